Source: an optimization exercise on an open RTL-to-GDS flow (aim: small area and a short achievable clock period). Production flows keep margins and buffers that such runs may drop.
Where RTL was checked, it was by simulation tests only, not by an equivalence proof against the original.
Runs are listed by start time; runs that overlapped did not see each other's results, and the first one shown may already differ from the original design.
Some runs may be left out. An edit can pass the tests and still lose a function that they never use.
The RTL of runs 1 to 3 was laid out without a check of its function.
Power and IR drop assume default switching activity.

### design.v
module MUX  #(parameter MUX_SIZE = 32)
(
 input   wire   [MUX_SIZE - 1 : 0]     IN_0,
 input   wire   [MUX_SIZE - 1 : 0]     IN_1,
 input   wire                          SEL,
 output  reg    [MUX_SIZE - 1 : 0]     OUT 
 );
  always @ (*)
    begin
     case(SEL)
	  1'b0 :  OUT = IN_0 ;       
	  1'b1 :  OUT = IN_1 ;     		
     endcase        	   
  end
endmodule
module Adder #(parameter ADDER_WIDTH = 32)
(
input  [ADDER_WIDTH - 1 : 0] IN_1 , IN_2 ,
output [ADDER_WIDTH - 1 : 0] OUT  
);
assign OUT = IN_1 + IN_2 ;
endmodule
module Sign_Extend #(parameter DATA_IN = 16 , DATA_OUT = 32 )
(
 input   [DATA_IN  - 1 : 0]  IN ,
 output  [DATA_OUT - 1 : 0]  OUT 
);
assign OUT = { {DATA_IN{IN[DATA_IN-1]} } , IN } ;  
endmodule
module Shift_left_twice #(parameter Shift_WIDTH = 32)
(
input   [Shift_WIDTH - 1 : 0]  Shift_IN ,
output  [Shift_WIDTH - 1 : 0]  Shift_OUT
);
assign Shift_OUT = Shift_IN << 2 ;
endmodule
module PC #(parameter PC_WIDTH = 32)
(
input                          CLK ,RST,
input      [PC_WIDTH - 1 : 0]   PC_reg ,
output reg [PC_WIDTH - 1 : 0]   PC 
);
always @( posedge CLK or negedge RST )
begin
if (!RST)
  PC <= 32'b0 ;
else 
  PC <= PC_reg ;
end
endmodule
module Register_File #(parameter RegAdd_WIDTH = 5 , RegFile_WIDTH = 32 , RegFile_DEPTH = 32)
(
 input                                  CLK ,RST ,
 input                                  WE3 ,
 input      [RegAdd_WIDTH - 1 : 0]      A1 , A2 , A3 ,
 input      [RegFile_WIDTH - 1 : 0]     WD3 ,
 output reg [RegFile_WIDTH - 1 : 0]     RD1 ,RD2
);
reg [RegFile_WIDTH - 1 : 0] RegFile [RegFile_DEPTH - 1 : 0] ;
integer I ;
always @(posedge CLK or negedge RST)
begin
if(!RST)   
    begin
      for (I = 0 ; I < RegFile_DEPTH ; I = I +1)
        begin
          RegFile[I] <= {RegFile_WIDTH{1'b0}}; 
        end
     end
else if (WE3) 
   RegFile[A3] <= WD3 ;
end 
always @*
begin
   RD1 = RegFile[A1] ;
   RD2 = RegFile[A2] ;
end
endmodule
module ALU #(parameter ALUResult_WIDTH = 32 ,
                       ALUIN_WIDTH   = 32 ,
					             ALUControl_WIDTH = 3  
	        )
(
input          [ALUIN_WIDTH - 1 : 0]         SrcA , SrcB , 
input          [ALUControl_WIDTH - 1 : 0]    ALUControl ,
output reg     [ALUResult_WIDTH - 1 : 0]     ALUResult ,
output reg                                   Zero_flag 
) ;
always @(*)
begin
 ALUResult = 32'b0 ;
 case (ALUControl)
 3'b000 : ALUResult = SrcA & SrcB ;
 3'b001 : ALUResult = SrcA | SrcB ;
 3'b010 : ALUResult = SrcA + SrcB ;
 3'b100 : ALUResult = SrcA - SrcB ;
 3'b101 : ALUResult = SrcA * SrcB ;
 3'b110 : begin 
           if(SrcA < SrcB)
             ALUResult = 32'b1 ; 
		   else
		     ALUResult = 32'b0 ; 
		  end
default : ALUResult = 32'b0 ;
 endcase
end
always @(*) begin
 Zero_flag = (ALUResult == 32'b0);
end 
endmodule
module Control_Unit #(parameter OpCode_WIDTH = 6 ,Funct_Width = 6 , ALUControl_WIDTH = 3 , ALUOp_WIDTH = 2)
(
 input       [OpCode_WIDTH - 1 : 0]         OpCode ,
 input       [Funct_Width  - 1 : 0]          Funct ,
 input                                       Zero_flag ,
 output  reg                                 MemtoReg ,
 output  reg                                 MemWrite ,
 output  reg                                 PCSrc ,
 output  reg [ALUControl_WIDTH - 1 : 0]      ALUControl ,
 output  reg                                 ALUSrc ,
 output  reg                                 RegDst ,
 output  reg                                 RegWrite  ,
 output  reg                                 Jump
); 
  reg [ALUOp_WIDTH - 1 : 0] ALUOp ;
  reg Branch ;
  always @(*)
  begin
    Jump     = 1'b0 ;
    ALUOp    = 2'b00 ;
    MemWrite = 1'b0 ;
    RegWrite = 1'b0 ;
    RegDst   = 1'b0 ;
    ALUSrc   = 1'b0 ;
    MemtoReg = 1'b0 ;
    Branch   = 1'b0 ;
    case (OpCode) 
      6'b10_0011 : begin      
        RegWrite = 1'b1 ;
        ALUSrc   = 1'b1 ;
        MemtoReg = 1'b1 ;
      end
      6'b10_1011 : begin    
        MemWrite = 1'b1 ;
        ALUSrc   = 1'b1 ;
        MemtoReg = 1'b1 ;
      end
      6'b00_0000 : begin    
        ALUOp    = 2'b10 ;
        RegWrite = 1'b1 ;
        RegDst   = 1'b1 ;
      end
      6'b00_1000 : begin    
        RegWrite = 1'b1 ;
        ALUSrc   = 1'b1 ;
      end
      6'b00_0100 : begin      
        ALUOp  = 2'b01 ;
        Branch = 1'b1 ;
      end
      6'b00_0010 : begin      
        Jump     = 1'b1 ;
      end
      default : begin    
        Jump     = 1'b0 ;
        ALUOp    = 2'b00 ;
        MemWrite = 1'b0 ;
        RegWrite = 1'b0 ;
        RegDst   = 1'b0 ;
        ALUSrc   = 1'b0 ;
        MemtoReg = 1'b0 ;
        Branch   = 1'b0 ;
      end
    endcase 
  end
  always @(*)
  begin
    case(ALUOp)
      2'b00 : ALUControl = 3'b010 ;
      2'b01 : ALUControl = 3'b100 ;
      2'b10 : begin 
        case (Funct)
          6'b10_0000 : ALUControl = 3'b010;
          6'b10_0010 : ALUControl = 3'b100;
          6'b10_0100 : ALUControl = 3'b000;
          6'b10_0101 : ALUControl = 3'b001;
          6'b10_1010 : ALUControl = 3'b110;
          6'b01_1100 : ALUControl = 3'b101; 
          default :    ALUControl = 3'b010;
        endcase 
      end
      default: ALUControl = 3'b010;
    endcase
  end
always @(*) begin
 PCSrc = Branch & Zero_flag ;
end
endmodule
module Data_Path 
   #(parameter MIPS_SIZE = 32 , 
			   ALUControl_WIDTH = 3 ,
			   RegAdd_WIDTH = 5  
    )
(
 input                                 CLK , RST ,
 input   [MIPS_SIZE - 1 : 0 ]          ReadData ,
 output  [MIPS_SIZE - 1 : 0 ]          WriteData ,
 output  [MIPS_SIZE - 1 : 0]           PC ,
 input   [MIPS_SIZE - 1 : 0]           instr ,
 output  [MIPS_SIZE - 1 : 0]           ALUResult ,
 output                                Zero_flag ,
 input                                 MemtoReg ,
 input                                 PCSrc ,
 input   [ALUControl_WIDTH - 1 : 0]    ALUControl ,
 input                                 ALUSrc ,
 input                                 RegDst ,
 input                                 RegWrite  ,
 input                                 Jump
);
wire  [RegAdd_WIDTH - 1 : 0]   A3_mux ;
wire  [MIPS_SIZE - 1 : 0]      WD3_Result ;
wire  [MIPS_SIZE - 1 : 0]      RD1_SrcA ;
wire  [MIPS_SIZE - 1 : 0]      SrcB_mux ;
wire  [MIPS_SIZE - 1 : 0]      Signlmm ; 
wire  [MIPS_SIZE - 1 : 0]      Signlmm_Shift ; 
wire  [MIPS_SIZE - 1 : 0]      PCPlus4 ;
wire  [MIPS_SIZE - 1 : 0]      PCBranch ;
wire  [MIPS_SIZE - 1 : 0]      Branch_mux ;
wire  [MIPS_SIZE - 1 : 0]      Shift_mux ;
wire  [MIPS_SIZE - 1 : 0]      PC_mux ;
Register_File RegFile (
.CLK(CLK) ,
.RST(RST) ,
.A1(instr[25:21]) ,
.A2(instr[20:16]) ,
.A3(A3_mux) ,
.WE3(RegWrite) ,
.WD3(WD3_Result) ,
.RD1(RD1_SrcA) ,
.RD2(WriteData)
);
MUX #(.MUX_SIZE(5)) MUX_A3 (
.IN_0(instr[20:16]) ,
.IN_1(instr[15:11]) ,
.SEL(RegDst) ,
.OUT(A3_mux)
);
MUX  MUX_Result (
.IN_0(ALUResult) ,
.IN_1(ReadData) ,
.SEL(MemtoReg) ,
.OUT(WD3_Result)
);
Sign_Extend Sign_Extend (
.IN(instr[15:0]) ,
.OUT(Signlmm) 
);
MUX  MUX_SrcB (
.IN_0(WriteData) ,
.IN_1(Signlmm) ,
.SEL(ALUSrc) ,
.OUT(SrcB_mux)
);
ALU ALU1 (
.SrcA(RD1_SrcA) ,
.SrcB(SrcB_mux) ,
.ALUControl(ALUControl) ,
.ALUResult(ALUResult) ,
.Zero_flag(Zero_flag)
);
Shift_left_twice SLT_Signlmm (
.Shift_IN(Signlmm) ,
.Shift_OUT(Signlmm_Shift)
);
Shift_left_twice SLT_PCJump (
.Shift_IN({6'd0 ,instr[25:0] }) ,
.Shift_OUT(Shift_mux)
);
Adder Adder_PCBranch(
.IN_1(Signlmm_Shift) ,
.IN_2(PCPlus4) ,
.OUT(PCBranch)
);
Adder Adder_PCPlus4(
.IN_1(PC) ,
.IN_2(32'd4) ,
.OUT(PCPlus4)
);
MUX MUX_Branch (
.IN_0(PCPlus4) ,
.IN_1(PCBranch) ,
.SEL(PCSrc) ,
.OUT(Branch_mux)
);
MUX MUX_PCJump (
.IN_0(Branch_mux) ,
.IN_1({PCPlus4[31:28],Shift_mux[27:0]}) ,
.SEL(Jump) ,
.OUT(PC_mux)
);
PC PC1 (
.CLK(CLK) ,
.RST(RST) ,
.PC_reg(PC_mux) ,
.PC(PC)
);
endmodule
module MIPS 
#( parameter    MIPS_SIZE = 32 , 
			    ALUControl_WIDTH = 3 	 
)            
(
input  wire                           CLK ,
input  wire                           RST ,
input  wire [MIPS_SIZE - 1 : 0]       instr ,
input  wire [MIPS_SIZE - 1 : 0]       ReadData ,
output wire [MIPS_SIZE - 1 : 0]       PC ,
output wire [MIPS_SIZE - 1 : 0]       ALUOut ,
output wire [MIPS_SIZE - 1 : 0]       WriteData ,
output wire                           MemWrite
);
 wire                                 Zero_flag ;
 wire                                 MemtoReg ;
 wire                                 PCSrc ;
 wire   [ALUControl_WIDTH - 1 : 0]    ALUControl ;
 wire                                 ALUSrc ;
 wire                                 RegDst ;
 wire                                 RegWrite  ;
 wire                                 Jump ;
Data_Path DP (
.CLK(CLK) ,
.RST(RST) ,
.ReadData(ReadData) ,
.WriteData(WriteData) ,
.PC(PC) ,
.instr(instr) ,
.ALUResult(ALUOut) ,
.Zero_flag(Zero_flag) ,
.MemtoReg(MemtoReg) ,
.PCSrc(PCSrc) ,
.ALUControl(ALUControl) ,
.ALUSrc(ALUSrc) ,
.RegDst(RegDst) ,
.RegWrite(RegWrite) ,
.Jump(Jump) 
);
Control_Unit CU (
.OpCode(instr[31:26]) ,
.Funct(instr[5:0]) ,
.Zero_flag(Zero_flag) ,
.MemtoReg(MemtoReg) ,
.MemWrite(MemWrite) ,
.PCSrc(PCSrc) ,
.ALUControl(ALUControl) ,
.ALUSrc(ALUSrc) ,
.RegDst(RegDst) ,
.RegWrite(RegWrite)  ,
.Jump(Jump)
);
endmodule
### run.sh
#!/bin/bash
# synth_recipe.tcl (not shown) runs the flow's synth.tcl, then flattens the netlist and writes it again
# the make line also repeats each setting of config.mk as NAME=value (left out here)
make -C /OpenROAD-flow-scripts/flow DESIGN_CONFIG=/design/flow/config.mk WORK_HOME=/design/flow/orfs CLKGATE_MAP_FILE= SYNTH_SCRIPT=/design/flow/synth_recipe.tcl finish
### config.mk
export PLATFORM = sky130hd
export DESIGN_NAME = MIPS
export DESIGN_NICKNAME = MIPS
export VERILOG_FILES = /design/flow/design.v
export SDC_FILE = /design/flow/constraint.sdc
export NUM_CORES = 8
export LEC_CHECK = 0
export CAP_MARGIN = 20
export CORE_MARGIN = 2
export CORE_UTILIZATION = 40
export PLACE_DENSITY = 0.6
export SETUP_SLACK_MARGIN = 0.5
export SLEW_MARGIN = 20
### constraint.sdc
create_clock -name core_clock -period 17.0 [get_ports {CLK}]
set_input_delay 3.4000 -clock core_clock [delete_from_list [all_inputs] [get_ports {CLK}]]
set_output_delay 3.4000 -clock core_clock [all_outputs]
set_load 0.01 [all_outputs]
==> run_results.csv, run 1 <==
group,metric,value,unit
finish,largest_reg_flops,1024,
job,max-cap-violations,0,
routing,ant_nets,0,
power_and_ir_drop,vdd_drop_max,0.09604,mV
synth,ys_ff_latch,1054,
floorplanning,die_w,434.3,um
placed_design,numPlacedInstances,11620,
clocking,cts-root-buf,"clkbuf_16",
clocking,cts_buffer_depth,3,
clocking,cts_hold_buf,0,
timing,rsz0062_at_grt,"yes",
timing,worstMarginPinSlew,1298,ps
synth,async_reset_ff_frac,1.000,
finish,fin_nets,10090,
grt,grt_pass1_vias,74800,
grt,grt_max_degree,167,
grt,antenna_found_initial,33,
timing,min_period,16320,ps
critical_path,crit_fanout,11,
placed_design,port_buffers,160,
min_path,worstHoldPathType,"flip-flop to flip-flop",
finish,syn_to_final_growth,22.99,%
timing,slew-limit-headroom,0.1344,
synth,yosys_warnings,7,
critical_path,path_class,"input port to output pin",
routing,vias,77350,
clocking,h-tree-depth,3,
grt,grt_pass1_wl,592500,um
critical_path,arrival,12920,ps
routing,dr.first_iter.drc_count,11760,
timing,period_share,0.9603,
power_and_ir_drop,power.leakage,41.83,nW
synth,syn_area_per_cell,8.535,sq um
timing,clock.fmax,61.26,MHz
clocking,clkSinkCount,1054,
synth,synth_cell_type_count,107,
routing,drt_wl_total,429500,um
synth,synth_edf_count,0,
routing,firstDrtPassIters,12,
finish,stdcell_count,11950,
status,outcome,"timing/DRC/antenna clean",
floorplanning,start_util,0.4037,
finish,final_area,91100,sq um
critical_path,cpMostUsedCell,"fa_1",
synth,yosys-top-cells-area,"dfrtp_1 36%, fa_1 11%, nand2_1 7.5%",
placed_design,dpl_worst_slack,-574.6,ps
placed_design,placed_area,85260,sq um
synth,synth_cells,8679,
grt,grt_usage,0.4501,
critical_path,critical_path.max_stage_delay,600,ps
critical_path,worstPathRequired,13600,ps
floorplanning,rows,157,
timing,final_hold_viol_count,0,
timing,whs,504.4,ps
critical_path,worst-r2r-setup-slack,4900,ps
placed_design,globalplace.congestion,1.063,
power_and_ir_drop,power_density,69.69,nW/um^2
timing,setup_violations,0,
synth,synth-seq-area-share,0.3561,
routing,drc_errors,0,
synth,syn_area,74070,sq um
finish,fill_cells,17770,
timing,setup_slack,675.3,ps
floorplanning,die_h,434.3,um
timing,fin_skew,89.16,ps
critical_path,path_buf_inv,18,
min_path,hold_depth,2,
clocking,clkTransAtPathRegs,60,ps
timing,tns,0,ps
synth,ys.flop_type,"dfrtp_1",
timing,slew_violations,0,
synth,synth_top_area_cell,"dfrtp_1",
placed_design,dpl.hpwl,315900,um
critical_path,cp_slowest_cell,"fa_1",
critical_path,r2r_end,"DP.PC1.PC[25]",
critical_path,cp_top_family,"adder cells",
finish,final_util,0.4965,
floorplanning,ioPinCount,163,
clocking,insertion_delay,820,ps
finish,drive_gt1_frac,0.1745,
clocking,numCtsBuffers,116,
min_path,hold_path_end,"DP.RegFile.RegFile[30][5]",
routing,vias_per_cell,6.475,
routing,wl_per_cell,35.95,um
critical_path,ff2ff_path_depth,45,
critical_path,startpoint_type,"input port",
power_and_ir_drop,power,6.349,mW
floorplanning,core_area,183500,sq um
critical_path,end_kind,"output pin",
clocking,cts_tree,"done",
critical_path,reg2reg_from,"DP.RegFile.RegFile[12][12]",
min_path,min-delay-start,"DP.RegFile.RegFile[30][5]",
critical_path,cp.depth,44,
floorplanning,dieArea,188600,sq um
grt,overflow,0,
synth,yosysTopAreaCellShare,0.3561,
## cell type report
cell class                 count  area (sq um)  area share
antenna                       20         50.05   0.0005494
clock buffer                 174          3411     0.03744
clock inverter                44         588.1    0.006455
inverter                     650          2466     0.02707
multi-input combinational   6297         44030      0.4833
sequential                  1054         26380      0.2895
tap                         2464          3083     0.03384
timing repair buffer        1242         11100      0.1218
## what timing repair did
item | CTS | global route
cloned | 0 | 1
resized for setup | 88 | 183
buffers inserted | 25 | 63
setup endpoints to repair | 15 | 17
pin swaps | 25 | 69
## Yosys cell counts (all sizes together), types with 175 or more instances
cell type     n
a21oi       182
a22oi       559
buf         203
clkbuf      476
dfrtp      1054
fa          411
ha          251
inv         637
nand2      1473
nand3       378
nand4       175
nor2        550
o21ai      1105
## cell families after synthesis
group / after synthesis / share of synthesized area
simple gates: 3041 / 0.1839
mux: 104 / 0.01492
compound gates: 2344 / 0.2011
buf+inv: 1329 / 0.07177
flops: 1054 / 0.3561
fa+ha+maj: 662 / 0.1535
other cells: 1 / 0.00005063
xor+xnor: 144 / 0.01870
## power breakdown
| part | total [mW] | internal (mW) | leakage (nW) | switching (mW) |
|---|---|---|---|---|
| logic | 1.03 | 0.374 | 25.2 | 0.654 |
| clock network | 2.69 | 1.53 | 1.96 | 1.17 |
| registers | 2.63 | 2.56 | 14.6 | 0.0666 |
## worst min-delay path, delay by kind of cell, from the launching register on
family / cells / cell delay [ps]
AND/OR/NAND/NOR: 1 / 50
AO/OA/AOI/OAI: 1 / 60
flip-flops: 1 / 360
## per-layer routing
metal,GRT usage,vias up,routed length (um)
met4,0.3064,30,38620
met3,0.1568,1871,57670
met2,0.6391,6074,172300
li1,-,31500,-
met1,0.5741,37880,160700
met5,0,-,204
## cells in the final DEF, fill, tap and decap left out, types with 175 or more instances in the layout
master	Yosys	final
a22oi_1	559	553
o21ai_0	1095	1071
nand2_1	1472	1438
nand4_1	175	175
ha_1	251	246
nor2_1	548	481
nand3_1	377	377
inv_1	633	620
fa_1	411	403
dfrtp_1	1054	1054
buf_4	8	933
## worst max path at each step
stage                         start         end  slack, ps
after floorplan           instr[18]  ALUOut[31]        750
after global placement    instr[25]  ALUOut[31]       -530
after detailed placement  instr[25]  ALUOut[27]       -570
after CTS                 instr[25]  ALUOut[27]        440
after global routing      instr[18]  ALUOut[27]        420
final                     instr[16]  ALUOut[27]        680
==> inputs of run 2 (changes only) <==
==> design.v (replaced) <==
module MUX  #(parameter MUX_SIZE = 32)
(
 input   wire   [MUX_SIZE - 1 : 0]     IN_0,
 input   wire   [MUX_SIZE - 1 : 0]     IN_1,
 input   wire                          SEL,
 output  reg    [MUX_SIZE - 1 : 0]     OUT 
 );
  always @ (*)
    begin
     case(SEL)
	  1'b0 :  OUT = IN_0 ;       
	  1'b1 :  OUT = IN_1 ;     		
     endcase        	   
  end
endmodule
module Adder #(parameter ADDER_WIDTH = 32)
(
input  [ADDER_WIDTH - 1 : 0] IN_1 , IN_2 ,
output [ADDER_WIDTH - 1 : 0] OUT  
);
assign OUT = IN_1 + IN_2 ;
endmodule
module Sign_Extend #(parameter DATA_IN = 16 , DATA_OUT = 32 )
(
 input   [DATA_IN  - 1 : 0]  IN ,
 output  [DATA_OUT - 1 : 0]  OUT 
);
assign OUT = { {DATA_IN{IN[DATA_IN-1]} } , IN } ;  
endmodule
module Shift_left_twice #(parameter Shift_WIDTH = 32)
(
input   [Shift_WIDTH - 1 : 0]  Shift_IN ,
output  [Shift_WIDTH - 1 : 0]  Shift_OUT
);
assign Shift_OUT = Shift_IN << 2 ;
endmodule
module PC (
  input             CLK, RST,
  input      [31:2] PC_next,
  output reg [31:2] PC
);
always @(posedge CLK or negedge RST)
  if (!RST) PC <= 30'b0;
  else      PC <= PC_next;
endmodule
module Register_File (
  input             CLK, RST,
  input             WE3,
  input      [4:0]  A1, A2, A3,
  input      [31:0] WD3,
  output     [31:0] RD1, RD2
);
reg [31:0] RegFile [0:31];
reg [31:0] valid;
wire [31:0] we = WE3 ? (32'b1 << A3) : 32'b0;
integer i;
always @(posedge CLK)
  for (i = 0; i < 32; i = i + 1)
    if (we[i]) RegFile[i] <= WD3;
always @(posedge CLK or negedge RST)
  if (!RST) valid <= 32'b0;
  else      valid <= valid | we;
wire [31:0] sel1 = (32'b1 << A1) & valid;
wire [31:0] sel2 = (32'b1 << A2) & valid;
reg  [31:0] r1, r2;
integer k;
always @* begin
  r1 = 32'b0; r2 = 32'b0;
  for (k = 0; k < 32; k = k + 1) begin
    r1 = r1 | ({32{sel1[k]}} & RegFile[k]);
    r2 = r2 | ({32{sel2[k]}} & RegFile[k]);
  end
end
assign RD1 = r1;
assign RD2 = r2;
endmodule
module ALU (
  input  [31:0] SrcA, RegB, Imm,
  input         ALUSrc, Sub,
  input         SelAnd, SelOr, SelSlt, SelMul,
  output [31:0] Sum,
  output [31:0] ALUResult
);
wire [31:0] b   = ALUSrc ? Imm : RegB;
wire [31:0] bx  = Sub ? ~b : b;
wire [32:0] s   = {1'b0, SrcA} + {1'b0, bx} + {32'b0, Sub};
assign Sum = s[31:0];
wire        ltu = ~s[32];
wire [31:0] prod = SrcA * RegB;
assign ALUResult = SelMul ? prod :
                   SelAnd ? (SrcA & RegB) :
                   SelOr  ? (SrcA | RegB) :
                   SelSlt ? {31'b0, ltu} : s[31:0];
endmodule
module Control_Unit (
  input      [5:0] OpCode,
  input      [5:0] Funct,
  output           MemtoReg,    
  output           MemWrite,    
  output           ALUSrc,      
  output           RegDst,      
  output           RegWrite,
  output           Branch,      
  output           Jump,        
  output           Sub,         
  output           SelAnd, SelOr, SelSlt, SelMul
);
wire rtype = OpCode == 6'b000000;
wire addi  = OpCode == 6'b001000;
wire lw    = OpCode == 6'b100011;
wire sw    = OpCode == 6'b101011;
assign Branch   = OpCode == 6'b000100;
assign Jump     = OpCode == 6'b000010;
assign MemtoReg = lw;
assign MemWrite = sw;
assign ALUSrc   = addi | lw | sw;
assign RegDst   = rtype;
assign RegWrite = rtype | addi | lw;
wire f_sub = Funct == 6'b100010;
wire f_slt = Funct == 6'b101010;
assign SelAnd = rtype & (Funct == 6'b100100);
assign SelOr  = rtype & (Funct == 6'b100101);
assign SelSlt = rtype & f_slt;
assign SelMul = rtype & (Funct == 6'b011100);
assign Sub    = (rtype & (f_sub | f_slt)) | Branch;
endmodule
module Data_Path (
  input         CLK, RST,
  input  [31:0] instr,
  input  [31:0] ReadData,
  output [31:0] PC,
  output [31:0] ALUOut,
  output [31:0] WriteData,
  input         MemtoReg, ALUSrc, RegDst, RegWrite, Branch, Jump, Sub,
  input         SelAnd, SelOr, SelSlt, SelMul
);
wire [31:0] A, B, result;
wire [31:0] imm;
Sign_Extend SE (.IN(instr[15:0]), .OUT(imm));
Register_File RF (
  .CLK(CLK), .RST(RST), .WE3(RegWrite),
  .A1(instr[25:21]), .A2(instr[20:16]),
  .A3(RegDst ? instr[15:11] : instr[20:16]),
  .WD3(MemtoReg ? ReadData : result),
  .RD1(A), .RD2(B)
);
assign WriteData = B;
ALU alu (
  .SrcA(A), .RegB(B), .Imm(imm), .ALUSrc(ALUSrc), .Sub(Sub),
  .SelAnd(SelAnd), .SelOr(SelOr), .SelSlt(SelSlt), .SelMul(SelMul),
  .Sum(ALUOut), .ALUResult(result)
);
wire [31:2] pc;
wire [31:2] pc4 = pc + 30'd1;
wire [31:2] pcb = pc4 + imm[29:0];
wire        taken = Branch & (A == B);
wire [31:2] pcn = Jump ? {pc4[31:28], instr[25:0]} : taken ? pcb : pc4;
PC pcreg (.CLK(CLK), .RST(RST), .PC_next(pcn), .PC(pc));
assign PC = {pc, 2'b00};
endmodule
module MIPS (
  input  wire        CLK,
  input  wire        RST,
  input  wire [31:0] instr,
  input  wire [31:0] ReadData,
  output wire [31:0] PC,
  output wire [31:0] ALUOut,
  output wire [31:0] WriteData,
  output wire        MemWrite
);
wire MemtoReg, ALUSrc, RegDst, RegWrite, Branch, Jump, Sub;
wire SelAnd, SelOr, SelSlt, SelMul;
Control_Unit CU (
  .OpCode(instr[31:26]), .Funct(instr[5:0]),
  .MemtoReg(MemtoReg), .MemWrite(MemWrite), .ALUSrc(ALUSrc),
  .RegDst(RegDst), .RegWrite(RegWrite), .Branch(Branch), .Jump(Jump),
  .Sub(Sub), .SelAnd(SelAnd), .SelOr(SelOr), .SelSlt(SelSlt), .SelMul(SelMul)
);
Data_Path DP (
  .CLK(CLK), .RST(RST), .instr(instr), .ReadData(ReadData),
  .PC(PC), .ALUOut(ALUOut), .WriteData(WriteData),
  .MemtoReg(MemtoReg), .ALUSrc(ALUSrc), .RegDst(RegDst), .RegWrite(RegWrite),
  .Branch(Branch), .Jump(Jump), .Sub(Sub),
  .SelAnd(SelAnd), .SelOr(SelOr), .SelSlt(SelSlt), .SelMul(SelMul)
);
endmodule
==> run_results.csv, run 2 <==
group,metric,value,unit
critical_path,cp_top_family,"simple AND/OR/NAND/NOR gates",
timing,setup_slack,927.5,ps
critical_path,arrival,12670,ps
clocking,h-tree-depth,3,
timing,worstMarginPinSlew,1364,ps
routing,dr.first_iter.drc_count,13340,
min_path,worstHoldPathType,"flip-flop to flip-flop",
synth,synth_edf_count,1024,
synth,syn_area_per_cell,10.14,sq um
synth,synthMuxAreaShare,0.002420,
finish,regMostFlops,"DP.RF.RegFile",
finish,final_util,0.4597,
timing,tns,0,ps
power_and_ir_drop,power,7.438,mW
finish,final_common_cell,"nand2_1",
timing,slew_violations,0,
floorplanning,ioPinCount,163,
synth,synth_fa_ha_area_frac,0.1585,
timing,whs,622.7,ps
synth,synth-seq-area-share,0.4527,
synth,yosys-top-cells-area,"edfxtp_1 43%, fa_1 12%, nand2_1 5.7%",
timing,fin_skew,59.59,ps
routing,firstDrtPassIters,11,
synth,ys_ff_latch,1086,
finish,stdcell_count,9711,
finish,layout_common_cells,"1079 x nand2_1, 1024 x edfxtp_1, 602 x o22ai_1",
synth,syn_area,71350,sq um
grt,grt_max_degree,63,
routing,ant_nets,0,
placed_design,globalplace.congestion,1.083,
placed_design,port_buffers,160,
timing,slew-limit-headroom,0.08835,
clocking,clkTransAtPathRegs,60,ps
routing,drt_wl_total,441700,um
routing,drc_errors,0,
grt,overflow,0,
critical_path,path_buf_inv,4,
grt,grt_pass1_vias,66780,
power_and_ir_drop,power_frac_comb,0.198,
timing,setup_violations,0,
power_and_ir_drop,power_density,90.99,nW/um^2
routing,wl_per_cell,45.49,um
critical_path,cp_slowest_cell,"clkdlybuf4s50_1",
power_and_ir_drop,p_int,5.110,mW
floorplanning,start_util,0.4012,
clocking,cts-root-buf,"clkbuf_16",
floorplanning,dieArea,181800,sq um
timing,clock.fmax,62.22,MHz
synth,synth_cells,7037,
timing,final_hold_viol_count,0,
synth,yosysTopAreaCellShare,0.4310,
clocking,numCtsBuffers,117,
clocking,cts_hold_buf,0,
floorplanning,die_h,426.3,um
min_path,min-delay-start,"DP.pcreg.PC[31]",
routing,vias_per_cell,7.297,
critical_path,crit_fanout,19,
clocking,post_cts_buffers,0,
synth,yosysMostFrequentCell,"nand2_1",
critical_path,path_class,"input port to output pin",
floorplanning,die_w,426.3,um
synth,async_reset_ff_frac,0.05709,
floorplanning,core_area,177800,sq um
finish,fin_nets,7956,
power_and_ir_drop,switching_share,0.3130,
finish,reg.largest.list,"DP.RF.RegFile: 1024 flops, DP.RF.valid: 32 flops, DP.pcreg.PC: 30 flops",
placed_design,placed_area,77510,sq um
critical_path,crit_start,"instr[25]",
power_and_ir_drop,p_clk_frac,0.380,
status,outcome,"timing/DRC/antenna clean",
power_and_ir_drop,vdd_drop_max,0.08640,mV
critical_path,startpoint_type,"input port",
timing,period_share,0.9454,
synth,yosys_warnings,3,
routing,vias,70860,
power_and_ir_drop,power.leakage,29.59,nW
clocking,insertion_delay,840,ps
clocking,clkSinkCount,1086,
synth,ys.flop_type,"edfxtp_1",
floorplanning,rows,155,
placed_design,dpl_worst_slack,922.4,ps
synth,synth_top_area_cell,"edfxtp_1",
synth,synth-compound-area-share,0.1129,
timing,rsz0062_at_grt,"no",
placed_design,numPlacedInstances,9465,
synth,synth_commonest_cells,"1081 x nand2_1, 1024 x edfxtp_1, 602 x o22ai_1",
grt,antenna_found_initial,43,
clocking,cts-resized-gates,0,
critical_path,critical_path.cell_chain,"clkdlybuf4s50_1 -> nor2b_2 -> nand2_1 -> buf_4 -> o2111ai_1 -> or4_1 -> or3_1 -> buf_4 -> ha_1 -> a21o_1 -> a21oi_1 -> o21ai_0 -> a311o_1 -> a21oi_1 -> a211oi_1 -> or3_1 -> o31a_1 -> a211oi_1 -> xnor2_2 -> clkdlybuf4s50_1",
job,max-cap-violations,0,
finish,syn_to_final_growth,14.58,%
critical_path,end_kind,"output pin",
synth,synth_simple_gate_area_frac,0.1869,
grt,grt_usage,0.4741,
finish,largest_reg_flops,1024,
grt,grt_pass1_wl,582800,um
clocking,cts_tree,"done",
critical_path,critical_path.max_stage_delay,1230,ps
finish,final_area,81750,sq um
finish,drive_gt1_frac,0.1117,
synth,synth_top_family_by_area,"simple AND/OR/NAND/NOR gates",
placed_design,dpl.hpwl,298600,um
synth,synth_xor_area_frac,0.02502,
synth,synth_cell_type_count,97,
power_and_ir_drop,p_seq_frac,0.422,
power_and_ir_drop,p_sw,2.328,mW
timing,min_period,16070,ps
critical_path,reg2reg_from,"DP.RF.valid[7]",
clocking,cts_buffer_depth,3,
critical_path,worstPathRequired,13600,ps
## run 2: cell count changes in the layout (fill, tap and decap cells not counted), sizes merged, moves of 74 or more
cell | previous run | this run
and3 | 148 | 64
dfrtp | 1054 | 62
nor2 | 550 | 476
nand3 | 378 | 292
edfxtp | 0 | 1024
o21ai | 1105 | 91
nand4 | 175 | 313
nor4 | 44 | 127
a22oi | 559 | 82
o22ai | 12 | 602
buf | 1094 | 431
nand2 | 1473 | 1098
## run 2: cell families after synthesis
kind of cell,count (synthesis)
compound gates,1227
xor+xnor,196
fa+ha+maj,658
buf+inv,1092
flops,1086
mux,17
other cells,1
simple gates,2760
## run 2: final timing paths
check / to / slack [ps] / cells past startpoint
hold reg to reg: DP.pcreg.PC[31] / 620 / 2
hold / removal: DP.pcreg.PC[31] / 620 / 2
min in group asynchronous: DP.pcreg.PC[30] / 2870 / 2
setup / recovery: ALUOut[30] / 930 / 20
max in group asynchronous: DP.RF.valid[2] / 13370 / 2
setup reg to reg: DP.RF.RegFile[14][29] / 4800 / 35
## run 2: metal layers
metal  part of all wire  vias to the layer above  routed length, um  track usage
met1               0.34                    34900             150300       0.5608
li1                   -                    25890                  -            -
met4               0.10                       40              44270       0.3537
met2               0.39                     7485             172800       0.6474
met3               0.17                     2552              73830       0.2463
met5             0.0013                        -                573      0.02063
## run 2: cell type report
class	instances	area [sq um]
Fill cell	16800	96090
Timing Repair Buffer	588	4921
Inverter	579	2175
Clock inverter	80	1032
Clock buffer	136	3062
Tap cell	2355	2947
Antenna cell	27	67.56
Sequential cell	1086	32340
Multi-Input combinational cell	4860	35210
## run 2: worst reg2reg max path, delay by kind of cell, from the launching register on
kind                     cells  cell delay (ps)
AO/OA/AOI/OAI                9             3610
XOR/XNOR                     1              190
adder cells (fa/ha/maj)      9             3540
buffers and inverters        9             1780
flip-flops                   1              990
AND/OR/NAND/NOR              7             1750
## run 2: power groups by stage
stage / sequential (mW) / clock [mW] / combinational (mW)
global placement: 3.19 / 0 / 1.37
finish: 3.14 / 2.83 / 1.47
global route: 3.14 / 2.89 / 1.50
floorplan: 3.16 / 0 / 0.696
CTS: 3.13 / 2.79 / 1.39
detailed placement: 3.19 / 0 / 1.38
==> inputs of run 3 (changes only) <==
==> design.v (replaced) <==
module MUX  #(parameter MUX_SIZE = 32)
(
 input   wire   [MUX_SIZE - 1 : 0]     IN_0,
 input   wire   [MUX_SIZE - 1 : 0]     IN_1,
 input   wire                          SEL,
 output  reg    [MUX_SIZE - 1 : 0]     OUT 
 );
  always @ (*)
    begin
     case(SEL)
	  1'b0 :  OUT = IN_0 ;       
	  1'b1 :  OUT = IN_1 ;     		
     endcase        	   
  end
endmodule
module Adder #(parameter ADDER_WIDTH = 32)
(
input  [ADDER_WIDTH - 1 : 0] IN_1 , IN_2 ,
output [ADDER_WIDTH - 1 : 0] OUT  
);
assign OUT = IN_1 + IN_2 ;
endmodule
module Sign_Extend #(parameter DATA_IN = 16 , DATA_OUT = 32 )
(
 input   [DATA_IN  - 1 : 0]  IN ,
 output  [DATA_OUT - 1 : 0]  OUT 
);
assign OUT = { {DATA_IN{IN[DATA_IN-1]} } , IN } ;  
endmodule
module Shift_left_twice #(parameter Shift_WIDTH = 32)
(
input   [Shift_WIDTH - 1 : 0]  Shift_IN ,
output  [Shift_WIDTH - 1 : 0]  Shift_OUT
);
assign Shift_OUT = Shift_IN << 2 ;
endmodule
module PC (
  input             CLK, RST,
  input      [31:2] PC_next,
  output reg [31:2] PC
);
always @(posedge CLK or negedge RST)
  if (!RST) PC <= 30'b0;
  else      PC <= PC_next;
endmodule
module Register_File (
  input         CLK, RST,
  input         WE3,
  input  [4:0]  A1, A2, A3,
  input  [31:0] WD3,
  input         Inval,         
  input  [4:0]  AI,
  input         Hit1, Hit2,
  input  [31:0] BypVal,
  output [31:0] RD1, RD2
);
reg [31:0] RegFile [0:31];
reg [31:0] valid;
wire [31:0] we  = WE3   ? (32'b1 << A3) : 32'b0;
wire [31:0] inv = Inval ? (32'b1 << AI) : 32'b0;
integer i;
always @(posedge CLK)
  for (i = 0; i < 32; i = i + 1)
    if (we[i]) RegFile[i] <= WD3;
always @(posedge CLK or negedge RST)
  if (!RST) valid <= 32'b0;
  else      valid <= (valid | we) & ~inv;
wire [31:0] sel1 = (32'b1 << A1) & valid;
wire [31:0] sel2 = (32'b1 << A2) & valid;
reg  [31:0] r1, r2;
integer k;
always @* begin
  r1 = {32{Hit1}} & BypVal;
  r2 = {32{Hit2}} & BypVal;
  for (k = 0; k < 32; k = k + 1) begin
    r1 = r1 | ({32{sel1[k]}} & RegFile[k]);
    r2 = r2 | ({32{sel2[k]}} & RegFile[k]);
  end
end
assign RD1 = r1;
assign RD2 = r2;
endmodule
module ALU (
  input  [31:0] SrcA, RegB, Imm,
  input         ALUSrc, Sub,
  input         SelAnd, SelOr, SelSlt,
  output [31:0] Sum,
  output [31:0] ALUResult
);
wire [31:0] b   = ALUSrc ? Imm : RegB;
wire [31:0] bx  = Sub ? ~b : b;
wire [32:0] s   = {1'b0, SrcA} + {1'b0, bx} + {32'b0, Sub};
wire        ltu = ~s[32];
assign Sum = s[31:0];
assign ALUResult = SelAnd ? (SrcA & RegB) :
                   SelOr  ? (SrcA | RegB) :
                   SelSlt ? {31'b0, ltu} : s[31:0];
endmodule
module Multiplier (
  input  [31:0] a, b,
  output [31:0] ra, rb
);
wire t1;
wire t2;
wire p3;
wire p4;
wire p5;
wire p6;
wire p7;
wire p8;
wire p9;
wire p10;
wire p11;
wire p12;
wire p13;
wire p14;
wire p15;
wire p16;
wire p17;
wire p18;
wire p19;
wire p20;
wire p21;
wire p22;
wire p23;
wire p24;
wire p25;
wire p26;
wire p27;
wire p28;
wire p29;
wire p30;
wire p31;
wire p32;
wire p33;
wire t34;
wire t35;
wire p36;
wire p37;
wire p38;
wire p39;
wire p40;
wire p41;
wire p42;
wire p43;
wire p44;
wire p45;
wire p46;
wire p47;
wire p48;
wire p49;
wire p50;
wire p51;
wire p52;
wire p53;
wire p54;
wire p55;
wire p56;
wire p57;
wire p58;
wire p59;
wire p60;
wire p61;
wire p62;
wire p63;
wire p64;
wire t65;
wire t66;
wire p67;
wire p68;
wire p69;
wire p70;
wire p71;
wire p72;
wire p73;
wire p74;
wire p75;
wire p76;
wire p77;
wire p78;
wire p79;
wire p80;
wire p81;
wire p82;
wire p83;
wire p84;
wire p85;
wire p86;
wire p87;
wire p88;
wire p89;
wire p90;
wire p91;
wire p92;
wire p93;
wire t94;
wire t95;
wire p96;
wire p97;
wire p98;
wire p99;
wire p100;
wire p101;
wire p102;
wire p103;
wire p104;
wire p105;
wire p106;
wire p107;
wire p108;
wire p109;
wire p110;
wire p111;
wire p112;
wire p113;
wire p114;
wire p115;
wire p116;
wire p117;
wire p118;
wire p119;
wire p120;
wire t121;
wire t122;
wire p123;
wire p124;
wire p125;
wire p126;
wire p127;
wire p128;
wire p129;
wire p130;
wire p131;
wire p132;
wire p133;
wire p134;
wire p135;
wire p136;
wire p137;
wire p138;
wire p139;
wire p140;
wire p141;
wire p142;
wire p143;
wire p144;
wire p145;
wire t146;
wire t147;
wire p148;
wire p149;
wire p150;
wire p151;
wire p152;
wire p153;
wire p154;
wire p155;
wire p156;
wire p157;
wire p158;
wire p159;
wire p160;
wire p161;
wire p162;
wire p163;
wire p164;
wire p165;
wire p166;
wire p167;
wire p168;
wire t169;
wire t170;
wire p171;
wire p172;
wire p173;
wire p174;
wire p175;
wire p176;
wire p177;
wire p178;
wire p179;
wire p180;
wire p181;
wire p182;
wire p183;
wire p184;
wire p185;
wire p186;
wire p187;
wire p188;
wire p189;
wire t190;
wire t191;
wire p192;
wire p193;
wire p194;
wire p195;
wire p196;
wire p197;
wire p198;
wire p199;
wire p200;
wire p201;
wire p202;
wire p203;
wire p204;
wire p205;
wire p206;
wire p207;
wire p208;
wire t209;
wire t210;
wire p211;
wire p212;
wire p213;
wire p214;
wire p215;
wire p216;
wire p217;
wire p218;
wire p219;
wire p220;
wire p221;
wire p222;
wire p223;
wire p224;
wire p225;
wire t226;
wire t227;
wire p228;
wire p229;
wire p230;
wire p231;
wire p232;
wire p233;
wire p234;
wire p235;
wire p236;
wire p237;
wire p238;
wire p239;
wire p240;
wire t241;
wire t242;
wire p243;
wire p244;
wire p245;
wire p246;
wire p247;
wire p248;
wire p249;
wire p250;
wire p251;
wire p252;
wire p253;
wire t254;
wire t255;
wire p256;
wire p257;
wire p258;
wire p259;
wire p260;
wire p261;
wire p262;
wire p263;
wire p264;
wire t265;
wire t266;
wire p267;
wire p268;
wire p269;
wire p270;
wire p271;
wire p272;
wire p273;
wire t274;
wire t275;
wire p276;
wire p277;
wire p278;
wire p279;
wire p280;
wire t281;
wire t282;
wire p283;
wire p284;
wire p285;
wire t286;
wire t287;
wire p288;
wire s289;
wire c290;
wire s291;
wire c292;
wire s293;
wire c294;
wire s295;
wire c296;
wire s297;
wire c298;
wire s299;
wire c300;
wire s301;
wire c302;
wire s303;
wire c304;
wire s305;
wire c306;
wire s307;
wire c308;
wire s309;
wire c310;
wire s311;
wire c312;
wire s313;
wire c314;
wire s315;
wire c316;
wire s317;
wire c318;
wire s319;
wire c320;
wire s321;
wire c322;
wire s323;
wire c324;
wire s325;
wire c326;
wire s327;
wire c328;
wire s329;
wire c330;
wire s331;
wire c332;
wire s333;
wire c334;
wire s335;
wire c336;
wire s337;
wire c338;
wire s339;
wire c340;
wire s341;
wire c342;
wire s343;
wire c344;
wire s345;
wire c346;
wire s347;
wire c348;
wire s349;
wire c350;
wire s351;
wire c352;
wire s353;
wire c354;
wire s355;
wire c356;
wire s357;
wire c358;
wire s359;
wire c360;
wire s361;
wire c362;
wire s363;
wire c364;
wire s365;
wire c366;
wire s367;
wire c368;
wire s369;
wire c370;
wire s371;
wire c372;
wire s373;
wire c374;
wire s375;
wire c376;
wire s377;
wire c378;
wire s379;
wire c380;
wire s381;
wire c382;
wire s383;
wire c384;
wire s385;
wire c386;
wire s387;
wire c388;
wire s389;
wire c390;
wire s391;
wire c392;
wire s393;
wire c394;
wire s395;
wire c396;
wire s397;
wire c398;
wire s399;
wire c400;
wire s401;
wire c402;
wire s403;
wire c404;
wire s405;
wire c406;
wire s407;
wire c408;
wire s409;
wire c410;
wire s411;
wire c412;
wire s413;
wire c414;
wire s415;
wire c416;
wire s417;
wire c418;
wire s419;
wire c420;
wire s421;
wire c422;
wire s423;
wire c424;
wire s425;
wire c426;
wire s427;
wire c428;
wire s429;
wire c430;
wire s431;
wire c432;
wire s433;
wire c434;
wire s435;
wire c436;
wire s437;
wire c438;
wire s439;
wire c440;
wire s441;
wire c442;
wire s443;
wire c444;
wire s445;
wire c446;
wire s447;
wire c448;
wire s449;
wire c450;
wire s451;
wire c452;
wire s453;
wire c454;
wire s455;
wire c456;
wire s457;
wire c458;
wire s459;
wire c460;
wire s461;
wire c462;
wire s463;
wire c464;
wire s465;
wire c466;
wire s467;
wire c468;
wire s469;
wire c470;
wire s471;
wire c472;
wire s473;
wire c474;
wire s475;
wire c476;
wire s477;
wire c478;
wire s479;
wire c480;
wire s481;
wire c482;
wire s483;
wire c484;
wire s485;
wire c486;
wire s487;
wire c488;
wire s489;
wire c490;
wire s491;
wire c492;
wire s493;
wire c494;
wire s495;
wire c496;
wire s497;
wire c498;
wire s499;
wire c500;
wire s501;
wire c502;
wire s503;
wire c504;
wire s505;
wire c506;
wire s507;
wire c508;
wire s509;
wire c510;
wire s511;
wire c512;
wire s513;
wire c514;
wire s515;
wire c516;
wire s517;
wire c518;
wire s519;
wire c520;
wire s521;
wire c522;
wire s523;
wire c524;
wire s525;
wire c526;
wire s527;
wire c528;
wire s529;
wire c530;
wire s531;
wire c532;
wire s533;
wire c534;
wire s535;
wire c536;
wire s537;
wire c538;
wire s539;
wire c540;
wire s541;
wire c542;
wire s543;
wire c544;
wire s545;
wire c546;
wire s547;
wire c548;
wire s549;
wire c550;
wire s551;
wire c552;
wire s553;
wire c554;
wire s555;
wire c556;
wire s557;
wire c558;
wire s559;
wire c560;
wire s561;
wire c562;
wire s563;
wire c564;
wire s565;
wire c566;
wire s567;
wire c568;
wire s569;
wire c570;
wire s571;
wire c572;
wire s573;
wire c574;
wire s575;
wire c576;
wire s577;
wire c578;
wire s579;
wire c580;
wire s581;
wire c582;
wire s583;
wire c584;
wire s585;
wire c586;
wire s587;
wire c588;
wire s589;
wire c590;
wire s591;
wire c592;
wire s593;
wire c594;
wire s595;
wire c596;
wire s597;
wire c598;
wire s599;
wire c600;
wire s601;
wire c602;
wire s603;
wire c604;
wire s605;
wire c606;
wire s607;
wire c608;
wire s609;
wire c610;
wire s611;
wire c612;
wire s613;
wire c614;
wire s615;
wire c616;
wire s617;
wire c618;
wire s619;
wire c620;
wire s621;
wire c622;
wire s623;
wire c624;
wire s625;
wire c626;
wire s627;
wire c628;
wire s629;
wire c630;
wire s631;
wire c632;
wire s633;
wire c634;
wire s635;
wire c636;
wire s637;
wire c638;
wire s639;
wire c640;
wire s641;
wire c642;
wire s643;
wire c644;
wire s645;
wire c646;
wire s647;
wire c648;
wire s649;
wire c650;
wire s651;
wire c652;
wire s653;
wire c654;
wire s655;
wire c656;
wire s657;
wire c658;
wire s659;
wire c660;
wire s661;
wire c662;
wire s663;
wire c664;
wire s665;
wire c666;
wire s667;
wire c668;
wire s669;
wire c670;
wire s671;
wire c672;
wire s673;
wire c674;
wire s675;
wire c676;
wire s677;
wire c678;
wire s679;
wire c680;
wire s681;
wire c682;
wire s683;
wire c684;
wire s685;
wire c686;
wire s687;
wire c688;
wire s689;
wire c690;
wire s691;
wire c692;
wire s693;
wire c694;
wire s695;
wire c696;
wire s697;
wire c698;
wire s699;
wire c700;
wire s701;
wire c702;
wire s703;
wire c704;
wire s705;
wire c706;
wire s707;
wire c708;
wire x1_0 = b[0] ^ 1'b0;
wire x2_0 = (b[1] ^ b[0]) & ~x1_0;
wire ng_0 = b[1];
assign t1 = x1_0 & a[0];
assign t2 = ng_0 & ~(x1_0 & a[0]);
assign p3 = ((x1_0 & a[1]) | (x2_0 & a[0])) ^ ng_0;
assign p4 = ((x1_0 & a[2]) | (x2_0 & a[1])) ^ ng_0;
assign p5 = ((x1_0 & a[3]) | (x2_0 & a[2])) ^ ng_0;
assign p6 = ((x1_0 & a[4]) | (x2_0 & a[3])) ^ ng_0;
assign p7 = ((x1_0 & a[5]) | (x2_0 & a[4])) ^ ng_0;
assign p8 = ((x1_0 & a[6]) | (x2_0 & a[5])) ^ ng_0;
assign p9 = ((x1_0 & a[7]) | (x2_0 & a[6])) ^ ng_0;
assign p10 = ((x1_0 & a[8]) | (x2_0 & a[7])) ^ ng_0;
assign p11 = ((x1_0 & a[9]) | (x2_0 & a[8])) ^ ng_0;
assign p12 = ((x1_0 & a[10]) | (x2_0 & a[9])) ^ ng_0;
assign p13 = ((x1_0 & a[11]) | (x2_0 & a[10])) ^ ng_0;
assign p14 = ((x1_0 & a[12]) | (x2_0 & a[11])) ^ ng_0;
assign p15 = ((x1_0 & a[13]) | (x2_0 & a[12])) ^ ng_0;
assign p16 = ((x1_0 & a[14]) | (x2_0 & a[13])) ^ ng_0;
assign p17 = ((x1_0 & a[15]) | (x2_0 & a[14])) ^ ng_0;
assign p18 = ((x1_0 & a[16]) | (x2_0 & a[15])) ^ ng_0;
assign p19 = ((x1_0 & a[17]) | (x2_0 & a[16])) ^ ng_0;
assign p20 = ((x1_0 & a[18]) | (x2_0 & a[17])) ^ ng_0;
assign p21 = ((x1_0 & a[19]) | (x2_0 & a[18])) ^ ng_0;
assign p22 = ((x1_0 & a[20]) | (x2_0 & a[19])) ^ ng_0;
assign p23 = ((x1_0 & a[21]) | (x2_0 & a[20])) ^ ng_0;
assign p24 = ((x1_0 & a[22]) | (x2_0 & a[21])) ^ ng_0;
assign p25 = ((x1_0 & a[23]) | (x2_0 & a[22])) ^ ng_0;
assign p26 = ((x1_0 & a[24]) | (x2_0 & a[23])) ^ ng_0;
assign p27 = ((x1_0 & a[25]) | (x2_0 & a[24])) ^ ng_0;
assign p28 = ((x1_0 & a[26]) | (x2_0 & a[25])) ^ ng_0;
assign p29 = ((x1_0 & a[27]) | (x2_0 & a[26])) ^ ng_0;
assign p30 = ((x1_0 & a[28]) | (x2_0 & a[27])) ^ ng_0;
assign p31 = ((x1_0 & a[29]) | (x2_0 & a[28])) ^ ng_0;
assign p32 = ((x1_0 & a[30]) | (x2_0 & a[29])) ^ ng_0;
assign p33 = ((x1_0 & a[31]) | (x2_0 & a[30])) ^ ng_0;
wire x1_1 = b[2] ^ b[1];
wire x2_1 = (b[3] ^ b[2]) & ~x1_1;
wire ng_1 = b[3];
assign t34 = x1_1 & a[0];
assign t35 = ng_1 & ~(x1_1 & a[0]);
assign p36 = ((x1_1 & a[1]) | (x2_1 & a[0])) ^ ng_1;
assign p37 = ((x1_1 & a[2]) | (x2_1 & a[1])) ^ ng_1;
assign p38 = ((x1_1 & a[3]) | (x2_1 & a[2])) ^ ng_1;
assign p39 = ((x1_1 & a[4]) | (x2_1 & a[3])) ^ ng_1;
assign p40 = ((x1_1 & a[5]) | (x2_1 & a[4])) ^ ng_1;
assign p41 = ((x1_1 & a[6]) | (x2_1 & a[5])) ^ ng_1;
assign p42 = ((x1_1 & a[7]) | (x2_1 & a[6])) ^ ng_1;
assign p43 = ((x1_1 & a[8]) | (x2_1 & a[7])) ^ ng_1;
assign p44 = ((x1_1 & a[9]) | (x2_1 & a[8])) ^ ng_1;
assign p45 = ((x1_1 & a[10]) | (x2_1 & a[9])) ^ ng_1;
assign p46 = ((x1_1 & a[11]) | (x2_1 & a[10])) ^ ng_1;
assign p47 = ((x1_1 & a[12]) | (x2_1 & a[11])) ^ ng_1;
assign p48 = ((x1_1 & a[13]) | (x2_1 & a[12])) ^ ng_1;
assign p49 = ((x1_1 & a[14]) | (x2_1 & a[13])) ^ ng_1;
assign p50 = ((x1_1 & a[15]) | (x2_1 & a[14])) ^ ng_1;
assign p51 = ((x1_1 & a[16]) | (x2_1 & a[15])) ^ ng_1;
assign p52 = ((x1_1 & a[17]) | (x2_1 & a[16])) ^ ng_1;
assign p53 = ((x1_1 & a[18]) | (x2_1 & a[17])) ^ ng_1;
assign p54 = ((x1_1 & a[19]) | (x2_1 & a[18])) ^ ng_1;
assign p55 = ((x1_1 & a[20]) | (x2_1 & a[19])) ^ ng_1;
assign p56 = ((x1_1 & a[21]) | (x2_1 & a[20])) ^ ng_1;
assign p57 = ((x1_1 & a[22]) | (x2_1 & a[21])) ^ ng_1;
assign p58 = ((x1_1 & a[23]) | (x2_1 & a[22])) ^ ng_1;
assign p59 = ((x1_1 & a[24]) | (x2_1 & a[23])) ^ ng_1;
assign p60 = ((x1_1 & a[25]) | (x2_1 & a[24])) ^ ng_1;
assign p61 = ((x1_1 & a[26]) | (x2_1 & a[25])) ^ ng_1;
assign p62 = ((x1_1 & a[27]) | (x2_1 & a[26])) ^ ng_1;
assign p63 = ((x1_1 & a[28]) | (x2_1 & a[27])) ^ ng_1;
assign p64 = ((x1_1 & a[29]) | (x2_1 & a[28])) ^ ng_1;
wire x1_2 = b[4] ^ b[3];
wire x2_2 = (b[5] ^ b[4]) & ~x1_2;
wire ng_2 = b[5];
assign t65 = x1_2 & a[0];
assign t66 = ng_2 & ~(x1_2 & a[0]);
assign p67 = ((x1_2 & a[1]) | (x2_2 & a[0])) ^ ng_2;
assign p68 = ((x1_2 & a[2]) | (x2_2 & a[1])) ^ ng_2;
assign p69 = ((x1_2 & a[3]) | (x2_2 & a[2])) ^ ng_2;
assign p70 = ((x1_2 & a[4]) | (x2_2 & a[3])) ^ ng_2;
assign p71 = ((x1_2 & a[5]) | (x2_2 & a[4])) ^ ng_2;
assign p72 = ((x1_2 & a[6]) | (x2_2 & a[5])) ^ ng_2;
assign p73 = ((x1_2 & a[7]) | (x2_2 & a[6])) ^ ng_2;
assign p74 = ((x1_2 & a[8]) | (x2_2 & a[7])) ^ ng_2;
assign p75 = ((x1_2 & a[9]) | (x2_2 & a[8])) ^ ng_2;
assign p76 = ((x1_2 & a[10]) | (x2_2 & a[9])) ^ ng_2;
assign p77 = ((x1_2 & a[11]) | (x2_2 & a[10])) ^ ng_2;
assign p78 = ((x1_2 & a[12]) | (x2_2 & a[11])) ^ ng_2;
assign p79 = ((x1_2 & a[13]) | (x2_2 & a[12])) ^ ng_2;
assign p80 = ((x1_2 & a[14]) | (x2_2 & a[13])) ^ ng_2;
assign p81 = ((x1_2 & a[15]) | (x2_2 & a[14])) ^ ng_2;
assign p82 = ((x1_2 & a[16]) | (x2_2 & a[15])) ^ ng_2;
assign p83 = ((x1_2 & a[17]) | (x2_2 & a[16])) ^ ng_2;
assign p84 = ((x1_2 & a[18]) | (x2_2 & a[17])) ^ ng_2;
assign p85 = ((x1_2 & a[19]) | (x2_2 & a[18])) ^ ng_2;
assign p86 = ((x1_2 & a[20]) | (x2_2 & a[19])) ^ ng_2;
assign p87 = ((x1_2 & a[21]) | (x2_2 & a[20])) ^ ng_2;
assign p88 = ((x1_2 & a[22]) | (x2_2 & a[21])) ^ ng_2;
assign p89 = ((x1_2 & a[23]) | (x2_2 & a[22])) ^ ng_2;
assign p90 = ((x1_2 & a[24]) | (x2_2 & a[23])) ^ ng_2;
assign p91 = ((x1_2 & a[25]) | (x2_2 & a[24])) ^ ng_2;
assign p92 = ((x1_2 & a[26]) | (x2_2 & a[25])) ^ ng_2;
assign p93 = ((x1_2 & a[27]) | (x2_2 & a[26])) ^ ng_2;
wire x1_3 = b[6] ^ b[5];
wire x2_3 = (b[7] ^ b[6]) & ~x1_3;
wire ng_3 = b[7];
assign t94 = x1_3 & a[0];
assign t95 = ng_3 & ~(x1_3 & a[0]);
assign p96 = ((x1_3 & a[1]) | (x2_3 & a[0])) ^ ng_3;
assign p97 = ((x1_3 & a[2]) | (x2_3 & a[1])) ^ ng_3;
assign p98 = ((x1_3 & a[3]) | (x2_3 & a[2])) ^ ng_3;
assign p99 = ((x1_3 & a[4]) | (x2_3 & a[3])) ^ ng_3;
assign p100 = ((x1_3 & a[5]) | (x2_3 & a[4])) ^ ng_3;
assign p101 = ((x1_3 & a[6]) | (x2_3 & a[5])) ^ ng_3;
assign p102 = ((x1_3 & a[7]) | (x2_3 & a[6])) ^ ng_3;
assign p103 = ((x1_3 & a[8]) | (x2_3 & a[7])) ^ ng_3;
assign p104 = ((x1_3 & a[9]) | (x2_3 & a[8])) ^ ng_3;
assign p105 = ((x1_3 & a[10]) | (x2_3 & a[9])) ^ ng_3;
assign p106 = ((x1_3 & a[11]) | (x2_3 & a[10])) ^ ng_3;
assign p107 = ((x1_3 & a[12]) | (x2_3 & a[11])) ^ ng_3;
assign p108 = ((x1_3 & a[13]) | (x2_3 & a[12])) ^ ng_3;
assign p109 = ((x1_3 & a[14]) | (x2_3 & a[13])) ^ ng_3;
assign p110 = ((x1_3 & a[15]) | (x2_3 & a[14])) ^ ng_3;
assign p111 = ((x1_3 & a[16]) | (x2_3 & a[15])) ^ ng_3;
assign p112 = ((x1_3 & a[17]) | (x2_3 & a[16])) ^ ng_3;
assign p113 = ((x1_3 & a[18]) | (x2_3 & a[17])) ^ ng_3;
assign p114 = ((x1_3 & a[19]) | (x2_3 & a[18])) ^ ng_3;
assign p115 = ((x1_3 & a[20]) | (x2_3 & a[19])) ^ ng_3;
assign p116 = ((x1_3 & a[21]) | (x2_3 & a[20])) ^ ng_3;
assign p117 = ((x1_3 & a[22]) | (x2_3 & a[21])) ^ ng_3;
assign p118 = ((x1_3 & a[23]) | (x2_3 & a[22])) ^ ng_3;
assign p119 = ((x1_3 & a[24]) | (x2_3 & a[23])) ^ ng_3;
assign p120 = ((x1_3 & a[25]) | (x2_3 & a[24])) ^ ng_3;
wire x1_4 = b[8] ^ b[7];
wire x2_4 = (b[9] ^ b[8]) & ~x1_4;
wire ng_4 = b[9];
assign t121 = x1_4 & a[0];
assign t122 = ng_4 & ~(x1_4 & a[0]);
assign p123 = ((x1_4 & a[1]) | (x2_4 & a[0])) ^ ng_4;
assign p124 = ((x1_4 & a[2]) | (x2_4 & a[1])) ^ ng_4;
assign p125 = ((x1_4 & a[3]) | (x2_4 & a[2])) ^ ng_4;
assign p126 = ((x1_4 & a[4]) | (x2_4 & a[3])) ^ ng_4;
assign p127 = ((x1_4 & a[5]) | (x2_4 & a[4])) ^ ng_4;
assign p128 = ((x1_4 & a[6]) | (x2_4 & a[5])) ^ ng_4;
assign p129 = ((x1_4 & a[7]) | (x2_4 & a[6])) ^ ng_4;
assign p130 = ((x1_4 & a[8]) | (x2_4 & a[7])) ^ ng_4;
assign p131 = ((x1_4 & a[9]) | (x2_4 & a[8])) ^ ng_4;
assign p132 = ((x1_4 & a[10]) | (x2_4 & a[9])) ^ ng_4;
assign p133 = ((x1_4 & a[11]) | (x2_4 & a[10])) ^ ng_4;
assign p134 = ((x1_4 & a[12]) | (x2_4 & a[11])) ^ ng_4;
assign p135 = ((x1_4 & a[13]) | (x2_4 & a[12])) ^ ng_4;
assign p136 = ((x1_4 & a[14]) | (x2_4 & a[13])) ^ ng_4;
assign p137 = ((x1_4 & a[15]) | (x2_4 & a[14])) ^ ng_4;
assign p138 = ((x1_4 & a[16]) | (x2_4 & a[15])) ^ ng_4;
assign p139 = ((x1_4 & a[17]) | (x2_4 & a[16])) ^ ng_4;
assign p140 = ((x1_4 & a[18]) | (x2_4 & a[17])) ^ ng_4;
assign p141 = ((x1_4 & a[19]) | (x2_4 & a[18])) ^ ng_4;
assign p142 = ((x1_4 & a[20]) | (x2_4 & a[19])) ^ ng_4;
assign p143 = ((x1_4 & a[21]) | (x2_4 & a[20])) ^ ng_4;
assign p144 = ((x1_4 & a[22]) | (x2_4 & a[21])) ^ ng_4;
assign p145 = ((x1_4 & a[23]) | (x2_4 & a[22])) ^ ng_4;
wire x1_5 = b[10] ^ b[9];
wire x2_5 = (b[11] ^ b[10]) & ~x1_5;
wire ng_5 = b[11];
assign t146 = x1_5 & a[0];
assign t147 = ng_5 & ~(x1_5 & a[0]);
assign p148 = ((x1_5 & a[1]) | (x2_5 & a[0])) ^ ng_5;
assign p149 = ((x1_5 & a[2]) | (x2_5 & a[1])) ^ ng_5;
assign p150 = ((x1_5 & a[3]) | (x2_5 & a[2])) ^ ng_5;
assign p151 = ((x1_5 & a[4]) | (x2_5 & a[3])) ^ ng_5;
assign p152 = ((x1_5 & a[5]) | (x2_5 & a[4])) ^ ng_5;
assign p153 = ((x1_5 & a[6]) | (x2_5 & a[5])) ^ ng_5;
assign p154 = ((x1_5 & a[7]) | (x2_5 & a[6])) ^ ng_5;
assign p155 = ((x1_5 & a[8]) | (x2_5 & a[7])) ^ ng_5;
assign p156 = ((x1_5 & a[9]) | (x2_5 & a[8])) ^ ng_5;
assign p157 = ((x1_5 & a[10]) | (x2_5 & a[9])) ^ ng_5;
assign p158 = ((x1_5 & a[11]) | (x2_5 & a[10])) ^ ng_5;
assign p159 = ((x1_5 & a[12]) | (x2_5 & a[11])) ^ ng_5;
assign p160 = ((x1_5 & a[13]) | (x2_5 & a[12])) ^ ng_5;
assign p161 = ((x1_5 & a[14]) | (x2_5 & a[13])) ^ ng_5;
assign p162 = ((x1_5 & a[15]) | (x2_5 & a[14])) ^ ng_5;
assign p163 = ((x1_5 & a[16]) | (x2_5 & a[15])) ^ ng_5;
assign p164 = ((x1_5 & a[17]) | (x2_5 & a[16])) ^ ng_5;
assign p165 = ((x1_5 & a[18]) | (x2_5 & a[17])) ^ ng_5;
assign p166 = ((x1_5 & a[19]) | (x2_5 & a[18])) ^ ng_5;
assign p167 = ((x1_5 & a[20]) | (x2_5 & a[19])) ^ ng_5;
assign p168 = ((x1_5 & a[21]) | (x2_5 & a[20])) ^ ng_5;
wire x1_6 = b[12] ^ b[11];
wire x2_6 = (b[13] ^ b[12]) & ~x1_6;
wire ng_6 = b[13];
assign t169 = x1_6 & a[0];
assign t170 = ng_6 & ~(x1_6 & a[0]);
assign p171 = ((x1_6 & a[1]) | (x2_6 & a[0])) ^ ng_6;
assign p172 = ((x1_6 & a[2]) | (x2_6 & a[1])) ^ ng_6;
assign p173 = ((x1_6 & a[3]) | (x2_6 & a[2])) ^ ng_6;
assign p174 = ((x1_6 & a[4]) | (x2_6 & a[3])) ^ ng_6;
assign p175 = ((x1_6 & a[5]) | (x2_6 & a[4])) ^ ng_6;
assign p176 = ((x1_6 & a[6]) | (x2_6 & a[5])) ^ ng_6;
assign p177 = ((x1_6 & a[7]) | (x2_6 & a[6])) ^ ng_6;
assign p178 = ((x1_6 & a[8]) | (x2_6 & a[7])) ^ ng_6;
assign p179 = ((x1_6 & a[9]) | (x2_6 & a[8])) ^ ng_6;
assign p180 = ((x1_6 & a[10]) | (x2_6 & a[9])) ^ ng_6;
assign p181 = ((x1_6 & a[11]) | (x2_6 & a[10])) ^ ng_6;
assign p182 = ((x1_6 & a[12]) | (x2_6 & a[11])) ^ ng_6;
assign p183 = ((x1_6 & a[13]) | (x2_6 & a[12])) ^ ng_6;
assign p184 = ((x1_6 & a[14]) | (x2_6 & a[13])) ^ ng_6;
assign p185 = ((x1_6 & a[15]) | (x2_6 & a[14])) ^ ng_6;
assign p186 = ((x1_6 & a[16]) | (x2_6 & a[15])) ^ ng_6;
assign p187 = ((x1_6 & a[17]) | (x2_6 & a[16])) ^ ng_6;
assign p188 = ((x1_6 & a[18]) | (x2_6 & a[17])) ^ ng_6;
assign p189 = ((x1_6 & a[19]) | (x2_6 & a[18])) ^ ng_6;
wire x1_7 = b[14] ^ b[13];
wire x2_7 = (b[15] ^ b[14]) & ~x1_7;
wire ng_7 = b[15];
assign t190 = x1_7 & a[0];
assign t191 = ng_7 & ~(x1_7 & a[0]);
assign p192 = ((x1_7 & a[1]) | (x2_7 & a[0])) ^ ng_7;
assign p193 = ((x1_7 & a[2]) | (x2_7 & a[1])) ^ ng_7;
assign p194 = ((x1_7 & a[3]) | (x2_7 & a[2])) ^ ng_7;
assign p195 = ((x1_7 & a[4]) | (x2_7 & a[3])) ^ ng_7;
assign p196 = ((x1_7 & a[5]) | (x2_7 & a[4])) ^ ng_7;
assign p197 = ((x1_7 & a[6]) | (x2_7 & a[5])) ^ ng_7;
assign p198 = ((x1_7 & a[7]) | (x2_7 & a[6])) ^ ng_7;
assign p199 = ((x1_7 & a[8]) | (x2_7 & a[7])) ^ ng_7;
assign p200 = ((x1_7 & a[9]) | (x2_7 & a[8])) ^ ng_7;
assign p201 = ((x1_7 & a[10]) | (x2_7 & a[9])) ^ ng_7;
assign p202 = ((x1_7 & a[11]) | (x2_7 & a[10])) ^ ng_7;
assign p203 = ((x1_7 & a[12]) | (x2_7 & a[11])) ^ ng_7;
assign p204 = ((x1_7 & a[13]) | (x2_7 & a[12])) ^ ng_7;
assign p205 = ((x1_7 & a[14]) | (x2_7 & a[13])) ^ ng_7;
assign p206 = ((x1_7 & a[15]) | (x2_7 & a[14])) ^ ng_7;
assign p207 = ((x1_7 & a[16]) | (x2_7 & a[15])) ^ ng_7;
assign p208 = ((x1_7 & a[17]) | (x2_7 & a[16])) ^ ng_7;
wire x1_8 = b[16] ^ b[15];
wire x2_8 = (b[17] ^ b[16]) & ~x1_8;
wire ng_8 = b[17];
assign t209 = x1_8 & a[0];
assign t210 = ng_8 & ~(x1_8 & a[0]);
assign p211 = ((x1_8 & a[1]) | (x2_8 & a[0])) ^ ng_8;
assign p212 = ((x1_8 & a[2]) | (x2_8 & a[1])) ^ ng_8;
assign p213 = ((x1_8 & a[3]) | (x2_8 & a[2])) ^ ng_8;
assign p214 = ((x1_8 & a[4]) | (x2_8 & a[3])) ^ ng_8;
assign p215 = ((x1_8 & a[5]) | (x2_8 & a[4])) ^ ng_8;
assign p216 = ((x1_8 & a[6]) | (x2_8 & a[5])) ^ ng_8;
assign p217 = ((x1_8 & a[7]) | (x2_8 & a[6])) ^ ng_8;
assign p218 = ((x1_8 & a[8]) | (x2_8 & a[7])) ^ ng_8;
assign p219 = ((x1_8 & a[9]) | (x2_8 & a[8])) ^ ng_8;
assign p220 = ((x1_8 & a[10]) | (x2_8 & a[9])) ^ ng_8;
assign p221 = ((x1_8 & a[11]) | (x2_8 & a[10])) ^ ng_8;
assign p222 = ((x1_8 & a[12]) | (x2_8 & a[11])) ^ ng_8;
assign p223 = ((x1_8 & a[13]) | (x2_8 & a[12])) ^ ng_8;
assign p224 = ((x1_8 & a[14]) | (x2_8 & a[13])) ^ ng_8;
assign p225 = ((x1_8 & a[15]) | (x2_8 & a[14])) ^ ng_8;
wire x1_9 = b[18] ^ b[17];
wire x2_9 = (b[19] ^ b[18]) & ~x1_9;
wire ng_9 = b[19];
assign t226 = x1_9 & a[0];
assign t227 = ng_9 & ~(x1_9 & a[0]);
assign p228 = ((x1_9 & a[1]) | (x2_9 & a[0])) ^ ng_9;
assign p229 = ((x1_9 & a[2]) | (x2_9 & a[1])) ^ ng_9;
assign p230 = ((x1_9 & a[3]) | (x2_9 & a[2])) ^ ng_9;
assign p231 = ((x1_9 & a[4]) | (x2_9 & a[3])) ^ ng_9;
assign p232 = ((x1_9 & a[5]) | (x2_9 & a[4])) ^ ng_9;
assign p233 = ((x1_9 & a[6]) | (x2_9 & a[5])) ^ ng_9;
assign p234 = ((x1_9 & a[7]) | (x2_9 & a[6])) ^ ng_9;
assign p235 = ((x1_9 & a[8]) | (x2_9 & a[7])) ^ ng_9;
assign p236 = ((x1_9 & a[9]) | (x2_9 & a[8])) ^ ng_9;
assign p237 = ((x1_9 & a[10]) | (x2_9 & a[9])) ^ ng_9;
assign p238 = ((x1_9 & a[11]) | (x2_9 & a[10])) ^ ng_9;
assign p239 = ((x1_9 & a[12]) | (x2_9 & a[11])) ^ ng_9;
assign p240 = ((x1_9 & a[13]) | (x2_9 & a[12])) ^ ng_9;
wire x1_10 = b[20] ^ b[19];
wire x2_10 = (b[21] ^ b[20]) & ~x1_10;
wire ng_10 = b[21];
assign t241 = x1_10 & a[0];
assign t242 = ng_10 & ~(x1_10 & a[0]);
assign p243 = ((x1_10 & a[1]) | (x2_10 & a[0])) ^ ng_10;
assign p244 = ((x1_10 & a[2]) | (x2_10 & a[1])) ^ ng_10;
assign p245 = ((x1_10 & a[3]) | (x2_10 & a[2])) ^ ng_10;
assign p246 = ((x1_10 & a[4]) | (x2_10 & a[3])) ^ ng_10;
assign p247 = ((x1_10 & a[5]) | (x2_10 & a[4])) ^ ng_10;
assign p248 = ((x1_10 & a[6]) | (x2_10 & a[5])) ^ ng_10;
assign p249 = ((x1_10 & a[7]) | (x2_10 & a[6])) ^ ng_10;
assign p250 = ((x1_10 & a[8]) | (x2_10 & a[7])) ^ ng_10;
assign p251 = ((x1_10 & a[9]) | (x2_10 & a[8])) ^ ng_10;
assign p252 = ((x1_10 & a[10]) | (x2_10 & a[9])) ^ ng_10;
assign p253 = ((x1_10 & a[11]) | (x2_10 & a[10])) ^ ng_10;
wire x1_11 = b[22] ^ b[21];
wire x2_11 = (b[23] ^ b[22]) & ~x1_11;
wire ng_11 = b[23];
assign t254 = x1_11 & a[0];
assign t255 = ng_11 & ~(x1_11 & a[0]);
assign p256 = ((x1_11 & a[1]) | (x2_11 & a[0])) ^ ng_11;
assign p257 = ((x1_11 & a[2]) | (x2_11 & a[1])) ^ ng_11;
assign p258 = ((x1_11 & a[3]) | (x2_11 & a[2])) ^ ng_11;
assign p259 = ((x1_11 & a[4]) | (x2_11 & a[3])) ^ ng_11;
assign p260 = ((x1_11 & a[5]) | (x2_11 & a[4])) ^ ng_11;
assign p261 = ((x1_11 & a[6]) | (x2_11 & a[5])) ^ ng_11;
assign p262 = ((x1_11 & a[7]) | (x2_11 & a[6])) ^ ng_11;
assign p263 = ((x1_11 & a[8]) | (x2_11 & a[7])) ^ ng_11;
assign p264 = ((x1_11 & a[9]) | (x2_11 & a[8])) ^ ng_11;
wire x1_12 = b[24] ^ b[23];
wire x2_12 = (b[25] ^ b[24]) & ~x1_12;
wire ng_12 = b[25];
assign t265 = x1_12 & a[0];
assign t266 = ng_12 & ~(x1_12 & a[0]);
assign p267 = ((x1_12 & a[1]) | (x2_12 & a[0])) ^ ng_12;
assign p268 = ((x1_12 & a[2]) | (x2_12 & a[1])) ^ ng_12;
assign p269 = ((x1_12 & a[3]) | (x2_12 & a[2])) ^ ng_12;
assign p270 = ((x1_12 & a[4]) | (x2_12 & a[3])) ^ ng_12;
assign p271 = ((x1_12 & a[5]) | (x2_12 & a[4])) ^ ng_12;
assign p272 = ((x1_12 & a[6]) | (x2_12 & a[5])) ^ ng_12;
assign p273 = ((x1_12 & a[7]) | (x2_12 & a[6])) ^ ng_12;
wire x1_13 = b[26] ^ b[25];
wire x2_13 = (b[27] ^ b[26]) & ~x1_13;
wire ng_13 = b[27];
assign t274 = x1_13 & a[0];
assign t275 = ng_13 & ~(x1_13 & a[0]);
assign p276 = ((x1_13 & a[1]) | (x2_13 & a[0])) ^ ng_13;
assign p277 = ((x1_13 & a[2]) | (x2_13 & a[1])) ^ ng_13;
assign p278 = ((x1_13 & a[3]) | (x2_13 & a[2])) ^ ng_13;
assign p279 = ((x1_13 & a[4]) | (x2_13 & a[3])) ^ ng_13;
assign p280 = ((x1_13 & a[5]) | (x2_13 & a[4])) ^ ng_13;
wire x1_14 = b[28] ^ b[27];
wire x2_14 = (b[29] ^ b[28]) & ~x1_14;
wire ng_14 = b[29];
assign t281 = x1_14 & a[0];
assign t282 = ng_14 & ~(x1_14 & a[0]);
assign p283 = ((x1_14 & a[1]) | (x2_14 & a[0])) ^ ng_14;
assign p284 = ((x1_14 & a[2]) | (x2_14 & a[1])) ^ ng_14;
assign p285 = ((x1_14 & a[3]) | (x2_14 & a[2])) ^ ng_14;
wire x1_15 = b[30] ^ b[29];
wire x2_15 = (b[31] ^ b[30]) & ~x1_15;
wire ng_15 = b[31];
assign t286 = x1_15 & a[0];
assign t287 = ng_15 & ~(x1_15 & a[0]);
assign p288 = ((x1_15 & a[1]) | (x2_15 & a[0])) ^ ng_15;
assign s289 = t35 ^ p36 ^ p5;
assign c290 = (t35 & p36) | (t35 & p5) | (p36 & p5);
assign s291 = t65 ^ p37 ^ p6;
assign c292 = (t65 & p37) | (t65 & p6) | (p37 & p6);
assign s293 = t66 ^ p38 ^ p67;
assign c294 = (t66 & p38) | (t66 & p67) | (p38 & p67);
assign s295 = p7 ^ c292 ^ s293;
assign c296 = (p7 & c292) | (p7 & s293) | (c292 & s293);
assign s297 = t94 ^ p39 ^ p68;
assign c298 = (t94 & p39) | (t94 & p68) | (p39 & p68);
assign s299 = p8 ^ c294 ^ s297;
assign c300 = (p8 & c294) | (p8 & s297) | (c294 & s297);
assign s301 = t95 ^ p40 ^ p69;
assign c302 = (t95 & p40) | (t95 & p69) | (p40 & p69);
assign s303 = p9 ^ p96 ^ c298;
assign c304 = (p9 & p96) | (p9 & c298) | (p96 & c298);
assign s305 = s301 ^ c300 ^ s303;
assign c306 = (s301 & c300) | (s301 & s303) | (c300 & s303);
assign s307 = t121 ^ p10 ^ p41;
assign c308 = (t121 & p10) | (t121 & p41) | (p10 & p41);
assign s309 = p70 ^ p97 ^ c302;
assign c310 = (p70 & p97) | (p70 & c302) | (p97 & c302);
assign s311 = s307 ^ c304 ^ s309;
assign c312 = (s307 & c304) | (s307 & s309) | (c304 & s309);
assign s313 = t122 ^ p11 ^ p123;
assign c314 = (t122 & p11) | (t122 & p123) | (p11 & p123);
assign s315 = p42 ^ p71 ^ p98;
assign c316 = (p42 & p71) | (p42 & p98) | (p71 & p98);
assign s317 = c308 ^ s313 ^ s315;
assign c318 = (c308 & s313) | (c308 & s315) | (s313 & s315);
assign s319 = c310 ^ s317 ^ c312;
assign c320 = (c310 & s317) | (c310 & c312) | (s317 & c312);
assign s321 = t146 ^ p12 ^ p124;
assign c322 = (t146 & p12) | (t146 & p124) | (p12 & p124);
assign s323 = p43 ^ p72 ^ p99;
assign c324 = (p43 & p72) | (p43 & p99) | (p72 & p99);
assign s325 = c314 ^ c316 ^ s321;
assign c326 = (c314 & c316) | (c314 & s321) | (c316 & s321);
assign s327 = s323 ^ c318 ^ s325;
assign c328 = (s323 & c318) | (s323 & s325) | (c318 & s325);
assign s329 = t147 ^ p100 ^ p125;
assign c330 = (t147 & p100) | (t147 & p125) | (p100 & p125);
assign s331 = p13 ^ p148 ^ p44;
assign c332 = (p13 & p148) | (p13 & p44) | (p148 & p44);
assign s333 = p73 ^ c322 ^ c324;
assign c334 = (p73 & c322) | (p73 & c324) | (c322 & c324);
assign s335 = s329 ^ s331 ^ c326;
assign c336 = (s329 & s331) | (s329 & c326) | (s331 & c326);
assign s337 = s333 ^ s335 ^ c328;
assign c338 = (s333 & s335) | (s333 & c328) | (s335 & c328);
assign s339 = t169 ^ p101 ^ p126;
assign c340 = (t169 & p101) | (t169 & p126) | (p101 & p126);
assign s341 = p14 ^ p149 ^ p45;
assign c342 = (p14 & p149) | (p14 & p45) | (p149 & p45);
assign s343 = p74 ^ c330 ^ c332;
assign c344 = (p74 & c330) | (p74 & c332) | (c330 & c332);
assign s345 = s339 ^ s341 ^ c334;
assign c346 = (s339 & s341) | (s339 & c334) | (s341 & c334);
assign s347 = s343 ^ s345 ^ c336;
assign c348 = (s343 & s345) | (s343 & c336) | (s345 & c336);
assign s349 = t170 ^ p102 ^ p127;
assign c350 = (t170 & p102) | (t170 & p127) | (p102 & p127);
assign s351 = p15 ^ p150 ^ p171;
assign c352 = (p15 & p150) | (p15 & p171) | (p150 & p171);
assign s353 = p46 ^ p75 ^ c340;
assign c354 = (p46 & p75) | (p46 & c340) | (p75 & c340);
assign s355 = c342 ^ s349 ^ s351;
assign c356 = (c342 & s349) | (c342 & s351) | (s349 & s351);
assign s357 = c344 ^ s353 ^ s355;
assign c358 = (c344 & s353) | (c344 & s355) | (s353 & s355);
assign s359 = c346 ^ s357 ^ c348;
assign c360 = (c346 & s357) | (c346 & c348) | (s357 & c348);
assign s361 = t190 ^ p103 ^ p128;
assign c362 = (t190 & p103) | (t190 & p128) | (p103 & p128);
assign s363 = p151 ^ p16 ^ p172;
assign c364 = (p151 & p16) | (p151 & p172) | (p16 & p172);
assign s365 = p47 ^ p76 ^ c350;
assign c366 = (p47 & p76) | (p47 & c350) | (p76 & c350);
assign s367 = c352 ^ s361 ^ s363;
assign c368 = (c352 & s361) | (c352 & s363) | (s361 & s363);
assign s369 = c354 ^ c356 ^ s365;
assign c370 = (c354 & c356) | (c354 & s365) | (c356 & s365);
assign s371 = s367 ^ s369 ^ c358;
assign c372 = (s367 & s369) | (s367 & c358) | (s369 & c358);
assign s373 = t191 ^ p104 ^ p129;
assign c374 = (t191 & p104) | (t191 & p129) | (p104 & p129);
assign s375 = p152 ^ p17 ^ p173;
assign c376 = (p152 & p17) | (p152 & p173) | (p17 & p173);
assign s377 = p192 ^ p48 ^ p77;
assign c378 = (p192 & p48) | (p192 & p77) | (p48 & p77);
assign s379 = c362 ^ c364 ^ s373;
assign c380 = (c362 & c364) | (c362 & s373) | (c364 & s373);
assign s381 = s375 ^ s377 ^ c366;
assign c382 = (s375 & s377) | (s375 & c366) | (s377 & c366);
assign s383 = c368 ^ s379 ^ s381;
assign c384 = (c368 & s379) | (c368 & s381) | (s379 & s381);
assign s385 = c370 ^ s383 ^ c372;
assign c386 = (c370 & s383) | (c370 & c372) | (s383 & c372);
assign s387 = t209 ^ p105 ^ p130;
assign c388 = (t209 & p105) | (t209 & p130) | (p105 & p130);
assign s389 = p153 ^ p174 ^ p18;
assign c390 = (p153 & p174) | (p153 & p18) | (p174 & p18);
assign s391 = p193 ^ p49 ^ p78;
assign c392 = (p193 & p49) | (p193 & p78) | (p49 & p78);
assign s393 = c374 ^ c376 ^ c378;
assign c394 = (c374 & c376) | (c374 & c378) | (c376 & c378);
assign s395 = s387 ^ s389 ^ s391;
assign c396 = (s387 & s389) | (s387 & s391) | (s389 & s391);
assign s397 = c380 ^ s393 ^ s395;
assign c398 = (c380 & s393) | (c380 & s395) | (s393 & s395);
assign s399 = c382 ^ s397 ^ c384;
assign c400 = (c382 & s397) | (c382 & c384) | (s397 & c384);
assign s401 = t210 ^ p106 ^ p131;
assign c402 = (t210 & p106) | (t210 & p131) | (p106 & p131);
assign s403 = p154 ^ p175 ^ p19;
assign c404 = (p154 & p175) | (p154 & p19) | (p175 & p19);
assign s405 = p194 ^ p211 ^ p50;
assign c406 = (p194 & p211) | (p194 & p50) | (p211 & p50);
assign s407 = p79 ^ c388 ^ c390;
assign c408 = (p79 & c388) | (p79 & c390) | (c388 & c390);
assign s409 = c392 ^ s401 ^ s403;
assign c410 = (c392 & s401) | (c392 & s403) | (s401 & s403);
assign s411 = s405 ^ c394 ^ c396;
assign c412 = (s405 & c394) | (s405 & c396) | (c394 & c396);
assign s413 = s407 ^ s409 ^ s411;
assign c414 = (s407 & s409) | (s407 & s411) | (s409 & s411);
assign s415 = c398 ^ s413 ^ c400;
assign c416 = (c398 & s413) | (c398 & c400) | (s413 & c400);
assign s417 = t226 ^ p107 ^ p132;
assign c418 = (t226 & p107) | (t226 & p132) | (p107 & p132);
assign s419 = p155 ^ p176 ^ p195;
assign c420 = (p155 & p176) | (p155 & p195) | (p176 & p195);
assign s421 = p20 ^ p212 ^ p51;
assign c422 = (p20 & p212) | (p20 & p51) | (p212 & p51);
assign s423 = p80 ^ c402 ^ c404;
assign c424 = (p80 & c402) | (p80 & c404) | (c402 & c404);
assign s425 = c406 ^ s417 ^ s419;
assign c426 = (c406 & s417) | (c406 & s419) | (s417 & s419);
assign s427 = s421 ^ c408 ^ c410;
assign c428 = (s421 & c408) | (s421 & c410) | (c408 & c410);
assign s429 = s423 ^ s425 ^ c412;
assign c430 = (s423 & s425) | (s423 & c412) | (s425 & c412);
assign s431 = s427 ^ c414 ^ s429;
assign c432 = (s427 & c414) | (s427 & s429) | (c414 & s429);
assign s433 = t227 ^ p108 ^ p133;
assign c434 = (t227 & p108) | (t227 & p133) | (p108 & p133);
assign s435 = p156 ^ p177 ^ p196;
assign c436 = (p156 & p177) | (p156 & p196) | (p177 & p196);
assign s437 = p21 ^ p213 ^ p228;
assign c438 = (p21 & p213) | (p21 & p228) | (p213 & p228);
assign s439 = p52 ^ p81 ^ c418;
assign c440 = (p52 & p81) | (p52 & c418) | (p81 & c418);
assign s441 = c420 ^ c422 ^ s433;
assign c442 = (c420 & c422) | (c420 & s433) | (c422 & s433);
assign s443 = s435 ^ s437 ^ c424;
assign c444 = (s435 & s437) | (s435 & c424) | (s437 & c424);
assign s445 = c426 ^ s439 ^ s441;
assign c446 = (c426 & s439) | (c426 & s441) | (s439 & s441);
assign s447 = s443 ^ c428 ^ s445;
assign c448 = (s443 & c428) | (s443 & s445) | (c428 & s445);
assign s449 = c430 ^ s447 ^ c432;
assign c450 = (c430 & s447) | (c430 & c432) | (s447 & c432);
assign s451 = t241 ^ p109 ^ p134;
assign c452 = (t241 & p109) | (t241 & p134) | (p109 & p134);
assign s453 = p157 ^ p178 ^ p197;
assign c454 = (p157 & p178) | (p157 & p197) | (p178 & p197);
assign s455 = p214 ^ p22 ^ p229;
assign c456 = (p214 & p22) | (p214 & p229) | (p22 & p229);
assign s457 = p53 ^ p82 ^ c434;
assign c458 = (p53 & p82) | (p53 & c434) | (p82 & c434);
assign s459 = c436 ^ c438 ^ s451;
assign c460 = (c436 & c438) | (c436 & s451) | (c438 & s451);
assign s461 = s453 ^ s455 ^ c440;
assign c462 = (s453 & s455) | (s453 & c440) | (s455 & c440);
assign s463 = c442 ^ s457 ^ s459;
assign c464 = (c442 & s457) | (c442 & s459) | (s457 & s459);
assign s465 = c444 ^ s461 ^ c446;
assign c466 = (c444 & s461) | (c444 & c446) | (s461 & c446);
assign s467 = s463 ^ c448 ^ s465;
assign c468 = (s463 & c448) | (s463 & s465) | (c448 & s465);
assign s469 = t242 ^ p110 ^ p135;
assign c470 = (t242 & p110) | (t242 & p135) | (p110 & p135);
assign s471 = p158 ^ p179 ^ p198;
assign c472 = (p158 & p179) | (p158 & p198) | (p179 & p198);
assign s473 = p215 ^ p23 ^ p230;
assign c474 = (p215 & p23) | (p215 & p230) | (p23 & p230);
assign s475 = p243 ^ p54 ^ p83;
assign c476 = (p243 & p54) | (p243 & p83) | (p54 & p83);
assign s477 = c452 ^ c454 ^ c456;
assign c478 = (c452 & c454) | (c452 & c456) | (c454 & c456);
assign s479 = s469 ^ s471 ^ s473;
assign c480 = (s469 & s471) | (s469 & s473) | (s471 & s473);
assign s481 = s475 ^ c458 ^ c460;
assign c482 = (s475 & c458) | (s475 & c460) | (c458 & c460);
assign s483 = s477 ^ s479 ^ c462;
assign c484 = (s477 & s479) | (s477 & c462) | (s479 & c462);
assign s485 = s481 ^ c464 ^ s483;
assign c486 = (s481 & c464) | (s481 & s483) | (c464 & s483);
assign s487 = c466 ^ s485 ^ c468;
assign c488 = (c466 & s485) | (c466 & c468) | (s485 & c468);
assign s489 = t254 ^ p111 ^ p136;
assign c490 = (t254 & p111) | (t254 & p136) | (p111 & p136);
assign s491 = p159 ^ p180 ^ p199;
assign c492 = (p159 & p180) | (p159 & p199) | (p180 & p199);
assign s493 = p216 ^ p231 ^ p24;
assign c494 = (p216 & p231) | (p216 & p24) | (p231 & p24);
assign s495 = p244 ^ p55 ^ p84;
assign c496 = (p244 & p55) | (p244 & p84) | (p55 & p84);
assign s497 = c470 ^ c472 ^ c474;
assign c498 = (c470 & c472) | (c470 & c474) | (c472 & c474);
assign s499 = c476 ^ s489 ^ s491;
assign c500 = (c476 & s489) | (c476 & s491) | (s489 & s491);
assign s501 = s493 ^ s495 ^ c478;
assign c502 = (s493 & s495) | (s493 & c478) | (s495 & c478);
assign s503 = c480 ^ s497 ^ s499;
assign c504 = (c480 & s497) | (c480 & s499) | (s497 & s499);
assign s505 = s501 ^ c482 ^ s503;
assign c506 = (s501 & c482) | (s501 & s503) | (c482 & s503);
assign s507 = c484 ^ s505 ^ c486;
assign c508 = (c484 & s505) | (c484 & c486) | (s505 & c486);
assign s509 = t255 ^ p112 ^ p137;
assign c510 = (t255 & p112) | (t255 & p137) | (p112 & p137);
assign s511 = p160 ^ p181 ^ p200;
assign c512 = (p160 & p181) | (p160 & p200) | (p181 & p200);
assign s513 = p217 ^ p232 ^ p245;
assign c514 = (p217 & p232) | (p217 & p245) | (p232 & p245);
assign s515 = p25 ^ p256 ^ p56;
assign c516 = (p25 & p256) | (p25 & p56) | (p256 & p56);
assign s517 = p85 ^ c490 ^ c492;
assign c518 = (p85 & c490) | (p85 & c492) | (c490 & c492);
assign s519 = c494 ^ c496 ^ s509;
assign c520 = (c494 & c496) | (c494 & s509) | (c496 & s509);
assign s521 = s511 ^ s513 ^ s515;
assign c522 = (s511 & s513) | (s511 & s515) | (s513 & s515);
assign s523 = c498 ^ c500 ^ s517;
assign c524 = (c498 & c500) | (c498 & s517) | (c500 & s517);
assign s525 = s519 ^ s521 ^ c502;
assign c526 = (s519 & s521) | (s519 & c502) | (s521 & c502);
assign s527 = s523 ^ c504 ^ s525;
assign c528 = (s523 & c504) | (s523 & s525) | (c504 & s525);
assign s529 = c506 ^ s527 ^ c508;
assign c530 = (c506 & s527) | (c506 & c508) | (s527 & c508);
assign s531 = t265 ^ p113 ^ p138;
assign c532 = (t265 & p113) | (t265 & p138) | (p113 & p138);
assign s533 = p161 ^ p182 ^ p201;
assign c534 = (p161 & p182) | (p161 & p201) | (p182 & p201);
assign s535 = p218 ^ p233 ^ p246;
assign c536 = (p218 & p233) | (p218 & p246) | (p233 & p246);
assign s537 = p257 ^ p26 ^ p57;
assign c538 = (p257 & p26) | (p257 & p57) | (p26 & p57);
assign s539 = p86 ^ c510 ^ c512;
assign c540 = (p86 & c510) | (p86 & c512) | (c510 & c512);
assign s541 = c514 ^ c516 ^ s531;
assign c542 = (c514 & c516) | (c514 & s531) | (c516 & s531);
assign s543 = s533 ^ s535 ^ s537;
assign c544 = (s533 & s535) | (s533 & s537) | (s535 & s537);
assign s545 = c518 ^ c520 ^ c522;
assign c546 = (c518 & c520) | (c518 & c522) | (c520 & c522);
assign s547 = s539 ^ s541 ^ s543;
assign c548 = (s539 & s541) | (s539 & s543) | (s541 & s543);
assign s549 = c524 ^ s545 ^ s547;
assign c550 = (c524 & s545) | (c524 & s547) | (s545 & s547);
assign s551 = c526 ^ s549 ^ c528;
assign c552 = (c526 & s549) | (c526 & c528) | (s549 & c528);
assign s553 = t266 ^ p114 ^ p139;
assign c554 = (t266 & p114) | (t266 & p139) | (p114 & p139);
assign s555 = p162 ^ p183 ^ p202;
assign c556 = (p162 & p183) | (p162 & p202) | (p183 & p202);
assign s557 = p219 ^ p234 ^ p247;
assign c558 = (p219 & p234) | (p219 & p247) | (p234 & p247);
assign s559 = p258 ^ p267 ^ p27;
assign c560 = (p258 & p267) | (p258 & p27) | (p267 & p27);
assign s561 = p58 ^ p87 ^ c532;
assign c562 = (p58 & p87) | (p58 & c532) | (p87 & c532);
assign s563 = c534 ^ c536 ^ c538;
assign c564 = (c534 & c536) | (c534 & c538) | (c536 & c538);
assign s565 = s553 ^ s555 ^ s557;
assign c566 = (s553 & s555) | (s553 & s557) | (s555 & s557);
assign s567 = s559 ^ c540 ^ c542;
assign c568 = (s559 & c540) | (s559 & c542) | (c540 & c542);
assign s569 = c544 ^ s561 ^ s563;
assign c570 = (c544 & s561) | (c544 & s563) | (s561 & s563);
assign s571 = s565 ^ c546 ^ s567;
assign c572 = (s565 & c546) | (s565 & s567) | (c546 & s567);
assign s573 = s569 ^ c548 ^ c550;
assign c574 = (s569 & c548) | (s569 & c550) | (c548 & c550);
assign s575 = s571 ^ s573 ^ c552;
assign c576 = (s571 & s573) | (s571 & c552) | (s573 & c552);
assign s577 = t274 ^ p115 ^ p140;
assign c578 = (t274 & p115) | (t274 & p140) | (p115 & p140);
assign s579 = p163 ^ p184 ^ p203;
assign c580 = (p163 & p184) | (p163 & p203) | (p184 & p203);
assign s581 = p220 ^ p235 ^ p248;
assign c582 = (p220 & p235) | (p220 & p248) | (p235 & p248);
assign s583 = p259 ^ p268 ^ p28;
assign c584 = (p259 & p268) | (p259 & p28) | (p268 & p28);
assign s585 = p59 ^ p88 ^ c554;
assign c586 = (p59 & p88) | (p59 & c554) | (p88 & c554);
assign s587 = c556 ^ c558 ^ c560;
assign c588 = (c556 & c558) | (c556 & c560) | (c558 & c560);
assign s589 = s577 ^ s579 ^ s581;
assign c590 = (s577 & s579) | (s577 & s581) | (s579 & s581);
assign s591 = s583 ^ c562 ^ c564;
assign c592 = (s583 & c562) | (s583 & c564) | (c562 & c564);
assign s593 = c566 ^ s585 ^ s587;
assign c594 = (c566 & s585) | (c566 & s587) | (s585 & s587);
assign s595 = s589 ^ s591 ^ c568;
assign c596 = (s589 & s591) | (s589 & c568) | (s591 & c568);
assign s597 = c570 ^ s593 ^ c572;
assign c598 = (c570 & s593) | (c570 & c572) | (s593 & c572);
assign s599 = s595 ^ c574 ^ s597;
assign c600 = (s595 & c574) | (s595 & s597) | (c574 & s597);
assign s601 = t275 ^ p116 ^ p141;
assign c602 = (t275 & p116) | (t275 & p141) | (p116 & p141);
assign s603 = p164 ^ p185 ^ p204;
assign c604 = (p164 & p185) | (p164 & p204) | (p185 & p204);
assign s605 = p221 ^ p236 ^ p249;
assign c606 = (p221 & p236) | (p221 & p249) | (p236 & p249);
assign s607 = p260 ^ p269 ^ p276;
assign c608 = (p260 & p269) | (p260 & p276) | (p269 & p276);
assign s609 = p29 ^ p60 ^ p89;
assign c610 = (p29 & p60) | (p29 & p89) | (p60 & p89);
assign s611 = c578 ^ c580 ^ c582;
assign c612 = (c578 & c580) | (c578 & c582) | (c580 & c582);
assign s613 = c584 ^ s601 ^ s603;
assign c614 = (c584 & s601) | (c584 & s603) | (s601 & s603);
assign s615 = s605 ^ s607 ^ s609;
assign c616 = (s605 & s607) | (s605 & s609) | (s607 & s609);
assign s617 = c586 ^ c588 ^ c590;
assign c618 = (c586 & c588) | (c586 & c590) | (c588 & c590);
assign s619 = s611 ^ s613 ^ s615;
assign c620 = (s611 & s613) | (s611 & s615) | (s613 & s615);
assign s621 = c592 ^ c594 ^ s617;
assign c622 = (c592 & c594) | (c592 & s617) | (c594 & s617);
assign s623 = s619 ^ c596 ^ s621;
assign c624 = (s619 & c596) | (s619 & s621) | (c596 & s621);
assign s625 = c598 ^ s623 ^ c600;
assign c626 = (c598 & s623) | (c598 & c600) | (s623 & c600);
assign s627 = t281 ^ p117 ^ p142;
assign c628 = (t281 & p117) | (t281 & p142) | (p117 & p142);
assign s629 = p165 ^ p186 ^ p205;
assign c630 = (p165 & p186) | (p165 & p205) | (p186 & p205);
assign s631 = p222 ^ p237 ^ p250;
assign c632 = (p222 & p237) | (p222 & p250) | (p237 & p250);
assign s633 = p261 ^ p270 ^ p277;
assign c634 = (p261 & p270) | (p261 & p277) | (p270 & p277);
assign s635 = p30 ^ p61 ^ p90;
assign c636 = (p30 & p61) | (p30 & p90) | (p61 & p90);
assign s637 = c602 ^ c604 ^ c606;
assign c638 = (c602 & c604) | (c602 & c606) | (c604 & c606);
assign s639 = c608 ^ c610 ^ s627;
assign c640 = (c608 & c610) | (c608 & s627) | (c610 & s627);
assign s641 = s629 ^ s631 ^ s633;
assign c642 = (s629 & s631) | (s629 & s633) | (s631 & s633);
assign s643 = s635 ^ c612 ^ c614;
assign c644 = (s635 & c612) | (s635 & c614) | (c612 & c614);
assign s645 = c616 ^ s637 ^ s639;
assign c646 = (c616 & s637) | (c616 & s639) | (s637 & s639);
assign s647 = s641 ^ c618 ^ s643;
assign c648 = (s641 & c618) | (s641 & s643) | (c618 & s643);
assign s649 = c620 ^ s645 ^ c622;
assign c650 = (c620 & s645) | (c620 & c622) | (s645 & c622);
assign s651 = s647 ^ c624 ^ s649;
assign c652 = (s647 & c624) | (s647 & s649) | (c624 & s649);
assign s653 = t282 ^ p118 ^ p143;
assign c654 = (t282 & p118) | (t282 & p143) | (p118 & p143);
assign s655 = p166 ^ p187 ^ p206;
assign c656 = (p166 & p187) | (p166 & p206) | (p187 & p206);
assign s657 = p223 ^ p238 ^ p251;
assign c658 = (p223 & p238) | (p223 & p251) | (p238 & p251);
assign s659 = p262 ^ p271 ^ p278;
assign c660 = (p262 & p271) | (p262 & p278) | (p271 & p278);
assign s661 = p283 ^ p31 ^ p62;
assign c662 = (p283 & p31) | (p283 & p62) | (p31 & p62);
assign s663 = p91 ^ c628 ^ c630;
assign c664 = (p91 & c628) | (p91 & c630) | (c628 & c630);
assign s665 = c632 ^ c634 ^ c636;
assign c666 = (c632 & c634) | (c632 & c636) | (c634 & c636);
assign s667 = s653 ^ s655 ^ s657;
assign c668 = (s653 & s655) | (s653 & s657) | (s655 & s657);
assign s669 = s659 ^ s661 ^ c638;
assign c670 = (s659 & s661) | (s659 & c638) | (s661 & c638);
assign s671 = c640 ^ c642 ^ s663;
assign c672 = (c640 & c642) | (c640 & s663) | (c642 & s663);
assign s673 = s665 ^ s667 ^ s669;
assign c674 = (s665 & s667) | (s665 & s669) | (s667 & s669);
assign s675 = c644 ^ s671 ^ c646;
assign c676 = (c644 & s671) | (c644 & c646) | (s671 & c646);
assign s677 = c648 ^ s673 ^ s675;
assign c678 = (c648 & s673) | (c648 & s675) | (s673 & s675);
assign s679 = c650 ^ s677 ^ c652;
assign c680 = (c650 & s677) | (c650 & c652) | (s677 & c652);
assign s681 = t286 ^ p119 ^ p144;
assign c682 = (t286 & p119) | (t286 & p144) | (p119 & p144);
assign s683 = p167 ^ p188 ^ p207;
assign c684 = (p167 & p188) | (p167 & p207) | (p188 & p207);
assign s685 = p224 ^ p239 ^ p252;
assign c686 = (p224 & p239) | (p224 & p252) | (p239 & p252);
assign s687 = p263 ^ p272 ^ p279;
assign c688 = (p263 & p272) | (p263 & p279) | (p272 & p279);
assign s689 = p284 ^ p32 ^ p63;
assign c690 = (p284 & p32) | (p284 & p63) | (p32 & p63);
assign s691 = p92 ^ c654 ^ c656;
assign c692 = (p92 & c654) | (p92 & c656) | (c654 & c656);
assign s693 = c658 ^ c660 ^ c662;
assign c694 = (c658 & c660) | (c658 & c662) | (c660 & c662);
assign s695 = s681 ^ s683 ^ s685;
assign c696 = (s681 & s683) | (s681 & s685) | (s683 & s685);
assign s697 = s687 ^ s689 ^ c664;
assign c698 = (s687 & s689) | (s687 & c664) | (s689 & c664);
assign s699 = c666 ^ c668 ^ s691;
assign c700 = (c666 & c668) | (c666 & s691) | (c668 & s691);
assign s701 = s693 ^ s695 ^ c670;
assign c702 = (s693 & s695) | (s693 & c670) | (s695 & c670);
assign s703 = s697 ^ c672 ^ s699;
assign c704 = (s697 & c672) | (s697 & s699) | (c672 & s699);
assign s705 = c674 ^ s701 ^ c676;
assign c706 = (c674 & s701) | (c674 & c676) | (s701 & c676);
assign s707 = s703 ^ c678 ^ s705;
assign c708 = (s703 & c678) | (s703 & s705) | (c678 & s705);
assign ra[0] = t1;
assign rb[0] = 1'b0;
assign ra[1] = t2;
assign rb[1] = p3;
assign ra[2] = t34;
assign rb[2] = p4;
assign ra[3] = s289;
assign rb[3] = 1'b0;
assign ra[4] = c290;
assign rb[4] = s291;
assign ra[5] = s295;
assign rb[5] = 1'b0;
assign ra[6] = c296;
assign rb[6] = s299;
assign ra[7] = s305;
assign rb[7] = 1'b0;
assign ra[8] = c306;
assign rb[8] = s311;
assign ra[9] = s319;
assign rb[9] = 1'b0;
assign ra[10] = s327;
assign rb[10] = c320;
assign ra[11] = s337;
assign rb[11] = 1'b0;
assign ra[12] = c338;
assign rb[12] = s347;
assign ra[13] = s359;
assign rb[13] = 1'b0;
assign ra[14] = s371;
assign rb[14] = c360;
assign ra[15] = s385;
assign rb[15] = 1'b0;
assign ra[16] = s399;
assign rb[16] = c386;
assign ra[17] = s415;
assign rb[17] = 1'b0;
assign ra[18] = s431;
assign rb[18] = c416;
assign ra[19] = s449;
assign rb[19] = 1'b0;
assign ra[20] = s467;
assign rb[20] = c450;
assign ra[21] = s487;
assign rb[21] = 1'b0;
assign ra[22] = s507;
assign rb[22] = c488;
assign ra[23] = s529;
assign rb[23] = 1'b0;
assign ra[24] = s551;
assign rb[24] = c530;
assign ra[25] = s575;
assign rb[25] = 1'b0;
assign ra[26] = s599;
assign rb[26] = c576;
assign ra[27] = s625;
assign rb[27] = 1'b0;
assign ra[28] = s651;
assign rb[28] = c626;
assign ra[29] = s679;
assign rb[29] = 1'b0;
assign ra[30] = s707;
assign rb[30] = c680;
assign ra[31] = p33 ^ p64 ^ p93 ^ p120 ^ p145 ^ p168 ^ p189 ^ p208 ^ p225 ^ p240 ^ p253 ^ p264 ^ p273 ^ p280 ^ p285 ^ t287 ^ p288 ^ c682 ^ c684 ^ c686 ^ c688 ^ c690 ^ c692 ^ c694 ^ c696 ^ c698 ^ c700 ^ c702 ^ c704 ^ c706 ^ c708;
assign rb[31] = 1'b0;
endmodule
module Control_Unit (
  input      [5:0] OpCode,
  input      [5:0] Funct,
  output           MemtoReg,    
  output           MemWrite,    
  output           ALUSrc,      
  output           RegDst,      
  output           RegWrite,    
  output           Branch,      
  output           Jump,        
  output           Sub,         
  output           SelAnd, SelOr, SelSlt,
  output           Mul          
);
wire rtype = OpCode == 6'b000000;
wire addi  = OpCode == 6'b001000;
wire lw    = OpCode == 6'b100011;
wire sw    = OpCode == 6'b101011;
assign Branch   = OpCode == 6'b000100;
assign Jump     = OpCode == 6'b000010;
assign MemtoReg = lw;
assign MemWrite = sw;
assign ALUSrc   = addi | lw | sw;
assign RegDst   = rtype;
wire f_sub = Funct == 6'b100010;
wire f_slt = Funct == 6'b101010;
assign Mul      = rtype & (Funct == 6'b011100);
assign RegWrite = (rtype & ~Mul) | addi | lw;
assign SelAnd   = rtype & (Funct == 6'b100100);
assign SelOr    = rtype & (Funct == 6'b100101);
assign SelSlt   = rtype & f_slt;
assign Sub      = (rtype & (f_sub | f_slt)) | Branch;
endmodule
module Data_Path (
  input         CLK, RST,
  input  [31:0] instr,
  input  [31:0] ReadData,
  output [31:0] PC,
  output [31:0] ALUOut,
  output [31:0] WriteData,
  input         MemtoReg, ALUSrc, RegDst, RegWrite, Branch, Jump, Sub,
  input         SelAnd, SelOr, SelSlt, Mul
);
wire [4:0]  rs = instr[25:21];
wire [4:0]  rt = instr[20:16];
wire [4:0]  rd = instr[15:11];
wire [31:0] A, B, result, imm;
Sign_Extend SE (.IN(instr[15:0]), .OUT(imm));
reg  [31:0] pra, prb;
reg  [4:0]  prd;
reg         pend;
wire [31:0] pfin = pra + prb;
wire [31:0] ra, rb;
Multiplier mult (.a(A), .b(B), .ra(ra), .rb(rb));
wire [4:0] a3 = RegDst ? rd : rt;
always @(posedge CLK)
  if (Mul) begin
    pra <= ra;
    prb <= rb;
    prd <= rd;
  end
always @(posedge CLK or negedge RST)
  if (!RST)                          pend <= 1'b0;
  else if (Mul)                      pend <= 1'b1;
  else if (RegWrite && a3 == prd)    pend <= 1'b0;
Register_File RF (
  .CLK(CLK), .RST(RST),
  .WE3(RegWrite | (Mul & pend)),
  .A1(rs), .A2(rt),
  .A3(Mul ? prd : a3),
  .WD3(Mul ? pfin : MemtoReg ? ReadData : result),
  .Inval(Mul), .AI(rd),
  .Hit1(pend && rs == prd), .Hit2(pend && rt == prd), .BypVal(pfin),
  .RD1(A), .RD2(B)
);
assign WriteData = B;
ALU alu (
  .SrcA(A), .RegB(B), .Imm(imm), .ALUSrc(ALUSrc), .Sub(Sub),
  .SelAnd(SelAnd), .SelOr(SelOr), .SelSlt(SelSlt),
  .Sum(ALUOut), .ALUResult(result)
);
wire [31:2] pcq;
wire [31:2] pc4 = pcq + 30'd1;
wire [31:2] pcb = pc4 + imm[29:0];
wire        taken = Branch & (A == B);
wire [31:2] pcn = Jump ? {pc4[31:28], instr[25:0]} : taken ? pcb : pc4;
PC pcreg (.CLK(CLK), .RST(RST), .PC_next(pcn), .PC(pcq));
assign PC = {pcq, 2'b00};
endmodule
module MIPS (
  input  wire        CLK,
  input  wire        RST,
  input  wire [31:0] instr,
  input  wire [31:0] ReadData,
  output wire [31:0] PC,
  output wire [31:0] ALUOut,
  output wire [31:0] WriteData,
  output wire        MemWrite
);
wire MemtoReg, ALUSrc, RegDst, RegWrite, Branch, Jump, Sub;
wire SelAnd, SelOr, SelSlt, Mul;
Control_Unit CU (
  .OpCode(instr[31:26]), .Funct(instr[5:0]),
  .MemtoReg(MemtoReg), .MemWrite(MemWrite), .ALUSrc(ALUSrc),
  .RegDst(RegDst), .RegWrite(RegWrite), .Branch(Branch), .Jump(Jump),
  .Sub(Sub), .SelAnd(SelAnd), .SelOr(SelOr), .SelSlt(SelSlt), .Mul(Mul)
);
Data_Path DP (
  .CLK(CLK), .RST(RST), .instr(instr), .ReadData(ReadData),
  .PC(PC), .ALUOut(ALUOut), .WriteData(WriteData),
  .MemtoReg(MemtoReg), .ALUSrc(ALUSrc), .RegDst(RegDst), .RegWrite(RegWrite),
  .Branch(Branch), .Jump(Jump), .Sub(Sub),
  .SelAnd(SelAnd), .SelOr(SelOr), .SelSlt(SelSlt), .Mul(Mul)
);
endmodule
--- a/config.mk
+++ b/config.mk
@@ -9,5 +9,5 @@
 export CORE_MARGIN = 2
 export CORE_UTILIZATION = 40
 export PLACE_DENSITY = 0.6
-export SETUP_SLACK_MARGIN = 0.5
+export SETUP_SLACK_MARGIN = 4.5
 export SLEW_MARGIN = 20
==> run_results.csv, run 3 <==
group,metric,value,unit
timing,setup_violations,0,
finish,fill_cells,15490,
clocking,cts_hold_buf,0,
power_and_ir_drop,vdd_drop_max,0.09420,mV
critical_path,startpoint_type,"input port",
critical_path,critical_path.cell_chain,"buf_2 -> and3b_2 -> buf_4 -> and3_4 -> buf_4 -> a22o_1 -> a221oi_1 -> nand4_1 -> nor3_1 -> nand2_1 -> a21oi_2 -> buf_4 -> clkinv_2 -> ha_1 -> and2_1 -> a41oi_4 -> buf_12 -> buf_4 -> o31ai_4 -> o311ai_2 -> a21oi_1 -> xor2_1 -> buf_2",
clocking,cts_buffer_depth,3,
critical_path,cp_slowest_cell,"ha_1",
synth,async_reset_ff_frac,0.05526,
placed_design,dpl_worst_slack,1862,ps
power_and_ir_drop,p_seq_frac,0.429,
power_and_ir_drop,p_sw,2.375,mW
synth,ys_ff_latch,1140,
grt,grt_max_degree,64,
power_and_ir_drop,p_clk_frac,0.351,
critical_path,end_kind,"output pin",
timing,min_period,12550,ps
synth,yosysMostFrequentCell,"edfxtp_1",
finish,reg.largest.list,"DP.RF.RegFile: 1024 flops, DP.RF.valid: 32 flops, DP.pra: 32 flops",
timing,slew-limit-headroom,0.1248,
synth,synth-seq-area-share,0.4918,
finish,regArea,33920,sq um
finish,regMostFlops,"DP.RF.RegFile",
synth,synth_cells,6357,
grt,grt_usage,0.4344,
floorplanning,die_h,419.2,um
timing,tns,0,ps
grt,grt_pass1_vias,63340,
floorplanning,die_w,419.2,um
floorplanning,core_area,171500,sq um
floorplanning,start_util,0.4021,
finish,layout_common_cells,"1077 x edfxtp_1, 541 x a22oi_1, 481 x a21oi_1",
synth,synth_cell_type_count,98,
power_and_ir_drop,power_density,94.08,nW/um^2
timing,slew_violations,0,
clocking,clkSinkCount,1140,
placed_design,dpl.hpwl,239600,um
critical_path,cpMostUsedCell,"buf_4",
synth,synth_commonest_cells,"1077 x edfxtp_1, 547 x a22oi_1, 511 x a21oi_1",
power_and_ir_drop,power_frac_comb,0.220,
grt,grt_pass1_wl,527600,um
synth,yosys_warnings,4,
routing,ant_nets,0,
clocking,numCtsBuffers,121,
routing,vias,68840,
clocking,insertion_delay,810,ps
timing,setup_slack,4446,ps
timing,rsz0062_at_grt,"yes",
finish,final_common_cell,"edfxtp_1",
grt,overflow,0,
critical_path,crit_fanout,21,
floorplanning,rows,152,
min_path,worstHoldPathType,"flip-flop to flip-flop",
synth,syn_area_per_cell,10.85,sq um
timing,clock.fmax,79.65,MHz
synth,yosys-top-cells-area,"edfxtp_1 47%, fa_1 6.2%, a22oi_1 6.0%",
synth,synth_edf_count,1077,
power_and_ir_drop,switching_share,0.3094,
timing,final_hold_viol_count,0,
finish,largest_reg_flops,1024,
floorplanning,dieArea,175800,sq um
status,outcome,"timing/DRC/antenna clean",
synth,syn_area,68970,sq um
finish,drive_gt1_frac,0.1591,
routing,wl_per_cell,43.64,um
critical_path,critical_path.max_stage_delay,470,ps
clocking,cts-root-buf,"clkbuf_16",
grt,antenna_found_initial,35,
timing,worstMarginPinSlew,1313,ps
synth,synth_top_area_cell,"edfxtp_1",
power_and_ir_drop,power.leakage,29.48,nW
critical_path,path_class,"input port to output pin",
routing,drc_errors,0,
clocking,clkTransAtPathRegs,60,ps
routing,drt_wl_total,394200,um
synth,ys.flop_type,"edfxtp_1",
finish,syn_to_final_growth,18.32,%
finish,final_util,0.4757,
power_and_ir_drop,p_int,5.302,mW
placed_design,port_buffers,160,
routing,firstDrtPassIters,16,
critical_path,worstPathRequired,13600,ps
finish,multi_input_area,33580,sq um
clocking,cts_tree,"done",
routing,dr.first_iter.drc_count,16410,
critical_path,arrival,9150,ps
timing,period_share,0.7385,
synth,yosysTopAreaCellShare,0.4689,
job,max-cap-violations,0,
clocking,h-tree-depth,3,
timing,fin_skew,85.50,ps
placed_design,globalplace.congestion,1.068,
routing,vias_per_cell,7.621,
floorplanning,ioPinCount,163,
finish,fin_nets,7011,
==> run 3: changes by cell type in the layout (fill, tap and decap cells not counted), sizes merged, moves of 124 or more <==
cell / before / now
nand2: 1098 / 368
o22ai: 602 / 89
a22oi: 82 / 547
a21oi: 165 / 512
inv: 568 / 274
o21ai: 91 / 320
a221oi: 6 / 203
fa: 410 / 213
nand3: 292 / 141
nor2: 476 / 352
==> run 3: per-stage QoR <==
| step | area [sq um] | cells | power [mW] | hold slack [ps] |
|---|---|---|---|---|
| after floorplan | 68970 | 6358 | 4.257 | 534.0 |
| after global placement | 74250 | 8556 | 4.883 | 581.7 |
| after detailed placement | 74260 | 8556 | 4.905 | 597.2 |
| after CTS | 80280 | 8931 | 7.567 | 621.7 |
| after global routing | 81550 | 9010 | 7.867 | 666.3 |
| final | 81600 | 9033 | 7.677 | 626.3 |
==> run 3: path summary, 6_finish.rpt <==
| kind | slack [ps] | cells past startpoint | start | to |
|---|---|---|---|---|
| min in group asynchronous | 2830 | 2 | RST | DP.RF.valid[27] |
| worst min register to register | 630 | 2 | DP.pcreg.PC[31] | DP.pcreg.PC[31] |
| worst max-delay path | 4450 | 23 | instr[21] | ALUOut[31] |
| worst max register to register | 6610 | 32 | DP.prb[1] | DP.pra[31] |
| max in group asynchronous | 13490 | 2 | RST | DP.RF.valid[31] |
| worst min-delay path | 630 | 2 | DP.pcreg.PC[31] | DP.pcreg.PC[31] |
==> run 3: power groups by stage <==
stage / clock, mW / combinational [mW] / sequential (mW)
after floorplan: 0 / 0.925 / 3.33
after global placement: 0 / 1.54 / 3.34
after detailed placement: 0 / 1.56 / 3.34
after CTS: 2.67 / 1.60 / 3.29
after global routing: 2.79 / 1.79 / 3.30
final: 2.70 / 1.69 / 3.29
==> run 3: final cells by class <==
class	instances	area share
repair buffers	679	0.07455
clock inverters	69	0.008326
diodes	29	0.0008893
well taps	2310	0.03542
multi-input cells	4366	0.4115
flip-flops and latches	1140	0.4157
clock buffers	157	0.04017
inverters	283	0.01352
==> run 3: logic make-up (layout without fill, tap and decap cells) <==
logic type,count (synthesis),count (layout),share of synthesized area
AOI/OAI and AO/OA,2226,2227,0.2259
xor gates and xnor gates,205,205,0.02757
adders and majority gates,363,363,0.08871
buffers and inverters,864,1188,0.04811
DFF,1140,1140,0.4918
muxes,46,46,0.006712
other,1,31,0.00005437
and+or+nand+nor,1512,1523,0.1112
==> run 3: repair_timing <==
item / CTS / global route
gates resized for setup: 253 / 155
pin swaps: 65 / 57
buffers inserted: 136 / 68
setup endpoints to repair: 32 / 24
gates cloned: 13 / 3
==> run 3: per-layer routing <==
metal  GRT usage  routed length [um]  up-vias
li1            -                   -    25480
met1      0.5055              127600    32690
met2      0.6034              154700     7915
met3      0.2108               66050     2717
met4      0.3462               44490       40
met5     0.02445                1322        -
==> run 3: critical path, delay by kind of cell <==
family                   cells  cell delay, ps
AND/OR/NAND/NOR              6            1600
XOR/XNOR                     1             250
AO/OA/AOI/OAI                7            1490
buffers and inverters        8            1890
adder cells (fa/ha/maj)      1             470
==> inputs of run 4 (changes only) <==
==> design.v (replaced) <==
module MUX  #(parameter MUX_SIZE = 32)
(
 input   wire   [MUX_SIZE - 1 : 0]     IN_0,
 input   wire   [MUX_SIZE - 1 : 0]     IN_1,
 input   wire                          SEL,
 output  reg    [MUX_SIZE - 1 : 0]     OUT 
 );
  always @ (*)
    begin
     case(SEL)
	  1'b0 :  OUT = IN_0 ;       
	  1'b1 :  OUT = IN_1 ;     		
     endcase        	   
  end
endmodule
module Adder #(parameter W = 32)
(
  input  [W-1:0] a, b,
  input          cin,
  output [W-1:0] s,
  output         cout
);
localparam L = (W <= 2) ? 1 : (W <= 4) ? 2 : (W <= 8) ? 3 : (W <= 16) ? 4 : (W <= 32) ? 5 : 6;
wire [W-1:0] p = a ^ b;
reg  [W-1:0] g [0:L];
reg  [W-1:0] t [0:L];
integer l, i, j;
always @* begin
  g[0] = a & b;
  t[0] = p;
  g[0][0] = g[0][0] | (p[0] & cin);
  for (l = 0; l < L; l = l + 1) begin
    g[l+1] = g[l];
    t[l+1] = t[l];
    for (i = 0; i < W; i = i + 1)
      if ((i >> l) & 1) begin
        j = ((i >> l) << l) - 1;
        g[l+1][i] = g[l][i] | (t[l][i] & g[l][j]);
        t[l+1][i] = t[l][i] & t[l][j];
      end
  end
end
wire [W:0] c = {g[L], cin};
assign s    = p ^ c[W-1:0];
assign cout = c[W];
endmodule
module Sign_Extend #(parameter DATA_IN = 16 , DATA_OUT = 32 )
(
 input   [DATA_IN  - 1 : 0]  IN ,
 output  [DATA_OUT - 1 : 0]  OUT 
);
assign OUT = { {DATA_IN{IN[DATA_IN-1]} } , IN } ;  
endmodule
module Shift_left_twice #(parameter Shift_WIDTH = 32)
(
input   [Shift_WIDTH - 1 : 0]  Shift_IN ,
output  [Shift_WIDTH - 1 : 0]  Shift_OUT
);
assign Shift_OUT = Shift_IN << 2 ;
endmodule
module PC (
  input  [31:2] PC,
  input  [25:0] Target,       
  input  [29:0] Offset,       
  input         Jump,
  input         Taken,        
  output [31:2] PC_next
);
wire [31:2] pc4 = PC + 30'd1;
wire [31:2] pcb = pc4 + Offset;
assign PC_next = Jump ? {pc4[31:28], Target} : Taken ? pcb : pc4;
endmodule
module Register_File (
  input  [1023:0] Regs,       
  input  [31:0]   Sel,        
  input           Hit,        
  input  [31:0]   Byp,
  output [31:0]   RD
);
reg [31:0] r;
integer k;
always @* begin
  r = {32{Hit}} & Byp;
  for (k = 0; k < 32; k = k + 1)
    r = r | ({32{Sel[k]}} & Regs[32*k +: 32]);
end
assign RD = r;
endmodule
module ALU (
  input  [31:0] SrcA, RegB, Imm,
  input         ALUSrc, Sub,
  input         SelAnd, SelOr, SelSlt,
  output [31:0] Sum,
  output [31:0] ALUResult
);
wire [31:0] b  = ALUSrc ? Imm : RegB;
wire [31:0] bx = Sub ? ~b : b;
wire        co;
Adder #(32) add (.a(SrcA), .b(bx), .cin(Sub), .s(Sum), .cout(co));
assign ALUResult = SelAnd ? (SrcA & RegB) :
                   SelOr  ? (SrcA | RegB) :
                   SelSlt ? {31'b0, ~co} : Sum;
endmodule
module Multiplier (
  input  [31:0] a, b,
  output [31:0] ra, rb,
  output [2:0] rx       
);
wire t1;
wire t2;
wire p3;
wire p4;
wire p5;
wire p6;
wire p7;
wire p8;
wire p9;
wire p10;
wire p11;
wire p12;
wire p13;
wire p14;
wire p15;
wire p16;
wire p17;
wire p18;
wire p19;
wire p20;
wire p21;
wire p22;
wire p23;
wire p24;
wire p25;
wire p26;
wire p27;
wire p28;
wire p29;
wire p30;
wire p31;
wire p32;
wire p33;
wire t34;
wire t35;
wire p36;
wire p37;
wire p38;
wire p39;
wire p40;
wire p41;
wire p42;
wire p43;
wire p44;
wire p45;
wire p46;
wire p47;
wire p48;
wire p49;
wire p50;
wire p51;
wire p52;
wire p53;
wire p54;
wire p55;
wire p56;
wire p57;
wire p58;
wire p59;
wire p60;
wire p61;
wire p62;
wire p63;
wire p64;
wire t65;
wire t66;
wire p67;
wire p68;
wire p69;
wire p70;
wire p71;
wire p72;
wire p73;
wire p74;
wire p75;
wire p76;
wire p77;
wire p78;
wire p79;
wire p80;
wire p81;
wire p82;
wire p83;
wire p84;
wire p85;
wire p86;
wire p87;
wire p88;
wire p89;
wire p90;
wire p91;
wire p92;
wire p93;
wire t94;
wire t95;
wire p96;
wire p97;
wire p98;
wire p99;
wire p100;
wire p101;
wire p102;
wire p103;
wire p104;
wire p105;
wire p106;
wire p107;
wire p108;
wire p109;
wire p110;
wire p111;
wire p112;
wire p113;
wire p114;
wire p115;
wire p116;
wire p117;
wire p118;
wire p119;
wire p120;
wire t121;
wire t122;
wire p123;
wire p124;
wire p125;
wire p126;
wire p127;
wire p128;
wire p129;
wire p130;
wire p131;
wire p132;
wire p133;
wire p134;
wire p135;
wire p136;
wire p137;
wire p138;
wire p139;
wire p140;
wire p141;
wire p142;
wire p143;
wire p144;
wire p145;
wire t146;
wire t147;
wire p148;
wire p149;
wire p150;
wire p151;
wire p152;
wire p153;
wire p154;
wire p155;
wire p156;
wire p157;
wire p158;
wire p159;
wire p160;
wire p161;
wire p162;
wire p163;
wire p164;
wire p165;
wire p166;
wire p167;
wire p168;
wire t169;
wire t170;
wire p171;
wire p172;
wire p173;
wire p174;
wire p175;
wire p176;
wire p177;
wire p178;
wire p179;
wire p180;
wire p181;
wire p182;
wire p183;
wire p184;
wire p185;
wire p186;
wire p187;
wire p188;
wire p189;
wire t190;
wire t191;
wire p192;
wire p193;
wire p194;
wire p195;
wire p196;
wire p197;
wire p198;
wire p199;
wire p200;
wire p201;
wire p202;
wire p203;
wire p204;
wire p205;
wire p206;
wire p207;
wire p208;
wire t209;
wire t210;
wire p211;
wire p212;
wire p213;
wire p214;
wire p215;
wire p216;
wire p217;
wire p218;
wire p219;
wire p220;
wire p221;
wire p222;
wire p223;
wire p224;
wire p225;
wire t226;
wire t227;
wire p228;
wire p229;
wire p230;
wire p231;
wire p232;
wire p233;
wire p234;
wire p235;
wire p236;
wire p237;
wire p238;
wire p239;
wire p240;
wire t241;
wire t242;
wire p243;
wire p244;
wire p245;
wire p246;
wire p247;
wire p248;
wire p249;
wire p250;
wire p251;
wire p252;
wire p253;
wire t254;
wire t255;
wire p256;
wire p257;
wire p258;
wire p259;
wire p260;
wire p261;
wire p262;
wire p263;
wire p264;
wire t265;
wire t266;
wire p267;
wire p268;
wire p269;
wire p270;
wire p271;
wire p272;
wire p273;
wire t274;
wire t275;
wire p276;
wire p277;
wire p278;
wire p279;
wire p280;
wire t281;
wire t282;
wire p283;
wire p284;
wire p285;
wire t286;
wire t287;
wire p288;
wire s289;
wire c290;
wire s291;
wire c292;
wire s293;
wire c294;
wire s295;
wire c296;
wire s297;
wire c298;
wire s299;
wire c300;
wire s301;
wire c302;
wire s303;
wire c304;
wire s305;
wire c306;
wire s307;
wire c308;
wire s309;
wire c310;
wire s311;
wire c312;
wire s313;
wire c314;
wire s315;
wire c316;
wire s317;
wire c318;
wire s319;
wire c320;
wire s321;
wire c322;
wire s323;
wire c324;
wire s325;
wire c326;
wire s327;
wire c328;
wire s329;
wire c330;
wire s331;
wire c332;
wire s333;
wire c334;
wire s335;
wire c336;
wire s337;
wire c338;
wire s339;
wire c340;
wire s341;
wire c342;
wire s343;
wire c344;
wire s345;
wire c346;
wire s347;
wire c348;
wire s349;
wire c350;
wire s351;
wire c352;
wire s353;
wire c354;
wire s355;
wire c356;
wire s357;
wire c358;
wire s359;
wire c360;
wire s361;
wire c362;
wire s363;
wire c364;
wire s365;
wire c366;
wire s367;
wire c368;
wire s369;
wire c370;
wire s371;
wire c372;
wire s373;
wire c374;
wire s375;
wire c376;
wire s377;
wire c378;
wire s379;
wire c380;
wire s381;
wire c382;
wire s383;
wire c384;
wire s385;
wire c386;
wire s387;
wire c388;
wire s389;
wire c390;
wire s391;
wire c392;
wire s393;
wire c394;
wire s395;
wire c396;
wire s397;
wire c398;
wire s399;
wire c400;
wire s401;
wire c402;
wire s403;
wire c404;
wire s405;
wire c406;
wire s407;
wire c408;
wire s409;
wire c410;
wire s411;
wire c412;
wire s413;
wire c414;
wire s415;
wire c416;
wire s417;
wire c418;
wire s419;
wire c420;
wire s421;
wire c422;
wire s423;
wire c424;
wire s425;
wire c426;
wire s427;
wire c428;
wire s429;
wire c430;
wire s431;
wire c432;
wire s433;
wire c434;
wire s435;
wire c436;
wire s437;
wire c438;
wire s439;
wire c440;
wire s441;
wire c442;
wire s443;
wire c444;
wire s445;
wire c446;
wire s447;
wire c448;
wire s449;
wire c450;
wire s451;
wire c452;
wire s453;
wire c454;
wire s455;
wire c456;
wire s457;
wire c458;
wire s459;
wire c460;
wire s461;
wire c462;
wire s463;
wire c464;
wire s465;
wire c466;
wire s467;
wire c468;
wire s469;
wire c470;
wire s471;
wire c472;
wire s473;
wire c474;
wire s475;
wire c476;
wire s477;
wire c478;
wire s479;
wire c480;
wire s481;
wire c482;
wire s483;
wire c484;
wire s485;
wire c486;
wire s487;
wire c488;
wire s489;
wire c490;
wire s491;
wire c492;
wire s493;
wire c494;
wire s495;
wire c496;
wire s497;
wire c498;
wire s499;
wire c500;
wire s501;
wire c502;
wire s503;
wire c504;
wire s505;
wire c506;
wire s507;
wire c508;
wire s509;
wire c510;
wire s511;
wire c512;
wire s513;
wire c514;
wire s515;
wire c516;
wire s517;
wire c518;
wire s519;
wire c520;
wire s521;
wire c522;
wire s523;
wire c524;
wire s525;
wire c526;
wire s527;
wire c528;
wire s529;
wire c530;
wire s531;
wire c532;
wire s533;
wire c534;
wire s535;
wire c536;
wire s537;
wire c538;
wire s539;
wire c540;
wire s541;
wire c542;
wire s543;
wire c544;
wire s545;
wire c546;
wire s547;
wire c548;
wire s549;
wire c550;
wire s551;
wire c552;
wire s553;
wire c554;
wire s555;
wire c556;
wire s557;
wire c558;
wire s559;
wire c560;
wire s561;
wire c562;
wire s563;
wire c564;
wire s565;
wire c566;
wire s567;
wire c568;
wire s569;
wire c570;
wire s571;
wire c572;
wire s573;
wire c574;
wire s575;
wire c576;
wire s577;
wire c578;
wire s579;
wire c580;
wire s581;
wire c582;
wire s583;
wire c584;
wire s585;
wire c586;
wire s587;
wire c588;
wire s589;
wire c590;
wire s591;
wire c592;
wire s593;
wire c594;
wire s595;
wire c596;
wire s597;
wire c598;
wire s599;
wire c600;
wire s601;
wire c602;
wire s603;
wire c604;
wire s605;
wire c606;
wire s607;
wire c608;
wire s609;
wire c610;
wire s611;
wire c612;
wire s613;
wire c614;
wire s615;
wire c616;
wire s617;
wire c618;
wire s619;
wire c620;
wire s621;
wire c622;
wire s623;
wire c624;
wire s625;
wire c626;
wire s627;
wire c628;
wire s629;
wire c630;
wire s631;
wire c632;
wire s633;
wire c634;
wire s635;
wire c636;
wire s637;
wire c638;
wire s639;
wire c640;
wire s641;
wire c642;
wire s643;
wire c644;
wire s645;
wire c646;
wire s647;
wire c648;
wire s649;
wire c650;
wire s651;
wire c652;
wire s653;
wire c654;
wire s655;
wire c656;
wire s657;
wire c658;
wire s659;
wire c660;
wire s661;
wire c662;
wire s663;
wire c664;
wire s665;
wire c666;
wire s667;
wire c668;
wire s669;
wire c670;
wire s671;
wire c672;
wire s673;
wire c674;
wire s675;
wire c676;
wire s677;
wire c678;
wire s679;
wire c680;
wire s681;
wire c682;
wire s683;
wire c684;
wire s685;
wire c686;
wire s687;
wire c688;
wire s689;
wire c690;
wire s691;
wire c692;
wire s693;
wire c694;
wire s695;
wire c696;
wire s697;
wire c698;
wire s699;
wire c700;
wire s701;
wire c702;
wire s703;
wire c704;
wire s705;
wire c706;
wire s707;
wire c708;
wire x709;
wire x710;
wire x711;
wire x712;
wire x713;
wire x714;
wire x715;
wire x716;
wire x717;
wire x718;
wire x719;
wire x720;
wire x721;
wire x722;
wire x723;
wire x724;
wire x725;
wire x726;
wire x727;
wire x728;
wire x729;
wire x730;
wire x731;
wire x732;
wire x733;
wire x734;
wire x735;
wire x1_0, x2_0;
wire ng_0 = b[1];
Booth_Enc e0 (.b2(b[1]), .b1(b[0]), .b0(1'b0), .x1(x1_0), .x2(x2_0));
assign t1 = x1_0 & a[0];
assign t2 = ng_0 & ~(x1_0 & a[0]);
Booth_Sel2 sp3 (.x1(x1_0), .x2(x2_0), .ng(ng_0), .a0(a[0]), .a1(a[1]), .a2(a[2]), .p0(p3), .p1(p4));
Booth_Sel2 sp5 (.x1(x1_0), .x2(x2_0), .ng(ng_0), .a0(a[2]), .a1(a[3]), .a2(a[4]), .p0(p5), .p1(p6));
Booth_Sel2 sp7 (.x1(x1_0), .x2(x2_0), .ng(ng_0), .a0(a[4]), .a1(a[5]), .a2(a[6]), .p0(p7), .p1(p8));
Booth_Sel2 sp9 (.x1(x1_0), .x2(x2_0), .ng(ng_0), .a0(a[6]), .a1(a[7]), .a2(a[8]), .p0(p9), .p1(p10));
Booth_Sel2 sp11 (.x1(x1_0), .x2(x2_0), .ng(ng_0), .a0(a[8]), .a1(a[9]), .a2(a[10]), .p0(p11), .p1(p12));
Booth_Sel2 sp13 (.x1(x1_0), .x2(x2_0), .ng(ng_0), .a0(a[10]), .a1(a[11]), .a2(a[12]), .p0(p13), .p1(p14));
Booth_Sel2 sp15 (.x1(x1_0), .x2(x2_0), .ng(ng_0), .a0(a[12]), .a1(a[13]), .a2(a[14]), .p0(p15), .p1(p16));
Booth_Sel2 sp17 (.x1(x1_0), .x2(x2_0), .ng(ng_0), .a0(a[14]), .a1(a[15]), .a2(a[16]), .p0(p17), .p1(p18));
Booth_Sel2 sp19 (.x1(x1_0), .x2(x2_0), .ng(ng_0), .a0(a[16]), .a1(a[17]), .a2(a[18]), .p0(p19), .p1(p20));
Booth_Sel2 sp21 (.x1(x1_0), .x2(x2_0), .ng(ng_0), .a0(a[18]), .a1(a[19]), .a2(a[20]), .p0(p21), .p1(p22));
Booth_Sel2 sp23 (.x1(x1_0), .x2(x2_0), .ng(ng_0), .a0(a[20]), .a1(a[21]), .a2(a[22]), .p0(p23), .p1(p24));
Booth_Sel2 sp25 (.x1(x1_0), .x2(x2_0), .ng(ng_0), .a0(a[22]), .a1(a[23]), .a2(a[24]), .p0(p25), .p1(p26));
Booth_Sel2 sp27 (.x1(x1_0), .x2(x2_0), .ng(ng_0), .a0(a[24]), .a1(a[25]), .a2(a[26]), .p0(p27), .p1(p28));
Booth_Sel2 sp29 (.x1(x1_0), .x2(x2_0), .ng(ng_0), .a0(a[26]), .a1(a[27]), .a2(a[28]), .p0(p29), .p1(p30));
Booth_Sel2 sp31 (.x1(x1_0), .x2(x2_0), .ng(ng_0), .a0(a[28]), .a1(a[29]), .a2(a[30]), .p0(p31), .p1(p32));
Booth_Sel sp33 (.x1(x1_0), .x2(x2_0), .ng(ng_0), .a1(a[31]), .a2(a[30]), .p(p33));
wire x1_1, x2_1;
wire ng_1 = b[3];
Booth_Enc e1 (.b2(b[3]), .b1(b[2]), .b0(b[1]), .x1(x1_1), .x2(x2_1));
assign t34 = x1_1 & a[0];
assign t35 = ng_1 & ~(x1_1 & a[0]);
Booth_Sel2 sp36 (.x1(x1_1), .x2(x2_1), .ng(ng_1), .a0(a[0]), .a1(a[1]), .a2(a[2]), .p0(p36), .p1(p37));
Booth_Sel2 sp38 (.x1(x1_1), .x2(x2_1), .ng(ng_1), .a0(a[2]), .a1(a[3]), .a2(a[4]), .p0(p38), .p1(p39));
Booth_Sel2 sp40 (.x1(x1_1), .x2(x2_1), .ng(ng_1), .a0(a[4]), .a1(a[5]), .a2(a[6]), .p0(p40), .p1(p41));
Booth_Sel2 sp42 (.x1(x1_1), .x2(x2_1), .ng(ng_1), .a0(a[6]), .a1(a[7]), .a2(a[8]), .p0(p42), .p1(p43));
Booth_Sel2 sp44 (.x1(x1_1), .x2(x2_1), .ng(ng_1), .a0(a[8]), .a1(a[9]), .a2(a[10]), .p0(p44), .p1(p45));
Booth_Sel2 sp46 (.x1(x1_1), .x2(x2_1), .ng(ng_1), .a0(a[10]), .a1(a[11]), .a2(a[12]), .p0(p46), .p1(p47));
Booth_Sel2 sp48 (.x1(x1_1), .x2(x2_1), .ng(ng_1), .a0(a[12]), .a1(a[13]), .a2(a[14]), .p0(p48), .p1(p49));
Booth_Sel2 sp50 (.x1(x1_1), .x2(x2_1), .ng(ng_1), .a0(a[14]), .a1(a[15]), .a2(a[16]), .p0(p50), .p1(p51));
Booth_Sel2 sp52 (.x1(x1_1), .x2(x2_1), .ng(ng_1), .a0(a[16]), .a1(a[17]), .a2(a[18]), .p0(p52), .p1(p53));
Booth_Sel2 sp54 (.x1(x1_1), .x2(x2_1), .ng(ng_1), .a0(a[18]), .a1(a[19]), .a2(a[20]), .p0(p54), .p1(p55));
Booth_Sel2 sp56 (.x1(x1_1), .x2(x2_1), .ng(ng_1), .a0(a[20]), .a1(a[21]), .a2(a[22]), .p0(p56), .p1(p57));
Booth_Sel2 sp58 (.x1(x1_1), .x2(x2_1), .ng(ng_1), .a0(a[22]), .a1(a[23]), .a2(a[24]), .p0(p58), .p1(p59));
Booth_Sel2 sp60 (.x1(x1_1), .x2(x2_1), .ng(ng_1), .a0(a[24]), .a1(a[25]), .a2(a[26]), .p0(p60), .p1(p61));
Booth_Sel2 sp62 (.x1(x1_1), .x2(x2_1), .ng(ng_1), .a0(a[26]), .a1(a[27]), .a2(a[28]), .p0(p62), .p1(p63));
Booth_Sel sp64 (.x1(x1_1), .x2(x2_1), .ng(ng_1), .a1(a[29]), .a2(a[28]), .p(p64));
wire x1_2, x2_2;
wire ng_2 = b[5];
Booth_Enc e2 (.b2(b[5]), .b1(b[4]), .b0(b[3]), .x1(x1_2), .x2(x2_2));
assign t65 = x1_2 & a[0];
assign t66 = ng_2 & ~(x1_2 & a[0]);
Booth_Sel2 sp67 (.x1(x1_2), .x2(x2_2), .ng(ng_2), .a0(a[0]), .a1(a[1]), .a2(a[2]), .p0(p67), .p1(p68));
Booth_Sel2 sp69 (.x1(x1_2), .x2(x2_2), .ng(ng_2), .a0(a[2]), .a1(a[3]), .a2(a[4]), .p0(p69), .p1(p70));
Booth_Sel2 sp71 (.x1(x1_2), .x2(x2_2), .ng(ng_2), .a0(a[4]), .a1(a[5]), .a2(a[6]), .p0(p71), .p1(p72));
Booth_Sel2 sp73 (.x1(x1_2), .x2(x2_2), .ng(ng_2), .a0(a[6]), .a1(a[7]), .a2(a[8]), .p0(p73), .p1(p74));
Booth_Sel2 sp75 (.x1(x1_2), .x2(x2_2), .ng(ng_2), .a0(a[8]), .a1(a[9]), .a2(a[10]), .p0(p75), .p1(p76));
Booth_Sel2 sp77 (.x1(x1_2), .x2(x2_2), .ng(ng_2), .a0(a[10]), .a1(a[11]), .a2(a[12]), .p0(p77), .p1(p78));
Booth_Sel2 sp79 (.x1(x1_2), .x2(x2_2), .ng(ng_2), .a0(a[12]), .a1(a[13]), .a2(a[14]), .p0(p79), .p1(p80));
Booth_Sel2 sp81 (.x1(x1_2), .x2(x2_2), .ng(ng_2), .a0(a[14]), .a1(a[15]), .a2(a[16]), .p0(p81), .p1(p82));
Booth_Sel2 sp83 (.x1(x1_2), .x2(x2_2), .ng(ng_2), .a0(a[16]), .a1(a[17]), .a2(a[18]), .p0(p83), .p1(p84));
Booth_Sel2 sp85 (.x1(x1_2), .x2(x2_2), .ng(ng_2), .a0(a[18]), .a1(a[19]), .a2(a[20]), .p0(p85), .p1(p86));
Booth_Sel2 sp87 (.x1(x1_2), .x2(x2_2), .ng(ng_2), .a0(a[20]), .a1(a[21]), .a2(a[22]), .p0(p87), .p1(p88));
Booth_Sel2 sp89 (.x1(x1_2), .x2(x2_2), .ng(ng_2), .a0(a[22]), .a1(a[23]), .a2(a[24]), .p0(p89), .p1(p90));
Booth_Sel2 sp91 (.x1(x1_2), .x2(x2_2), .ng(ng_2), .a0(a[24]), .a1(a[25]), .a2(a[26]), .p0(p91), .p1(p92));
Booth_Sel sp93 (.x1(x1_2), .x2(x2_2), .ng(ng_2), .a1(a[27]), .a2(a[26]), .p(p93));
wire x1_3, x2_3;
wire ng_3 = b[7];
Booth_Enc e3 (.b2(b[7]), .b1(b[6]), .b0(b[5]), .x1(x1_3), .x2(x2_3));
assign t94 = x1_3 & a[0];
assign t95 = ng_3 & ~(x1_3 & a[0]);
Booth_Sel2 sp96 (.x1(x1_3), .x2(x2_3), .ng(ng_3), .a0(a[0]), .a1(a[1]), .a2(a[2]), .p0(p96), .p1(p97));
Booth_Sel2 sp98 (.x1(x1_3), .x2(x2_3), .ng(ng_3), .a0(a[2]), .a1(a[3]), .a2(a[4]), .p0(p98), .p1(p99));
Booth_Sel2 sp100 (.x1(x1_3), .x2(x2_3), .ng(ng_3), .a0(a[4]), .a1(a[5]), .a2(a[6]), .p0(p100), .p1(p101));
Booth_Sel2 sp102 (.x1(x1_3), .x2(x2_3), .ng(ng_3), .a0(a[6]), .a1(a[7]), .a2(a[8]), .p0(p102), .p1(p103));
Booth_Sel2 sp104 (.x1(x1_3), .x2(x2_3), .ng(ng_3), .a0(a[8]), .a1(a[9]), .a2(a[10]), .p0(p104), .p1(p105));
Booth_Sel2 sp106 (.x1(x1_3), .x2(x2_3), .ng(ng_3), .a0(a[10]), .a1(a[11]), .a2(a[12]), .p0(p106), .p1(p107));
Booth_Sel2 sp108 (.x1(x1_3), .x2(x2_3), .ng(ng_3), .a0(a[12]), .a1(a[13]), .a2(a[14]), .p0(p108), .p1(p109));
Booth_Sel2 sp110 (.x1(x1_3), .x2(x2_3), .ng(ng_3), .a0(a[14]), .a1(a[15]), .a2(a[16]), .p0(p110), .p1(p111));
Booth_Sel2 sp112 (.x1(x1_3), .x2(x2_3), .ng(ng_3), .a0(a[16]), .a1(a[17]), .a2(a[18]), .p0(p112), .p1(p113));
Booth_Sel2 sp114 (.x1(x1_3), .x2(x2_3), .ng(ng_3), .a0(a[18]), .a1(a[19]), .a2(a[20]), .p0(p114), .p1(p115));
Booth_Sel2 sp116 (.x1(x1_3), .x2(x2_3), .ng(ng_3), .a0(a[20]), .a1(a[21]), .a2(a[22]), .p0(p116), .p1(p117));
Booth_Sel2 sp118 (.x1(x1_3), .x2(x2_3), .ng(ng_3), .a0(a[22]), .a1(a[23]), .a2(a[24]), .p0(p118), .p1(p119));
Booth_Sel sp120 (.x1(x1_3), .x2(x2_3), .ng(ng_3), .a1(a[25]), .a2(a[24]), .p(p120));
wire x1_4, x2_4;
wire ng_4 = b[9];
Booth_Enc e4 (.b2(b[9]), .b1(b[8]), .b0(b[7]), .x1(x1_4), .x2(x2_4));
assign t121 = x1_4 & a[0];
assign t122 = ng_4 & ~(x1_4 & a[0]);
Booth_Sel2 sp123 (.x1(x1_4), .x2(x2_4), .ng(ng_4), .a0(a[0]), .a1(a[1]), .a2(a[2]), .p0(p123), .p1(p124));
Booth_Sel2 sp125 (.x1(x1_4), .x2(x2_4), .ng(ng_4), .a0(a[2]), .a1(a[3]), .a2(a[4]), .p0(p125), .p1(p126));
Booth_Sel2 sp127 (.x1(x1_4), .x2(x2_4), .ng(ng_4), .a0(a[4]), .a1(a[5]), .a2(a[6]), .p0(p127), .p1(p128));
Booth_Sel2 sp129 (.x1(x1_4), .x2(x2_4), .ng(ng_4), .a0(a[6]), .a1(a[7]), .a2(a[8]), .p0(p129), .p1(p130));
Booth_Sel2 sp131 (.x1(x1_4), .x2(x2_4), .ng(ng_4), .a0(a[8]), .a1(a[9]), .a2(a[10]), .p0(p131), .p1(p132));
Booth_Sel2 sp133 (.x1(x1_4), .x2(x2_4), .ng(ng_4), .a0(a[10]), .a1(a[11]), .a2(a[12]), .p0(p133), .p1(p134));
Booth_Sel2 sp135 (.x1(x1_4), .x2(x2_4), .ng(ng_4), .a0(a[12]), .a1(a[13]), .a2(a[14]), .p0(p135), .p1(p136));
Booth_Sel2 sp137 (.x1(x1_4), .x2(x2_4), .ng(ng_4), .a0(a[14]), .a1(a[15]), .a2(a[16]), .p0(p137), .p1(p138));
Booth_Sel2 sp139 (.x1(x1_4), .x2(x2_4), .ng(ng_4), .a0(a[16]), .a1(a[17]), .a2(a[18]), .p0(p139), .p1(p140));
Booth_Sel2 sp141 (.x1(x1_4), .x2(x2_4), .ng(ng_4), .a0(a[18]), .a1(a[19]), .a2(a[20]), .p0(p141), .p1(p142));
Booth_Sel2 sp143 (.x1(x1_4), .x2(x2_4), .ng(ng_4), .a0(a[20]), .a1(a[21]), .a2(a[22]), .p0(p143), .p1(p144));
Booth_Sel sp145 (.x1(x1_4), .x2(x2_4), .ng(ng_4), .a1(a[23]), .a2(a[22]), .p(p145));
wire x1_5, x2_5;
wire ng_5 = b[11];
Booth_Enc e5 (.b2(b[11]), .b1(b[10]), .b0(b[9]), .x1(x1_5), .x2(x2_5));
assign t146 = x1_5 & a[0];
assign t147 = ng_5 & ~(x1_5 & a[0]);
Booth_Sel2 sp148 (.x1(x1_5), .x2(x2_5), .ng(ng_5), .a0(a[0]), .a1(a[1]), .a2(a[2]), .p0(p148), .p1(p149));
Booth_Sel2 sp150 (.x1(x1_5), .x2(x2_5), .ng(ng_5), .a0(a[2]), .a1(a[3]), .a2(a[4]), .p0(p150), .p1(p151));
Booth_Sel2 sp152 (.x1(x1_5), .x2(x2_5), .ng(ng_5), .a0(a[4]), .a1(a[5]), .a2(a[6]), .p0(p152), .p1(p153));
Booth_Sel2 sp154 (.x1(x1_5), .x2(x2_5), .ng(ng_5), .a0(a[6]), .a1(a[7]), .a2(a[8]), .p0(p154), .p1(p155));
Booth_Sel2 sp156 (.x1(x1_5), .x2(x2_5), .ng(ng_5), .a0(a[8]), .a1(a[9]), .a2(a[10]), .p0(p156), .p1(p157));
Booth_Sel2 sp158 (.x1(x1_5), .x2(x2_5), .ng(ng_5), .a0(a[10]), .a1(a[11]), .a2(a[12]), .p0(p158), .p1(p159));
Booth_Sel2 sp160 (.x1(x1_5), .x2(x2_5), .ng(ng_5), .a0(a[12]), .a1(a[13]), .a2(a[14]), .p0(p160), .p1(p161));
Booth_Sel2 sp162 (.x1(x1_5), .x2(x2_5), .ng(ng_5), .a0(a[14]), .a1(a[15]), .a2(a[16]), .p0(p162), .p1(p163));
Booth_Sel2 sp164 (.x1(x1_5), .x2(x2_5), .ng(ng_5), .a0(a[16]), .a1(a[17]), .a2(a[18]), .p0(p164), .p1(p165));
Booth_Sel2 sp166 (.x1(x1_5), .x2(x2_5), .ng(ng_5), .a0(a[18]), .a1(a[19]), .a2(a[20]), .p0(p166), .p1(p167));
Booth_Sel sp168 (.x1(x1_5), .x2(x2_5), .ng(ng_5), .a1(a[21]), .a2(a[20]), .p(p168));
wire x1_6, x2_6;
wire ng_6 = b[13];
Booth_Enc e6 (.b2(b[13]), .b1(b[12]), .b0(b[11]), .x1(x1_6), .x2(x2_6));
assign t169 = x1_6 & a[0];
assign t170 = ng_6 & ~(x1_6 & a[0]);
Booth_Sel2 sp171 (.x1(x1_6), .x2(x2_6), .ng(ng_6), .a0(a[0]), .a1(a[1]), .a2(a[2]), .p0(p171), .p1(p172));
Booth_Sel2 sp173 (.x1(x1_6), .x2(x2_6), .ng(ng_6), .a0(a[2]), .a1(a[3]), .a2(a[4]), .p0(p173), .p1(p174));
Booth_Sel2 sp175 (.x1(x1_6), .x2(x2_6), .ng(ng_6), .a0(a[4]), .a1(a[5]), .a2(a[6]), .p0(p175), .p1(p176));
Booth_Sel2 sp177 (.x1(x1_6), .x2(x2_6), .ng(ng_6), .a0(a[6]), .a1(a[7]), .a2(a[8]), .p0(p177), .p1(p178));
Booth_Sel2 sp179 (.x1(x1_6), .x2(x2_6), .ng(ng_6), .a0(a[8]), .a1(a[9]), .a2(a[10]), .p0(p179), .p1(p180));
Booth_Sel2 sp181 (.x1(x1_6), .x2(x2_6), .ng(ng_6), .a0(a[10]), .a1(a[11]), .a2(a[12]), .p0(p181), .p1(p182));
Booth_Sel2 sp183 (.x1(x1_6), .x2(x2_6), .ng(ng_6), .a0(a[12]), .a1(a[13]), .a2(a[14]), .p0(p183), .p1(p184));
Booth_Sel2 sp185 (.x1(x1_6), .x2(x2_6), .ng(ng_6), .a0(a[14]), .a1(a[15]), .a2(a[16]), .p0(p185), .p1(p186));
Booth_Sel2 sp187 (.x1(x1_6), .x2(x2_6), .ng(ng_6), .a0(a[16]), .a1(a[17]), .a2(a[18]), .p0(p187), .p1(p188));
Booth_Sel sp189 (.x1(x1_6), .x2(x2_6), .ng(ng_6), .a1(a[19]), .a2(a[18]), .p(p189));
wire x1_7, x2_7;
wire ng_7 = b[15];
Booth_Enc e7 (.b2(b[15]), .b1(b[14]), .b0(b[13]), .x1(x1_7), .x2(x2_7));
assign t190 = x1_7 & a[0];
assign t191 = ng_7 & ~(x1_7 & a[0]);
Booth_Sel2 sp192 (.x1(x1_7), .x2(x2_7), .ng(ng_7), .a0(a[0]), .a1(a[1]), .a2(a[2]), .p0(p192), .p1(p193));
Booth_Sel2 sp194 (.x1(x1_7), .x2(x2_7), .ng(ng_7), .a0(a[2]), .a1(a[3]), .a2(a[4]), .p0(p194), .p1(p195));
Booth_Sel2 sp196 (.x1(x1_7), .x2(x2_7), .ng(ng_7), .a0(a[4]), .a1(a[5]), .a2(a[6]), .p0(p196), .p1(p197));
Booth_Sel2 sp198 (.x1(x1_7), .x2(x2_7), .ng(ng_7), .a0(a[6]), .a1(a[7]), .a2(a[8]), .p0(p198), .p1(p199));
Booth_Sel2 sp200 (.x1(x1_7), .x2(x2_7), .ng(ng_7), .a0(a[8]), .a1(a[9]), .a2(a[10]), .p0(p200), .p1(p201));
Booth_Sel2 sp202 (.x1(x1_7), .x2(x2_7), .ng(ng_7), .a0(a[10]), .a1(a[11]), .a2(a[12]), .p0(p202), .p1(p203));
Booth_Sel2 sp204 (.x1(x1_7), .x2(x2_7), .ng(ng_7), .a0(a[12]), .a1(a[13]), .a2(a[14]), .p0(p204), .p1(p205));
Booth_Sel2 sp206 (.x1(x1_7), .x2(x2_7), .ng(ng_7), .a0(a[14]), .a1(a[15]), .a2(a[16]), .p0(p206), .p1(p207));
Booth_Sel sp208 (.x1(x1_7), .x2(x2_7), .ng(ng_7), .a1(a[17]), .a2(a[16]), .p(p208));
wire x1_8, x2_8;
wire ng_8 = b[17];
Booth_Enc e8 (.b2(b[17]), .b1(b[16]), .b0(b[15]), .x1(x1_8), .x2(x2_8));
assign t209 = x1_8 & a[0];
assign t210 = ng_8 & ~(x1_8 & a[0]);
Booth_Sel2 sp211 (.x1(x1_8), .x2(x2_8), .ng(ng_8), .a0(a[0]), .a1(a[1]), .a2(a[2]), .p0(p211), .p1(p212));
Booth_Sel2 sp213 (.x1(x1_8), .x2(x2_8), .ng(ng_8), .a0(a[2]), .a1(a[3]), .a2(a[4]), .p0(p213), .p1(p214));
Booth_Sel2 sp215 (.x1(x1_8), .x2(x2_8), .ng(ng_8), .a0(a[4]), .a1(a[5]), .a2(a[6]), .p0(p215), .p1(p216));
Booth_Sel2 sp217 (.x1(x1_8), .x2(x2_8), .ng(ng_8), .a0(a[6]), .a1(a[7]), .a2(a[8]), .p0(p217), .p1(p218));
Booth_Sel2 sp219 (.x1(x1_8), .x2(x2_8), .ng(ng_8), .a0(a[8]), .a1(a[9]), .a2(a[10]), .p0(p219), .p1(p220));
Booth_Sel2 sp221 (.x1(x1_8), .x2(x2_8), .ng(ng_8), .a0(a[10]), .a1(a[11]), .a2(a[12]), .p0(p221), .p1(p222));
Booth_Sel2 sp223 (.x1(x1_8), .x2(x2_8), .ng(ng_8), .a0(a[12]), .a1(a[13]), .a2(a[14]), .p0(p223), .p1(p224));
Booth_Sel sp225 (.x1(x1_8), .x2(x2_8), .ng(ng_8), .a1(a[15]), .a2(a[14]), .p(p225));
wire x1_9, x2_9;
wire ng_9 = b[19];
Booth_Enc e9 (.b2(b[19]), .b1(b[18]), .b0(b[17]), .x1(x1_9), .x2(x2_9));
assign t226 = x1_9 & a[0];
assign t227 = ng_9 & ~(x1_9 & a[0]);
Booth_Sel2 sp228 (.x1(x1_9), .x2(x2_9), .ng(ng_9), .a0(a[0]), .a1(a[1]), .a2(a[2]), .p0(p228), .p1(p229));
Booth_Sel2 sp230 (.x1(x1_9), .x2(x2_9), .ng(ng_9), .a0(a[2]), .a1(a[3]), .a2(a[4]), .p0(p230), .p1(p231));
Booth_Sel2 sp232 (.x1(x1_9), .x2(x2_9), .ng(ng_9), .a0(a[4]), .a1(a[5]), .a2(a[6]), .p0(p232), .p1(p233));
Booth_Sel2 sp234 (.x1(x1_9), .x2(x2_9), .ng(ng_9), .a0(a[6]), .a1(a[7]), .a2(a[8]), .p0(p234), .p1(p235));
Booth_Sel2 sp236 (.x1(x1_9), .x2(x2_9), .ng(ng_9), .a0(a[8]), .a1(a[9]), .a2(a[10]), .p0(p236), .p1(p237));
Booth_Sel2 sp238 (.x1(x1_9), .x2(x2_9), .ng(ng_9), .a0(a[10]), .a1(a[11]), .a2(a[12]), .p0(p238), .p1(p239));
Booth_Sel sp240 (.x1(x1_9), .x2(x2_9), .ng(ng_9), .a1(a[13]), .a2(a[12]), .p(p240));
wire x1_10, x2_10;
wire ng_10 = b[21];
Booth_Enc e10 (.b2(b[21]), .b1(b[20]), .b0(b[19]), .x1(x1_10), .x2(x2_10));
assign t241 = x1_10 & a[0];
assign t242 = ng_10 & ~(x1_10 & a[0]);
Booth_Sel2 sp243 (.x1(x1_10), .x2(x2_10), .ng(ng_10), .a0(a[0]), .a1(a[1]), .a2(a[2]), .p0(p243), .p1(p244));
Booth_Sel2 sp245 (.x1(x1_10), .x2(x2_10), .ng(ng_10), .a0(a[2]), .a1(a[3]), .a2(a[4]), .p0(p245), .p1(p246));
Booth_Sel2 sp247 (.x1(x1_10), .x2(x2_10), .ng(ng_10), .a0(a[4]), .a1(a[5]), .a2(a[6]), .p0(p247), .p1(p248));
Booth_Sel2 sp249 (.x1(x1_10), .x2(x2_10), .ng(ng_10), .a0(a[6]), .a1(a[7]), .a2(a[8]), .p0(p249), .p1(p250));
Booth_Sel2 sp251 (.x1(x1_10), .x2(x2_10), .ng(ng_10), .a0(a[8]), .a1(a[9]), .a2(a[10]), .p0(p251), .p1(p252));
Booth_Sel sp253 (.x1(x1_10), .x2(x2_10), .ng(ng_10), .a1(a[11]), .a2(a[10]), .p(p253));
wire x1_11, x2_11;
wire ng_11 = b[23];
Booth_Enc e11 (.b2(b[23]), .b1(b[22]), .b0(b[21]), .x1(x1_11), .x2(x2_11));
assign t254 = x1_11 & a[0];
assign t255 = ng_11 & ~(x1_11 & a[0]);
Booth_Sel2 sp256 (.x1(x1_11), .x2(x2_11), .ng(ng_11), .a0(a[0]), .a1(a[1]), .a2(a[2]), .p0(p256), .p1(p257));
Booth_Sel2 sp258 (.x1(x1_11), .x2(x2_11), .ng(ng_11), .a0(a[2]), .a1(a[3]), .a2(a[4]), .p0(p258), .p1(p259));
Booth_Sel2 sp260 (.x1(x1_11), .x2(x2_11), .ng(ng_11), .a0(a[4]), .a1(a[5]), .a2(a[6]), .p0(p260), .p1(p261));
Booth_Sel2 sp262 (.x1(x1_11), .x2(x2_11), .ng(ng_11), .a0(a[6]), .a1(a[7]), .a2(a[8]), .p0(p262), .p1(p263));
Booth_Sel sp264 (.x1(x1_11), .x2(x2_11), .ng(ng_11), .a1(a[9]), .a2(a[8]), .p(p264));
wire x1_12, x2_12;
wire ng_12 = b[25];
Booth_Enc e12 (.b2(b[25]), .b1(b[24]), .b0(b[23]), .x1(x1_12), .x2(x2_12));
assign t265 = x1_12 & a[0];
assign t266 = ng_12 & ~(x1_12 & a[0]);
Booth_Sel2 sp267 (.x1(x1_12), .x2(x2_12), .ng(ng_12), .a0(a[0]), .a1(a[1]), .a2(a[2]), .p0(p267), .p1(p268));
Booth_Sel2 sp269 (.x1(x1_12), .x2(x2_12), .ng(ng_12), .a0(a[2]), .a1(a[3]), .a2(a[4]), .p0(p269), .p1(p270));
Booth_Sel2 sp271 (.x1(x1_12), .x2(x2_12), .ng(ng_12), .a0(a[4]), .a1(a[5]), .a2(a[6]), .p0(p271), .p1(p272));
Booth_Sel sp273 (.x1(x1_12), .x2(x2_12), .ng(ng_12), .a1(a[7]), .a2(a[6]), .p(p273));
wire x1_13, x2_13;
wire ng_13 = b[27];
Booth_Enc e13 (.b2(b[27]), .b1(b[26]), .b0(b[25]), .x1(x1_13), .x2(x2_13));
assign t274 = x1_13 & a[0];
assign t275 = ng_13 & ~(x1_13 & a[0]);
Booth_Sel2 sp276 (.x1(x1_13), .x2(x2_13), .ng(ng_13), .a0(a[0]), .a1(a[1]), .a2(a[2]), .p0(p276), .p1(p277));
Booth_Sel2 sp278 (.x1(x1_13), .x2(x2_13), .ng(ng_13), .a0(a[2]), .a1(a[3]), .a2(a[4]), .p0(p278), .p1(p279));
Booth_Sel sp280 (.x1(x1_13), .x2(x2_13), .ng(ng_13), .a1(a[5]), .a2(a[4]), .p(p280));
wire x1_14, x2_14;
wire ng_14 = b[29];
Booth_Enc e14 (.b2(b[29]), .b1(b[28]), .b0(b[27]), .x1(x1_14), .x2(x2_14));
assign t281 = x1_14 & a[0];
assign t282 = ng_14 & ~(x1_14 & a[0]);
Booth_Sel2 sp283 (.x1(x1_14), .x2(x2_14), .ng(ng_14), .a0(a[0]), .a1(a[1]), .a2(a[2]), .p0(p283), .p1(p284));
Booth_Sel sp285 (.x1(x1_14), .x2(x2_14), .ng(ng_14), .a1(a[3]), .a2(a[2]), .p(p285));
wire x1_15, x2_15;
wire ng_15 = b[31];
Booth_Enc e15 (.b2(b[31]), .b1(b[30]), .b0(b[29]), .x1(x1_15), .x2(x2_15));
assign t286 = x1_15 & a[0];
assign t287 = ng_15 & ~(x1_15 & a[0]);
Booth_Sel sp288 (.x1(x1_15), .x2(x2_15), .ng(ng_15), .a1(a[1]), .a2(a[0]), .p(p288));
Full_Add fs289 (.a(t35), .b(p36), .c(p5), .s(s289), .co(c290));
Full_Add fs291 (.a(t65), .b(p37), .c(p6), .s(s291), .co(c292));
Full_Add fs293 (.a(t66), .b(p38), .c(p67), .s(s293), .co(c294));
Full_Add fs295 (.a(p7), .b(c292), .c(s293), .s(s295), .co(c296));
Full_Add fs297 (.a(t94), .b(p39), .c(p68), .s(s297), .co(c298));
Full_Add fs299 (.a(p8), .b(c294), .c(s297), .s(s299), .co(c300));
Full_Add fs301 (.a(t95), .b(p40), .c(p69), .s(s301), .co(c302));
Full_Add fs303 (.a(p9), .b(p96), .c(c298), .s(s303), .co(c304));
Full_Add fs305 (.a(s301), .b(c300), .c(s303), .s(s305), .co(c306));
Full_Add fs307 (.a(t121), .b(p10), .c(p41), .s(s307), .co(c308));
Full_Add fs309 (.a(p70), .b(p97), .c(c302), .s(s309), .co(c310));
Full_Add fs311 (.a(s307), .b(c304), .c(s309), .s(s311), .co(c312));
Full_Add fs313 (.a(t122), .b(p11), .c(p123), .s(s313), .co(c314));
Full_Add fs315 (.a(p42), .b(p71), .c(p98), .s(s315), .co(c316));
Full_Add fs317 (.a(c308), .b(s313), .c(s315), .s(s317), .co(c318));
Full_Add fs319 (.a(c310), .b(s317), .c(c312), .s(s319), .co(c320));
Full_Add fs321 (.a(t146), .b(p12), .c(p124), .s(s321), .co(c322));
Full_Add fs323 (.a(p43), .b(p72), .c(p99), .s(s323), .co(c324));
Full_Add fs325 (.a(c314), .b(c316), .c(s321), .s(s325), .co(c326));
Full_Add fs327 (.a(s323), .b(c318), .c(s325), .s(s327), .co(c328));
Full_Add fs329 (.a(t147), .b(p100), .c(p125), .s(s329), .co(c330));
Full_Add fs331 (.a(p13), .b(p148), .c(p44), .s(s331), .co(c332));
Full_Add fs333 (.a(p73), .b(c322), .c(c324), .s(s333), .co(c334));
Full_Add fs335 (.a(s329), .b(s331), .c(c326), .s(s335), .co(c336));
Full_Add fs337 (.a(s333), .b(s335), .c(c328), .s(s337), .co(c338));
Full_Add fs339 (.a(t169), .b(p101), .c(p126), .s(s339), .co(c340));
Full_Add fs341 (.a(p14), .b(p149), .c(p45), .s(s341), .co(c342));
Full_Add fs343 (.a(p74), .b(c330), .c(c332), .s(s343), .co(c344));
Full_Add fs345 (.a(s339), .b(s341), .c(c334), .s(s345), .co(c346));
Full_Add fs347 (.a(s343), .b(s345), .c(c336), .s(s347), .co(c348));
Full_Add fs349 (.a(t170), .b(p102), .c(p127), .s(s349), .co(c350));
Full_Add fs351 (.a(p15), .b(p150), .c(p171), .s(s351), .co(c352));
Full_Add fs353 (.a(p46), .b(p75), .c(c340), .s(s353), .co(c354));
Full_Add fs355 (.a(c342), .b(s349), .c(s351), .s(s355), .co(c356));
Full_Add fs357 (.a(c344), .b(s353), .c(s355), .s(s357), .co(c358));
Full_Add fs359 (.a(c346), .b(s357), .c(c348), .s(s359), .co(c360));
Full_Add fs361 (.a(t190), .b(p103), .c(p128), .s(s361), .co(c362));
Full_Add fs363 (.a(p151), .b(p16), .c(p172), .s(s363), .co(c364));
Full_Add fs365 (.a(p47), .b(p76), .c(c350), .s(s365), .co(c366));
Full_Add fs367 (.a(c352), .b(s361), .c(s363), .s(s367), .co(c368));
Full_Add fs369 (.a(c354), .b(c356), .c(s365), .s(s369), .co(c370));
Full_Add fs371 (.a(s367), .b(s369), .c(c358), .s(s371), .co(c372));
Full_Add fs373 (.a(t191), .b(p104), .c(p129), .s(s373), .co(c374));
Full_Add fs375 (.a(p152), .b(p17), .c(p173), .s(s375), .co(c376));
Full_Add fs377 (.a(p192), .b(p48), .c(p77), .s(s377), .co(c378));
Full_Add fs379 (.a(c362), .b(c364), .c(s373), .s(s379), .co(c380));
Full_Add fs381 (.a(s375), .b(s377), .c(c366), .s(s381), .co(c382));
Full_Add fs383 (.a(c368), .b(s379), .c(s381), .s(s383), .co(c384));
Full_Add fs385 (.a(c370), .b(s383), .c(c372), .s(s385), .co(c386));
Full_Add fs387 (.a(t209), .b(p105), .c(p130), .s(s387), .co(c388));
Full_Add fs389 (.a(p153), .b(p174), .c(p18), .s(s389), .co(c390));
Full_Add fs391 (.a(p193), .b(p49), .c(p78), .s(s391), .co(c392));
Full_Add fs393 (.a(c374), .b(c376), .c(c378), .s(s393), .co(c394));
Full_Add fs395 (.a(s387), .b(s389), .c(s391), .s(s395), .co(c396));
Full_Add fs397 (.a(c380), .b(s393), .c(s395), .s(s397), .co(c398));
Full_Add fs399 (.a(c382), .b(s397), .c(c384), .s(s399), .co(c400));
Full_Add fs401 (.a(t210), .b(p106), .c(p131), .s(s401), .co(c402));
Full_Add fs403 (.a(p154), .b(p175), .c(p19), .s(s403), .co(c404));
Full_Add fs405 (.a(p194), .b(p211), .c(p50), .s(s405), .co(c406));
Full_Add fs407 (.a(p79), .b(c388), .c(c390), .s(s407), .co(c408));
Full_Add fs409 (.a(c392), .b(s401), .c(s403), .s(s409), .co(c410));
Full_Add fs411 (.a(s405), .b(c394), .c(c396), .s(s411), .co(c412));
Full_Add fs413 (.a(s407), .b(s409), .c(s411), .s(s413), .co(c414));
Full_Add fs415 (.a(c398), .b(s413), .c(c400), .s(s415), .co(c416));
Full_Add fs417 (.a(t226), .b(p107), .c(p132), .s(s417), .co(c418));
Full_Add fs419 (.a(p155), .b(p176), .c(p195), .s(s419), .co(c420));
Full_Add fs421 (.a(p20), .b(p212), .c(p51), .s(s421), .co(c422));
Full_Add fs423 (.a(p80), .b(c402), .c(c404), .s(s423), .co(c424));
Full_Add fs425 (.a(c406), .b(s417), .c(s419), .s(s425), .co(c426));
Full_Add fs427 (.a(s421), .b(c408), .c(c410), .s(s427), .co(c428));
Full_Add fs429 (.a(s423), .b(s425), .c(c412), .s(s429), .co(c430));
Full_Add fs431 (.a(s427), .b(c414), .c(s429), .s(s431), .co(c432));
Full_Add fs433 (.a(t227), .b(p108), .c(p133), .s(s433), .co(c434));
Full_Add fs435 (.a(p156), .b(p177), .c(p196), .s(s435), .co(c436));
Full_Add fs437 (.a(p21), .b(p213), .c(p228), .s(s437), .co(c438));
Full_Add fs439 (.a(p52), .b(p81), .c(c418), .s(s439), .co(c440));
Full_Add fs441 (.a(c420), .b(c422), .c(s433), .s(s441), .co(c442));
Full_Add fs443 (.a(s435), .b(s437), .c(c424), .s(s443), .co(c444));
Full_Add fs445 (.a(c426), .b(s439), .c(s441), .s(s445), .co(c446));
Full_Add fs447 (.a(s443), .b(c428), .c(s445), .s(s447), .co(c448));
Full_Add fs449 (.a(c430), .b(s447), .c(c432), .s(s449), .co(c450));
Full_Add fs451 (.a(t241), .b(p109), .c(p134), .s(s451), .co(c452));
Full_Add fs453 (.a(p157), .b(p178), .c(p197), .s(s453), .co(c454));
Full_Add fs455 (.a(p214), .b(p22), .c(p229), .s(s455), .co(c456));
Full_Add fs457 (.a(p53), .b(p82), .c(c434), .s(s457), .co(c458));
Full_Add fs459 (.a(c436), .b(c438), .c(s451), .s(s459), .co(c460));
Full_Add fs461 (.a(s453), .b(s455), .c(c440), .s(s461), .co(c462));
Full_Add fs463 (.a(c442), .b(s457), .c(s459), .s(s463), .co(c464));
Full_Add fs465 (.a(c444), .b(s461), .c(c446), .s(s465), .co(c466));
Full_Add fs467 (.a(s463), .b(c448), .c(s465), .s(s467), .co(c468));
Full_Add fs469 (.a(t242), .b(p110), .c(p135), .s(s469), .co(c470));
Full_Add fs471 (.a(p158), .b(p179), .c(p198), .s(s471), .co(c472));
Full_Add fs473 (.a(p215), .b(p23), .c(p230), .s(s473), .co(c474));
Full_Add fs475 (.a(p243), .b(p54), .c(p83), .s(s475), .co(c476));
Full_Add fs477 (.a(c452), .b(c454), .c(c456), .s(s477), .co(c478));
Full_Add fs479 (.a(s469), .b(s471), .c(s473), .s(s479), .co(c480));
Full_Add fs481 (.a(s475), .b(c458), .c(c460), .s(s481), .co(c482));
Full_Add fs483 (.a(s477), .b(s479), .c(c462), .s(s483), .co(c484));
Full_Add fs485 (.a(s481), .b(c464), .c(s483), .s(s485), .co(c486));
Full_Add fs487 (.a(c466), .b(s485), .c(c468), .s(s487), .co(c488));
Full_Add fs489 (.a(t254), .b(p111), .c(p136), .s(s489), .co(c490));
Full_Add fs491 (.a(p159), .b(p180), .c(p199), .s(s491), .co(c492));
Full_Add fs493 (.a(p216), .b(p231), .c(p24), .s(s493), .co(c494));
Full_Add fs495 (.a(p244), .b(p55), .c(p84), .s(s495), .co(c496));
Full_Add fs497 (.a(c470), .b(c472), .c(c474), .s(s497), .co(c498));
Full_Add fs499 (.a(c476), .b(s489), .c(s491), .s(s499), .co(c500));
Full_Add fs501 (.a(s493), .b(s495), .c(c478), .s(s501), .co(c502));
Full_Add fs503 (.a(c480), .b(s497), .c(s499), .s(s503), .co(c504));
Full_Add fs505 (.a(s501), .b(c482), .c(s503), .s(s505), .co(c506));
Full_Add fs507 (.a(c484), .b(s505), .c(c486), .s(s507), .co(c508));
Full_Add fs509 (.a(t255), .b(p112), .c(p137), .s(s509), .co(c510));
Full_Add fs511 (.a(p160), .b(p181), .c(p200), .s(s511), .co(c512));
Full_Add fs513 (.a(p217), .b(p232), .c(p245), .s(s513), .co(c514));
Full_Add fs515 (.a(p25), .b(p256), .c(p56), .s(s515), .co(c516));
Full_Add fs517 (.a(p85), .b(c490), .c(c492), .s(s517), .co(c518));
Full_Add fs519 (.a(c494), .b(c496), .c(s509), .s(s519), .co(c520));
Full_Add fs521 (.a(s511), .b(s513), .c(s515), .s(s521), .co(c522));
Full_Add fs523 (.a(c498), .b(c500), .c(s517), .s(s523), .co(c524));
Full_Add fs525 (.a(s519), .b(s521), .c(c502), .s(s525), .co(c526));
Full_Add fs527 (.a(s523), .b(c504), .c(s525), .s(s527), .co(c528));
Full_Add fs529 (.a(c506), .b(s527), .c(c508), .s(s529), .co(c530));
Full_Add fs531 (.a(t265), .b(p113), .c(p138), .s(s531), .co(c532));
Full_Add fs533 (.a(p161), .b(p182), .c(p201), .s(s533), .co(c534));
Full_Add fs535 (.a(p218), .b(p233), .c(p246), .s(s535), .co(c536));
Full_Add fs537 (.a(p257), .b(p26), .c(p57), .s(s537), .co(c538));
Full_Add fs539 (.a(p86), .b(c510), .c(c512), .s(s539), .co(c540));
Full_Add fs541 (.a(c514), .b(c516), .c(s531), .s(s541), .co(c542));
Full_Add fs543 (.a(s533), .b(s535), .c(s537), .s(s543), .co(c544));
Full_Add fs545 (.a(c518), .b(c520), .c(c522), .s(s545), .co(c546));
Full_Add fs547 (.a(s539), .b(s541), .c(s543), .s(s547), .co(c548));
Full_Add fs549 (.a(c524), .b(s545), .c(s547), .s(s549), .co(c550));
Full_Add fs551 (.a(c526), .b(s549), .c(c528), .s(s551), .co(c552));
Full_Add fs553 (.a(t266), .b(p114), .c(p139), .s(s553), .co(c554));
Full_Add fs555 (.a(p162), .b(p183), .c(p202), .s(s555), .co(c556));
Full_Add fs557 (.a(p219), .b(p234), .c(p247), .s(s557), .co(c558));
Full_Add fs559 (.a(p258), .b(p267), .c(p27), .s(s559), .co(c560));
Full_Add fs561 (.a(p58), .b(p87), .c(c532), .s(s561), .co(c562));
Full_Add fs563 (.a(c534), .b(c536), .c(c538), .s(s563), .co(c564));
Full_Add fs565 (.a(s553), .b(s555), .c(s557), .s(s565), .co(c566));
Full_Add fs567 (.a(s559), .b(c540), .c(c542), .s(s567), .co(c568));
Full_Add fs569 (.a(c544), .b(s561), .c(s563), .s(s569), .co(c570));
Full_Add fs571 (.a(s565), .b(c546), .c(s567), .s(s571), .co(c572));
Full_Add fs573 (.a(s569), .b(c548), .c(c550), .s(s573), .co(c574));
Full_Add fs575 (.a(s571), .b(s573), .c(c552), .s(s575), .co(c576));
Full_Add fs577 (.a(t274), .b(p115), .c(p140), .s(s577), .co(c578));
Full_Add fs579 (.a(p163), .b(p184), .c(p203), .s(s579), .co(c580));
Full_Add fs581 (.a(p220), .b(p235), .c(p248), .s(s581), .co(c582));
Full_Add fs583 (.a(p259), .b(p268), .c(p28), .s(s583), .co(c584));
Full_Add fs585 (.a(p59), .b(p88), .c(c554), .s(s585), .co(c586));
Full_Add fs587 (.a(c556), .b(c558), .c(c560), .s(s587), .co(c588));
Full_Add fs589 (.a(s577), .b(s579), .c(s581), .s(s589), .co(c590));
Full_Add fs591 (.a(s583), .b(c562), .c(c564), .s(s591), .co(c592));
Full_Add fs593 (.a(c566), .b(s585), .c(s587), .s(s593), .co(c594));
Full_Add fs595 (.a(s589), .b(s591), .c(c568), .s(s595), .co(c596));
Full_Add fs597 (.a(c570), .b(s593), .c(c572), .s(s597), .co(c598));
Full_Add fs599 (.a(s595), .b(c574), .c(s597), .s(s599), .co(c600));
Full_Add fs601 (.a(t275), .b(p116), .c(p141), .s(s601), .co(c602));
Full_Add fs603 (.a(p164), .b(p185), .c(p204), .s(s603), .co(c604));
Full_Add fs605 (.a(p221), .b(p236), .c(p249), .s(s605), .co(c606));
Full_Add fs607 (.a(p260), .b(p269), .c(p276), .s(s607), .co(c608));
Full_Add fs609 (.a(p29), .b(p60), .c(p89), .s(s609), .co(c610));
Full_Add fs611 (.a(c578), .b(c580), .c(c582), .s(s611), .co(c612));
Full_Add fs613 (.a(c584), .b(s601), .c(s603), .s(s613), .co(c614));
Full_Add fs615 (.a(s605), .b(s607), .c(s609), .s(s615), .co(c616));
Full_Add fs617 (.a(c586), .b(c588), .c(c590), .s(s617), .co(c618));
Full_Add fs619 (.a(s611), .b(s613), .c(s615), .s(s619), .co(c620));
Full_Add fs621 (.a(c592), .b(c594), .c(s617), .s(s621), .co(c622));
Full_Add fs623 (.a(s619), .b(c596), .c(s621), .s(s623), .co(c624));
Full_Add fs625 (.a(c598), .b(s623), .c(c600), .s(s625), .co(c626));
Full_Add fs627 (.a(t281), .b(p117), .c(p142), .s(s627), .co(c628));
Full_Add fs629 (.a(p165), .b(p186), .c(p205), .s(s629), .co(c630));
Full_Add fs631 (.a(p222), .b(p237), .c(p250), .s(s631), .co(c632));
Full_Add fs633 (.a(p261), .b(p270), .c(p277), .s(s633), .co(c634));
Full_Add fs635 (.a(p30), .b(p61), .c(p90), .s(s635), .co(c636));
Full_Add fs637 (.a(c602), .b(c604), .c(c606), .s(s637), .co(c638));
Full_Add fs639 (.a(c608), .b(c610), .c(s627), .s(s639), .co(c640));
Full_Add fs641 (.a(s629), .b(s631), .c(s633), .s(s641), .co(c642));
Full_Add fs643 (.a(s635), .b(c612), .c(c614), .s(s643), .co(c644));
Full_Add fs645 (.a(c616), .b(s637), .c(s639), .s(s645), .co(c646));
Full_Add fs647 (.a(s641), .b(c618), .c(s643), .s(s647), .co(c648));
Full_Add fs649 (.a(c620), .b(s645), .c(c622), .s(s649), .co(c650));
Full_Add fs651 (.a(s647), .b(c624), .c(s649), .s(s651), .co(c652));
Full_Add fs653 (.a(t282), .b(p118), .c(p143), .s(s653), .co(c654));
Full_Add fs655 (.a(p166), .b(p187), .c(p206), .s(s655), .co(c656));
Full_Add fs657 (.a(p223), .b(p238), .c(p251), .s(s657), .co(c658));
Full_Add fs659 (.a(p262), .b(p271), .c(p278), .s(s659), .co(c660));
Full_Add fs661 (.a(p283), .b(p31), .c(p62), .s(s661), .co(c662));
Full_Add fs663 (.a(p91), .b(c628), .c(c630), .s(s663), .co(c664));
Full_Add fs665 (.a(c632), .b(c634), .c(c636), .s(s665), .co(c666));
Full_Add fs667 (.a(s653), .b(s655), .c(s657), .s(s667), .co(c668));
Full_Add fs669 (.a(s659), .b(s661), .c(c638), .s(s669), .co(c670));
Full_Add fs671 (.a(c640), .b(c642), .c(s663), .s(s671), .co(c672));
Full_Add fs673 (.a(s665), .b(s667), .c(s669), .s(s673), .co(c674));
Full_Add fs675 (.a(c644), .b(s671), .c(c646), .s(s675), .co(c676));
Full_Add fs677 (.a(c648), .b(s673), .c(s675), .s(s677), .co(c678));
Full_Add fs679 (.a(c650), .b(s677), .c(c652), .s(s679), .co(c680));
Full_Add fs681 (.a(t286), .b(p119), .c(p144), .s(s681), .co(c682));
Full_Add fs683 (.a(p167), .b(p188), .c(p207), .s(s683), .co(c684));
Full_Add fs685 (.a(p224), .b(p239), .c(p252), .s(s685), .co(c686));
Full_Add fs687 (.a(p263), .b(p272), .c(p279), .s(s687), .co(c688));
Full_Add fs689 (.a(p284), .b(p32), .c(p63), .s(s689), .co(c690));
Full_Add fs691 (.a(p92), .b(c654), .c(c656), .s(s691), .co(c692));
Full_Add fs693 (.a(c658), .b(c660), .c(c662), .s(s693), .co(c694));
Full_Add fs695 (.a(s681), .b(s683), .c(s685), .s(s695), .co(c696));
Full_Add fs697 (.a(s687), .b(s689), .c(c664), .s(s697), .co(c698));
Full_Add fs699 (.a(c666), .b(c668), .c(s691), .s(s699), .co(c700));
Full_Add fs701 (.a(s693), .b(s695), .c(c670), .s(s701), .co(c702));
Full_Add fs703 (.a(s697), .b(c672), .c(s699), .s(s703), .co(c704));
Full_Add fs705 (.a(c674), .b(s701), .c(c676), .s(s705), .co(c706));
Full_Add fs707 (.a(s703), .b(c678), .c(s705), .s(s707), .co(c708));
Xor_2 gx709 (.a(t287), .b(p120), .y(x709));
Xor_2 gx710 (.a(p145), .b(p168), .y(x710));
Xor_2 gx711 (.a(p189), .b(p208), .y(x711));
Xor_2 gx712 (.a(p225), .b(p240), .y(x712));
Xor_2 gx713 (.a(p253), .b(p264), .y(x713));
Xor_2 gx714 (.a(p273), .b(p280), .y(x714));
Xor_2 gx715 (.a(p285), .b(p288), .y(x715));
Xor_2 gx716 (.a(p33), .b(p64), .y(x716));
Xor_2 gx717 (.a(p93), .b(x709), .y(x717));
Xor_2 gx718 (.a(x710), .b(x711), .y(x718));
Xor_2 gx719 (.a(x712), .b(x713), .y(x719));
Xor_2 gx720 (.a(x714), .b(x715), .y(x720));
Xor_2 gx721 (.a(x716), .b(c682), .y(x721));
Xor_2 gx722 (.a(c684), .b(c686), .y(x722));
Xor_2 gx723 (.a(c688), .b(c690), .y(x723));
Xor_2 gx724 (.a(x717), .b(x718), .y(x724));
Xor_2 gx725 (.a(x719), .b(x720), .y(x725));
Xor_2 gx726 (.a(x721), .b(x722), .y(x726));
Xor_2 gx727 (.a(x723), .b(x724), .y(x727));
Xor_2 gx728 (.a(x725), .b(c692), .y(x728));
Xor_2 gx729 (.a(c694), .b(x726), .y(x729));
Xor_2 gx730 (.a(c696), .b(x727), .y(x730));
Xor_2 gx731 (.a(x728), .b(x729), .y(x731));
Xor_2 gx732 (.a(x730), .b(c698), .y(x732));
Xor_2 gx733 (.a(x731), .b(c700), .y(x733));
Xor_2 gx734 (.a(x732), .b(x733), .y(x734));
Xor_2 gx735 (.a(c702), .b(x734), .y(x735));
assign ra[0] = t1;
assign rb[0] = 1'b0;
assign ra[1] = t2;
assign rb[1] = p3;
assign ra[2] = t34;
assign rb[2] = p4;
assign ra[3] = s289;
assign rb[3] = 1'b0;
assign ra[4] = c290;
assign rb[4] = s291;
assign ra[5] = s295;
assign rb[5] = 1'b0;
assign ra[6] = c296;
assign rb[6] = s299;
assign ra[7] = s305;
assign rb[7] = 1'b0;
assign ra[8] = c306;
assign rb[8] = s311;
assign ra[9] = s319;
assign rb[9] = 1'b0;
assign ra[10] = s327;
assign rb[10] = c320;
assign ra[11] = s337;
assign rb[11] = 1'b0;
assign ra[12] = c338;
assign rb[12] = s347;
assign ra[13] = s359;
assign rb[13] = 1'b0;
assign ra[14] = s371;
assign rb[14] = c360;
assign ra[15] = s385;
assign rb[15] = 1'b0;
assign ra[16] = s399;
assign rb[16] = c386;
assign ra[17] = s415;
assign rb[17] = 1'b0;
assign ra[18] = s431;
assign rb[18] = c416;
assign ra[19] = s449;
assign rb[19] = 1'b0;
assign ra[20] = s467;
assign rb[20] = c450;
assign ra[21] = s487;
assign rb[21] = 1'b0;
assign ra[22] = s507;
assign rb[22] = c488;
assign ra[23] = s529;
assign rb[23] = 1'b0;
assign ra[24] = s551;
assign rb[24] = c530;
assign ra[25] = s575;
assign rb[25] = 1'b0;
assign ra[26] = s599;
assign rb[26] = c576;
assign ra[27] = s625;
assign rb[27] = 1'b0;
assign ra[28] = s651;
assign rb[28] = c626;
assign ra[29] = s679;
assign rb[29] = 1'b0;
assign ra[30] = s707;
assign rb[30] = c680;
assign ra[31] = x735;
assign rb[31] = 1'b0;
assign rx[0] = c704;
assign rx[1] = c706;
assign rx[2] = c708;
endmodule
module Booth_Enc (input b2, b1, b0, output x1, x2);
assign x1 = b1 ^ b0;
assign x2 = (b2 ^ b1) & ~(b1 ^ b0);
endmodule
module Booth_Sel (input x1, x2, ng, a1, a2, output p);
assign p = ((x1 & a1) | (x2 & a2)) ^ ng;
endmodule
module Booth_Sel2 (input x1, x2, ng, a0, a1, a2, output p0, p1);
assign p0 = ((x1 & a1) | (x2 & a0)) ^ ng;
assign p1 = ((x1 & a2) | (x2 & a1)) ^ ng;
endmodule
module Full_Add (input a, b, c, output s, co);
assign s  = a ^ b ^ c;
assign co = (a & b) | (a & c) | (b & c);
endmodule
module Xor_2 (input a, b, output y);
assign y = a ^ b;
endmodule
module Control_Unit (
  input      [5:0] OpCode,
  input      [5:0] Funct,
  output           MemtoReg,    
  output           MemWrite,    
  output           ALUSrc,      
  output           RegDst,      
  output           RegWrite,    
  output           Branch,      
  output           Jump,        
  output           Sub,         
  output           SelAnd, SelOr, SelSlt,
  output           Mul          
);
wire rtype = OpCode == 6'b000000;
wire addi  = OpCode == 6'b001000;
wire lw    = OpCode == 6'b100011;
wire sw    = OpCode == 6'b101011;
assign Branch   = OpCode == 6'b000100;
assign Jump     = OpCode == 6'b000010;
assign MemtoReg = lw;
assign MemWrite = sw;
assign ALUSrc   = addi | lw | sw;
assign RegDst   = rtype;
wire f_sub = Funct == 6'b100010;
wire f_slt = Funct == 6'b101010;
assign Mul      = rtype & (Funct == 6'b011100);
assign RegWrite = rtype | addi | lw;
assign SelAnd   = rtype & (Funct == 6'b100100);
assign SelOr    = rtype & (Funct == 6'b100101);
assign SelSlt   = rtype & f_slt;
assign Sub      = (rtype & (f_sub | f_slt)) | Branch;
endmodule
module Data_Path (
  input         CLK, RST,
  input  [31:0] instr,
  input  [31:0] ReadData,
  output [31:0] PC,
  output [31:0] ALUOut,
  output [31:0] WriteData,
  input         MemtoReg, ALUSrc, RegDst, RegWrite, Branch, Jump, Sub,
  input         SelAnd, SelOr, SelSlt, Mul
);
wire [4:0]  rs = instr[25:21];
wire [4:0]  rt = instr[20:16];
wire [4:0]  rd = instr[15:11];
wire [31:0] imm;
Sign_Extend SE (.IN(instr[15:0]), .OUT(imm));
reg  [31:0] wa, wb;
reg  [1:0]  wx;
reg  [4:0]  wd;
reg         wv;
wire [31:0] wsum, wres;
Adder #(32) wadd (.a(wa), .b(wb), .cin(1'b0), .s(wsum), .cout());
assign wres = {wsum[31] ^ wx[1] ^ wx[0], wsum[30:0]};
reg  [31:0]   RegFile [0:31];
reg  [31:0]   valid;
wire [31:0]   wsel = wv ? (32'b1 << wd) : 32'b0;
integer i;
always @(posedge CLK)
  for (i = 0; i < 32; i = i + 1)
    if (wsel[i]) RegFile[i] <= wres;
always @(posedge CLK or negedge RST)
  if (!RST) valid <= 32'b0;
  else      valid <= valid | wsel;
reg [1023:0] regs;
always @* for (i = 0; i < 32; i = i + 1) regs[32*i +: 32] = RegFile[i];
wire [31:0] rok = valid & ~wsel;           
wire [31:0] A, B;
Register_File RP1 (.Regs(regs), .Sel((32'b1 << rs) & rok),
                   .Hit(wv && rs == wd), .Byp(wres), .RD(A));
Register_File RP2 (.Regs(regs), .Sel((32'b1 << rt) & rok),
                   .Hit(wv && rt == wd), .Byp(wres), .RD(B));
assign WriteData = B;
Adder #(32) aadd (.a(A), .b(imm), .cin(1'b0), .s(ALUOut), .cout());
wire [31:0] result, ra, rb;
wire [2:0]  rx;
ALU alu (
  .SrcA(A), .RegB(B), .Imm(imm), .ALUSrc(ALUSrc), .Sub(Sub),
  .SelAnd(SelAnd), .SelOr(SelOr), .SelSlt(SelSlt),
  .Sum(), .ALUResult(result)
);
Multiplier mult (.a(A), .b(B), .ra(ra), .rb(rb), .rx(rx));
always @(posedge CLK) begin
  wa <= Mul ? ra : MemtoReg ? ReadData : result;
  wb <= Mul ? {rx[2], rb[30:0]} : 32'b0;     
  wx <= Mul ? rx[1:0] : 2'b0;
  wd <= RegDst ? rd : rt;
end
always @(posedge CLK or negedge RST)
  if (!RST) wv <= 1'b0;
  else      wv <= RegWrite;
reg  [31:2] pcq;
wire [31:2] pcn;
PC npc (.PC(pcq), .Target(instr[25:0]), .Offset(imm[29:0]), .Jump(Jump),
        .Taken(Branch && A == B), .PC_next(pcn));
always @(posedge CLK or negedge RST)
  if (!RST) pcq <= 30'b0;
  else      pcq <= pcn;
assign PC = {pcq, 2'b00};
endmodule
module MIPS (
  input  wire        CLK,
  input  wire        RST,
  input  wire [31:0] instr,
  input  wire [31:0] ReadData,
  output wire [31:0] PC,
  output wire [31:0] ALUOut,
  output wire [31:0] WriteData,
  output wire        MemWrite
);
wire MemtoReg, ALUSrc, RegDst, RegWrite, Branch, Jump, Sub;
wire SelAnd, SelOr, SelSlt, Mul;
Control_Unit CU (
  .OpCode(instr[31:26]), .Funct(instr[5:0]),
  .MemtoReg(MemtoReg), .MemWrite(MemWrite), .ALUSrc(ALUSrc),
  .RegDst(RegDst), .RegWrite(RegWrite), .Branch(Branch), .Jump(Jump),
  .Sub(Sub), .SelAnd(SelAnd), .SelOr(SelOr), .SelSlt(SelSlt), .Mul(Mul)
);
Data_Path DP (
  .CLK(CLK), .RST(RST), .instr(instr), .ReadData(ReadData),
  .PC(PC), .ALUOut(ALUOut), .WriteData(WriteData),
  .MemtoReg(MemtoReg), .ALUSrc(ALUSrc), .RegDst(RegDst), .RegWrite(RegWrite),
  .Branch(Branch), .Jump(Jump), .Sub(Sub),
  .SelAnd(SelAnd), .SelOr(SelOr), .SelSlt(SelSlt), .Mul(Mul)
);
endmodule
==> flow/run.sh (new file) <==
#!/bin/bash
# Layout flow: the standard synthesis and layout (standard.sh), with two
# changes to how the layout is made:
#  - the port buffers are buf_4 cells (the default choice is a slow delay
#    buffer whose footprint the resizer may not change);
#  - timing repair aims for 6 ns of setup slack instead of 5.
# Each step's full output goes to a log file of its own in this folder.
set -euo pipefail
export BUFFER_PORTS_ARGS="-buffer_cell sky130_fd_sc_hd__buf_4"
bash standard.sh synth > synth.log 2>&1
bash standard.sh SETUP_SLACK_MARGIN=6 finish > layout.log 2>&1
==> standard.sh (new file) <==
#!/bin/bash
# synth_recipe.tcl (not shown) runs the flow's synth.tcl, then flattens the netlist and writes it again
# the make line also repeats each setting of config.mk as NAME=value (left out here)
make -C /OpenROAD-flow-scripts/flow DESIGN_CONFIG=/design/flow/config.mk WORK_HOME=/design/flow/orfs CLKGATE_MAP_FILE= SYNTH_SCRIPT=/design/flow/synth_recipe.tcl "${@:-finish}"
--- a/config.mk
+++ b/config.mk
@@ -7,7 +7,11 @@
 export LEC_CHECK = 0
 export CAP_MARGIN = 20
 export CORE_MARGIN = 2
-export CORE_UTILIZATION = 40
-export PLACE_DENSITY = 0.6
-export SETUP_SLACK_MARGIN = 4.5
+export CORE_UTILIZATION = 55
+export CTS_BUF_LIST = sky130_fd_sc_hd__clkbuf_8
+export CTS_CLUSTER_DIAMETER = 60
+export CTS_CLUSTER_SIZE = 20
+export PLACE_DENSITY = 0.7
+export SETUP_SLACK_MARGIN = 5
 export SLEW_MARGIN = 20
+export SYNTH_HIERARCHICAL = 1
removed: run.sh
==> run_results.csv, run 4 <==
group,metric,value,unit
routing,ant_nets,0,
finish,fill_cells,9217,
grt,overflow,0,
power_and_ir_drop,power,6.538,mW
routing,vias,56660,
finish,layout_common_cells,"1189 x a22oi_1, 1024 x edfxtp_1, 408 x buf_4",
grt,antenna_found_initial,9,
power_and_ir_drop,power_density,88.14,nW/um^2
power_and_ir_drop,p_clk_frac,0.263,
power_and_ir_drop,p_seq_frac,0.504,
routing,dr.first_iter.drc_count,12070,
power_and_ir_drop,power.leakage,26.22,nW
timing,period_share,0.6655,
placed_design,globalplace.congestion,0.9918,
routing,drc_errors,0,
timing,clock.fmax,88.39,MHz
timing,fin_skew,90.77,ps
finish,regMostFlops,"DP.RegFile",
floorplanning,die_w,351.8,um
synth,synth_cells,5315,
critical_path,arrival,7910,ps
timing,slew_violations,0,
synth,syn_area_per_cell,12.52,sq um
clocking,cts_hold_buf,0,
finish,drive_gt1_frac,0.1894,
timing,min_period,11310,ps
clocking,numCtsBuffers,92,
clocking,clkSinkCount,1158,
finish,stdcell_count,7238,
power_and_ir_drop,power_frac_comb,0.233,
floorplanning,start_util,0.5545,
finish,largest_reg_flops,1024,
power_and_ir_drop,p_int,4.430,mW
timing,slew-limit-headroom,0.1022,
timing,setup_violations,0,
critical_path,worst-r2r-setup-slack,6840,ps
clocking,clkTransAtPathRegs,90,ps
timing,worstMarginPinSlew,1333,ps
finish,final_area,74180,sq um
routing,vias_per_cell,7.829,
grt,grt_pass1_vias,54800,
floorplanning,ioPinCount,163,
grt,grt_max_degree,99,
placed_design,port_buffers,160,
finish,fin_nets,5972,
synth,syn_area,66520,sq um
routing,wl_per_cell,39.67,um
clocking,cts_tree,"done",
power_and_ir_drop,p_sw,2.109,mW
power_and_ir_drop,switching_share,0.3225,
clocking,h-tree-depth,3,
timing,final_hold_viol_count,0,
clocking,cts-root-buf,"clkbuf_8",
floorplanning,die_h,351.8,um
placed_design,placed_area,70260,sq um
grt,grt_pass1_wl,397800,um
floorplanning,dieArea,123700,sq um
clocking,cts_buffer_depth,3,
placed_design,dpl.hpwl,164500,um
status,outcome,"timing/DRC/antenna clean",
clocking,insertion_delay,920,ps
routing,drt_wl_total,287100,um
grt,grt_usage,0.4571,
critical_path,end_kind,"output pin",
min_path,worstHoldPathType,"flip-flop to flip-flop",
routing,firstDrtPassIters,13,
timing,tns,0,ps
floorplanning,core_area,120000,sq um
critical_path,crit_fanout,24,
job,max-cap-violations,0,
power_and_ir_drop,vdd_drop_max,0.08773,mV
timing,rsz0062_at_grt,"yes",
finish,final_common_cell,"a22oi_1",
synth,yosys_warnings,12,
timing,whs,472.1,ps
critical_path,path_class,"input port to output pin",
finish,syn_to_final_growth,11.51,%
placed_design,numPlacedInstances,6981,
floorplanning,rows,127,
critical_path,worstPathRequired,13600,ps
critical_path,startpoint_type,"input port",
==> run 4: timing repair <==
item | in CTS | in global routing
gates resized for setup | 144 | 94
gates cloned | 5 | 2
endpoints found under the hold margin | 0 | 0
setup endpoints to repair | 30 | 25
pin swaps | 33 | 55
buffers inserted | 60 | 19
==> run 4: path summary, 6_finish.rpt <==
| path | startpoint | end | depth (start not counted) |
|---|---|---|---|
| worst min-delay path | DP.valid[22] | DP.valid[22] | 1 |
| worst max-delay path | instr[25] | ALUOut[23] | 21 |
| worst min register to register | DP.valid[22] | DP.valid[22] | 1 |
| max in group asynchronous | RST | DP.pcq[4] | 1 |
| min in group asynchronous | RST | DP.pcq[13] | 1 |
| worst max register to register | DP.wd[3] | DP.wa[27] | 24 |
==> run 4: per-stage QoR <==
step                      worst slack [ps]    util
after floorplan                       5988       -
after global placement                4522  0.5856
after detailed placement              4564  0.5856
after CTS                             5835  0.6130
after global routing                  5666  0.6183
final                                 5686  0.6183
==> run 4: power by group through the flow <==
stage	Clock [mW]	Combinational (mW)	Sequential (mW)
after global routing	1.80	1.62	3.30
after detailed placement	0	1.43	3.36
final	1.72	1.52	3.30
after global placement	0	1.41	3.36
after floorplan	0	0.971	3.36
after CTS	1.71	1.46	3.30
==> run 4: routing by layer <==
layer,track usage,share of wire
met2,0.6352,0.40
met4,0.3515,0.11
met3,0.2092,0.18
met5,0.005102,0.00065
met1,0.5505,0.31
==> run 4: cell type report <==
| cell class | instances | area, sq um | share of cell area |
|---|---|---|---|
| inverters | 66 | 252.7 | 0.003407 |
| clock buffers | 93 | 1280 | 0.01726 |
| multi-input cells | 3735 | 31730 | 0.4277 |
| diodes | 4 | 10.01 | 0.0001349 |
| well taps | 1612 | 2017 | 0.02719 |
| clock inverters | 73 | 775.7 | 0.01046 |
| flip-flops and latches | 1158 | 33750 | 0.4549 |
| repair buffers | 497 | 4370 | 0.05892 |
==> run 4: worst max-delay path, stage by stage <==
cell	delay [ps]
buf_12	110
nand3b_1	250
nor3_2	80
buf_6	220
buf_6	240
a22oi_1	280
nand4_1	220
nor4_1	490
nand2_1	100
buf_4	260
ha_1	400
a21oi_1	160
nor2b_1	60
a41o_1	230
a31o_4	240
a211oi_4	290
buf_6	160
o21bai_4	60
or4_4	420
nand3_2	80
buf_6	100
==> inputs of run 5 (changes only) <==
--- a/design.v
+++ b/design.v
@@ -44,6 +44,642 @@
 assign s    = p ^ c[W-1:0];
 assign cout = c[W];
 endmodule
+module Adder_KS (
+  input  [31:0] a, b,
+  output [31:0] s
+);
+wire g0_0;
+wire t0_0;
+wire p_0;
+wire g0_1;
+wire t0_1;
+wire p_1;
+wire g0_2;
+wire t0_2;
+wire p_2;
+wire g0_3;
+wire t0_3;
+wire p_3;
+wire g0_4;
+wire t0_4;
+wire p_4;
+wire g0_5;
+wire t0_5;
+wire p_5;
+wire g0_6;
+wire t0_6;
+wire p_6;
+wire g0_7;
+wire t0_7;
+wire p_7;
+wire g0_8;
+wire t0_8;
+wire p_8;
+wire g0_9;
+wire t0_9;
+wire p_9;
+wire g0_10;
+wire t0_10;
+wire p_10;
+wire g0_11;
+wire t0_11;
+wire p_11;
+wire g0_12;
+wire t0_12;
+wire p_12;
+wire g0_13;
+wire t0_13;
+wire p_13;
+wire g0_14;
+wire t0_14;
+wire p_14;
+wire g0_15;
+wire t0_15;
+wire p_15;
+wire g0_16;
+wire t0_16;
+wire p_16;
+wire g0_17;
+wire t0_17;
+wire p_17;
+wire g0_18;
+wire t0_18;
+wire p_18;
+wire g0_19;
+wire t0_19;
+wire p_19;
+wire g0_20;
+wire t0_20;
+wire p_20;
+wire g0_21;
+wire t0_21;
+wire p_21;
+wire g0_22;
+wire t0_22;
+wire p_22;
+wire g0_23;
+wire t0_23;
+wire p_23;
+wire g0_24;
+wire t0_24;
+wire p_24;
+wire g0_25;
+wire t0_25;
+wire p_25;
+wire g0_26;
+wire t0_26;
+wire p_26;
+wire g0_27;
+wire t0_27;
+wire p_27;
+wire g0_28;
+wire t0_28;
+wire p_28;
+wire g0_29;
+wire t0_29;
+wire p_29;
+wire g0_30;
+wire t0_30;
+wire p_30;
+wire g0_31;
+wire t0_31;
+wire p_31;
+wire g1_0;
+wire g1_1;
+wire g1_2;
+wire t1_2;
+wire g1_3;
+wire t1_3;
+wire g1_4;
+wire t1_4;
+wire g1_5;
+wire t1_5;
+wire g1_6;
+wire t1_6;
+wire g1_7;
+wire t1_7;
+wire g1_8;
+wire t1_8;
+wire g1_9;
+wire t1_9;
+wire g1_10;
+wire t1_10;
+wire g1_11;
+wire t1_11;
+wire g1_12;
+wire t1_12;
+wire g1_13;
+wire t1_13;
+wire g1_14;
+wire t1_14;
+wire g1_15;
+wire t1_15;
+wire g1_16;
+wire t1_16;
+wire g1_17;
+wire t1_17;
+wire g1_18;
+wire t1_18;
+wire g1_19;
+wire t1_19;
+wire g1_20;
+wire t1_20;
+wire g1_21;
+wire t1_21;
+wire g1_22;
+wire t1_22;
+wire g1_23;
+wire t1_23;
+wire g1_24;
+wire t1_24;
+wire g1_25;
+wire t1_25;
+wire g1_26;
+wire t1_26;
+wire g1_27;
+wire t1_27;
+wire g1_28;
+wire t1_28;
+wire g1_29;
+wire t1_29;
+wire g1_30;
+wire t1_30;
+wire g1_31;
+wire t1_31;
+wire g2_0;
+wire g2_1;
+wire g2_2;
+wire g2_3;
+wire g2_4;
+wire t2_4;
+wire g2_5;
+wire t2_5;
+wire g2_6;
+wire t2_6;
+wire g2_7;
+wire t2_7;
+wire g2_8;
+wire t2_8;
+wire g2_9;
+wire t2_9;
+wire g2_10;
+wire t2_10;
+wire g2_11;
+wire t2_11;
+wire g2_12;
+wire t2_12;
+wire g2_13;
+wire t2_13;
+wire g2_14;
+wire t2_14;
+wire g2_15;
+wire t2_15;
+wire g2_16;
+wire t2_16;
+wire g2_17;
+wire t2_17;
+wire g2_18;
+wire t2_18;
+wire g2_19;
+wire t2_19;
+wire g2_20;
+wire t2_20;
+wire g2_21;
+wire t2_21;
+wire g2_22;
+wire t2_22;
+wire g2_23;
+wire t2_23;
+wire g2_24;
+wire t2_24;
+wire g2_25;
+wire t2_25;
+wire g2_26;
+wire t2_26;
+wire g2_27;
+wire t2_27;
+wire g2_28;
+wire t2_28;
+wire g2_29;
+wire t2_29;
+wire g2_30;
+wire t2_30;
+wire g2_31;
+wire t2_31;
+wire g3_0;
+wire g3_1;
+wire g3_2;
+wire g3_3;
+wire g3_4;
+wire g3_5;
+wire g3_6;
+wire g3_7;
+wire g3_8;
+wire t3_8;
+wire g3_9;
+wire t3_9;
+wire g3_10;
+wire t3_10;
+wire g3_11;
+wire t3_11;
+wire g3_12;
+wire t3_12;
+wire g3_13;
+wire t3_13;
+wire g3_14;
+wire t3_14;
+wire g3_15;
+wire t3_15;
+wire g3_16;
+wire t3_16;
+wire g3_17;
+wire t3_17;
+wire g3_18;
+wire t3_18;
+wire g3_19;
+wire t3_19;
+wire g3_20;
+wire t3_20;
+wire g3_21;
+wire t3_21;
+wire g3_22;
+wire t3_22;
+wire g3_23;
+wire t3_23;
+wire g3_24;
+wire t3_24;
+wire g3_25;
+wire t3_25;
+wire g3_26;
+wire t3_26;
+wire g3_27;
+wire t3_27;
+wire g3_28;
+wire t3_28;
+wire g3_29;
+wire t3_29;
+wire g3_30;
+wire t3_30;
+wire g3_31;
+wire t3_31;
+wire g4_0;
+wire g4_1;
+wire g4_2;
+wire g4_3;
+wire g4_4;
+wire g4_5;
+wire g4_6;
+wire g4_7;
+wire g4_8;
+wire g4_9;
+wire g4_10;
+wire g4_11;
+wire g4_12;
+wire g4_13;
+wire g4_14;
+wire g4_15;
+wire g4_16;
+wire t4_16;
+wire g4_17;
+wire t4_17;
+wire g4_18;
+wire t4_18;
+wire g4_19;
+wire t4_19;
+wire g4_20;
+wire t4_20;
+wire g4_21;
+wire t4_21;
+wire g4_22;
+wire t4_22;
+wire g4_23;
+wire t4_23;
+wire g4_24;
+wire t4_24;
+wire g4_25;
+wire t4_25;
+wire g4_26;
+wire t4_26;
+wire g4_27;
+wire t4_27;
+wire g4_28;
+wire t4_28;
+wire g4_29;
+wire t4_29;
+wire g4_30;
+wire t4_30;
+wire g4_31;
+wire t4_31;
+wire g5_0;
+wire g5_1;
+wire g5_2;
+wire g5_3;
+wire g5_4;
+wire g5_5;
+wire g5_6;
+wire g5_7;
+wire g5_8;
+wire g5_9;
+wire g5_10;
+wire g5_11;
+wire g5_12;
+wire g5_13;
+wire g5_14;
+wire g5_15;
+wire g5_16;
+wire g5_17;
+wire g5_18;
+wire g5_19;
+wire g5_20;
+wire g5_21;
+wire g5_22;
+wire g5_23;
+wire g5_24;
+wire g5_25;
+wire g5_26;
+wire g5_27;
+wire g5_28;
+wire g5_29;
+wire g5_30;
+wire g5_31;
+PG_N pg0 (.a(a[0]), .b(b[0]), .gn(g0_0), .tn(t0_0));
+Xor_2 px0 (.a(a[0]), .b(b[0]), .y(p_0));
+PG_N pg1 (.a(a[1]), .b(b[1]), .gn(g0_1), .tn(t0_1));
+Xor_2 px1 (.a(a[1]), .b(b[1]), .y(p_1));
+PG_N pg2 (.a(a[2]), .b(b[2]), .gn(g0_2), .tn(t0_2));
+Xor_2 px2 (.a(a[2]), .b(b[2]), .y(p_2));
+PG_N pg3 (.a(a[3]), .b(b[3]), .gn(g0_3), .tn(t0_3));
+Xor_2 px3 (.a(a[3]), .b(b[3]), .y(p_3));
+PG_N pg4 (.a(a[4]), .b(b[4]), .gn(g0_4), .tn(t0_4));
+Xor_2 px4 (.a(a[4]), .b(b[4]), .y(p_4));
+PG_N pg5 (.a(a[5]), .b(b[5]), .gn(g0_5), .tn(t0_5));
+Xor_2 px5 (.a(a[5]), .b(b[5]), .y(p_5));
+PG_N pg6 (.a(a[6]), .b(b[6]), .gn(g0_6), .tn(t0_6));
+Xor_2 px6 (.a(a[6]), .b(b[6]), .y(p_6));
+PG_N pg7 (.a(a[7]), .b(b[7]), .gn(g0_7), .tn(t0_7));
+Xor_2 px7 (.a(a[7]), .b(b[7]), .y(p_7));
+PG_N pg8 (.a(a[8]), .b(b[8]), .gn(g0_8), .tn(t0_8));
+Xor_2 px8 (.a(a[8]), .b(b[8]), .y(p_8));
+PG_N pg9 (.a(a[9]), .b(b[9]), .gn(g0_9), .tn(t0_9));
+Xor_2 px9 (.a(a[9]), .b(b[9]), .y(p_9));
+PG_N pg10 (.a(a[10]), .b(b[10]), .gn(g0_10), .tn(t0_10));
+Xor_2 px10 (.a(a[10]), .b(b[10]), .y(p_10));
+PG_N pg11 (.a(a[11]), .b(b[11]), .gn(g0_11), .tn(t0_11));
+Xor_2 px11 (.a(a[11]), .b(b[11]), .y(p_11));
+PG_N pg12 (.a(a[12]), .b(b[12]), .gn(g0_12), .tn(t0_12));
+Xor_2 px12 (.a(a[12]), .b(b[12]), .y(p_12));
+PG_N pg13 (.a(a[13]), .b(b[13]), .gn(g0_13), .tn(t0_13));
+Xor_2 px13 (.a(a[13]), .b(b[13]), .y(p_13));
+PG_N pg14 (.a(a[14]), .b(b[14]), .gn(g0_14), .tn(t0_14));
+Xor_2 px14 (.a(a[14]), .b(b[14]), .y(p_14));
+PG_N pg15 (.a(a[15]), .b(b[15]), .gn(g0_15), .tn(t0_15));
+Xor_2 px15 (.a(a[15]), .b(b[15]), .y(p_15));
+PG_N pg16 (.a(a[16]), .b(b[16]), .gn(g0_16), .tn(t0_16));
+Xor_2 px16 (.a(a[16]), .b(b[16]), .y(p_16));
+PG_N pg17 (.a(a[17]), .b(b[17]), .gn(g0_17), .tn(t0_17));
+Xor_2 px17 (.a(a[17]), .b(b[17]), .y(p_17));
+PG_N pg18 (.a(a[18]), .b(b[18]), .gn(g0_18), .tn(t0_18));
+Xor_2 px18 (.a(a[18]), .b(b[18]), .y(p_18));
+PG_N pg19 (.a(a[19]), .b(b[19]), .gn(g0_19), .tn(t0_19));
+Xor_2 px19 (.a(a[19]), .b(b[19]), .y(p_19));
+PG_N pg20 (.a(a[20]), .b(b[20]), .gn(g0_20), .tn(t0_20));
+Xor_2 px20 (.a(a[20]), .b(b[20]), .y(p_20));
+PG_N pg21 (.a(a[21]), .b(b[21]), .gn(g0_21), .tn(t0_21));
+Xor_2 px21 (.a(a[21]), .b(b[21]), .y(p_21));
+PG_N pg22 (.a(a[22]), .b(b[22]), .gn(g0_22), .tn(t0_22));
+Xor_2 px22 (.a(a[22]), .b(b[22]), .y(p_22));
+PG_N pg23 (.a(a[23]), .b(b[23]), .gn(g0_23), .tn(t0_23));
+Xor_2 px23 (.a(a[23]), .b(b[23]), .y(p_23));
+PG_N pg24 (.a(a[24]), .b(b[24]), .gn(g0_24), .tn(t0_24));
+Xor_2 px24 (.a(a[24]), .b(b[24]), .y(p_24));
+PG_N pg25 (.a(a[25]), .b(b[25]), .gn(g0_25), .tn(t0_25));
+Xor_2 px25 (.a(a[25]), .b(b[25]), .y(p_25));
+PG_N pg26 (.a(a[26]), .b(b[26]), .gn(g0_26), .tn(t0_26));
+Xor_2 px26 (.a(a[26]), .b(b[26]), .y(p_26));
+PG_N pg27 (.a(a[27]), .b(b[27]), .gn(g0_27), .tn(t0_27));
+Xor_2 px27 (.a(a[27]), .b(b[27]), .y(p_27));
+PG_N pg28 (.a(a[28]), .b(b[28]), .gn(g0_28), .tn(t0_28));
+Xor_2 px28 (.a(a[28]), .b(b[28]), .y(p_28));
+PG_N pg29 (.a(a[29]), .b(b[29]), .gn(g0_29), .tn(t0_29));
+Xor_2 px29 (.a(a[29]), .b(b[29]), .y(p_29));
+PG_N pg30 (.a(a[30]), .b(b[30]), .gn(g0_30), .tn(t0_30));
+Xor_2 px30 (.a(a[30]), .b(b[30]), .y(p_30));
+PG_N pg31 (.a(a[31]), .b(b[31]), .gn(g0_31), .tn(t0_31));
+Xor_2 px31 (.a(a[31]), .b(b[31]), .y(p_31));
+Inv_1 v1_0 (.a(g0_0), .y(g1_0));
+Gray_N b1_1 (.gn_hi(g0_1), .tn_hi(t0_1), .gn_lo(g0_0), .g(g1_1));
+Black_N b1_2 (.gn_hi(g0_2), .tn_hi(t0_2), .gn_lo(g0_1), .tn_lo(t0_1), .g(g1_2), .t(t1_2));
+Black_N b1_3 (.gn_hi(g0_3), .tn_hi(t0_3), .gn_lo(g0_2), .tn_lo(t0_2), .g(g1_3), .t(t1_3));
+Black_N b1_4 (.gn_hi(g0_4), .tn_hi(t0_4), .gn_lo(g0_3), .tn_lo(t0_3), .g(g1_4), .t(t1_4));
+Black_N b1_5 (.gn_hi(g0_5), .tn_hi(t0_5), .gn_lo(g0_4), .tn_lo(t0_4), .g(g1_5), .t(t1_5));
+Black_N b1_6 (.gn_hi(g0_6), .tn_hi(t0_6), .gn_lo(g0_5), .tn_lo(t0_5), .g(g1_6), .t(t1_6));
+Black_N b1_7 (.gn_hi(g0_7), .tn_hi(t0_7), .gn_lo(g0_6), .tn_lo(t0_6), .g(g1_7), .t(t1_7));
+Black_N b1_8 (.gn_hi(g0_8), .tn_hi(t0_8), .gn_lo(g0_7), .tn_lo(t0_7), .g(g1_8), .t(t1_8));
+Black_N b1_9 (.gn_hi(g0_9), .tn_hi(t0_9), .gn_lo(g0_8), .tn_lo(t0_8), .g(g1_9), .t(t1_9));
+Black_N b1_10 (.gn_hi(g0_10), .tn_hi(t0_10), .gn_lo(g0_9), .tn_lo(t0_9), .g(g1_10), .t(t1_10));
+Black_N b1_11 (.gn_hi(g0_11), .tn_hi(t0_11), .gn_lo(g0_10), .tn_lo(t0_10), .g(g1_11), .t(t1_11));
+Black_N b1_12 (.gn_hi(g0_12), .tn_hi(t0_12), .gn_lo(g0_11), .tn_lo(t0_11), .g(g1_12), .t(t1_12));
+Black_N b1_13 (.gn_hi(g0_13), .tn_hi(t0_13), .gn_lo(g0_12), .tn_lo(t0_12), .g(g1_13), .t(t1_13));
+Black_N b1_14 (.gn_hi(g0_14), .tn_hi(t0_14), .gn_lo(g0_13), .tn_lo(t0_13), .g(g1_14), .t(t1_14));
+Black_N b1_15 (.gn_hi(g0_15), .tn_hi(t0_15), .gn_lo(g0_14), .tn_lo(t0_14), .g(g1_15), .t(t1_15));
+Black_N b1_16 (.gn_hi(g0_16), .tn_hi(t0_16), .gn_lo(g0_15), .tn_lo(t0_15), .g(g1_16), .t(t1_16));
+Black_N b1_17 (.gn_hi(g0_17), .tn_hi(t0_17), .gn_lo(g0_16), .tn_lo(t0_16), .g(g1_17), .t(t1_17));
+Black_N b1_18 (.gn_hi(g0_18), .tn_hi(t0_18), .gn_lo(g0_17), .tn_lo(t0_17), .g(g1_18), .t(t1_18));
+Black_N b1_19 (.gn_hi(g0_19), .tn_hi(t0_19), .gn_lo(g0_18), .tn_lo(t0_18), .g(g1_19), .t(t1_19));
+Black_N b1_20 (.gn_hi(g0_20), .tn_hi(t0_20), .gn_lo(g0_19), .tn_lo(t0_19), .g(g1_20), .t(t1_20));
+Black_N b1_21 (.gn_hi(g0_21), .tn_hi(t0_21), .gn_lo(g0_20), .tn_lo(t0_20), .g(g1_21), .t(t1_21));
+Black_N b1_22 (.gn_hi(g0_22), .tn_hi(t0_22), .gn_lo(g0_21), .tn_lo(t0_21), .g(g1_22), .t(t1_22));
+Black_N b1_23 (.gn_hi(g0_23), .tn_hi(t0_23), .gn_lo(g0_22), .tn_lo(t0_22), .g(g1_23), .t(t1_23));
+Black_N b1_24 (.gn_hi(g0_24), .tn_hi(t0_24), .gn_lo(g0_23), .tn_lo(t0_23), .g(g1_24), .t(t1_24));
+Black_N b1_25 (.gn_hi(g0_25), .tn_hi(t0_25), .gn_lo(g0_24), .tn_lo(t0_24), .g(g1_25), .t(t1_25));
+Black_N b1_26 (.gn_hi(g0_26), .tn_hi(t0_26), .gn_lo(g0_25), .tn_lo(t0_25), .g(g1_26), .t(t1_26));
+Black_N b1_27 (.gn_hi(g0_27), .tn_hi(t0_27), .gn_lo(g0_26), .tn_lo(t0_26), .g(g1_27), .t(t1_27));
+Black_N b1_28 (.gn_hi(g0_28), .tn_hi(t0_28), .gn_lo(g0_27), .tn_lo(t0_27), .g(g1_28), .t(t1_28));
+Black_N b1_29 (.gn_hi(g0_29), .tn_hi(t0_29), .gn_lo(g0_28), .tn_lo(t0_28), .g(g1_29), .t(t1_29));
+Black_N b1_30 (.gn_hi(g0_30), .tn_hi(t0_30), .gn_lo(g0_29), .tn_lo(t0_29), .g(g1_30), .t(t1_30));
+Black_N b1_31 (.gn_hi(g0_31), .tn_hi(t0_31), .gn_lo(g0_30), .tn_lo(t0_30), .g(g1_31), .t(t1_31));
+Inv_1 v2_0 (.a(g1_0), .y(g2_0));
+Inv_1 v2_1 (.a(g1_1), .y(g2_1));
+Gray_P b2_2 (.g_hi(g1_2), .t_hi(t1_2), .g_lo(g1_0), .gn(g2_2));
+Gray_P b2_3 (.g_hi(g1_3), .t_hi(t1_3), .g_lo(g1_1), .gn(g2_3));
+Black_P b2_4 (.g_hi(g1_4), .t_hi(t1_4), .g_lo(g1_2), .t_lo(t1_2), .gn(g2_4), .tn(t2_4));
+Black_P b2_5 (.g_hi(g1_5), .t_hi(t1_5), .g_lo(g1_3), .t_lo(t1_3), .gn(g2_5), .tn(t2_5));
+Black_P b2_6 (.g_hi(g1_6), .t_hi(t1_6), .g_lo(g1_4), .t_lo(t1_4), .gn(g2_6), .tn(t2_6));
+Black_P b2_7 (.g_hi(g1_7), .t_hi(t1_7), .g_lo(g1_5), .t_lo(t1_5), .gn(g2_7), .tn(t2_7));
+Black_P b2_8 (.g_hi(g1_8), .t_hi(t1_8), .g_lo(g1_6), .t_lo(t1_6), .gn(g2_8), .tn(t2_8));
+Black_P b2_9 (.g_hi(g1_9), .t_hi(t1_9), .g_lo(g1_7), .t_lo(t1_7), .gn(g2_9), .tn(t2_9));
+Black_P b2_10 (.g_hi(g1_10), .t_hi(t1_10), .g_lo(g1_8), .t_lo(t1_8), .gn(g2_10), .tn(t2_10));
+Black_P b2_11 (.g_hi(g1_11), .t_hi(t1_11), .g_lo(g1_9), .t_lo(t1_9), .gn(g2_11), .tn(t2_11));
+Black_P b2_12 (.g_hi(g1_12), .t_hi(t1_12), .g_lo(g1_10), .t_lo(t1_10), .gn(g2_12), .tn(t2_12));
+Black_P b2_13 (.g_hi(g1_13), .t_hi(t1_13), .g_lo(g1_11), .t_lo(t1_11), .gn(g2_13), .tn(t2_13));
+Black_P b2_14 (.g_hi(g1_14), .t_hi(t1_14), .g_lo(g1_12), .t_lo(t1_12), .gn(g2_14), .tn(t2_14));
+Black_P b2_15 (.g_hi(g1_15), .t_hi(t1_15), .g_lo(g1_13), .t_lo(t1_13), .gn(g2_15), .tn(t2_15));
+Black_P b2_16 (.g_hi(g1_16), .t_hi(t1_16), .g_lo(g1_14), .t_lo(t1_14), .gn(g2_16), .tn(t2_16));
+Black_P b2_17 (.g_hi(g1_17), .t_hi(t1_17), .g_lo(g1_15), .t_lo(t1_15), .gn(g2_17), .tn(t2_17));
+Black_P b2_18 (.g_hi(g1_18), .t_hi(t1_18), .g_lo(g1_16), .t_lo(t1_16), .gn(g2_18), .tn(t2_18));
+Black_P b2_19 (.g_hi(g1_19), .t_hi(t1_19), .g_lo(g1_17), .t_lo(t1_17), .gn(g2_19), .tn(t2_19));
+Black_P b2_20 (.g_hi(g1_20), .t_hi(t1_20), .g_lo(g1_18), .t_lo(t1_18), .gn(g2_20), .tn(t2_20));
+Black_P b2_21 (.g_hi(g1_21), .t_hi(t1_21), .g_lo(g1_19), .t_lo(t1_19), .gn(g2_21), .tn(t2_21));
+Black_P b2_22 (.g_hi(g1_22), .t_hi(t1_22), .g_lo(g1_20), .t_lo(t1_20), .gn(g2_22), .tn(t2_22));
+Black_P b2_23 (.g_hi(g1_23), .t_hi(t1_23), .g_lo(g1_21), .t_lo(t1_21), .gn(g2_23), .tn(t2_23));
+Black_P b2_24 (.g_hi(g1_24), .t_hi(t1_24), .g_lo(g1_22), .t_lo(t1_22), .gn(g2_24), .tn(t2_24));
+Black_P b2_25 (.g_hi(g1_25), .t_hi(t1_25), .g_lo(g1_23), .t_lo(t1_23), .gn(g2_25), .tn(t2_25));
+Black_P b2_26 (.g_hi(g1_26), .t_hi(t1_26), .g_lo(g1_24), .t_lo(t1_24), .gn(g2_26), .tn(t2_26));
+Black_P b2_27 (.g_hi(g1_27), .t_hi(t1_27), .g_lo(g1_25), .t_lo(t1_25), .gn(g2_27), .tn(t2_27));
+Black_P b2_28 (.g_hi(g1_28), .t_hi(t1_28), .g_lo(g1_26), .t_lo(t1_26), .gn(g2_28), .tn(t2_28));
+Black_P b2_29 (.g_hi(g1_29), .t_hi(t1_29), .g_lo(g1_27), .t_lo(t1_27), .gn(g2_29), .tn(t2_29));
+Black_P b2_30 (.g_hi(g1_30), .t_hi(t1_30), .g_lo(g1_28), .t_lo(t1_28), .gn(g2_30), .tn(t2_30));
+Black_P b2_31 (.g_hi(g1_31), .t_hi(t1_31), .g_lo(g1_29), .t_lo(t1_29), .gn(g2_31), .tn(t2_31));
+Inv_1 v3_0 (.a(g2_0), .y(g3_0));
+Inv_1 v3_1 (.a(g2_1), .y(g3_1));
+Inv_1 v3_2 (.a(g2_2), .y(g3_2));
+Inv_1 v3_3 (.a(g2_3), .y(g3_3));
+Gray_N b3_4 (.gn_hi(g2_4), .tn_hi(t2_4), .gn_lo(g2_0), .g(g3_4));
+Gray_N b3_5 (.gn_hi(g2_5), .tn_hi(t2_5), .gn_lo(g2_1), .g(g3_5));
+Gray_N b3_6 (.gn_hi(g2_6), .tn_hi(t2_6), .gn_lo(g2_2), .g(g3_6));
+Gray_N b3_7 (.gn_hi(g2_7), .tn_hi(t2_7), .gn_lo(g2_3), .g(g3_7));
+Black_N b3_8 (.gn_hi(g2_8), .tn_hi(t2_8), .gn_lo(g2_4), .tn_lo(t2_4), .g(g3_8), .t(t3_8));
+Black_N b3_9 (.gn_hi(g2_9), .tn_hi(t2_9), .gn_lo(g2_5), .tn_lo(t2_5), .g(g3_9), .t(t3_9));
+Black_N b3_10 (.gn_hi(g2_10), .tn_hi(t2_10), .gn_lo(g2_6), .tn_lo(t2_6), .g(g3_10), .t(t3_10));
+Black_N b3_11 (.gn_hi(g2_11), .tn_hi(t2_11), .gn_lo(g2_7), .tn_lo(t2_7), .g(g3_11), .t(t3_11));
+Black_N b3_12 (.gn_hi(g2_12), .tn_hi(t2_12), .gn_lo(g2_8), .tn_lo(t2_8), .g(g3_12), .t(t3_12));
+Black_N b3_13 (.gn_hi(g2_13), .tn_hi(t2_13), .gn_lo(g2_9), .tn_lo(t2_9), .g(g3_13), .t(t3_13));
+Black_N b3_14 (.gn_hi(g2_14), .tn_hi(t2_14), .gn_lo(g2_10), .tn_lo(t2_10), .g(g3_14), .t(t3_14));
+Black_N b3_15 (.gn_hi(g2_15), .tn_hi(t2_15), .gn_lo(g2_11), .tn_lo(t2_11), .g(g3_15), .t(t3_15));
+Black_N b3_16 (.gn_hi(g2_16), .tn_hi(t2_16), .gn_lo(g2_12), .tn_lo(t2_12), .g(g3_16), .t(t3_16));
+Black_N b3_17 (.gn_hi(g2_17), .tn_hi(t2_17), .gn_lo(g2_13), .tn_lo(t2_13), .g(g3_17), .t(t3_17));
+Black_N b3_18 (.gn_hi(g2_18), .tn_hi(t2_18), .gn_lo(g2_14), .tn_lo(t2_14), .g(g3_18), .t(t3_18));
+Black_N b3_19 (.gn_hi(g2_19), .tn_hi(t2_19), .gn_lo(g2_15), .tn_lo(t2_15), .g(g3_19), .t(t3_19));
+Black_N b3_20 (.gn_hi(g2_20), .tn_hi(t2_20), .gn_lo(g2_16), .tn_lo(t2_16), .g(g3_20), .t(t3_20));
+Black_N b3_21 (.gn_hi(g2_21), .tn_hi(t2_21), .gn_lo(g2_17), .tn_lo(t2_17), .g(g3_21), .t(t3_21));
+Black_N b3_22 (.gn_hi(g2_22), .tn_hi(t2_22), .gn_lo(g2_18), .tn_lo(t2_18), .g(g3_22), .t(t3_22));
+Black_N b3_23 (.gn_hi(g2_23), .tn_hi(t2_23), .gn_lo(g2_19), .tn_lo(t2_19), .g(g3_23), .t(t3_23));
+Black_N b3_24 (.gn_hi(g2_24), .tn_hi(t2_24), .gn_lo(g2_20), .tn_lo(t2_20), .g(g3_24), .t(t3_24));
+Black_N b3_25 (.gn_hi(g2_25), .tn_hi(t2_25), .gn_lo(g2_21), .tn_lo(t2_21), .g(g3_25), .t(t3_25));
+Black_N b3_26 (.gn_hi(g2_26), .tn_hi(t2_26), .gn_lo(g2_22), .tn_lo(t2_22), .g(g3_26), .t(t3_26));
+Black_N b3_27 (.gn_hi(g2_27), .tn_hi(t2_27), .gn_lo(g2_23), .tn_lo(t2_23), .g(g3_27), .t(t3_27));
+Black_N b3_28 (.gn_hi(g2_28), .tn_hi(t2_28), .gn_lo(g2_24), .tn_lo(t2_24), .g(g3_28), .t(t3_28));
+Black_N b3_29 (.gn_hi(g2_29), .tn_hi(t2_29), .gn_lo(g2_25), .tn_lo(t2_25), .g(g3_29), .t(t3_29));
+Black_N b3_30 (.gn_hi(g2_30), .tn_hi(t2_30), .gn_lo(g2_26), .tn_lo(t2_26), .g(g3_30), .t(t3_30));
+Black_N b3_31 (.gn_hi(g2_31), .tn_hi(t2_31), .gn_lo(g2_27), .tn_lo(t2_27), .g(g3_31), .t(t3_31));
+Inv_1 v4_0 (.a(g3_0), .y(g4_0));
+Inv_1 v4_1 (.a(g3_1), .y(g4_1));
+Inv_1 v4_2 (.a(g3_2), .y(g4_2));
+Inv_1 v4_3 (.a(g3_3), .y(g4_3));
+Inv_1 v4_4 (.a(g3_4), .y(g4_4));
+Inv_1 v4_5 (.a(g3_5), .y(g4_5));
+Inv_1 v4_6 (.a(g3_6), .y(g4_6));
+Inv_1 v4_7 (.a(g3_7), .y(g4_7));
+Gray_P b4_8 (.g_hi(g3_8), .t_hi(t3_8), .g_lo(g3_0), .gn(g4_8));
+Gray_P b4_9 (.g_hi(g3_9), .t_hi(t3_9), .g_lo(g3_1), .gn(g4_9));
+Gray_P b4_10 (.g_hi(g3_10), .t_hi(t3_10), .g_lo(g3_2), .gn(g4_10));
+Gray_P b4_11 (.g_hi(g3_11), .t_hi(t3_11), .g_lo(g3_3), .gn(g4_11));
+Gray_P b4_12 (.g_hi(g3_12), .t_hi(t3_12), .g_lo(g3_4), .gn(g4_12));
+Gray_P b4_13 (.g_hi(g3_13), .t_hi(t3_13), .g_lo(g3_5), .gn(g4_13));
+Gray_P b4_14 (.g_hi(g3_14), .t_hi(t3_14), .g_lo(g3_6), .gn(g4_14));
+Gray_P b4_15 (.g_hi(g3_15), .t_hi(t3_15), .g_lo(g3_7), .gn(g4_15));
+Black_P b4_16 (.g_hi(g3_16), .t_hi(t3_16), .g_lo(g3_8), .t_lo(t3_8), .gn(g4_16), .tn(t4_16));
+Black_P b4_17 (.g_hi(g3_17), .t_hi(t3_17), .g_lo(g3_9), .t_lo(t3_9), .gn(g4_17), .tn(t4_17));
+Black_P b4_18 (.g_hi(g3_18), .t_hi(t3_18), .g_lo(g3_10), .t_lo(t3_10), .gn(g4_18), .tn(t4_18));
+Black_P b4_19 (.g_hi(g3_19), .t_hi(t3_19), .g_lo(g3_11), .t_lo(t3_11), .gn(g4_19), .tn(t4_19));
+Black_P b4_20 (.g_hi(g3_20), .t_hi(t3_20), .g_lo(g3_12), .t_lo(t3_12), .gn(g4_20), .tn(t4_20));
+Black_P b4_21 (.g_hi(g3_21), .t_hi(t3_21), .g_lo(g3_13), .t_lo(t3_13), .gn(g4_21), .tn(t4_21));
+Black_P b4_22 (.g_hi(g3_22), .t_hi(t3_22), .g_lo(g3_14), .t_lo(t3_14), .gn(g4_22), .tn(t4_22));
+Black_P b4_23 (.g_hi(g3_23), .t_hi(t3_23), .g_lo(g3_15), .t_lo(t3_15), .gn(g4_23), .tn(t4_23));
+Black_P b4_24 (.g_hi(g3_24), .t_hi(t3_24), .g_lo(g3_16), .t_lo(t3_16), .gn(g4_24), .tn(t4_24));
+Black_P b4_25 (.g_hi(g3_25), .t_hi(t3_25), .g_lo(g3_17), .t_lo(t3_17), .gn(g4_25), .tn(t4_25));
+Black_P b4_26 (.g_hi(g3_26), .t_hi(t3_26), .g_lo(g3_18), .t_lo(t3_18), .gn(g4_26), .tn(t4_26));
+Black_P b4_27 (.g_hi(g3_27), .t_hi(t3_27), .g_lo(g3_19), .t_lo(t3_19), .gn(g4_27), .tn(t4_27));
+Black_P b4_28 (.g_hi(g3_28), .t_hi(t3_28), .g_lo(g3_20), .t_lo(t3_20), .gn(g4_28), .tn(t4_28));
+Black_P b4_29 (.g_hi(g3_29), .t_hi(t3_29), .g_lo(g3_21), .t_lo(t3_21), .gn(g4_29), .tn(t4_29));
+Black_P b4_30 (.g_hi(g3_30), .t_hi(t3_30), .g_lo(g3_22), .t_lo(t3_22), .gn(g4_30), .tn(t4_30));
+Black_P b4_31 (.g_hi(g3_31), .t_hi(t3_31), .g_lo(g3_23), .t_lo(t3_23), .gn(g4_31), .tn(t4_31));
+Inv_1 v5_0 (.a(g4_0), .y(g5_0));
+Inv_1 v5_1 (.a(g4_1), .y(g5_1));
+Inv_1 v5_2 (.a(g4_2), .y(g5_2));
+Inv_1 v5_3 (.a(g4_3), .y(g5_3));
+Inv_1 v5_4 (.a(g4_4), .y(g5_4));
+Inv_1 v5_5 (.a(g4_5), .y(g5_5));
+Inv_1 v5_6 (.a(g4_6), .y(g5_6));
+Inv_1 v5_7 (.a(g4_7), .y(g5_7));
+Inv_1 v5_8 (.a(g4_8), .y(g5_8));
+Inv_1 v5_9 (.a(g4_9), .y(g5_9));
+Inv_1 v5_10 (.a(g4_10), .y(g5_10));
+Inv_1 v5_11 (.a(g4_11), .y(g5_11));
+Inv_1 v5_12 (.a(g4_12), .y(g5_12));
+Inv_1 v5_13 (.a(g4_13), .y(g5_13));
+Inv_1 v5_14 (.a(g4_14), .y(g5_14));
+Inv_1 v5_15 (.a(g4_15), .y(g5_15));
+Gray_N b5_16 (.gn_hi(g4_16), .tn_hi(t4_16), .gn_lo(g4_0), .g(g5_16));
+Gray_N b5_17 (.gn_hi(g4_17), .tn_hi(t4_17), .gn_lo(g4_1), .g(g5_17));
+Gray_N b5_18 (.gn_hi(g4_18), .tn_hi(t4_18), .gn_lo(g4_2), .g(g5_18));
+Gray_N b5_19 (.gn_hi(g4_19), .tn_hi(t4_19), .gn_lo(g4_3), .g(g5_19));
+Gray_N b5_20 (.gn_hi(g4_20), .tn_hi(t4_20), .gn_lo(g4_4), .g(g5_20));
+Gray_N b5_21 (.gn_hi(g4_21), .tn_hi(t4_21), .gn_lo(g4_5), .g(g5_21));
+Gray_N b5_22 (.gn_hi(g4_22), .tn_hi(t4_22), .gn_lo(g4_6), .g(g5_22));
+Gray_N b5_23 (.gn_hi(g4_23), .tn_hi(t4_23), .gn_lo(g4_7), .g(g5_23));
+Gray_N b5_24 (.gn_hi(g4_24), .tn_hi(t4_24), .gn_lo(g4_8), .g(g5_24));
+Gray_N b5_25 (.gn_hi(g4_25), .tn_hi(t4_25), .gn_lo(g4_9), .g(g5_25));
+Gray_N b5_26 (.gn_hi(g4_26), .tn_hi(t4_26), .gn_lo(g4_10), .g(g5_26));
+Gray_N b5_27 (.gn_hi(g4_27), .tn_hi(t4_27), .gn_lo(g4_11), .g(g5_27));
+Gray_N b5_28 (.gn_hi(g4_28), .tn_hi(t4_28), .gn_lo(g4_12), .g(g5_28));
+Gray_N b5_29 (.gn_hi(g4_29), .tn_hi(t4_29), .gn_lo(g4_13), .g(g5_29));
+Gray_N b5_30 (.gn_hi(g4_30), .tn_hi(t4_30), .gn_lo(g4_14), .g(g5_30));
+Gray_N b5_31 (.gn_hi(g4_31), .tn_hi(t4_31), .gn_lo(g4_15), .g(g5_31));
+assign s[0] = p_0;
+Xor_2 sx1 (.a(p_1), .b(g5_0), .y(s[1]));
+Xor_2 sx2 (.a(p_2), .b(g5_1), .y(s[2]));
+Xor_2 sx3 (.a(p_3), .b(g5_2), .y(s[3]));
+Xor_2 sx4 (.a(p_4), .b(g5_3), .y(s[4]));
+Xor_2 sx5 (.a(p_5), .b(g5_4), .y(s[5]));
+Xor_2 sx6 (.a(p_6), .b(g5_5), .y(s[6]));
+Xor_2 sx7 (.a(p_7), .b(g5_6), .y(s[7]));
+Xor_2 sx8 (.a(p_8), .b(g5_7), .y(s[8]));
+Xor_2 sx9 (.a(p_9), .b(g5_8), .y(s[9]));
+Xor_2 sx10 (.a(p_10), .b(g5_9), .y(s[10]));
+Xor_2 sx11 (.a(p_11), .b(g5_10), .y(s[11]));
+Xor_2 sx12 (.a(p_12), .b(g5_11), .y(s[12]));
+Xor_2 sx13 (.a(p_13), .b(g5_12), .y(s[13]));
+Xor_2 sx14 (.a(p_14), .b(g5_13), .y(s[14]));
+Xor_2 sx15 (.a(p_15), .b(g5_14), .y(s[15]));
+Xor_2 sx16 (.a(p_16), .b(g5_15), .y(s[16]));
+Xor_2 sx17 (.a(p_17), .b(g5_16), .y(s[17]));
+Xor_2 sx18 (.a(p_18), .b(g5_17), .y(s[18]));
+Xor_2 sx19 (.a(p_19), .b(g5_18), .y(s[19]));
+Xor_2 sx20 (.a(p_20), .b(g5_19), .y(s[20]));
+Xor_2 sx21 (.a(p_21), .b(g5_20), .y(s[21]));
+Xor_2 sx22 (.a(p_22), .b(g5_21), .y(s[22]));
+Xor_2 sx23 (.a(p_23), .b(g5_22), .y(s[23]));
+Xor_2 sx24 (.a(p_24), .b(g5_23), .y(s[24]));
+Xor_2 sx25 (.a(p_25), .b(g5_24), .y(s[25]));
+Xor_2 sx26 (.a(p_26), .b(g5_25), .y(s[26]));
+Xor_2 sx27 (.a(p_27), .b(g5_26), .y(s[27]));
+Xor_2 sx28 (.a(p_28), .b(g5_27), .y(s[28]));
+Xor_2 sx29 (.a(p_29), .b(g5_28), .y(s[29]));
+Xor_2 sx30 (.a(p_30), .b(g5_29), .y(s[30]));
+Xor_2 sx31 (.a(p_31), .b(g5_30), .y(s[31]));
+endmodule
+module PG_N (input a, b, output gn, tn);
+assign gn = ~(a & b);
+assign tn = ~(a | b);
+endmodule
+module Black_N (input gn_hi, tn_hi, gn_lo, tn_lo, output g, t);
+assign g = ~(gn_hi & (tn_hi | gn_lo));
+assign t = ~(tn_hi | tn_lo);
+endmodule
+module Black_P (input g_hi, t_hi, g_lo, t_lo, output gn, tn);
+assign gn = ~(g_hi | (t_hi & g_lo));
+assign tn = ~(t_hi & t_lo);
+endmodule
+module Gray_N (input gn_hi, tn_hi, gn_lo, output g);
+assign g = ~(gn_hi & (tn_hi | gn_lo));
+endmodule
+module Gray_P (input g_hi, t_hi, g_lo, output gn);
+assign gn = ~(g_hi | (t_hi & g_lo));
+endmodule
+module Inv_1 (input a, output y);
+assign y = ~a;
+endmodule
 module Sign_Extend #(parameter DATA_IN = 16 , DATA_OUT = 32 )
 (
  input   [DATA_IN  - 1 : 0]  IN ,
@@ -59,17 +695,28 @@
 assign Shift_OUT = Shift_IN << 2 ;
 endmodule
 module PC (
-  input  [31:2] PC,
+  input  [31:2] Cur,          
   input  [25:0] Target,       
   input  [29:0] Offset,       
   input         Jump,
   input         Taken,        
   output [31:2] PC_next
 );
-wire [31:2] pc4 = PC + 30'd1;
-wire [31:2] pcb = pc4 + Offset;
+wire [31:2] pc4;
+wire [30:0] c;
+assign c[0] = 1'b1;
+genvar i;
+generate for (i = 0; i < 30; i = i + 1) begin : inc
+  Half_Add h (.a(Cur[i+2]), .b(c[i]), .s(pc4[i+2]), .co(c[i+1]));
+end endgenerate
+wire [31:2] pcb;
+Adder #(30) add (.a(Cur), .b(Offset), .cin(1'b1), .s(pcb), .cout());
 assign PC_next = Jump ? {pc4[31:28], Target} : Taken ? pcb : pc4;
 endmodule
+module Half_Add (input a, b, output s, co);
+assign s  = a ^ b;
+assign co = a & b;
+endmodule
 module Register_File (
   input  [1023:0] Regs,       
   input  [31:0]   Sel,        
@@ -87,19 +734,18 @@
 assign RD = r;
 endmodule
 module ALU (
-  input  [31:0] SrcA, RegB, Imm,
-  input         ALUSrc, Sub,
+  input  [31:0] SrcA, SrcB,
+  input         Sub,
   input         SelAnd, SelOr, SelSlt,
-  output [31:0] Sum,
   output [31:0] ALUResult
 );
-wire [31:0] b  = ALUSrc ? Imm : RegB;
-wire [31:0] bx = Sub ? ~b : b;
+wire [31:0] bx = Sub ? ~SrcB : SrcB;
+wire [31:0] sum;
 wire        co;
-Adder #(32) add (.a(SrcA), .b(bx), .cin(Sub), .s(Sum), .cout(co));
-assign ALUResult = SelAnd ? (SrcA & RegB) :
-                   SelOr  ? (SrcA | RegB) :
-                   SelSlt ? {31'b0, ~co} : Sum;
+Adder #(32) add (.a(SrcA), .b(bx), .cin(Sub), .s(sum), .cout(co));
+assign ALUResult = SelAnd ? (SrcA & SrcB) :
+                   SelOr  ? (SrcA | SrcB) :
+                   SelSlt ? {31'b0, ~co} : sum;
 endmodule
 module Multiplier (
   input  [31:0] a, b,
@@ -1411,7 +2057,7 @@
 assign SelAnd   = rtype & (Funct == 6'b100100);
 assign SelOr    = rtype & (Funct == 6'b100101);
 assign SelSlt   = rtype & f_slt;
-assign Sub      = (rtype & (f_sub | f_slt)) | Branch;
+assign Sub      = rtype & (f_sub | f_slt);
 endmodule
 module Data_Path (
   input         CLK, RST,
@@ -1433,20 +2079,30 @@
 reg  [4:0]  wd;
 reg         wv;
 wire [31:0] wsum, wres;
-Adder #(32) wadd (.a(wa), .b(wb), .cin(1'b0), .s(wsum), .cout());
+Adder_KS wadd (.a(wa), .b(wb), .s(wsum));
 assign wres = {wsum[31] ^ wx[1] ^ wx[0], wsum[30:0]};
 reg  [31:0]   RegFile [0:31];
 reg  [31:0]   valid;
 wire [31:0]   wsel = wv ? (32'b1 << wd) : 32'b0;
+wire [31:0]   nwres = ~wres;
+wire [31:0]   nwsel = ~wsel;
+wire [1023:0] rnext;
 integer i;
 always @(posedge CLK)
   for (i = 0; i < 32; i = i + 1)
-    if (wsel[i]) RegFile[i] <= wres;
+    RegFile[i] <= rnext[32*i +: 32];
 always @(posedge CLK or negedge RST)
   if (!RST) valid <= 32'b0;
   else      valid <= valid | wsel;
 reg [1023:0] regs;
 always @* for (i = 0; i < 32; i = i + 1) regs[32*i +: 32] = RegFile[i];
+genvar gi, gj;
+generate for (gi = 0; gi < 32; gi = gi + 1) begin : hr
+  for (gj = 0; gj < 32; gj = gj + 1) begin : hb
+    Reg_Hold h (.nwe(nwsel[gi]), .nd(nwres[gj]), .q(regs[32*gi + gj]),
+                .y(rnext[32*gi + gj]));
+  end
+end endgenerate
 wire [31:0] rok = valid & ~wsel;           
 wire [31:0] A, B;
 Register_File RP1 (.Regs(regs), .Sel((32'b1 << rs) & rok),
@@ -1454,17 +2110,17 @@
 Register_File RP2 (.Regs(regs), .Sel((32'b1 << rt) & rok),
                    .Hit(wv && rt == wd), .Byp(wres), .RD(B));
 assign WriteData = B;
-Adder #(32) aadd (.a(A), .b(imm), .cin(1'b0), .s(ALUOut), .cout());
+Adder_KS aadd (.a(A), .b(imm), .s(ALUOut));
 wire [31:0] result, ra, rb;
 wire [2:0]  rx;
 ALU alu (
-  .SrcA(A), .RegB(B), .Imm(imm), .ALUSrc(ALUSrc), .Sub(Sub),
+  .SrcA(A), .SrcB(B), .Sub(Sub),
   .SelAnd(SelAnd), .SelOr(SelOr), .SelSlt(SelSlt),
-  .Sum(), .ALUResult(result)
+  .ALUResult(result)
 );
 Multiplier mult (.a(A), .b(B), .ra(ra), .rb(rb), .rx(rx));
 always @(posedge CLK) begin
-  wa <= Mul ? ra : MemtoReg ? ReadData : result;
+  wa <= Mul ? ra : MemtoReg ? ReadData : ALUSrc ? ALUOut : result;
   wb <= Mul ? {rx[2], rb[30:0]} : 32'b0;     
   wx <= Mul ? rx[1:0] : 2'b0;
   wd <= RegDst ? rd : rt;
@@ -1474,13 +2130,16 @@
   else      wv <= RegWrite;
 reg  [31:2] pcq;
 wire [31:2] pcn;
-PC npc (.PC(pcq), .Target(instr[25:0]), .Offset(imm[29:0]), .Jump(Jump),
+PC npc (.Cur(pcq), .Target(instr[25:0]), .Offset(imm[29:0]), .Jump(Jump),
         .Taken(Branch && A == B), .PC_next(pcn));
 always @(posedge CLK or negedge RST)
   if (!RST) pcq <= 30'b0;
   else      pcq <= pcn;
 assign PC = {pcq, 2'b00};
 endmodule
+module Reg_Hold (input nwe, nd, q, output y);
+assign y = ~((nd | nwe) & ~(q & nwe));
+endmodule
 module MIPS (
   input  wire        CLK,
   input  wire        RST,
==> flow/run.sh (replaced) <==
#!/bin/bash
# Layout flow: the standard synthesis and layout (standard.sh), with two
# changes to how the layout is made:
#  - the port buffers are buf_2 cells (the default choice is a slow delay
#    buffer whose footprint the resizer may not change);
#  - timing repair aims for 6 ns of setup slack instead of 5.
# Each step's full output goes to a log file of its own in this folder.
set -euo pipefail
export BUFFER_PORTS_ARGS="-buffer_cell sky130_fd_sc_hd__buf_2"
bash standard.sh synth > synth.log 2>&1
bash standard.sh SETUP_SLACK_MARGIN=6 finish > layout.log 2>&1
--- a/config.mk
+++ b/config.mk
@@ -9,8 +9,8 @@
 export CORE_MARGIN = 2
 export CORE_UTILIZATION = 55
 export CTS_BUF_LIST = sky130_fd_sc_hd__clkbuf_8
-export CTS_CLUSTER_DIAMETER = 60
-export CTS_CLUSTER_SIZE = 20
+export CTS_CLUSTER_DIAMETER = 50
+export CTS_CLUSTER_SIZE = 16
 export PLACE_DENSITY = 0.7
 export SETUP_SLACK_MARGIN = 5
 export SLEW_MARGIN = 20
==> run_results.csv, run 5 <==
group,metric,value,unit
routing,drt_wl_total,306600,um
clocking,insertion_delay,930,ps
grt,grt_max_degree,89,
power_and_ir_drop,vdd_drop_max,0.1009,mV
routing,drc_errors,0,
finish,stdcell_count,9595,
routing,firstDrtPassIters,12,
synth,yosys_warnings,15,
synth,syn_area,66990,sq um
floorplanning,start_util,0.5518,
routing,vias_per_cell,7.086,
clocking,numCtsBuffers,113,
clocking,h-tree-depth,3,
floorplanning,dieArea,124600,sq um
clocking,clkSinkCount,1158,
finish,fin_nets,8247,
placed_design,port_buffers,160,
timing,worstMarginPinSlew,1317,ps
timing,min_period,11050,ps
clocking,cts_tree,"done",
timing,tns,0,ps
floorplanning,die_h,353.0,um
finish,largest_reg_flops,1024,
floorplanning,ioPinCount,163,
placed_design,globalplace.congestion,0.9933,
clocking,clkTransAtPathRegs,70,ps
timing,whs,464.5,ps
clocking,cts-root-buf,"clkbuf_8",
placed_design,dpl.hpwl,185300,um
grt,grt_pass1_vias,63700,
synth,syn_area_per_cell,8.651,sq um
critical_path,worstPathRequired,13600,ps
finish,multi_input_area,41490,sq um
timing,slew-limit-headroom,0.1220,
timing,rsz0062_at_grt,"no",
routing,vias,67990,
synth,synth_cells,7743,
critical_path,startpoint_type,"input port",
timing,slew_violations,0,
finish,regMostFlops,"DP.RegFile",
critical_path,cp_slowest_cell,"nand3b_1",
timing,final_hold_viol_count,0,
placed_design,numPlacedInstances,9375,
power_and_ir_drop,switching_share,0.2872,
routing,dr.first_iter.drc_count,12230,
finish,layout_common_cells,"1363 x nand2_1, 1198 x a22oi_1, 1095 x dfxtp_1",
grt,antenna_found_initial,19,
power_and_ir_drop,p_sw,1.554,mW
finish,final_common_cell,"nand2_1",
critical_path,arrival,7650,ps
routing,wl_per_cell,31.95,um
routing,ant_nets,0,
status,outcome,"timing/DRC/antenna clean",
critical_path,path_class,"input port to output pin",
timing,fin_skew,81.30,ps
finish,fill_cells,10860,
power_and_ir_drop,power_density,74.38,nW/um^2
power_and_ir_drop,power_frac_comb,0.103,
critical_path,critical_path.max_stage_delay,390,ps
finish,regArea,23500,sq um
floorplanning,core_area,121400,sq um
timing,clock.fmax,90.51,MHz
routing,dr_wl_met2,118900,um
routing,topRoutingLayerUsed,"met5",
timing,setup_violations,0,
critical_path,crit_fanout,36,
floorplanning,rows,128,
power_and_ir_drop,power.leakage,26.91,nW
floorplanning,die_w,353.0,um
timing,period_share,0.6499,
grt,overflow,0,
power_and_ir_drop,p_clk_frac,0.376,
critical_path,critical_path.cell_chain,"buf_2 -> nand3b_1 -> nor3_2 -> buf_4 -> buf_12 -> a22oi_1 -> nand4_1 -> nor4_1 -> nand2_2 -> buf_12 -> nor2_1 -> nor2_1 -> nand2_1 -> o21ai_1 -> a21oi_2 -> o21ai_1 -> xor2_1 -> buf_2",
min_path,worstHoldPathType,"flip-flop to flip-flop",
grt,grt_pass1_wl,437000,um
power_and_ir_drop,p_int,3.857,mW
routing,dr_wl_met3,52730,um
power_and_ir_drop,p_seq_frac,0.521,
finish,drive_gt1_frac,0.1311,
job,max-cap-violations,0,
routing,met1_length,105700,um
grt,grt_usage,0.4747,
critical_path,end_kind,"output pin",
finish,syn_to_final_growth,8.620,%
clocking,cts_buffer_depth,3,
-- run 5: cell count changes in the layout (fill, tap and decap cells not counted), sizes merged, moves of 87 or more --
cell and delta:
o21ai +1138, nor2 +115, xor2 +137, dfxtp +1024, xnor2 -87, edfxtp -1024
buf -132, nand2 +1185
-- run 5: power by group through the flow --
stage / registers, mW / clock network (mW) / logic (mW)
after floorplan: 2.88 / 0 / 0.369
after global placement: 2.88 / 0 / 0.527
after detailed placement: 2.88 / 0 / 0.546
after CTS: 2.82 / 2.01 / 0.549
after global routing: 2.83 / 2.12 / 0.615
final: 2.82 / 2.03 / 0.558
-- run 5: path summary, 6_finish.rpt --
path,from,to,slack [ps],cells past startpoint
max in group asynchronous,RST,DP.valid[0],13730,2
min in group asynchronous,RST,DP.pcq[10],2680,2
min,DP.RegFile[29][26],DP.RegFile[29][26],460,2
max reg2reg,DP.wd[3],DP.wa[29],7090,23
max,instr[24],ALUOut[31],5950,18
min reg2reg,DP.RegFile[29][26],DP.RegFile[29][26],460,2
-- run 5: layout make-up --
cell class | count | area share
Multi-Input combinational cell | 6097 | 0.5702
Sequential cell | 1158 | 0.3229
Timing Repair Buffer | 366 | 0.03566
Tap cell | 1625 | 0.02794
Clock buffer | 122 | 0.02308
Clock inverter | 79 | 0.01276
Inverter | 135 | 0.006964
Antenna cell | 13 | 0.0004471
-- run 5: stage by stage --
step           area, sq um  utilization  total power [mW]  worst slack (ps)
4_1_cts              72450       0.5968             5.384              6015
3_3_place_gp         69750       0.5746             3.406              5582
2_1_floorplan        67060            -             3.252              6083
5_1_grt              72730       0.5991             5.568              6005
6_report             72760       0.5994             5.412              5952
3_5_place_dp         69760       0.5746             3.428              5560
-- run 5: routing by layer --
layer,up-vias,GRT usage
li1,28870,-
met4,26,0.3426
met2,6010,0.6599
met5,-,0
met3,1920,0.1925
met1,31170,0.5921
-- run 5: critical path: cells and delay by family --
kind,cells,cell delay (ps)
xor gates and xnor gates,1,360
and+or+nand+nor,8,1730
buffers and inverters,5,1330
AOI/OAI and AO/OA,4,730
-- run 5: timing repair --
item                       4_1_cts  5_1_grt
resized for setup               20       52
pin swaps                        1        0
buffers inserted                 1        0
hold buffers                     0        0
setup endpoints to repair       30       26
## Run 6: large edit since run 5, in outline
design.v: 2168 -> 3150 lines; modules unchanged: 20
  Adder_A: new, 573 lines, shown in part
  Adder_W: new, 357 lines
  Adder_L: new, 360 lines, not shown
  Adder_P: new, 329 lines
  Nor_Or: new, 3 lines
  PG_C: new, 3 lines
  Xnor_2: new, 3 lines
  PC: edited, 19 -> 19 lines
  ALU: edited, 14 -> 14 lines
  Data_Path: edited, 78 -> 78 lines
  removed: Adder, Adder_KS
==> module Adder_A as of run 6, first 171 of 573 lines <==
module Adder_A (
  input  [31:0] a, b,
  output [31:0] s
);
wire g1;
wire t2;
wire p3;
wire g4;
wire t5;
wire p6;
wire g7;
wire t8;
wire p9;
wire g10;
wire t11;
wire p12;
wire g13;
wire t14;
wire p15;
wire g16;
wire t17;
wire p18;
wire g19;
wire t20;
wire p21;
wire g22;
wire t23;
wire p24;
wire g25;
wire t26;
wire p27;
wire g28;
wire t29;
wire p30;
wire g31;
wire t32;
wire p33;
wire g34;
wire t35;
wire p36;
wire g37;
wire t38;
wire p39;
wire g40;
wire t41;
wire p42;
wire g43;
wire t44;
wire p45;
wire g46;
wire t47;
wire p48;
wire g49;
wire t50;
wire p51;
wire g52;
wire t53;
wire p54;
wire g55;
wire t56;
wire p57;
wire g58;
wire t59;
wire p60;
wire g61;
wire t62;
wire p63;
wire g64;
wire t65;
wire p66;
wire g67;
wire t68;
wire p69;
wire g70;
wire t71;
wire p72;
wire g73;
wire t74;
wire p75;
wire g76;
wire t77;
wire p78;
wire g79;
wire t80;
wire p81;
wire g82;
wire t83;
wire p84;
wire g85;
wire t86;
wire p87;
wire g88;
wire t89;
wire p90;
wire g91;
wire t92;
wire p93;
wire g94;
wire t95;
wire p96;
wire g97;
wire t98;
wire g99;
wire t100;
wire g101;
wire t102;
wire g103;
wire t104;
wire g105;
wire t106;
wire g107;
wire t108;
wire g109;
wire t110;
wire g111;
wire t112;
wire g113;
wire t114;
wire g115;
wire t116;
wire g117;
wire t118;
wire g119;
wire t120;
wire g121;
wire t122;
wire g123;
wire t124;
wire g125;
wire t126;
wire g127;
wire t128;
wire g129;
wire t130;
wire g131;
wire t132;
wire g133;
wire t134;
wire g135;
wire t136;
wire g137;
wire t138;
wire g139;
wire t140;
wire g141;
wire t142;
wire g143;
wire t144;
wire g145;
wire t146;
wire g147;
wire t148;
wire g149;
wire t150;
wire g151;
wire t152;
wire g153;
wire t154;
wire g155;
wire t156;
wire g157;
wire g158;
wire t159;
wire g160;
wire t161;
wire g162;
wire t163;
wire g164;
wire t165;
wire g166;
wire t167;
==> module Adder_W as of run 6 <==
module Adder_W (
  input  [31:0] a, b,
  output [31:0] s
);
wire g1;
wire t2;
wire p3;
wire g4;
wire t5;
wire p6;
wire g7;
wire t8;
wire p9;
wire g10;
wire t11;
wire p12;
wire g13;
wire t14;
wire p15;
wire g16;
wire t17;
wire p18;
wire g19;
wire t20;
wire p21;
wire g22;
wire t23;
wire p24;
wire g25;
wire t26;
wire p27;
wire g28;
wire t29;
wire p30;
wire g31;
wire t32;
wire p33;
wire g34;
wire t35;
wire p36;
wire g37;
wire t38;
wire p39;
wire g40;
wire t41;
wire p42;
wire g43;
wire t44;
wire p45;
wire g46;
wire t47;
wire p48;
wire g49;
wire t50;
wire p51;
wire g52;
wire t53;
wire p54;
wire g55;
wire t56;
wire p57;
wire g58;
wire t59;
wire p60;
wire g61;
wire t62;
wire p63;
wire g64;
wire t65;
wire p66;
wire g67;
wire t68;
wire p69;
wire g70;
wire t71;
wire p72;
wire g73;
wire t74;
wire p75;
wire g76;
wire t77;
wire p78;
wire g79;
wire t80;
wire p81;
wire g82;
wire t83;
wire p84;
wire g85;
wire t86;
wire p87;
wire g88;
wire t89;
wire p90;
wire g91;
wire t92;
wire p93;
wire g94;
wire t95;
wire p96;
wire g97;
wire g98;
wire t99;
wire g100;
wire t101;
wire g102;
wire t103;
wire g104;
wire t105;
wire g106;
wire t107;
wire g108;
wire t109;
wire g110;
wire t111;
wire g112;
wire t113;
wire g114;
wire t115;
wire g116;
wire t117;
wire g118;
wire t119;
wire g120;
wire t121;
wire g122;
wire t123;
wire g124;
wire t125;
wire g126;
wire t127;
wire g128;
wire g129;
wire t130;
wire g131;
wire t132;
wire g133;
wire t134;
wire g135;
wire t136;
wire g137;
wire t138;
wire g139;
wire t140;
wire g141;
wire t142;
wire g143;
wire g144;
wire t145;
wire g146;
wire t147;
wire g148;
wire t149;
wire g150;
wire g151;
wire t152;
wire g153;
wire v154;
wire g155;
wire v156;
wire g157;
wire g158;
wire g159;
wire v160;
wire g161;
wire g162;
wire g163;
wire v164;
wire g165;
wire g166;
wire v167;
wire g168;
wire g169;
wire v170;
wire g171;
wire g172;
wire g173;
wire v174;
wire g175;
wire g176;
wire v177;
wire g178;
wire g179;
wire g180;
wire g181;
wire v182;
wire g183;
wire g184;
wire g185;
wire g186;
wire v187;
wire g188;
wire g189;
PG_N pg0 (.a(a[0]), .b(b[0]), .gn(g1), .tn(t2));
Xor_2 px0 (.a(a[0]), .b(b[0]), .y(p3));
PG_N pg1 (.a(a[1]), .b(b[1]), .gn(g4), .tn(t5));
Xor_2 px1 (.a(a[1]), .b(b[1]), .y(p6));
PG_N pg2 (.a(a[2]), .b(b[2]), .gn(g7), .tn(t8));
Xor_2 px2 (.a(a[2]), .b(b[2]), .y(p9));
PG_N pg3 (.a(a[3]), .b(b[3]), .gn(g10), .tn(t11));
Xor_2 px3 (.a(a[3]), .b(b[3]), .y(p12));
PG_N pg4 (.a(a[4]), .b(b[4]), .gn(g13), .tn(t14));
Xor_2 px4 (.a(a[4]), .b(b[4]), .y(p15));
PG_N pg5 (.a(a[5]), .b(b[5]), .gn(g16), .tn(t17));
Xor_2 px5 (.a(a[5]), .b(b[5]), .y(p18));
PG_N pg6 (.a(a[6]), .b(b[6]), .gn(g19), .tn(t20));
Xor_2 px6 (.a(a[6]), .b(b[6]), .y(p21));
PG_N pg7 (.a(a[7]), .b(b[7]), .gn(g22), .tn(t23));
Xor_2 px7 (.a(a[7]), .b(b[7]), .y(p24));
PG_N pg8 (.a(a[8]), .b(b[8]), .gn(g25), .tn(t26));
Xor_2 px8 (.a(a[8]), .b(b[8]), .y(p27));
PG_N pg9 (.a(a[9]), .b(b[9]), .gn(g28), .tn(t29));
Xor_2 px9 (.a(a[9]), .b(b[9]), .y(p30));
PG_N pg10 (.a(a[10]), .b(b[10]), .gn(g31), .tn(t32));
Xor_2 px10 (.a(a[10]), .b(b[10]), .y(p33));
PG_N pg11 (.a(a[11]), .b(b[11]), .gn(g34), .tn(t35));
Xor_2 px11 (.a(a[11]), .b(b[11]), .y(p36));
PG_N pg12 (.a(a[12]), .b(b[12]), .gn(g37), .tn(t38));
Xor_2 px12 (.a(a[12]), .b(b[12]), .y(p39));
PG_N pg13 (.a(a[13]), .b(b[13]), .gn(g40), .tn(t41));
Xor_2 px13 (.a(a[13]), .b(b[13]), .y(p42));
PG_N pg14 (.a(a[14]), .b(b[14]), .gn(g43), .tn(t44));
Xor_2 px14 (.a(a[14]), .b(b[14]), .y(p45));
PG_N pg15 (.a(a[15]), .b(b[15]), .gn(g46), .tn(t47));
Xor_2 px15 (.a(a[15]), .b(b[15]), .y(p48));
PG_N pg16 (.a(a[16]), .b(b[16]), .gn(g49), .tn(t50));
Xor_2 px16 (.a(a[16]), .b(b[16]), .y(p51));
PG_N pg17 (.a(a[17]), .b(b[17]), .gn(g52), .tn(t53));
Xor_2 px17 (.a(a[17]), .b(b[17]), .y(p54));
PG_N pg18 (.a(a[18]), .b(b[18]), .gn(g55), .tn(t56));
Xor_2 px18 (.a(a[18]), .b(b[18]), .y(p57));
PG_N pg19 (.a(a[19]), .b(b[19]), .gn(g58), .tn(t59));
Xor_2 px19 (.a(a[19]), .b(b[19]), .y(p60));
PG_N pg20 (.a(a[20]), .b(b[20]), .gn(g61), .tn(t62));
Xor_2 px20 (.a(a[20]), .b(b[20]), .y(p63));
PG_N pg21 (.a(a[21]), .b(b[21]), .gn(g64), .tn(t65));
Xor_2 px21 (.a(a[21]), .b(b[21]), .y(p66));
PG_N pg22 (.a(a[22]), .b(b[22]), .gn(g67), .tn(t68));
Xor_2 px22 (.a(a[22]), .b(b[22]), .y(p69));
PG_N pg23 (.a(a[23]), .b(b[23]), .gn(g70), .tn(t71));
Xor_2 px23 (.a(a[23]), .b(b[23]), .y(p72));
PG_N pg24 (.a(a[24]), .b(b[24]), .gn(g73), .tn(t74));
Xor_2 px24 (.a(a[24]), .b(b[24]), .y(p75));
PG_N pg25 (.a(a[25]), .b(b[25]), .gn(g76), .tn(t77));
Xor_2 px25 (.a(a[25]), .b(b[25]), .y(p78));
PG_N pg26 (.a(a[26]), .b(b[26]), .gn(g79), .tn(t80));
Xor_2 px26 (.a(a[26]), .b(b[26]), .y(p81));
PG_N pg27 (.a(a[27]), .b(b[27]), .gn(g82), .tn(t83));
Xor_2 px27 (.a(a[27]), .b(b[27]), .y(p84));
PG_N pg28 (.a(a[28]), .b(b[28]), .gn(g85), .tn(t86));
Xor_2 px28 (.a(a[28]), .b(b[28]), .y(p87));
PG_N pg29 (.a(a[29]), .b(b[29]), .gn(g88), .tn(t89));
Xor_2 px29 (.a(a[29]), .b(b[29]), .y(p90));
PG_N pg30 (.a(a[30]), .b(b[30]), .gn(g91), .tn(t92));
Xor_2 px30 (.a(a[30]), .b(b[30]), .y(p93));
PG_N pg31 (.a(a[31]), .b(b[31]), .gn(g94), .tn(t95));
Xor_2 px31 (.a(a[31]), .b(b[31]), .y(p96));
Gray_N cg97 (.gn_hi(g4), .tn_hi(t5), .gn_lo(g1), .g(g97));
Black_N cg98 (.gn_hi(g10), .tn_hi(t11), .gn_lo(g7), .tn_lo(t8), .g(g98), .t(t99));
Black_N cg100 (.gn_hi(g16), .tn_hi(t17), .gn_lo(g13), .tn_lo(t14), .g(g100), .t(t101));
Black_N cg102 (.gn_hi(g22), .tn_hi(t23), .gn_lo(g19), .tn_lo(t20), .g(g102), .t(t103));
Black_N cg104 (.gn_hi(g28), .tn_hi(t29), .gn_lo(g25), .tn_lo(t26), .g(g104), .t(t105));
Black_N cg106 (.gn_hi(g34), .tn_hi(t35), .gn_lo(g31), .tn_lo(t32), .g(g106), .t(t107));
Black_N cg108 (.gn_hi(g40), .tn_hi(t41), .gn_lo(g37), .tn_lo(t38), .g(g108), .t(t109));
Black_N cg110 (.gn_hi(g46), .tn_hi(t47), .gn_lo(g43), .tn_lo(t44), .g(g110), .t(t111));
Black_N cg112 (.gn_hi(g52), .tn_hi(t53), .gn_lo(g49), .tn_lo(t50), .g(g112), .t(t113));
Black_N cg114 (.gn_hi(g58), .tn_hi(t59), .gn_lo(g55), .tn_lo(t56), .g(g114), .t(t115));
Black_N cg116 (.gn_hi(g64), .tn_hi(t65), .gn_lo(g61), .tn_lo(t62), .g(g116), .t(t117));
Black_N cg118 (.gn_hi(g70), .tn_hi(t71), .gn_lo(g67), .tn_lo(t68), .g(g118), .t(t119));
Black_N cg120 (.gn_hi(g76), .tn_hi(t77), .gn_lo(g73), .tn_lo(t74), .g(g120), .t(t121));
Black_N cg122 (.gn_hi(g82), .tn_hi(t83), .gn_lo(g79), .tn_lo(t80), .g(g122), .t(t123));
Black_N cg124 (.gn_hi(g88), .tn_hi(t89), .gn_lo(g85), .tn_lo(t86), .g(g124), .t(t125));
Black_N cg126 (.gn_hi(g94), .tn_hi(t95), .gn_lo(g91), .tn_lo(t92), .g(g126), .t(t127));
Gray_P cg128 (.g_hi(g98), .t_hi(t99), .g_lo(g97), .gn(g128));
Black_P cg129 (.g_hi(g102), .t_hi(t103), .g_lo(g100), .t_lo(t101), .gn(g129), .tn(t130));
Black_P cg131 (.g_hi(g106), .t_hi(t107), .g_lo(g104), .t_lo(t105), .gn(g131), .tn(t132));
Black_P cg133 (.g_hi(g110), .t_hi(t111), .g_lo(g108), .t_lo(t109), .gn(g133), .tn(t134));
Black_P cg135 (.g_hi(g114), .t_hi(t115), .g_lo(g112), .t_lo(t113), .gn(g135), .tn(t136));
Black_P cg137 (.g_hi(g118), .t_hi(t119), .g_lo(g116), .t_lo(t117), .gn(g137), .tn(t138));
Black_P cg139 (.g_hi(g122), .t_hi(t123), .g_lo(g120), .t_lo(t121), .gn(g139), .tn(t140));
Black_P cg141 (.g_hi(g126), .t_hi(t127), .g_lo(g124), .t_lo(t125), .gn(g141), .tn(t142));
Gray_N cg143 (.gn_hi(g129), .tn_hi(t130), .gn_lo(g128), .g(g143));
Black_N cg144 (.gn_hi(g133), .tn_hi(t134), .gn_lo(g131), .tn_lo(t132), .g(g144), .t(t145));
Black_N cg146 (.gn_hi(g137), .tn_hi(t138), .gn_lo(g135), .tn_lo(t136), .g(g146), .t(t147));
Black_N cg148 (.gn_hi(g141), .tn_hi(t142), .gn_lo(g139), .tn_lo(t140), .g(g148), .t(t149));
Gray_P cg150 (.g_hi(g144), .t_hi(t145), .g_lo(g143), .gn(g150));
Black_P cg151 (.g_hi(g148), .t_hi(t149), .g_lo(g146), .t_lo(t147), .gn(g151), .tn(t152));
Gray_N cg153 (.gn_hi(g151), .tn_hi(t152), .gn_lo(g150), .g(g153));
Inv_1 iv154 (.a(g150), .y(v154));
Gray_P cg155 (.g_hi(g146), .t_hi(t147), .g_lo(v154), .gn(g155));
Inv_1 iv156 (.a(g143), .y(v156));
Gray_N cg157 (.gn_hi(g131), .tn_hi(t132), .gn_lo(v156), .g(g157));
Gray_N cg158 (.gn_hi(g135), .tn_hi(t136), .gn_lo(g150), .g(g158));
Gray_N cg159 (.gn_hi(g139), .tn_hi(t140), .gn_lo(g155), .g(g159));
Inv_1 iv160 (.a(g128), .y(v160));
Gray_P cg161 (.g_hi(g100), .t_hi(t101), .g_lo(v160), .gn(g161));
Gray_P cg162 (.g_hi(g104), .t_hi(t105), .g_lo(g143), .gn(g162));
Gray_P cg163 (.g_hi(g108), .t_hi(t109), .g_lo(g157), .gn(g163));
Inv_1 iv164 (.a(g150), .y(v164));
Gray_P cg165 (.g_hi(g112), .t_hi(t113), .g_lo(v164), .gn(g165));
Gray_P cg166 (.g_hi(g116), .t_hi(t117), .g_lo(g158), .gn(g166));
Inv_1 iv167 (.a(g155), .y(v167));
Gray_P cg168 (.g_hi(g120), .t_hi(t121), .g_lo(v167), .gn(g168));
Gray_P cg169 (.g_hi(g124), .t_hi(t125), .g_lo(g159), .gn(g169));
Inv_1 iv170 (.a(g97), .y(v170));
Gray_N cg171 (.gn_hi(g7), .tn_hi(t8), .gn_lo(v170), .g(g171));
Gray_N cg172 (.gn_hi(g13), .tn_hi(t14), .gn_lo(g128), .g(g172));
Gray_N cg173 (.gn_hi(g19), .tn_hi(t20), .gn_lo(g161), .g(g173));
Inv_1 iv174 (.a(g143), .y(v174));
Gray_N cg175 (.gn_hi(g25), .tn_hi(t26), .gn_lo(v174), .g(g175));
Gray_N cg176 (.gn_hi(g31), .tn_hi(t32), .gn_lo(g162), .g(g176));
Inv_1 iv177 (.a(g157), .y(v177));
Gray_N cg178 (.gn_hi(g37), .tn_hi(t38), .gn_lo(v177), .g(g178));
Gray_N cg179 (.gn_hi(g43), .tn_hi(t44), .gn_lo(g163), .g(g179));
Gray_N cg180 (.gn_hi(g49), .tn_hi(t50), .gn_lo(g150), .g(g180));
Gray_N cg181 (.gn_hi(g55), .tn_hi(t56), .gn_lo(g165), .g(g181));
Inv_1 iv182 (.a(g158), .y(v182));
Gray_N cg183 (.gn_hi(g61), .tn_hi(t62), .gn_lo(v182), .g(g183));
Gray_N cg184 (.gn_hi(g67), .tn_hi(t68), .gn_lo(g166), .g(g184));
Gray_N cg185 (.gn_hi(g73), .tn_hi(t74), .gn_lo(g155), .g(g185));
Gray_N cg186 (.gn_hi(g79), .tn_hi(t80), .gn_lo(g168), .g(g186));
Inv_1 iv187 (.a(g159), .y(v187));
Gray_N cg188 (.gn_hi(g85), .tn_hi(t86), .gn_lo(v187), .g(g188));
Gray_N cg189 (.gn_hi(g91), .tn_hi(t92), .gn_lo(g169), .g(g189));
assign s[0] = p3;
Xnor_2 s1 (.a(p6), .b(g1), .y(s[1]));
Xor_2 s2 (.a(p9), .b(g97), .y(s[2]));
Xor_2 s3 (.a(p12), .b(g171), .y(s[3]));
Xnor_2 s4 (.a(p15), .b(g128), .y(s[4]));
Xor_2 s5 (.a(p18), .b(g172), .y(s[5]));
Xnor_2 s6 (.a(p21), .b(g161), .y(s[6]));
Xor_2 s7 (.a(p24), .b(g173), .y(s[7]));
Xor_2 s8 (.a(p27), .b(g143), .y(s[8]));
Xor_2 s9 (.a(p30), .b(g175), .y(s[9]));
Xnor_2 s10 (.a(p33), .b(g162), .y(s[10]));
Xor_2 s11 (.a(p36), .b(g176), .y(s[11]));
Xor_2 s12 (.a(p39), .b(g157), .y(s[12]));
Xor_2 s13 (.a(p42), .b(g178), .y(s[13]));
Xnor_2 s14 (.a(p45), .b(g163), .y(s[14]));
Xor_2 s15 (.a(p48), .b(g179), .y(s[15]));
Xnor_2 s16 (.a(p51), .b(g150), .y(s[16]));
Xor_2 s17 (.a(p54), .b(g180), .y(s[17]));
Xnor_2 s18 (.a(p57), .b(g165), .y(s[18]));
Xor_2 s19 (.a(p60), .b(g181), .y(s[19]));
Xor_2 s20 (.a(p63), .b(g158), .y(s[20]));
Xor_2 s21 (.a(p66), .b(g183), .y(s[21]));
Xnor_2 s22 (.a(p69), .b(g166), .y(s[22]));
Xor_2 s23 (.a(p72), .b(g184), .y(s[23]));
Xnor_2 s24 (.a(p75), .b(g155), .y(s[24]));
Xor_2 s25 (.a(p78), .b(g185), .y(s[25]));
Xnor_2 s26 (.a(p81), .b(g168), .y(s[26]));
Xor_2 s27 (.a(p84), .b(g186), .y(s[27]));
Xor_2 s28 (.a(p87), .b(g159), .y(s[28]));
Xor_2 s29 (.a(p90), .b(g188), .y(s[29]));
Xnor_2 s30 (.a(p93), .b(g169), .y(s[30]));
Xor_2 s31 (.a(p96), .b(g189), .y(s[31]));
endmodule
==> module Adder_P as of run 6 <==
module Adder_P (
  input  [29:0] a, b,
  output [29:0] s
);
wire g1;
wire t2;
wire p3;
wire g4;
wire t5;
wire p6;
wire g7;
wire t8;
wire p9;
wire g10;
wire t11;
wire p12;
wire g13;
wire t14;
wire p15;
wire g16;
wire t17;
wire p18;
wire g19;
wire t20;
wire p21;
wire g22;
wire t23;
wire p24;
wire g25;
wire t26;
wire p27;
wire g28;
wire t29;
wire p30;
wire g31;
wire t32;
wire p33;
wire g34;
wire t35;
wire p36;
wire g37;
wire t38;
wire p39;
wire g40;
wire t41;
wire p42;
wire g43;
wire t44;
wire p45;
wire g46;
wire t47;
wire p48;
wire g49;
wire t50;
wire p51;
wire g52;
wire t53;
wire p54;
wire g55;
wire t56;
wire p57;
wire g58;
wire t59;
wire p60;
wire g61;
wire t62;
wire p63;
wire g64;
wire t65;
wire p66;
wire g67;
wire t68;
wire p69;
wire g70;
wire t71;
wire p72;
wire g73;
wire t74;
wire p75;
wire g76;
wire t77;
wire p78;
wire g79;
wire t80;
wire p81;
wire g82;
wire t83;
wire p84;
wire g85;
wire t86;
wire p87;
wire g88;
wire t89;
wire p90;
wire g91;
wire g92;
wire t93;
wire g94;
wire t95;
wire g96;
wire t97;
wire g98;
wire t99;
wire g100;
wire t101;
wire g102;
wire t103;
wire g104;
wire t105;
wire g106;
wire t107;
wire g108;
wire t109;
wire g110;
wire t111;
wire g112;
wire t113;
wire g114;
wire t115;
wire g116;
wire t117;
wire g118;
wire t119;
wire g120;
wire g121;
wire t122;
wire g123;
wire t124;
wire g125;
wire t126;
wire g127;
wire t128;
wire g129;
wire t130;
wire g131;
wire t132;
wire g133;
wire g134;
wire t135;
wire g136;
wire t137;
wire g138;
wire v139;
wire g140;
wire v141;
wire g142;
wire g143;
wire g144;
wire v145;
wire g146;
wire g147;
wire g148;
wire v149;
wire g150;
wire g151;
wire v152;
wire g153;
wire g154;
wire v155;
wire g156;
wire g157;
wire g158;
wire v159;
wire g160;
wire g161;
wire v162;
wire g163;
wire g164;
wire g165;
wire g166;
wire v167;
wire g168;
wire g169;
wire g170;
wire g171;
wire v172;
wire g173;
Nor_Or pg0 (.a(a[0]), .b(b[0]), .gn(g1));
Xor_2 px0 (.a(a[0]), .b(b[0]), .y(p3));
PG_N pg1 (.a(a[1]), .b(b[1]), .gn(g4), .tn(t5));
Xor_2 px1 (.a(a[1]), .b(b[1]), .y(p6));
PG_N pg2 (.a(a[2]), .b(b[2]), .gn(g7), .tn(t8));
Xor_2 px2 (.a(a[2]), .b(b[2]), .y(p9));
PG_N pg3 (.a(a[3]), .b(b[3]), .gn(g10), .tn(t11));
Xor_2 px3 (.a(a[3]), .b(b[3]), .y(p12));
PG_N pg4 (.a(a[4]), .b(b[4]), .gn(g13), .tn(t14));
Xor_2 px4 (.a(a[4]), .b(b[4]), .y(p15));
PG_N pg5 (.a(a[5]), .b(b[5]), .gn(g16), .tn(t17));
Xor_2 px5 (.a(a[5]), .b(b[5]), .y(p18));
PG_N pg6 (.a(a[6]), .b(b[6]), .gn(g19), .tn(t20));
Xor_2 px6 (.a(a[6]), .b(b[6]), .y(p21));
PG_N pg7 (.a(a[7]), .b(b[7]), .gn(g22), .tn(t23));
Xor_2 px7 (.a(a[7]), .b(b[7]), .y(p24));
PG_N pg8 (.a(a[8]), .b(b[8]), .gn(g25), .tn(t26));
Xor_2 px8 (.a(a[8]), .b(b[8]), .y(p27));
PG_N pg9 (.a(a[9]), .b(b[9]), .gn(g28), .tn(t29));
Xor_2 px9 (.a(a[9]), .b(b[9]), .y(p30));
PG_N pg10 (.a(a[10]), .b(b[10]), .gn(g31), .tn(t32));
Xor_2 px10 (.a(a[10]), .b(b[10]), .y(p33));
PG_N pg11 (.a(a[11]), .b(b[11]), .gn(g34), .tn(t35));
Xor_2 px11 (.a(a[11]), .b(b[11]), .y(p36));
PG_N pg12 (.a(a[12]), .b(b[12]), .gn(g37), .tn(t38));
Xor_2 px12 (.a(a[12]), .b(b[12]), .y(p39));
PG_N pg13 (.a(a[13]), .b(b[13]), .gn(g40), .tn(t41));
Xor_2 px13 (.a(a[13]), .b(b[13]), .y(p42));
PG_N pg14 (.a(a[14]), .b(b[14]), .gn(g43), .tn(t44));
Xor_2 px14 (.a(a[14]), .b(b[14]), .y(p45));
PG_N pg15 (.a(a[15]), .b(b[15]), .gn(g46), .tn(t47));
Xor_2 px15 (.a(a[15]), .b(b[15]), .y(p48));
PG_N pg16 (.a(a[16]), .b(b[16]), .gn(g49), .tn(t50));
Xor_2 px16 (.a(a[16]), .b(b[16]), .y(p51));
PG_N pg17 (.a(a[17]), .b(b[17]), .gn(g52), .tn(t53));
Xor_2 px17 (.a(a[17]), .b(b[17]), .y(p54));
PG_N pg18 (.a(a[18]), .b(b[18]), .gn(g55), .tn(t56));
Xor_2 px18 (.a(a[18]), .b(b[18]), .y(p57));
PG_N pg19 (.a(a[19]), .b(b[19]), .gn(g58), .tn(t59));
Xor_2 px19 (.a(a[19]), .b(b[19]), .y(p60));
PG_N pg20 (.a(a[20]), .b(b[20]), .gn(g61), .tn(t62));
Xor_2 px20 (.a(a[20]), .b(b[20]), .y(p63));
PG_N pg21 (.a(a[21]), .b(b[21]), .gn(g64), .tn(t65));
Xor_2 px21 (.a(a[21]), .b(b[21]), .y(p66));
PG_N pg22 (.a(a[22]), .b(b[22]), .gn(g67), .tn(t68));
Xor_2 px22 (.a(a[22]), .b(b[22]), .y(p69));
PG_N pg23 (.a(a[23]), .b(b[23]), .gn(g70), .tn(t71));
Xor_2 px23 (.a(a[23]), .b(b[23]), .y(p72));
PG_N pg24 (.a(a[24]), .b(b[24]), .gn(g73), .tn(t74));
Xor_2 px24 (.a(a[24]), .b(b[24]), .y(p75));
PG_N pg25 (.a(a[25]), .b(b[25]), .gn(g76), .tn(t77));
Xor_2 px25 (.a(a[25]), .b(b[25]), .y(p78));
PG_N pg26 (.a(a[26]), .b(b[26]), .gn(g79), .tn(t80));
Xor_2 px26 (.a(a[26]), .b(b[26]), .y(p81));
PG_N pg27 (.a(a[27]), .b(b[27]), .gn(g82), .tn(t83));
Xor_2 px27 (.a(a[27]), .b(b[27]), .y(p84));
PG_N pg28 (.a(a[28]), .b(b[28]), .gn(g85), .tn(t86));
Xor_2 px28 (.a(a[28]), .b(b[28]), .y(p87));
PG_N pg29 (.a(a[29]), .b(b[29]), .gn(g88), .tn(t89));
Xor_2 px29 (.a(a[29]), .b(b[29]), .y(p90));
Gray_N cg91 (.gn_hi(g4), .tn_hi(t5), .gn_lo(g1), .g(g91));
Black_N cg92 (.gn_hi(g10), .tn_hi(t11), .gn_lo(g7), .tn_lo(t8), .g(g92), .t(t93));
Black_N cg94 (.gn_hi(g16), .tn_hi(t17), .gn_lo(g13), .tn_lo(t14), .g(g94), .t(t95));
Black_N cg96 (.gn_hi(g22), .tn_hi(t23), .gn_lo(g19), .tn_lo(t20), .g(g96), .t(t97));
Black_N cg98 (.gn_hi(g28), .tn_hi(t29), .gn_lo(g25), .tn_lo(t26), .g(g98), .t(t99));
Black_N cg100 (.gn_hi(g34), .tn_hi(t35), .gn_lo(g31), .tn_lo(t32), .g(g100), .t(t101));
Black_N cg102 (.gn_hi(g40), .tn_hi(t41), .gn_lo(g37), .tn_lo(t38), .g(g102), .t(t103));
Black_N cg104 (.gn_hi(g46), .tn_hi(t47), .gn_lo(g43), .tn_lo(t44), .g(g104), .t(t105));
Black_N cg106 (.gn_hi(g52), .tn_hi(t53), .gn_lo(g49), .tn_lo(t50), .g(g106), .t(t107));
Black_N cg108 (.gn_hi(g58), .tn_hi(t59), .gn_lo(g55), .tn_lo(t56), .g(g108), .t(t109));
Black_N cg110 (.gn_hi(g64), .tn_hi(t65), .gn_lo(g61), .tn_lo(t62), .g(g110), .t(t111));
Black_N cg112 (.gn_hi(g70), .tn_hi(t71), .gn_lo(g67), .tn_lo(t68), .g(g112), .t(t113));
Black_N cg114 (.gn_hi(g76), .tn_hi(t77), .gn_lo(g73), .tn_lo(t74), .g(g114), .t(t115));
Black_N cg116 (.gn_hi(g82), .tn_hi(t83), .gn_lo(g79), .tn_lo(t80), .g(g116), .t(t117));
Black_N cg118 (.gn_hi(g88), .tn_hi(t89), .gn_lo(g85), .tn_lo(t86), .g(g118), .t(t119));
Gray_P cg120 (.g_hi(g92), .t_hi(t93), .g_lo(g91), .gn(g120));
Black_P cg121 (.g_hi(g96), .t_hi(t97), .g_lo(g94), .t_lo(t95), .gn(g121), .tn(t122));
Black_P cg123 (.g_hi(g100), .t_hi(t101), .g_lo(g98), .t_lo(t99), .gn(g123), .tn(t124));
Black_P cg125 (.g_hi(g104), .t_hi(t105), .g_lo(g102), .t_lo(t103), .gn(g125), .tn(t126));
Black_P cg127 (.g_hi(g108), .t_hi(t109), .g_lo(g106), .t_lo(t107), .gn(g127), .tn(t128));
Black_P cg129 (.g_hi(g112), .t_hi(t113), .g_lo(g110), .t_lo(t111), .gn(g129), .tn(t130));
Black_P cg131 (.g_hi(g116), .t_hi(t117), .g_lo(g114), .t_lo(t115), .gn(g131), .tn(t132));
Gray_N cg133 (.gn_hi(g121), .tn_hi(t122), .gn_lo(g120), .g(g133));
Black_N cg134 (.gn_hi(g125), .tn_hi(t126), .gn_lo(g123), .tn_lo(t124), .g(g134), .t(t135));
Black_N cg136 (.gn_hi(g129), .tn_hi(t130), .gn_lo(g127), .tn_lo(t128), .g(g136), .t(t137));
Gray_P cg138 (.g_hi(g134), .t_hi(t135), .g_lo(g133), .gn(g138));
Inv_1 iv139 (.a(g138), .y(v139));
Gray_P cg140 (.g_hi(g136), .t_hi(t137), .g_lo(v139), .gn(g140));
Inv_1 iv141 (.a(g133), .y(v141));
Gray_N cg142 (.gn_hi(g123), .tn_hi(t124), .gn_lo(v141), .g(g142));
Gray_N cg143 (.gn_hi(g127), .tn_hi(t128), .gn_lo(g138), .g(g143));
Gray_N cg144 (.gn_hi(g131), .tn_hi(t132), .gn_lo(g140), .g(g144));
Inv_1 iv145 (.a(g120), .y(v145));
Gray_P cg146 (.g_hi(g94), .t_hi(t95), .g_lo(v145), .gn(g146));
Gray_P cg147 (.g_hi(g98), .t_hi(t99), .g_lo(g133), .gn(g147));
Gray_P cg148 (.g_hi(g102), .t_hi(t103), .g_lo(g142), .gn(g148));
Inv_1 iv149 (.a(g138), .y(v149));
Gray_P cg150 (.g_hi(g106), .t_hi(t107), .g_lo(v149), .gn(g150));
Gray_P cg151 (.g_hi(g110), .t_hi(t111), .g_lo(g143), .gn(g151));
Inv_1 iv152 (.a(g140), .y(v152));
Gray_P cg153 (.g_hi(g114), .t_hi(t115), .g_lo(v152), .gn(g153));
Gray_P cg154 (.g_hi(g118), .t_hi(t119), .g_lo(g144), .gn(g154));
Inv_1 iv155 (.a(g91), .y(v155));
Gray_N cg156 (.gn_hi(g7), .tn_hi(t8), .gn_lo(v155), .g(g156));
Gray_N cg157 (.gn_hi(g13), .tn_hi(t14), .gn_lo(g120), .g(g157));
Gray_N cg158 (.gn_hi(g19), .tn_hi(t20), .gn_lo(g146), .g(g158));
Inv_1 iv159 (.a(g133), .y(v159));
Gray_N cg160 (.gn_hi(g25), .tn_hi(t26), .gn_lo(v159), .g(g160));
Gray_N cg161 (.gn_hi(g31), .tn_hi(t32), .gn_lo(g147), .g(g161));
Inv_1 iv162 (.a(g142), .y(v162));
Gray_N cg163 (.gn_hi(g37), .tn_hi(t38), .gn_lo(v162), .g(g163));
Gray_N cg164 (.gn_hi(g43), .tn_hi(t44), .gn_lo(g148), .g(g164));
Gray_N cg165 (.gn_hi(g49), .tn_hi(t50), .gn_lo(g138), .g(g165));
Gray_N cg166 (.gn_hi(g55), .tn_hi(t56), .gn_lo(g150), .g(g166));
Inv_1 iv167 (.a(g143), .y(v167));
Gray_N cg168 (.gn_hi(g61), .tn_hi(t62), .gn_lo(v167), .g(g168));
Gray_N cg169 (.gn_hi(g67), .tn_hi(t68), .gn_lo(g151), .g(g169));
Gray_N cg170 (.gn_hi(g73), .tn_hi(t74), .gn_lo(g140), .g(g170));
Gray_N cg171 (.gn_hi(g79), .tn_hi(t80), .gn_lo(g153), .g(g171));
Inv_1 iv172 (.a(g144), .y(v172));
Gray_N cg173 (.gn_hi(g85), .tn_hi(t86), .gn_lo(v172), .g(g173));
Inv_1 s0 (.a(p3), .y(s[0]));
Xnor_2 s1 (.a(p6), .b(g1), .y(s[1]));
Xor_2 s2 (.a(p9), .b(g91), .y(s[2]));
Xor_2 s3 (.a(p12), .b(g156), .y(s[3]));
Xnor_2 s4 (.a(p15), .b(g120), .y(s[4]));
Xor_2 s5 (.a(p18), .b(g157), .y(s[5]));
Xnor_2 s6 (.a(p21), .b(g146), .y(s[6]));
Xor_2 s7 (.a(p24), .b(g158), .y(s[7]));
Xor_2 s8 (.a(p27), .b(g133), .y(s[8]));
Xor_2 s9 (.a(p30), .b(g160), .y(s[9]));
Xnor_2 s10 (.a(p33), .b(g147), .y(s[10]));
Xor_2 s11 (.a(p36), .b(g161), .y(s[11]));
Xor_2 s12 (.a(p39), .b(g142), .y(s[12]));
Xor_2 s13 (.a(p42), .b(g163), .y(s[13]));
Xnor_2 s14 (.a(p45), .b(g148), .y(s[14]));
Xor_2 s15 (.a(p48), .b(g164), .y(s[15]));
Xnor_2 s16 (.a(p51), .b(g138), .y(s[16]));
Xor_2 s17 (.a(p54), .b(g165), .y(s[17]));
Xnor_2 s18 (.a(p57), .b(g150), .y(s[18]));
Xor_2 s19 (.a(p60), .b(g166), .y(s[19]));
Xor_2 s20 (.a(p63), .b(g143), .y(s[20]));
Xor_2 s21 (.a(p66), .b(g168), .y(s[21]));
Xnor_2 s22 (.a(p69), .b(g151), .y(s[22]));
Xor_2 s23 (.a(p72), .b(g169), .y(s[23]));
Xnor_2 s24 (.a(p75), .b(g140), .y(s[24]));
Xor_2 s25 (.a(p78), .b(g170), .y(s[25]));
Xnor_2 s26 (.a(p81), .b(g153), .y(s[26]));
Xor_2 s27 (.a(p84), .b(g171), .y(s[27]));
Xor_2 s28 (.a(p87), .b(g144), .y(s[28]));
Xor_2 s29 (.a(p90), .b(g173), .y(s[29]));
endmodule
==> module Nor_Or as of run 6 <==
module Nor_Or (input a, b, output gn);
assign gn = ~(a | b);
endmodule
==> module PG_C as of run 6 <==
module PG_C (input a, b, c, output gn);
assign gn = ~((a & b) | (a & c) | (b & c));
endmodule
==> module Xnor_2 as of run 6 <==
module Xnor_2 (input a, b, output y);
assign y = ~(a ^ b);
endmodule
==> module PC, changes in run 6 <==
@@ -14,6 +14,6 @@
   Half_Add h (.a(Cur[i+2]), .b(c[i]), .s(pc4[i+2]), .co(c[i+1]));
 end endgenerate
 wire [31:2] pcb;
-Adder #(30) add (.a(Cur), .b(Offset), .cin(1'b1), .s(pcb), .cout());
+Adder_P add (.a(Cur), .b(Offset), .s(pcb));
 assign PC_next = Jump ? {pc4[31:28], Target} : Taken ? pcb : pc4;
 endmodule
==> module ALU as of run 6 <==
module ALU (
  input  [31:0] SrcA, SrcB,
  input         Sub,
  input         SelAnd, SelOr, SelSlt,
  output [31:0] ALUResult
);
wire [31:0] bx = Sub ? ~SrcB : SrcB;
wire [31:0] sum;
wire        co;
Adder_L add (.a(SrcA), .b(bx), .cin(Sub), .s(sum), .cout(co));
assign ALUResult = SelAnd ? (SrcA & SrcB) :
                   SelOr  ? (SrcA | SrcB) :
                   SelSlt ? {31'b0, ~co} : sum;
endmodule
==> module Data_Path, changes in run 6 <==
@@ -18,7 +18,7 @@
 reg  [4:0]  wd;
 reg         wv;
 wire [31:0] wsum, wres;
-Adder_KS wadd (.a(wa), .b(wb), .s(wsum));
+Adder_W wadd (.a(wa), .b(wb), .s(wsum));
 assign wres = {wsum[31] ^ wx[1] ^ wx[0], wsum[30:0]};
 reg  [31:0]   RegFile [0:31];
 reg  [31:0]   valid;
@@ -49,7 +49,7 @@
 Register_File RP2 (.Regs(regs), .Sel((32'b1 << rt) & rok),
                    .Hit(wv && rt == wd), .Byp(wres), .RD(B));
 assign WriteData = B;
-Adder_KS aadd (.a(A), .b(imm), .s(ALUOut));
+Adder_A aadd (.a(A), .b(imm), .s(ALUOut));
 wire [31:0] result, ra, rb;
 wire [2:0]  rx;
 ALU alu (
==> flow/run.sh (replaced) <==
#!/bin/bash
# Layout flow: the standard synthesis and layout (standard.sh), with two
# changes to how the layout is made:
#  - the port buffers are buf_2 cells (the default choice is a slow delay
#    buffer whose footprint the resizer may not change);
#  - timing repair aims for 6.5 ns of setup slack instead of 5.
# Each step's full output goes to a log file of its own in this folder.
set -euo pipefail
export BUFFER_PORTS_ARGS="-buffer_cell sky130_fd_sc_hd__buf_2"
bash standard.sh synth > synth.log 2>&1
bash standard.sh SETUP_SLACK_MARGIN=6.5 finish > layout.log 2>&1
==> run_results.csv, run 6 <==
group,metric,value,unit
status,outcome,"timing/DRC/antenna clean",
critical_path,path_class,"input port to output pin",
power_and_ir_drop,power_density,75.22,nW/um^2
grt,grtUsageMet2,0.6731,
floorplanning,die_h,349.3,um
timing,setup_slack,6380,ps
placed_design,dpl.hpwl,176200,um
timing,clock.fmax,94.16,MHz
clocking,insertion_delay,960,ps
timing,fin_skew,98.88,ps
finish,final_common_cell,"nand2_1",
timing,min_period,10620,ps
grt,busiest_layer,"met2",
floorplanning,ioPinCount,163,
routing,dr.first_iter.drc_count,11780,
timing,rsz0062_at_grt,"yes",
grt,grt_pass1_wl,424700,um
critical_path,arrival,7220,ps
timing,slew-limit-headroom,0.1329,
critical_path,crit_fanout,39,
finish,fill_cells,10430,
critical_path,ff2ff_path_depth,23,
power_and_ir_drop,vdd_drop_max,0.08054,mV
job,max-cap-violations,0,
critical_path,path_buf_inv,5,
clocking,h-tree-depth,3,
min_path,hold_path_end,"DP.RegFile[29][25]",
synth,yosys_warnings,9,
floorplanning,dieArea,122000,sq um
critical_path,cp_top_family,"simple AND/OR/NAND/NOR gates",
clocking,cts_buffer_depth,3,
timing,setup_violations,0,
min_path,hold_depth,2,
critical_path,worst-r2r-setup-slack,7510,ps
grt,grt_usage,0.4765,
critical_path,cp_slowest_cell,"nor4_4",
finish,drive_gt1_frac,0.1398,
floorplanning,rows,126,
clocking,cts-root-buf,"clkbuf_8",
routing,vias_per_cell,7.131,
finish,syn_to_final_growth,10.23,%
critical_path,critical_path.cell_chain,"clkbuf_4 -> nand3b_1 -> buf_4 -> nor3_2 -> clkbuf_8 -> a22oi_2 -> nand4_1 -> nor4_4 -> nand2_2 -> buf_12 -> nor2_2 -> nor2_1 -> a21oi_2 -> o21ai_2 -> a21oi_2 -> o21ai_1 -> xor2_1 -> buf_2",
grt,use_met3,0.2121,
routing,wl_per_cell,31.83,um
grt,grt_pass1_vias,61720,
critical_path,worstPathRequired,13600,ps
timing,period_share,0.6247,
clocking,clkSinkCount,1158,
timing,worstMarginPinSlew,1301,ps
placed_design,port_buffers,160,
routing,ant_nets,0,
grt,gr-usage-met1,0.5820,
floorplanning,die_w,349.3,um
timing,final_hold_viol_count,0,
power_and_ir_drop,power.leakage,26.34,nW
floorplanning,core_area,118100,sq um
grt,overflow,0,
finish,final_util,0.6122,
finish,regArea,23500,sq um
finish,fin_nets,8061,
floorplanning,start_util,0.5554,
routing,drt_wl_total,299200,um
critical_path,critical_path.max_stage_delay,690,ps
placed_design,globalplace.congestion,0.9969,
clocking,numCtsBuffers,117,
synth,synth_cells,7602,
timing,slew_violations,0,
timing,tns,0,ps
finish,multi_input_area,40620,sq um
routing,firstDrtPassIters,17,
routing,drc_errors,0,
critical_path,end_kind,"output pin",
clocking,cts_tree,"done",
grt,antenna_found_initial,18,
grt,grt_max_degree,70,
critical_path,r2r_end,"DP.wa[29]",
clocking,cts_hold_buf,0,
critical_path,cpMostUsedCell,"a21oi_2",
finish,largest_reg_flops,1024,
synth,syn_area_per_cell,8.626,sq um
synth,syn_area,65580,sq um
min_path,min-delay-start,"DP.RegFile[29][25]",
critical_path,startpoint_type,"input port",
placed_design,dpl_worst_slack,5632,ps
clocking,clkTransAtPathRegs,100,ps
finish,regMostFlops,"DP.RegFile",
critical_path,reg2reg_from,"DP.wd[4]",
finish,layout_common_cells,"1376 x nand2_1, 1196 x a22oi_1, 1119 x o21ai_1",
routing,vias,67030,
min_path,worstHoldPathType,"flip-flop to flip-flop",
-- run 6: cell types whose count changed in the layout (fill, tap and decap cells not counted), moves of 13 or more --
cell     before   now
nand2_1    1363  1376
o21ai_1    1088  1119
buf_6        34    15
nand3_1      85    68
ha_1         88    30
buf_12        4    19
xnor2_1     283   301
buf_8         6    20
nor2_2        2    22
xor2_1      243   310
a21oi_1      66    36
inv_1       143    79
-- run 6: report_power, final --
group	leakage, nW	total (mW)	switching, mW	internal [mW]
clock	1.44	2.10	1.18	0.921
combinational	15.3	0.501	0.314	0.188
sequential	9.64	2.83	0.0688	2.76
-- run 6: how the worst max path moves through the flow --
| stage | endpoint | slack [ps] | startpoint | depth (start not counted) |
|---|---|---|---|---|
| floorplan | DP.wa[29] | 6530 | instr[16] | 21 |
| global placement | DP.wa[27] | 5630 | instr[19] | 24 |
| detailed placement | DP.wa[29] | 5630 | instr[20] | 22 |
| CTS | ALUOut[29] | 6480 | instr[25] | 17 |
| global route | ALUOut[27] | 6320 | instr[25] | 19 |
| finish | ALUOut[31] | 6380 | instr[25] | 18 |
-- run 6: repair_timing --
action                     in CTS  in global routing
gates cloned                    1                  1
pin swaps                       3                 14
hold endpoints to repair        0                  0
gates resized for setup       109                116
setup endpoints to repair      30                 40
buffers inserted                2                 23
-- run 6: metal layers --
layer,vias up,share of wire
met5,-,0.0020
li1,28280,-
met3,1941,0.17
met1,30980,0.35
met2,5802,0.39
met4,28,0.091
-- run 6: cell type report --
| type | instances | share of cell area |
|---|---|---|
| timing repair buffer | 384 | 0.04346 |
| sequential | 1158 | 0.3251 |
| multi-input combinational | 6020 | 0.5619 |
| tap | 1536 | 0.02659 |
| antenna | 15 | 0.0005193 |
| inverter | 74 | 0.003843 |
| clock inverter | 82 | 0.01364 |
| clock buffer | 131 | 0.02494 |
-- run 6: tightest hold or removal path, stage by stage (launching register included) --
cell	delay, ps
dfxtp_1	330
nand2_1	50
o21ai_1	50
-- run 6: through the flow --
| stage | instances | hold WS [ps] | total power [mW] | area [sq um] |
|---|---|---|---|---|
| after floorplan | 7620 | 434.6 | 3.223 | 65670 |
| after global placement | 9139 | 448.0 | 3.361 | 68150 |
| after detailed placement | 9139 | 452.3 | 3.382 | 68150 |
| after CTS | 9355 | 468.0 | 5.418 | 71440 |
| after global routing | 9387 | 484.1 | 5.593 | 72250 |
| final | 9400 | 465.8 | 5.437 | 72290 |
==> inputs of run 7 (changes only) <==
--- a/design.v
+++ b/design.v
@@ -1709,14 +1709,32 @@
   input  [31:0]   Byp,
   output [31:0]   RD
 );
-reg [31:0] r;
-integer k;
-always @* begin
-  r = {32{Hit}} & Byp;
-  for (k = 0; k < 32; k = k + 1)
-    r = r | ({32{Sel[k]}} & Regs[32*k +: 32]);
-end
-assign RD = r;
+wire [32:0]   s = {Hit, Sel};
+wire [1055:0] d = {Byp, Regs};            
+wire [351:0]  y;                          
+genvar t, b;
+generate
+  for (t = 0; t < 11; t = t + 1) begin : tr
+    for (b = 0; b < 32; b = b + 2) begin : bt
+      Read_Cell c (
+        .s0(s[3*t]), .s1(s[3*t+1]), .s2(s[3*t+2]),
+        .d0({d[32*(3*t)   + b + 1], d[32*(3*t)   + b]}),
+        .d1({d[32*(3*t+1) + b + 1], d[32*(3*t+1) + b]}),
+        .d2({d[32*(3*t+2) + b + 1], d[32*(3*t+2) + b]}),
+        .y ({y[11*(b+1) + t], y[11*b + t]})
+      );
+    end
+  end
+  for (b = 0; b < 32; b = b + 1) begin : nd
+    Read_Nand n (.y(y[11*b +: 11]), .o(RD[b]));
+  end
+endgenerate
+endmodule
+module Read_Cell (input s0, s1, s2, input [1:0] d0, d1, d2, output [1:0] y);
+assign y = ~(({2{s0}} & d0) | ({2{s1}} & d1) | ({2{s2}} & d2));
+endmodule
+module Read_Nand (input [10:0] y, output o);
+assign o = ~&y;
 endmodule
 module ALU (
   input  [31:0] SrcA, SrcB,
==> run_results.csv, run 7 <==
group,metric,value,unit
clocking,insertion_delay,920,ps
critical_path,r2r_end,"DP.wa[27]",
floorplanning,core_area,114000,sq um
critical_path,startpoint_type,"input port",
synth,yosys_warnings,8,
timing,final_hold_viol_count,0,
floorplanning,ioPinCount,163,
grt,grt_pass1_vias,59280,
status,outcome,"timing/DRC/antenna clean",
routing,drt_wl_total,265300,um
timing,whs,466.3,ps
grt,grt_usage,0.4345,
timing,fin_skew,88.54,ps
clocking,cts_tree,"done",
timing,clock.fmax,94.06,MHz
grt,antenna_found_initial,22,
placed_design,placed_area,67000,sq um
finish,layout_common_cells,"1320 x nand2_1, 1114 x o21ai_1, 1095 x dfxtp_1",
placed_design,dpl.hpwl,165300,um
routing,vias_per_cell,7.014,
routing,firstDrtPassIters,14,
critical_path,critical_path.max_stage_delay,530,ps
critical_path,crit_fanout,37,
critical_path,ff2ff_path_depth,24,
critical_path,worst-r2r-setup-slack,7710,ps
finish,fin_nets,7661,
floorplanning,rows,124,
routing,ant_nets,0,
timing,slew_violations,0,
timing,setup_slack,6369,ps
timing,setup_violations,0,
critical_path,arrival,7230,ps
routing,wl_per_cell,29.58,um
placed_design,dpl_worst_slack,5256,ps
critical_path,cpMostUsedCell,"a21oi_2",
min_path,hold_depth,2,
clocking,clkSinkCount,1158,
critical_path,crit_end,"ALUOut[29]",
timing,tns,0,ps
critical_path,path_class,"input port to output pin",
timing,slew-limit-headroom,0.2732,
placed_design,port_buffers,160,
critical_path,cp_slowest_cell,"or3_4",
critical_path,critical_path.cell_chain,"buf_12 -> or3b_4 -> nor3_4 -> buf_6 -> clkbuf_16 -> a222oi_1 -> nand4_1 -> or3_4 -> buf_8 -> nor2_2 -> nor2_1 -> a21oi_2 -> o21ai_1 -> a21oi_2 -> o21ai_2 -> xor2_1 -> buf_2",
critical_path,worstPathRequired,13600,ps
timing,min_period,10630,ps
synth,synth_cells,6956,
timing,worstMarginPinSlew,1082,ps
floorplanning,start_util,0.5527,
min_path,worstHoldPathType,"flip-flop to flip-flop",
routing,vias,62910,
synth,syn_area_per_cell,9.061,sq um
timing,rsz0062_at_grt,"yes",
timing,period_share,0.6254,
grt,overflow,0,
job,max-cap-violations,0,
finish,syn_to_final_growth,13.62,%
routing,dr.first_iter.drc_count,12890,
clocking,h-tree-depth,3,
synth,syn_area,63030,sq um
power_and_ir_drop,vdd_drop_max,0.1027,mV
floorplanning,die_h,342.5,um
critical_path,end_kind,"output pin",
finish,final_area,71610,sq um
grt,grt_pass1_wl,383300,um
clocking,clkTransAtPathRegs,90,ps
finish,largest_reg_flops,1024,
finish,regMostFlops,"DP.RegFile",
clocking,cts-root-buf,"clkbuf_8",
floorplanning,die_w,342.5,um
finish,final_common_cell,"nand2_1",
routing,drc_errors,0,
grt,grt_max_degree,67,
floorplanning,dieArea,117300,sq um
critical_path,crit_start,"instr[25]",
clocking,numCtsBuffers,112,
placed_design,globalplace.congestion,1.021,
clocking,cts_buffer_depth,3,
power_and_ir_drop,power_density,75.36,nW/um^2
critical_path,reg2reg_from,"DP.wd[4]",
finish,final_util,0.6280,
finish,drive_gt1_frac,0.1605,
power_and_ir_drop,power.leakage,26.18,nW
run 7: what timing repair did:
action	in CTS	in global routing
hold buffers	0	0
setup buffers	44	24
pin swaps	63	102
gates cloned	3	7
gates resized for setup	135	150
setup endpoints to repair	56	44
run 7: area by class of cell:
type                       count  area, sq um
tap                         1512         1892
sequential                  1158        23500
fill                        9857        42420
timing repair buffer         437         3654
clock inverter                83         1003
antenna                       10        25.02
clock buffer                 123         1693
multi-input combinational   5572        39570
inverter                      74        277.8
run 7: through the flow:
stage / total power [mW] / std cells
2_1_floorplan: 3.234 / 6974
3_3_place_gp: 3.371 / 8673
3_5_place_dp: 3.388 / 8675
4_1_cts: 5.383 / 8928
5_1_grt: 5.554 / 8962
6_report: 5.397 / 8969
run 7: report_power, final:
group / switching (mW) / leakage [nW] / total, mW / internal [mW]
Clock: 1.14 / 1.37 / 2.04 / 0.905
Sequential: 0.0735 / 9.64 / 2.84 / 2.76
Combinational: 0.318 / 15.2 / 0.516 / 0.198
run 7: how the worst min path moves through the flow:
stage | startpoint | to | slack, ps
after floorplan | DP.valid[10] | DP.valid[10] | 430
after global placement | DP.RegFile[29][19] | DP.RegFile[29][19] | 450
after detailed placement | DP.valid[4] | DP.valid[4] | 450
after CTS | DP.RegFile[14][17] | DP.RegFile[14][17] | 470
after global routing | DP.RegFile[31][26] | DP.RegFile[31][26] | 480
final | DP.RegFile[20][21] | DP.RegFile[20][21] | 470
run 7: critical path: cells and delay by family:
family          cells  cell delay (ps)
compound gates      5             1090
xor+xnor            1              210
buf+inv             5              830
simple gates        6             1660
run 7: per-layer routing:
layer / track usage / wire length, um / up-vias
met3: 0.1412 / 39550 / 1134
met1: 0.5543 / 96290 / 29360
met2: 0.6276 / 109000 / 4908
met4: 0.2899 / 20250 / 20
met5: 0 / 138 / -
li1: - / - / 27490
==> inputs of run 8 (changes only) <==
--- a/design.v
+++ b/design.v
@@ -1709,32 +1709,14 @@
   input  [31:0]   Byp,
   output [31:0]   RD
 );
-wire [32:0]   s = {Hit, Sel};
-wire [1055:0] d = {Byp, Regs};            
-wire [351:0]  y;                          
-genvar t, b;
-generate
-  for (t = 0; t < 11; t = t + 1) begin : tr
-    for (b = 0; b < 32; b = b + 2) begin : bt
-      Read_Cell c (
-        .s0(s[3*t]), .s1(s[3*t+1]), .s2(s[3*t+2]),
-        .d0({d[32*(3*t)   + b + 1], d[32*(3*t)   + b]}),
-        .d1({d[32*(3*t+1) + b + 1], d[32*(3*t+1) + b]}),
-        .d2({d[32*(3*t+2) + b + 1], d[32*(3*t+2) + b]}),
-        .y ({y[11*(b+1) + t], y[11*b + t]})
-      );
-    end
-  end
-  for (b = 0; b < 32; b = b + 1) begin : nd
-    Read_Nand n (.y(y[11*b +: 11]), .o(RD[b]));
-  end
-endgenerate
-endmodule
-module Read_Cell (input s0, s1, s2, input [1:0] d0, d1, d2, output [1:0] y);
-assign y = ~(({2{s0}} & d0) | ({2{s1}} & d1) | ({2{s2}} & d2));
-endmodule
-module Read_Nand (input [10:0] y, output o);
-assign o = ~&y;
+reg [31:0] r;
+integer k;
+always @* begin
+  r = {32{Hit}} & Byp;
+  for (k = 0; k < 32; k = k + 1)
+    r = r | ({32{Sel[k]}} & Regs[32*k +: 32]);
+end
+assign RD = r;
 endmodule
 module ALU (
   input  [31:0] SrcA, SrcB,
@@ -2706,216 +2688,216 @@
 assign t286 = x1_15 & a[0];
 assign t287 = ng_15 & ~(x1_15 & a[0]);
 Booth_Sel sp288 (.x1(x1_15), .x2(x2_15), .ng(ng_15), .a1(a[1]), .a2(a[0]), .p(p288));
-Full_Add fs289 (.a(t35), .b(p36), .c(p5), .s(s289), .co(c290));
-Full_Add fs291 (.a(t65), .b(p37), .c(p6), .s(s291), .co(c292));
-Full_Add fs293 (.a(t66), .b(p38), .c(p67), .s(s293), .co(c294));
-Full_Add fs295 (.a(p7), .b(c292), .c(s293), .s(s295), .co(c296));
-Full_Add fs297 (.a(t94), .b(p39), .c(p68), .s(s297), .co(c298));
-Full_Add fs299 (.a(p8), .b(c294), .c(s297), .s(s299), .co(c300));
-Full_Add fs301 (.a(t95), .b(p40), .c(p69), .s(s301), .co(c302));
-Full_Add fs303 (.a(p9), .b(p96), .c(c298), .s(s303), .co(c304));
-Full_Add fs305 (.a(s301), .b(c300), .c(s303), .s(s305), .co(c306));
-Full_Add fs307 (.a(t121), .b(p10), .c(p41), .s(s307), .co(c308));
-Full_Add fs309 (.a(p70), .b(p97), .c(c302), .s(s309), .co(c310));
-Full_Add fs311 (.a(s307), .b(c304), .c(s309), .s(s311), .co(c312));
-Full_Add fs313 (.a(t122), .b(p11), .c(p123), .s(s313), .co(c314));
-Full_Add fs315 (.a(p42), .b(p71), .c(p98), .s(s315), .co(c316));
-Full_Add fs317 (.a(c308), .b(s313), .c(s315), .s(s317), .co(c318));
-Full_Add fs319 (.a(c310), .b(s317), .c(c312), .s(s319), .co(c320));
-Full_Add fs321 (.a(t146), .b(p12), .c(p124), .s(s321), .co(c322));
-Full_Add fs323 (.a(p43), .b(p72), .c(p99), .s(s323), .co(c324));
-Full_Add fs325 (.a(c314), .b(c316), .c(s321), .s(s325), .co(c326));
-Full_Add fs327 (.a(s323), .b(c318), .c(s325), .s(s327), .co(c328));
-Full_Add fs329 (.a(t147), .b(p100), .c(p125), .s(s329), .co(c330));
-Full_Add fs331 (.a(p13), .b(p148), .c(p44), .s(s331), .co(c332));
-Full_Add fs333 (.a(p73), .b(c322), .c(c324), .s(s333), .co(c334));
-Full_Add fs335 (.a(s329), .b(s331), .c(c326), .s(s335), .co(c336));
-Full_Add fs337 (.a(s333), .b(s335), .c(c328), .s(s337), .co(c338));
-Full_Add fs339 (.a(t169), .b(p101), .c(p126), .s(s339), .co(c340));
-Full_Add fs341 (.a(p14), .b(p149), .c(p45), .s(s341), .co(c342));
-Full_Add fs343 (.a(p74), .b(c330), .c(c332), .s(s343), .co(c344));
-Full_Add fs345 (.a(s339), .b(s341), .c(c334), .s(s345), .co(c346));
-Full_Add fs347 (.a(s343), .b(s345), .c(c336), .s(s347), .co(c348));
-Full_Add fs349 (.a(t170), .b(p102), .c(p127), .s(s349), .co(c350));
-Full_Add fs351 (.a(p15), .b(p150), .c(p171), .s(s351), .co(c352));
-Full_Add fs353 (.a(p46), .b(p75), .c(c340), .s(s353), .co(c354));
-Full_Add fs355 (.a(c342), .b(s349), .c(s351), .s(s355), .co(c356));
-Full_Add fs357 (.a(c344), .b(s353), .c(s355), .s(s357), .co(c358));
-Full_Add fs359 (.a(c346), .b(s357), .c(c348), .s(s359), .co(c360));
-Full_Add fs361 (.a(t190), .b(p103), .c(p128), .s(s361), .co(c362));
-Full_Add fs363 (.a(p151), .b(p16), .c(p172), .s(s363), .co(c364));
-Full_Add fs365 (.a(p47), .b(p76), .c(c350), .s(s365), .co(c366));
-Full_Add fs367 (.a(c352), .b(s361), .c(s363), .s(s367), .co(c368));
-Full_Add fs369 (.a(c354), .b(c356), .c(s365), .s(s369), .co(c370));
-Full_Add fs371 (.a(s367), .b(s369), .c(c358), .s(s371), .co(c372));
-Full_Add fs373 (.a(t191), .b(p104), .c(p129), .s(s373), .co(c374));
-Full_Add fs375 (.a(p152), .b(p17), .c(p173), .s(s375), .co(c376));
-Full_Add fs377 (.a(p192), .b(p48), .c(p77), .s(s377), .co(c378));
-Full_Add fs379 (.a(c362), .b(c364), .c(s373), .s(s379), .co(c380));
-Full_Add fs381 (.a(s375), .b(s377), .c(c366), .s(s381), .co(c382));
-Full_Add fs383 (.a(c368), .b(s379), .c(s381), .s(s383), .co(c384));
-Full_Add fs385 (.a(c370), .b(s383), .c(c372), .s(s385), .co(c386));
-Full_Add fs387 (.a(t209), .b(p105), .c(p130), .s(s387), .co(c388));
-Full_Add fs389 (.a(p153), .b(p174), .c(p18), .s(s389), .co(c390));
-Full_Add fs391 (.a(p193), .b(p49), .c(p78), .s(s391), .co(c392));
-Full_Add fs393 (.a(c374), .b(c376), .c(c378), .s(s393), .co(c394));
-Full_Add fs395 (.a(s387), .b(s389), .c(s391), .s(s395), .co(c396));
-Full_Add fs397 (.a(c380), .b(s393), .c(s395), .s(s397), .co(c398));
-Full_Add fs399 (.a(c382), .b(s397), .c(c384), .s(s399), .co(c400));
-Full_Add fs401 (.a(t210), .b(p106), .c(p131), .s(s401), .co(c402));
-Full_Add fs403 (.a(p154), .b(p175), .c(p19), .s(s403), .co(c404));
-Full_Add fs405 (.a(p194), .b(p211), .c(p50), .s(s405), .co(c406));
-Full_Add fs407 (.a(p79), .b(c388), .c(c390), .s(s407), .co(c408));
-Full_Add fs409 (.a(c392), .b(s401), .c(s403), .s(s409), .co(c410));
-Full_Add fs411 (.a(s405), .b(c394), .c(c396), .s(s411), .co(c412));
-Full_Add fs413 (.a(s407), .b(s409), .c(s411), .s(s413), .co(c414));
-Full_Add fs415 (.a(c398), .b(s413), .c(c400), .s(s415), .co(c416));
-Full_Add fs417 (.a(t226), .b(p107), .c(p132), .s(s417), .co(c418));
-Full_Add fs419 (.a(p155), .b(p176), .c(p195), .s(s419), .co(c420));
-Full_Add fs421 (.a(p20), .b(p212), .c(p51), .s(s421), .co(c422));
-Full_Add fs423 (.a(p80), .b(c402), .c(c404), .s(s423), .co(c424));
-Full_Add fs425 (.a(c406), .b(s417), .c(s419), .s(s425), .co(c426));
-Full_Add fs427 (.a(s421), .b(c408), .c(c410), .s(s427), .co(c428));
-Full_Add fs429 (.a(s423), .b(s425), .c(c412), .s(s429), .co(c430));
-Full_Add fs431 (.a(s427), .b(c414), .c(s429), .s(s431), .co(c432));
-Full_Add fs433 (.a(t227), .b(p108), .c(p133), .s(s433), .co(c434));
-Full_Add fs435 (.a(p156), .b(p177), .c(p196), .s(s435), .co(c436));
-Full_Add fs437 (.a(p21), .b(p213), .c(p228), .s(s437), .co(c438));
-Full_Add fs439 (.a(p52), .b(p81), .c(c418), .s(s439), .co(c440));
-Full_Add fs441 (.a(c420), .b(c422), .c(s433), .s(s441), .co(c442));
-Full_Add fs443 (.a(s435), .b(s437), .c(c424), .s(s443), .co(c444));
-Full_Add fs445 (.a(c426), .b(s439), .c(s441), .s(s445), .co(c446));
-Full_Add fs447 (.a(s443), .b(c428), .c(s445), .s(s447), .co(c448));
-Full_Add fs449 (.a(c430), .b(s447), .c(c432), .s(s449), .co(c450));
-Full_Add fs451 (.a(t241), .b(p109), .c(p134), .s(s451), .co(c452));
-Full_Add fs453 (.a(p157), .b(p178), .c(p197), .s(s453), .co(c454));
-Full_Add fs455 (.a(p214), .b(p22), .c(p229), .s(s455), .co(c456));
-Full_Add fs457 (.a(p53), .b(p82), .c(c434), .s(s457), .co(c458));
-Full_Add fs459 (.a(c436), .b(c438), .c(s451), .s(s459), .co(c460));
-Full_Add fs461 (.a(s453), .b(s455), .c(c440), .s(s461), .co(c462));
-Full_Add fs463 (.a(c442), .b(s457), .c(s459), .s(s463), .co(c464));
-Full_Add fs465 (.a(c444), .b(s461), .c(c446), .s(s465), .co(c466));
-Full_Add fs467 (.a(s463), .b(c448), .c(s465), .s(s467), .co(c468));
-Full_Add fs469 (.a(t242), .b(p110), .c(p135), .s(s469), .co(c470));
-Full_Add fs471 (.a(p158), .b(p179), .c(p198), .s(s471), .co(c472));
-Full_Add fs473 (.a(p215), .b(p23), .c(p230), .s(s473), .co(c474));
-Full_Add fs475 (.a(p243), .b(p54), .c(p83), .s(s475), .co(c476));
-Full_Add fs477 (.a(c452), .b(c454), .c(c456), .s(s477), .co(c478));
-Full_Add fs479 (.a(s469), .b(s471), .c(s473), .s(s479), .co(c480));
-Full_Add fs481 (.a(s475), .b(c458), .c(c460), .s(s481), .co(c482));
-Full_Add fs483 (.a(s477), .b(s479), .c(c462), .s(s483), .co(c484));
-Full_Add fs485 (.a(s481), .b(c464), .c(s483), .s(s485), .co(c486));
-Full_Add fs487 (.a(c466), .b(s485), .c(c468), .s(s487), .co(c488));
-Full_Add fs489 (.a(t254), .b(p111), .c(p136), .s(s489), .co(c490));
-Full_Add fs491 (.a(p159), .b(p180), .c(p199), .s(s491), .co(c492));
-Full_Add fs493 (.a(p216), .b(p231), .c(p24), .s(s493), .co(c494));
-Full_Add fs495 (.a(p244), .b(p55), .c(p84), .s(s495), .co(c496));
-Full_Add fs497 (.a(c470), .b(c472), .c(c474), .s(s497), .co(c498));
-Full_Add fs499 (.a(c476), .b(s489), .c(s491), .s(s499), .co(c500));
-Full_Add fs501 (.a(s493), .b(s495), .c(c478), .s(s501), .co(c502));
-Full_Add fs503 (.a(c480), .b(s497), .c(s499), .s(s503), .co(c504));
-Full_Add fs505 (.a(s501), .b(c482), .c(s503), .s(s505), .co(c506));
-Full_Add fs507 (.a(c484), .b(s505), .c(c486), .s(s507), .co(c508));
-Full_Add fs509 (.a(t255), .b(p112), .c(p137), .s(s509), .co(c510));
-Full_Add fs511 (.a(p160), .b(p181), .c(p200), .s(s511), .co(c512));
-Full_Add fs513 (.a(p217), .b(p232), .c(p245), .s(s513), .co(c514));
-Full_Add fs515 (.a(p25), .b(p256), .c(p56), .s(s515), .co(c516));
-Full_Add fs517 (.a(p85), .b(c490), .c(c492), .s(s517), .co(c518));
-Full_Add fs519 (.a(c494), .b(c496), .c(s509), .s(s519), .co(c520));
-Full_Add fs521 (.a(s511), .b(s513), .c(s515), .s(s521), .co(c522));
-Full_Add fs523 (.a(c498), .b(c500), .c(s517), .s(s523), .co(c524));
-Full_Add fs525 (.a(s519), .b(s521), .c(c502), .s(s525), .co(c526));
-Full_Add fs527 (.a(s523), .b(c504), .c(s525), .s(s527), .co(c528));
-Full_Add fs529 (.a(c506), .b(s527), .c(c508), .s(s529), .co(c530));
-Full_Add fs531 (.a(t265), .b(p113), .c(p138), .s(s531), .co(c532));
-Full_Add fs533 (.a(p161), .b(p182), .c(p201), .s(s533), .co(c534));
-Full_Add fs535 (.a(p218), .b(p233), .c(p246), .s(s535), .co(c536));
-Full_Add fs537 (.a(p257), .b(p26), .c(p57), .s(s537), .co(c538));
-Full_Add fs539 (.a(p86), .b(c510), .c(c512), .s(s539), .co(c540));
-Full_Add fs541 (.a(c514), .b(c516), .c(s531), .s(s541), .co(c542));
-Full_Add fs543 (.a(s533), .b(s535), .c(s537), .s(s543), .co(c544));
-Full_Add fs545 (.a(c518), .b(c520), .c(c522), .s(s545), .co(c546));
-Full_Add fs547 (.a(s539), .b(s541), .c(s543), .s(s547), .co(c548));
-Full_Add fs549 (.a(c524), .b(s545), .c(s547), .s(s549), .co(c550));
-Full_Add fs551 (.a(c526), .b(s549), .c(c528), .s(s551), .co(c552));
-Full_Add fs553 (.a(t266), .b(p114), .c(p139), .s(s553), .co(c554));
-Full_Add fs555 (.a(p162), .b(p183), .c(p202), .s(s555), .co(c556));
-Full_Add fs557 (.a(p219), .b(p234), .c(p247), .s(s557), .co(c558));
-Full_Add fs559 (.a(p258), .b(p267), .c(p27), .s(s559), .co(c560));
-Full_Add fs561 (.a(p58), .b(p87), .c(c532), .s(s561), .co(c562));
-Full_Add fs563 (.a(c534), .b(c536), .c(c538), .s(s563), .co(c564));
-Full_Add fs565 (.a(s553), .b(s555), .c(s557), .s(s565), .co(c566));
-Full_Add fs567 (.a(s559), .b(c540), .c(c542), .s(s567), .co(c568));
-Full_Add fs569 (.a(c544), .b(s561), .c(s563), .s(s569), .co(c570));
-Full_Add fs571 (.a(s565), .b(c546), .c(s567), .s(s571), .co(c572));
-Full_Add fs573 (.a(s569), .b(c548), .c(c550), .s(s573), .co(c574));
-Full_Add fs575 (.a(s571), .b(s573), .c(c552), .s(s575), .co(c576));
-Full_Add fs577 (.a(t274), .b(p115), .c(p140), .s(s577), .co(c578));
-Full_Add fs579 (.a(p163), .b(p184), .c(p203), .s(s579), .co(c580));
-Full_Add fs581 (.a(p220), .b(p235), .c(p248), .s(s581), .co(c582));
-Full_Add fs583 (.a(p259), .b(p268), .c(p28), .s(s583), .co(c584));
-Full_Add fs585 (.a(p59), .b(p88), .c(c554), .s(s585), .co(c586));
-Full_Add fs587 (.a(c556), .b(c558), .c(c560), .s(s587), .co(c588));
-Full_Add fs589 (.a(s577), .b(s579), .c(s581), .s(s589), .co(c590));
-Full_Add fs591 (.a(s583), .b(c562), .c(c564), .s(s591), .co(c592));
-Full_Add fs593 (.a(c566), .b(s585), .c(s587), .s(s593), .co(c594));
-Full_Add fs595 (.a(s589), .b(s591), .c(c568), .s(s595), .co(c596));
-Full_Add fs597 (.a(c570), .b(s593), .c(c572), .s(s597), .co(c598));
-Full_Add fs599 (.a(s595), .b(c574), .c(s597), .s(s599), .co(c600));
-Full_Add fs601 (.a(t275), .b(p116), .c(p141), .s(s601), .co(c602));
-Full_Add fs603 (.a(p164), .b(p185), .c(p204), .s(s603), .co(c604));
-Full_Add fs605 (.a(p221), .b(p236), .c(p249), .s(s605), .co(c606));
-Full_Add fs607 (.a(p260), .b(p269), .c(p276), .s(s607), .co(c608));
-Full_Add fs609 (.a(p29), .b(p60), .c(p89), .s(s609), .co(c610));
-Full_Add fs611 (.a(c578), .b(c580), .c(c582), .s(s611), .co(c612));
-Full_Add fs613 (.a(c584), .b(s601), .c(s603), .s(s613), .co(c614));
-Full_Add fs615 (.a(s605), .b(s607), .c(s609), .s(s615), .co(c616));
-Full_Add fs617 (.a(c586), .b(c588), .c(c590), .s(s617), .co(c618));
-Full_Add fs619 (.a(s611), .b(s613), .c(s615), .s(s619), .co(c620));
-Full_Add fs621 (.a(c592), .b(c594), .c(s617), .s(s621), .co(c622));
-Full_Add fs623 (.a(s619), .b(c596), .c(s621), .s(s623), .co(c624));
-Full_Add fs625 (.a(c598), .b(s623), .c(c600), .s(s625), .co(c626));
-Full_Add fs627 (.a(t281), .b(p117), .c(p142), .s(s627), .co(c628));
-Full_Add fs629 (.a(p165), .b(p186), .c(p205), .s(s629), .co(c630));
-Full_Add fs631 (.a(p222), .b(p237), .c(p250), .s(s631), .co(c632));
-Full_Add fs633 (.a(p261), .b(p270), .c(p277), .s(s633), .co(c634));
-Full_Add fs635 (.a(p30), .b(p61), .c(p90), .s(s635), .co(c636));
-Full_Add fs637 (.a(c602), .b(c604), .c(c606), .s(s637), .co(c638));
-Full_Add fs639 (.a(c608), .b(c610), .c(s627), .s(s639), .co(c640));
-Full_Add fs641 (.a(s629), .b(s631), .c(s633), .s(s641), .co(c642));
-Full_Add fs643 (.a(s635), .b(c612), .c(c614), .s(s643), .co(c644));
-Full_Add fs645 (.a(c616), .b(s637), .c(s639), .s(s645), .co(c646));
-Full_Add fs647 (.a(s641), .b(c618), .c(s643), .s(s647), .co(c648));
-Full_Add fs649 (.a(c620), .b(s645), .c(c622), .s(s649), .co(c650));
-Full_Add fs651 (.a(s647), .b(c624), .c(s649), .s(s651), .co(c652));
-Full_Add fs653 (.a(t282), .b(p118), .c(p143), .s(s653), .co(c654));
-Full_Add fs655 (.a(p166), .b(p187), .c(p206), .s(s655), .co(c656));
-Full_Add fs657 (.a(p223), .b(p238), .c(p251), .s(s657), .co(c658));
-Full_Add fs659 (.a(p262), .b(p271), .c(p278), .s(s659), .co(c660));
-Full_Add fs661 (.a(p283), .b(p31), .c(p62), .s(s661), .co(c662));
-Full_Add fs663 (.a(p91), .b(c628), .c(c630), .s(s663), .co(c664));
-Full_Add fs665 (.a(c632), .b(c634), .c(c636), .s(s665), .co(c666));
-Full_Add fs667 (.a(s653), .b(s655), .c(s657), .s(s667), .co(c668));
-Full_Add fs669 (.a(s659), .b(s661), .c(c638), .s(s669), .co(c670));
-Full_Add fs671 (.a(c640), .b(c642), .c(s663), .s(s671), .co(c672));
-Full_Add fs673 (.a(s665), .b(s667), .c(s669), .s(s673), .co(c674));
-Full_Add fs675 (.a(c644), .b(s671), .c(c646), .s(s675), .co(c676));
-Full_Add fs677 (.a(c648), .b(s673), .c(s675), .s(s677), .co(c678));
-Full_Add fs679 (.a(c650), .b(s677), .c(c652), .s(s679), .co(c680));
-Full_Add fs681 (.a(t286), .b(p119), .c(p144), .s(s681), .co(c682));
-Full_Add fs683 (.a(p167), .b(p188), .c(p207), .s(s683), .co(c684));
-Full_Add fs685 (.a(p224), .b(p239), .c(p252), .s(s685), .co(c686));
-Full_Add fs687 (.a(p263), .b(p272), .c(p279), .s(s687), .co(c688));
-Full_Add fs689 (.a(p284), .b(p32), .c(p63), .s(s689), .co(c690));
-Full_Add fs691 (.a(p92), .b(c654), .c(c656), .s(s691), .co(c692));
-Full_Add fs693 (.a(c658), .b(c660), .c(c662), .s(s693), .co(c694));
-Full_Add fs695 (.a(s681), .b(s683), .c(s685), .s(s695), .co(c696));
-Full_Add fs697 (.a(s687), .b(s689), .c(c664), .s(s697), .co(c698));
-Full_Add fs699 (.a(c666), .b(c668), .c(s691), .s(s699), .co(c700));
-Full_Add fs701 (.a(s693), .b(s695), .c(c670), .s(s701), .co(c702));
-Full_Add fs703 (.a(s697), .b(c672), .c(s699), .s(s703), .co(c704));
-Full_Add fs705 (.a(c674), .b(s701), .c(c676), .s(s705), .co(c706));
-Full_Add fs707 (.a(s703), .b(c678), .c(s705), .s(s707), .co(c708));
+Half_Add hs289 (.a(t266), .b(p114), .s(s289), .co(c290));
+Full_Add fs291 (.a(t274), .b(p115), .c(p140), .s(s291), .co(c292));
+Full_Add fs293 (.a(t275), .b(p116), .c(p141), .s(s293), .co(c294));
+Half_Add hs295 (.a(p164), .b(p185), .s(s295), .co(c296));
+Full_Add fs297 (.a(t281), .b(p117), .c(p142), .s(s297), .co(c298));
+Full_Add fs299 (.a(p165), .b(p186), .c(p205), .s(s299), .co(c300));
+Full_Add fs301 (.a(t282), .b(p118), .c(p143), .s(s301), .co(c302));
+Full_Add fs303 (.a(p166), .b(p187), .c(p206), .s(s303), .co(c304));
+Half_Add hs305 (.a(p223), .b(p238), .s(s305), .co(c306));
+Full_Add fs307 (.a(t286), .b(p119), .c(p144), .s(s307), .co(c308));
+Full_Add fs309 (.a(p167), .b(p188), .c(p207), .s(s309), .co(c310));
+Full_Add fs311 (.a(p224), .b(p239), .c(p252), .s(s311), .co(c312));
+Half_Add hs313 (.a(t210), .b(p106), .s(s313), .co(c314));
+Full_Add fs315 (.a(t226), .b(p107), .c(p132), .s(s315), .co(c316));
+Full_Add fs317 (.a(t227), .b(p108), .c(p133), .s(s317), .co(c318));
+Half_Add hs319 (.a(p156), .b(p177), .s(s319), .co(c320));
+Full_Add fs321 (.a(t241), .b(p109), .c(p134), .s(s321), .co(c322));
+Full_Add fs323 (.a(p157), .b(p178), .c(p197), .s(s323), .co(c324));
+Full_Add fs325 (.a(t242), .b(p110), .c(p135), .s(s325), .co(c326));
+Full_Add fs327 (.a(p158), .b(p179), .c(p198), .s(s327), .co(c328));
+Half_Add hs329 (.a(p215), .b(p23), .s(s329), .co(c330));
+Full_Add fs331 (.a(t254), .b(p111), .c(p136), .s(s331), .co(c332));
+Full_Add fs333 (.a(p159), .b(p180), .c(p199), .s(s333), .co(c334));
+Full_Add fs335 (.a(p216), .b(p231), .c(p24), .s(s335), .co(c336));
+Full_Add fs337 (.a(t255), .b(p112), .c(p137), .s(s337), .co(c338));
+Full_Add fs339 (.a(p160), .b(p181), .c(p200), .s(s339), .co(c340));
+Full_Add fs341 (.a(p217), .b(p232), .c(p245), .s(s341), .co(c342));
+Half_Add hs343 (.a(p25), .b(p256), .s(s343), .co(c344));
+Full_Add fs345 (.a(t265), .b(p113), .c(p138), .s(s345), .co(c346));
+Full_Add fs347 (.a(p161), .b(p182), .c(p201), .s(s347), .co(c348));
+Full_Add fs349 (.a(p218), .b(p233), .c(p246), .s(s349), .co(c350));
+Full_Add fs351 (.a(p257), .b(p26), .c(p57), .s(s351), .co(c352));
+Full_Add fs353 (.a(p139), .b(p162), .c(p183), .s(s353), .co(c354));
+Full_Add fs355 (.a(p202), .b(p219), .c(p234), .s(s355), .co(c356));
+Full_Add fs357 (.a(p247), .b(p258), .c(p267), .s(s357), .co(c358));
+Full_Add fs359 (.a(p27), .b(p58), .c(p87), .s(s359), .co(c360));
+Full_Add fs361 (.a(p163), .b(p184), .c(p203), .s(s361), .co(c362));
+Full_Add fs363 (.a(p220), .b(p235), .c(p248), .s(s363), .co(c364));
+Full_Add fs365 (.a(p259), .b(p268), .c(p28), .s(s365), .co(c366));
+Full_Add fs367 (.a(p59), .b(p88), .c(c290), .s(s367), .co(c368));
+Full_Add fs369 (.a(p204), .b(p221), .c(p236), .s(s369), .co(c370));
+Full_Add fs371 (.a(p249), .b(p260), .c(p269), .s(s371), .co(c372));
+Full_Add fs373 (.a(p276), .b(p29), .c(p60), .s(s373), .co(c374));
+Full_Add fs375 (.a(p89), .b(s295), .c(c292), .s(s375), .co(c376));
+Full_Add fs377 (.a(p222), .b(p237), .c(p250), .s(s377), .co(c378));
+Full_Add fs379 (.a(p261), .b(p270), .c(p277), .s(s379), .co(c380));
+Full_Add fs381 (.a(p30), .b(p61), .c(p90), .s(s381), .co(c382));
+Full_Add fs383 (.a(c296), .b(c294), .c(s297), .s(s383), .co(c384));
+Full_Add fs385 (.a(p251), .b(p262), .c(p271), .s(s385), .co(c386));
+Full_Add fs387 (.a(p278), .b(p283), .c(p31), .s(s387), .co(c388));
+Full_Add fs389 (.a(p62), .b(p91), .c(s305), .s(s389), .co(c390));
+Full_Add fs391 (.a(c298), .b(c300), .c(s301), .s(s391), .co(c392));
+Full_Add fs393 (.a(p263), .b(p272), .c(p279), .s(s393), .co(c394));
+Full_Add fs395 (.a(p284), .b(p32), .c(p63), .s(s395), .co(c396));
+Full_Add fs397 (.a(p92), .b(c306), .c(c302), .s(s397), .co(c398));
+Full_Add fs399 (.a(c304), .b(s307), .c(s309), .s(s399), .co(c400));
+Half_Add hs401 (.a(t147), .b(p100), .s(s401), .co(c402));
+Full_Add fs403 (.a(t169), .b(p101), .c(p126), .s(s403), .co(c404));
+Full_Add fs405 (.a(t170), .b(p102), .c(p127), .s(s405), .co(c406));
+Half_Add hs407 (.a(p15), .b(p150), .s(s407), .co(c408));
+Full_Add fs409 (.a(t190), .b(p103), .c(p128), .s(s409), .co(c410));
+Full_Add fs411 (.a(p151), .b(p16), .c(p172), .s(s411), .co(c412));
+Full_Add fs413 (.a(t191), .b(p104), .c(p129), .s(s413), .co(c414));
+Full_Add fs415 (.a(p152), .b(p17), .c(p173), .s(s415), .co(c416));
+Half_Add hs417 (.a(p192), .b(p48), .s(s417), .co(c418));
+Full_Add fs419 (.a(t209), .b(p105), .c(p130), .s(s419), .co(c420));
+Full_Add fs421 (.a(p153), .b(p174), .c(p18), .s(s421), .co(c422));
+Full_Add fs423 (.a(p193), .b(p49), .c(p78), .s(s423), .co(c424));
+Full_Add fs425 (.a(p131), .b(p154), .c(p175), .s(s425), .co(c426));
+Full_Add fs427 (.a(p19), .b(p194), .c(p211), .s(s427), .co(c428));
+Full_Add fs429 (.a(p50), .b(p79), .c(s313), .s(s429), .co(c430));
+Full_Add fs431 (.a(p155), .b(p176), .c(p195), .s(s431), .co(c432));
+Full_Add fs433 (.a(p20), .b(p212), .c(p51), .s(s433), .co(c434));
+Full_Add fs435 (.a(p80), .b(c314), .c(s315), .s(s435), .co(c436));
+Full_Add fs437 (.a(p196), .b(p21), .c(p213), .s(s437), .co(c438));
+Full_Add fs439 (.a(p228), .b(p52), .c(p81), .s(s439), .co(c440));
+Full_Add fs441 (.a(s319), .b(c316), .c(s317), .s(s441), .co(c442));
+Full_Add fs443 (.a(p214), .b(p22), .c(p229), .s(s443), .co(c444));
+Full_Add fs445 (.a(p53), .b(p82), .c(c320), .s(s445), .co(c446));
+Full_Add fs447 (.a(c318), .b(s321), .c(s323), .s(s447), .co(c448));
+Full_Add fs449 (.a(p230), .b(p243), .c(p54), .s(s449), .co(c450));
+Full_Add fs451 (.a(p83), .b(s329), .c(c322), .s(s451), .co(c452));
+Full_Add fs453 (.a(c324), .b(s325), .c(s327), .s(s453), .co(c454));
+Full_Add fs455 (.a(p244), .b(p55), .c(p84), .s(s455), .co(c456));
+Full_Add fs457 (.a(c330), .b(c326), .c(c328), .s(s457), .co(c458));
+Full_Add fs459 (.a(s331), .b(s333), .c(s335), .s(s459), .co(c460));
+Full_Add fs461 (.a(p56), .b(p85), .c(s343), .s(s461), .co(c462));
+Full_Add fs463 (.a(c332), .b(c334), .c(c336), .s(s463), .co(c464));
+Full_Add fs465 (.a(s337), .b(s339), .c(s341), .s(s465), .co(c466));
+Full_Add fs467 (.a(p86), .b(c344), .c(c338), .s(s467), .co(c468));
+Full_Add fs469 (.a(c340), .b(c342), .c(s345), .s(s469), .co(c470));
+Full_Add fs471 (.a(s347), .b(s349), .c(s351), .s(s471), .co(c472));
+Full_Add fs473 (.a(s289), .b(c346), .c(c348), .s(s473), .co(c474));
+Full_Add fs475 (.a(c350), .b(c352), .c(s353), .s(s475), .co(c476));
+Full_Add fs477 (.a(s355), .b(s357), .c(s359), .s(s477), .co(c478));
+Full_Add fs479 (.a(c354), .b(c356), .c(c358), .s(s479), .co(c480));
+Full_Add fs481 (.a(c360), .b(s291), .c(s361), .s(s481), .co(c482));
+Full_Add fs483 (.a(s363), .b(s365), .c(s367), .s(s483), .co(c484));
+Full_Add fs485 (.a(c362), .b(c364), .c(c366), .s(s485), .co(c486));
+Full_Add fs487 (.a(s293), .b(s369), .c(s371), .s(s487), .co(c488));
+Full_Add fs489 (.a(s373), .b(c368), .c(s375), .s(s489), .co(c490));
+Full_Add fs491 (.a(c370), .b(c372), .c(c374), .s(s491), .co(c492));
+Full_Add fs493 (.a(s299), .b(s377), .c(s379), .s(s493), .co(c494));
+Full_Add fs495 (.a(s381), .b(c376), .c(s383), .s(s495), .co(c496));
+Full_Add fs497 (.a(c378), .b(c380), .c(c382), .s(s497), .co(c498));
+Full_Add fs499 (.a(s303), .b(s385), .c(s387), .s(s499), .co(c500));
+Full_Add fs501 (.a(s389), .b(c384), .c(s391), .s(s501), .co(c502));
+Full_Add fs503 (.a(c386), .b(c388), .c(s311), .s(s503), .co(c504));
+Full_Add fs505 (.a(s393), .b(s395), .c(c390), .s(s505), .co(c506));
+Full_Add fs507 (.a(c392), .b(s397), .c(s399), .s(s507), .co(c508));
+Half_Add hs509 (.a(t95), .b(p40), .s(s509), .co(c510));
+Full_Add fs511 (.a(t121), .b(p10), .c(p41), .s(s511), .co(c512));
+Full_Add fs513 (.a(t122), .b(p11), .c(p123), .s(s513), .co(c514));
+Half_Add hs515 (.a(p42), .b(p71), .s(s515), .co(c516));
+Full_Add fs517 (.a(t146), .b(p12), .c(p124), .s(s517), .co(c518));
+Full_Add fs519 (.a(p43), .b(p72), .c(p99), .s(s519), .co(c520));
+Full_Add fs521 (.a(p125), .b(p13), .c(p148), .s(s521), .co(c522));
+Full_Add fs523 (.a(p44), .b(p73), .c(s401), .s(s523), .co(c524));
+Full_Add fs525 (.a(p14), .b(p149), .c(p45), .s(s525), .co(c526));
+Full_Add fs527 (.a(p74), .b(c402), .c(s403), .s(s527), .co(c528));
+Full_Add fs529 (.a(p171), .b(p46), .c(p75), .s(s529), .co(c530));
+Full_Add fs531 (.a(s407), .b(c404), .c(s405), .s(s531), .co(c532));
+Full_Add fs533 (.a(p47), .b(p76), .c(c408), .s(s533), .co(c534));
+Full_Add fs535 (.a(c406), .b(s409), .c(s411), .s(s535), .co(c536));
+Full_Add fs537 (.a(p77), .b(s417), .c(c410), .s(s537), .co(c538));
+Full_Add fs539 (.a(c412), .b(s413), .c(s415), .s(s539), .co(c540));
+Full_Add fs541 (.a(c418), .b(c414), .c(c416), .s(s541), .co(c542));
+Full_Add fs543 (.a(s419), .b(s421), .c(s423), .s(s543), .co(c544));
+Full_Add fs545 (.a(c420), .b(c422), .c(c424), .s(s545), .co(c546));
+Full_Add fs547 (.a(s425), .b(s427), .c(s429), .s(s547), .co(c548));
+Full_Add fs549 (.a(c426), .b(c428), .c(s431), .s(s549), .co(c550));
+Full_Add fs551 (.a(s433), .b(c430), .c(s435), .s(s551), .co(c552));
+Full_Add fs553 (.a(c432), .b(c434), .c(s437), .s(s553), .co(c554));
+Full_Add fs555 (.a(s439), .b(c436), .c(s441), .s(s555), .co(c556));
+Full_Add fs557 (.a(c438), .b(c440), .c(s443), .s(s557), .co(c558));
+Full_Add fs559 (.a(s445), .b(c442), .c(s447), .s(s559), .co(c560));
+Full_Add fs561 (.a(c444), .b(s449), .c(c446), .s(s561), .co(c562));
+Full_Add fs563 (.a(c448), .b(s451), .c(s453), .s(s563), .co(c564));
+Full_Add fs565 (.a(c450), .b(s455), .c(c452), .s(s565), .co(c566));
+Full_Add fs567 (.a(c454), .b(s457), .c(s459), .s(s567), .co(c568));
+Full_Add fs569 (.a(c456), .b(s461), .c(c458), .s(s569), .co(c570));
+Full_Add fs571 (.a(c460), .b(s463), .c(s465), .s(s571), .co(c572));
+Full_Add fs573 (.a(c462), .b(c464), .c(c466), .s(s573), .co(c574));
+Full_Add fs575 (.a(s467), .b(s469), .c(s471), .s(s575), .co(c576));
+Full_Add fs577 (.a(c468), .b(c470), .c(c472), .s(s577), .co(c578));
+Full_Add fs579 (.a(s473), .b(s475), .c(s477), .s(s579), .co(c580));
+Full_Add fs581 (.a(c474), .b(c476), .c(c478), .s(s581), .co(c582));
+Full_Add fs583 (.a(s479), .b(s481), .c(s483), .s(s583), .co(c584));
+Full_Add fs585 (.a(c480), .b(c482), .c(s485), .s(s585), .co(c586));
+Full_Add fs587 (.a(s487), .b(c484), .c(s489), .s(s587), .co(c588));
+Full_Add fs589 (.a(c486), .b(c488), .c(s491), .s(s589), .co(c590));
+Full_Add fs591 (.a(s493), .b(c490), .c(s495), .s(s591), .co(c592));
+Full_Add fs593 (.a(c492), .b(c494), .c(s497), .s(s593), .co(c594));
+Full_Add fs595 (.a(s499), .b(c496), .c(s501), .s(s595), .co(c596));
+Full_Add fs597 (.a(c498), .b(c500), .c(s503), .s(s597), .co(c598));
+Full_Add fs599 (.a(s505), .b(c502), .c(s507), .s(s599), .co(c600));
+Half_Add hs601 (.a(t66), .b(p38), .s(s601), .co(c602));
+Full_Add fs603 (.a(t94), .b(p39), .c(p68), .s(s603), .co(c604));
+Full_Add fs605 (.a(p69), .b(p9), .c(p96), .s(s605), .co(c606));
+Full_Add fs607 (.a(p70), .b(p97), .c(c510), .s(s607), .co(c608));
+Full_Add fs609 (.a(p98), .b(s515), .c(c512), .s(s609), .co(c610));
+Full_Add fs611 (.a(c516), .b(c514), .c(s517), .s(s611), .co(c612));
+Full_Add fs613 (.a(c518), .b(c520), .c(s521), .s(s613), .co(c614));
+Full_Add fs615 (.a(c522), .b(s525), .c(c524), .s(s615), .co(c616));
+Full_Add fs617 (.a(c526), .b(s529), .c(c528), .s(s617), .co(c618));
+Full_Add fs619 (.a(c530), .b(s533), .c(c532), .s(s619), .co(c620));
+Full_Add fs621 (.a(c534), .b(c536), .c(s537), .s(s621), .co(c622));
+Full_Add fs623 (.a(c538), .b(c540), .c(s541), .s(s623), .co(c624));
+Full_Add fs625 (.a(c542), .b(c544), .c(s545), .s(s625), .co(c626));
+Full_Add fs627 (.a(c546), .b(s549), .c(c548), .s(s627), .co(c628));
+Full_Add fs629 (.a(c550), .b(s553), .c(c552), .s(s629), .co(c630));
+Full_Add fs631 (.a(c554), .b(s557), .c(c556), .s(s631), .co(c632));
+Full_Add fs633 (.a(c558), .b(s561), .c(c560), .s(s633), .co(c634));
+Full_Add fs635 (.a(c562), .b(s565), .c(c564), .s(s635), .co(c636));
+Full_Add fs637 (.a(c566), .b(s569), .c(c568), .s(s637), .co(c638));
+Full_Add fs639 (.a(c570), .b(s573), .c(c572), .s(s639), .co(c640));
+Full_Add fs641 (.a(c574), .b(s577), .c(c576), .s(s641), .co(c642));
+Full_Add fs643 (.a(c578), .b(s581), .c(c580), .s(s643), .co(c644));
+Full_Add fs645 (.a(c582), .b(s585), .c(c584), .s(s645), .co(c646));
+Full_Add fs647 (.a(c586), .b(s589), .c(c588), .s(s647), .co(c648));
+Full_Add fs649 (.a(c590), .b(s593), .c(c592), .s(s649), .co(c650));
+Full_Add fs651 (.a(c594), .b(s597), .c(c596), .s(s651), .co(c652));
+Half_Add hs653 (.a(t35), .b(p36), .s(s653), .co(c654));
+Full_Add fs655 (.a(t65), .b(p37), .c(p6), .s(s655), .co(c656));
+Full_Add fs657 (.a(p67), .b(p7), .c(s601), .s(s657), .co(c658));
+Full_Add fs659 (.a(p8), .b(c602), .c(s603), .s(s659), .co(c660));
+Full_Add fs661 (.a(s509), .b(c604), .c(s605), .s(s661), .co(c662));
+Full_Add fs663 (.a(c606), .b(s511), .c(s607), .s(s663), .co(c664));
+Full_Add fs665 (.a(s513), .b(c608), .c(s609), .s(s665), .co(c666));
+Full_Add fs667 (.a(s519), .b(c610), .c(s611), .s(s667), .co(c668));
+Full_Add fs669 (.a(s523), .b(c612), .c(s613), .s(s669), .co(c670));
+Full_Add fs671 (.a(c614), .b(s527), .c(s615), .s(s671), .co(c672));
+Full_Add fs673 (.a(s531), .b(c616), .c(s617), .s(s673), .co(c674));
+Full_Add fs675 (.a(s535), .b(c618), .c(s619), .s(s675), .co(c676));
+Full_Add fs677 (.a(s539), .b(c620), .c(s621), .s(s677), .co(c678));
+Full_Add fs679 (.a(s543), .b(c622), .c(s623), .s(s679), .co(c680));
+Full_Add fs681 (.a(s547), .b(c624), .c(s625), .s(s681), .co(c682));
+Full_Add fs683 (.a(c626), .b(s551), .c(s627), .s(s683), .co(c684));
+Full_Add fs685 (.a(s555), .b(c628), .c(s629), .s(s685), .co(c686));
+Full_Add fs687 (.a(s559), .b(c630), .c(s631), .s(s687), .co(c688));
+Full_Add fs689 (.a(s563), .b(c632), .c(s633), .s(s689), .co(c690));
+Full_Add fs691 (.a(s567), .b(c634), .c(s635), .s(s691), .co(c692));
+Full_Add fs693 (.a(s571), .b(c636), .c(s637), .s(s693), .co(c694));
+Full_Add fs695 (.a(s575), .b(c638), .c(s639), .s(s695), .co(c696));
+Full_Add fs697 (.a(s579), .b(c640), .c(s641), .s(s697), .co(c698));
+Full_Add fs699 (.a(s583), .b(c642), .c(s643), .s(s699), .co(c700));
+Full_Add fs701 (.a(c644), .b(s587), .c(s645), .s(s701), .co(c702));
+Full_Add fs703 (.a(s591), .b(c646), .c(s647), .s(s703), .co(c704));
+Full_Add fs705 (.a(s595), .b(c648), .c(s649), .s(s705), .co(c706));
+Full_Add fs707 (.a(s599), .b(c650), .c(s651), .s(s707), .co(c708));
 Xor_2 gx709 (.a(t287), .b(p120), .y(x709));
 Xor_2 gx710 (.a(p145), .b(p168), .y(x710));
 Xor_2 gx711 (.a(p189), .b(p208), .y(x711));
@@ -2928,87 +2910,87 @@
 Xor_2 gx718 (.a(x710), .b(x711), .y(x718));
 Xor_2 gx719 (.a(x712), .b(x713), .y(x719));
 Xor_2 gx720 (.a(x714), .b(x715), .y(x720));
-Xor_2 gx721 (.a(x716), .b(c682), .y(x721));
-Xor_2 gx722 (.a(c684), .b(c686), .y(x722));
-Xor_2 gx723 (.a(c688), .b(c690), .y(x723));
-Xor_2 gx724 (.a(x717), .b(x718), .y(x724));
-Xor_2 gx725 (.a(x719), .b(x720), .y(x725));
+Xor_2 gx721 (.a(x716), .b(x717), .y(x721));
+Xor_2 gx722 (.a(x718), .b(x719), .y(x722));
+Xor_2 gx723 (.a(x720), .b(c308), .y(x723));
+Xor_2 gx724 (.a(c310), .b(c312), .y(x724));
+Xor_2 gx725 (.a(c394), .b(c396), .y(x725));
 Xor_2 gx726 (.a(x721), .b(x722), .y(x726));
 Xor_2 gx727 (.a(x723), .b(x724), .y(x727));
-Xor_2 gx728 (.a(x725), .b(c692), .y(x728));
-Xor_2 gx729 (.a(c694), .b(x726), .y(x729));
-Xor_2 gx730 (.a(c696), .b(x727), .y(x730));
+Xor_2 gx728 (.a(x725), .b(x726), .y(x728));
+Xor_2 gx729 (.a(x727), .b(c398), .y(x729));
+Xor_2 gx730 (.a(c400), .b(c504), .y(x730));
 Xor_2 gx731 (.a(x728), .b(x729), .y(x731));
-Xor_2 gx732 (.a(x730), .b(c698), .y(x732));
-Xor_2 gx733 (.a(x731), .b(c700), .y(x733));
-Xor_2 gx734 (.a(x732), .b(x733), .y(x734));
-Xor_2 gx735 (.a(c702), .b(x734), .y(x735));
+Xor_2 gx732 (.a(x730), .b(c506), .y(x732));
+Xor_2 gx733 (.a(x731), .b(x732), .y(x733));
+Xor_2 gx734 (.a(c508), .b(c598), .y(x734));
+Xor_2 gx735 (.a(x733), .b(x734), .y(x735));
 assign ra[0] = t1;
 assign rb[0] = 1'b0;
 assign ra[1] = t2;
 assign rb[1] = p3;
 assign ra[2] = t34;
 assign rb[2] = p4;
-assign ra[3] = s289;
-assign rb[3] = 1'b0;
-assign ra[4] = c290;
-assign rb[4] = s291;
-assign ra[5] = s295;
-assign rb[5] = 1'b0;
-assign ra[6] = c296;
-assign rb[6] = s299;
-assign ra[7] = s305;
-assign rb[7] = 1'b0;
-assign ra[8] = c306;
-assign rb[8] = s311;
-assign ra[9] = s319;
-assign rb[9] = 1'b0;
-assign ra[10] = s327;
-assign rb[10] = c320;
-assign ra[11] = s337;
-assign rb[11] = 1'b0;
-assign ra[12] = c338;
-assign rb[12] = s347;
-assign ra[13] = s359;
-assign rb[13] = 1'b0;
-assign ra[14] = s371;
-assign rb[14] = c360;
-assign ra[15] = s385;
-assign rb[15] = 1'b0;
-assign ra[16] = s399;
-assign rb[16] = c386;
-assign ra[17] = s415;
-assign rb[17] = 1'b0;
-assign ra[18] = s431;
-assign rb[18] = c416;
-assign ra[19] = s449;
-assign rb[19] = 1'b0;
-assign ra[20] = s467;
-assign rb[20] = c450;
-assign ra[21] = s487;
-assign rb[21] = 1'b0;
-assign ra[22] = s507;
-assign rb[22] = c488;
-assign ra[23] = s529;
-assign rb[23] = 1'b0;
-assign ra[24] = s551;
-assign rb[24] = c530;
-assign ra[25] = s575;
-assign rb[25] = 1'b0;
-assign ra[26] = s599;
-assign rb[26] = c576;
-assign ra[27] = s625;
-assign rb[27] = 1'b0;
-assign ra[28] = s651;
-assign rb[28] = c626;
-assign ra[29] = s679;
-assign rb[29] = 1'b0;
-assign ra[30] = s707;
-assign rb[30] = c680;
+assign ra[3] = p5;
+assign rb[3] = s653;
+assign ra[4] = c654;
+assign rb[4] = s655;
+assign ra[5] = c656;
+assign rb[5] = s657;
+assign ra[6] = c658;
+assign rb[6] = s659;
+assign ra[7] = c660;
+assign rb[7] = s661;
+assign ra[8] = c662;
+assign rb[8] = s663;
+assign ra[9] = c664;
+assign rb[9] = s665;
+assign ra[10] = c666;
+assign rb[10] = s667;
+assign ra[11] = c668;
+assign rb[11] = s669;
+assign ra[12] = c670;
+assign rb[12] = s671;
+assign ra[13] = c672;
+assign rb[13] = s673;
+assign ra[14] = c674;
+assign rb[14] = s675;
+assign ra[15] = c676;
+assign rb[15] = s677;
+assign ra[16] = c678;
+assign rb[16] = s679;
+assign ra[17] = c680;
+assign rb[17] = s681;
+assign ra[18] = c682;
+assign rb[18] = s683;
+assign ra[19] = c684;
+assign rb[19] = s685;
+assign ra[20] = c686;
+assign rb[20] = s687;
+assign ra[21] = c688;
+assign rb[21] = s689;
+assign ra[22] = c690;
+assign rb[22] = s691;
+assign ra[23] = c692;
+assign rb[23] = s693;
+assign ra[24] = c694;
+assign rb[24] = s695;
+assign ra[25] = c696;
+assign rb[25] = s697;
+assign ra[26] = c698;
+assign rb[26] = s699;
+assign ra[27] = c700;
+assign rb[27] = s701;
+assign ra[28] = c702;
+assign rb[28] = s703;
+assign ra[29] = c704;
+assign rb[29] = s705;
+assign ra[30] = c706;
+assign rb[30] = s707;
 assign ra[31] = x735;
 assign rb[31] = 1'b0;
-assign rx[0] = c704;
-assign rx[1] = c706;
+assign rx[0] = c600;
+assign rx[1] = c652;
 assign rx[2] = c708;
 endmodule
 module Booth_Enc (input b2, b1, b0, output x1, x2);
==> run_results.csv, run 8 <==
group,metric,value,unit
status,outcome,"timing/DRC/antenna clean",
routing,dr.first_iter.drc_count,12070,
routing,vias_per_cell,7.176,
floorplanning,die_w,349.0,um
power_and_ir_drop,vdd_drop_max,0.1162,mV
grt,antenna_found_initial,21,
timing,setup_slack,6392,ps
min_path,hold_depth,2,
placed_design,dpl_worst_slack,5798,ps
finish,fin_nets,8063,
floorplanning,start_util,0.5545,
grt,grt_usage,0.4758,
timing,fin_skew,125.0,ps
critical_path,reg2reg_from,"DP.wv",
routing,firstDrtPassIters,11,
clocking,clkTransAtPathRegs,80,ps
finish,drive_gt1_frac,0.1461,
critical_path,path_class,"input port to output pin",
critical_path,worstPathRequired,13600,ps
clocking,numCtsBuffers,116,
critical_path,arrival,7210,ps
finish,layout_common_cells,"1368 x nand2_1, 1198 x a22oi_1, 1116 x o21ai_1",
min_path,worstHoldPathType,"flip-flop to flip-flop",
routing,drt_wl_total,305700,um
finish,final_area,72580,sq um
job,max-cap-violations,0,
synth,syn_area_per_cell,8.612,sq um
grt,grt_pass1_vias,61940,
finish,fill_cells,10370,
routing,drc_errors,0,
timing,min_period,10610,ps
timing,worstMarginPinSlew,1283,ps
timing,period_share,0.6240,
clocking,cts-root-buf,"clkbuf_8",
routing,wl_per_cell,32.54,um
grt,overflow,0,
critical_path,end_kind,"output pin",
power_and_ir_drop,power_density,75.05,nW/um^2
routing,ant_nets,0,
placed_design,placed_area,68070,sq um
timing,final_hold_viol_count,0,
timing,slew_violations,0,
finish,multi_input_area,40620,sq um
finish,largest_reg_flops,1024,
synth,syn_area,65470,sq um
timing,tns,0,ps
finish,regMostFlops,"DP.RegFile",
timing,slew-limit-headroom,0.1416,
min_path,hold_path_end,"DP.RegFile[29][12]",
clocking,cts_hold_buf,0,
grt,grt_max_degree,99,
power_and_ir_drop,power.leakage,26.40,nW
timing,clock.fmax,94.26,MHz
grt,grt_pass1_wl,424300,um
placed_design,globalplace.congestion,0.9759,
critical_path,crit_fanout,16,
synth,synth_cells,7602,
finish,final_common_cell,"nand2_1",
clocking,cts_tree,"done",
placed_design,dpl.hpwl,175400,um
floorplanning,die_h,349.0,um
clocking,h-tree-depth,3,
critical_path,startpoint_type,"input port",
floorplanning,ioPinCount,163,
floorplanning,core_area,118100,sq um
critical_path,worst-r2r-setup-slack,7800,ps
placed_design,port_buffers,160,
timing,rsz0062_at_grt,"yes",
clocking,clkSinkCount,1158,
clocking,insertion_delay,970,ps
critical_path,r2r_end,"DP.wb[29]",
min_path,min-delay-start,"DP.RegFile[29][12]",
routing,vias,67400,
synth,yosys_warnings,9,
critical_path,ff2ff_path_depth,20,
finish,regArea,23500,sq um
floorplanning,dieArea,121800,sq um
timing,setup_violations,0,
clocking,cts_buffer_depth,3,
finish,syn_to_final_growth,10.85,%
floorplanning,rows,126,
## run 8: repair_timing
action	4_1_cts	5_1_grt
cloned	1	12
buffers inserted	4	28
pin swaps	4	20
setup endpoints to repair	28	32
gates resized for setup	138	153
endpoints found under the hold margin	0	0
## run 8: cell type report
type	count	area share
Antenna cell	11	0.0003793
Tap cell	1536	0.02648
Inverter	74	0.003827
Clock inverter	83	0.01469
Multi-Input combinational cell	6005	0.5596
Clock buffer	123	0.02332
Timing Repair Buffer	402	0.04794
Sequential cell	1158	0.3238
## run 8: power by group
part	switching, mW	internal (mW)	total, mW
clock network	1.20	0.905	2.11
logic	0.315	0.188	0.503
registers	0.0707	2.76	2.84
total	1.59	3.86	5.45
## run 8: metrics by stage
step	util	power [mW]	std cells	hold WS [ps]
3_3_place_gp	0.5763	3.358	9129	448.7
3_5_place_dp	0.5765	3.381	9129	452.0
4_1_cts	0.6051	5.417	9340	469.2
2_1_floorplan	-	3.220	7606	434.6
6_report	0.6147	5.447	9392	469.2
5_1_grt	0.6145	5.591	9383	484.0
## run 8: worst max-delay path, stage by stage
cell and delay, ps:
buf_2 230, nand3b_1 290, buf_4 180, nor3_4 40, buf_4 170, buf_6 240
a22oi_1 260, nand4_1 170, nor4_2 590, nand2_2 370, nor2_1 250, nor2_1 100
a21oi_2 170, o21ai_2 70, a21oi_2 110, o21ai_2 100, xor2_2 250, buf_2 190
## run 8: how the worst max path moves through the flow
stage              start    endpoint  slack (ps)  depth (start not counted)
2_1_floorplan  instr[16]   DP.wb[29]        6590                         18
3_3_place_gp   instr[21]  ALUOut[31]        5790                         17
3_5_place_dp   instr[21]  ALUOut[31]        5800                         17
4_1_cts        instr[25]  ALUOut[31]        6480                         18
5_1_grt        instr[23]  ALUOut[26]        6430                         19
6_report       instr[23]  ALUOut[31]        6390                         18
## run 8: routing by layer
metal / track usage / routed length [um]
met4: 0.3417 / 30940
met2: 0.6769 / 119300
met3: 0.1977 / 52150
met5: 0.01120 / 615
met1: 0.5759 / 102600
==> inputs of run 9 (changes only) <==
--- a/design.v
+++ b/design.v
@@ -1709,14 +1709,55 @@
   input  [31:0]   Byp,
   output [31:0]   RD
 );
-reg [31:0] r;
-integer k;
-always @* begin
-  r = {32{Hit}} & Byp;
-  for (k = 0; k < 32; k = k + 1)
-    r = r | ({32{Sel[k]}} & Regs[32*k +: 32]);
-end
-assign RD = r;
+wire [32:0]   s = {Hit, Sel};
+wire [1055:0] d = {Byp, Regs};            
+wire [351:0]  y;                          
+genvar t, b;
+generate
+  for (t = 0; t < 11; t = t + 1) begin : tr
+    for (b = 0; b < 32; b = b + 2) begin : bt
+      Read_Cell c (
+        .s0(s[3*t]), .s1(s[3*t+1]), .s2(s[3*t+2]),
+        .d0({d[32*(3*t)   + b + 1], d[32*(3*t)   + b]}),
+        .d1({d[32*(3*t+1) + b + 1], d[32*(3*t+1) + b]}),
+        .d2({d[32*(3*t+2) + b + 1], d[32*(3*t+2) + b]}),
+        .y ({y[11*(b+1) + t], y[11*b + t]})
+      );
+    end
+  end
+  for (b = 0; b < 32; b = b + 1) begin : nd
+    Read_Nand n (.y(y[11*b +: 11]), .o(RD[b]));
+  end
+endgenerate
+endmodule
+module Read_Cell (input s0, s1, s2, input [1:0] d0, d1, d2, output [1:0] y);
+assign y = ~(({2{s0}} & d0) | ({2{s1}} & d1) | ({2{s2}} & d2));
+endmodule
+module Read_Nand (input [10:0] y, output o);
+assign o = ~&y;
+endmodule
+module Reg_Decode (
+  input  [4:0]  A,
+  input  [31:0] OKn,
+  output [31:0] Sel
+);
+wire [3:0] lo_n;
+wire [7:0] hi_n;
+Reg_Pre2 p2 (.a(A[1:0]), .yn(lo_n));
+Reg_Pre3 p3 (.a(A[4:2]), .yn(hi_n));
+genvar k;
+generate for (k = 0; k < 32; k = k + 1) begin : sl
+  Reg_Sel s (.an(lo_n[k % 4]), .bn(hi_n[k / 4]), .okn(OKn[k]), .y(Sel[k]));
+end endgenerate
+endmodule
+module Reg_Pre2 (input [1:0] a, output [3:0] yn);
+assign yn = ~(4'b1 << a);
+endmodule
+module Reg_Pre3 (input [2:0] a, output [7:0] yn);
+assign yn = ~(8'b1 << a);
+endmodule
+module Reg_Sel (input an, bn, okn, output y);
+assign y = ~(an | bn | okn);
 endmodule
 module ALU (
   input  [31:0] SrcA, SrcB,
@@ -3086,10 +3127,12 @@
   end
 end endgenerate
 wire [31:0] rok = valid & ~wsel;           
-wire [31:0] A, B;
-Register_File RP1 (.Regs(regs), .Sel((32'b1 << rs) & rok),
+wire [31:0] A, B, sel1, sel2;
+Reg_Decode d1 (.A(rs), .OKn(~rok), .Sel(sel1));
+Reg_Decode d2 (.A(rt), .OKn(~rok), .Sel(sel2));
+Register_File RP1 (.Regs(regs), .Sel(sel1),
                    .Hit(wv && rs == wd), .Byp(wres), .RD(A));
-Register_File RP2 (.Regs(regs), .Sel((32'b1 << rt) & rok),
+Register_File RP2 (.Regs(regs), .Sel(sel2),
                    .Hit(wv && rt == wd), .Byp(wres), .RD(B));
 assign WriteData = B;
 Adder_A aadd (.a(A), .b(imm), .s(ALUOut));
==> flow/run.sh (replaced) <==
#!/bin/bash
# Layout flow: the standard synthesis and layout (standard.sh), with two
# changes to how the layout is made:
#  - the port buffers are buf_2 cells (the default choice is a slow delay
#    buffer whose footprint the resizer may not change);
#  - timing repair aims for 6.25 ns of setup slack instead of 5.
# Each step's full output goes to a log file of its own in this folder.
set -euo pipefail
export BUFFER_PORTS_ARGS="-buffer_cell sky130_fd_sc_hd__buf_2"
bash standard.sh synth > synth.log 2>&1
bash standard.sh SETUP_SLACK_MARGIN=6.25 finish > layout.log 2>&1
==> run_results.csv, run 9 <==
group,metric,value,unit
status,outcome,"timing/DRC/antenna clean",
routing,vias,62510,
finish,largest_reg_flops,1024,
finish,final_common_cell,"nand2_1",
critical_path,path_buf_inv,5,
floorplanning,dieArea,117400,sq um
synth,syn_area,63100,sq um
synth,yosys_warnings,8,
floorplanning,start_util,0.5533,
job,max-cap-violations,0,
floorplanning,core_area,114000,sq um
routing,firstDrtPassIters,15,
timing,fin_skew,87.40,ps
timing,period_share,0.6353,
critical_path,worstPathRequired,13600,ps
finish,syn_to_final_growth,12.25,%
clocking,clkTransAtPathRegs,80,ps
finish,layout_common_cells,"1323 x nand2_1, 1121 x o21ai_1, 1095 x dfxtp_1",
timing,final_hold_viol_count,0,
critical_path,critical_path.cell_chain,"clkbuf_4 -> or2_4 -> buf_4 -> nor3_4 -> buf_6 -> a222oi_1 -> nand4_1 -> or3_1 -> buf_4 -> nor2_2 -> nor2_1 -> a21oi_2 -> o21ai_2 -> a21oi_2 -> o21ai_1 -> xor2_2 -> buf_2",
timing,min_period,10800,ps
critical_path,cp_top_family,"simple AND/OR/NAND/NOR gates",
floorplanning,ioPinCount,163,
timing,slew_violations,0,
routing,wl_per_cell,29.59,um
routing,ant_nets,0,
synth,synth_cells,6942,
floorplanning,rows,124,
placed_design,dpl.hpwl,167600,um
min_path,worstHoldPathType,"flip-flop to flip-flop",
clocking,cts_hold_buf,0,
power_and_ir_drop,p_int,4.006,mW
placed_design,globalplace.congestion,0.9751,
power_and_ir_drop,p_seq_frac,0.509,
timing,clock.fmax,92.59,MHz
timing,tns,0,ps
grt,grt_pass1_wl,381900,um
timing,slew-limit-headroom,0.2012,
grt,grt_max_degree,82,
grt,grt_pass1_vias,58260,
routing,dr.first_iter.drc_count,12030,
floorplanning,die_h,342.7,um
timing,setup_violations,0,
critical_path,critical_path.max_stage_delay,610,ps
grt,overflow,0,
power_and_ir_drop,power.leakage,25.96,nW
clocking,numCtsBuffers,130,
clocking,insertion_delay,900,ps
power_and_ir_drop,vdd_drop_max,0.1192,mV
finish,stdcell_count,8932,
power_and_ir_drop,power_frac_comb,0.091,
placed_design,numPlacedInstances,8661,
critical_path,cp_slowest_cell,"a222oi_1",
grt,grt_usage,0.4362,
clocking,cts_tree,"done",
critical_path,startpoint_type,"input port",
routing,drt_wl_total,264300,um
synth,syn_area_per_cell,9.089,sq um
grt,antenna_found_initial,14,
timing,worstMarginPinSlew,1194,ps
critical_path,arrival,7400,ps
routing,drc_errors,0,
timing,rsz0062_at_grt,"yes",
clocking,h-tree-depth,4,
finish,regMostFlops,"DP.RegFile",
clocking,cts-root-buf,"clkbuf_8",
power_and_ir_drop,p_clk_frac,0.400,
finish,final_util,0.6211,
finish,drive_gt1_frac,0.1496,
finish,fill_cells,9985,
finish,fin_nets,7617,
clocking,cts_buffer_depth,3,
placed_design,port_buffers,160,
power_and_ir_drop,switching_share,0.2813,
clocking,clkSinkCount,1158,
routing,vias_per_cell,6.998,
critical_path,crit_fanout,32,
power_and_ir_drop,power_density,78.69,nW/um^2
floorplanning,die_w,342.7,um
power_and_ir_drop,p_sw,1.568,mW
critical_path,path_class,"input port to output pin",
critical_path,end_kind,"output pin",
[run 9: metrics by stage]
step           total power [mW]  setup WS (ps)  hold slack, ps  instance area, sq um
2_1_floorplan             3.220           6253           434.6                 63120
6_report                  5.574           6199           466.0                 70830
5_1_grt                   5.745           6213           479.1                 70820
3_5_place_dp              3.389           5102           452.0                 66840
3_3_place_gp              3.371           4995           447.4                 66810
4_1_cts                   5.567           6256           466.2                 70350
[run 9: worst reg2reg max path, delay by kind of cell, from the launching register on]
family,cells,cell delay (ps)
XOR/XNOR,2,390
flip-flops,1,960
AND/OR/NAND/NOR,10,2770
multiplexers,1,160
AO/OA/AOI/OAI,12,3120
buffers and inverters,4,1820
[run 9: layout make-up]
class                           count  area, sq um  share of cell area
Antenna cell                        6        15.01           0.0002120
Clock buffer                      139         1913             0.02701
Clock inverter                     96         1171             0.01654
Inverter                           74        277.8            0.003922
Multi-Input combinational cell   5556        39140              0.5526
Sequential cell                  1158        23500              0.3318
Tap cell                         1512         1892             0.02671
Timing Repair Buffer              391         2922             0.04125
[run 9: per-layer routing]
metal	vias to the layer above	track usage	wire, um
li1	27440	-	-
met1	29170	0.5565	95160
met2	4840	0.6152	106500
met3	1045	0.1430	40290
met4	14	0.3189	22150
met5	-	0	157
[run 9: timing repair]
| item | in CTS | in global routing |
|---|---|---|
| buffers inserted | 20 | 9 |
| hold endpoints to repair | 0 | 0 |
| setup endpoints to repair | 34 | 30 |
| pin swaps | 15 | 55 |
| gates resized for setup | 70 | 98 |
[run 9: path summary, 6_finish.rpt]
kind / from / to / slack [ps] / depth (start not counted)
max in group asynchronous: RST / DP.valid[27] / 13560 / 2
worst max register to register: DP.wd[3] / DP.wa[31] / 7670 / 29
worst min register to register: DP.RegFile[17][27] / DP.RegFile[17][27] / 470 / 2
worst min-delay path: DP.RegFile[17][27] / DP.RegFile[17][27] / 470 / 2
min in group asynchronous: RST / DP.pcq[17] / 2760 / 2
worst max-delay path: instr[21] / ALUOut[21] / 6200 / 17
[run 9: power by group through the flow]
stage | Combinational, mW | Clock, mW | Sequential, mW
finish | 0.506 | 2.23 | 2.84
CTS | 0.499 | 2.23 | 2.83
global route | 0.554 | 2.35 | 2.85
floorplan | 0.324 | 0 | 2.90
global placement | 0.478 | 0 | 2.89
detailed placement | 0.493 | 0 | 2.90
==> inputs of run 10 (changes only) <==
--- a/design.v
+++ b/design.v
@@ -1709,32 +1709,43 @@
   input  [31:0]   Byp,
   output [31:0]   RD
 );
-wire [32:0]   s = {Hit, Sel};
-wire [1055:0] d = {Byp, Regs};            
-wire [351:0]  y;                          
-genvar t, b;
+wire [511:0] y;                           
+wire [127:0] g;                           
+wire [63:0]  h;                           
+genvar p, b;
 generate
-  for (t = 0; t < 11; t = t + 1) begin : tr
+  for (p = 0; p < 16; p = p + 1) begin : pr
     for (b = 0; b < 32; b = b + 2) begin : bt
-      Read_Cell c (
-        .s0(s[3*t]), .s1(s[3*t+1]), .s2(s[3*t+2]),
-        .d0({d[32*(3*t)   + b + 1], d[32*(3*t)   + b]}),
-        .d1({d[32*(3*t+1) + b + 1], d[32*(3*t+1) + b]}),
-        .d2({d[32*(3*t+2) + b + 1], d[32*(3*t+2) + b]}),
-        .y ({y[11*(b+1) + t], y[11*b + t]})
+      Read_AO c (
+        .s0(Sel[2*p]), .s1(Sel[2*p+1]),
+        .d0({Regs[32*(2*p)   + b + 1], Regs[32*(2*p)   + b]}),
+        .d1({Regs[32*(2*p+1) + b + 1], Regs[32*(2*p+1) + b]}),
+        .y ({y[16*(b+1) + p], y[16*b + p]})
       );
     end
   end
-  for (b = 0; b < 32; b = b + 1) begin : nd
-    Read_Nand n (.y(y[11*b +: 11]), .o(RD[b]));
+  for (b = 0; b < 32; b = b + 1) begin : tl
+    Read_Nand4 n0 (.a(y[16*b +: 4]),      .y(g[4*b]));
+    Read_Nand4 n1 (.a(y[16*b + 4 +: 4]),  .y(g[4*b + 1]));
+    Read_Nand4 n2 (.a(y[16*b + 8 +: 4]),  .y(g[4*b + 2]));
+    Read_Nand4 n3 (.a(y[16*b + 12 +: 4]), .y(g[4*b + 3]));
+    Read_Nor2  r0 (.a(g[4*b]),     .b(g[4*b + 1]), .y(h[2*b]));
+    Read_Nor2  r1 (.a(g[4*b + 2]), .b(g[4*b + 3]), .y(h[2*b + 1]));
+    Read_Last  l  (.h0(h[2*b]), .h1(h[2*b + 1]), .hit(Hit), .byp(Byp[b]), .o(RD[b]));
   end
 endgenerate
 endmodule
-module Read_Cell (input s0, s1, s2, input [1:0] d0, d1, d2, output [1:0] y);
-assign y = ~(({2{s0}} & d0) | ({2{s1}} & d1) | ({2{s2}} & d2));
+module Read_AO (input s0, s1, input [1:0] d0, d1, output [1:0] y);
+assign y = ~(({2{s0}} & d0) | ({2{s1}} & d1));
 endmodule
-module Read_Nand (input [10:0] y, output o);
-assign o = ~&y;
+module Read_Nand4 (input [3:0] a, output y);
+assign y = ~&a;
+endmodule
+module Read_Nor2 (input a, b, output y);
+assign y = ~(a | b);
+endmodule
+module Read_Last (input h0, h1, hit, byp, output o);
+assign o = ~(h0 & h1 & ~(hit & byp));
 endmodule
 module Reg_Decode (
   input  [4:0]  A,
==> flow/run.sh (replaced) <==
#!/bin/bash
# Layout flow: the standard synthesis and layout (standard.sh), with two
# changes to how the layout is made:
#  - the port buffers are buf_2 cells (the default choice is a slow delay
#    buffer whose footprint the resizer may not change);
#  - timing repair aims for 6.75 ns of setup slack instead of 5.
# Each step's full output goes to a log file of its own in this folder.
set -euo pipefail
export BUFFER_PORTS_ARGS="-buffer_cell sky130_fd_sc_hd__buf_2"
bash standard.sh synth > synth.log 2>&1
bash standard.sh SETUP_SLACK_MARGIN=6.75 finish > layout.log 2>&1
==> run_results.csv, run 10 <==
group,metric,value,unit
synth,syn_area_per_cell,8.627,sq um
timing,min_period,10300,ps
placed_design,port_buffers,160,
finish,syn_to_final_growth,13.77,%
routing,ant_nets,0,
clocking,insertion_delay,910,ps
grt,grt_pass1_wl,383100,um
critical_path,startpoint_type,"input port",
critical_path,crit_fanout,32,
power_and_ir_drop,power.leakage,26.99,nW
critical_path,path_class,"input port to output pin",
power_and_ir_drop,power_density,72.58,nW/um^2
floorplanning,ioPinCount,163,
critical_path,reg2reg_from,"DP.wd[2]",
finish,fin_nets,8210,
floorplanning,rows,125,
finish,largest_reg_flops,1024,
critical_path,worstPathRequired,13600,ps
clocking,numCtsBuffers,112,
timing,slew_violations,0,
grt,grt_usage,0.4174,
timing,setup_slack,6699,ps
placed_design,dpl.hpwl,161900,um
power_and_ir_drop,power,5.356,mW
min_path,hold_depth,2,
finish,drive_gt1_frac,0.1534,
finish,regMostFlops,"DP.RegFile",
min_path,min-delay-start,"DP.RegFile[21][16]",
floorplanning,die_w,347.4,um
timing,fin_skew,64.48,ps
placed_design,dpl_worst_slack,5777,ps
status,outcome,"timing/DRC/antenna clean",
clocking,cts_tree,"done",
clocking,cts-root-buf,"clkbuf_8",
power_and_ir_drop,vdd_drop_max,0.09536,mV
finish,final_area,73790,sq um
critical_path,path_buf_inv,4,
clocking,clkTransAtPathRegs,90,ps
grt,antenna_found_initial,11,
timing,whs,466.0,ps
timing,final_hold_viol_count,0,
finish,final_common_cell,"nand2_1",
critical_path,cp_slowest_cell,"or3b_4",
critical_path,crit_start,"instr[25]",
critical_path,cp_top_family,"simple AND/OR/NAND/NOR gates",
clocking,cts_buffer_depth,3,
routing,drt_wl_total,263200,um
clocking,cts_hold_buf,0,
clocking,h-tree-depth,3,
critical_path,ff2ff_path_depth,19,
critical_path,end_kind,"output pin",
timing,period_share,0.6059,
floorplanning,start_util,0.5566,
synth,synth_cells,7518,
routing,vias,64210,
timing,clock.fmax,97.08,MHz
grt,grt_pass1_vias,60610,
placed_design,globalplace.congestion,0.9819,
floorplanning,dieArea,120700,sq um
timing,tns,0,ps
timing,setup_violations,0,
floorplanning,die_h,347.4,um
routing,vias_per_cell,6.744,
timing,slew-limit-headroom,0.1838,
timing,worstMarginPinSlew,1220,ps
routing,dr.first_iter.drc_count,9284,
routing,drc_errors,0,
placed_design,placed_area,68620,sq um
job,max-cap-violations,0,
routing,firstDrtPassIters,9,
critical_path,arrival,6900,ps
floorplanning,core_area,116500,sq um
critical_path,critical_path.max_stage_delay,510,ps
synth,yosys_warnings,8,
routing,wl_per_cell,27.64,um
grt,grt_max_degree,99,
synth,syn_area,64860,sq um
finish,layout_common_cells,"1378 x nand2_1, 1264 x a22oi_1, 1117 x o21ai_1",
grt,overflow,0,
critical_path,critical_path.cell_chain,"buf_4 -> or3b_4 -> nor3_4 -> buf_12 -> a22oi_1 -> nand4_1 -> nor2_4 -> nand3_4 -> buf_12 -> nand2_1 -> o21ai_2 -> a21oi_2 -> o21ai_2 -> a21oi_2 -> o21ai_1 -> xor2_1 -> buf_2",
min_path,worstHoldPathType,"flip-flop to flip-flop",
timing,rsz0062_at_grt,"yes",
critical_path,cp.depth,17,
clocking,clkSinkCount,1158,
-- run 10: worst register-to-register path: stages (launching register included) --
cell and delay [ps]:
dfxtp_1 730, and4_1 590, nand3_4 780, nand2_1 600
nor3_4 50, buf_4 330, a22oi_1 260, nand4_1 190
nor2_1 320, nand3_1 670, o21ai_2 980, a22oi_1 240
xnor2_1 180, ha_1 340, fa_1 480, fa_1 540
fa_1 440, fa_1 510, fa_1 420, and2_1 170
-- run 10: metal layers --
layer / routed length, um / track usage / up-vias / share of wire
met5: 157 / 0.005602 / - / 0.00060
met3: 38330 / 0.1343 / 1095 / 0.15
met1: 97160 / 0.5362 / 29910 / 0.37
met4: 19010 / 0.2548 / 12 / 0.072
met2: 108500 / 0.6084 / 4584 / 0.41
li1: - / - / 28610 / -
-- run 10: worst paths after layout --
path / end / slack [ps]
worst min-delay path: DP.RegFile[21][16] / 470
max in group asynchronous: DP.valid[27] / 13620
worst min register to register: DP.RegFile[21][16] / 470
worst max register to register: DP.wb[30] / 8060
min in group asynchronous: DP.pcq[3] / 2740
worst max-delay path: ALUOut[25] / 6700
-- run 10: per-stage QoR --
step	utilization	instances
2_1_floorplan	-	7522
3_3_place_gp	0.5890	9244
3_5_place_dp	0.5890	9244
4_1_cts	0.6226	9476
5_1_grt	0.6332	9519
6_report	0.6333	9521
-- run 10: cell type report --
cell class                 instances  area (sq um)
fill                           10040         42730
multi-input combinational       6132         41530
sequential                      1158         23500
timing repair buffer             426          3940
tap                             1524          1907
clock buffer                     123          1693
clock inverter                    79         932.1
inverter                          74         277.8
antenna                            5         12.51
-- run 10: power by group --
part           leakage, nW  total [mW]  switching (mW)  internal (mW)
logic                 16.0       0.515           0.321          0.194
clock network         1.35        2.01            1.11          0.896
registers             9.64        2.83          0.0691           2.76
-- run 10: repair_timing --
action,in CTS,in global routing
cloned,9,13
endpoints found under the setup margin,36,28
gates resized for setup,222,171
buffers inserted,21,23
pin swaps,17,27

-- static timing again, ports no longer ideal --
Ports are ideal in the flow. The routed layouts listed here were re-timed in OpenROAD. Step 1 assumes that a clkbuf_16 drives the clock port and a buf_2 every other input. Step 2 also shifts input and output timing later by t, the mid clock arrival at the registers, as if the neighbouring blocks saw the same clock. Slacks: ideal ports / drivers / drivers and shift; pairs: ideal ports / drivers.
| run | shift t [ns] | slack for setup (ns) | worst data-port slew with drivers (ns) | pins driven straight from the clock port |
|---|---|---|---|---|
| run 1 | 0.871 | 0.675 / 0.537 / 0.537 | 0.21 | 1 |
| run 2 | 0.891 | 0.927 / 0.904 / 0.291 | 0.15 | 1 |
| run 3 | 0.862 | 4.446 / 4.420 / 3.844 | 0.07 | 1 |
| run 4 | 0.958 | 5.686 / 5.493 / 5.222 | 0.22 | 1 |
| run 5 | 0.972 | 5.952 / 5.930 / 5.271 | 0.11 | 1 |
| run 6 | 0.994 | 6.380 / 6.357 / 5.543 | 0.08 | 1 |
| run 7 | 0.955 | 6.369 / 6.256 / 5.504 | 0.17 | 1 |
| run 8 | 0.998 | 6.392 / 6.351 / 5.797 | 0.05 | 1 |
| run 9 | 0.937 | 6.199 / 6.173 / 5.735 | 0.04 | 1 |
| run 10 | 0.961 | 6.699 / 6.672 / 6.139 | 0.10 | 1 |
After both steps setup and hold are still met in every run listed. The setup slack of run 7, which loses most, moves by -0.113 ns with the drivers and by -0.865 ns with both steps.
